This is an optimization exercise on Yosys and OpenROAD, whose aim is small area, a short achievable clock period and few clock cycles, not a production implementation. RTL that was checked went through simulation tests only; none was proved equivalent to the original. Runs are listed by start time; runs that overlapped did not see each other's results, and the first one shown may already differ from the original design. Some runs may be left out. An edit can pass the tests and still lose a function that they never use. No functional check of the RTL was part of runs 3 to 11, 16, 17, 20 and 31 to 33. Power is estimated from default activity; no workload was simulated.

$ cat run.sh
#!/bin/bash
# synth_recipe.tcl (not shown) runs the flow's synth.tcl, then flattens the netlist and writes it again
# the make line also repeats each setting of config.mk as NAME=value (left out here)
make -C /OpenROAD-flow-scripts/flow DESIGN_CONFIG=/design/flow/config.mk WORK_HOME=/design/flow/orfs CLKGATE_MAP_FILE= SYNTH_SCRIPT=/design/flow/synth_recipe.tcl finish
$ cat config.mk
export PLATFORM = sky130hd
export DESIGN_NAME = SOBEL
export DESIGN_NICKNAME = SOBEL
export VERILOG_FILES = /design/flow/design.v
export SDC_FILE = /design/flow/constraint.sdc
export NUM_CORES = 4
export LEC_CHECK = 0
export CAP_MARGIN = 20
export CORE_MARGIN = 2
export CORE_UTILIZATION = 40
export SLEW_MARGIN = 20
$ cat constraint.sdc
create_clock -name core_clock -period 5.0 [get_ports {clk}]
set_input_delay 1.0000 -clock core_clock [delete_from_list [all_inputs] [get_ports {clk}]]
set_output_delay 1.0000 -clock core_clock [all_outputs]
set_load 0.01 [all_outputs]
$ cat design.v
`timescale 1ns/10ps
module  SOBEL(clk,reset,busy,ready,iaddr,idata,cdata_rd,cdata_wr,caddr_rd,caddr_wr,cwr,crd,csel	);
input				clk;
input				reset;
output	reg 		busy;	
input				ready;	
output 	reg [16:0]		iaddr;
input  	[7:0]		idata;	
input	[7:0]		cdata_rd;
output	reg [7:0]		cdata_wr;
output 	[15:0]		caddr_rd;
output 	reg [15:0]	caddr_wr;
output	reg         cwr;
output              crd;
output 	reg [1:0]	csel;
parameter STATE_INIT   = 4'b0,
          STATE_REC    = 4'b1,
          STATE_SEND_X = 4'b10,
          STATE_SEND_Y = 4'b100,
          STATE_SEND_F = 4'b101,
          STATE_FIN    = 4'b11,
          STATE_SEC_REC = 4'b110,
          STATE_WAIT_1 = 4'b1000,
          STATE_WAIT = 4'b111,
          STATE_WAIT_2 = 4'b1001,
          STATE_WAIT_3 = 4'b1010,
          STATE_WAIT_4 = 4'b1011;
integer i;
reg [3:0] state;
reg [3:0] nxt_state;
reg [7:0] buffer[8:0];
reg [8:0] row;
reg [8:0] col;
reg [1:0] cnt;
reg act_cnt;
reg [16:0] base_addr;
reg nxt;
reg incr_addr;
reg incr_w_addr;
reg x;
reg data_ok;
reg [7:0]data_x;
reg [7:0]data_y;
reg signed[8:0] t1;
reg signed[9:0] t2;
reg signed[8:0] t3;
reg signed[9:0] t4;
reg signed[9:0] t5;
reg send_x;
reg send_y;
reg busyx;
wire [8:0]combine;
wire next_state;
wire [1:0] cmp_cnt;
wire nxt_col;
wire nxt_row;
wire first_row;
wire first_col;
wire last_row;
wire last_col;
wire [16:0] add_base_addr;
wire [16:0] add_i_addr1;
wire [16:0] add_i_addr2;
wire [7:0] mul1;
wire [7:0] mul2;
wire [7:0] mul3;
wire [7:0] mul4;
wire signed [8:0] add1;
wire signed [9:0] add2;
wire signed [8:0] add3;
wire signed [10:0] result;
wire [7:0] ans;
assign first_row = row == 9'b1;
assign first_col = col == 9'b1;
assign cmp_cnt   = (first_row) ? 2'b01 : 2'b10;
assign next_state = cnt == cmp_cnt;
assign nxt_col   = (next_state & first_col) | nxt;
assign nxt_row   = nxt_col & last_col;
assign last_row  = row == 9'd256; 
assign last_col  = col == 9'd257;
assign add_base_addr = (last_col & next_state) ? 17'd2:17'd1;
assign add_i_addr1 = (nxt_col & next_state) ? 17'd2 : nxt_col ? 17'd1 : 17'd258;
assign add_i_addr2 = (nxt_col & next_state) ? base_addr : nxt_col ? base_addr : iaddr;
assign mul1 = (x) ? buffer[2] : buffer[6];
assign add1 = {1'b0,buffer[8]} - {1'b0,mul1};
assign mul2 = (x) ? buffer[7] : buffer[5];
assign mul3 = (x) ? buffer[1] : buffer[3];
assign add2 = {1'b0,mul2,1'b0} - {1'b0,mul3,1'b0};
assign mul4 = (x) ? buffer[6] : buffer[2];
assign add3 = {1'b0,mul4} - {1'b0,buffer[0]};
assign result = t4 + t5; 
assign ans = result[10] ? 8'b0 : |result[10:8] ? 8'hff : result[7:0];
assign combine = {1'b0,data_x} + {1'b0,data_y};
assign caddr_rd = 16'd0;
assign crd = 1'b0;
always@(posedge clk or posedge reset) begin
    if(reset) begin
       state <= STATE_INIT; 
    end
    else begin
        state <= nxt_state;
    end
end
always@(*)begin
    nxt_state = state;
    case(state)
        STATE_INIT  :nxt_state = (ready)?STATE_WAIT_1:STATE_INIT;
        STATE_WAIT_1 :nxt_state = STATE_WAIT_2;
        STATE_WAIT_2 :nxt_state = STATE_REC;
        STATE_REC   :nxt_state = (next_state & first_col) ? STATE_SEC_REC:(next_state)?STATE_WAIT:STATE_REC;
        STATE_SEC_REC :nxt_state = (next_state) ? STATE_WAIT :STATE_SEC_REC;
        STATE_WAIT  :nxt_state =STATE_WAIT_3;
        STATE_WAIT_3:nxt_state =STATE_SEND_X;
        STATE_SEND_X:nxt_state =STATE_SEND_Y;
        STATE_SEND_Y:nxt_state =STATE_SEND_F;
        STATE_SEND_F:nxt_state =(last_row & nxt_row)?STATE_FIN :STATE_REC;
    endcase
end
always@(*) begin
    act_cnt = 1'b0;
    nxt = 1'b0;
    busyx = 1'b1;
    incr_addr = 1'b0;
    incr_w_addr = 1'b0;
    csel = 2'b0;
    x = 1'b0;
    send_x = 1'b0;
    send_y = 1'b0;
    cwr = 1'b0;
    data_ok = 1'b0;
    cdata_wr = 8'b0;
    case(state)
        STATE_INIT:begin
            busyx = 1'b0;
        end
        STATE_REC:begin
            act_cnt = 1'b1;
            incr_addr = 1'b1;
            data_ok = 1'b1;
        end
        STATE_SEC_REC:begin
            act_cnt = 1'b1;
            incr_addr = 1'b1;
            data_ok = 1'b1;
        end
        STATE_WAIT:begin
            x = 1'b1;
        end
        STATE_SEND_X:begin
            send_x = 1'b1;
            csel = 2'b1;
            cwr = 1'b1;
            cdata_wr = ans;
        end
        STATE_SEND_Y:begin
            send_y = 1'b1;
            cwr = 1'b1;
            csel = 2'b10;
            cdata_wr = ans;
        end
        STATE_SEND_F:begin
            cwr = 1'b1;
            nxt = 1'b1;
            incr_addr = 1'b1;
            incr_w_addr = 1'b1;
            csel = 2'b11;
            cdata_wr = combine[8:1] + {7'b0,combine[0]};
        end
        STATE_FIN:begin
            busyx = 1'b0;
        end
    endcase
end
always@(posedge clk or posedge reset) begin
    if(reset) begin
        col <= 9'b1;
        row <= 9'b1;
        cnt <= 2'b0;
        base_addr <= 17'd258;
        caddr_wr <= 16'd0;
        iaddr <= 17'd259;
        t1 <= 9'b0;
        t2 <= 10'b0;
        t3 <= 9'b0;
        busy <= 1'b0;
        t4 <= 10'b0;
        t5 <= 10'b0;
    end
    else begin
        col <= (nxt_row) ? 9'b1 : (nxt_col) ? col + 9'b1 : col;
        row <= (nxt_row) ? row + 9'b1 : row;
        cnt <= (nxt_row | nxt_col ) ? 2'b0: act_cnt ? cnt + 2'b1 : cnt; 
        base_addr <=  (~next_state)?base_addr : (first_row & last_col)? 17'd258  : base_addr + add_base_addr;
        caddr_wr <= (incr_w_addr) ? caddr_wr + 16'd1 : caddr_wr;
        iaddr <= (~incr_addr)?iaddr: add_i_addr1 + add_i_addr2;
        t1 <= add1;
        t2 <= add2;
        t3 <= add3;
        busy <= busyx;
        t4 <= t1 + t3;
        t5 <= t2;
    end
end
always@(posedge clk) begin
    data_x <= (send_x) ? ans:data_x;
    data_y <= (send_y) ? ans:data_y;
end
always@(posedge clk or posedge reset) begin
    if(reset) begin
        for(i=0;i<9;i=i+1) 
            buffer[i] <= 8'b0;
    end
    else if(nxt_row) begin
        for(i=0;i<9;i=i+1) 
            buffer[i] <= 8'b0;
    end
    else if(data_ok) begin
        if(first_row)begin
            buffer[0] <= idata;
            buffer[1] <= buffer[0];
            buffer[3] <= buffer[1];
            buffer[4] <= buffer[3];
            buffer[6] <= buffer[4];
            buffer[7] <= buffer[6];  
        end
        else begin
            buffer[0] <= idata;
            for(i=0;i<8;i=i+1) 
                buffer[i+1] <= buffer[i];
        end
    end
end
endmodule
==> results of run 1 <==
## registers in the layout, summed over array words and instances, names as in the netlist
name       count
t1             9
col            9
t5             9
data_y         8
t3             9
t4            10
cnt            2
state          4
buffer        72
busy           1
iaddr         17
caddr_wr      16
base_addr     17
t2             9
data_x         8
row            9
## report_power, final
group          internal, mW  total [mW]  switching, mW
registers              1.88        1.94         0.0563
logic                 0.313       0.737          0.424
clock network          1.14        1.83          0.691
total                  3.33        4.50           1.17
## final timing paths
kind,from,endpoint,slack (ns)
max,t4[1]$_DFF_PP0_,cdata_wr[2],0.24
min,t2[5]$_DFF_PP0_,t5[5]$_DFF_PP0_,0.34
max reg2reg,row[0]$_DFFE_PP1P_,iaddr[14]$_DFFE_PP0P_,0.50
min reg2reg,t2[5]$_DFF_PP0_,t5[5]$_DFF_PP0_,0.34
max in group asynchronous,reset,caddr_wr[14]$_DFFE_PP0P_,2.86
min in group asynchronous,reset,iaddr[16]$_DFFE_PP0P_,0.85
## placed cells by master (no fill, tap or decap), types with 6 or more instances in the layout
| cell | n |
|---|---|
| dfrtp_1 | 186 |
| nand2b_1 | 11 |
| fa_1 | 8 |
| clkbuf_16 | 26 |
| and3_1 | 12 |
| clkdlybuf4s50_1 | 55 |
| or2_2 | 6 |
| nor3_1 | 15 |
| a31oi_1 | 9 |
| edfxtp_1 | 16 |
| nor2_1 | 86 |
| mux2_2 | 16 |
| o21bai_1 | 10 |
| conb_1 | 17 |
| mux2i_1 | 40 |
| xnor2_1 | 54 |
| clkbuf_8 | 6 |
| nand3_1 | 23 |
| xor2_1 | 36 |
| buf_4 | 17 |
| a21oi_1 | 113 |
| nor2b_1 | 10 |
| nand2_1 | 191 |
| nand4_1 | 21 |
| a21o_1 | 19 |
| a211oi_1 | 21 |
| ha_1 | 63 |
| inv_1 | 54 |
| o21ai_0 | 29 |
| dfstp_2 | 7 |
## layout make-up
cell class	instances	area [µm²]	share of cell area [%]
Clock buffer	37	752.0	5.616
Clock inverter	6	83.83	0.6261
Multi-Input combinational cell	888	5842	43.63
Timing Repair Buffer	73	698.2	5.214
Inverter	56	214.0	1.598
Sequential cell	209	5319	39.73
Tap cell	384	480.5	3.588
## logic make-up after synthesis
| logic type | count (synthesis) |
|---|---|
| AOI/OAI and AO/OA | 246 |
| xor gates and xnor gates | 90 |
| adders and majority gates | 71 |
| buffers and inverters | 130 |
| DFF | 209 |
| muxes | 57 |
| other | 1 |
| and+or+nand+nor | 407 |
## worst max-delay path, cell delays in order (launching register included)
cell and delay, ns:
dfrtp_1 0.36, ha_1 0.21, inv_1 0.07, fa_1 0.19, nor2b_1 0.05, o21ai_0 0.20
a21boi_0 0.18, o311a_1 0.35, nor3_1 0.14, mux2i_1 0.09, nor4_1 0.35, nor3_1 0.11
buf_4 0.19, or2_2 0.29, clkdlybuf4s50_1 0.48
## layer usage
metal  up-vias  wire length (µm)  global-route usage (%)
li1       4235                 -                       -
met1      3958             12600                   25.02
met2       143             10540                   25.12
met3        27               911                   2.143
met4         0               418                   3.576
met5         -                 0                       0
## per-stage QoR
step                      power, mW  utilization [%]  hold WS [ns]  std cells  instance area [µm²]
after floorplan               2.547                -        0.3312       1227                11690
after global placement        2.684            43.74        0.3343       1610                12550
after detailed placement      2.701            43.74        0.3355       1610                12550
after CTS                     4.557            46.65        0.3452       1653                13390
after global routing          4.741            46.65        0.3453       1653                13390
final                         4.498            46.65        0.3406       1653                13390
==> flow_summary.yaml, run 1 <==
cts:
  postCtsHoldBufs: 0
  cts.path.max_buffers: 3
  clk_latency_ns: 0.51
  numCtsBuffers: 25
  cts_sinks: 209
  cts-root-buf: "clkbuf_16"
  cts_tree: "done"
  clkSlewWorstSetupHoldPaths_ns: 0.06
  post_cts_buffers: 0
  htreeDepth: 1
  cts_resized: 0
global_routing:
  grt_use_total_pct: 16.48
  antenna_found_initial: 0
  grt_pass1_vias: 8108
  grt-ovfl-total: 0
  grt_max_degree: 179
  grt_first_pass_wirelength_mm: 41.82
timing:
  setup_violations: 0
  max_slew.worst_pin.slew_ns: 0.9876
  clock.fmax_ghz: 0.2103
  setup_tns_ns: 0
  fin_skew_ns: 0.01773
  fin_crit_sh_pct: 95.11
  hold_viol: 0
  timing.final.ws_setup_ns: 0.2447
  slew_headroom_pct: 34.16
  rsz0062_at_grt: "false"
  fin_crit_ns: 4.755
  finalMaxSlewViolations: 0
die:
  pin_count: 81
  dieArea_um2: 30450
  die_h_um: 174.5
  initial_core_util_pct: 40.51
  dieWidth_um: 174.5
  num_rows: 62
  core_area_um2: 28700
route:
  ant_nets: 0
  wl_per_cell_um: 14.80
  drc: 0
  num_vias: 8363
  wl_mm: 24.47
  via_per_inst: 5.059
  drtPass1Iterations: 4
  drt_iter0_markers: 381
placed_design:
  post-place-ws_ns: 0.5331
  io_buffers: 55
  post-dp-hpwl_mm: 16.18
  place_congestion: 0.7814
logic_synthesis:
  synth_edf_count: 16
  ys_async_sr_fraction_pct: 92.34
  synth_warnings: 2
  synth_top_family_by_area: "simple AND/OR/NAND/NOR gates"
  synth_compound_area_share_pct: 13.16
  synth.distinct_cells: 75
  syn_inst: 1211
  synth_fa_ha_area_share_pct: 8.156
  ys_top_cells_by_area: "dfrtp_1, ha_1, nand2_1, a21oi_1, edfxtp_1"
  yosys.area_share.simple_pct: 16.14
  yosys_most_used_dff: "dfrtp_1"
  synth.cell_area_um2: 11630
  yosysSeqAreaShare_pct: 45.74
  syn_avg_cell_area_um2: 9.603
  yosysMostFrequentCell: "nand2_1"
  yosys.area.top_type: "dfrtp_1"
  synth_top_area_share_pct: 40.03
  synth_xor_area_share_pct: 6.779
  synthMuxAreaShare_pct: 5.122
  synth_common_cells: "nand2_1, dfrtp_1, a21oi_1"
  ys_ff_latch: 209
power_and_ir_drop:
  p_per_area_nw_per_um2: 336.0
  peakVddDrop_mv: 0.2781
  p_leak_nw: 6.073
outcome:
  status: "finished clean"
finish:
  n_fill_cell: 2713
  drive_gt1_share_pct: 8.353
  area_growth_pct: 15.14
  num_antenna_cells: 0
  nNetsFinal: 1343
critical_path:
  reg2reg_depth: 21
  end_kind: "primary output"
  crit_required_ns: 4.00
  crit_fanout: 8
  arrival_ns: 3.76
  startpoint_type: "flop"
  crit_type: "flop to primary output"
worst_hold_path:
  min_path_cells: 0
  min_path_type: "flop to flop"
flow_run:
  cap_violations: 0
Testbench counts, summed over its fixed seeds: cycles 2,099,216.
==> run 2: changes to the inputs <==
==> design.v (replaced) <==
`timescale 1ns/10ps
module  SOBEL(clk,reset,busy,ready,iaddr,idata,cdata_rd,cdata_wr,caddr_rd,caddr_wr,cwr,crd,csel	);
input				clk;
input				reset;
output	reg 		busy;
input				ready;
output 	reg [16:0]		iaddr;
input  	[7:0]		idata;
input	[7:0]		cdata_rd;
output	reg [7:0]		cdata_wr;
output 	[15:0]		caddr_rd;
output 	reg [15:0]	caddr_wr;
output	reg         cwr;
output              crd;
output 	reg [1:0]	csel;
assign caddr_rd = 16'd0;
assign crd = 1'b0;
wire top = csel == 2'd3;
wire mid = csel == 2'd1;
wire bot = csel == 2'd2;
reg vnext;       
reg init;        
wire rowend = caddr_wr[7:0] == 8'd254;    
wire done   = top & cwr & (&caddr_wr);
reg [10:0] F;    
reg [9:0]  W;    
reg [9:0]  N;    
reg [10:0] G1;   
reg [10:0] G2;   
reg [8:0]  G3;   
reg [7:0]  ybuf;
wire [9:0] pix  = mid ? {1'b0, idata, 1'b0} : {2'b0, idata};
wire [7:0] xc = F[10]  ? 8'd0 : (|F[9:8])  ? 8'hff : F[7:0];
wire [7:0] yc = G1[10] ? 8'd0 : (|G1[9:8]) ? 8'hff : G1[7:0];
wire [8:0] csum = {1'b0, cdata_wr} + {1'b0, ybuf} + 9'd1;
always @(posedge clk) begin
    F  <= (top ? {1'b0, W} : F) - {1'b0, pix};
    N  <= (top ? 10'd0 : N) + pix;
    if (top) W <= N;
    if (top) begin
        G1 <= G2 + {3'b0, idata};
        G2 <= {{2{G3[8]}}, G3} + {2'b0, idata, 1'b0};
        G3 <= {1'b0, idata};
    end else if (bot) begin
        G1 <= G1 - {3'b0, idata};
        G2 <= G2 - {2'b0, idata, 1'b0};
        G3 <= G3 - {1'b0, idata};
    end
    cdata_wr <= top ? xc : ybuf;
    ybuf     <= top ? yc : csum[8:1];
end
always @(posedge clk or posedge reset) begin
    if (reset) begin
        busy     <= 1'b0;
        csel     <= 2'd3;
        iaddr    <= 17'd0;
        caddr_wr <= 16'd0;
        cwr      <= 1'b0;
        vnext    <= 1'b0;
        init     <= 1'b1;
    end else if (busy) begin
        csel  <= done ? 2'd0 : {csel[0] ^ csel[1], csel[1]};
        iaddr <= iaddr + (bot ? 17'h1FDFD : 17'd258) + {16'd0, bot & rowend};
        if (top) begin
            cwr      <= vnext & ~done;
            vnext    <= ~rowend & ~init;
            init     <= init & ~iaddr[0];
            if (cwr) caddr_wr <= caddr_wr + 16'd1;
            if (done) busy <= 1'b0;
        end
    end else begin
        busy <= ready & (csel != 2'd0);
    end
end
endmodule
==> run 2 against run 1 <==
Cell count shrank 27%; design area shrank 29%; via count shrank 25%; largest cell class unchanged; setup slack gained 1.2 ns; highest routed layer unchanged; clock skew shrank 0.0037 ns; combinational power is essentially flat; register-to-register slack gained 0.90 ns; global-route usage grew 1.1 points; sequential power shrank about 40%; synthesized cell count shrank 29%.
==> flow_summary.yaml, run 2 <==
die:
  die_h_um: 146.9
  core_area_um2: 20100
  initial_core_util_pct: 40.61
  num_rows: 52
  dieArea_um2: 21570
  pin_count: 81
  dieWidth_um: 146.9
cts:
  htreeDepth: 4
  cts_sinks: 117
  cts_tree: "done"
  cts_resized: 0
  postCtsHoldBufs: 0
  numCtsBuffers: 17
  cts-root-buf: "clkbuf_16"
  post_cts_buffers: 0
  clkSlewWorstSetupHoldPaths_ns: 0.06
  clk_latency_ns: 0.42
  cts.path.max_buffers: 2
flow_run:
  cap_violations: 0
critical_path:
  crit_buf_inv: 2
  r2r_start: "csel[0]$_DFFE_PP1P_"
  end_kind: "flop"
  startpoint_type: "flop"
  reg2reg_depth: 12
  crit_fanout: 18
  max_stage_delay_ns: 0.58
  crit_required_ns: 5.27
  reg2reg_setup_slack_ns: 1.40
  arrival_ns: 3.87
  cp_slowest_cell: "dfstp_2"
  crit_type: "flop to flop"
  r2r_end: "iaddr[14]$_DFFE_PP0P_"
  cp_cell_sequence: "inv_1 > ha_1 > and3_1 > fa_1 > inv_1 > fa_1 > nor2b_1 > o31a_1 > o21ba_2 > o31ai_1 > mux2i_1 > o311ai_0"
  cp_top_family: "adder cells"
placed_design:
  post-dp-hpwl_mm: 12.90
  dp_cells: 1171
  place_congestion: 0.8041
  io_buffers: 55
timing:
  fin_skew_ns: 0.01400
  setup_violations: 0
  setup_tns_ns: 0
  slew_headroom_pct: 45.81
  hold_viol: 0
  clock.fmax_ghz: 0.2779
  rsz0062_at_grt: "false"
  max_slew.worst_pin.slew_ns: 0.8116
  fin_crit_ns: 3.598
  fin_crit_sh_pct: 71.96
  finalMaxSlewViolations: 0
outcome:
  status: "finished clean"
logic_synthesis:
  ys_top_cells_by_area: "edfxtp_1, ha_1, dfrtp_1, dfxtp_1, xnor2_1"
  yosys_most_used_dff: "edfxtp_1"
  synth_edf_count: 40
  syn_avg_cell_area_um2: 9.438
  synth_top_area_share_pct: 14.71
  yosysSeqAreaShare_pct: 36.03
  synth_common_cells: "ha_1, nand2_1, nor2_1"
  yosys.area.top_type: "edfxtp_1"
  synth.distinct_cells: 62
  synth.cell_area_um2: 8164
  synth_warnings: 1
  ys_ff_latch: 117
  syn_inst: 865
  yosysMostFrequentCell: "ha_1"
  ys_async_sr_fraction_pct: 33.33
worst_hold_path:
  hold_path.startpoint: "N[2]$_DFF_P_"
  min_path_type: "flop to flop"
  min_path_cells: 0
  holdPathEnd: "W[2]$_DFFE_PP_"
route:
  drtPass1Iterations: 7
  ant_nets: 0
  wl_per_cell_um: 15.04
  drc: 0
  drt_iter0_markers: 342
  num_vias: 6234
  via_per_inst: 5.182
  wl_mm: 18.10
finish:
  area_growth_pct: 17.10
  layout_common_cells: "ha_1, nand2_1, nor2_1, clkdlybuf4s50_1, inv_1"
  largest_register_ffs: 17
  num_antenna_cells: 0
  reg_top3: "iaddr (17), caddr_wr (16)"
  drive_gt1_share_pct: 7.074
  nNetsFinal: 1034
  n_fill_cell: 1918
  final_cells: 1203
  final_common_cell: "ha_1"
  largest-register: "iaddr"
global_routing:
  grt_use_total_pct: 17.59
  antenna_found_initial: 0
  grt_first_pass_wirelength_mm: 30.50
  grt_max_degree: 50
  grt_pass1_vias: 6096
  grt-ovfl-total: 0
power_and_ir_drop:
  peakVddDrop_mv: 0.2323
  p_per_area_nw_per_um2: 333.3
  p_leak_nw: 4.017
-- run 2: stage by stage --
step	hold slack [ns]	total power [mW]	setup slack, ns	util, %	instance area [µm²]
floorplan	0.4005	1.779	1.352	-	8224
global placement	0.4028	1.894	1.065	44.50	8947
detailed placement	0.4072	1.914	0.9894	44.50	8947
CTS	0.4212	3.223	1.352	47.55	9560
global route	0.4363	3.372	1.128	47.55	9560
finish	0.4213	3.187	1.402	47.55	9560
-- run 2: worst register-to-register path: cells and delay by family, from the launching register on --
| family | cells | cell delay [ns] |
|---|---|---|
| AND/OR/NAND/NOR | 2 | 0.37 |
| adder cells (fa/ha/maj) | 3 | 1.11 |
| AO/OA/AOI/OAI | 4 | 1.00 |
| flip-flops | 1 | 0.58 |
| multiplexers | 1 | 0.21 |
| buffers and inverters | 2 | 0.18 |
-- run 2: routing by layer --
metal	part of all wire, %	GRT usage [%]
met5	0	0
met4	1.2	5.825
met3	4.0	3.975
met2	45	27.44
met1	50	24.23
-- run 2: layout make-up --
cell class                      count  area [µm²]  share of cell area, %
Clock buffer                       19       432.9                  4.528
Clock inverter                     13       180.2                  1.885
Inverter                           53       198.9                  2.081
Multi-Input combinational cell    671        4881                  51.05
Sequential cell                   117        2942                  30.77
Tap cell                          270       337.8                  3.534
Timing Repair Buffer               60       588.1                  6.151
-- run 2: how the worst max path moves through the flow --
stage | cells after the start | endpoint | startpoint | slack, ns
5_1_grt | 9 | iaddr[13]$_DFFE_PP0P_ | csel[1]$_DFFE_PP1P_ | 1.13
4_1_cts | 12 | iaddr[12]$_DFFE_PP0P_ | csel[0]$_DFFE_PP1P_ | 1.35
3_5_place_dp | 12 | N[8]$_DFF_P_ | idata[1] | 0.99
3_3_place_gp | 12 | N[8]$_DFF_P_ | idata[1] | 1.06
2_1_floorplan | 13 | F[10]$_DFF_P_ | csel[1]$_DFFE_PP1P_ | 1.35
6_report | 12 | iaddr[14]$_DFFE_PP0P_ | csel[0]$_DFFE_PP1P_ | 1.40
-- run 2: cell families after synthesis --
family                   synth area share (%)
flip-flops                              36.03
other                                 0.04593
adder cells (fa/ha/maj)                 15.48
AO/OA/AOI/OAI                           19.05
AND/OR/NAND/NOR                         14.27
multiplexers                            3.402
buffers and inverters                   5.073
XOR/XNOR                                6.651
-- run 2: where the power goes --
part           internal, mW  leakage [nW]  switching [mW]  total, mW
Sequential             1.11          1.17          0.0572       1.16
Clock                 0.833         0.297           0.457       1.29
Combinational         0.358          2.55           0.377      0.735
Testbench counts for the RTL of run 2, summed over its fixed seeds: cycles 789,540.
==> run 3: changes to the inputs <==
--- a/design.v
+++ b/design.v
@@ -15,2 +15,30 @@
 output 	reg [1:0]	csel;
+function [10:0] radd;
+    input [10:0] a;
+    input [10:0] b;
+    input        ci;
+    integer k;
+    reg c;
+    begin
+        c = ci;
+        for (k = 0; k < 11; k = k + 1) begin
+            radd[k] = a[k] ^ b[k] ^ c;
+            c = (a[k] & b[k]) | (c & (a[k] ^ b[k]));
+        end
+    end
+endfunction
+function [16:0] radd17;
+    input [16:0] a;
+    input [16:0] b;
+    input        ci;
+    integer k;
+    reg c;
+    begin
+        c = ci;
+        for (k = 0; k < 17; k = k + 1) begin
+            radd17[k] = a[k] ^ b[k] ^ c;
+            c = (a[k] & b[k]) | (c & (a[k] ^ b[k]));
+        end
+    end
+endfunction
 assign caddr_rd = 16'd0;
@@ -34,15 +62,15 @@
 wire [7:0] yc = G1[10] ? 8'd0 : (|G1[9:8]) ? 8'hff : G1[7:0];
-wire [8:0] csum = {1'b0, cdata_wr} + {1'b0, ybuf} + 9'd1;
+wire [10:0] csum = radd({3'b0, cdata_wr}, {3'b0, ybuf}, 1'b1);
 always @(posedge clk) begin
-    F  <= (top ? {1'b0, W} : F) - {1'b0, pix};
-    N  <= (top ? 10'd0 : N) + pix;
+    F  <= radd(top ? {1'b0, W} : F, ~{1'b0, pix}, 1'b1);
+    N  <= radd({1'b0, top ? 10'd0 : N}, {1'b0, pix}, 1'b0);
     if (top) W <= N;
     if (top) begin
-        G1 <= G2 + {3'b0, idata};
-        G2 <= {{2{G3[8]}}, G3} + {2'b0, idata, 1'b0};
+        G1 <= radd(G2, {3'b0, idata}, 1'b0);
+        G2 <= radd({{2{G3[8]}}, G3}, {2'b0, idata, 1'b0}, 1'b0);
         G3 <= {1'b0, idata};
     end else if (bot) begin
-        G1 <= G1 - {3'b0, idata};
-        G2 <= G2 - {2'b0, idata, 1'b0};
-        G3 <= G3 - {1'b0, idata};
+        G1 <= radd(G1, ~{3'b0, idata}, 1'b1);
+        G2 <= radd(G2, ~{2'b0, idata, 1'b0}, 1'b1);
+        G3 <= radd({2'b0, G3}, ~{3'b0, idata}, 1'b1);
     end
@@ -62,3 +90,3 @@
         csel  <= done ? 2'd0 : {csel[0] ^ csel[1], csel[1]};
-        iaddr <= iaddr + (bot ? 17'h1FDFD : 17'd258) + {16'd0, bot & rowend};
+        iaddr <= radd17(iaddr, bot ? 17'h1FDFD : 17'd258, bot & rowend);
         if (top) begin
@@ -67,3 +95,3 @@
             init     <= init & ~iaddr[0];
-            if (cwr) caddr_wr <= caddr_wr + 16'd1;
+            if (cwr) caddr_wr <= radd17({1'b0, caddr_wr}, 17'd0, 1'b1);
             if (done) busy <= 1'b0;
==> run 3 against run 2 <==
Now fails the layout checks on negative setup slack; routed wire length shrank 31%; setup slack lost 2.9 ns; critical path depth grew 15; largest power group unchanged.
==> flow_summary.yaml, run 3 <==
outcome:
  status: "complete, but fails checks"
  checkFailReasons: "negative setup slack"
timing:
  setup_violations: 5
  finalMaxSlewViolations: 0
  timing.final.ws_setup_ns: -1.512
  setup_tns_ns: -5.091
  slew_headroom_pct: 36.16
  fin_crit_sh_pct: 130.2
  fin_skew_ns: 0.007291
  fin_crit_ns: 6.512
  hold_viol: 0
  max_slew.worst_pin.slew_ns: 0.9576
  clock.fmax_ghz: 0.1536
  rsz0062_at_grt: "true"
  holdWs_ns: 0.4214
critical_path:
  cp_slowest_cell: "dfstp_2"
  cp_top_family: "adder cells"
  reg2reg_depth: 27
  crit_fanout: 4
  crit_type: "flop to flop"
  cpMostUsedCell: "fa_2"
  crit_required_ns: 5.30
  crit_buf_inv: 6
  end_kind: "flop"
  arrival_ns: 6.81
  max_stage_delay_ns: 0.53
  crit_cells: 27
  startpoint_type: "flop"
cts:
  clk_latency_ns: 0.41
  clkSlewWorstSetupHoldPaths_ns: 0.06
  postCtsHoldBufs: 0
  htreeDepth: 4
  cts-root-buf: "clkbuf_16"
  cts_sinks: 117
  cts_tree: "done"
  numCtsBuffers: 17
  cts.path.max_buffers: 2
logic_synthesis:
  synth_common_cells: "fa_1, inv_1, edfxtp_1"
  syn_inst: 526
  ys_async_sr_fraction_pct: 33.33
  synth_edf_count: 40
  synth_top_area_share_pct: 21.25
  ys_top_cells_by_area: "fa_1, edfxtp_1, dfrtp_1, dfxtp_1, ha_1"
  syn_avg_cell_area_um2: 12.89
  synth.distinct_cells: 37
  synth_warnings: 1
  yosys_most_used_dff: "edfxtp_1"
  synth.cell_area_um2: 6782
  yosysSeqAreaShare_pct: 43.38
  ys_ff_latch: 117
  yosys.area.top_type: "fa_1"
route:
  drc: 0
  drt_iter0_markers: 130
  ant_nets: 0
  num_vias: 3978
  drtPass1Iterations: 4
  via_per_inst: 4.669
  wl_per_cell_um: 14.75
  wl_mm: 12.57
global_routing:
  grt_use_total_pct: 15.77
  grt_pass1_vias: 4592
  grt-ovfl-total: 0
  use_met2_pct: 26.87
  busiest_layer: "met2"
  use_met3_pct: 4.422
  grt_max_degree: 89
  antenna_found_initial: 0
  grt_use_met1_pct: 19.50
  grt_first_pass_wirelength_mm: 22.25
finish:
  layout_common_cells: "inv_1, fa_1, clkdlybuf4s50_1, edfxtp_1, buf_4"
  num_antenna_cells: 0
  drive_gt1_share_pct: 23.42
  reg_top3: "iaddr (17), caddr_wr (16)"
  area_growth_pct: 24.58
  largest-register: "iaddr"
  final_common_cell: "inv_1"
  largest_register_ffs: 17
  nNetsFinal: 745
die:
  num_rows: 47
  core_area_um2: 16580
  pin_count: 81
  initial_core_util_pct: 40.89
  dieArea_um2: 18010
  dieWidth_um: 134.2
  die_h_um: 134.2
power_and_ir_drop:
  p_per_area_nw_per_um2: 334.0
  swShare_pct: 25.53
  p_leak_nw: 3.723
  peakVddDrop_mv: 0.2286
  internal_power_mw: 2.102
  comb_power_share_pct: 14.0
  clkPwrFrac_pct: 44.4
  pwr-share-seq_pct: 41.6
  power_mw: 2.822
  p_sw_mw: 0.7205
placed_design:
  post-place-ws_ns: -1.550
  io_buffers: 55
  post-dp-hpwl_mm: 9.206
  place_congestion: 0.7520
worst_hold_path:
  min_path_type: "flop to flop"
  min_path_cells: 0
flow_run:
  cap_violations: 0
## run 3: per-layer routing
layer	routed length [µm]	part of all wire (%)
met1	5373	43
met2	6444	51
met3	605	4.8
met4	144	1.1
met5	0	0
## run 3: logic make-up (layout without fill, tap and decap cells)
logic type      count (synthesis)  in the layout  synth area share, %
other cells                     1             17              0.05530
fa+ha+maj                     107            107                27.71
buf+inv                       109            199                7.454
compound gates                 41             41                3.340
xor+xnor                       10             10                1.292
flops                         117            117                43.38
simple gates                   72             72                5.369
mux                            69             69                11.40
## run 3: path summary, 6_finish.rpt
path,startpoint,end,slack [ns]
worst max-delay path,csel[0]$_DFFE_PP1P_,iaddr[16]$_DFFE_PP0P_,-1.51
worst min-delay path,N[4]$_DFF_P_,W[4]$_DFFE_PP_,0.42
worst max register to register,csel[0]$_DFFE_PP1P_,iaddr[16]$_DFFE_PP0P_,-1.51
worst min register to register,N[4]$_DFF_P_,W[4]$_DFFE_PP_,0.42
max in group asynchronous,reset,init$_DFFE_PP1P_,3.62
min in group asynchronous,reset,caddr_wr[0]$_DFFE_PP0P_,1.03
## run 3: power by group through the flow
| stage | logic [mW] | registers [mW] | clock network (mW) |
|---|---|---|---|
| final | 0.394 | 1.17 | 1.25 |
| after global routing | 0.480 | 1.19 | 1.33 |
| after CTS | 0.412 | 1.18 | 1.28 |
| after detailed placement | 0.405 | 1.19 | 0 |
| after global placement | 0.377 | 1.19 | 0 |
| after floorplan | 0.335 | 1.15 | 0 |
## run 3: worst register-to-register path, cell delays in order, from the launching register on
cell and delay (ns):
dfstp_2 0.53, inv_2 0.05, ha_4 0.18, inv_4 0.06, nor4_4 0.04, fa_2 0.34, inv_2 0.06, fa_2 0.18
inv_2 0.04, fa_2 0.33, fa_2 0.35, fa_2 0.35, fa_2 0.35, fa_2 0.35, inv_2 0.06, fa_2 0.20
ha_4 0.12, inv_2 0.04, ha_4 0.15, fa_2 0.37, fa_2 0.37, fa_2 0.37, fa_2 0.38, fa_2 0.37
fa_2 0.37, xor2_1 0.17, nand2_1 0.09, xnor2_1 0.14
## run 3: metrics by stage
step | utilization, % | cells | instance area (µm²)
6_report | 50.94 | 852 | 8448
5_1_grt | 50.94 | 852 | 8448
2_1_floorplan | - | 542 | 6898
3_3_place_gp | 46.79 | 815 | 7760
4_1_cts | 50.82 | 850 | 8428
3_5_place_dp | 46.79 | 815 | 7760
## run 3: layout make-up
cell class	count	area, µm²
fillers	1462	8135
multi-input cells	316	3501
flip-flops and latches	117	2942
repair buffers	94	845.8
clock buffers	19	454.2
inverters	73	276.5
well taps	220	275.3
clock inverters	13	153.9
## run 3: repair_timing
item | 4_1_cts | 5_1_grt
setup endpoints to repair | 6 | 12
pin swaps | 0 | 1
buffers inserted | 3 | 2
endpoints found under the hold margin | 0 | 0
gates resized for setup | 8 | 2
==> run 4: changes to the inputs <==
==> design.v (replaced) <==
`timescale 1ns/10ps
module  SOBEL(clk,reset,busy,ready,iaddr,idata,cdata_rd,cdata_wr,caddr_rd,caddr_wr,cwr,crd,csel	);
input				clk;
input				reset;
output	reg 		busy;
input				ready;
output 	reg [16:0]		iaddr;
input  	[7:0]		idata;
input	[7:0]		cdata_rd;
output	reg [7:0]		cdata_wr;
output 	[15:0]		caddr_rd;
output 	reg [15:0]	caddr_wr;
output	reg         cwr;
output              crd;
output 	reg [1:0]	csel;
function [16:0] add;
    input [16:0] a;
    input [16:0] b;
    input        ci;
    integer i, j;
    reg [16:0] p, g, x;
    begin
        x = a ^ b;
        p = x;
        g = a & b;
        g[0] = g[0] | (p[0] & ci);
        for (i = 1; i <= 5; i = i + 1)
            for (j = 2**i - 1; j < 17; j = j + 2**i) begin
                g[j] = g[j] | (p[j] & g[j - 2**(i-1)]);
                p[j] = p[j] & p[j - 2**(i-1)];
            end
        for (i = 5; i > 0; i = i - 1)
            for (j = 2**i + 2**(i-1) - 1; j < 17; j = j + 2**i) begin
                g[j] = g[j] | (p[j] & g[j - 2**(i-1)]);
                p[j] = p[j] & p[j - 2**(i-1)];
            end
        add = x ^ {g[15:0], ci};
    end
endfunction
assign caddr_rd = 16'd0;
assign crd = 1'b0;
wire top = csel == 2'd3;
wire mid = csel == 2'd1;
wire bot = csel == 2'd2;
reg vnext;       
reg init;        
wire rowend = caddr_wr[7:0] == 8'd254;    
wire done   = top & cwr & (&caddr_wr);
reg [9:0]  N;     
reg [9:0]  S1;    
reg [9:0]  S2;    
reg [8:0]  K;     
reg [8:0]  D1;    
reg [10:0] G2;    
reg [7:0]  ybuf;
wire [9:0]  pix = mid ? {1'b0, idata, 1'b0} : {2'b0, idata};
wire [8:0]  d0  = ~K;                                    
wire [16:0] nsum = add({7'd0, top ? 10'd0 : N}, {7'd0, pix}, 1'b0);
wire [16:0] ksum = add({8'd0, K}, {9'd0, idata}, 1'b0);
wire [16:0] gx   = add({7'd0, S2}, ~{7'd0, N}, 1'b1);    
wire [16:0] gy   = add({6'd0, G2}, {{8{d0[8]}}, d0}, 1'b0);
wire [16:0] g2n  = add({{8{D1[8]}}, D1}, {{7{d0[8]}}, d0, 1'b0}, 1'b0);
wire [16:0] csum = add({9'd0, cdata_wr}, {9'd0, ybuf}, 1'b1);
wire [7:0] xc = gx[10] ? 8'd0 : (|gx[9:8]) ? 8'hff : gx[7:0];
wire [7:0] yc = gy[10] ? 8'd0 : (|gy[9:8]) ? 8'hff : gy[7:0];
always @(posedge clk) begin
    N <= nsum[9:0];
    if (top) begin
        S1 <= N;
        S2 <= S1;
        D1 <= d0;
        G2 <= g2n[10:0];
        K  <= ~{1'b0, idata};
    end else if (bot) begin
        K  <= ksum[8:0];
    end
    cdata_wr <= top ? xc : ybuf;
    ybuf     <= top ? yc : csum[8:1];
end
always @(posedge clk or posedge reset) begin
    if (reset) begin
        busy     <= 1'b0;
        csel     <= 2'd3;
        iaddr    <= 17'd0;
        caddr_wr <= 16'd0;
        cwr      <= 1'b0;
        vnext    <= 1'b0;
        init     <= 1'b1;
    end else if (busy) begin
        csel  <= done ? 2'd0 : {csel[0] ^ csel[1], csel[1]};
        iaddr <= add(iaddr, bot ? 17'h1FDFD : 17'd258, bot & rowend);
        if (top) begin
            cwr      <= vnext & ~done;
            vnext    <= ~rowend & ~init;
            init     <= init & ~iaddr[0];
            if (cwr) caddr_wr <= add({1'b0, caddr_wr}, 17'd1, 1'b0);
            if (done) busy <= 1'b0;
        end
    end else begin
        busy <= ready & (csel != 2'd0);
    end
end
endmodule
==> run 4 against run 3 <==
The run now finishes clean; routed wire length is 5.6% higher; power grew 16%; cell count increased by 11%; highest routed layer unchanged.
==> flow_summary.yaml, run 4 <==
route:
  ant_nets: 0
  num_vias: 4600
  drc: 0
  drtPass1Iterations: 4
  drt_iter0_markers: 99
  via_per_inst: 4.847
  wl_mm: 13.26
  wl_per_cell_um: 13.98
timing:
  finalMaxSlewViolations: 0
  timing.final.ws_setup_ns: 1.027
  rsz0062_at_grt: "false"
  slew_headroom_pct: 42.74
  max_slew.worst_pin.slew_ns: 0.8590
  setup_violations: 0
  hold_viol: 0
  fin_skew_ns: 0.006835
  holdWs_ns: 0.4168
  fin_crit_sh_pct: 79.46
  setup_tns_ns: 0
  clock.fmax_ghz: 0.2517
  fin_crit_ns: 3.973
critical_path:
  startpoint_type: "flop"
  r2r_start: "csel[1]$_DFFE_PP1P_"
  arrival_ns: 4.27
  r2r_end: "iaddr[14]$_DFFE_PP0P_"
  crit_fanout: 13
  end_kind: "flop"
  crit_required_ns: 5.30
  reg2reg_setup_slack_ns: 1.03
  crit_type: "flop to flop"
  reg2reg_depth: 13
logic_synthesis:
  yosysMostFrequentCell: "ha_1"
  synth_warnings: 1
  yosys_most_used_dff: "edfxtp_1"
  synth_edf_count: 49
  ys_top_cells_by_area: "edfxtp_1, ha_1, dfrtp_1, fa_1, dfxtp_1"
  yosys.area.top_type: "edfxtp_1"
  synth_common_cells: "ha_1, inv_1, nand2_1"
  synth.distinct_cells: 56
  synth.cell_area_um2: 7117
  ys_async_sr_fraction_pct: 34.21
  syn_avg_cell_area_um2: 10.97
  synth_top_area_share_pct: 20.68
  syn_inst: 649
  ys_ff_latch: 114
  yosysSeqAreaShare_pct: 41.75
worst_hold_path:
  hold_path.startpoint: "D1[0]$_DFFE_PP_"
  min_path_cells: 0
  min_path_type: "flop to flop"
  holdPathEnd: "G2[0]$_DFFE_PP_"
cts:
  cts.path.max_buffers: 2
  post_cts_buffers: 0
  clkSlewWorstSetupHoldPaths_ns: 0.05
  postCtsHoldBufs: 0
  numCtsBuffers: 17
  clk_latency_ns: 0.41
  cts_sinks: 114
  cts_resized: 0
  cts_tree: "done"
  htreeDepth: 4
  cts-root-buf: "clkbuf_16"
power_and_ir_drop:
  power_mw: 3.263
  p_leak_nw: 3.694
  peakVddDrop_mv: 0.3101
  p_per_area_nw_per_um2: 387.8
die:
  num_rows: 48
  dieArea_um2: 18870
  core_area_um2: 17360
  dieWidth_um: 137.4
  pin_count: 81
  die_h_um: 137.4
  initial_core_util_pct: 41.00
placed_design:
  dp_cells: 917
  io_buffers: 55
  post-place-ws_ns: 1.013
  place_congestion: 0.7814
  post-dp-hpwl_mm: 9.879
global_routing:
  grt_pass1_vias: 4722
  grt_first_pass_wirelength_mm: 22.60
  grt_max_degree: 82
  grt_use_total_pct: 15.48
  antenna_found_initial: 0
  grt-ovfl-total: 0
finish:
  drive_gt1_share_pct: 8.564
  largest_register_ffs: 17
  nNetsFinal: 838
  area_growth_pct: 18.25
  num_antenna_cells: 0
  reg_top3: "iaddr (17), caddr_wr (16), G2 (11)"
  layout_common_cells: "ha_1, inv_1, clkdlybuf4s50_1, nand2_1, edfxtp_1"
  final_common_cell: "ha_1"
  final_cells: 949
  largest-register: "iaddr"
flow_run:
  cap_violations: 0
outcome:
  status: "finished clean"
run 4: cell types whose count changed in the layout (fill, tap and decap cells not counted), sizes merged, moves of 16 or more:
cell / change
a21oi: +29
buf: -35
fa: -37
ha: +38
mux2: -32
mux2i: -16
nand2: +21
nand2b: +16
nor2: +26
xnor2: +24
run 4: power breakdown:
| part | switching [mW] | internal, mW |
|---|---|---|
| combinational | 0.478 | 0.439 |
| sequential | 0.0987 | 1.09 |
| clock | 0.418 | 0.739 |
| total | 0.994 | 2.27 |
run 4: critical path, stage by stage (launching register included):
cell and delay [ns]:
dfstp_2 0.59, ha_1 0.52, and2_1 0.22, fa_1 0.19, inv_1 0.06, fa_1 0.38
nand2b_1 0.17, a21oi_1 0.19, o21ai_0 0.15, o21ai_1 0.42, a21o_1 0.18, a21o_1 0.12
fa_1 0.40, mux2_2 0.27
run 4: kinds of logic (layout without fill, tap and decap cells):
| group | after synthesis | in the layout | synth area share [%] |
|---|---|---|---|
| AND/OR/NAND/NOR | 162 | 162 | 10.97 |
| XOR/XNOR | 39 | 39 | 5.063 |
| adder cells (fa/ha/maj) | 108 | 108 | 22.68 |
| AO/OA/AOI/OAI | 105 | 105 | 9.968 |
| flip-flops | 114 | 114 | 41.75 |
| buffers and inverters | 99 | 158 | 6.329 |
| other | 1 | 17 | 0.05269 |
| multiplexers | 21 | 21 | 3.182 |
run 4: worst max-delay path by stage:
stage,endpoint,start,depth (start not counted)
floorplan,N[9]$_DFF_P_,csel[1]$_DFFE_PP1P_,15
global placement,iaddr[14]$_DFFE_PP0P_,csel[1]$_DFFE_PP1P_,13
detailed placement,iaddr[14]$_DFFE_PP0P_,csel[1]$_DFFE_PP1P_,13
CTS,iaddr[14]$_DFFE_PP0P_,csel[1]$_DFFE_PP1P_,13
global route,iaddr[14]$_DFFE_PP0P_,csel[1]$_DFFE_PP1P_,13
finish,iaddr[14]$_DFFE_PP0P_,csel[1]$_DFFE_PP1P_,13
run 4: area by class of cell:
cell class | count | area (µm²)
clock buffers | 21 | 450.4
clock inverters | 11 | 112.6
fillers | 1551 | 8941
inverters | 67 | 251.5
multi-input cells | 452 | 3767
flip-flops and latches | 114 | 2972
well taps | 225 | 281.5
repair buffers | 59 | 580.6
run 4: routing by layer:
metal	GRT usage (%)	up-vias	wire length (µm)	share of wire [%]
met4	3.780	0	128	0.97
met5	0	-	0	0
li1	-	2313	-	-
met1	19.67	2184	5946	45
met3	6.107	10	984	7.4
met2	24.79	93	6204	47
run 4: metrics by stage:
| stage | util [%] | area [µm²] |
|---|---|---|
| after floorplan | - | 7177 |
| after global placement | 45.24 | 7853 |
| after detailed placement | 45.24 | 7853 |
| after CTS | 48.49 | 8416 |
| after global routing | 48.49 | 8416 |
| final | 48.49 | 8416 |
==> run 5: changes to the inputs <==
--- a/config.mk
+++ b/config.mk
@@ -10,2 +10,3 @@
 export CORE_UTILIZATION = 40
+export SETUP_SLACK_MARGIN = 2.0
 export SLEW_MARGIN = 20
==> run 5 against run 4 <==
Still clean; non-clock buffer count rose by 44; routed wire length up 11%; critical path depth is 3 higher; global-route usage grew 1.4 points; combinational power up 32%; largest power group is now clock.
==> flow_summary.yaml, run 5 <==
timing:
  rsz0062_at_grt: "true"
  max_slew.worst_pin.slew_ns: 0.7413
  finalMaxSlewViolations: 0
  holdWs_ns: 0.4163
  fin_crit_ns: 3.142
  setup_tns_ns: 0
  fin_crit_sh_pct: 62.83
  hold_viol: 0
  timing.final.ws_setup_ns: 1.858
  slew_headroom_pct: 50.53
  setup_violations: 0
  fin_skew_ns: 0.007621
  clock.fmax_ghz: 0.3183
die:
  pin_count: 81
  dieArea_um2: 18870
  core_area_um2: 17360
  dieWidth_um: 137.4
  num_rows: 48
  die_h_um: 137.4
  initial_core_util_pct: 41.00
global_routing:
  antenna_found_initial: 0
  grt_pass1_vias: 5129
  grt_use_total_pct: 16.90
  grt_max_degree: 40
  grt-ovfl-total: 0
  grt_first_pass_wirelength_mm: 24.56
critical_path:
  end_kind: "flop"
  arrival_ns: 3.44
  startpoint_type: "flop"
  crit_fanout: 2
  crit_type: "flop to flop"
  crit_required_ns: 5.30
logic_synthesis:
  synth.cell_area_um2: 7117
  synth_top_area_share_pct: 20.68
  synth_edf_count: 49
  ys_ff_latch: 114
  synth.distinct_cells: 56
  ys_async_sr_fraction_pct: 34.21
  yosysSeqAreaShare_pct: 41.75
  synth_warnings: 1
  syn_inst: 649
  ys_top_cells_by_area: "edfxtp_1, ha_1, dfrtp_1, fa_1, dfxtp_1"
  syn_avg_cell_area_um2: 10.97
  synth_common_cells: "ha_1, inv_1, nand2_1"
  yosysMostFrequentCell: "ha_1"
  yosys_most_used_dff: "edfxtp_1"
  yosys.area.top_type: "edfxtp_1"
route:
  wl_per_cell_um: 14.78
  ant_nets: 0
  num_vias: 4909
  drc: 0
  drt_iter0_markers: 217
  wl_mm: 14.67
  via_per_inst: 4.944
  drtPass1Iterations: 4
power_and_ir_drop:
  p_per_area_nw_per_um2: 400.5
  peakVddDrop_mv: 0.2792
  p_leak_nw: 4.011
finish:
  layout_common_cells: "ha_1, inv_1, clkdlybuf4s50_1, edfxtp_1, nand2_1"
  num_antenna_cells: 0
  nNetsFinal: 882
  area_growth_pct: 28.50
  largest_register_ffs: 17
  largest-register: "iaddr"
  reg_top3: "iaddr (17), caddr_wr (16), G2 (11)"
  design_area_um2: 9145
  drive_gt1_share_pct: 22.40
  n_fill_cell: 1496
  final_common_cell: "ha_1"
worst_hold_path:
  min_path_type: "flop to flop"
placed_design:
  io_buffers: 55
  post-dp-hpwl_mm: 10.03
  post-place-ws_ns: 1.249
  place_congestion: 0.7811
  placed_cell_area_um2: 7921
outcome:
  status: "finished clean"
cts:
  numCtsBuffers: 17
  cts.path.max_buffers: 2
  clk_latency_ns: 0.41
  clkSlewWorstSetupHoldPaths_ns: 0.06
  cts_sinks: 114
  cts_tree: "done"
  cts-root-buf: "clkbuf_16"
  htreeDepth: 4
  postCtsHoldBufs: 0
flow_run:
  cap_violations: 0
==> run 5: changes by cell type in the layout (fill, tap and decap cells not counted), moves of 4 or more <==
| cell | before | now |
|---|---|---|
| a21oi_1 | 35 | 31 |
| fa_2 | 0 | 10 |
| fa_1 | 35 | 25 |
| ha_1 | 72 | 66 |
| ha_4 | 1 | 5 |
| nor2_1 | 37 | 30 |
| nor2_4 | 0 | 5 |
| clkdlybuf4s50_1 | 55 | 51 |
| inv_1 | 67 | 59 |
| o311ai_0 | 8 | 1 |
| inv_2 | 0 | 8 |
| buf_4 | 4 | 44 |
| o311ai_1 | 0 | 7 |
| o21ai_0 | 11 | 4 |
==> run 5: path summary, 6_finish.rpt <==
kind                                    startpoint               endpoint  slack [ns]  depth (start not counted)
hold reg to reg                    S1[3]$_DFFE_PP_        S2[3]$_DFFE_PP_        0.42                          0
min in group asynchronous                    reset  iaddr[15]$_DFFE_PP0P_        1.01                          3
max in group asynchronous                    reset    csel[0]$_DFFE_PP1P_        3.61                          3
hold / removal                     S1[3]$_DFFE_PP_        S2[3]$_DFFE_PP_        0.42                          0
setup reg to reg           caddr_wr[0]$_DFFE_PP0P_  iaddr[14]$_DFFE_PP0P_        1.86                         16
setup / recovery           caddr_wr[0]$_DFFE_PP0P_  iaddr[14]$_DFFE_PP0P_        1.86                         16
==> run 5: repair_timing <==
item,CTS,global route
setup endpoints to repair,34,28
buffers inserted,14,31
gates resized for setup,39,44
pin swaps,11,28
==> run 5: per-layer routing <==
metal | part of all wire, % | track usage, % | vias to the layer above
li1 | - | - | 2410
met1 | 43 | 19.82 | 2384
met2 | 50 | 29.08 | 95
met3 | 5.5 | 5.923 | 20
met4 | 1.4 | 5.155 | 0
met5 | 0 | 0 | -
==> run 5: cell families (layout without fill, tap and decap cells) <==
group,after synthesis,after routing,synth area share [%]
adders and majority gates,108,108,22.68
DFF,114,114,41.75
xor gates and xnor gates,39,39,5.063
other,1,17,0.05269
and+or+nand+nor,162,162,10.97
muxes,21,21,3.182
AOI/OAI and AO/OA,105,105,9.968
buffers and inverters,99,202,6.329
==> run 5: per-stage QoR <==
step	total power [mW]	utilization, %	instances
5_1_grt	3.887	52.69	993
2_1_floorplan	1.870	-	665
3_5_place_dp	2.168	45.64	916
3_3_place_gp	2.118	45.64	916
4_1_cts	3.546	50.70	962
6_report	3.662	52.69	993
==> run 5: final cells by class <==
cell class,instances,area [µm²],area share [%]
Clock buffer,26,563.0,6.157
Inverter,67,251.5,2.750
Sequential cell,114,2978,32.56
Tap cell,225,281.5,3.078
Multi-Input combinational cell,452,4083,44.64
Timing Repair Buffer,103,925.9,10.12
Clock inverter,6,62.56,0.6841
==> run 5: report_power, final <==
group / leakage [nW] / internal [mW] / switching (mW)
Sequential: 1.14 / 1.09 / 0.103
Combinational: 2.57 / 0.597 / 0.614
Clock: 0.300 / 0.824 / 0.430
==> run 5: worst max-delay path: stages, from the launching register on <==
cell,delay (ns)
dfrtp_1,0.39
inv_2,0.09
ha_4,0.14
nand3_4,0.07
nor2_4,0.10
and2_4,0.14
fa_2,0.19
inv_2,0.04
fa_2,0.33
nand2b_4,0.16
a21oi_4,0.18
o21ai_4,0.09
o21ai_4,0.13
a21o_1,0.12
a21o_1,0.12
fa_2,0.43
mux2_2,0.28
==> run 6: changes to the inputs <==
--- a/config.mk
+++ b/config.mk
@@ -10,3 +10,3 @@
 export CORE_UTILIZATION = 40
-export SETUP_SLACK_MARGIN = 2.0
+export SETUP_SLACK_MARGIN = 2.8
 export SLEW_MARGIN = 20
==> run 6 against run 5 <==
Still clean; design area is 4.0% higher; register-to-register slack hardly changed; power is 1.3% higher; sequential power hardly changed; cell count is 2.3% higher; largest cell class unchanged.
==> flow_summary.yaml, run 6 <==
timing:
  setup_violations: 0
  finalMaxSlewViolations: 0
  fin_crit_ns: 3.141
  max_slew.worst_pin.slew_ns: 0.8297
  hold_viol: 0
  rsz0062_at_grt: "true"
  setup_tns_ns: 0
  clock.fmax_ghz: 0.3184
  slew_headroom_pct: 44.48
  fin_skew_ns: 0.01219
  fin_crit_sh_pct: 62.81
cts:
  clkSlewWorstSetupHoldPaths_ns: 0.06
  cts-root-buf: "clkbuf_16"
  numCtsBuffers: 17
  cts.path.max_buffers: 2
  htreeDepth: 4
  cts_tree: "done"
  postCtsHoldBufs: 0
  cts_sinks: 114
  clk_latency_ns: 0.42
finish:
  utilization_pct: 54.79
  final_cells: 1016
  area_growth_pct: 33.63
  layout_common_cells: "ha_1, inv_1, edfxtp_1, nand2_1, buf_4"
  reg_top3: "iaddr (17), caddr_wr (16), G2 (11)"
  design_area_um2: 9510
  drive_gt1_share_pct: 31.10
  final_common_cell: "ha_1"
  num_antenna_cells: 0
  largest_register_ffs: 17
  largest-register: "iaddr"
  nNetsFinal: 905
die:
  core_area_um2: 17360
  initial_core_util_pct: 41.00
  dieArea_um2: 18870
  dieWidth_um: 137.4
  die_h_um: 137.4
  num_rows: 48
  pin_count: 81
global_routing:
  grt-ovfl-total: 0
  grt_max_degree: 40
  grt_first_pass_wirelength_mm: 24.24
  grt_use_total_pct: 16.71
  antenna_found_initial: 0
  grt_pass1_vias: 5087
route:
  wl_per_cell_um: 15.62
  drc: 0
  num_vias: 5100
  via_per_inst: 5.020
  ant_nets: 0
  drtPass1Iterations: 4
  drt_iter0_markers: 157
  wl_mm: 15.87
critical_path:
  cp_slowest_cell: "dfstp_2"
  crit_type: "flop to flop"
  reg2reg_setup_slack_ns: 1.86
  startpoint_type: "flop"
  reg2reg_depth: 12
  max_stage_delay_ns: 0.55
  r2r_end: "iaddr[14]$_DFFE_PP0P_"
  arrival_ns: 3.45
  end_kind: "flop"
  r2r_start: "csel[0]$_DFFE_PP1P_"
  cp_cell_sequence: "inv_2 > ha_4 > buf_4 > ha_1 > a211oi_1 > nand2_1 > o21ai_4 > o21ai_4 > a21o_1 > a21o_1 > fa_1 > mux2_2"
  crit_required_ns: 5.31
  crit_fanout: 12
logic_synthesis:
  synth_edf_count: 49
  syn_inst: 649
  syn_avg_cell_area_um2: 10.97
  ys_top_cells_by_area: "edfxtp_1, ha_1, dfrtp_1, fa_1, dfxtp_1"
  synth_top_area_share_pct: 20.68
  synth.cell_area_um2: 7117
  synth.distinct_cells: 56
  ys_ff_latch: 114
  yosysSeqAreaShare_pct: 41.75
  yosys_most_used_dff: "edfxtp_1"
  yosys.area.top_type: "edfxtp_1"
  synth_warnings: 1
  ys_async_sr_fraction_pct: 34.21
  yosysMostFrequentCell: "ha_1"
  synth_common_cells: "ha_1, inv_1, nand2_1"
power_and_ir_drop:
  swShare_pct: 32.98
  p_sw_mw: 1.223
  p_leak_nw: 4.286
  power_mw: 3.708
  pwr-share-seq_pct: 32.2
  comb_power_share_pct: 37.4
  clkPwrFrac_pct: 30.4
  internal_power_mw: 2.485
  peakVddDrop_mv: 0.2958
  p_per_area_nw_per_um2: 389.9
placed_design:
  dp_cells: 916
  io_buffers: 55
  place_congestion: 0.7744
  placed_cell_area_um2: 8030
  post-dp-hpwl_mm: 10.14
outcome:
  status: "finished clean"
worst_hold_path:
  min_path_cells: 0
  min_path_type: "flop to flop"
  hold_path.startpoint: "S1[2]$_DFFE_PP_"
  holdPathEnd: "S2[2]$_DFFE_PP_"
flow_run:
  cap_violations: 0
run 6: changes by cell type in the layout (fill, tap and decap cells not counted), moves of 6 or more:
cell,previous run,this run
a21oi_1,31,25
xnor2_2,1,7
buf_6,3,22
inv_1,59,53
a21oi_2,3,9
fa_1,25,14
clkdlybuf4s50_1,51,4
fa_2,10,21
dlygate4sd2_1,1,41
run 6: worst max-delay path by stage:
stage	start	slack, ns	to	depth (start not counted)
floorplan	csel[1]$_DFFE_PP1P_	1.74	iaddr[14]$_DFFE_PP0P_	13
global placement	idata[0]	1.34	N[8]$_DFF_P_	12
detailed placement	idata[0]	1.32	N[8]$_DFF_P_	12
CTS	G2[0]$_DFFE_PP_	1.84	ybuf[0]$_DFF_P_	10
global route	caddr_wr[0]$_DFFE_PP0P_	1.74	iaddr[14]$_DFFE_PP0P_	16
finish	csel[0]$_DFFE_PP1P_	1.86	iaddr[14]$_DFFE_PP0P_	12
run 6: per-layer routing:
layer  vias up  global-route usage, %  wire (µm)
met2        93                  29.41       8225
met1      2540                  19.81       6805
met4         0                  5.326        166
met5         -                      0          0
met3        13                  4.489        673
li1       2454                      -          -
run 6: area by class of cell:
| type | count | area [µm²] |
|---|---|---|
| Clock inverter | 9 | 52.55 |
| Sequential cell | 114 | 2983 |
| Clock buffer | 23 | 499.2 |
| Timing Repair Buffer | 125 | 1177 |
| Fill cell | 1489 | 7846 |
| Inverter | 67 | 259.0 |
| Tap cell | 225 | 281.5 |
| Multi-Input combinational cell | 453 | 4258 |
run 6: what timing repair did:
action                     CTS  global route
pin swaps                   45            37
cloned                       0             3
resized for setup          135            58
buffers inserted            38            27
setup endpoints to repair  126            65
run 6: worst max-delay path, delay by kind of cell, from the launching register on:
kind | cells | cell delay [ns]
flops | 1 | 0.55
buf+inv | 2 | 0.26
compound gates | 5 | 0.85
mux | 1 | 0.27
simple gates | 1 | 0.12
fa+ha+maj | 3 | 0.98
run 6: cell families (layout without fill, tap and decap cells):
group / after synthesis / count (layout) / share of synthesized area (%)
DFF: 114 / 114 / 41.75
adders and majority gates: 108 / 108 / 22.68
other: 1 / 17 / 0.05269
and+or+nand+nor: 162 / 163 / 10.97
xor gates and xnor gates: 39 / 39 / 5.063
AOI/OAI and AO/OA: 105 / 105 / 9.968
muxes: 21 / 21 / 3.182
buffers and inverters: 99 / 224 / 6.329
run 6: power by group through the flow:
stage | logic (mW) | clock network, mW | registers, mW
final | 1.39 | 1.13 | 1.19
after global routing | 1.53 | 1.19 | 1.21
after CTS | 1.21 | 1.15 | 1.19
after detailed placement | 1.08 | 0 | 1.22
after global placement | 1.04 | 0 | 1.21
after floorplan | 0.780 | 0 | 1.22
run 6: through the flow:
step	hold WS, ns	worst slack (ns)
floorplan	0.4003	1.740
global placement	0.4003	1.343
detailed placement	0.4045	1.317
CTS	0.4170	1.841
global route	0.4232	1.736
finish	0.4155	1.860
==> run 7: changes to the inputs <==
--- a/design.v
+++ b/design.v
@@ -19,21 +19,3 @@
     input        ci;
-    integer i, j;
-    reg [16:0] p, g, x;
-    begin
-        x = a ^ b;
-        p = x;
-        g = a & b;
-        g[0] = g[0] | (p[0] & ci);
-        for (i = 1; i <= 5; i = i + 1)
-            for (j = 2**i - 1; j < 17; j = j + 2**i) begin
-                g[j] = g[j] | (p[j] & g[j - 2**(i-1)]);
-                p[j] = p[j] & p[j - 2**(i-1)];
-            end
-        for (i = 5; i > 0; i = i - 1)
-            for (j = 2**i + 2**(i-1) - 1; j < 17; j = j + 2**i) begin
-                g[j] = g[j] | (p[j] & g[j - 2**(i-1)]);
-                p[j] = p[j] & p[j - 2**(i-1)];
-            end
-        add = x ^ {g[15:0], ci};
-    end
+    add = a + b + {16'd0, ci};
 endfunction
--- a/config.mk
+++ b/config.mk
@@ -10,3 +10,3 @@
 export CORE_UTILIZATION = 40
-export SETUP_SLACK_MARGIN = 2.8
+export SETUP_SLACK_MARGIN = 2.0
 export SLEW_MARGIN = 20
==> run 7 against run 6 <==
Area after synthesis grew 2.8%; critical endpoint is now N[9]$_DFF_P_; combinational power is 52% lower; sequential cell count unchanged; hold slack worse by 0.0039 ns; largest power group is now clock.
==> flow_summary.yaml, run 7 <==
route:
  route.layer.met1.wl_mm: 7.365
  drtPass1Iterations: 6
  routed.top_layer: "met4"
  met2_length_mm: 7.805
  wl_met3_um: 761
  drt_iter0_markers: 294
  drc: 0
  via_per_inst: 5.379
  num_vias: 5562
  wl_mm: 16.24
  wl_per_cell_um: 15.71
  ant_nets: 0
placed_design:
  dp_cells: 988
  place_congestion: 0.8317
  io_buffers: 55
  placed_cell_area_um2: 8078
  post-dp-hpwl_mm: 11.67
critical_path:
  crit_fanout: 4
  crit_type: "primary input to flop"
  reg2reg_setup_slack_ns: 2.10
  startpoint_type: "primary input"
  reg2reg_depth: 13
  r2r_start: "csel[0]$_DFFE_PP1P_"
  end_kind: "flop"
  arrival_ns: 3.24
  r2r_end: "iaddr[16]$_DFFE_PP0P_"
  crit_required_ns: 5.33
global_routing:
  grt_pass1_vias: 5662
  antenna_found_initial: 0
  grt_first_pass_wirelength_mm: 26.84
  grt_max_degree: 40
  grt_use_total_pct: 16.94
  grt-ovfl-total: 0
die:
  core_area_um2: 17960
  initial_core_util_pct: 40.71
  num_rows: 49
  die_h_um: 139.2
  pin_count: 81
  dieWidth_um: 139.2
  dieArea_um2: 19380
cts:
  cts-root-buf: "clkbuf_16"
  numCtsBuffers: 17
  htreeDepth: 4
  cts_sinks: 114
  clk_latency_ns: 0.41
  cts.path.max_buffers: 2
  cts_tree: "done"
  clkSlewWorstSetupHoldPaths_ns: 0.06
  postCtsHoldBufs: 0
finish:
  num_antenna_cells: 0
  layout_common_cells: "ha_1, clkdlybuf4s50_1, inv_1, edfxtp_1, nand2_1"
  largest_register_ffs: 17
  area_growth_pct: 21.03
  design_area_um2: 8851
  largest-register: "iaddr"
  nNetsFinal: 891
  reg_top3: "iaddr (17), caddr_wr (16), G2 (11)"
  drive_gt1_share_pct: 13.29
  final_cells: 1034
  final_common_cell: "ha_1"
power_and_ir_drop:
  p_leak_nw: 3.703
  p_per_area_nw_per_um2: 331.1
  peakVddDrop_mv: 0.2998
logic_synthesis:
  synth_top_area_share_pct: 20.12
  synth_warnings: 1
  ys_ff_latch: 114
  synth.distinct_cells: 75
  synth.cell_area_um2: 7313
  synth_edf_count: 49
  ys_top_cells_by_area: "edfxtp_1, dfrtp_1, ha_1, dfxtp_1, xnor2_1"
  yosysMostFrequentCell: "ha_1"
  synth_common_cells: "ha_1, inv_1, edfxtp_1"
  yosys_most_used_dff: "edfxtp_1"
  ys_async_sr_fraction_pct: 34.21
  yosysSeqAreaShare_pct: 40.63
  yosys.area.top_type: "edfxtp_1"
  syn_avg_cell_area_um2: 10.26
  syn_inst: 713
timing:
  finalMaxSlewViolations: 0
  clock.fmax_ghz: 0.3435
  setup_tns_ns: 0
  fin_skew_ns: 0.01089
  setup_violations: 0
  rsz0062_at_grt: "true"
  fin_crit_sh_pct: 58.23
  holdWs_ns: 0.4116
  fin_crit_ns: 2.911
  hold_viol: 0
worst_hold_path:
  holdPathEnd: "S2[8]$_DFFE_PP_"
  min_path_cells: 0
  hold_path.startpoint: "S1[8]$_DFFE_PP_"
  min_path_type: "flop to flop"
flow_run:
  cap_violations: 0
outcome:
  status: "finished clean"
## run 7: cell types whose count changed in the layout (fill, tap and decap cells not counted), sizes merged, moves of 12 or more
cell	delta
o21ai	+23
inv	-12
nand3	+12
fa	-27
dlygate4sd2	-38
clkdlybuf4s50	+48
buf	-57
## run 7: worst max-delay path by stage
stage | endpoint | from | slack [ns] | cells past startpoint
2_1_floorplan | N[9]$_DFF_P_ | csel[1]$_DFFE_PP1P_ | 1.90 | 11
3_3_place_gp | N[9]$_DFF_P_ | idata[1] | 1.41 | 10
3_5_place_dp | N[9]$_DFF_P_ | idata[1] | 1.36 | 10
4_1_cts | iaddr[12]$_DFFE_PP0P_ | caddr_wr[0]$_DFFE_PP0P_ | 2.02 | 13
5_1_grt | iaddr[16]$_DFFE_PP0P_ | caddr_wr[0]$_DFFE_PP0P_ | 1.96 | 14
6_report | N[9]$_DFF_P_ | idata[3] | 2.09 | 8
## run 7: cell families (layout without fill, tap and decap cells)
group                      Yosys count  count (layout)  share of synthesized area, %
AOI/OAI and AO/OA                  166             166                         16.48
adders and majority gates           80              80                         14.51
and+or+nand+nor                    191             191                         13.09
buffers and inverters               81             157                         5.047
DFF                                114             114                         40.63
other                                1              17                       0.05128
muxes                               21              21                         3.131
xor gates and xnor gates            59              59                         7.066
## run 7: per-stage QoR
stage | util, % | worst slack [ns] | total power, mW
after global routing | 49.27 | 1.962 | 3.079
after global placement | 44.97 | 1.405 | 1.703
after floorplan | - | 1.905 | 1.596
after detailed placement | 44.97 | 1.364 | 1.722
final | 49.27 | 2.089 | 2.931
after CTS | 48.76 | 2.021 | 2.944
## run 7: timing repair
action / in CTS / in global routing
gates resized for setup: 14 / 10
pin swaps: 5 / 9
buffers inserted: 7 / 7
setup endpoints to repair: 10 / 8
## run 7: cell type report
type                       instances  area, µm²
tap                              229      286.5
clock buffer                      20      479.2
fill                            1639       9112
inverter                          53      198.9
sequential                       114       2973
multi-input combinational        534       4101
timing repair buffer              72      694.4
clock inverter                    12      117.6
## run 7: where the power goes
group,switching (mW),internal [mW]
registers,0.0275,1.03
logic,0.377,0.287
clock network,0.459,0.749
## run 7: per-layer routing
metal	track usage, %	vias to the layer above
li1	-	2731
met1	20.88	2681
met2	28.78	126
met3	4.921	24
met4	5.316	0
met5	0	-
## run 7: worst max-delay path, cell delays in order
cell             delay (ns)
clkdlybuf4s50_1        0.50
mux2_2                 0.31
ha_1                   0.34
nand2_1                0.08
o21ai_1                0.09
or4_4                  0.43
a2111o_1               0.39
o211ai_1               0.10
==> run 8: changes to the inputs <==
==> design.v (replaced) <==
`timescale 1ns/10ps
module  SOBEL(clk,reset,busy,ready,iaddr,idata,cdata_rd,cdata_wr,caddr_rd,caddr_wr,cwr,crd,csel	);
input				clk;
input				reset;
output	reg 		busy;
input				ready;
output 	reg [16:0]		iaddr;
input  	[7:0]		idata;
input	[7:0]		cdata_rd;
output	reg [7:0]		cdata_wr;
output 	[15:0]		caddr_rd;
output 	reg [15:0]	caddr_wr;
output	reg         cwr;
output              crd;
output 	reg [1:0]	csel;
assign caddr_rd = 16'd0;
assign crd = 1'b0;
wire rtop = csel == 2'd2;
wire rbot = csel == 2'd1;
wire top  = csel == 2'd3;
wire mid  = csel == 2'd1;
wire bot  = csel == 2'd2;
reg vnext;       
reg init;        
wire rowend = caddr_wr[7:0] == 8'd254;    
wire done   = top & cwr & (&caddr_wr);
reg [7:0]  idr;   
reg [9:0]  N;     
reg [9:0]  S1;    
reg [9:0]  S2;    
reg [8:0]  K;     
reg [8:0]  D1;    
reg [10:0] G2;    
reg [7:0]  ybuf;
wire [9:0]  pix = mid ? {1'b0, idr, 1'b0} : {2'b0, idr};
wire [8:0]  d0  = ~K;                                    
wire [9:0]  nsum = (top ? 10'd0 : N) + pix;
wire [8:0]  ksum = K + {1'b0, idr};
wire [10:0] gx   = {1'b0, S2} - {1'b0, N};               
wire [10:0] gy   = G2 + {{2{d0[8]}}, d0};
wire [10:0] g2n  = {{2{D1[8]}}, D1} + {d0[8], d0, 1'b0};
wire [8:0]  csum = {1'b0, cdata_wr} + {1'b0, ybuf} + 9'd1;
wire [7:0] xc = gx[10] ? 8'd0 : (|gx[9:8]) ? 8'hff : gx[7:0];
wire [7:0] yc = gy[10] ? 8'd0 : (|gy[9:8]) ? 8'hff : gy[7:0];
always @(posedge clk) begin
    idr <= idata;
    N <= nsum;
    if (top) begin
        S1 <= N;
        S2 <= S1;
        D1 <= d0;
        G2 <= g2n;
        K  <= ~{1'b0, idr};
    end else if (bot) begin
        K  <= ksum;
    end
    cdata_wr <= top ? xc : ybuf;
    ybuf     <= top ? yc : csum[8:1];
end
always @(posedge clk or posedge reset) begin
    if (reset) begin
        busy     <= 1'b0;
        csel     <= 2'd2;
        iaddr    <= 17'd0;
        caddr_wr <= 16'd0;
        cwr      <= 1'b0;
        vnext    <= 1'b0;
        init     <= 1'b1;
    end else if (busy) begin
        csel  <= done ? 2'd0 : {~csel[1] | ~csel[0], csel[1]};
        iaddr <= rbot ? iaddr + 17'h1FDFD + {16'd0, rowend} : iaddr + 17'd258;
        if (top) begin
            cwr      <= vnext & ~done;
            vnext    <= ~rowend & ~init;
            init     <= init & ~iaddr[0];
            if (cwr) caddr_wr <= caddr_wr + 16'd1;
            if (done) busy <= 1'b0;
        end
    end else begin
        busy <= ready & (csel != 2'd0);
    end
end
endmodule
--- a/config.mk
+++ b/config.mk
@@ -10,3 +10,3 @@
 export CORE_UTILIZATION = 40
-export SETUP_SLACK_MARGIN = 2.0
+export SETUP_SLACK_MARGIN = 2.2
 export SLEW_MARGIN = 20
==> run 8 against run 7 <==
Largest cell class unchanged; fmax rose by 6.7%; clock skew down 0.0030 ns; still clean on timing, DRC and antenna; global-route usage up 0.16 points; sequential cell count up 8; die area shrank 4.4%.
==> flow_summary.yaml, run 8 <==
die:
  num_rows: 48
  core_area_um2: 17180
  dieWidth_um: 136.1
  pin_count: 81
  initial_core_util_pct: 40.63
  dieArea_um2: 18520
  die_h_um: 136.1
timing:
  slew_headroom_pct: 55.53
  fin_skew_ns: 0.007938
  finalMaxSlewViolations: 0
  fin_crit_sh_pct: 54.55
  setup_violations: 0
  rsz0062_at_grt: "false"
  clock.fmax_ghz: 0.3666
  fin_crit_ns: 2.728
  setup_tns_ns: 0
  max_slew.worst_pin.slew_ns: 0.6671
  hold_viol: 0
finish:
  final_cells: 1006
  layout_common_cells: "nand2_1, nor2_1, ha_1, clkdlybuf4s50_1, edfxtp_1"
  reg_top3: "iaddr (17), caddr_wr (16), G2 (11)"
  largest-register: "iaddr"
  design_area_um2: 8532
  nNetsFinal: 852
  largest_register_ffs: 17
  num_antenna_cells: 0
  area_growth_pct: 22.25
  final_common_cell: "nand2_1"
  drive_gt1_share_pct: 10.88
  n_fill_cell: 1557
global_routing:
  grt_use_total_pct: 17.10
  grt-ovfl-total: 0
  grt_pass1_vias: 5065
  grt_first_pass_wirelength_mm: 24.63
  antenna_found_initial: 1
  grt_max_degree: 61
logic_synthesis:
  synth_edf_count: 49
  synth_top_area_share_pct: 21.08
  yosys.area.top_type: "edfxtp_1"
  synth.distinct_cells: 69
  ys_top_cells_by_area: "edfxtp_1, dfrtp_1, ha_1, dfxtp_1, xnor2_1"
  synth_warnings: 1
  yosys_most_used_dff: "edfxtp_1"
  synth.cell_area_um2: 6979
  syn_avg_cell_area_um2: 10.10
  syn_inst: 691
  yosysMostFrequentCell: "nand2_1"
  ys_ff_latch: 122
  yosysSeqAreaShare_pct: 44.85
  synth_common_cells: "nand2_1, ha_1, nor2_1"
  ys_async_sr_fraction_pct: 31.97
cts:
  cts.path.max_buffers: 2
  htreeDepth: 4
  cts_sinks: 122
  postCtsHoldBufs: 0
  cts_tree: "done"
  numCtsBuffers: 17
  clk_latency_ns: 0.42
  cts-root-buf: "clkbuf_16"
  clkSlewWorstSetupHoldPaths_ns: 0.06
route:
  ant_nets: 0
  drt_iter0_markers: 249
  num_vias: 5217
  wl_mm: 15.10
  drtPass1Iterations: 5
  drc: 0
  wl_per_cell_um: 15.01
  via_per_inst: 5.186
power_and_ir_drop:
  p_leak_nw: 3.564
  peakVddDrop_mv: 0.2485
  p_per_area_nw_per_um2: 351.4
  power_mw: 2.998
placed_design:
  post-dp-hpwl_mm: 10.60
  io_buffers: 55
  place_congestion: 0.8183
  placed_cell_area_um2: 7719
  dp_cells: 957
critical_path:
  cp_slowest_cell: "dfstp_4"
  max_stage_delay_ns: 0.69
  crit_type: "flop to flop"
  startpoint_type: "flop"
  crit_fanout: 7
  end_kind: "flop"
  crit_required_ns: 5.30
  arrival_ns: 3.03
  cp_cell_sequence: "nand2_8 > and2_1 > ha_2 > fa_2 > a21o_1 > a21oi_2 > nor2b_1 > o21a_1 > o41a_1 > xor2_1"
worst_hold_path:
  min_path_type: "flop to flop"
outcome:
  status: "finished clean"
flow_run:
  cap_violations: 0
==> run 8: changes by cell type in the layout (fill, tap and decap cells not counted), sizes merged, moves of 9 or more <==
| cell | change |
|---|---|
| nor2 | +15 |
| nor2b | -9 |
| inv | -16 |
| mux2 | -15 |
| nand2 | +20 |
| nand3 | -10 |
| ha | -13 |
==> run 8: repair_timing <==
item                                    CTS  global route
setup buffers                             7             8
endpoints found under the hold margin     0             0
gates cloned                              1             1
resized for setup                         9            12
pin swaps                                 2             5
endpoints found under the setup margin   18            14
==> run 8: area by class of cell <==
type,instances,area [µm²],share of cell area (%)
sequential,122,3139,36.79
multi-input combinational,515,3661,42.91
timing repair inverter,1,11.26,0.1320
inverter,39,172.7,2.024
clock buffer,17,425.4,4.986
timing repair buffer,72,689.4,8.080
clock inverter,15,151.4,1.774
tap,225,281.5,3.300
==> run 8: cell families after synthesis <==
group / after synthesis / share of synthesized area (%)
DFF: 122 / 44.85
adders and majority gates: 65 / 12.30
muxes: 4 / 0.5737
AOI/OAI and AO/OA: 153 / 14.75
xor gates and xnor gates: 63 / 7.906
buffers and inverters: 71 / 4.948
other: 1 / 0.05373
and+or+nand+nor: 212 / 14.61
==> run 8: worst max-delay path, delay by kind of cell, from the launching register on <==
family          cells  cell delay (ns)
xor+xnor            1             0.15
simple gates        3             0.38
fa+ha+maj           2             0.55
compound gates      4             0.85
flops               1             0.69
==> run 8: routing by layer <==
layer | track usage (%) | vias to the layer above | part of all wire, %
met3 | 4.549 | 25 | 4.5
li1 | - | 2616 | -
met1 | 21.66 | 2462 | 46
met2 | 26.66 | 114 | 47
met4 | 9.201 | 0 | 2.7
met5 | 0 | - | 0
==> run 8: where the power goes <==
part | switching [mW] | internal (mW)
clock network | 0.465 | 0.731
registers | 0.0302 | 1.10
logic | 0.367 | 0.306
total | 0.862 | 2.14
==> run 8: path summary, 6_finish.rpt <==
path	from	depth (start not counted)	slack, ns	end
max in group asynchronous	reset	3	3.61	busy$_DFF_PP0_
worst min register to register	S1[6]$_DFFE_PP_	0	0.42	S2[6]$_DFFE_PP_
worst max-delay path	csel[1]$_DFFE_PP1P_	10	2.27	N[8]$_DFF_P_
min in group asynchronous	reset	3	1.00	caddr_wr[13]$_DFFE_PP0P_
worst max register to register	csel[1]$_DFFE_PP1P_	10	2.27	N[8]$_DFF_P_
worst min-delay path	S1[6]$_DFFE_PP_	0	0.42	S2[6]$_DFFE_PP_
==> run 8: metrics by stage <==
| step | setup WS (ns) | utilization (%) | hold slack (ns) |
|---|---|---|---|
| finish | 2.272 | 49.67 | 0.4174 |
| global route | 2.184 | 49.67 | 0.4287 |
| CTS | 2.200 | 48.85 | 0.4196 |
| detailed placement | 1.594 | 44.94 | 0.4052 |
| global placement | 1.698 | 44.94 | 0.4006 |
| floorplan | 2.200 | - | 0.4003 |
==> run 9: changes to the inputs <==
--- a/config.mk
+++ b/config.mk
@@ -10,3 +10,3 @@
 export CORE_UTILIZATION = 40
-export SETUP_SLACK_MARGIN = 2.2
+export SETUP_SLACK_MARGIN = 2.8
 export SLEW_MARGIN = 20
==> run 9 against run 8 <==
Clock skew decreased by 0.0024 ns; critical endpoint unchanged; still clean on timing, DRC and antenna; sequential share of layout area is 3.5 points lower; design area increased by 11%; non-clock buffer count grew 62; area after synthesis did not move; clock power about the same; register-to-register slack better by 0.09 ns; setup slack better by 0.094 ns; critical path depth is the same; routed wire length is 9.9% higher; core utilization increased by 5.7 points.
==> flow_summary.yaml, run 9 <==
global_routing:
  antenna_found_initial: 0
  grt_max_degree: 59
  grt_first_pass_wirelength_mm: 26.41
  grt_use_total_pct: 18.32
  grt_pass1_vias: 5506
  grt-ovfl-total: 0
critical_path:
  crit_buf_inv: 0
  crit_fanout: 5
  cp_slowest_cell: "dfstp_4"
  r2r_start: "csel[1]$_DFFE_PP1P_"
  r2r_end: "N[8]$_DFF_P_"
  reg2reg_depth: 10
  crit_type: "flop to flop"
  crit_required_ns: 5.30
  cp_cell_sequence: "nand2_8 > and2_4 > ha_4 > fa_2 > a21o_1 > a21oi_2 > nor2b_1 > o21a_1 > o41a_1 > xor2_1"
  startpoint_type: "flop"
  reg2reg_setup_slack_ns: 2.37
  max_stage_delay_ns: 0.68
  cp_top_family: "compound AO/OA/AOI/OAI gates"
  end_kind: "flop"
  arrival_ns: 2.93
die:
  dieWidth_um: 136.1
  initial_core_util_pct: 40.63
  pin_count: 81
  num_rows: 48
  dieArea_um2: 18520
  die_h_um: 136.1
  core_area_um2: 17180
worst_hold_path:
  min_path_type: "flop to flop"
  hold_path.startpoint: "S1[6]$_DFFE_PP_"
  min_path_cells: 0
  holdPathEnd: "S2[6]$_DFFE_PP_"
timing:
  fin_crit_sh_pct: 52.67
  finalMaxSlewViolations: 0
  max_slew.worst_pin.slew_ns: 0.5239
  fin_crit_ns: 2.633
  fin_skew_ns: 0.005521
  slew_headroom_pct: 64.75
  rsz0062_at_grt: "true"
  setup_violations: 0
  setup_tns_ns: 0
  clock.fmax_ghz: 0.3797
  hold_viol: 0
cts:
  clk_latency_ns: 0.41
  cts_tree: "done"
  postCtsHoldBufs: 0
  htreeDepth: 4
  cts.path.max_buffers: 2
  numCtsBuffers: 17
  cts-root-buf: "clkbuf_16"
  clkSlewWorstSetupHoldPaths_ns: 0.05
  cts_sinks: 122
flow_run:
  cap_violations: 0
finish:
  layout_common_cells: "nand2_1, buf_4, nor2_1, edfxtp_1, ha_1"
  largest-register: "iaddr"
  nNetsFinal: 914
  n_fill_cell: 1476
  reg_top3: "iaddr (17), caddr_wr (16), G2 (11)"
  largest_register_ffs: 17
  area_growth_pct: 36.25
  final_cells: 1068
  num_antenna_cells: 0
  drive_gt1_share_pct: 26.69
  final_common_cell: "nand2_1"
outcome:
  status: "finished clean"
route:
  wl_per_cell_um: 15.54
  ant_nets: 0
  via_per_inst: 5.228
  wl_mm: 16.60
  drtPass1Iterations: 5
  drt_iter0_markers: 293
  drc: 0
  num_vias: 5584
logic_synthesis:
  ys_ff_latch: 122
  ys_top_cells_by_area: "edfxtp_1, dfrtp_1, ha_1, dfxtp_1, xnor2_1"
  synth.cell_area_um2: 6979
  syn_inst: 691
  yosysSeqAreaShare_pct: 44.85
  synth_edf_count: 49
  ys_async_sr_fraction_pct: 31.97
  synth_warnings: 1
  yosysMostFrequentCell: "nand2_1"
  yosys_most_used_dff: "edfxtp_1"
  synth_top_area_share_pct: 21.08
  synth.distinct_cells: 69
  yosys.area.top_type: "edfxtp_1"
  synth_common_cells: "nand2_1, ha_1, nor2_1"
  syn_avg_cell_area_um2: 10.10
placed_design:
  post-dp-hpwl_mm: 10.54
  io_buffers: 55
  place_congestion: 0.8210
  dp_cells: 957
power_and_ir_drop:
  p_per_area_nw_per_um2: 329.5
  p_leak_nw: 4.174
  peakVddDrop_mv: 0.2581
[run 9: worst max path at each step]
stage / depth (start not counted) / to / from / slack [ns]
floorplan: 12 / N[8]$_DFF_P_ / csel[1]$_DFFE_PP1P_ / 2.20
global placement: 9 / N[9]$_DFF_P_ / csel[1]$_DFFE_PP1P_ / 1.70
detailed placement: 10 / N[9]$_DFF_P_ / csel[0]$_DFFE_PP0P_ / 1.64
CTS: 10 / N[9]$_DFF_P_ / csel[1]$_DFFE_PP1P_ / 2.41
global route: 10 / N[8]$_DFF_P_ / csel[1]$_DFFE_PP1P_ / 2.32
finish: 10 / N[8]$_DFF_P_ / csel[1]$_DFFE_PP1P_ / 2.37
[run 9: what timing repair did]
| item | 4_1_cts | 5_1_grt |
|---|---|---|
| endpoints found under the hold margin | 0 | 0 |
| cloned | 2 | 0 |
| setup endpoints to repair | 121 | 38 |
| pin swaps | 33 | 42 |
| buffers inserted | 48 | 29 |
| gates resized for setup | 139 | 56 |
[run 9: through the flow]
stage               setup slack, ns  area, µm²  hold slack [ns]  power, mW  util, %
floorplan                     2.200       7146           0.4003      1.654        -
finish                        2.367       9509           0.4149      3.133    55.36
global route                  2.323       9509           0.4208      3.297    55.36
CTS                           2.409       9009           0.4170      3.066    52.45
global placement              1.703       7739           0.4001      1.754    45.05
detailed placement            1.638       7739           0.4057      1.777    45.05
[run 9: power by group]
| part | internal [mW] | leakage, nW | switching (mW) |
|---|---|---|---|
| logic | 0.391 | 2.66 | 0.425 |
| clock network | 0.765 | 0.282 | 0.418 |
| registers | 1.10 | 1.23 | 0.0320 |
| total | 2.26 | 4.17 | 0.875 |
[run 9: cells by family after synthesis]
kind of cell / count (synthesis) / synth area share, %
buffers and inverters: 71 / 4.948
DFF: 122 / 44.85
AOI/OAI and AO/OA: 153 / 14.75
xor gates and xnor gates: 63 / 7.906
muxes: 4 / 0.5737
and+or+nand+nor: 212 / 14.61
other: 1 / 0.05373
adders and majority gates: 65 / 12.30
[run 9: layer usage]
layer / GRT usage, % / up-vias / part of all wire [%]
met5: 0 / - / 0
met4: 8.275 / 0 / 2.7
met3: 4.847 / 31 / 4.9
met2: 29.84 / 130 / 48
met1: 22.77 / 2681 / 44
li1: - / 2742 / -
[run 9: cell type report]
| class | instances | area (µm²) | area share (%) |
|---|---|---|---|
| timing repair inverter | 1 | 16.27 | 0.1711 |
| clock inverter | 9 | 95.09 | 1.000 |
| clock buffer | 23 | 478.0 | 5.026 |
| multi-input combinational | 515 | 4120 | 43.33 |
| tap | 225 | 281.5 | 2.961 |
| timing repair buffer | 134 | 1176 | 12.37 |
| inverter | 39 | 180.2 | 1.895 |
| sequential | 122 | 3162 | 33.25 |
==> run 10: changes to the inputs <==
--- a/config.mk
+++ b/config.mk
@@ -10,3 +10,4 @@
 export CORE_UTILIZATION = 40
-export SETUP_SLACK_MARGIN = 2.8
+export CTS_BUF_LIST = sky130_fd_sc_hd__clkbuf_4
+export SETUP_SLACK_MARGIN = 2.2
 export SLEW_MARGIN = 20
==> run 10 against run 9 <==
Sequential power is essentially flat; critical path depth unchanged; design area fell by 14%; area after synthesis is the same; die area unchanged; combinational power shrank 19%; setup slack got worse by 0.11 ns; global-route usage is 1.2 points lower; cell count decreased by 6.0%; first-iteration DRC count up 5.8%; power fell by 21%; synthesized cell count unchanged; critical endpoint unchanged; largest cell class unchanged; largest power group is now sequential cells.
==> flow_summary.yaml, run 10 <==
outcome:
  status: "finished clean"
route:
  drc: 0
  wl_mm: 14.93
  wl_per_cell_um: 14.87
  drt_iter0_markers: 310
  drtPass1Iterations: 4
  via_per_inst: 5.190
  ant_nets: 0
  num_vias: 5211
critical_path:
  arrival_ns: 3.17
  crit_required_ns: 5.42
  crit_fanout: 5
  startpoint_type: "flop"
  end_kind: "flop"
  crit_type: "flop to flop"
die:
  dieArea_um2: 18520
  pin_count: 81
  initial_core_util_pct: 40.63
  die_h_um: 136.1
  core_area_um2: 17180
  num_rows: 48
  dieWidth_um: 136.1
timing:
  hold_viol: 0
  setup_violations: 0
  setup_tns_ns: 0
  rsz0062_at_grt: "true"
  clock.fmax_ghz: 0.3639
  finalMaxSlewViolations: 0
  holdWs_ns: 0.4250
  slew_headroom_pct: 55.42
  fin_skew_ns: 0.01872
  fin_crit_ns: 2.748
  fin_crit_sh_pct: 54.96
  max_slew.worst_pin.slew_ns: 0.6687
finish:
  nNetsFinal: 849
  area_growth_pct: 17.50
  largest_register_ffs: 17
  final_common_cell: "nand2_1"
  drive_gt1_share_pct: 10.67
  reg_top3: "iaddr (17), caddr_wr (16), G2 (11)"
  n_fill_cell: 1602
  layout_common_cells: "nand2_1, ha_1, nor2_1, clkdlybuf4s50_1, edfxtp_1"
  final_cells: 1004
  largest-register: "iaddr"
power_and_ir_drop:
  power_mw: 2.474
  peakVddDrop_mv: 0.1433
  p_leak_nw: 3.428
  p_per_area_nw_per_um2: 301.7
global_routing:
  grt_max_degree: 61
  grt-ovfl-total: 0
  use_met3_pct: 4.661
  busiest_layer: "met2"
  antenna_found_initial: 2
  grt_first_pass_wirelength_mm: 24.68
  grt_pass1_vias: 5108
  grt_use_total_pct: 17.10
  grt_use_met1_pct: 21.25
  use_met2_pct: 27.36
logic_synthesis:
  syn_inst: 691
  yosysSeqAreaShare_pct: 44.85
  ys_async_sr_fraction_pct: 31.97
  yosysMostFrequentCell: "nand2_1"
  yosys.area.top_type: "edfxtp_1"
  syn_avg_cell_area_um2: 10.10
  synth_edf_count: 49
  synth.distinct_cells: 69
  synth_warnings: 1
  ys_top_cells_by_area: "edfxtp_1, dfrtp_1, ha_1, dfxtp_1, xnor2_1"
  yosys_most_used_dff: "edfxtp_1"
  synth.cell_area_um2: 6979
  synth_top_area_share_pct: 21.08
  synth_common_cells: "nand2_1, ha_1, nor2_1"
  ys_ff_latch: 122
cts:
  cts.path.max_buffers: 2
  numCtsBuffers: 17
  cts-root-buf: "clkbuf_4"
  htreeDepth: 4
  cts_tree: "done"
  clkSlewWorstSetupHoldPaths_ns: 0.12
  clk_latency_ns: 0.53
  cts_sinks: 122
  postCtsHoldBufs: 0
placed_design:
  dp_cells: 957
  io_buffers: 55
  place_congestion: 0.8183
  post-dp-hpwl_mm: 10.60
flow_run:
  cap_violations: 0
worst_hold_path:
  min_path_type: "flop to flop"
-- run 10: cells by family (layout without fill, tap and decap cells) --
logic type               count (synthesis)  in the layout  share of synthesized area, %
AO/OA/AOI/OAI                          153            153                         14.75
XOR/XNOR                                63             63                         7.906
adder cells (fa/ha/maj)                 65             65                         12.30
buffers and inverters                   71            141                         4.948
flip-flops                             122            122                         44.85
multiplexers                             4              4                        0.5737
other                                    1             18                       0.05373
AND/OR/NAND/NOR                        212            213                         14.61
-- run 10: report_power, final --
group,total (mW),switching [mW],internal [mW],leakage [nW]
clock network,0.688,0.393,0.295,0.136
logic,0.659,0.360,0.299,2.04
registers,1.13,0.0306,1.10,1.25
-- run 10: routing by layer --
metal,share of wire [%],vias up
met5,0,-
met2,47,126
met4,2.6,0
met3,4.5,27
met1,46,2449
li1,-,2609
-- run 10: path summary, 6_finish.rpt --
path,startpoint,cells after the start,endpoint,slack (ns)
max,csel[1]$_DFFE_PP1P_,10,N[8]$_DFF_P_,2.25
min,S1[1]$_DFFE_PP_,0,S2[1]$_DFFE_PP_,0.42
max reg2reg,csel[1]$_DFFE_PP1P_,10,N[8]$_DFF_P_,2.25
min reg2reg,S1[1]$_DFFE_PP_,0,S2[1]$_DFFE_PP_,0.42
max in group asynchronous,reset,3,iaddr[2]$_DFFE_PP0P_,3.74
min in group asynchronous,reset,3,caddr_wr[12]$_DFFE_PP0P_,0.87
-- run 10: repair_timing --
item,4_1_cts,5_1_grt
pin swaps,2,8
gates resized for setup,10,14
hold endpoints to repair,0,0
buffers inserted,9,4
gates cloned,1,0
setup endpoints to repair,17,17
-- run 10: worst max-delay path: stages (launching register included) --
cell and delay (ns):
dfstp_4 0.70, nand2_8 0.10, and2_4 0.17, ha_4 0.16
fa_2 0.36, a21o_1 0.17, a21oi_2 0.13, nor2b_1 0.07
o21a_1 0.20, o41a_1 0.43, xor2_1 0.15
-- run 10: cell type report --
type                    count  area, µm²  area share, %
diodes                      1      2.502        0.03052
clock buffers              17      127.6          1.556
clock inverters            15      151.4          1.846
inverters                  39      172.7          2.106
multi-input cells         515       3657          44.60
flip-flops and latches    122       3142          38.31
well taps                 225      281.5          3.433
repair buffers             70      665.6          8.117
-- run 10: per-stage QoR --
stage	cell area [µm²]	worst slack [ns]	utilization, %
6_report	8200	2.252	47.74
5_1_grt	8200	2.148	47.74
4_1_cts	8112	2.193	47.22
3_5_place_dp	7719	1.594	44.94
3_3_place_gp	7719	1.698	44.94
2_1_floorplan	7126	2.200	-
==> run 11: changes to the inputs <==
--- a/config.mk
+++ b/config.mk
@@ -10,3 +10,4 @@
 export CORE_UTILIZATION = 40
-export CTS_BUF_LIST = sky130_fd_sc_hd__clkbuf_4
+export CTS_BUF_LIST = sky130_fd_sc_hd__clkbuf_8
+export CTS_CLUSTER_SIZE = 30
 export SETUP_SLACK_MARGIN = 2.2
==> run 11 against run 10 <==
Still clean on timing, DRC and antenna; die area is the same; register-to-register slack is essentially flat; core utilization rose by 0.95 points; cell count increased by 0.50%; area after synthesis unchanged; via count is 0.15% lower; design area rose by 2.0%; synthesized cell count is the same; routed wire length up 0.68%; critical endpoint is now N[9]$_DFF_P_; largest power group unchanged; highest routed layer unchanged.
==> flow_summary.yaml, run 11 <==
outcome:
  status: "finished clean"
route:
  wl_mm: 15.03
  drtPass1Iterations: 4
  drt_iter0_markers: 275
  ant_nets: 0
  wl_per_cell_um: 14.89
  num_vias: 5203
  drc: 0
  via_per_inst: 5.157
cts:
  postCtsHoldBufs: 0
  cts_tree: "done"
  cts-root-buf: "clkbuf_8"
  numCtsBuffers: 17
  cts.path.max_buffers: 2
  htreeDepth: 4
  clk_latency_ns: 0.45
  cts_sinks: 122
  clkSlewWorstSetupHoldPaths_ns: 0.08
logic_synthesis:
  synth_top_area_share_pct: 21.08
  yosysSeqAreaShare_pct: 44.85
  syn_avg_cell_area_um2: 10.10
  yosys.area.top_type: "edfxtp_1"
  synth_edf_count: 49
  synth.cell_area_um2: 6979
  synth.distinct_cells: 69
  synth_common_cells: "nand2_1, ha_1, nor2_1"
  ys_top_cells_by_area: "edfxtp_1, dfrtp_1, ha_1, dfxtp_1, xnor2_1"
  syn_inst: 691
  synth_warnings: 1
  yosys_most_used_dff: "edfxtp_1"
  ys_async_sr_fraction_pct: 31.97
  yosysMostFrequentCell: "nand2_1"
  ys_ff_latch: 122
global_routing:
  grt_first_pass_wirelength_mm: 24.61
  grt-ovfl-total: 0
  antenna_found_initial: 1
  grt_max_degree: 61
  grt_use_total_pct: 17.09
  grt_pass1_vias: 5067
timing:
  clock.fmax_ghz: 0.3641
  fin_skew_ns: 0.01110
  fin_crit_ns: 2.746
  rsz0062_at_grt: "true"
  setup_tns_ns: 0
  max_slew.worst_pin.slew_ns: 0.6624
  finalMaxSlewViolations: 0
  fin_crit_sh_pct: 54.93
  hold_viol: 0
  setup_violations: 0
  slew_headroom_pct: 55.84
die:
  core_area_um2: 17180
  num_rows: 48
  initial_core_util_pct: 40.63
  dieArea_um2: 18520
  pin_count: 81
  die_h_um: 136.1
  dieWidth_um: 136.1
critical_path:
  crit_required_ns: 5.36
  arrival_ns: 3.10
  cp_cell_sequence: "nand2_8 > and2_1 > ha_2 > a21o_1 > a21oi_2 > o21ai_2 > or4_4 > a2111o_1 > o211ai_1"
  max_stage_delay_ns: 0.69
  reg2reg_depth: 9
  end_kind: "flop"
  crit_fanout: 7
  reg2reg_setup_slack_ns: 2.25
  cp_slowest_cell: "dfstp_4"
  r2r_end: "N[9]$_DFF_P_"
  cp_top_family: "compound AO/OA/AOI/OAI gates"
  crit_type: "flop to flop"
  startpoint_type: "flop"
  r2r_start: "csel[1]$_DFFE_PP1P_"
  crit_buf_inv: 0
worst_hold_path:
  min_path_type: "flop to flop"
  hold_path.startpoint: "S1[6]$_DFFE_PP_"
  holdPathEnd: "S2[6]$_DFFE_PP_"
  min_path_cells: 0
finish:
  largest-register: "iaddr"
  layout_common_cells: "nand2_1, nor2_1, ha_1, clkdlybuf4s50_1, edfxtp_1"
  area_growth_pct: 19.83
  seqCellArea_um2: 3139
  nNetsFinal: 855
  final_common_cell: "nand2_1"
  n_fill_cell: 1581
  drive_gt1_share_pct: 11.22
  largest_register_ffs: 17
  design_area_um2: 8363
  multi_input_area_um2: 3661
  reg_top3: "iaddr (17), caddr_wr (16), G2 (11)"
  num_antenna_cells: 0
power_and_ir_drop:
  p_per_area_nw_per_um2: 317.7
  p_leak_nw: 3.493
  peakVddDrop_mv: 0.1614
flow_run:
  cap_violations: 0
placed_design:
  placed_cell_area_um2: 7719
  io_buffers: 55
  place_congestion: 0.8183
  post-dp-hpwl_mm: 10.60
-- run 11: cell type report --
| cell class | count | share of cell area, % |
|---|---|---|
| Multi-Input combinational cell | 515 | 43.78 |
| Sequential cell | 122 | 37.54 |
| Timing Repair Buffer | 75 | 8.513 |
| Tap cell | 225 | 3.366 |
| Clock buffer | 17 | 2.798 |
| Inverter | 39 | 2.065 |
| Clock inverter | 15 | 1.810 |
| Timing Repair inverter | 1 | 0.1346 |
-- run 11: routing by layer --
layer | part of all wire [%] | up-vias | GRT usage, %
met5 | 0 | - | 0
met4 | 3.3 | 0 | 9.664
met3 | 4.4 | 34 | 4.549
met2 | 47 | 126 | 26.69
met1 | 46 | 2428 | 21.41
li1 | - | 2615 | -
-- run 11: power breakdown --
group	internal [mW]	switching, mW	leakage [nW]
clock network	0.441	0.417	0.180
registers	1.10	0.0303	1.26
logic	0.306	0.366	2.06
-- run 11: worst max path at each step --
stage	startpoint	to	slack [ns]	cells past startpoint
after floorplan	csel[1]$_DFFE_PP1P_	N[8]$_DFF_P_	2.20	12
after global routing	csel[1]$_DFFE_PP1P_	N[9]$_DFF_P_	2.17	9
after detailed placement	csel[1]$_DFFE_PP1P_	N[9]$_DFF_P_	1.59	9
after global placement	csel[1]$_DFFE_PP1P_	N[9]$_DFF_P_	1.70	9
after CTS	csel[1]$_DFFE_PP1P_	N[9]$_DFF_P_	2.19	9
final	csel[1]$_DFFE_PP1P_	N[9]$_DFF_P_	2.25	9
-- run 11: what timing repair did --
action / in CTS / in global routing
pin swaps: 2 / 5
resized for setup: 10 / 11
endpoints found under the setup margin: 18 / 13
setup buffers: 7 / 11
cloned: 1 / 1
-- run 11: cells by family (layout without fill, tap and decap cells) --
kind of cell | Yosys count | in the layout | share of synthesized area (%)
AOI/OAI and AO/OA | 153 | 153 | 14.75
xor gates and xnor gates | 63 | 63 | 7.906
adders and majority gates | 65 | 65 | 12.30
buffers and inverters | 71 | 147 | 4.948
DFF | 122 | 122 | 44.85
muxes | 4 | 4 | 0.5737
other | 1 | 17 | 0.05373
and+or+nand+nor | 212 | 213 | 14.61
-- run 11: per-stage QoR --
| stage | utilization, % | setup WS (ns) | power [mW] | std cells | hold WS, ns |
|---|---|---|---|---|---|
| 5_1_grt | 48.69 | 2.173 | 2.822 | 1009 | 0.4313 |
| 3_3_place_gp | 44.94 | 1.698 | 1.753 | 957 | 0.4006 |
| 6_report | 48.69 | 2.254 | 2.657 | 1009 | 0.4205 |
| 2_1_floorplan | - | 2.200 | 1.654 | 707 | 0.4003 |
| 4_1_cts | 47.75 | 2.192 | 2.652 | 997 | 0.4237 |
| 3_5_place_dp | 44.94 | 1.594 | 1.784 | 957 | 0.4052 |
==> run 12: changes to the inputs <==
--- a/design.v
+++ b/design.v
@@ -17,12 +17,12 @@
 assign crd = 1'b0;
-wire rtop = csel == 2'd2;
+wire rmid = csel == 2'd3;
 wire rbot = csel == 2'd1;
 wire top  = csel == 2'd3;
-wire mid  = csel == 2'd1;
-wire bot  = csel == 2'd2;
+reg ptop;        
+reg pbot;        
 reg vnext;       
-reg init;        
+reg started;     
 wire rowend = caddr_wr[7:0] == 8'd254;    
 wire done   = top & cwr & (&caddr_wr);
-reg [7:0]  idr;   
+reg [8:0]  idr;   
 reg [9:0]  N;     
@@ -34,6 +34,5 @@
 reg [7:0]  ybuf;
-wire [9:0]  pix = mid ? {1'b0, idr, 1'b0} : {2'b0, idr};
 wire [8:0]  d0  = ~K;                                    
-wire [9:0]  nsum = (top ? 10'd0 : N) + pix;
-wire [8:0]  ksum = K + {1'b0, idr};
+wire [9:0]  nsum = (ptop ? 10'd0 : N) + {1'b0, idr};
+wire [8:0]  ksum = K + idr;
 wire [10:0] gx   = {1'b0, S2} - {1'b0, N};               
@@ -45,5 +44,5 @@
 always @(posedge clk) begin
-    idr <= idata;
+    idr <= rmid ? {idata, 1'b0} : {1'b0, idata};
     N <= nsum;
-    if (top) begin
+    if (ptop) begin
         S1 <= N;
@@ -52,8 +51,8 @@
         G2 <= g2n;
-        K  <= ~{1'b0, idr};
-    end else if (bot) begin
+        K  <= ~idr;
+    end else if (pbot) begin
         K  <= ksum;
     end
-    cdata_wr <= top ? xc : ybuf;
-    ybuf     <= top ? yc : csum[8:1];
+    cdata_wr <= ptop ? xc : ybuf;
+    ybuf     <= ptop ? yc : csum[8:1];
 end
@@ -62,3 +61,5 @@
         busy     <= 1'b0;
-        csel     <= 2'd2;
+        csel     <= 2'd0;
+        ptop     <= 1'b0;
+        pbot     <= 1'b0;
         iaddr    <= 17'd0;
@@ -67,5 +68,7 @@
         vnext    <= 1'b0;
-        init     <= 1'b1;
+        started  <= 1'b0;
     end else if (busy) begin
         csel  <= done ? 2'd0 : {~csel[1] | ~csel[0], csel[1]};
+        ptop  <= csel == 2'd2;
+        pbot  <= csel == 2'd1;
         iaddr <= rbot ? iaddr + 17'h1FDFD + {16'd0, rowend} : iaddr + 17'd258;
@@ -73,4 +76,4 @@
             cwr      <= vnext & ~done;
-            vnext    <= ~rowend & ~init;
-            init     <= init & ~iaddr[0];
+            vnext    <= ~rowend & started;
+            started  <= started | iaddr[0];
             if (cwr) caddr_wr <= caddr_wr + 16'd1;
@@ -78,4 +81,5 @@
         end
-    end else begin
-        busy <= ready & (csel != 2'd0);
+    end else if (ready & ~started) begin
+        busy <= 1'b1;
+        csel <= 2'd2;
     end
--- a/config.mk
+++ b/config.mk
@@ -10,4 +10,3 @@
 export CORE_UTILIZATION = 40
-export CTS_BUF_LIST = sky130_fd_sc_hd__clkbuf_8
-export CTS_CLUSTER_SIZE = 30
+export CTS_BUF_LIST = sky130_fd_sc_hd__clkbuf_4 sky130_fd_sc_hd__clkbuf_8
 export SETUP_SLACK_MARGIN = 2.2
==> run 12 against run 11 <==
Critical path depth shrank 8; design area grew 1.5%; fmax grew 3.8%; sequential cell count grew 3; still clean; via count grew 1.4%; setup slack gained 0.10 ns; critical endpoint is now busy; highest routed layer unchanged; first-iteration DRC count grew 13%; register-to-register slack gained 0.12 ns; largest cell class unchanged.
==> flow_summary.yaml, run 12 <==
logic_synthesis:
  ys_top_cells_by_area: "edfxtp_1, dfrtp_1, ha_1, dfxtp_1, xnor2_1"
  syn_avg_cell_area_um2: 10.26
  synth.distinct_cells: 70
  yosysSeqAreaShare_pct: 44.51
  yosysMostFrequentCell: "ha_1"
  synth_edf_count: 49
  ys_ff_latch: 125
  synth.cell_area_um2: 7184
  syn_inst: 700
  synth_common_cells: "ha_1, nand2_1, nor2_1"
  ys_async_sr_fraction_pct: 32.80
  synth_warnings: 1
  yosys_most_used_dff: "edfxtp_1"
  synth_top_area_share_pct: 20.48
  yosys.area.top_type: "edfxtp_1"
critical_path:
  end_kind: "primary output"
  crit_fanout: 27
  cp-endpoint: "busy"
  arrival_ns: 1.65
  crit_cells: 1
  crit_type: "flop to primary output"
  cp_slowest_cell: "dfrtp_4"
  r2r_start: "K[0]$_DFFE_PP_"
  crit_start: "busy$_DFF_PP0_"
  crit_buf_inv: 1
  startpoint_type: "flop"
  max_stage_delay_ns: 0.61
  cp_cell_sequence: "clkdlybuf4s50_1"
  reg2reg_depth: 10
  cp_top_family: "flip-flops"
  crit_required_ns: 4.00
  r2r_end: "ybuf[6]$_DFF_P_"
  reg2reg_setup_slack_ns: 2.37
cts:
  numCtsBuffers: 17
  clk_latency_ns: 0.44
  clkSlewWorstSetupHoldPaths_ns: 0.07
  cts_tree: "done"
  postCtsHoldBufs: 0
  htreeDepth: 4
  cts_sinks: 125
  cts.path.max_buffers: 2
  cts-root-buf: "clkbuf_8"
finish:
  largest-register: "iaddr"
  layout_common_cells: "ha_1, nand2_1, clkdlybuf4s50_1, nor2_1, edfxtp_1"
  drive_gt1_share_pct: 9.897
  n_fill_cell: 1638
  reg_top3: "iaddr (17), caddr_wr (16), G2 (11)"
  final_cells: 1007
  design_area_um2: 8489
  num_antenna_cells: 0
  final_common_cell: "ha_1"
  area_growth_pct: 18.16
  nNetsFinal: 849
  largest_register_ffs: 17
timing:
  max_slew.worst_pin.slew_ns: 0.8138
  rsz0062_at_grt: "false"
  setup_tns_ns: 0
  setup_violations: 0
  holdWs_ns: 0.4238
  fin_skew_ns: 0.01023
  slew_headroom_pct: 45.63
  fin_crit_sh_pct: 52.92
  finalMaxSlewViolations: 0
  hold_viol: 0
  clock.fmax_ghz: 0.3779
  fin_crit_ns: 2.646
global_routing:
  grt_use_total_pct: 16.21
  grt-ovfl-total: 0
  antenna_found_initial: 0
  grt_first_pass_wirelength_mm: 25.49
  grt_pass1_vias: 5256
  grt_max_degree: 55
die:
  num_rows: 49
  dieArea_um2: 19050
  initial_core_util_pct: 40.41
  dieWidth_um: 138.0
  die_h_um: 138.0
  pin_count: 81
  core_area_um2: 17780
placed_design:
  place_congestion: 0.8712
  dp_cells: 970
  placed_cell_area_um2: 7899
  io_buffers: 55
  post-dp-hpwl_mm: 10.86
route:
  wl_met3_um: 860
  route.layer.met1.wl_mm: 6.772
  wl_mm: 14.96
  drtPass1Iterations: 4
  routed.top_layer: "met4"
  drc: 0
  num_vias: 5278
  via_per_inst: 5.241
  wl_per_cell_um: 14.86
  ant_nets: 0
  drt_iter0_markers: 310
  met2_length_mm: 7.091
worst_hold_path:
  min_path_type: "flop to flop"
  hold_path.startpoint: "S1[2]$_DFFE_PP_"
  min_path_cells: 0
flow_run:
  cap_violations: 0
outcome:
  status: "finished clean"
[run 12: layout make-up]
class / instances / area, µm² / share of cell area (%)
clock buffer: 21 / 264.0 / 3.110
clock inverter: 11 / 191.4 / 2.255
inverter: 39 / 146.4 / 1.724
multi-input combinational: 520 / 3789 / 44.63
sequential: 125 / 3206 / 37.76
tap: 229 / 286.5 / 3.375
timing repair buffer: 62 / 606.8 / 7.148
[run 12: what timing repair did]
item                                    CTS  global route
setup buffers                             0             5
pin swaps                                 1             4
gates resized for setup                   8            15
endpoints found under the setup margin    9            19
hold endpoints to repair                  0             0
[run 12: cell families (layout without fill, tap and decap cells)]
| kind of cell | Yosys count | count (layout) | share of synthesized area (%) |
|---|---|---|---|
| DFF | 125 | 125 | 44.51 |
| muxes | 12 | 12 | 1.794 |
| other | 1 | 17 | 0.05220 |
| adders and majority gates | 65 | 65 | 11.95 |
| AOI/OAI and AO/OA | 146 | 146 | 13.85 |
| buffers and inverters | 71 | 133 | 5.050 |
| xor gates and xnor gates | 64 | 64 | 7.802 |
| and+or+nand+nor | 216 | 216 | 14.99 |
[run 12: how the worst min path moves through the flow]
stage	end
2_1_floorplan	G2[0]$_DFFE_PP_
3_3_place_gp	S2[2]$_DFFE_PP_
3_5_place_dp	S2[8]$_DFFE_PP_
4_1_cts	S2[8]$_DFFE_PP_
5_1_grt	S2[8]$_DFFE_PP_
6_report	S2[2]$_DFFE_PP_
[run 12: per-layer routing]
layer	vias to the layer above	track usage, %
li1	2638	-
met1	2490	20.53
met2	130	26.32
met3	20	4.988
met4	0	5.800
met5	-	0
[run 12: stage by stage]
step                setup WS [ns]  utilization (%)
floorplan                   2.177                -
global placement            2.140            44.43
detailed placement          2.019            44.43
CTS                         2.205            47.16
global route                2.170            47.75
finish                      2.354            47.75
Testbench counts for the RTL of run 12, summed over its fixed seeds: cycles 789,544.
Power of run 12 is not shown: the default activity estimate is doubtful for this run.
==> run 13: changes to the inputs <==
--- a/config.mk
+++ b/config.mk
@@ -10,3 +10,4 @@
 export CORE_UTILIZATION = 40
-export CTS_BUF_LIST = sky130_fd_sc_hd__clkbuf_4 sky130_fd_sc_hd__clkbuf_8
+export CTS_BUF_LIST = sky130_fd_sc_hd__clkbuf_8
+export CTS_CLUSTER_SIZE = 30
 export SETUP_SLACK_MARGIN = 2.2
==> run 13 against run 12 <==
Area after synthesis did not move; critical endpoint unchanged; first-iteration DRC count fell by 1.3%; global-route usage did not move; critical path depth did not move; sequential cell count did not move; sequential share of layout area rose by 0.067 points.
==> flow_summary.yaml, run 13 <==
timing:
  max_slew.worst_pin.slew_ns: 0.8124
  hold_viol: 0
  fin_skew_ns: 0.01115
  finalMaxSlewViolations: 0
  fin_crit_ns: 2.647
  slew_headroom_pct: 45.73
  setup_violations: 0
  clock.fmax_ghz: 0.3778
  fin_crit_sh_pct: 52.94
  setup_tns_ns: 0
  rsz0062_at_grt: "false"
placed_design:
  post-dp-hpwl_mm: 10.86
  place_congestion: 0.8712
  io_buffers: 55
die:
  dieWidth_um: 138.0
  initial_core_util_pct: 40.41
  core_area_um2: 17780
  pin_count: 81
  num_rows: 49
  dieArea_um2: 19050
  die_h_um: 138.0
flow_run:
  cap_violations: 0
logic_synthesis:
  synth.distinct_cells: 70
  yosys_most_used_dff: "edfxtp_1"
  synth_warnings: 1
  synth_top_area_share_pct: 20.48
  syn_avg_cell_area_um2: 10.26
  syn_inst: 700
  synth_edf_count: 49
  ys_async_sr_fraction_pct: 32.80
  ys_top_cells_by_area: "edfxtp_1, dfrtp_1, ha_1, dfxtp_1, xnor2_1"
  yosysMostFrequentCell: "ha_1"
  synth_common_cells: "ha_1, nand2_1, nor2_1"
  yosys.area.top_type: "edfxtp_1"
  synth.cell_area_um2: 7184
  ys_ff_latch: 125
  yosysSeqAreaShare_pct: 44.51
finish:
  drive_gt1_share_pct: 9.383
  largest-register: "iaddr"
  reg_top3: "iaddr (17), caddr_wr (16), G2 (11)"
  largest_register_ffs: 17
  num_antenna_cells: 0
  area_growth_pct: 17.96
  final_common_cell: "ha_1"
  nNetsFinal: 849
  layout_common_cells: "ha_1, nand2_1, clkdlybuf4s50_1, nor2_1, edfxtp_1"
cts:
  cts-root-buf: "clkbuf_8"
  clkSlewWorstSetupHoldPaths_ns: 0.07
  cts_sinks: 125
  numCtsBuffers: 17
  cts_tree: "done"
  htreeDepth: 4
  cts.path.max_buffers: 2
  clk_latency_ns: 0.44
critical_path:
  crit_type: "flop to primary output"
  cp_top_family: "flip-flops"
  crit_buf_inv: 1
  arrival_ns: 1.65
  startpoint_type: "flop"
  crit_fanout: 27
  crit_required_ns: 4.00
  cp_cell_sequence: "clkdlybuf4s50_1"
  cp_slowest_cell: "dfrtp_4"
  max_stage_delay_ns: 0.61
  end_kind: "primary output"
global_routing:
  antenna_found_initial: 0
  grt_first_pass_wirelength_mm: 25.48
  grt_max_degree: 55
  grt_use_total_pct: 16.21
  grt-ovfl-total: 0
  grt_pass1_vias: 5253
route:
  ant_nets: 0
  via_per_inst: 5.269
  drtPass1Iterations: 4
  wl_per_cell_um: 14.80
  drc: 0
  wl_mm: 14.90
  drt_iter0_markers: 306
  num_vias: 5306
worst_hold_path:
  min_path_type: "flop to flop"
outcome:
  status: "finished clean"
[run 13: cell counts after synthesis]
Identical to the previous run, type by type.
[run 13: routing by layer]
layer	GRT usage [%]	vias up	share of wire (%)
met4	5.800	0	1.6
met1	20.53	2511	45
met3	4.988	20	5.8
met5	0	-	0
met2	26.32	134	48
li1	-	2641	-
[run 13: area by class of cell]
| class | count | area [µm²] |
|---|---|---|
| Inverter | 39 | 146.4 |
| Fill cell | 1643 | 9305 |
| Timing Repair Buffer | 62 | 606.8 |
| Multi-Input combinational cell | 520 | 3789 |
| Sequential cell | 125 | 3206 |
| Clock inverter | 15 | 206.4 |
| Tap cell | 229 | 286.5 |
| Clock buffer | 17 | 234.0 |
[run 13: metrics by stage]
step	cells	setup WS (ns)	utilization (%)	cell area [µm²]	hold slack [ns]
after global placement	970	2.140	44.43	7899	0.4005
after floorplan	716	2.177	-	7297	0.4003
after global routing	1007	2.170	47.66	8474	0.4298
after detailed placement	970	2.019	44.43	7899	0.4062
final	1007	2.353	47.66	8474	0.4198
after CTS	1002	2.205	47.08	8371	0.4231
[run 13: cell families (layout without fill, tap and decap cells)]
kind of cell               after synthesis  in the layout  share of synthesized area (%)
adders and majority gates               65             65                          11.95
muxes                                   12             12                          1.794
other                                    1             17                        0.05220
buffers and inverters                   71            133                          5.050
AOI/OAI and AO/OA                      146            146                          13.85
DFF                                    125            125                          44.51
and+or+nand+nor                        216            216                          14.99
xor gates and xnor gates                64             64                          7.802
[run 13: worst paths after layout]
path	start	endpoint	slack (ns)	cells after the start
max	busy$_DFF_PP0_	busy	2.35	1
max in group asynchronous	reset	caddr_wr[6]$_DFFE_PP0P_	3.44	3
max reg2reg	K[0]$_DFFE_PP_	ybuf[2]$_DFF_P_	2.38	10
min in group asynchronous	reset	iaddr[15]$_DFFE_PP0P_	0.93	2
min	S1[8]$_DFFE_PP_	S2[8]$_DFFE_PP_	0.42	0
min reg2reg	S1[8]$_DFFE_PP_	S2[8]$_DFFE_PP_	0.42	0
[run 13: what timing repair did]
item	4_1_cts	5_1_grt
hold buffers	0	0
setup buffers	0	5
endpoints found under the setup margin	9	19
pin swaps	1	4
resized for setup	8	15
Power of run 13 is not shown: the default activity estimate is doubtful for this run.
==> run 14: changes to the inputs <==
--- a/config.mk
+++ b/config.mk
@@ -9,3 +9,3 @@
 export CORE_MARGIN = 2
-export CORE_UTILIZATION = 40
+export CORE_UTILIZATION = 60
 export CTS_BUF_LIST = sky130_fd_sc_hd__clkbuf_8
==> run 14 against run 13 <==
Setup slack got worse by 0.028 ns; critical path depth rose by 9; cell count down 8.5%; largest cell class unchanged; highest routed layer unchanged.
==> flow_summary.yaml, run 14 <==
global_routing:
  grt_pass1_vias: 5283
  grt_use_met1_pct: 29.26
  antenna_found_initial: 0
  grt-ovfl-total: 0
  grt_max_degree: 44
  busiest_layer: "met2"
  use_met2_pct: 40.36
  use_met3_pct: 5.367
  grt_first_pass_wirelength_mm: 24.38
  grt_use_total_pct: 23.70
finish:
  seqCellArea_um2: 3206
  drive_gt1_share_pct: 10.03
  reg_top3: "iaddr (17), caddr_wr (16), G2 (11)"
  largest_register_ffs: 17
  num_antenna_cells: 0
  final_common_cell: "ha_1"
  largest-register: "iaddr"
  nNetsFinal: 849
  multi_input_area_um2: 3794
  layout_common_cells: "ha_1, nand2_1, clkdlybuf4s50_1, nor2_1, edfxtp_1"
  n_fill_cell: 872
  area_growth_pct: 16.25
logic_synthesis:
  syn_inst: 700
  ys_async_sr_fraction_pct: 32.80
  yosys_most_used_dff: "edfxtp_1"
  synth_edf_count: 49
  yosys.area.top_type: "edfxtp_1"
  synth_common_cells: "ha_1, nand2_1, nor2_1"
  syn_avg_cell_area_um2: 10.26
  synth.cell_area_um2: 7184
  ys_ff_latch: 125
  yosysSeqAreaShare_pct: 44.51
  synth.distinct_cells: 70
  synth_top_area_share_pct: 20.48
  ys_top_cells_by_area: "edfxtp_1, dfrtp_1, ha_1, dfxtp_1, xnor2_1"
  yosysMostFrequentCell: "ha_1"
  synth_warnings: 1
placed_design:
  post-dp-hpwl_mm: 10.45
  io_buffers: 55
  place_congestion: 0.8700
flow_run:
  cap_violations: 0
route:
  drt_iter0_markers: 229
  num_vias: 5399
  ant_nets: 0
  drtPass1Iterations: 4
  drc: 0
  wl_per_cell_um: 16.32
  wl_mm: 15.03
  via_per_inst: 5.862
die:
  pin_count: 81
  die_h_um: 113.4
  dieWidth_um: 113.4
  dieArea_um2: 12870
  initial_core_util_pct: 62.12
  core_area_um2: 11560
  num_rows: 39
timing:
  clock.fmax_ghz: 0.3738
  rsz0062_at_grt: "false"
  fin_skew_ns: 0.009878
  slew_headroom_pct: 49.36
  hold_viol: 0
  setup_tns_ns: 0
  finalMaxSlewViolations: 0
  max_slew.worst_pin.slew_ns: 0.7580
  fin_crit_ns: 2.675
  setup_violations: 0
  fin_crit_sh_pct: 53.51
critical_path:
  cpMostUsedCell: "inv_1"
  max_stage_delay_ns: 0.44
  crit_required_ns: 5.31
  crit_buf_inv: 2
  cp_top_family: "compound AO/OA/AOI/OAI gates"
  crit_fanout: 8
  arrival_ns: 2.98
  cp_cell_sequence: "inv_1 > ha_1 > inv_1 > fa_1 > nand2b_1 > a21oi_2 > o211a_4 > a311oi_4 > a2111oi_1 > o22ai_1"
  crit_type: "flop to flop"
  cp_slowest_cell: "a2111oi_1"
  end_kind: "flop"
  startpoint_type: "flop"
cts:
  numCtsBuffers: 17
  cts_tree: "done"
  clkSlewWorstSetupHoldPaths_ns: 0.08
  postCtsHoldBufs: 0
  clk_latency_ns: 0.45
  cts.path.max_buffers: 2
  cts-root-buf: "clkbuf_8"
  htreeDepth: 4
  cts_sinks: 125
outcome:
  status: "finished clean"
worst_hold_path:
  min_path_type: "flop to flop"
-- run 14: cell types whose count changed in the layout (fill, tap and decap cells not counted), moves of 2 or more --
cell	previous run	this run
inv_1	39	36
clkinv_4	2	5
bufinv_16	5	1
buf_4	6	4
inv_6	0	3
-- run 14: worst paths after layout --
kind / from / end / slack [ns] / depth (start not counted)
setup reg to reg: K[0]$_DFFE_PP_ / ybuf[6]$_DFF_P_ / 2.32 / 10
setup / recovery: K[0]$_DFFE_PP_ / ybuf[6]$_DFF_P_ / 2.32 / 10
hold / removal: S1[0]$_DFFE_PP_ / S2[0]$_DFFE_PP_ / 0.42 / 0
max in group asynchronous: reset / iaddr[4]$_DFFE_PP0P_ / 3.42 / 3
hold reg to reg: S1[0]$_DFFE_PP_ / S2[0]$_DFFE_PP_ / 0.42 / 0
min in group asynchronous: reset / caddr_wr[10]$_DFFE_PP0P_ / 0.96 / 2
-- run 14: cell families (layout without fill, tap and decap cells) --
logic type	Yosys count	count (layout)	share of synthesized area, %
other cells	1	17	0.05220
mux	12	12	1.794
compound gates	146	146	13.85
flops	125	125	44.51
buf+inv	71	133	5.050
simple gates	216	216	14.99
xor+xnor	64	64	7.802
fa+ha+maj	65	65	11.95
-- run 14: what timing repair did --
item | in CTS | in global routing
resized for setup | 5 | 18
gates cloned | 0 | 0
pin swaps | 1 | 4
setup endpoints to repair | 13 | 18
buffers inserted | 1 | 5
-- run 14: area by class of cell --
type                       count  share of cell area [%]
clock inverter                14                   1.633
multi-input combinational    520                   45.42
sequential                   125                   38.38
inverter                      39                   1.753
clock buffer                  18                   2.966
timing repair buffer          62                   7.700
tap                          143                   2.142
-- run 14: metrics by stage --
step | setup WS [ns] | hold slack, ns | cell area, µm² | cells | util (%)
3_5_place_dp | 1.798 | 0.4045 | 7784 | 883 | 67.31
6_report | 2.325 | 0.4233 | 8352 | 921 | 72.22
5_1_grt | 2.132 | 0.4354 | 8352 | 921 | 72.22
3_3_place_gp | 1.975 | 0.4014 | 7784 | 883 | 67.31
2_1_floorplan | 2.177 | 0.4003 | 7297 | 716 | -
4_1_cts | 2.096 | 0.4232 | 8202 | 916 | 70.92
-- run 14: routing by layer --
layer | wire length [µm] | part of all wire [%]
met5 | 0 | 0
met4 | 424 | 2.8
met3 | 554 | 3.7
met2 | 7536 | 50
met1 | 6513 | 43
Power of run 14 is not shown: the default activity estimate is doubtful for this run.
==> run 15: changes to the inputs <==
--- a/config.mk
+++ b/config.mk
@@ -7,5 +7,6 @@
 export LEC_CHECK = 0
+export ABC_CLOCK_PERIOD_IN_PS = 2200
 export CAP_MARGIN = 20
 export CORE_MARGIN = 2
-export CORE_UTILIZATION = 60
+export CORE_UTILIZATION = 40
 export CTS_BUF_LIST = sky130_fd_sc_hd__clkbuf_8
==> run 15 against run 14 <==
Sequential share of layout area shrank 0.56 points; design area is 1.5% higher; global-route usage fell by 7.5 points; fmax up 1.1%; area after synthesis unchanged; register-to-register slack improved by 0.06 ns; clock skew grew 0.0013 ns; hold slack lost 0.0035 ns; die area up 48%; first-iteration DRC count increased by 34%; sequential cell count unchanged; synthesized cell count stayed put.
==> flow_summary.yaml, run 15 <==
critical_path:
  cp_cell_sequence: "clkdlybuf4s50_1"
  arrival_ns: 1.65
  crit_type: "flop to primary output"
  crit_buf_inv: 1
  reg2reg_setup_slack_ns: 2.38
  r2r_start: "K[0]$_DFFE_PP_"
  r2r_end: "ybuf[2]$_DFF_P_"
  cp_top_family: "flip-flops"
  max_stage_delay_ns: 0.61
  crit_fanout: 27
  cp_slowest_cell: "dfrtp_4"
  end_kind: "primary output"
  crit_required_ns: 4.00
  startpoint_type: "flop"
  reg2reg_depth: 10
timing:
  rsz0062_at_grt: "false"
  fin_crit_sh_pct: 52.94
  setup_violations: 0
  max_slew.worst_pin.slew_ns: 0.8124
  fin_skew_ns: 0.01115
  slew_headroom_pct: 45.73
  holdWs_ns: 0.4198
  setup_tns_ns: 0
  hold_viol: 0
  finalMaxSlewViolations: 0
  clock.fmax_ghz: 0.3778
  fin_crit_ns: 2.647
logic_synthesis:
  synth_compound_area_share_pct: 13.85
  synth_warnings: 1
  synth_top_family_by_area: "simple AND/OR/NAND/NOR gates"
  synth_common_cells: "ha_1, nand2_1, nor2_1"
  synth_top_area_share_pct: 20.48
  synth_xor_area_share_pct: 7.802
  yosys.area.top_type: "edfxtp_1"
  synth_fa_ha_area_share_pct: 11.95
  ys_async_sr_fraction_pct: 32.80
  synthMuxAreaShare_pct: 1.794
  yosys.area_share.simple_pct: 14.99
  syn_avg_cell_area_um2: 10.26
  ys_ff_latch: 125
  yosysMostFrequentCell: "ha_1"
  synth_edf_count: 49
  synth.cell_area_um2: 7184
  ys_top_cells_by_area: "edfxtp_1, dfrtp_1, ha_1, dfxtp_1, xnor2_1"
  yosys_most_used_dff: "edfxtp_1"
  synth.distinct_cells: 70
  syn_inst: 700
  yosysSeqAreaShare_pct: 44.51
route:
  ant_nets: 0
  wl_per_cell_um: 14.80
  wl_mm: 14.90
  num_vias: 5306
  drt_iter0_markers: 306
  via_per_inst: 5.269
  drc: 0
  drtPass1Iterations: 4
cts:
  numCtsBuffers: 17
  htreeDepth: 4
  cts_tree: "done"
  cts_sinks: 125
  clk_latency_ns: 0.44
  cts.path.max_buffers: 2
  cts-root-buf: "clkbuf_8"
  clkSlewWorstSetupHoldPaths_ns: 0.07
outcome:
  status: "finished clean"
finish:
  nNetsFinal: 849
  reg_top3: "iaddr (17), caddr_wr (16), G2 (11)"
  largest-register: "iaddr"
  utilization_pct: 47.66
  final_common_cell: "ha_1"
  num_antenna_cells: 0
  area_growth_pct: 17.96
  drive_gt1_share_pct: 9.383
  layout_common_cells: "ha_1, nand2_1, clkdlybuf4s50_1, nor2_1, edfxtp_1"
  largest_register_ffs: 17
placed_design:
  post-dp-hpwl_mm: 10.86
  place_congestion: 0.8712
  io_buffers: 55
die:
  dieArea_um2: 19050
  dieWidth_um: 138.0
  num_rows: 49
  core_area_um2: 17780
  initial_core_util_pct: 40.41
  die_h_um: 138.0
  pin_count: 81
worst_hold_path:
  min_path_cells: 0
  hold_path.startpoint: "S1[8]$_DFFE_PP_"
  holdPathEnd: "S2[8]$_DFFE_PP_"
  min_path_type: "flop to flop"
global_routing:
  grt_pass1_vias: 5253
  grt-ovfl-total: 0
  grt_max_degree: 55
  grt_first_pass_wirelength_mm: 25.48
  antenna_found_initial: 0
  grt_use_total_pct: 16.21
flow_run:
  cap_violations: 0
## run 15: cell count changes in the layout (fill, tap and decap cells not counted), sizes merged
cell,previous run,this run
clkinv,7,4
clkbuf,18,17
bufinv,1,5
## run 15: worst max-delay path by stage
stage	startpoint	cells after the start	endpoint	slack, ns
after floorplan	ptop$_DFFE_PP0P_	11	N[9]$_DFF_P_	2.18
after global placement	K[0]$_DFFE_PP_	10	ybuf[3]$_DFF_P_	2.14
after detailed placement	K[0]$_DFFE_PP_	10	ybuf[3]$_DFF_P_	2.02
after CTS	K[0]$_DFFE_PP_	10	ybuf[2]$_DFF_P_	2.20
after global routing	K[0]$_DFFE_PP_	10	ybuf[2]$_DFF_P_	2.17
final	busy$_DFF_PP0_	1	busy	2.35
## run 15: cell type report
type | count | area, µm²
Inverter | 39 | 146.4
Multi-Input combinational cell | 520 | 3789
Sequential cell | 125 | 3206
Clock buffer | 17 | 234.0
Fill cell | 1643 | 9305
Tap cell | 229 | 286.5
Clock inverter | 15 | 206.4
Timing Repair Buffer | 62 | 606.8
## run 15: through the flow
step                setup slack (ns)  cell area [µm²]  instances
finish                         2.353             8474       1007
floorplan                      2.177             7297        716
global placement               2.140             7899        970
CTS                            2.205             8371       1002
global route                   2.170             8474       1007
detailed placement             2.019             7899        970
## run 15: cells by family (layout without fill, tap and decap cells)
logic type	count (synthesis)	count (layout)
other	1	17
buffers and inverters	71	133
AND/OR/NAND/NOR	216	216
adder cells (fa/ha/maj)	65	65
flip-flops	125	125
XOR/XNOR	64	64
multiplexers	12	12
AO/OA/AOI/OAI	146	146
## run 15: repair_timing
item,4_1_cts,5_1_grt
hold buffers,0,0
pin swaps,1,4
buffers inserted,0,5
endpoints found under the setup margin,9,19
resized for setup,8,15
## run 15: metal layers
metal  track usage [%]  wire [µm]  vias up
met3             4.988        861       20
met1             20.53       6703     2511
met4             5.800        236        0
met2             26.32       7103      134
li1                  -          -     2641
met5                 0          0        -
Power of run 15 is not shown: the default activity estimate is doubtful for this run.
==> run 16: changes to the inputs <==
--- a/design.v
+++ b/design.v
@@ -21,2 +21,3 @@
 reg ptop;        
+reg pmid;        
 reg pbot;        
@@ -28,31 +29,27 @@
 reg [9:0]  N;     
-reg [9:0]  S1;    
-reg [9:0]  S2;    
-reg [8:0]  K;     
-reg [8:0]  D1;    
+reg [9:0]  W;     
+reg [10:0] FF;    
+reg [10:0] G1;    
 reg [10:0] G2;    
+reg [8:0]  G3;    
 reg [7:0]  ybuf;
-wire [8:0]  d0  = ~K;                                    
-wire [9:0]  nsum = (ptop ? 10'd0 : N) + {1'b0, idr};
-wire [8:0]  ksum = K + idr;
-wire [10:0] gx   = {1'b0, S2} - {1'b0, N};               
-wire [10:0] gy   = G2 + {{2{d0[8]}}, d0};
-wire [10:0] g2n  = {{2{D1[8]}}, D1} + {d0[8], d0, 1'b0};
-wire [8:0]  csum = {1'b0, cdata_wr} + {1'b0, ybuf} + 9'd1;
+wire [8:0]  gs  = pmid ? 9'd0 : idr ^ {9{pbot}};
+wire [10:0] gs1 = {{2{gs[8]}}, gs};
+wire [11:0] g1n = {ptop ? G2 : G1, 1'b1} + {gs1, pbot};
+wire [11:0] g2n = {ptop ? {{2{G3[8]}}, G3} : G2, 1'b1} + {gs1[9:0], pbot, pbot};
+wire [9:0]  g3n = {ptop ? 9'd0 : G3, 1'b1} + {gs, pbot};
+wire [9:0] csum = {1'b0, cdata_wr, 1'b1} + {1'b0, ybuf, 1'b1};     
+wire [10:0] gx = ~FF;
 wire [7:0] xc = gx[10] ? 8'd0 : (|gx[9:8]) ? 8'hff : gx[7:0];
-wire [7:0] yc = gy[10] ? 8'd0 : (|gy[9:8]) ? 8'hff : gy[7:0];
+wire [7:0] yc = G1[10] ? 8'd0 : (|G1[9:8]) ? 8'hff : G1[7:0];
 always @(posedge clk) begin
     idr <= rmid ? {idata, 1'b0} : {1'b0, idata};
-    N <= nsum;
-    if (ptop) begin
-        S1 <= N;
-        S2 <= S1;
-        D1 <= d0;
-        G2 <= g2n;
-        K  <= ~idr;
-    end else if (pbot) begin
-        K  <= ksum;
-    end
+    N   <= (ptop ? 10'd0 : N) + {1'b0, idr};
+    FF  <= (ptop ? ~{1'b0, W} : FF) + {2'b0, idr};
+    if (ptop) W <= N;
+    G1  <= g1n[11:1];
+    G2  <= g2n[11:1];
+    G3  <= g3n[9:1];
     cdata_wr <= ptop ? xc : ybuf;
-    ybuf     <= ptop ? yc : csum[8:1];
+    ybuf     <= ptop ? yc : csum[9:2];
 end
@@ -63,2 +60,3 @@
         ptop     <= 1'b0;
+        pmid     <= 1'b0;
         pbot     <= 1'b0;
@@ -72,2 +70,3 @@
         ptop  <= csel == 2'd2;
+        pmid  <= csel == 2'd3;
         pbot  <= csel == 2'd1;
--- a/config.mk
+++ b/config.mk
@@ -7,3 +7,2 @@
 export LEC_CHECK = 0
-export ABC_CLOCK_PERIOD_IN_PS = 2200
 export CAP_MARGIN = 20
@@ -13,3 +12,3 @@
 export CTS_CLUSTER_SIZE = 30
-export SETUP_SLACK_MARGIN = 2.2
+export SETUP_SLACK_MARGIN = 2.6
 export SLEW_MARGIN = 20
==> run 16 against run 15 <==
Still clean on timing, DRC and antenna; clock-buffer cell count is the same; first-iteration DRC count fell by 18%; critical path depth up 7; critical path type is now flop to flop; critical endpoint is now G1[10]$_DFF_P_.
==> flow_summary.yaml, run 16 <==
worst_hold_path:
  hold_path.startpoint: "N[5]$_DFF_P_"
  min_path_cells: 0
  min_path_type: "flop to flop"
  holdPathEnd: "W[5]$_DFFE_PP_"
logic_synthesis:
  yosysMostFrequentCell: "dfxtp_1"
  syn_inst: 794
  syn_avg_cell_area_um2: 9.263
  synth.distinct_cells: 60
  ys_ff_latch: 129
  ys_async_sr_fraction_pct: 32.56
  ys_top_cells_by_area: "dfxtp_1, dfrtp_1, ha_1, xnor2_1, edfxtp_1"
  synth_warnings: 1
  synth_common_cells: "dfxtp_1, nand2_1, nor2_1"
  synth.cell_area_um2: 7355
  yosys.area.top_type: "dfxtp_1"
  yosysSeqAreaShare_pct: 39.33
  synth_top_area_share_pct: 20.96
  yosys_most_used_dff: "dfxtp_1"
  synth_edf_count: 10
global_routing:
  grt_pass1_vias: 5576
  grt_use_total_pct: 17.67
  antenna_found_initial: 0
  grt_max_degree: 43
  grt-ovfl-total: 0
  grt_first_pass_wirelength_mm: 27.46
cts:
  htreeDepth: 4
  cts.path.max_buffers: 2
  cts-root-buf: "clkbuf_8"
  clkSlewWorstSetupHoldPaths_ns: 0.08
  clk_latency_ns: 0.45
  cts_tree: "done"
  cts_sinks: 129
  numCtsBuffers: 17
placed_design:
  place_congestion: 0.7987
  post-place-ws_ns: 1.892
  dp_cells: 1053
  post-dp-hpwl_mm: 10.95
  io_buffers: 55
timing:
  hold_viol: 0
  fin_crit_ns: 2.429
  rsz0062_at_grt: "true"
  fin_crit_sh_pct: 48.59
  finalMaxSlewViolations: 0
  max_slew.worst_pin.slew_ns: 0.6696
  setup_violations: 0
  fin_skew_ns: 0.009527
  holdWs_ns: 0.4288
  clock.fmax_ghz: 0.4116
  slew_headroom_pct: 55.27
  timing.final.ws_setup_ns: 2.571
  setup_tns_ns: 0
route:
  wl_mm: 17.05
  drtPass1Iterations: 5
  drc: 0
  ant_nets: 0
  num_vias: 5775
  wl_per_cell_um: 14.81
  drt_iter0_markers: 252
  via_per_inst: 5.017
die:
  pin_count: 81
  dieArea_um2: 19490
  die_h_um: 139.6
  dieWidth_um: 139.6
  num_rows: 49
  initial_core_util_pct: 40.80
  core_area_um2: 18020
critical_path:
  crit_type: "flop to flop"
  reg2reg_setup_slack_ns: 2.57
  crit_fanout: 6
  r2r_start: "ptop$_DFFE_PP0P_"
  end_kind: "flop"
  arrival_ns: 2.81
  reg2reg_depth: 8
  startpoint_type: "flop"
  r2r_end: "G1[10]$_DFF_P_"
  crit_required_ns: 5.38
finish:
  nNetsFinal: 993
  area_growth_pct: 31.56
  largest-register: "iaddr"
  drive_gt1_share_pct: 25.16
  layout_common_cells: "dfxtp_1, nand2_1, xnor2_1, nor2_1, buf_4"
  final_cells: 1151
  final_common_cell: "dfxtp_1"
  multi_input_area_um2: 4652
  n_fill_cell: 1633
  largest_register_ffs: 17
  seqCellArea_um2: 2928
  reg_top3: "iaddr (17), caddr_wr (16)"
  num_antenna_cells: 0
outcome:
  status: "finished clean"
flow_run:
  cap_violations: 0
## run 16: how the worst max path moves through the flow
stage,end,slack (ns),cells after the start,from
4_1_cts,G2[10]$_DFF_P_,2.53,9,pbot$_DFFE_PP0P_
3_3_place_gp,G1[9]$_DFF_P_,1.92,10,pbot$_DFFE_PP0P_
2_1_floorplan,G1[9]$_DFF_P_,2.39,10,ptop$_DFFE_PP0P_
5_1_grt,G3[7]$_DFF_P_,2.48,11,pbot$_DFFE_PP0P_
3_5_place_dp,G1[9]$_DFF_P_,1.89,10,pbot$_DFFE_PP0P_
6_report,G1[10]$_DFF_P_,2.57,8,ptop$_DFFE_PP0P_
## run 16: what timing repair did
item,4_1_cts,5_1_grt
cloned,2,0
endpoints found under the setup margin,77,47
hold buffers,0,0
pin swaps,24,41
gates resized for setup,83,85
buffers inserted,47,17
## run 16: kinds of logic (layout without fill, tap and decap cells)
kind of cell               after synthesis  count (layout)  synth area share [%]
AOI/OAI and AO/OA                      155             155                 13.44
xor gates and xnor gates                86              86                 10.24
adders and majority gates               65              65                 11.57
buffers and inverters                   77             189                 4.950
DFF                                    129             129                 39.33
muxes                                   28              28                 4.236
other                                    1              17               0.05099
and+or+nand+nor                        253             253                 16.18
## run 16: layout make-up
cell class              count  area share [%]
flip-flops and latches    129           30.26
multi-input cells         604           48.08
clock inverters            15           2.470
repair buffers            123           12.40
well taps                 229           2.961
inverters                  34           1.410
clock buffers              17           2.418
## run 16: critical path, cell delays in order, from the launching register on
cell and delay [ns]:
dfrtp_4 0.51, buf_12 0.16, mux2_2 0.27, ha_1 0.35, or2_2 0.31, o2111a_1 0.16
a311o_1 0.33, a21oi_2 0.15, xnor2_1 0.12
## run 16: metrics by stage
stage / instance area, µm² / utilization (%)
2_1_floorplan: 7596 / -
3_3_place_gp: 8139 / 45.15
3_5_place_dp: 8139 / 45.15
4_1_cts: 9199 / 51.03
5_1_grt: 9676 / 53.68
6_report: 9676 / 53.68
## run 16: layer usage
metal,wire length [µm],vias up,global-route usage [%]
li1,-,2939,-
met1,8033,2697,23.26
met2,7828,116,27.84
met3,851,23,5.678
met4,338,0,5.421
met5,0,-,0
Power of run 16 is not shown: the default activity estimate is doubtful for this run.
==> run 17: changes to the inputs <==
--- a/config.mk
+++ b/config.mk
@@ -12,3 +12,3 @@
 export CTS_CLUSTER_SIZE = 30
-export SETUP_SLACK_MARGIN = 2.6
+export SETUP_SLACK_MARGIN = 2.2
 export SLEW_MARGIN = 20
==> run 17 against run 16 <==
Hold slack lost 0.0020 ns; cell count shrank 5.0%; design area shrank 12%; largest cell class unchanged; highest routed layer unchanged.
==> flow_summary.yaml, run 17 <==
global_routing:
  antenna_found_initial: 0
  grt_first_pass_wirelength_mm: 25.11
  grt_pass1_vias: 5106
  grt-ovfl-total: 0
  grt_max_degree: 43
  grt_use_total_pct: 15.88
cts:
  numCtsBuffers: 17
  htreeDepth: 4
  cts-root-buf: "clkbuf_8"
  clk_latency_ns: 0.46
  cts_sinks: 129
  cts_tree: "done"
  clkSlewWorstSetupHoldPaths_ns: 0.08
  cts.path.max_buffers: 2
timing:
  rsz0062_at_grt: "false"
  clock.fmax_ghz: 0.3759
  setup_tns_ns: 0
  hold_viol: 0
  timing.final.ws_setup_ns: 2.340
  fin_crit_sh_pct: 53.21
  holdWs_ns: 0.4268
  setup_violations: 0
  fin_crit_ns: 2.660
  slew_headroom_pct: 55.36
  max_slew.worst_pin.slew_ns: 0.6671
  fin_skew_ns: 0.01238
  finalMaxSlewViolations: 0
logic_synthesis:
  yosysSeqAreaShare_pct: 39.33
  syn_avg_cell_area_um2: 9.263
  synth_warnings: 1
  synth_top_area_share_pct: 20.96
  yosys.area.top_type: "dfxtp_1"
  synth_edf_count: 10
  ys_async_sr_fraction_pct: 32.56
  synth_common_cells: "dfxtp_1, nand2_1, nor2_1"
  syn_inst: 794
  yosys_most_used_dff: "dfxtp_1"
  yosysMostFrequentCell: "dfxtp_1"
  synth.cell_area_um2: 7355
  synth.distinct_cells: 60
  ys_top_cells_by_area: "dfxtp_1, dfrtp_1, ha_1, xnor2_1, edfxtp_1"
  ys_ff_latch: 129
finish:
  n_fill_cell: 1761
  multi_input_area_um2: 4168
  reg_top3: "iaddr (17), caddr_wr (16)"
  largest-register: "iaddr"
  design_area_um2: 8494
  largest_register_ffs: 17
  area_growth_pct: 15.50
  drive_gt1_share_pct: 9.259
  layout_common_cells: "dfxtp_1, nand2_1, nor2_1, xnor2_1, ha_1"
  nNetsFinal: 935
  seqCellArea_um2: 2904
  num_antenna_cells: 0
  final_common_cell: "dfxtp_1"
critical_path:
  crit_type: "flop to primary output"
  arrival_ns: 1.66
  max_stage_delay_ns: 0.61
  crit_fanout: 29
  crit_cells: 1
  startpoint_type: "flop"
  cp-endpoint: "busy"
  crit_buf_inv: 1
  crit_start: "busy$_DFF_PP0_"
  reg2reg_depth: 9
  crit_required_ns: 4.00
  cp_slowest_cell: "dfrtp_4"
  r2r_end: "G1[10]$_DFF_P_"
  r2r_start: "pbot$_DFFE_PP0P_"
  end_kind: "primary output"
  reg2reg_setup_slack_ns: 2.34
  cp_cell_sequence: "clkdlybuf4s50_1"
  cp_top_family: "flip-flops"
route:
  wl_mm: 14.89
  ant_nets: 0
  num_vias: 5405
  drtPass1Iterations: 4
  drc: 0
  via_per_inst: 4.945
  wl_per_cell_um: 13.62
  drt_iter0_markers: 209
worst_hold_path:
  min_path_type: "flop to flop"
placed_design:
  post-place-ws_ns: 1.961
  place_congestion: 0.7562
  post-dp-hpwl_mm: 10.82
  placed_cell_area_um2: 8039
  io_buffers: 55
flow_run:
  cap_violations: 0
die:
  die_h_um: 139.6
  pin_count: 81
  num_rows: 49
  core_area_um2: 18020
  initial_core_util_pct: 40.80
  dieWidth_um: 139.6
  dieArea_um2: 19490
outcome:
  status: "finished clean"
==> run 17: worst min-delay path by stage <==
stage                       from             end  slack, ns  cells past startpoint
floorplan           N[0]$_DFF_P_  W[0]$_DFFE_PP_       0.40                      0
global placement    N[2]$_DFF_P_  W[2]$_DFFE_PP_       0.40                      0
detailed placement  N[1]$_DFF_P_  W[1]$_DFFE_PP_       0.41                      0
CTS                 N[2]$_DFF_P_  W[2]$_DFFE_PP_       0.43                      0
global route        N[5]$_DFF_P_  W[5]$_DFFE_PP_       0.44                      0
finish              N[2]$_DFF_P_  W[2]$_DFFE_PP_       0.43                      0
==> run 17: per-stage QoR <==
stage,utilization (%),cells
floorplan,-,810
global placement,44.60,1054
detailed placement,44.60,1054
CTS,46.74,1087
global route,47.13,1093
finish,47.13,1093
==> run 17: timing repair <==
item / in CTS / in global routing
hold buffers: 0 / 0
buffers inserted: 1 / 6
gates cloned: 0 / 0
resized for setup: 4 / 7
endpoints found under the setup margin: 15 / 10
==> run 17: metal layers <==
metal | vias up | global-route usage [%] | wire length (µm)
met4 | 0 | 5.316 | 242
met1 | 2452 | 22.99 | 7653
li1 | 2831 | - | -
met3 | 18 | 4.508 | 750
met5 | - | 0 | 0
met2 | 104 | 22.78 | 6242
==> run 17: logic make-up (layout without fill, tap and decap cells) <==
| kind of cell | Yosys count | after routing | share of synthesized area [%] |
|---|---|---|---|
| xor+xnor | 86 | 86 | 10.24 |
| simple gates | 253 | 253 | 16.18 |
| flops | 129 | 129 | 39.33 |
| other cells | 1 | 17 | 0.05099 |
| compound gates | 155 | 155 | 13.44 |
| buf+inv | 77 | 131 | 4.950 |
| fa+ha+maj | 65 | 65 | 11.57 |
| mux | 28 | 28 | 4.236 |
==> run 17: layout make-up <==
cell class	count	area share [%]
Clock buffer	17	2.754
Clock inverter	15	1.576
Inverter	34	1.547
Multi-Input combinational cell	604	49.06
Sequential cell	129	34.19
Tap cell	229	3.373
Timing Repair Buffer	65	7.497
==> run 17: worst reg2reg max path, cell delays in order (launching register included) <==
cell and delay (ns):
dfrtp_4 0.56, buf_4 0.17, xnor2_1 0.11, nor2_1 0.28
ha_1 0.35, or2_2 0.31, o2111a_1 0.15, a311o_1 0.36
a21oi_1 0.19, xnor2_1 0.13
Power of run 17 is not shown: the default activity estimate is doubtful for this run.
==> run 18: changes to the inputs <==
--- a/design.v
+++ b/design.v
@@ -21,3 +21,2 @@
 reg ptop;        
-reg pmid;        
 reg pbot;        
@@ -29,27 +28,31 @@
 reg [9:0]  N;     
-reg [9:0]  W;     
-reg [10:0] FF;    
-reg [10:0] G1;    
+reg [9:0]  S1;    
+reg [9:0]  S2;    
+reg [8:0]  K;     
+reg [8:0]  D1;    
 reg [10:0] G2;    
-reg [8:0]  G3;    
 reg [7:0]  ybuf;
-wire [8:0]  gs  = pmid ? 9'd0 : idr ^ {9{pbot}};
-wire [10:0] gs1 = {{2{gs[8]}}, gs};
-wire [11:0] g1n = {ptop ? G2 : G1, 1'b1} + {gs1, pbot};
-wire [11:0] g2n = {ptop ? {{2{G3[8]}}, G3} : G2, 1'b1} + {gs1[9:0], pbot, pbot};
-wire [9:0]  g3n = {ptop ? 9'd0 : G3, 1'b1} + {gs, pbot};
-wire [9:0] csum = {1'b0, cdata_wr, 1'b1} + {1'b0, ybuf, 1'b1};     
-wire [10:0] gx = ~FF;
+wire [8:0]  d0  = ~K;                                    
+wire [9:0]  nsum = (ptop ? 10'd0 : N) + {1'b0, idr};
+wire [8:0]  ksum = K + idr;
+wire [10:0] gx   = {1'b0, S2} - {1'b0, N};               
+wire [10:0] gy   = G2 + {{2{d0[8]}}, d0};
+wire [10:0] g2n  = {{2{D1[8]}}, D1} + {d0[8], d0, 1'b0};
+wire [8:0]  csum = {1'b0, cdata_wr} + {1'b0, ybuf} + 9'd1;
 wire [7:0] xc = gx[10] ? 8'd0 : (|gx[9:8]) ? 8'hff : gx[7:0];
-wire [7:0] yc = G1[10] ? 8'd0 : (|G1[9:8]) ? 8'hff : G1[7:0];
+wire [7:0] yc = gy[10] ? 8'd0 : (|gy[9:8]) ? 8'hff : gy[7:0];
 always @(posedge clk) begin
     idr <= rmid ? {idata, 1'b0} : {1'b0, idata};
-    N   <= (ptop ? 10'd0 : N) + {1'b0, idr};
-    FF  <= (ptop ? ~{1'b0, W} : FF) + {2'b0, idr};
-    if (ptop) W <= N;
-    G1  <= g1n[11:1];
-    G2  <= g2n[11:1];
-    G3  <= g3n[9:1];
+    N <= nsum;
+    if (ptop) begin
+        S1 <= N;
+        S2 <= S1;
+        D1 <= d0;
+        G2 <= g2n;
+        K  <= ~idr;
+    end else if (pbot) begin
+        K  <= ksum;
+    end
     cdata_wr <= ptop ? xc : ybuf;
-    ybuf     <= ptop ? yc : csum[9:2];
+    ybuf     <= ptop ? yc : csum[8:1];
 end
@@ -60,3 +63,2 @@
         ptop     <= 1'b0;
-        pmid     <= 1'b0;
         pbot     <= 1'b0;
@@ -70,3 +72,2 @@
         ptop  <= csel == 2'd2;
-        pmid  <= csel == 2'd3;
         pbot  <= csel == 2'd1;
==> flow/run.sh (new file) <==
#!/bin/bash
# The standard layout, with plain buffers (instead of delay cells) on the
# input and output ports. Each tool's output goes to its own log here.
set -euo pipefail
export BUFFER_PORTS_ARGS="-buffer_cell sky130_fd_sc_hd__buf_2"
bash standard.sh > standard.log 2>&1
==> standard.sh (new file) <==
#!/bin/bash
# synth_recipe.tcl (not shown) runs the flow's synth.tcl, then flattens the netlist and writes it again
# the make line also repeats each setting of config.mk as NAME=value (left out here)
make -C /OpenROAD-flow-scripts/flow DESIGN_CONFIG=/design/flow/config.mk WORK_HOME=/design/flow/orfs CLKGATE_MAP_FILE= SYNTH_SCRIPT=/design/flow/synth_recipe.tcl "${@:-finish}"
removed: run.sh
==> run 18 against run 17 <==
Still clean; sequential share of layout area grew 5.0 points; clock-buffer cell count grew 4; area after synthesis shrank 2.3%; global-route usage shrank 0.11 points; setup slack gained 0.027 ns; synthesized cell count shrank 12%; non-clock buffer count shrank 4; cell count shrank 8.0%; largest cell class unchanged.
==> flow_summary.yaml, run 18 <==
outcome:
  status: "finished clean"
logic_synthesis:
  syn_avg_cell_area_um2: 10.26
  synth_common_cells: "ha_1, nand2_1, nor2_1"
  ys_ff_latch: 125
  yosys.area.top_type: "edfxtp_1"
  ys_top_cells_by_area: "edfxtp_1, dfrtp_1, ha_1, dfxtp_1, xnor2_1"
  synth.cell_area_um2: 7184
  synth_top_area_share_pct: 20.48
  synth_edf_count: 49
  ys_async_sr_fraction_pct: 32.80
  syn_inst: 700
  yosysSeqAreaShare_pct: 44.51
  yosysMostFrequentCell: "ha_1"
  synth_warnings: 1
  synth.distinct_cells: 70
  yosys_most_used_dff: "edfxtp_1"
timing:
  setup_violations: 0
  setup_tns_ns: 0
  fin_crit_sh_pct: 52.67
  max_slew.worst_pin.slew_ns: 0.8444
  clock.fmax_ghz: 0.3797
  finalMaxSlewViolations: 0
  fin_crit_ns: 2.634
  fin_skew_ns: 0.01216
  slew_headroom_pct: 43.71
  hold_viol: 0
  rsz0062_at_grt: "true"
cts:
  clkSlewWorstSetupHoldPaths_ns: 0.07
  clk_latency_ns: 0.43
  cts-root-buf: "clkbuf_8"
  postCtsHoldBufs: 0
  cts_tree: "done"
  cts.path.max_buffers: 2
  cts_sinks: 125
  htreeDepth: 4
  numCtsBuffers: 17
finish:
  nNetsFinal: 848
  num_antenna_cells: 0
  area_growth_pct: 13.74
  design_area_um2: 8172
  largest_register_ffs: 17
  reg_top3: "iaddr (17), caddr_wr (16), G2 (11)"
  utilization_pct: 45.96
  n_fill_cell: 1667
  final_common_cell: "ha_1"
  drive_gt1_share_pct: 16.60
  layout_common_cells: "ha_1, nand2_1, buf_2, nor2_1, edfxtp_1"
  largest-register: "iaddr"
die:
  die_h_um: 138.0
  pin_count: 81
  initial_core_util_pct: 40.41
  dieArea_um2: 19050
  core_area_um2: 17780
  num_rows: 49
  dieWidth_um: 138.0
global_routing:
  grt-ovfl-total: 0
  grt_max_degree: 46
  antenna_found_initial: 1
  grt_first_pass_wirelength_mm: 24.85
  grt_pass1_vias: 5135
  grt_use_total_pct: 15.77
critical_path:
  arrival_ns: 2.95
  startpoint_type: "flop"
  crit_required_ns: 5.32
  crit_type: "flop to flop"
  reg2reg_setup_slack_ns: 2.37
  crit_fanout: 24
  end_kind: "flop"
  cp_cell_sequence: "nor2b_1 > ha_1 > fa_1 > a21o_1 > a21oi_2 > o21bai_1 > a2111oi_0 > nor3_1 > xor2_1"
  cp_slowest_cell: "dfrtp_4"
  max_stage_delay_ns: 0.66
route:
  wl_mm: 14.70
  wl_per_cell_um: 14.61
  ant_nets: 0
  via_per_inst: 5.251
  drt_iter0_markers: 254
  drc: 0
  drtPass1Iterations: 5
  num_vias: 5283
placed_design:
  post-dp-hpwl_mm: 10.80
  place_congestion: 0.8616
  placed_cell_area_um2: 7624
  io_buffers: 55
worst_hold_path:
  min_path_type: "flop to flop"
flow_run:
  cap_violations: 0
run 18: cell types whose count changed after synthesis, sizes merged, moves of 8 or more:
cell	previous run	this run
nand3	29	17
nand2	76	56
mux2	25	7
dfxtp	77	35
o21ai	46	29
nor2b	28	13
o21a	10	2
edfxtp	10	49
a2111oi	0	10
nor2	70	55
xnor2	65	43
clkbuf	18	8
a311oi	1	9
run 18: worst max-delay path, delay by kind of cell, from the launching register on:
family,cells,cell delay [ns]
and+or+nand+nor,2,0.22
AOI/OAI and AO/OA,4,0.88
xor gates and xnor gates,1,0.15
DFF,1,0.66
adders and majority gates,2,0.62
run 18: cells by family after synthesis:
| family | share of synthesized area, % |
|---|---|
| other cells | 0.05220 |
| compound gates | 13.85 |
| buf+inv | 5.050 |
| simple gates | 14.99 |
| fa+ha+maj | 11.95 |
| xor+xnor | 7.802 |
| mux | 1.794 |
| flops | 44.51 |
run 18: final cells by class:
| type | instances | area (µm²) | share of cell area, % |
|---|---|---|---|
| clock buffer | 21 | 289.0 | 3.537 |
| clock inverter | 11 | 91.34 | 1.118 |
| inverter | 39 | 146.4 | 1.791 |
| multi-input combinational | 520 | 3816 | 46.70 |
| sequential | 125 | 3202 | 39.18 |
| tap | 229 | 286.5 | 3.506 |
| timing repair buffer | 61 | 340.3 | 4.165 |
run 18: stage by stage:
| step | cells | hold slack (ns) | setup WS [ns] |
|---|---|---|---|
| floorplan | 716 | 0.4003 | 2.177 |
| finish | 1006 | 0.4188 | 2.366 |
| global placement | 970 | 0.4000 | 2.083 |
| detailed placement | 970 | 0.4045 | 2.121 |
| global route | 1006 | 0.4296 | 2.196 |
| CTS | 1002 | 0.4226 | 2.202 |
run 18: metal layers:
layer	share of wire (%)	wire (µm)	GRT usage [%]	up-vias
met4	1.6	236	5.854	0
met2	47	6969	25.35	115
met3	5.2	771	4.641	19
met1	46	6724	20.25	2518
li1	-	-	-	2631
met5	0	0	0	-
run 18: what timing repair did:
action / CTS / global route
resized for setup: 4 / 21
pin swaps: 1 / 3
endpoints found under the setup margin: 8 / 18
buffers inserted: 0 / 4
run 18: worst paths after layout:
| kind | cells after the start | from | to |
|---|---|---|---|
| max in group asynchronous | 3 | reset | ptop$_DFFE_PP0P_ |
| worst max-delay path | 9 | ptop$_DFFE_PP0P_ | N[8]$_DFF_P_ |
| worst max register to register | 9 | ptop$_DFFE_PP0P_ | N[8]$_DFF_P_ |
| worst min-delay path | 0 | S1[2]$_DFFE_PP_ | S2[2]$_DFFE_PP_ |
| worst min register to register | 0 | S1[2]$_DFFE_PP_ | S2[2]$_DFFE_PP_ |
| min in group asynchronous | 3 | reset | caddr_wr[14]$_DFFE_PP0P_ |
Testbench counts for the RTL of run 18, summed over its fixed seeds: cycles 789,544.
Power of run 18 is not shown: the default activity estimate is doubtful for this run.
==> run 19: changes to the inputs <==
--- a/config.mk
+++ b/config.mk
@@ -12,3 +12,3 @@
 export CTS_CLUSTER_SIZE = 30
-export SETUP_SLACK_MARGIN = 2.2
+export SETUP_SLACK_MARGIN = 2.0
 export SLEW_MARGIN = 20
==> run 19 against run 18 <==
Core utilization shrank 0.81 points; highest routed layer unchanged; setup slack lost 0.24 ns; sequential share of layout area grew 0.70 points; critical path depth grew 1; via count grew 0.32%; fmax shrank 8.2%; register-to-register slack lost 0.24 ns; clock skew shrank 0.0038 ns; cell count shrank 0.40%; die area is the same; sequential cell count is the same.
==> flow_summary.yaml, run 19 <==
timing:
  rsz0062_at_grt: "true"
  fin_skew_ns: 0.008324
  slew_headroom_pct: 33.19
  clock.fmax_ghz: 0.3484
  max_slew.worst_pin.slew_ns: 0.9944
  setup_tns_ns: 0
  fin_crit_sh_pct: 57.40
  finalMaxSlewViolations: 0
  setup_violations: 0
  hold_viol: 0
  fin_crit_ns: 2.870
logic_synthesis:
  yosysSeqAreaShare_pct: 44.51
  synth_top_area_share_pct: 20.48
  ys_top_cells_by_area: "edfxtp_1, dfrtp_1, ha_1, dfxtp_1, xnor2_1"
  syn_avg_cell_area_um2: 10.26
  synth_warnings: 1
  synth_common_cells: "ha_1, nand2_1, nor2_1"
  ys_async_sr_fraction_pct: 32.80
  ys_ff_latch: 125
  syn_inst: 700
  synth.distinct_cells: 70
  yosys_most_used_dff: "edfxtp_1"
  synth.cell_area_um2: 7184
  yosysMostFrequentCell: "ha_1"
  synth_edf_count: 49
  yosys.area.top_type: "edfxtp_1"
finish:
  design_area_um2: 8028
  layout_common_cells: "ha_1, nand2_1, buf_2, nor2_1, edfxtp_1"
  num_antenna_cells: 0
  utilization_pct: 45.15
  nNetsFinal: 844
  largest_register_ffs: 17
  largest-register: "iaddr"
  area_growth_pct: 11.74
  drive_gt1_share_pct: 13.84
  reg_top3: "iaddr (17), caddr_wr (16), G2 (11)"
  final_common_cell: "ha_1"
global_routing:
  antenna_found_initial: 0
  grt_use_total_pct: 15.77
  grt_pass1_vias: 5254
  grt-ovfl-total: 0
  grt_first_pass_wirelength_mm: 24.74
  grt_max_degree: 68
placed_design:
  post-dp-hpwl_mm: 10.85
  place_congestion: 0.8445
  placed_cell_area_um2: 7609
  io_buffers: 55
cts:
  cts_tree: "done"
  post_cts_buffers: 0
  clkSlewWorstSetupHoldPaths_ns: 0.07
  numCtsBuffers: 17
  cts-root-buf: "clkbuf_8"
  htreeDepth: 4
  cts.path.max_buffers: 2
  cts_sinks: 125
  clk_latency_ns: 0.44
route:
  drc: 0
  wl_mm: 14.70
  via_per_inst: 5.289
  ant_nets: 0
  drt_iter0_markers: 285
  num_vias: 5300
  drtPass1Iterations: 4
  wl_per_cell_um: 14.67
critical_path:
  startpoint_type: "flop"
  crit_type: "flop to flop"
  reg2reg_depth: 10
  end_kind: "flop"
  crit_fanout: 8
  crit_required_ns: 5.29
  arrival_ns: 3.16
  reg2reg_setup_slack_ns: 2.13
die:
  num_rows: 49
  dieArea_um2: 19050
  core_area_um2: 17780
  dieWidth_um: 138.0
  pin_count: 81
  initial_core_util_pct: 40.41
  die_h_um: 138.0
outcome:
  status: "finished clean"
worst_hold_path:
  min_path_cells: 0
  min_path_type: "flop to flop"
flow_run:
  cap_violations: 0
run 19: cell types whose count changed in the layout (fill, tap and decap cells not counted), sizes merged:
| cell | before | now |
|---|---|---|
| clkbuf | 21 | 17 |
| clkinvlp | 0 | 2 |
| bufinv | 1 | 4 |
| buf | 61 | 57 |
| clkinv | 5 | 4 |
run 19: worst max-delay path, stage by stage (launching register included):
cell       delay, ns
edfxtp_1        0.40
inv_1           0.13
ha_1            0.18
inv_1           0.05
fa_1            0.39
nand2b_1        0.18
a21oi_1         0.28
o211a_1         0.27
a311oi_1        0.24
a2111oi_1       0.46
o22ai_1         0.15
run 19: final timing paths:
check                                 from                     to
max in group asynchronous            reset       ptop$_DFFE_PP0P_
hold / removal             S1[1]$_DFFE_PP_        S2[1]$_DFFE_PP_
hold reg to reg            S1[1]$_DFFE_PP_        S2[1]$_DFFE_PP_
setup / recovery            K[0]$_DFFE_PP_        ybuf[2]$_DFF_P_
setup reg to reg            K[0]$_DFFE_PP_        ybuf[2]$_DFF_P_
min in group asynchronous            reset  iaddr[13]$_DFFE_PP0P_
run 19: what timing repair did:
action | CTS | global route
gates resized for setup | 0 | 4
hold buffers | 0 | 0
setup endpoints to repair | 0 | 6
endpoints found under the hold margin | 0 | 0
run 19: routing by layer:
metal	global-route usage [%]	part of all wire, %	vias up
met5	0	0	-
li1	-	-	2623
met4	6.928	2.5	0
met1	19.14	45	2539
met3	4.122	4.7	29
met2	26.52	48	109
run 19: final cells by class:
cell class,instances,area [µm²]
Clock buffer,17,234.0
Clock inverter,15,180.2
Fill cell,1706,9752
Inverter,39,146.4
Multi-Input combinational cell,520,3689
Sequential cell,125,3202
Tap cell,229,286.5
Timing Repair Buffer,57,290.3
run 19: kinds of logic after synthesis:
kind of cell | synth area share (%)
XOR/XNOR | 7.802
AO/OA/AOI/OAI | 13.85
multiplexers | 1.794
buffers and inverters | 5.050
adder cells (fa/ha/maj) | 11.95
AND/OR/NAND/NOR | 14.99
other | 0.05220
flip-flops | 44.51
run 19: stage by stage:
stage | hold WS, ns | setup slack, ns | instances
after CTS | 0.4176 | 2.071 | 1002
final | 0.4149 | 2.130 | 1002
after detailed placement | 0.4066 | 2.089 | 970
after floorplan | 0.4003 | 2.011 | 716
after global placement | 0.4005 | 2.095 | 970
after global routing | 0.4220 | 1.933 | 1002
Power of run 19 is not shown: the default activity estimate is doubtful for this run.
==> run 20: changes to the inputs <==
--- a/design.v
+++ b/design.v
@@ -15,2 +15,26 @@
 output 	reg [1:0]	csel;
+function [11:0] add;
+    input [11:0] a;
+    input [11:0] b;
+    input        ci;
+    integer i, j;
+    reg [11:0] p, g, x;
+    begin
+        x = a ^ b;
+        p = x;
+        g = a & b;
+        g[0] = g[0] | (p[0] & ci);
+        for (i = 1; i <= 4; i = i + 1)
+            for (j = 2**i - 1; j < 12; j = j + 2**i) begin
+                g[j] = g[j] | (p[j] & g[j - 2**(i-1)]);
+                p[j] = p[j] & p[j - 2**(i-1)];
+            end
+        for (i = 4; i > 0; i = i - 1)
+            for (j = 2**i + 2**(i-1) - 1; j < 12; j = j + 2**i) begin
+                g[j] = g[j] | (p[j] & g[j - 2**(i-1)]);
+                p[j] = p[j] & p[j - 2**(i-1)];
+            end
+        add = x ^ {g[10:0], ci};
+    end
+endfunction
 assign caddr_rd = 16'd0;
@@ -35,8 +59,8 @@
 wire [8:0]  d0  = ~K;                                    
-wire [9:0]  nsum = (ptop ? 10'd0 : N) + {1'b0, idr};
-wire [8:0]  ksum = K + idr;
-wire [10:0] gx   = {1'b0, S2} - {1'b0, N};               
-wire [10:0] gy   = G2 + {{2{d0[8]}}, d0};
-wire [10:0] g2n  = {{2{D1[8]}}, D1} + {d0[8], d0, 1'b0};
-wire [8:0]  csum = {1'b0, cdata_wr} + {1'b0, ybuf} + 9'd1;
+wire [11:0] nsum = add({2'd0, ptop ? 10'd0 : N}, {3'd0, idr}, 1'b0);
+wire [11:0] ksum = add({3'd0, K}, {3'd0, idr}, 1'b0);
+wire [11:0] gx   = add({2'd0, S2}, ~{2'd0, N}, 1'b1);    
+wire [11:0] gy   = add({1'b0, G2}, {3'd0, d0[8], d0[8], d0}, 1'b0);
+wire [11:0] g2n  = add({3'd0, D1[8], D1[8], D1}, {2'd0, d0[8], d0, 1'b0}, 1'b0);
+wire [11:0] csum = add({4'd0, cdata_wr}, {4'd0, ybuf}, 1'b1);
 wire [7:0] xc = gx[10] ? 8'd0 : (|gx[9:8]) ? 8'hff : gx[7:0];
@@ -45,3 +69,3 @@
     idr <= rmid ? {idata, 1'b0} : {1'b0, idata};
-    N <= nsum;
+    N <= nsum[9:0];
     if (ptop) begin
@@ -50,6 +74,6 @@
         D1 <= d0;
-        G2 <= g2n;
+        G2 <= g2n[10:0];
         K  <= ~idr;
     end else if (pbot) begin
-        K  <= ksum;
+        K  <= ksum[8:0];
     end
--- a/config.mk
+++ b/config.mk
@@ -12,3 +12,3 @@
 export CTS_CLUSTER_SIZE = 30
-export SETUP_SLACK_MARGIN = 2.0
+export SETUP_SLACK_MARGIN = 2.2
 export SLEW_MARGIN = 20
==> run 20 against run 19 <==
Still clean on timing, DRC and antenna; sequential cell count unchanged; non-clock buffer count rose by 5; core utilization increased by 1.9 points; die area decreased by 3.3%; first-iteration DRC count decreased by 34%; register-to-register slack gained 0.05 ns; clock-buffer cell count is the same.
==> flow_summary.yaml, run 20 <==
outcome:
  status: "finished clean"
timing:
  hold_viol: 0
  clock.fmax_ghz: 0.3549
  fin_crit_ns: 2.818
  max_slew.worst_pin.slew_ns: 0.7012
  rsz0062_at_grt: "true"
  finalMaxSlewViolations: 0
  fin_crit_sh_pct: 56.36
  setup_violations: 0
  fin_skew_ns: 0.008511
  slew_headroom_pct: 53.25
  setup_tns_ns: 0
global_routing:
  antenna_found_initial: 0
  grt_max_degree: 42
  grt_use_total_pct: 16.33
  grt-ovfl-total: 0
  grt_first_pass_wirelength_mm: 23.48
  grt_pass1_vias: 4892
finish:
  layout_common_cells: "buf_2, inv_1, ha_1, edfxtp_1, nand2_1"
  n_fill_cell: 1571
  drive_gt1_share_pct: 22.13
  largest_register_ffs: 17
  reg_top3: "iaddr (17), caddr_wr (16), G2 (11)"
  num_antenna_cells: 0
  area_growth_pct: 16.07
  largest-register: "iaddr"
  nNetsFinal: 800
  final_common_cell: "buf_2"
logic_synthesis:
  synth_common_cells: "inv_1, ha_1, edfxtp_1"
  syn_inst: 637
  yosys_most_used_dff: "edfxtp_1"
  ys_async_sr_fraction_pct: 32.80
  synth_top_area_share_pct: 21.20
  yosysSeqAreaShare_pct: 46.09
  ys_ff_latch: 125
  ys_top_cells_by_area: "edfxtp_1, dfrtp_1, dfxtp_1, ha_1, fa_1"
  yosys.area.top_type: "edfxtp_1"
  synth.cell_area_um2: 6939
  synth.distinct_cells: 58
  syn_avg_cell_area_um2: 10.89
  synth_warnings: 1
  synth_edf_count: 49
  yosysMostFrequentCell: "inv_1"
route:
  wl_per_cell_um: 14.94
  route.layer.met1.wl_mm: 6.126
  drtPass1Iterations: 4
  num_vias: 4732
  drt_iter0_markers: 188
  routed.top_layer: "met4"
  via_per_inst: 5.039
  ant_nets: 0
  met2_length_mm: 7.161
  drc: 0
  wl_met3_um: 617
  wl_mm: 14.03
power_and_ir_drop:
  p_leak_nw: 3.569
  peakVddDrop_mv: 0.2003
  power_mw: 2.853
  p_per_area_nw_per_um2: 354.3
cts:
  htreeDepth: 4
  cts_sinks: 125
  cts_tree: "done"
  clk_latency_ns: 0.44
  cts-root-buf: "clkbuf_8"
  cts.path.max_buffers: 2
  clkSlewWorstSetupHoldPaths_ns: 0.07
  numCtsBuffers: 17
critical_path:
  cp_cell_sequence: "inv_2 > ha_4 > inv_2 > fa_2 > nor2b_2 > o2111ai_2 > and2_4 > o21ai_2 > fa_1 > or3_4 > o22ai_2 > nor2_1"
  cpMostUsedCell: "inv_2"
  cp_top_family: "adder cells"
  crit_fanout: 8
  max_stage_delay_ns: 0.42
  crit_type: "flop to flop"
  end_kind: "flop"
  startpoint_type: "flop"
  crit_buf_inv: 2
  arrival_ns: 3.12
  cp_slowest_cell: "edfxtp_1"
  crit_required_ns: 5.30
flow_run:
  cap_violations: 0
placed_design:
  io_buffers: 55
  place_congestion: 0.7660
  post-dp-hpwl_mm: 10.08
worst_hold_path:
  min_path_type: "flop to flop"
die:
  num_rows: 48
  pin_count: 81
  initial_core_util_pct: 40.54
  die_h_um: 135.7
  dieWidth_um: 135.7
  core_area_um2: 17120
  dieArea_um2: 18420
==> run 20: cell count changes in the layout (fill, tap and decap cells not counted), moves of 7 or more <==
cell / previous run / this run
nor2_1: 54 / 35
o21ai_1: 18 / 1
fa_1: 6 / 22
o21ai_0: 11 / 27
xnor2_1: 43 / 28
o22ai_2: 0 / 14
inv_1: 40 / 53
nand2_1: 56 / 43
a21oi_1: 33 / 23
a311oi_1: 8 / 0
ha_1: 59 / 51
nor2b_1: 13 / 6
==> run 20: per-layer routing <==
metal  global-route usage [%]  vias to the layer above
li1                         -                     2313
met1                    19.60                     2328
met2                    28.37                       80
met3                    5.275                       11
met4                    4.167                        0
met5                        0                        -
==> run 20: path summary, 6_finish.rpt <==
check                                startpoint                    end  slack, ns  cells past startpoint
max in group asynchronous                 reset       ptop$_DFFE_PP0P_       3.93                      3
worst max-delay path             K[0]$_DFFE_PP_        ybuf[2]$_DFF_P_       2.18                     12
worst max register to register   K[0]$_DFFE_PP_        ybuf[2]$_DFF_P_       2.18                     12
worst min-delay path            S1[3]$_DFFE_PP_        S2[3]$_DFFE_PP_       0.42                      0
worst min register to register  S1[3]$_DFFE_PP_        S2[3]$_DFFE_PP_       0.42                      0
min in group asynchronous                 reset  iaddr[15]$_DFFE_PP0P_       0.68                      3
==> run 20: what timing repair did <==
action,in CTS,in global routing
setup buffers,2,2
resized for setup,20,24
hold buffers,0,0
setup endpoints to repair,21,21
pin swaps,8,8
==> run 20: final cells by class <==
type / instances / area [µm²] / area share (%)
sequential: 125 / 3203 / 39.77
clock inverter: 15 / 197.7 / 2.455
tap: 225 / 281.5 / 3.495
clock buffer: 17 / 234.0 / 2.905
inverter: 58 / 217.7 / 2.703
timing repair buffer: 62 / 340.3 / 4.226
multi-input combinational: 437 / 3580 / 44.45
==> run 20: kinds of logic (layout without fill, tap and decap cells) <==
group	Yosys count	in the layout	share of synthesized area (%)
flops	125	125	46.09
mux	10	10	1.569
compound gates	119	119	11.13
xor+xnor	52	52	6.563
buf+inv	91	152	5.950
simple gates	159	159	11.31
fa+ha+maj	80	80	17.35
other cells	1	17	0.05404
==> run 20: through the flow <==
step	setup slack (ns)	hold WS [ns]	std cells	instance area [µm²]	utilization, %
after floorplan	2.143	0.4003	653	7046	-
after global placement	1.987	0.4005	903	7401	43.24
after detailed placement	1.909	0.4045	903	7401	43.24
after CTS	2.081	0.4222	937	7938	46.37
after global routing	2.084	0.4355	939	8054	47.05
final	2.182	0.4195	939	8054	47.05
==> run 20: power breakdown <==
part           switching, mW  internal [mW]
Sequential            0.0724           1.19
Clock                  0.421          0.541
Combinational          0.310          0.316
Total                  0.803           2.05
==> run 21: changes to the inputs <==
--- a/design.v
+++ b/design.v
@@ -15,26 +15,2 @@
 output 	reg [1:0]	csel;
-function [11:0] add;
-    input [11:0] a;
-    input [11:0] b;
-    input        ci;
-    integer i, j;
-    reg [11:0] p, g, x;
-    begin
-        x = a ^ b;
-        p = x;
-        g = a & b;
-        g[0] = g[0] | (p[0] & ci);
-        for (i = 1; i <= 4; i = i + 1)
-            for (j = 2**i - 1; j < 12; j = j + 2**i) begin
-                g[j] = g[j] | (p[j] & g[j - 2**(i-1)]);
-                p[j] = p[j] & p[j - 2**(i-1)];
-            end
-        for (i = 4; i > 0; i = i - 1)
-            for (j = 2**i + 2**(i-1) - 1; j < 12; j = j + 2**i) begin
-                g[j] = g[j] | (p[j] & g[j - 2**(i-1)]);
-                p[j] = p[j] & p[j - 2**(i-1)];
-            end
-        add = x ^ {g[10:0], ci};
-    end
-endfunction
 assign caddr_rd = 16'd0;
@@ -59,8 +35,8 @@
 wire [8:0]  d0  = ~K;                                    
-wire [11:0] nsum = add({2'd0, ptop ? 10'd0 : N}, {3'd0, idr}, 1'b0);
-wire [11:0] ksum = add({3'd0, K}, {3'd0, idr}, 1'b0);
-wire [11:0] gx   = add({2'd0, S2}, ~{2'd0, N}, 1'b1);    
-wire [11:0] gy   = add({1'b0, G2}, {3'd0, d0[8], d0[8], d0}, 1'b0);
-wire [11:0] g2n  = add({3'd0, D1[8], D1[8], D1}, {2'd0, d0[8], d0, 1'b0}, 1'b0);
-wire [11:0] csum = add({4'd0, cdata_wr}, {4'd0, ybuf}, 1'b1);
+wire [9:0]  nsum = (ptop ? 10'd0 : N) + {1'b0, idr};
+wire [8:0]  ksum = K + idr;
+wire [10:0] gx   = {1'b0, S2} - {1'b0, N};               
+wire [10:0] gy   = G2 + {{2{d0[8]}}, d0};
+wire [10:0] g2n  = {{2{D1[8]}}, D1} + {d0[8], d0, 1'b0};
+wire [8:0]  csum = {1'b0, cdata_wr} + {1'b0, ybuf} + 9'd1;
 wire [7:0] xc = gx[10] ? 8'd0 : (|gx[9:8]) ? 8'hff : gx[7:0];
@@ -69,3 +45,3 @@
     idr <= rmid ? {idata, 1'b0} : {1'b0, idata};
-    N <= nsum[9:0];
+    N <= nsum;
     if (ptop) begin
@@ -74,6 +50,6 @@
         D1 <= d0;
-        G2 <= g2n[10:0];
+        G2 <= g2n;
         K  <= ~idr;
     end else if (pbot) begin
-        K  <= ksum[8:0];
+        K  <= ksum;
     end
--- a/config.mk
+++ b/config.mk
@@ -12,3 +12,3 @@
 export CTS_CLUSTER_SIZE = 30
-export SETUP_SLACK_MARGIN = 2.2
+export SETUP_SLACK_MARGIN = 2.7
 export SLEW_MARGIN = 20
==> run 21 against run 20 <==
Still clean on timing, DRC and antenna; sequential share of layout area shrank 4.1 points; hold slack got worse by 0.0013 ns; die area increased by 3.4%; sequential cell count did not move; non-clock buffer count increased by 49; global-route usage rose by 0.41 points; setup slack improved by 0.41 ns; critical path depth decreased by 1; area after synthesis is 3.5% higher.
==> flow_summary.yaml, run 21 <==
outcome:
  status: "finished clean"
logic_synthesis:
  synth_edf_count: 49
  ys_top_cells_by_area: "edfxtp_1, dfrtp_1, ha_1, dfxtp_1, xnor2_1"
  synth_top_family_by_area: "simple AND/OR/NAND/NOR gates"
  synth_xor_area_share_pct: 7.802
  synth_fa_ha_area_share_pct: 11.95
  syn_avg_cell_area_um2: 10.26
  synth.distinct_cells: 70
  yosysSeqAreaShare_pct: 44.51
  yosys.area.top_type: "edfxtp_1"
  synth.cell_area_um2: 7184
  yosysMostFrequentCell: "ha_1"
  ys_async_sr_fraction_pct: 32.80
  yosys.area_share.simple_pct: 14.99
  synth_compound_area_share_pct: 13.85
  syn_inst: 700
  ys_ff_latch: 125
  synth_warnings: 1
  yosys_most_used_dff: "edfxtp_1"
  synth_top_area_share_pct: 20.48
  synth_common_cells: "ha_1, nand2_1, nor2_1"
  synthMuxAreaShare_pct: 1.794
finish:
  design_area_um2: 9016
  drive_gt1_share_pct: 28.78
  largest_register_ffs: 17
  largest-register: "iaddr"
  n_fill_cell: 1604
  reg_top3: "iaddr (17), caddr_wr (16), G2 (11)"
  layout_common_cells: "nand2_1, buf_2, nor2_1, edfxtp_1, buf_4"
  utilization_pct: 50.71
  nNetsFinal: 898
  area_growth_pct: 25.50
critical_path:
  crit_fanout: 8
  crit_required_ns: 5.31
  cp_slowest_cell: "edfxtp_1"
  max_stage_delay_ns: 0.41
  crit_type: "flop to flop"
  end_kind: "flop"
  r2r_start: "K[0]$_DFFE_PP_"
  cp_top_family: "compound AO/OA/AOI/OAI gates"
  cpMostUsedCell: "inv_2"
  crit_buf_inv: 3
  crit_start: "K[0]$_DFFE_PP_"
  cp_cell_sequence: "inv_2 > ha_4 > inv_2 > fa_2 > nand2b_4 > a21oi_4 > o211a_4 > a311oi_4 > buf_12 > a2111oi_4 > o22ai_1"
  arrival_ns: 2.73
  startpoint_type: "flop"
cts:
  clk_latency_ns: 0.44
  clkSlewWorstSetupHoldPaths_ns: 0.08
  htreeDepth: 4
  cts.path.max_buffers: 2
  cts-root-buf: "clkbuf_8"
  cts_sinks: 125
  cts_tree: "done"
  postCtsHoldBufs: 0
  numCtsBuffers: 17
route:
  drt_iter0_markers: 319
  wl_per_cell_um: 15.50
  wl_mm: 16.39
  num_vias: 5632
  ant_nets: 0
  drc: 0
  drtPass1Iterations: 4
  via_per_inst: 5.328
timing:
  slew_headroom_pct: 54.63
  max_slew.worst_pin.slew_ns: 0.6744
  clock.fmax_ghz: 0.4147
  rsz0062_at_grt: "true"
  fin_crit_sh_pct: 48.22
  setup_violations: 0
  fin_crit_ns: 2.411
  hold_viol: 0
  fin_skew_ns: 0.01501
  finalMaxSlewViolations: 0
  setup_tns_ns: 0
worst_hold_path:
  hold_path.startpoint: "S1[3]$_DFFE_PP_"
  min_path_type: "flop to flop"
global_routing:
  grt_max_degree: 42
  grt_use_total_pct: 16.74
  grt_first_pass_wirelength_mm: 26.18
  grt-ovfl-total: 0
  antenna_found_initial: 1
  grt_pass1_vias: 5473
die:
  pin_count: 81
  num_rows: 49
  die_h_um: 138.0
  dieArea_um2: 19050
  core_area_um2: 17780
  dieWidth_um: 138.0
  initial_core_util_pct: 40.41
placed_design:
  placed_cell_area_um2: 7665
  place_congestion: 0.8510
  io_buffers: 55
  post-dp-hpwl_mm: 10.98
flow_run:
  cap_violations: 0
[run 21: per-layer routing]
metal / wire [µm] / up-vias / global-route usage (%) / share of wire [%]
li1: - / 2749 / - / -
met1: 7193 / 2717 / 20.21 / 44
met2: 7987 / 138 / 28.06 / 49
met3: 854 / 28 / 4.849 / 5.2
met4: 349 / 0 / 7.089 / 2.1
met5: 0 / - / 0 / 0
[run 21: stage by stage]
step	setup slack [ns]	hold WS [ns]	std cells
4_1_cts	2.563	0.4197	1039
5_1_grt	2.470	0.4234	1056
6_report	2.589	0.4182	1057
3_5_place_dp	2.220	0.4057	970
3_3_place_gp	2.236	0.4004	970
2_1_floorplan	2.177	0.4003	716
[run 21: what timing repair did]
action                                  CTS  global route
endpoints found under the setup margin   43            27
resized for setup                        70            34
pin swaps                                27            32
setup buffers                            37            17
[run 21: path summary, 6_finish.rpt]
kind,depth (start not counted),slack (ns),endpoint
worst min-delay path,0,0.42,S2[3]$_DFFE_PP_
max in group asynchronous,3,3.91,ptop$_DFFE_PP0P_
min in group asynchronous,3,0.68,caddr_wr[7]$_DFFE_PP0P_
worst max-delay path,11,2.59,ybuf[6]$_DFF_P_
worst min register to register,0,0.42,S2[3]$_DFFE_PP_
worst max register to register,11,2.59,ybuf[6]$_DFF_P_
[run 21: area by class of cell]
cell class                 count  area [µm²]  area share (%)
inverter                      39       151.4           1.679
antenna                        1       2.502         0.02775
timing repair buffer         111       779.5           8.646
clock inverter                14       128.9           1.429
clock buffer                  18       247.7           2.748
tap                          229       286.5           3.178
multi-input combinational    520        4207           46.66
sequential                   125        3213           35.64
[run 21: cell families after synthesis]
| group | count (synthesis) |
|---|---|
| compound gates | 146 |
| other cells | 1 |
| mux | 12 |
| buf+inv | 71 |
| fa+ha+maj | 65 |
| simple gates | 216 |
| xor+xnor | 64 |
| flops | 125 |
[run 21: worst register-to-register path, cell delays in order (launching register included)]
cell       delay (ns)
edfxtp_1         0.41
inv_2            0.11
ha_4             0.14
inv_2            0.03
fa_2             0.33
nand2b_4         0.16
a21oi_4          0.18
o211a_4          0.24
a311oi_4         0.11
buf_12           0.18
a2111oi_4        0.28
o22ai_1          0.11
Testbench counts for the RTL of run 21, summed over its fixed seeds: cycles 789,544.
Power of run 21 is not shown: the default activity estimate is doubtful for this run.
==> run 22: changes to the inputs <==
--- a/config.mk
+++ b/config.mk
@@ -12,3 +12,3 @@
 export CTS_CLUSTER_SIZE = 30
-export SETUP_SLACK_MARGIN = 2.7
+export SETUP_SLACK_MARGIN = 2.4
 export SLEW_MARGIN = 20
==> run 22 against run 21 <==
Synthesized cell count is the same; cell count shrank 4.3%; clock skew shrank 0.0042 ns; critical path type unchanged; routed wire length shrank 7.5%; hold slack gained 0.0058 ns; sequential cell count is the same; sequential share of layout area grew 2.6 points; area after synthesis is the same.
==> flow_summary.yaml, run 22 <==
global_routing:
  antenna_found_initial: 2
  grt_pass1_vias: 5229
  grt_max_degree: 68
  grt_first_pass_wirelength_mm: 25.20
  grt_use_total_pct: 16.08
  grt-ovfl-total: 0
cts:
  clkSlewWorstSetupHoldPaths_ns: 0.07
  postCtsHoldBufs: 0
  clk_latency_ns: 0.44
  cts_tree: "done"
  cts-root-buf: "clkbuf_8"
  htreeDepth: 4
  numCtsBuffers: 17
  cts_sinks: 125
  cts.path.max_buffers: 2
finish:
  final_common_cell: "ha_1"
  largest-register: "iaddr"
  layout_common_cells: "ha_1, nand2_1, buf_2, nor2_1, edfxtp_1"
  n_fill_cell: 1654
  drive_gt1_share_pct: 18.57
  area_growth_pct: 16.60
  largest_register_ffs: 17
  nNetsFinal: 852
  reg_top3: "iaddr (17), caddr_wr (16), G2 (11)"
route:
  wl_mm: 15.16
  drtPass1Iterations: 5
  route.layer.met1.wl_mm: 6.783
  wl_met3_um: 814
  via_per_inst: 5.234
  drt_iter0_markers: 280
  routed.top_layer: "met4"
  met2_length_mm: 7.282
  ant_nets: 0
  wl_per_cell_um: 14.98
  num_vias: 5297
  drc: 0
timing:
  max_slew.worst_pin.slew_ns: 0.7266
  finalMaxSlewViolations: 0
  slew_headroom_pct: 51.56
  setup_violations: 0
  fin_crit_sh_pct: 50.83
  fin_crit_ns: 2.541
  fin_skew_ns: 0.01086
  hold_viol: 0
  setup_tns_ns: 0
  clock.fmax_ghz: 0.3935
  rsz0062_at_grt: "true"
  holdWs_ns: 0.4240
critical_path:
  end_kind: "flop"
  crit_buf_inv: 1
  crit_required_ns: 5.36
  max_stage_delay_ns: 0.69
  crit_fanout: 8
  cp_top_family: "compound AO/OA/AOI/OAI gates"
  reg2reg_setup_slack_ns: 2.46
  arrival_ns: 2.90
  cp_cell_sequence: "inv_1 > ha_1 > o211ai_1 > a21oi_4 > o211a_4 > a311oi_4 > a211oi_1 > a22oi_1"
  cp_slowest_cell: "a311oi_4"
  r2r_end: "ybuf[7]$_DFF_P_"
  r2r_start: "K[3]$_DFFE_PP_"
  reg2reg_depth: 8
  startpoint_type: "flop"
  crit_type: "flop to flop"
die:
  core_area_um2: 17780
  initial_core_util_pct: 40.41
  pin_count: 81
  dieArea_um2: 19050
  die_h_um: 138.0
  num_rows: 49
  dieWidth_um: 138.0
logic_synthesis:
  yosysSeqAreaShare_pct: 44.51
  ys_ff_latch: 125
  synth_warnings: 1
  yosys.area.top_type: "edfxtp_1"
  yosys.area_share.simple_pct: 14.99
  synth.distinct_cells: 70
  synth_compound_area_share_pct: 13.85
  yosysMostFrequentCell: "ha_1"
  synth_fa_ha_area_share_pct: 11.95
  synthMuxAreaShare_pct: 1.794
  synth_edf_count: 49
  syn_inst: 700
  ys_async_sr_fraction_pct: 32.80
  synth_top_family_by_area: "simple AND/OR/NAND/NOR gates"
  synth_top_area_share_pct: 20.48
  ys_top_cells_by_area: "edfxtp_1, dfrtp_1, ha_1, dfxtp_1, xnor2_1"
  synth_xor_area_share_pct: 7.802
  yosys_most_used_dff: "edfxtp_1"
  synth_common_cells: "ha_1, nand2_1, nor2_1"
  syn_avg_cell_area_um2: 10.26
  synth.cell_area_um2: 7184
placed_design:
  place_congestion: 0.8577
  io_buffers: 55
  post-dp-hpwl_mm: 10.86
worst_hold_path:
  min_path_cells: 0
  hold_path.startpoint: "S1[0]$_DFFE_PP_"
  holdPathEnd: "S2[0]$_DFFE_PP_"
  min_path_type: "flop to flop"
flow_run:
  cap_violations: 0
outcome:
  status: "finished clean"
-- run 22: cell count changes in the layout (fill, tap and decap cells not counted), moves of 4 or more --
cell     change
a21oi_1      +6
a21oi_2      -5
ha_2         -7
buf_6        -7
ha_1        +15
ha_4         -8
buf_4       -36
fa_2         -4
inv_2        -6
inv_1        +4
fa_1         +4
-- run 22: cell type report --
cell class / instances / area [µm²] / area share (%)
clock buffers: 18 / 247.7 / 2.957
repair buffers: 65 / 357.8 / 4.272
clock inverters: 14 / 214.0 / 2.554
multi-input cells: 520 / 3914 / 46.72
flip-flops and latches: 125 / 3203 / 38.24
inverters: 39 / 148.9 / 1.777
well taps: 229 / 286.5 / 3.420
diodes: 2 / 5.005 / 0.05975
-- run 22: per-layer routing --
layer  up-vias  global-route usage, %
li1       2644                      -
met1      2503                  20.67
met2       125                  25.92
met3        25                  4.745
met4         0                  5.747
met5         -                      0
-- run 22: stage by stage --
stage          setup slack [ns]  cell area, µm²  utilization [%]  instances
6_report                  2.459            8377            47.11       1012
5_1_grt                   2.259            8372            47.09       1010
2_1_floorplan             2.177            7297                -        716
4_1_cts                   2.406            8200            46.12       1004
3_3_place_gp              2.117            7624            42.88        970
3_5_place_dp              2.125            7624            42.88        970
-- run 22: kinds of logic after synthesis --
| kind of cell | Yosys count |
|---|---|
| AO/OA/AOI/OAI | 146 |
| XOR/XNOR | 64 |
| adder cells (fa/ha/maj) | 65 |
| buffers and inverters | 71 |
| flip-flops | 125 |
| multiplexers | 12 |
| other | 1 |
| AND/OR/NAND/NOR | 216 |
-- run 22: how the worst max path moves through the flow --
stage,startpoint,to,slack (ns),cells after the start
detailed placement,K[0]$_DFFE_PP_,ybuf[1]$_DFF_P_,2.13,10
finish,K[3]$_DFFE_PP_,ybuf[7]$_DFF_P_,2.46,8
CTS,S2[0]$_DFFE_PP_,cdata_wr[4]$_DFF_P_,2.41,9
floorplan,ptop$_DFFE_PP0P_,N[9]$_DFF_P_,2.18,11
global route,K[3]$_DFFE_PP_,ybuf[7]$_DFF_P_,2.26,8
global placement,K[0]$_DFFE_PP_,ybuf[3]$_DFF_P_,2.12,10
-- run 22: timing repair --
item | in CTS | in global routing
endpoints found under the setup margin | 19 | 20
pin swaps | 3 | 9
gates resized for setup | 23 | 25
setup buffers | 2 | 6
-- run 22: worst reg2reg max path, delay by kind of cell (launching register included) --
family	cells	cell delay, ns
buf+inv	1	0.14
fa+ha+maj	1	0.31
compound gates	6	1.62
flops	1	0.39
Power of run 22 is not shown: the default activity estimate is doubtful for this run.
==> run 23: changes to the inputs <==
--- a/config.mk
+++ b/config.mk
@@ -10,4 +10,5 @@
 export CORE_UTILIZATION = 40
-export CTS_BUF_LIST = sky130_fd_sc_hd__clkbuf_8
-export CTS_CLUSTER_SIZE = 30
+export CTS_BUF_LIST = sky130_fd_sc_hd__clkbuf_16
+export CTS_CLUSTER_DIAMETER = 150
+export CTS_CLUSTER_SIZE = 40
 export SETUP_SLACK_MARGIN = 2.4
==> run 23 against run 22 <==
Still clean; die area stayed put; cell count rose by 0.30%; clock skew down 0.0045 ns; via count increased by 0.98%; setup slack gained 0.00061 ns; global-route usage increased by 0.17 points; hold slack got worse by 0.0040 ns.
==> flow_summary.yaml, run 23 <==
cts:
  cts_tree: "done"
  cts-root-buf: "clkbuf_16"
  clk_latency_ns: 0.42
  htreeDepth: 4
  clkSlewWorstSetupHoldPaths_ns: 0.06
  cts_sinks: 125
  numCtsBuffers: 17
  cts.path.max_buffers: 2
  postCtsHoldBufs: 0
logic_synthesis:
  syn_inst: 700
  ys_top_cells_by_area: "edfxtp_1, dfrtp_1, ha_1, dfxtp_1, xnor2_1"
  synth.cell_area_um2: 7184
  ys_async_sr_fraction_pct: 32.80
  synth.distinct_cells: 70
  synth_top_area_share_pct: 20.48
  yosysMostFrequentCell: "ha_1"
  yosysSeqAreaShare_pct: 44.51
  ys_ff_latch: 125
  synth_warnings: 1
  synth_edf_count: 49
  yosys_most_used_dff: "edfxtp_1"
  syn_avg_cell_area_um2: 10.26
  yosys.area.top_type: "edfxtp_1"
  synth_common_cells: "ha_1, nand2_1, nor2_1"
route:
  wl_mm: 15.44
  via_per_inst: 5.270
  drt_iter0_markers: 311
  wl_per_cell_um: 15.22
  wl_met3_um: 791
  drtPass1Iterations: 4
  route.layer.met1.wl_mm: 6.908
  num_vias: 5349
  ant_nets: 0
  routed.top_layer: "met4"
  met2_length_mm: 7.407
  drc: 0
critical_path:
  crit_type: "flop to flop"
  crit_required_ns: 5.34
  arrival_ns: 2.88
  end_kind: "flop"
  startpoint_type: "flop"
  crit_fanout: 8
global_routing:
  grt_use_total_pct: 16.25
  grt_pass1_vias: 5231
  grt-ovfl-total: 0
  grt_max_degree: 68
  grt_first_pass_wirelength_mm: 25.40
  antenna_found_initial: 2
finish:
  drive_gt1_share_pct: 19.39
  seqCellArea_um2: 3203
  largest_register_ffs: 17
  area_growth_pct: 19.91
  largest-register: "iaddr"
  reg_top3: "iaddr (17), caddr_wr (16), G2 (11)"
  final_common_cell: "ha_1"
  layout_common_cells: "ha_1, nand2_1, buf_2, nor2_1, edfxtp_1"
  multi_input_area_um2: 3940
  design_area_um2: 8615
  n_fill_cell: 1630
  nNetsFinal: 855
placed_design:
  post-dp-hpwl_mm: 10.86
  placed_cell_area_um2: 7624
  post-place-ws_ns: 2.125
  place_congestion: 0.8577
  io_buffers: 55
die:
  num_rows: 49
  pin_count: 81
  dieArea_um2: 19050
  initial_core_util_pct: 40.41
  core_area_um2: 17780
  die_h_um: 138.0
  dieWidth_um: 138.0
timing:
  fin_crit_sh_pct: 50.82
  slew_headroom_pct: 58.35
  rsz0062_at_grt: "true"
  fin_crit_ns: 2.541
  max_slew.worst_pin.slew_ns: 0.6240
  hold_viol: 0
  finalMaxSlewViolations: 0
  setup_tns_ns: 0
  clock.fmax_ghz: 0.3936
  fin_skew_ns: 0.006375
  timing.final.ws_setup_ns: 2.459
  setup_violations: 0
flow_run:
  cap_violations: 0
worst_hold_path:
  min_path_type: "flop to flop"
outcome:
  status: "finished clean"
==> run 23: changes by cell type in the layout (fill, tap and decap cells not counted), moves of 2 or more <==
cell,previous run,this run
buf_6,0,2
a2111oi_4,4,6
clkbuf_16,0,17
a2111oi_2,3,1
clkbuf_8,18,0
inv_1,35,32
inv_2,3,6
==> run 23: what timing repair did <==
action / CTS / global route
setup endpoints to repair: 19 / 20
buffers inserted: 3 / 8
pin swaps: 3 / 11
gates resized for setup: 17 / 39
==> run 23: metrics by stage <==
step	utilization [%]	instances	hold WS, ns
floorplan	-	716	0.4003
global placement	42.88	970	0.4008
detailed placement	42.88	970	0.4056
CTS	47.04	1005	0.4192
global route	48.42	1013	0.4323
finish	48.45	1015	0.4200
==> run 23: layout make-up <==
| cell class | count | area share (%) |
|---|---|---|
| Multi-Input combinational cell | 520 | 45.74 |
| Sequential cell | 125 | 37.18 |
| Clock buffer | 17 | 4.938 |
| Timing Repair Buffer | 68 | 4.503 |
| Tap cell | 229 | 3.326 |
| Clock inverter | 15 | 2.527 |
| Inverter | 39 | 1.728 |
| Antenna cell | 2 | 0.05810 |
==> run 23: metal layers <==
metal / vias to the layer above / track usage [%]
li1: 2655 / -
met1: 2544 / 20.76
met2: 120 / 26.24
met3: 30 / 4.641
met4: 0 / 6.284
met5: - / 0
==> run 23: worst max-delay path: stages (launching register included) <==
cell and delay [ns]:
edfxtp_1 0.41, inv_2 0.09, ha_1 0.16, inv_1 0.06
fa_2 0.36, nand2b_4 0.18, a21oi_4 0.21, o211a_4 0.23
buf_4 0.12, mux2i_2 0.24, a311oi_4 0.05, buf_6 0.17
a22oi_1 0.16
==> run 23: cells by family (layout without fill, tap and decap cells) <==
group / after synthesis / count (layout) / synth area share [%]
XOR/XNOR: 64 / 64 / 7.802
flip-flops: 125 / 125 / 44.51
adder cells (fa/ha/maj): 65 / 65 / 11.95
other: 1 / 19 / 0.05220
AO/OA/AOI/OAI: 146 / 146 / 13.85
multiplexers: 12 / 12 / 1.794
AND/OR/NAND/NOR: 216 / 216 / 14.99
buffers and inverters: 71 / 139 / 5.050
==> run 23: worst paths after layout <==
check	from	endpoint	slack, ns	depth (start not counted)
worst min register to register	S1[1]$_DFFE_PP_	S2[1]$_DFFE_PP_	0.42	0
min in group asynchronous	reset	iaddr[15]$_DFFE_PP0P_	0.70	3
worst max register to register	K[0]$_DFFE_PP_	ybuf[7]$_DFF_P_	2.46	12
worst min-delay path	S1[1]$_DFFE_PP_	S2[1]$_DFFE_PP_	0.42	0
max in group asynchronous	reset	ptop$_DFFE_PP0P_	3.91	3
worst max-delay path	K[0]$_DFFE_PP_	ybuf[7]$_DFF_P_	2.46	12
Power of run 23 is not shown: the default activity estimate is doubtful for this run.
==> run 24: changes to the inputs <==
--- a/design.v
+++ b/design.v
@@ -9,3 +9,3 @@
 input	[7:0]		cdata_rd;
-output	reg [7:0]		cdata_wr;
+output	[7:0]		cdata_wr;
 output 	[15:0]		caddr_rd;
@@ -24,3 +24,3 @@
 reg started;     
-wire rowend = caddr_wr[7:0] == 8'd254;    
+reg  rowend;     
 wire done   = top & cwr & (&caddr_wr);
@@ -33,3 +33,4 @@
 reg [10:0] G2;    
-reg [7:0]  ybuf;
+reg [10:0] cw;    
+reg [10:0] ybuf;  
 wire [8:0]  d0  = ~K;                                    
@@ -40,5 +41,5 @@
 wire [10:0] g2n  = {{2{D1[8]}}, D1} + {d0[8], d0, 1'b0};
-wire [8:0]  csum = {1'b0, cdata_wr} + {1'b0, ybuf} + 9'd1;
-wire [7:0] xc = gx[10] ? 8'd0 : (|gx[9:8]) ? 8'hff : gx[7:0];
-wire [7:0] yc = gy[10] ? 8'd0 : (|gy[9:8]) ? 8'hff : gy[7:0];
+wire [7:0]  yc   = ybuf[10] ? 8'd0 : (|ybuf[9:8]) ? 8'hff : ybuf[7:0];
+wire [9:0]  csum = {1'b0, cdata_wr, 1'b1} + {1'b0, yc, 1'b1};   
+assign cdata_wr = cw[10] ? 8'd0 : (|cw[9:8]) ? 8'hff : cw[7:0];
 always @(posedge clk) begin
@@ -55,4 +56,4 @@
     end
-    cdata_wr <= ptop ? xc : ybuf;
-    ybuf     <= ptop ? yc : csum[8:1];
+    cw   <= ptop ? gx : {3'd0, yc};
+    ybuf <= ptop ? gy : {3'd0, csum[9:2]};
 end
@@ -69,2 +70,3 @@
         started  <= 1'b0;
+        rowend   <= 1'b0;
     end else if (busy) begin
@@ -79,2 +81,3 @@
             if (cwr) caddr_wr <= caddr_wr + 16'd1;
+            rowend   <= caddr_wr[7:0] == (cwr ? 8'd253 : 8'd254);
             if (done) busy <= 1'b0;
--- a/config.mk
+++ b/config.mk
@@ -10,6 +10,5 @@
 export CORE_UTILIZATION = 40
-export CTS_BUF_LIST = sky130_fd_sc_hd__clkbuf_16
-export CTS_CLUSTER_DIAMETER = 150
-export CTS_CLUSTER_SIZE = 40
-export SETUP_SLACK_MARGIN = 2.4
+export CTS_BUF_LIST = sky130_fd_sc_hd__clkbuf_8
+export CTS_CLUSTER_SIZE = 30
+export SETUP_SLACK_MARGIN = 2.6
 export SLEW_MARGIN = 20
==> run 24 against run 23 <==
Still clean on timing, DRC and antenna; setup slack gained 0.12 ns; fmax grew 4.9%; hold slack lost 0.0037 ns; design area shrank 1.5%; die area grew 1.9%; routed wire length shrank 5.9%; clock-buffer cell count grew 1; cell count grew 2.4%; largest cell class unchanged.
==> flow_summary.yaml, run 24 <==
route:
  drc: 0
  ant_nets: 0
  wl_per_cell_um: 13.99
  drtPass1Iterations: 4
  via_per_inst: 5.008
  num_vias: 5203
  wl_mm: 14.54
  drt_iter0_markers: 256
finish:
  largest_register_ffs: 17
  drive_gt1_share_pct: 21.73
  largest-register: "iaddr"
  reg_top3: "iaddr (17), caddr_wr (16)"
  final_common_cell: "nor2_1"
  utilization_pct: 47.22
  num_antenna_cells: 0
  area_growth_pct: 15.86
  layout_common_cells: "nor2_1, nand2_1, ha_1, buf_2, edfxtp_1"
  nNetsFinal: 880
outcome:
  status: "finished clean"
logic_synthesis:
  ys_top_cells_by_area: "edfxtp_1, dfrtp_1, dfxtp_1, ha_1, xnor2_1"
  yosysMostFrequentCell: "nor2_1"
  yosys.area.top_type: "edfxtp_1"
  synth_common_cells: "nor2_1, ha_1, nand2_1"
  yosys_most_used_dff: "edfxtp_1"
  synth_edf_count: 49
  syn_inst: 730
  ys_ff_latch: 132
  synth_warnings: 1
  synth.distinct_cells: 68
  synth.cell_area_um2: 7322
  syn_avg_cell_area_um2: 10.03
  yosysSeqAreaShare_pct: 45.66
  synth_top_area_share_pct: 20.10
  ys_async_sr_fraction_pct: 31.82
critical_path:
  arrival_ns: 1.42
  crit_required_ns: 4.00
  crit_fanout: 7
  startpoint_type: "flop"
  end_kind: "primary output"
  crit_type: "flop to primary output"
global_routing:
  grt_first_pass_wirelength_mm: 24.09
  antenna_found_initial: 0
  grt_pass1_vias: 4959
  grt-ovfl-total: 0
  grt_max_degree: 43
  grt_use_total_pct: 15.33
flow_run:
  cap_violations: 0
cts:
  cts-root-buf: "clkbuf_8"
  numCtsBuffers: 17
  clk_latency_ns: 0.44
  clkSlewWorstSetupHoldPaths_ns: 0.08
  htreeDepth: 4
  cts_sinks: 132
  cts_tree: "done"
  cts.path.max_buffers: 2
timing:
  finalMaxSlewViolations: 0
  setup_violations: 0
  fin_crit_ns: 2.422
  fin_crit_sh_pct: 48.44
  holdWs_ns: 0.4164
  hold_viol: 0
  rsz0062_at_grt: "true"
  clock.fmax_ghz: 0.4129
  slew_headroom_pct: 55.36
  fin_skew_ns: 0.01186
  setup_tns_ns: 0
  max_slew.worst_pin.slew_ns: 0.6682
die:
  pin_count: 81
  die_h_um: 139.3
  num_rows: 49
  dieWidth_um: 139.3
  initial_core_util_pct: 40.76
  dieArea_um2: 19400
  core_area_um2: 17960
placed_design:
  place_congestion: 0.7926
  io_buffers: 55
  post-dp-hpwl_mm: 10.16
worst_hold_path:
  min_path_type: "flop to flop"
==> run 24: changes by cell type after synthesis, moves of 8 or more <==
| cell | delta |
|---|---|
| o21ai_1 | -18 |
| a311oi_1 | -8 |
| clkbuf_1 | +8 |
| o21ai_0 | +40 |
| nor2_1 | +19 |
| a2111oi_0 | -9 |
| o211ai_1 | -8 |
==> run 24: final cells by class <==
cell class              instances  area (µm²)
clock buffers                  18       247.7
clock inverters                14       150.1
fillers                      1717        9480
inverters                      42       162.7
multi-input cells             532        3854
flip-flops and latches        132        3349
well taps                     229       286.5
repair buffers                 72       432.9
==> run 24: worst max-delay path, cell delays in order (launching register included) <==
cell and delay (ns):
dfxtp_2 0.33, or2_4 0.29, nor2_2 0.09, or2_4 0.12
inv_2 0.04, buf_6 0.11
==> run 24: logic make-up (layout without fill, tap and decap cells) <==
| group | after synthesis | after routing | synth area share [%] |
|---|---|---|---|
| simple gates | 223 | 223 | 14.46 |
| compound gates | 153 | 153 | 13.59 |
| flops | 132 | 132 | 45.66 |
| buf+inv | 82 | 146 | 5.280 |
| fa+ha+maj | 64 | 64 | 11.55 |
| xor+xnor | 60 | 60 | 7.177 |
| mux | 15 | 15 | 2.239 |
| other cells | 1 | 17 | 0.05122 |
==> run 24: timing repair <==
action | CTS | global route
endpoints found under the setup margin | 19 | 25
buffers inserted | 6 | 9
resized for setup | 17 | 31
hold buffers | 0 | 0
pin swaps | 8 | 16
==> run 24: worst paths after layout <==
check / from / to / slack (ns) / cells after the start
setup / recovery: cw[9]$_SDFF_PN0_ / cdata_wr[1] / 2.58 / 5
hold / removal: S1[4]$_DFFE_PP_ / S2[4]$_DFFE_PP_ / 0.42 / 0
setup reg to reg: K[0]$_DFFE_PP_ / K[8]$_DFFE_PP_ / 2.61 / 8
hold reg to reg: S1[4]$_DFFE_PP_ / S2[4]$_DFFE_PP_ / 0.42 / 0
min in group asynchronous: reset / cwr$_DFFE_PP0P_ / 0.69 / 3
max in group asynchronous: reset / ptop$_DFFE_PP0P_ / 3.92 / 3
==> run 24: metal layers <==
layer | track usage [%] | vias up | wire length, µm
li1 | - | 2698 | -
met1 | 20.59 | 2417 | 7086
met2 | 24.15 | 75 | 6709
met3 | 4.439 | 13 | 578
met4 | 4.519 | 0 | 164
met5 | 0 | - | 0
==> run 24: metrics by stage <==
step	cells	setup WS, ns	instance area (µm²)
after global placement	992	2.243	7784
after detailed placement	992	2.218	7784
final	1039	2.578	8483
after global routing	1039	2.478	8483
after CTS	1030	2.533	8298
after floorplan	746	2.531	7477
Testbench counts for the RTL of run 24, summed over its fixed seeds: cycles 789,544.
Power of run 24 is not shown: the default activity estimate is doubtful for this run.
==> run 25: changes to the inputs <==
--- a/flow/run.sh
+++ b/flow/run.sh
@@ -4,3 +4,3 @@
 set -euo pipefail
-export BUFFER_PORTS_ARGS="-buffer_cell sky130_fd_sc_hd__buf_2"
+export BUFFER_PORTS_ARGS="-buffer_cell sky130_fd_sc_hd__buf_1"
 bash standard.sh > standard.log 2>&1
--- a/config.mk
+++ b/config.mk
@@ -12,3 +12,3 @@
 export CTS_CLUSTER_SIZE = 30
-export SETUP_SLACK_MARGIN = 2.6
+export SETUP_SLACK_MARGIN = 2.4
 export SLEW_MARGIN = 20
==> run 25 against run 24 <==
Global-route usage about the same; sequential cell count is the same; die area is the same; clock-buffer cell count down 1; clock skew rose by 0.0012 ns; first-iteration DRC count rose by 25%; core utilization fell by 1.4 points; cell count shrank 0.87%; area after synthesis unchanged; synthesized cell count unchanged; register-to-register slack got worse by 0.16 ns; setup slack got worse by 0.13 ns.
==> flow_summary.yaml, run 25 <==
cts:
  numCtsBuffers: 17
  cts_tree: "done"
  clk_latency_ns: 0.44
  htreeDepth: 4
  cts_sinks: 132
  clkSlewWorstSetupHoldPaths_ns: 0.07
  cts.path.max_buffers: 2
  cts-root-buf: "clkbuf_8"
finish:
  final_common_cell: "nor2_1"
  reg_top3: "iaddr (17), caddr_wr (16)"
  num_antenna_cells: 0
  largest-register: "iaddr"
  n_fill_cell: 1738
  layout_common_cells: "nor2_1, nand2_1, ha_1, buf_1, edfxtp_1"
  utilization_pct: 45.82
  drive_gt1_share_pct: 9.863
  nNetsFinal: 871
  area_growth_pct: 12.41
  seqCellArea_um2: 3348
  largest_register_ffs: 17
  multi_input_area_um2: 3711
worst_hold_path:
  min_path_type: "flop to flop"
  holdPathEnd: "S2[2]$_DFFE_PP_"
  hold_path.startpoint: "S1[2]$_DFFE_PP_"
  min_path_cells: 0
placed_design:
  place_congestion: 0.7735
  io_buffers: 55
  post-dp-hpwl_mm: 10.13
  post-place-ws_ns: 2.268
global_routing:
  grt_first_pass_wirelength_mm: 24.21
  grt-ovfl-total: 0
  grt_max_degree: 43
  grt_pass1_vias: 5050
  grt_use_total_pct: 15.34
  antenna_found_initial: 0
route:
  wl_mm: 14.53
  drc: 0
  wl_per_cell_um: 14.10
  drtPass1Iterations: 4
  ant_nets: 0
  drt_iter0_markers: 321
  via_per_inst: 5.021
  num_vias: 5172
timing:
  slew_headroom_pct: 48.35
  hold_viol: 0
  clock.fmax_ghz: 0.3924
  setup_violations: 0
  setup_tns_ns: 0
  timing.final.ws_setup_ns: 2.452
  finalMaxSlewViolations: 0
  holdWs_ns: 0.4196
  fin_crit_sh_pct: 50.96
  fin_skew_ns: 0.01309
  max_slew.worst_pin.slew_ns: 0.7748
  fin_crit_ns: 2.548
  rsz0062_at_grt: "true"
critical_path:
  reg2reg_depth: 8
  crit_type: "flop to flop"
  r2r_end: "K[8]$_DFFE_PP_"
  crit_fanout: 3
  arrival_ns: 2.74
  r2r_start: "K[1]$_DFFE_PP_"
  reg2reg_setup_slack_ns: 2.45
  startpoint_type: "flop"
  crit_required_ns: 5.19
  end_kind: "flop"
logic_synthesis:
  synth_common_cells: "nor2_1, ha_1, nand2_1"
  yosys.area.top_type: "edfxtp_1"
  synth.distinct_cells: 68
  ys_async_sr_fraction_pct: 31.82
  yosysMostFrequentCell: "nor2_1"
  syn_avg_cell_area_um2: 10.03
  ys_top_cells_by_area: "edfxtp_1, dfrtp_1, dfxtp_1, ha_1, xnor2_1"
  synth.cell_area_um2: 7322
  ys_ff_latch: 132
  syn_inst: 730
  yosys_most_used_dff: "edfxtp_1"
  yosysSeqAreaShare_pct: 45.66
  synth_edf_count: 49
  synth_top_area_share_pct: 20.10
  synth_warnings: 1
die:
  dieWidth_um: 139.3
  initial_core_util_pct: 40.76
  dieArea_um2: 19400
  die_h_um: 139.3
  pin_count: 81
  core_area_um2: 17960
  num_rows: 49
outcome:
  status: "finished clean"
flow_run:
  cap_violations: 0
[run 25: cell count changes in the layout (fill, tap and decap cells not counted), sizes merged]
| cell | before | now |
|---|---|---|
| bufinv | 2 | 4 |
| buf | 72 | 62 |
| clkinv | 4 | 3 |
[run 25: how the worst max path moves through the flow]
| stage | startpoint | to | slack (ns) | cells past startpoint |
|---|---|---|---|---|
| final | K[1]$_DFFE_PP_ | K[8]$_DFFE_PP_ | 2.45 | 8 |
| after global routing | K[0]$_DFFE_PP_ | K[8]$_DFFE_PP_ | 2.36 | 8 |
| after detailed placement | ybuf[9]$_SDFF_PN0_ | ybuf[6]$_DFF_P_ | 2.27 | 10 |
| after floorplan | ptop$_DFFE_PP0P_ | N[9]$_DFF_P_ | 2.41 | 13 |
| after CTS | cw[9]$_SDFF_PN0_ | cdata_wr[1] | 2.42 | 5 |
| after global placement | ybuf[9]$_SDFF_PN0_ | ybuf[6]$_DFF_P_ | 2.27 | 10 |
[run 25: critical path, cell delays in order, from the launching register on]
cell and delay (ns):
edfxtp_1 0.43, buf_4 0.18, fa_1 0.49, a211oi_2 0.28, o21bai_1 0.18, a2111oi_4 0.35
o31a_1 0.19, o21ai_1 0.06, xor2_1 0.16
[run 25: repair_timing]
action / in CTS / in global routing
buffers inserted: 1 / 4
endpoints found under the setup margin: 5 / 10
hold buffers: 0 / 0
resized for setup: 3 / 13
pin swaps: 1 / 2
endpoints found under the hold margin: 0 / 0
[run 25: stage by stage]
stage | cells | area, µm²
5_1_grt | 1030 | 8230
6_report | 1030 | 8230
4_1_cts | 1026 | 8133
3_3_place_gp | 993 | 7680
2_1_floorplan | 746 | 7418
3_5_place_dp | 993 | 7680
[run 25: routing by layer]
layer / wire [µm] / share of wire (%) / track usage (%)
met4: 139 / 0.96 / 4.253
met3: 732 / 5.0 / 4.955
met1: 6899 / 47 / 19.91
met2: 6757 / 47 / 24.72
met5: 0 / 0 / 0
[run 25: area by class of cell]
| cell class | instances | share of cell area (%) |
|---|---|---|
| sequential | 132 | 40.68 |
| tap | 229 | 3.481 |
| multi-input combinational | 532 | 45.09 |
| clock buffer | 17 | 2.843 |
| clock inverter | 15 | 2.296 |
| inverter | 42 | 1.915 |
| timing repair buffer | 63 | 3.694 |
[run 25: logic make-up (layout without fill, tap and decap cells)]
logic type | after synthesis | in the layout | synth area share, %
compound gates | 153 | 153 | 13.59
xor+xnor | 60 | 60 | 7.177
fa+ha+maj | 64 | 64 | 11.55
buf+inv | 82 | 137 | 5.280
flops | 132 | 132 | 45.66
mux | 15 | 15 | 2.239
other cells | 1 | 17 | 0.05122
simple gates | 223 | 223 | 14.46
Power of run 25 is not shown: the default activity estimate is doubtful for this run.
==> run 26: changes to the inputs <==
--- a/flow/run.sh
+++ b/flow/run.sh
@@ -4,3 +4,3 @@
 set -euo pipefail
-export BUFFER_PORTS_ARGS="-buffer_cell sky130_fd_sc_hd__buf_1"
+export BUFFER_PORTS_ARGS="-buffer_cell sky130_fd_sc_hd__buf_2"
 bash standard.sh > standard.log 2>&1
==> run 26 against run 25 <==
Core utilization about the same; critical path depth stayed put; synthesized cell count did not move; die area is the same; hold slack better by 0.0041 ns; via count rose by 0.48%.
==> flow_summary.yaml, run 26 <==
critical_path:
  startpoint_type: "flop"
  cp_slowest_cell: "edfxtp_1"
  cp_cell_sequence: "buf_4 > fa_2 > a211oi_2 > o21bai_2 > a2111oi_4 > o31a_1 > o21ai_0 > xor2_1"
  arrival_ns: 2.66
  crit_required_ns: 5.19
  r2r_start: "K[1]$_DFFE_PP_"
  max_stage_delay_ns: 0.45
  crit_fanout: 4
  reg2reg_setup_slack_ns: 2.53
  end_kind: "flop"
  r2r_end: "K[8]$_DFFE_PP_"
  reg2reg_depth: 8
  crit_type: "flop to flop"
finish:
  area_growth_pct: 12.32
  largest-register: "iaddr"
  reg_top3: "iaddr (17), caddr_wr (16)"
  drive_gt1_share_pct: 16.96
  final_common_cell: "nor2_1"
  final_cells: 1032
  multi_input_area_um2: 3706
  nNetsFinal: 872
  layout_common_cells: "nor2_1, nand2_1, ha_1, buf_2, o21ai_0"
  largest_register_ffs: 17
  seqCellArea_um2: 3349
  n_fill_cell: 1711
cts:
  htreeDepth: 4
  cts_tree: "done"
  clkSlewWorstSetupHoldPaths_ns: 0.07
  cts.path.max_buffers: 2
  cts-root-buf: "clkbuf_8"
  numCtsBuffers: 17
  postCtsHoldBufs: 0
  cts_sinks: 132
  clk_latency_ns: 0.45
die:
  dieWidth_um: 139.3
  dieArea_um2: 19400
  die_h_um: 139.3
  core_area_um2: 17960
  num_rows: 49
  pin_count: 81
  initial_core_util_pct: 40.76
route:
  wl_met3_um: 753
  wl_mm: 14.45
  wl_per_cell_um: 14.00
  route.layer.met1.wl_mm: 6.756
  routed.top_layer: "met5"
  via_per_inst: 5.036
  num_vias: 5197
  drc: 0
  drt_iter0_markers: 277
  drtPass1Iterations: 5
  met2_length_mm: 6.680
  ant_nets: 0
logic_synthesis:
  synth_fa_ha_area_share_pct: 11.55
  yosysMostFrequentCell: "nor2_1"
  syn_avg_cell_area_um2: 10.03
  synth.cell_area_um2: 7322
  ys_async_sr_fraction_pct: 31.82
  yosys.area.top_type: "edfxtp_1"
  synth_edf_count: 49
  synth_top_family_by_area: "simple AND/OR/NAND/NOR gates"
  syn_inst: 730
  synth_top_area_share_pct: 20.10
  synth_xor_area_share_pct: 7.177
  synth_compound_area_share_pct: 13.59
  ys_ff_latch: 132
  ys_top_cells_by_area: "edfxtp_1, dfrtp_1, dfxtp_1, ha_1, xnor2_1"
  yosysSeqAreaShare_pct: 45.66
  yosys_most_used_dff: "edfxtp_1"
  synth_warnings: 1
  synthMuxAreaShare_pct: 2.239
  synth_common_cells: "nor2_1, ha_1, nand2_1"
  yosys.area_share.simple_pct: 14.46
  synth.distinct_cells: 68
placed_design:
  dp_cells: 993
  io_buffers: 55
  place_congestion: 0.7750
  post-dp-hpwl_mm: 10.10
global_routing:
  grt_first_pass_wirelength_mm: 23.71
  antenna_found_initial: 3
  grt-ovfl-total: 0
  grt_max_degree: 43
  grt_use_total_pct: 15.21
  grt_pass1_vias: 4965
timing:
  fin_crit_ns: 2.468
  rsz0062_at_grt: "true"
  fin_skew_ns: 0.006908
  hold_viol: 0
  setup_violations: 0
  setup_tns_ns: 0
  max_slew.worst_pin.slew_ns: 0.7817
  fin_crit_sh_pct: 49.36
  holdWs_ns: 0.4236
  slew_headroom_pct: 47.89
  finalMaxSlewViolations: 0
  clock.fmax_ghz: 0.4052
outcome:
  status: "finished clean"
flow_run:
  cap_violations: 0
worst_hold_path:
  min_path_type: "flop to flop"
  min_path_cells: 0
  hold_path.startpoint: "S1[1]$_DFFE_PP_"
  holdPathEnd: "S2[1]$_DFFE_PP_"
## run 26: cell counts after synthesis
No cell type changed its count.
## run 26: what timing repair did
item,CTS,global route
gates resized for setup,2,11
setup buffers,1,5
pin swaps,1,2
endpoints found under the setup margin,5,10
## run 26: cell families (layout without fill, tap and decap cells)
| group | after synthesis | count (layout) |
|---|---|---|
| simple gates | 223 | 223 |
| compound gates | 153 | 153 |
| flops | 132 | 132 |
| buf+inv | 82 | 138 |
| fa+ha+maj | 64 | 64 |
| xor+xnor | 60 | 60 |
| mux | 15 | 15 |
| other cells | 1 | 18 |
## run 26: critical path: cells and delay by family (launching register included)
kind	cells	cell delay (ns)
buf+inv	1	0.18
compound gates	5	1.00
xor+xnor	1	0.16
fa+ha+maj	1	0.41
flops	1	0.45
## run 26: through the flow
step	setup WS (ns)	utilization [%]	cell area [µm²]
global route	2.329	45.78	8224
floorplan	2.408	-	7418
CTS	2.346	45.19	8118
detailed placement	2.222	43.14	7749
finish	2.532	45.78	8224
global placement	2.271	43.14	7749
## run 26: layout make-up
cell class	instances	area share [%]
Timing Repair Buffer	64	4.610
Tap cell	229	3.484
Multi-Input combinational cell	532	45.06
Clock buffer	17	2.845
Antenna cell	1	0.03043
Inverter	42	1.917
Clock inverter	15	1.324
Sequential cell	132	40.73
## run 26: worst max-delay path by stage
stage / startpoint / to / slack, ns / cells past startpoint
2_1_floorplan: ptop$_DFFE_PP0P_ / N[9]$_DFF_P_ / 2.41 / 13
3_3_place_gp: ybuf[9]$_SDFF_PN0_ / ybuf[6]$_DFF_P_ / 2.27 / 10
3_5_place_dp: ybuf[9]$_SDFF_PN0_ / ybuf[6]$_DFF_P_ / 2.22 / 10
4_1_cts: ybuf[9]$_SDFF_PN0_ / ybuf[6]$_DFF_P_ / 2.35 / 10
5_1_grt: ybuf[9]$_SDFF_PN0_ / ybuf[6]$_DFF_P_ / 2.33 / 10
6_report: K[1]$_DFFE_PP_ / K[8]$_DFFE_PP_ / 2.53 / 8
## run 26: routing by layer
metal  vias up  GRT usage [%]
li1       2685              -
met1      2392          19.55
met2        96          23.84
met3        22          4.990
met4         2          5.954
met5         -              0
Power of run 26 is not shown: the default activity estimate is doubtful for this run.
==> run 27: changes to the inputs <==
==> flow/run.sh (replaced) <==
#!/bin/bash
# The standard layout, with plain buffers (instead of delay cells) on the
# input and output ports and larger clock-tree clusters. Each tool's output
# goes to its own log here.
set -euo pipefail
export BUFFER_PORTS_ARGS="-buffer_cell sky130_fd_sc_hd__buf_2"
export CTS_ARGS="-sink_clustering_enable -repair_clock_nets -sink_clustering_size 30 -sink_clustering_max_diameter 300 -buf_list sky130_fd_sc_hd__clkbuf_8"
bash standard.sh > standard.log 2>&1
==> run 27 against run 26 <==
Critical endpoint unchanged; register-to-register slack about the same; sequential share of layout area unchanged; highest routed layer unchanged; sequential cell count did not move; via count did not move; first-iteration DRC count is the same.
==> flow_summary.yaml, run 27 <==
timing:
  max_slew.worst_pin.slew_ns: 0.7817
  fin_crit_ns: 2.468
  rsz0062_at_grt: "true"
  hold_viol: 0
  setup_violations: 0
  clock.fmax_ghz: 0.4052
  fin_crit_sh_pct: 49.36
  fin_skew_ns: 0.006908
  slew_headroom_pct: 47.89
  setup_tns_ns: 0
  finalMaxSlewViolations: 0
critical_path:
  end_kind: "flop"
  cp_cell_sequence: "buf_4 > fa_2 > a211oi_2 > o21bai_2 > a2111oi_4 > o31a_1 > o21ai_0 > xor2_1"
  crit_type: "flop to flop"
  crit_fanout: 4
  cp_slowest_cell: "edfxtp_1"
  max_stage_delay_ns: 0.45
  arrival_ns: 2.66
  startpoint_type: "flop"
  crit_required_ns: 5.19
route:
  met2_length_mm: 6.680
  drt_iter0_markers: 277
  drtPass1Iterations: 5
  drc: 0
  route.layer.met1.wl_mm: 6.756
  via_per_inst: 5.036
  wl_met3_um: 753
  wl_per_cell_um: 14.00
  wl_mm: 14.45
  routed.top_layer: "met5"
  num_vias: 5197
  ant_nets: 0
global_routing:
  antenna_found_initial: 3
  grt-ovfl-total: 0
  grt_first_pass_wirelength_mm: 23.71
  grt_pass1_vias: 4965
  grt_max_degree: 43
  grt_use_total_pct: 15.21
cts:
  cts.path.max_buffers: 2
  clk_latency_ns: 0.45
  clkSlewWorstSetupHoldPaths_ns: 0.07
  cts_sinks: 132
  numCtsBuffers: 17
  htreeDepth: 4
  cts_tree: "done"
  cts-root-buf: "clkbuf_8"
logic_synthesis:
  ys_ff_latch: 132
  synth_top_area_share_pct: 20.10
  syn_inst: 730
  synth.cell_area_um2: 7322
  synth_warnings: 1
  synth.distinct_cells: 68
  ys_top_cells_by_area: "edfxtp_1, dfrtp_1, dfxtp_1, ha_1, xnor2_1"
  synth_common_cells: "nor2_1, ha_1, nand2_1"
  ys_async_sr_fraction_pct: 31.82
  synth_edf_count: 49
  syn_avg_cell_area_um2: 10.03
  yosys_most_used_dff: "edfxtp_1"
  yosysMostFrequentCell: "nor2_1"
  yosysSeqAreaShare_pct: 45.66
  yosys.area.top_type: "edfxtp_1"
placed_design:
  io_buffers: 55
  post-dp-hpwl_mm: 10.10
  place_congestion: 0.7750
finish:
  reg_top3: "iaddr (17), caddr_wr (16)"
  multi_input_area_um2: 3706
  largest_register_ffs: 17
  largest-register: "iaddr"
  n_fill_cell: 1711
  drive_gt1_share_pct: 16.96
  nNetsFinal: 872
  seqCellArea_um2: 3349
  layout_common_cells: "nor2_1, nand2_1, ha_1, buf_2, o21ai_0"
  final_common_cell: "nor2_1"
  area_growth_pct: 12.32
die:
  initial_core_util_pct: 40.76
  dieArea_um2: 19400
  dieWidth_um: 139.3
  num_rows: 49
  pin_count: 81
  core_area_um2: 17960
  die_h_um: 139.3
worst_hold_path:
  min_path_type: "flop to flop"
outcome:
  status: "finished clean"
flow_run:
  cap_violations: 0
[run 27: cell counts after synthesis]
Identical to the previous run, type by type.
[run 27: per-stage QoR]
step                utilization [%]  instances  instance area [µm²]  hold WS, ns  setup slack (ns)
CTS                           45.19       1026                 8118       0.4238             2.346
detailed placement            43.14        993                 7749       0.4061             2.222
global route                  45.78       1032                 8224       0.4277             2.329
floorplan                         -        746                 7418       0.4003             2.408
global placement              43.14        993                 7749       0.4006             2.271
finish                        45.78       1032                 8224       0.4236             2.532
[run 27: final timing paths]
check                                start                  end  slack (ns)  cells after the start
setup reg to reg            K[1]$_DFFE_PP_       K[8]$_DFFE_PP_        2.53                      8
hold reg to reg            S1[1]$_DFFE_PP_      S2[1]$_DFFE_PP_        0.42                      0
min in group asynchronous            reset  csel[0]$_DFFE_PP0P_        0.68                      3
setup / recovery            K[1]$_DFFE_PP_       K[8]$_DFFE_PP_        2.53                      8
max in group asynchronous            reset     ptop$_DFFE_PP0P_        3.92                      3
hold / removal             S1[1]$_DFFE_PP_      S2[1]$_DFFE_PP_        0.42                      0
[run 27: cells by family after synthesis]
group	after synthesis	share of synthesized area [%]
buffers and inverters	82	5.280
muxes	15	2.239
xor gates and xnor gates	60	7.177
adders and majority gates	64	11.55
and+or+nand+nor	223	14.46
AOI/OAI and AO/OA	153	13.59
DFF	132	45.66
other	1	0.05122
[run 27: worst max-delay path, delay by kind of cell (launching register included)]
kind / cells / cell delay [ns]
fa+ha+maj: 1 / 0.41
buf+inv: 1 / 0.18
xor+xnor: 1 / 0.16
flops: 1 / 0.45
compound gates: 5 / 1.00
[run 27: what timing repair did]
| action | CTS | global route |
|---|---|---|
| endpoints found under the hold margin | 0 | 0 |
| pin swaps | 1 | 2 |
| setup buffers | 1 | 5 |
| cloned | 0 | 0 |
| hold buffers | 0 | 0 |
| resized for setup | 2 | 11 |
| endpoints found under the setup margin | 5 | 10 |
[run 27: area by class of cell]
type,count,area share [%]
Clock buffer,17,2.845
Sequential cell,132,40.73
Tap cell,229,3.484
Antenna cell,1,0.03043
Multi-Input combinational cell,532,45.06
Clock inverter,15,1.324
Timing Repair Buffer,64,4.610
Inverter,42,1.917
[run 27: routing by layer]
metal | global-route usage [%] | up-vias
met4 | 5.954 | 2
li1 | - | 2685
met1 | 19.55 | 2392
met2 | 23.84 | 96
met3 | 4.990 | 22
met5 | 0 | -
Power of run 27 is not shown: the default activity estimate is doubtful for this run.
==> run 28: changes to the inputs <==
==> flow/run.sh (replaced) <==
#!/bin/bash
# The standard layout, with plain buffers (instead of delay cells) on the
# input and output ports, and full/half adder cells left out so that abc
# maps the adders itself. Each tool's output goes to its own log here.
set -euo pipefail
export BUFFER_PORTS_ARGS="-buffer_cell sky130_fd_sc_hd__buf_2"
export DONT_USE_CELLS="sky130_fd_sc_hd__fa_1 sky130_fd_sc_hd__fa_2 sky130_fd_sc_hd__fa_4 sky130_fd_sc_hd__ha_1 sky130_fd_sc_hd__ha_2 sky130_fd_sc_hd__ha_4 sky130_fd_sc_hd__fah_1 sky130_fd_sc_hd__fahcin_1 sky130_fd_sc_hd__fahcon_1"
bash standard.sh > standard.log 2>&1
==> run 28 against run 27 <==
Still clean; die area unchanged; area after synthesis unchanged; clock skew unchanged; fmax unchanged; critical path type unchanged.
==> flow_summary.yaml, run 28 <==
route:
  drc: 0
  drtPass1Iterations: 5
  wl_mm: 14.45
  via_per_inst: 5.036
  ant_nets: 0
  drt_iter0_markers: 277
  num_vias: 5197
  wl_per_cell_um: 14.00
die:
  dieArea_um2: 19400
  die_h_um: 139.3
  dieWidth_um: 139.3
  pin_count: 81
  core_area_um2: 17960
  num_rows: 49
  initial_core_util_pct: 40.76
finish:
  utilization_pct: 45.78
  n_fill_cell: 1711
  final_common_cell: "nor2_1"
  multi_input_area_um2: 3706
  layout_common_cells: "nor2_1, nand2_1, ha_1, buf_2, o21ai_0"
  nNetsFinal: 872
  reg_top3: "iaddr (17), caddr_wr (16)"
  largest_register_ffs: 17
  drive_gt1_share_pct: 16.96
  seqCellArea_um2: 3349
  largest-register: "iaddr"
  area_growth_pct: 12.32
placed_design:
  post-dp-hpwl_mm: 10.10
  place_congestion: 0.7750
  io_buffers: 55
logic_synthesis:
  ys_ff_latch: 132
  yosys.area.top_type: "edfxtp_1"
  synth_warnings: 1
  synth_edf_count: 49
  yosysMostFrequentCell: "nor2_1"
  syn_inst: 730
  yosysSeqAreaShare_pct: 45.66
  synth.cell_area_um2: 7322
  synth_common_cells: "nor2_1, ha_1, nand2_1"
  synth_top_area_share_pct: 20.10
  synth.distinct_cells: 68
  yosys_most_used_dff: "edfxtp_1"
  ys_async_sr_fraction_pct: 31.82
  ys_top_cells_by_area: "edfxtp_1, dfrtp_1, dfxtp_1, ha_1, xnor2_1"
  syn_avg_cell_area_um2: 10.03
timing:
  setup_violations: 0
  fin_crit_sh_pct: 49.36
  rsz0062_at_grt: "true"
  fin_skew_ns: 0.006908
  finalMaxSlewViolations: 0
  max_slew.worst_pin.slew_ns: 0.7817
  clock.fmax_ghz: 0.4052
  fin_crit_ns: 2.468
  setup_tns_ns: 0
  hold_viol: 0
  slew_headroom_pct: 47.89
cts:
  cts.path.max_buffers: 2
  clk_latency_ns: 0.45
  postCtsHoldBufs: 0
  cts_tree: "done"
  htreeDepth: 4
  cts_sinks: 132
  numCtsBuffers: 17
  cts-root-buf: "clkbuf_8"
  clkSlewWorstSetupHoldPaths_ns: 0.07
global_routing:
  antenna_found_initial: 3
  grt-ovfl-total: 0
  grt_pass1_vias: 4965
  grt_use_total_pct: 15.21
  grt_first_pass_wirelength_mm: 23.71
  grt_max_degree: 43
critical_path:
  arrival_ns: 2.66
  crit_fanout: 4
  startpoint_type: "flop"
  cp_cell_sequence: "buf_4 > fa_2 > a211oi_2 > o21bai_2 > a2111oi_4 > o31a_1 > o21ai_0 > xor2_1"
  cp_slowest_cell: "edfxtp_1"
  crit_type: "flop to flop"
  max_stage_delay_ns: 0.45
  end_kind: "flop"
  crit_required_ns: 5.19
flow_run:
  cap_violations: 0
worst_hold_path:
  min_path_type: "flop to flop"
outcome:
  status: "finished clean"
## run 28: metrics by stage
| stage | hold slack (ns) | worst slack (ns) | area (µm²) | std cells |
|---|---|---|---|---|
| finish | 0.4236 | 2.532 | 8224 | 1032 |
| global route | 0.4277 | 2.329 | 8224 | 1032 |
| CTS | 0.4238 | 2.346 | 8118 | 1026 |
| detailed placement | 0.4061 | 2.222 | 7749 | 993 |
| global placement | 0.4006 | 2.271 | 7749 | 993 |
| floorplan | 0.4003 | 2.408 | 7418 | 746 |
## run 28: metal layers
layer | track usage, % | vias up | wire length, µm
met5 | 0 | - | 11
met2 | 23.84 | 96 | 6680
met3 | 4.990 | 22 | 753
met1 | 19.55 | 2392 | 6756
met4 | 5.954 | 2 | 244
li1 | - | 2685 | -
## run 28: path summary, 6_finish.rpt
| check | startpoint | to | slack, ns | cells after the start |
|---|---|---|---|---|
| min in group asynchronous | reset | csel[0]$_DFFE_PP0P_ | 0.68 | 3 |
| worst max-delay path | K[1]$_DFFE_PP_ | K[8]$_DFFE_PP_ | 2.53 | 8 |
| max in group asynchronous | reset | ptop$_DFFE_PP0P_ | 3.92 | 3 |
| worst min register to register | S1[1]$_DFFE_PP_ | S2[1]$_DFFE_PP_ | 0.42 | 0 |
| worst min-delay path | S1[1]$_DFFE_PP_ | S2[1]$_DFFE_PP_ | 0.42 | 0 |
| worst max register to register | K[1]$_DFFE_PP_ | K[8]$_DFFE_PP_ | 2.53 | 8 |
## run 28: cells by family (layout without fill, tap and decap cells)
logic type / Yosys count / after routing / share of synthesized area, %
muxes: 15 / 15 / 2.239
buffers and inverters: 82 / 138 / 5.280
and+or+nand+nor: 223 / 223 / 14.46
other: 1 / 18 / 0.05122
adders and majority gates: 64 / 64 / 11.55
DFF: 132 / 132 / 45.66
xor gates and xnor gates: 60 / 60 / 7.177
AOI/OAI and AO/OA: 153 / 153 / 13.59
## run 28: repair_timing
| item | in CTS | in global routing |
|---|---|---|
| setup buffers | 1 | 5 |
| gates resized for setup | 2 | 11 |
| pin swaps | 1 | 2 |
| endpoints found under the setup margin | 5 | 10 |
## run 28: worst max-delay path, delay by kind of cell, from the launching register on
family                   cells  cell delay (ns)
AO/OA/AOI/OAI                5             1.00
XOR/XNOR                     1             0.16
adder cells (fa/ha/maj)      1             0.41
buffers and inverters        1             0.18
flip-flops                   1             0.45
## run 28: area by class of cell
class	instances	share of cell area, %
Multi-Input combinational cell	532	45.06
Timing Repair Buffer	64	4.610
Sequential cell	132	40.73
Antenna cell	1	0.03043
Tap cell	229	3.484
Clock buffer	17	2.845
Inverter	42	1.917
Clock inverter	15	1.324
Power of run 28 is not shown: the default activity estimate is doubtful for this run.
==> run 29: changes to the inputs <==
==> flow/run.sh (replaced) <==
#!/bin/bash
# The standard layout, with plain buffers (instead of delay cells) on the
# input and output ports, and full/half adder cells left out so that abc
# maps the adders itself. Each tool's output goes to its own log here.
set -euo pipefail
cp config.mk own_config.mk
echo 'export DONT_USE_CELLS = sky130_fd_sc_hd__fa_1 sky130_fd_sc_hd__fa_2 sky130_fd_sc_hd__fa_4 sky130_fd_sc_hd__ha_1 sky130_fd_sc_hd__ha_2 sky130_fd_sc_hd__ha_4 sky130_fd_sc_hd__fah_1 sky130_fd_sc_hd__fahcin_1 sky130_fd_sc_hd__fahcon_1' >> own_config.mk
echo 'export BUFFER_PORTS_ARGS = -buffer_cell sky130_fd_sc_hd__buf_2' >> own_config.mk
sed "s#DESIGN_CONFIG=[^ ]*config.mk#DESIGN_CONFIG=$PWD/own_config.mk#" standard.sh > own_standard.sh
bash own_standard.sh > standard.log 2>&1
==> run 29 against run 28 <==
Via count is 2.6% higher; fmax shrank 20%; die area is 4.1% lower; non-clock buffer count is 49 higher; sequential cell count stayed put; synthesized cell count down 3.3%; critical path type unchanged; critical endpoint is now G2[9]$_DFFE_PP_; highest routed layer is now met4.
==> flow_summary.yaml, run 29 <==
cts:
  clkSlewWorstSetupHoldPaths_ns: 0.07
  cts-root-buf: "clkbuf_8"
  cts_sinks: 132
  postCtsHoldBufs: 0
  numCtsBuffers: 17
  htreeDepth: 4
  clk_latency_ns: 0.44
  cts.path.max_buffers: 2
  cts_tree: "done"
logic_synthesis:
  synth_top_area_share_pct: 20.99
  syn_avg_cell_area_um2: 9.930
  yosys.area.top_type: "edfxtp_1"
  synth_warnings: 1
  synth_edf_count: 49
  yosysSeqAreaShare_pct: 47.69
  ys_async_sr_fraction_pct: 31.82
  ys_ff_latch: 132
  synth_common_cells: "xnor2_1, nor2_1, edfxtp_1"
  yosysMostFrequentCell: "xnor2_1"
  synth.cell_area_um2: 7010
  yosys_most_used_dff: "edfxtp_1"
  syn_inst: 706
  synth.distinct_cells: 59
  ys_top_cells_by_area: "edfxtp_1, dfrtp_1, dfxtp_1, xnor2_1, nor2_1"
route:
  wl_per_cell_um: 14.65
  ant_nets: 0
  drtPass1Iterations: 4
  wl_mm: 15.31
  drc: 0
  num_vias: 5330
  via_per_inst: 5.100
  drt_iter0_markers: 339
timing:
  fin_crit_sh_pct: 61.56
  fin_crit_ns: 3.078
  rsz0062_at_grt: "true"
  setup_violations: 0
  setup_tns_ns: 0
  max_slew.worst_pin.slew_ns: 0.6636
  fin_skew_ns: 0.009957
  hold_viol: 0
  slew_headroom_pct: 55.35
  finalMaxSlewViolations: 0
  clock.fmax_ghz: 0.3249
finish:
  final_common_cell: "xnor2_1"
  multi_input_area_um2: 3712
  nNetsFinal: 826
  reg_top3: "iaddr (17), caddr_wr (16)"
  seqCellArea_um2: 3378
  design_area_um2: 8602
  layout_common_cells: "xnor2_1, nor2_1, buf_2, buf_4, edfxtp_1"
  area_growth_pct: 22.70
  largest_register_ffs: 17
  n_fill_cell: 1535
  drive_gt1_share_pct: 29.27
  largest-register: "iaddr"
  final_cells: 1045
  num_antenna_cells: 0
flow_run:
  cap_violations: 0
global_routing:
  grt_pass1_vias: 5208
  grt-ovfl-total: 0
  grt_max_degree: 52
  antenna_found_initial: 0
  grt_use_total_pct: 16.88
  grt_first_pass_wirelength_mm: 24.64
die:
  dieArea_um2: 18600
  initial_core_util_pct: 40.67
  pin_count: 81
  die_h_um: 136.4
  num_rows: 48
  core_area_um2: 17240
  dieWidth_um: 136.4
placed_design:
  dp_cells: 957
  io_buffers: 55
  place_congestion: 0.8300
  post-dp-hpwl_mm: 10.13
  placed_cell_area_um2: 7437
worst_hold_path:
  min_path_cells: 0
  min_path_type: "flop to flop"
critical_path:
  crit_fanout: 4
  crit_required_ns: 5.19
  end_kind: "flop"
  arrival_ns: 3.27
  startpoint_type: "flop"
  crit_type: "flop to flop"
  reg2reg_depth: 9
outcome:
  status: "finished clean"
## run 29: cell count changes after synthesis, sizes merged, moves of 11 or more
cell,before,now
ha,58,0
xnor2,41,91
o21ai,51,27
maj3,0,20
nand2,58,42
clkbuf,16,27
inv,42,31
## run 29: cell families after synthesis
logic type / count (synthesis) / share of synthesized area, %
mux: 22 / 3.373
xor+xnor: 120 / 14.99
simple gates: 222 / 15.92
buf+inv: 78 / 5.122
flops: 132 / 47.69
compound gates: 111 / 9.887
fa+ha+maj: 20 / 2.963
other cells: 1 / 0.05349
## run 29: what timing repair did
item | in CTS | in global routing
setup buffers | 38 | 18
setup endpoints to repair | 37 | 27
pin swaps | 24 | 19
resized for setup | 51 | 40
## run 29: final cells by class
class                   count  share of cell area, %
flip-flops and latches    132                  39.27
repair buffers            113                  8.480
clock buffers              23                  3.680
clock inverters             9                 0.7418
multi-input cells         512                  43.16
well taps                 225                  3.273
inverters                  31                  1.396
## run 29: worst paths after layout
check | from | to | slack [ns]
worst max-delay path | K[0]$_DFFE_PP_ | G2[9]$_DFFE_PP_ | 1.92
worst min-delay path | S1[4]$_DFFE_PP_ | S2[4]$_DFFE_PP_ | 0.42
worst max register to register | K[0]$_DFFE_PP_ | G2[9]$_DFFE_PP_ | 1.92
worst min register to register | S1[4]$_DFFE_PP_ | S2[4]$_DFFE_PP_ | 0.42
max in group asynchronous | reset | ptop$_DFFE_PP0P_ | 3.92
min in group asynchronous | reset | caddr_wr[10]$_DFFE_PP0P_ | 0.66
## run 29: through the flow
stage / hold slack (ns) / util (%) / worst slack, ns
floorplan: 0.4003 / - / 1.953
global placement: 0.4007 / 43.15 / 1.811
detailed placement: 0.4062 / 43.15 / 1.767
CTS: 0.4216 / 48.11 / 1.951
global route: 0.4379 / 49.91 / 1.848
finish: 0.4198 / 49.91 / 1.922
## run 29: per-layer routing
metal	global-route usage (%)	vias to the layer above	wire [µm]	share of wire, %
li1	-	2606	-	-
met1	21.00	2575	6960	45
met2	28.00	122	7466	49
met3	3.840	27	548	3.6
met4	7.523	0	335	2.2
met5	0	-	0	0
## run 29: worst max-delay path, cell delays in order (launching register included)
cell      delay [ns]
edfxtp_1        0.43
nand2b_4        0.17
maj3_2          0.33
maj3_2          0.32
maj3_2          0.32
maj3_2          0.32
maj3_2          0.31
maj3_2          0.35
mux2i_1         0.19
xnor2_1         0.08
Power of run 29 is not shown: the default activity estimate is doubtful for this run.
==> run 30: changes to the inputs <==
==> flow/run.sh (replaced) <==
#!/bin/bash
# The standard layout, with plain buffers (instead of delay cells) on the
# input and output ports. Each tool's output goes to its own log here.
set -euo pipefail
export BUFFER_PORTS_ARGS="-buffer_cell sky130_fd_sc_hd__buf_2"
bash standard.sh > standard.log 2>&1
--- a/config.mk
+++ b/config.mk
@@ -9,3 +9,3 @@
 export CORE_MARGIN = 2
-export CORE_UTILIZATION = 40
+export CORE_UTILIZATION = 55
 export CTS_BUF_LIST = sky130_fd_sc_hd__clkbuf_8
==> run 30 against run 29 <==
Routed wire length down 1.5%; sequential cell count unchanged; critical endpoint is now cdata_wr[1]; synthesized cell count up 3.4%; register-to-register slack better by 0.60 ns; setup slack better by 0.58 ns; critical path type is now flop to primary output; die area down 23%; hold slack better by 0.0030 ns; core utilization up 13 points; global-route usage up 5.1 points; non-clock buffer count down 50; clock-buffer cell count down 5.
==> flow_summary.yaml, run 30 <==
outcome:
  status: "finished clean"
critical_path:
  crit_type: "flop to primary output"
  r2r_end: "K[8]$_DFFE_PP_"
  reg2reg_setup_slack_ns: 2.52
  cp-endpoint: "cdata_wr[1]"
  startpoint_type: "flop"
  reg2reg_depth: 8
  crit_start: "cw[9]$_SDFF_PN0_"
  crit_fanout: 7
  arrival_ns: 1.50
  crit_required_ns: 4.00
  end_kind: "primary output"
  r2r_start: "K[1]$_DFFE_PP_"
timing:
  max_slew.worst_pin.slew_ns: 0.7342
  fin_crit_sh_pct: 49.98
  slew_headroom_pct: 51.05
  fin_crit_ns: 2.499
  rsz0062_at_grt: "true"
  setup_tns_ns: 0
  finalMaxSlewViolations: 0
  timing.final.ws_setup_ns: 2.501
  clock.fmax_ghz: 0.4001
  setup_violations: 0
  hold_viol: 0
  fin_skew_ns: 0.007428
placed_design:
  io_buffers: 55
  place_congestion: 0.8179
  post-dp-hpwl_mm: 10.65
  post-place-ws_ns: 2.201
cts:
  htreeDepth: 4
  cts_sinks: 132
  clkSlewWorstSetupHoldPaths_ns: 0.08
  clk_latency_ns: 0.45
  cts-root-buf: "clkbuf_8"
  cts_tree: "done"
  cts.path.max_buffers: 2
  postCtsHoldBufs: 0
  numCtsBuffers: 17
finish:
  n_fill_cell: 1128
  nNetsFinal: 871
  drive_gt1_share_pct: 16.98
  largest-register: "iaddr"
  layout_common_cells: "nor2_1, nand2_1, ha_1, buf_2"
  num_antenna_cells: 0
  multi_input_area_um2: 3726
  final_common_cell: "nor2_1"
  seqCellArea_um2: 3348
  reg_top3: "iaddr (17), caddr_wr (16)"
  largest_register_ffs: 17
  area_growth_pct: 12.13
logic_synthesis:
  ys_ff_latch: 132
  syn_inst: 730
  synth_top_area_share_pct: 20.10
  ys_async_sr_fraction_pct: 31.82
  synth_common_cells: "nor2_1, ha_1, nand2_1"
  yosys.area.top_type: "edfxtp_1"
  yosysMostFrequentCell: "nor2_1"
  syn_avg_cell_area_um2: 10.03
  synth.distinct_cells: 68
  yosys_most_used_dff: "edfxtp_1"
  ys_top_cells_by_area: "edfxtp_1, dfrtp_1, dfxtp_1, ha_1, xnor2_1"
  synth_edf_count: 49
  synth.cell_area_um2: 7322
  synth_warnings: 1
  yosysSeqAreaShare_pct: 45.66
global_routing:
  antenna_found_initial: 0
  grt_use_total_pct: 22.00
  grt_first_pass_wirelength_mm: 24.83
  grt_pass1_vias: 5349
  grt_max_degree: 43
  grt-ovfl-total: 0
worst_hold_path:
  min_path_type: "flop to flop"
route:
  drtPass1Iterations: 4
  drc: 0
  num_vias: 5371
  ant_nets: 0
  wl_per_cell_um: 15.44
  via_per_inst: 5.497
  wl_mm: 15.08
  drt_iter0_markers: 238
die:
  dieArea_um2: 14250
  num_rows: 42
  initial_core_util_pct: 55.73
  die_h_um: 119.4
  pin_count: 81
  core_area_um2: 13140
  dieWidth_um: 119.4
flow_run:
  cap_violations: 0
[run 30: cell types whose count changed after synthesis, moves of 11 or more]
| cell | before | now |
|---|---|---|
| clkbuf_1 | 27 | 15 |
| ha_1 | 0 | 58 |
| inv_1 | 31 | 42 |
| maj3_1 | 14 | 0 |
| nand2_1 | 42 | 58 |
| o21ai_0 | 27 | 51 |
| xnor2_1 | 91 | 41 |
[run 30: worst min path at each step]
| stage | cells after the start | end | startpoint | slack (ns) |
|---|---|---|---|---|
| final | 0 | S2[6]$_DFFE_PP_ | S1[6]$_DFFE_PP_ | 0.42 |
| after global routing | 0 | S2[6]$_DFFE_PP_ | S1[6]$_DFFE_PP_ | 0.43 |
| after CTS | 0 | S2[6]$_DFFE_PP_ | S1[6]$_DFFE_PP_ | 0.42 |
| after detailed placement | 0 | S2[6]$_DFFE_PP_ | S1[6]$_DFFE_PP_ | 0.40 |
| after global placement | 0 | S2[3]$_DFFE_PP_ | S1[3]$_DFFE_PP_ | 0.40 |
| after floorplan | 0 | G2[0]$_DFFE_PP_ | D1[0]$_DFFE_PP_ | 0.40 |
[run 30: kinds of logic after synthesis]
family | share of synthesized area [%]
flip-flops | 45.66
multiplexers | 2.239
AND/OR/NAND/NOR | 14.46
adder cells (fa/ha/maj) | 11.55
XOR/XNOR | 7.177
buffers and inverters | 5.280
other | 0.05122
AO/OA/AOI/OAI | 13.59
[run 30: stage by stage]
stage               hold WS [ns]  util (%)  cells  instance area [µm²]
floorplan                 0.4003         -    746                 7418
global placement          0.4008     58.48    940                 7682
detailed placement        0.4045     58.48    940                 7682
CTS                       0.4249     61.66    973                 8100
global route              0.4329     62.50    977                 8210
finish                    0.4228     62.50    977                 8210
[run 30: worst max-delay path, stage by stage, from the launching register on]
cell and delay, ns:
dfxtp_1 0.33, or2_4 0.15, nor2_1 0.04, or2_2 0.30, inv_1 0.10, buf_2 0.13
[run 30: area by class of cell]
type / count / area share, %
Multi-Input combinational cell: 532 / 45.38
Clock buffer: 18 / 3.017
Inverter: 42 / 1.920
Timing Repair Buffer: 63 / 4.526
Tap cell: 176 / 2.682
Sequential cell: 132 / 40.78
Clock inverter: 14 / 1.692
[run 30: what timing repair did]
action / CTS / global route
resized for setup: 3 / 14
pin swaps: 0 / 3
endpoints found under the hold margin: 0 / 0
setup buffers: 1 / 4
setup endpoints to repair: 5 / 11
[run 30: per-layer routing]
metal	wire length, µm	up-vias	part of all wire, %	global-route usage (%)
met3	597	20	4.0	5.077
met5	0	-	0	0
met4	351	0	2.3	10.74
met1	6483	2558	43	26.37
li1	-	2675	-	-
met2	7647	118	51	37.32
Power of run 30 is not shown: the default activity estimate is doubtful for this run.
==> run 31: changes to the inputs <==
--- a/design.v
+++ b/design.v
@@ -59,2 +59,7 @@
 end
+always @(posedge clk) begin
+    ptop <= busy & (csel == 2'd2);
+    pbot <= busy & (csel == 2'd1);
+    if (ptop) rowend <= caddr_wr[7:0] == (cwr ? 8'd253 : 8'd254);
+end
 always @(posedge clk or posedge reset) begin
@@ -63,4 +68,2 @@
         csel     <= 2'd0;
-        ptop     <= 1'b0;
-        pbot     <= 1'b0;
         iaddr    <= 17'd0;
@@ -70,7 +73,4 @@
         started  <= 1'b0;
-        rowend   <= 1'b0;
     end else if (busy) begin
         csel  <= done ? 2'd0 : {~csel[1] | ~csel[0], csel[1]};
-        ptop  <= csel == 2'd2;
-        pbot  <= csel == 2'd1;
         iaddr <= rbot ? iaddr + 17'h1FDFD + {16'd0, rowend} : iaddr + 17'd258;
@@ -81,3 +81,2 @@
             if (cwr) caddr_wr <= caddr_wr + 16'd1;
-            rowend   <= caddr_wr[7:0] == (cwr ? 8'd253 : 8'd254);
             if (done) busy <= 1'b0;
--- a/config.mk
+++ b/config.mk
@@ -9,5 +9,6 @@
 export CORE_MARGIN = 2
-export CORE_UTILIZATION = 55
+export CORE_UTILIZATION = 40
 export CTS_BUF_LIST = sky130_fd_sc_hd__clkbuf_8
 export CTS_CLUSTER_SIZE = 30
+export PLACE_DENSITY = 0.75
 export SETUP_SLACK_MARGIN = 2.4
==> run 31 against run 30 <==
Still clean; routed wire length down 2.7%; clock skew grew 0.0052 ns; sequential cell count stayed put; critical path depth increased by 5; largest cell class unchanged; highest routed layer unchanged.
==> flow_summary.yaml, run 31 <==
outcome:
  status: "finished clean"
placed_design:
  post-dp-hpwl_mm: 10.14
  io_buffers: 55
  place_congestion: 0.8369
  placed_cell_area_um2: 7697
critical_path:
  crit_fanout: 7
  end_kind: "flop"
  cp_cell_sequence: "or2_2 > nor2_1 > nor2_1 > ha_1 > nand3b_1 > o21ai_0 > nor3_1 > nor3_2 > a2111oi_0 > a211o_1"
  crit_start: "ybuf[9]$_SDFF_PN0_"
  crit_required_ns: 5.33
  cp_top_family: "simple AND/OR/NAND/NOR gates"
  cp_slowest_cell: "ha_1"
  max_stage_delay_ns: 0.38
  cpMostUsedCell: "nor2_1"
  crit_type: "flop to flop"
  arrival_ns: 2.82
  startpoint_type: "flop"
  r2r_start: "ybuf[9]$_SDFF_PN0_"
  crit_buf_inv: 0
logic_synthesis:
  ys_ff_latch: 132
  synth_warnings: 1
  synth_common_cells: "nor2_1, ha_1, nand2_1"
  ys_async_sr_fraction_pct: 29.55
  synth.cell_area_um2: 7278
  synth_top_area_share_pct: 20.63
  syn_avg_cell_area_um2: 10.01
  synth.distinct_cells: 63
  yosysMostFrequentCell: "nor2_1"
  syn_inst: 727
  ys_top_cells_by_area: "edfxtp_1, dfrtp_1, dfxtp_1, ha_1, xnor2_1"
  synth_edf_count: 50
  yosys.area.top_type: "edfxtp_1"
  yosys_most_used_dff: "edfxtp_1"
  yosysSeqAreaShare_pct: 45.87
timing:
  slew_headroom_pct: 50.01
  setup_violations: 0
  fin_skew_ns: 0.01265
  fin_crit_sh_pct: 49.80
  fin_crit_ns: 2.490
  clock.fmax_ghz: 0.4016
  finalMaxSlewViolations: 0
  setup_tns_ns: 0
  max_slew.worst_pin.slew_ns: 0.7498
  rsz0062_at_grt: "true"
  hold_viol: 0
finish:
  layout_common_cells: "nor2_1, ha_1, buf_2, nand2_1, edfxtp_1"
  drive_gt1_share_pct: 16.31
  reg_top3: "iaddr (17), caddr_wr (16)"
  design_area_um2: 8245
  final_common_cell: "nor2_1"
  area_growth_pct: 13.29
  largest_register_ffs: 17
  num_antenna_cells: 0
  largest-register: "iaddr"
  nNetsFinal: 867
cts:
  htreeDepth: 4
  cts_sinks: 132
  cts_tree: "done"
  cts-root-buf: "clkbuf_8"
  clk_latency_ns: 0.44
  numCtsBuffers: 17
  cts.path.max_buffers: 2
  clkSlewWorstSetupHoldPaths_ns: 0.08
route:
  ant_nets: 0
  via_per_inst: 5.148
  num_vias: 5282
  drc: 0
  drtPass1Iterations: 5
  drt_iter0_markers: 269
  wl_per_cell_um: 14.30
  wl_mm: 14.67
global_routing:
  grt-ovfl-total: 0
  grt_use_total_pct: 15.16
  grt_max_degree: 42
  antenna_found_initial: 0
  grt_first_pass_wirelength_mm: 23.98
  grt_pass1_vias: 5077
die:
  initial_core_util_pct: 40.66
  pin_count: 81
  dieWidth_um: 138.9
  die_h_um: 138.9
  num_rows: 49
  core_area_um2: 17900
  dieArea_um2: 19290
flow_run:
  cap_violations: 0
worst_hold_path:
  hold_path.startpoint: "D1[0]$_DFFE_PP_"
  min_path_type: "flop to flop"
==> run 31: changes by cell type in the layout (fill, tap and decap cells not counted), sizes merged, moves of 3 or more <==
cell	before	now
nand3	11	18
o21ai	51	44
nor2	73	79
clkinvlp	1	6
inv	51	46
nand2	58	54
buf	63	60
bufinv	1	4
dfrtp	42	39
or4	5	2
==> run 31: kinds of logic (layout without fill, tap and decap cells) <==
kind of cell               count (synthesis)  count (layout)  synth area share [%]
other                                      1              17               0.05152
DFF                                      132             132                 45.87
muxes                                     15              15                 2.252
AOI/OAI and AO/OA                        144             144                 12.86
adders and majority gates                 64              64                 11.62
and+or+nand+nor                          230             230                 14.80
buffers and inverters                     80             134                 5.209
xor gates and xnor gates                  61              61                 7.341
==> run 31: routing by layer <==
layer	wire, µm	up-vias	GRT usage [%]	part of all wire (%)
met5	0	-	0	0
met4	176	0	4.253	1.2
met3	811	13	4.558	5.5
met2	6798	137	23.80	46
met1	6884	2485	20.46	47
li1	-	2647	-	-
==> run 31: area by class of cell <==
type                       instances  area [µm²]
fill                            1671        9657
multi-input combinational        531        3672
sequential                       132        3346
timing repair buffer              60       345.3
tap                              229       286.5
clock buffer                      17       234.0
clock inverter                    15       203.9
inverter                          42       157.7
==> run 31: repair_timing <==
action,in CTS,in global routing
hold buffers,0,0
pin swaps,0,2
setup buffers,1,2
cloned,0,0
endpoints found under the setup margin,6,14
resized for setup,3,12
==> run 31: worst paths after layout <==
path                                    endpoint  cells after the start  slack (ns)
setup / recovery                 ybuf[6]$_DFF_P_                     10        2.51
hold / removal                   G2[0]$_DFFE_PP_                      0        0.42
setup reg to reg                 ybuf[6]$_DFF_P_                     10        2.51
hold reg to reg                  G2[0]$_DFFE_PP_                      0        0.42
max in group asynchronous         busy$_DFF_PP0_                      3        3.96
min in group asynchronous  iaddr[15]$_DFFE_PP0P_                      3        0.65
==> run 31: metrics by stage <==
stage          cells  hold slack, ns  util [%]  setup WS (ns)
2_1_floorplan    743          0.4003         -          2.423
6_report        1026          0.4233     46.06          2.510
4_1_cts         1024          0.4234     45.62          2.413
3_3_place_gp     991          0.4006     43.00          2.275
5_1_grt         1026          0.4345     46.06          2.339
3_5_place_dp     991          0.4054     43.00          2.222
==> run 31: worst reg2reg max path: cells and delay by family, from the launching register on <==
kind / cells / cell delay [ns]
flops: 1 / 0.31
fa+ha+maj: 1 / 0.38
simple gates: 6 / 1.03
compound gates: 3 / 0.67
Power of run 31 is not shown: the default activity estimate is doubtful for this run.
==> run 32: changes to the inputs <==
--- a/config.mk
+++ b/config.mk
@@ -12,3 +12,3 @@
 export CTS_CLUSTER_SIZE = 30
-export PLACE_DENSITY = 0.75
+export PLACE_DENSITY = 0.85
 export SETUP_SLACK_MARGIN = 2.4
==> run 32 against run 31 <==
Non-clock buffer count increased by 3; sequential cell count unchanged; design area decreased by 0.55%; cell count increased by 0.29%; synthesized cell count unchanged; critical path depth decreased by 2; routed wire length about the same; still clean; fmax decreased by 2.8%; highest routed layer unchanged; core utilization decreased by 0.25 points; clock-buffer cell count unchanged; hold slack got worse by 0.0011 ns.
==> flow_summary.yaml, run 32 <==
outcome:
  status: "finished clean"
route:
  drtPass1Iterations: 5
  drc: 0
  wl_mm: 14.68
  via_per_inst: 5.183
  wl_per_cell_um: 14.27
  drt_iter0_markers: 312
  num_vias: 5333
  ant_nets: 0
die:
  dieArea_um2: 19290
  pin_count: 81
  initial_core_util_pct: 40.66
  num_rows: 49
  dieWidth_um: 138.9
  core_area_um2: 17900
  die_h_um: 138.9
logic_synthesis:
  synth.distinct_cells: 63
  synth_top_area_share_pct: 20.63
  yosysMostFrequentCell: "nor2_1"
  synth.cell_area_um2: 7278
  ys_ff_latch: 132
  yosys_most_used_dff: "edfxtp_1"
  syn_inst: 727
  yosys.area.top_type: "edfxtp_1"
  synth_edf_count: 50
  ys_top_cells_by_area: "edfxtp_1, dfrtp_1, dfxtp_1, ha_1, xnor2_1"
  syn_avg_cell_area_um2: 10.01
  ys_async_sr_fraction_pct: 29.55
  synth_warnings: 1
  yosysSeqAreaShare_pct: 45.87
  synth_common_cells: "nor2_1, ha_1, nand2_1"
cts:
  cts_tree: "done"
  cts-root-buf: "clkbuf_8"
  numCtsBuffers: 17
  clkSlewWorstSetupHoldPaths_ns: 0.08
  cts_sinks: 132
  cts.path.max_buffers: 2
  htreeDepth: 4
  clk_latency_ns: 0.45
timing:
  clock.fmax_ghz: 0.3903
  rsz0062_at_grt: "true"
  setup_tns_ns: 0
  fin_crit_ns: 2.562
  fin_crit_sh_pct: 51.24
  slew_headroom_pct: 48.56
  fin_skew_ns: 0.01241
  max_slew.worst_pin.slew_ns: 0.7715
  hold_viol: 0
  finalMaxSlewViolations: 0
  holdWs_ns: 0.4223
  setup_violations: 0
critical_path:
  crit_required_ns: 5.19
  crit_cells: 8
  crit_buf_inv: 0
  reg2reg_depth: 8
  reg2reg_setup_slack_ns: 2.44
  cp_slowest_cell: "fa_1"
  arrival_ns: 2.75
  end_kind: "flop"
  r2r_start: "K[0]$_DFFE_PP_"
  crit_fanout: 3
  crit_start: "K[0]$_DFFE_PP_"
  cp-endpoint: "K[8]$_DFFE_PP_"
  crit_type: "flop to flop"
  r2r_end: "K[8]$_DFFE_PP_"
  startpoint_type: "flop"
  cp_cell_sequence: "ha_1 > fa_1 > a211oi_2 > o21bai_1 > a2111oi_2 > o31a_1 > o21ai_0 > xor2_1"
  max_stage_delay_ns: 0.43
  cp_top_family: "compound AO/OA/AOI/OAI gates"
finish:
  largest_register_ffs: 17
  drive_gt1_share_pct: 16.13
  area_growth_pct: 12.67
  layout_common_cells: "nor2_1, ha_1, buf_2, nand2_1, edfxtp_1"
  nNetsFinal: 870
  largest-register: "iaddr"
  final_cells: 1029
  num_antenna_cells: 0
  final_common_cell: "nor2_1"
  reg_top3: "iaddr (17), caddr_wr (16)"
  design_area_um2: 8200
flow_run:
  cap_violations: 0
placed_design:
  io_buffers: 55
  place_congestion: 0.8627
  placed_cell_area_um2: 7697
  dp_cells: 991
  post-dp-hpwl_mm: 10.27
global_routing:
  antenna_found_initial: 0
  grt_first_pass_wirelength_mm: 24.30
  grt_pass1_vias: 5152
  grt_use_total_pct: 15.32
  grt-ovfl-total: 0
  grt_max_degree: 42
worst_hold_path:
  min_path_type: "flop to flop"
run 32: what timing repair did:
item                       4_1_cts  5_1_grt
setup endpoints to repair        3       12
hold buffers                     0        0
setup buffers                    1        5
gates resized for setup          2       10
pin swaps                        0        3
gates cloned                     0        0
run 32: cell families after synthesis:
kind of cell,Yosys count,synth area share (%)
flops,132,45.87
other cells,1,0.05152
buf+inv,80,5.209
fa+ha+maj,64,11.62
simple gates,230,14.80
compound gates,144,12.86
xor+xnor,61,7.341
mux,15,2.252
run 32: routing by layer:
layer / share of wire (%) / GRT usage (%) / vias to the layer above / wire, µm
met2: 47 / 24.79 / 142 / 6930
met3: 6.3 / 4.834 / 21 / 918
met4: 1.8 / 5.210 / 0 / 264
met5: 0 / 0 / - / 0
met1: 45 / 19.50 / 2509 / 6569
li1: - / - / 2661 / -
run 32: how the worst min path moves through the flow:
stage	to	from	depth (start not counted)	slack, ns
6_report	S2[9]$_DFFE_PP_	S1[9]$_DFFE_PP_	0	0.42
5_1_grt	S2[7]$_DFFE_PP_	S1[7]$_DFFE_PP_	0	0.44
4_1_cts	S2[9]$_DFFE_PP_	S1[9]$_DFFE_PP_	0	0.42
3_5_place_dp	S2[9]$_DFFE_PP_	S1[9]$_DFFE_PP_	0	0.41
3_3_place_gp	S2[5]$_DFFE_PP_	S1[5]$_DFFE_PP_	0	0.40
2_1_floorplan	G2[0]$_DFFE_PP_	D1[0]$_DFFE_PP_	0	0.40
run 32: stage by stage:
step | setup slack (ns) | util, %
final | 2.438 | 45.81
after global routing | 2.286 | 45.81
after CTS | 2.404 | 45.42
after detailed placement | 2.246 | 43.00
after global placement | 2.322 | 43.00
after floorplan | 2.423 | -
run 32: final cells by class:
cell class	count	area, µm²
fill	1642	9702
clock buffer	17	234.0
inverter	42	157.7
timing repair buffer	63	347.8
sequential	132	3344
clock inverter	15	168.9
multi-input combinational	531	3661
tap	229	286.5
run 32: worst reg2reg max path, delay by kind of cell, from the launching register on:
| family | cells | cell delay, ns |
|---|---|---|
| adder cells (fa/ha/maj) | 2 | 0.68 |
| AO/OA/AOI/OAI | 5 | 1.05 |
| flip-flops | 1 | 0.41 |
| XOR/XNOR | 1 | 0.16 |
Power of run 32 is not shown: the default activity estimate is doubtful for this run.
==> run 33: changes to the inputs <==
--- a/design.v
+++ b/design.v
@@ -15,2 +15,16 @@
 output 	reg [1:0]	csel;
+function [10:0] csadd;
+    input [10:0] a;
+    input [10:0] b;
+    input        ci;
+    reg [5:0] lo;
+    reg [5:0] h0;
+    reg [5:0] h1;
+    begin
+        lo = {1'b0, a[4:0]} + {1'b0, b[4:0]} + {5'd0, ci};
+        h0 = {a[10:5]} + {b[10:5]};
+        h1 = {a[10:5]} + {b[10:5]} + 6'd1;
+        csadd = {lo[5] ? h1 : h0, lo[4:0]};
+    end
+endfunction
 assign caddr_rd = 16'd0;
@@ -36,7 +50,7 @@
 wire [8:0]  d0  = ~K;                                    
-wire [9:0]  nsum = (ptop ? 10'd0 : N) + {1'b0, idr};
-wire [8:0]  ksum = K + idr;
-wire [10:0] gx   = {1'b0, S2} - {1'b0, N};               
-wire [10:0] gy   = G2 + {{2{d0[8]}}, d0};
-wire [10:0] g2n  = {{2{D1[8]}}, D1} + {d0[8], d0, 1'b0};
+wire [10:0] nsum = csadd({1'b0, ptop ? 10'd0 : N}, {2'b0, idr}, 1'b0);
+wire [10:0] ksum = csadd({2'b0, K}, {2'b0, idr}, 1'b0);
+wire [10:0] gx   = csadd({1'b0, S2}, ~{1'b0, N}, 1'b1);   
+wire [10:0] gy   = csadd(G2, {{2{d0[8]}}, d0}, 1'b0);
+wire [10:0] g2n  = csadd({{2{D1[8]}}, D1}, {d0[8], d0, 1'b0}, 1'b0);
 wire [7:0]  yc   = ybuf[10] ? 8'd0 : (|ybuf[9:8]) ? 8'hff : ybuf[7:0];
@@ -46,3 +60,3 @@
     idr <= rmid ? {idata, 1'b0} : {1'b0, idata};
-    N <= nsum;
+    N <= nsum[9:0];
     if (ptop) begin
@@ -54,3 +68,3 @@
     end else if (pbot) begin
-        K  <= ksum;
+        K  <= ksum[8:0];
     end
@@ -58,7 +72,2 @@
     ybuf <= ptop ? gy : {3'd0, csum[9:2]};
-end
-always @(posedge clk) begin
-    ptop <= busy & (csel == 2'd2);
-    pbot <= busy & (csel == 2'd1);
-    if (ptop) rowend <= caddr_wr[7:0] == (cwr ? 8'd253 : 8'd254);
 end
@@ -68,2 +77,4 @@
         csel     <= 2'd0;
+        ptop     <= 1'b0;
+        pbot     <= 1'b0;
         iaddr    <= 17'd0;
@@ -73,4 +84,7 @@
         started  <= 1'b0;
+        rowend   <= 1'b0;
     end else if (busy) begin
         csel  <= done ? 2'd0 : {~csel[1] | ~csel[0], csel[1]};
+        ptop  <= csel == 2'd2;
+        pbot  <= csel == 2'd1;
         iaddr <= rbot ? iaddr + 17'h1FDFD + {16'd0, rowend} : iaddr + 17'd258;
@@ -81,2 +95,3 @@
             if (cwr) caddr_wr <= caddr_wr + 16'd1;
+            rowend   <= caddr_wr[7:0] == (cwr ? 8'd253 : 8'd254);
             if (done) busy <= 1'b0;
--- a/config.mk
+++ b/config.mk
@@ -12,3 +12,3 @@
 export CTS_CLUSTER_SIZE = 30
-export PLACE_DENSITY = 0.85
+export PLACE_DENSITY = 0.75
 export SETUP_SLACK_MARGIN = 2.4
==> run 33 against run 32 <==
Routed wire length down 2.3%; global-route usage shrank 0.40 points; hold slack better by 0.0033 ns; fmax grew 1.7%; clock skew grew 0.0016 ns; critical path type unchanged; critical endpoint is now G2[10]$_DFFE_PP_.
==> flow_summary.yaml, run 33 <==
outcome:
  status: "finished clean"
finish:
  reg_top3: "iaddr (17), caddr_wr (16)"
  largest-register: "iaddr"
  nNetsFinal: 884
  final_common_cell: "nor2_1"
  layout_common_cells: "nor2_1, ha_1, xnor2_1, buf_2"
  seqCellArea_um2: 3348
  n_fill_cell: 1706
  multi_input_area_um2: 3871
  utilization_pct: 45.51
  drive_gt1_share_pct: 16.17
  design_area_um2: 8428
  largest_register_ffs: 17
  area_growth_pct: 12.53
die:
  num_rows: 50
  initial_core_util_pct: 40.45
  dieArea_um2: 19830
  die_h_um: 140.8
  core_area_um2: 18520
  pin_count: 81
  dieWidth_um: 140.8
timing:
  fin_skew_ns: 0.01402
  clock.fmax_ghz: 0.3969
  setup_tns_ns: 0
  setup_violations: 0
  slew_headroom_pct: 52.98
  fin_crit_ns: 2.519
  max_slew.worst_pin.slew_ns: 0.7045
  finalMaxSlewViolations: 0
  rsz0062_at_grt: "true"
  fin_crit_sh_pct: 50.38
  hold_viol: 0
global_routing:
  grt_use_met1_pct: 19.63
  busiest_layer: "met2"
  use_met3_pct: 4.382
  grt-ovfl-total: 0
  use_met2_pct: 23.85
  grt_max_degree: 44
  grt_pass1_vias: 4985
  antenna_found_initial: 3
  grt_first_pass_wirelength_mm: 23.78
  grt_use_total_pct: 14.91
critical_path:
  r2r_start: "K[4]$_DFFE_PP_"
  reg2reg_setup_slack_ns: 2.48
  cp_top_family: "simple AND/OR/NAND/NOR gates"
  reg2reg_depth: 10
  arrival_ns: 2.77
  crit_fanout: 3
  cp_slowest_cell: "or4_1"
  crit_buf_inv: 2
  crit_type: "flop to flop"
  r2r_end: "G2[10]$_DFFE_PP_"
  max_stage_delay_ns: 0.49
  cp_cell_sequence: "inv_2 > ha_2 > inv_1 > fa_2 > nand2b_1 > a21oi_2 > xnor2_2 > nand3b_1 > or4_1 > o311ai_1"
  startpoint_type: "flop"
  crit_required_ns: 5.25
  end_kind: "flop"
logic_synthesis:
  yosys.area.top_type: "edfxtp_1"
  synth_fa_ha_area_share_pct: 13.46
  yosys_most_used_dff: "edfxtp_1"
  synth_top_family_by_area: "adder cells"
  synth_top_area_share_pct: 19.65
  ys_ff_latch: 132
  synthMuxAreaShare_pct: 2.890
  synth_warnings: 1
  synth.cell_area_um2: 7490
  synth_compound_area_share_pct: 11.39
  yosysMostFrequentCell: "nor2_1"
  synth_common_cells: "nor2_1, ha_1, xnor2_1"
  yosys.area_share.simple_pct: 13.25
  ys_top_cells_by_area: "edfxtp_1, dfrtp_1, dfxtp_1, ha_1, xnor2_1"
  synth.distinct_cells: 58
  synth_xor_area_share_pct: 9.004
  synth_edf_count: 49
  syn_inst: 728
  ys_async_sr_fraction_pct: 31.82
  yosysSeqAreaShare_pct: 44.64
  syn_avg_cell_area_um2: 10.29
route:
  ant_nets: 0
  wl_per_cell_um: 13.80
  drc: 0
  wl_mm: 14.35
  via_per_inst: 5.052
  drt_iter0_markers: 238
  drtPass1Iterations: 4
  num_vias: 5254
cts:
  clk_latency_ns: 0.44
  numCtsBuffers: 17
  cts_tree: "done"
  postCtsHoldBufs: 0
  cts.path.max_buffers: 2
  cts-root-buf: "clkbuf_8"
  cts_sinks: 132
  clkSlewWorstSetupHoldPaths_ns: 0.08
  htreeDepth: 4
placed_design:
  post-dp-hpwl_mm: 10.23
  placed_cell_area_um2: 7929
  place_congestion: 0.8097
  io_buffers: 55
worst_hold_path:
  holdPathEnd: "G2[0]$_DFFE_PP_"
  min_path_cells: 0
  hold_path.startpoint: "D1[0]$_DFFE_PP_"
  min_path_type: "flop to flop"
flow_run:
  cap_violations: 0
==> run 33: changes by cell type in the layout (fill, tap and decap cells not counted), sizes merged, moves of 4 or more <==
cell	before	now
xnor2	41	58
o21ai	44	29
o211ai	1	5
fa	6	11
a21o	7	20
a21boi	5	0
nor2	79	69
nor3	20	10
nand3	18	14
inv	44	56
ha	58	63
or2	9	3
==> run 33: what timing repair did <==
item / in CTS / in global routing
resized for setup: 3 / 12
endpoints found under the setup margin: 12 / 11
buffers inserted: 3 / 6
pin swaps: 2 / 6
==> run 33: worst max path at each step <==
stage | start | to | slack (ns) | cells past startpoint
2_1_floorplan | ptop$_DFFE_PP0P_ | N[6]$_DFF_P_ | 2.41 | 8
3_3_place_gp | K[4]$_DFFE_PP_ | G2[10]$_DFFE_PP_ | 2.40 | 9
3_5_place_dp | ptop$_DFFE_PP0P_ | N[6]$_DFF_P_ | 2.34 | 5
4_1_cts | cw[9]$_SDFF_PN0_ | cdata_wr[1] | 2.42 | 5
5_1_grt | K[5]$_DFFE_PP_ | ybuf[10]$_SDFF_PN0_ | 2.35 | 9
6_report | K[4]$_DFFE_PP_ | G2[10]$_DFFE_PP_ | 2.48 | 10
==> run 33: cell type report <==
class | count | share of cell area [%]
clock inverter | 13 | 1.128
timing repair buffer | 65 | 4.305
multi-input combinational | 524 | 45.93
antenna | 2 | 0.05938
inverter | 51 | 2.271
clock buffer | 19 | 3.103
sequential | 132 | 39.73
tap | 234 | 3.474
==> run 33: stage by stage <==
step / hold WS (ns) / setup slack, ns / std cells
3_5_place_dp: 0.4063 / 2.341 / 997
6_report: 0.4256 / 2.481 / 1040
5_1_grt: 0.4318 / 2.350 / 1039
2_1_floorplan: 0.4003 / 2.407 / 744
3_3_place_gp: 0.4000 / 2.404 / 997
4_1_cts: 0.4245 / 2.420 / 1032
==> run 33: worst register-to-register path, delay by kind of cell (launching register included) <==
kind	cells	cell delay, ns
fa+ha+maj	2	0.56
buf+inv	2	0.15
simple gates	3	0.78
xor+xnor	1	0.15
compound gates	2	0.29
flops	1	0.41
==> run 33: kinds of logic (layout without fill, tap and decap cells) <==
| kind of cell | count (synthesis) | in the layout |
|---|---|---|
| mux | 20 | 20 |
| flops | 132 | 132 |
| other cells | 1 | 19 |
| xor+xnor | 77 | 77 |
| buf+inv | 88 | 148 |
| simple gates | 204 | 204 |
| compound gates | 132 | 132 |
| fa+ha+maj | 74 | 74 |
==> run 33: layer usage <==
metal	vias to the layer above	wire, µm
li1	2631	-
met1	2491	6680
met2	113	6704
met3	17	741
met4	2	209
met5	-	11
Power of run 33 is not shown: the default activity estimate is doubtful for this run.
==> run 34: changes to the inputs <==
--- a/design.v
+++ b/design.v
@@ -15,16 +15,2 @@
 output 	reg [1:0]	csel;
-function [10:0] csadd;
-    input [10:0] a;
-    input [10:0] b;
-    input        ci;
-    reg [5:0] lo;
-    reg [5:0] h0;
-    reg [5:0] h1;
-    begin
-        lo = {1'b0, a[4:0]} + {1'b0, b[4:0]} + {5'd0, ci};
-        h0 = {a[10:5]} + {b[10:5]};
-        h1 = {a[10:5]} + {b[10:5]} + 6'd1;
-        csadd = {lo[5] ? h1 : h0, lo[4:0]};
-    end
-endfunction
 assign caddr_rd = 16'd0;
@@ -50,7 +36,7 @@
 wire [8:0]  d0  = ~K;                                    
-wire [10:0] nsum = csadd({1'b0, ptop ? 10'd0 : N}, {2'b0, idr}, 1'b0);
-wire [10:0] ksum = csadd({2'b0, K}, {2'b0, idr}, 1'b0);
-wire [10:0] gx   = csadd({1'b0, S2}, ~{1'b0, N}, 1'b1);   
-wire [10:0] gy   = csadd(G2, {{2{d0[8]}}, d0}, 1'b0);
-wire [10:0] g2n  = csadd({{2{D1[8]}}, D1}, {d0[8], d0, 1'b0}, 1'b0);
+wire [9:0]  nsum = (ptop ? 10'd0 : N) + {1'b0, idr};
+wire [8:0]  ksum = K + idr;
+wire [10:0] gx   = {1'b0, S2} - {1'b0, N};               
+wire [10:0] gy   = G2 + {{2{d0[8]}}, d0};
+wire [10:0] g2n  = {{2{D1[8]}}, D1} + {d0[8], d0, 1'b0};
 wire [7:0]  yc   = ybuf[10] ? 8'd0 : (|ybuf[9:8]) ? 8'hff : ybuf[7:0];
@@ -60,3 +46,3 @@
     idr <= rmid ? {idata, 1'b0} : {1'b0, idata};
-    N <= nsum[9:0];
+    N <= nsum;
     if (ptop) begin
@@ -68,3 +54,3 @@
     end else if (pbot) begin
-        K  <= ksum[8:0];
+        K  <= ksum;
     end
==> run 34 against run 33 <==
Still clean on timing, DRC and antenna; global-route usage shrank 0.34 points; clock skew decreased by 0.0011 ns; critical path depth is 5 lower; critical path type is now flop to primary output.
==> flow_summary.yaml, run 34 <==
cts:
  clk_latency_ns: 0.44
  cts.path.max_buffers: 2
  cts_tree: "done"
  cts_sinks: 132
  postCtsHoldBufs: 0
  htreeDepth: 4
  clkSlewWorstSetupHoldPaths_ns: 0.07
  cts-root-buf: "clkbuf_8"
  numCtsBuffers: 17
logic_synthesis:
  yosys_most_used_dff: "edfxtp_1"
  yosys.area.top_type: "edfxtp_1"
  synth_edf_count: 49
  synth_common_cells: "nor2_1, ha_1, nand2_1"
  synth.cell_area_um2: 7322
  syn_avg_cell_area_um2: 10.03
  yosysMostFrequentCell: "nor2_1"
  ys_top_cells_by_area: "edfxtp_1, dfrtp_1, dfxtp_1, ha_1, xnor2_1"
  synth.distinct_cells: 68
  ys_ff_latch: 132
  ys_async_sr_fraction_pct: 31.82
  synth_top_area_share_pct: 20.10
  synth_warnings: 1
  yosysSeqAreaShare_pct: 45.66
  syn_inst: 730
outcome:
  status: "finished clean"
die:
  pin_count: 81
  initial_core_util_pct: 40.76
  core_area_um2: 17960
  num_rows: 49
  dieArea_um2: 19400
  dieWidth_um: 139.3
  die_h_um: 139.3
finish:
  n_fill_cell: 1692
  num_antenna_cells: 0
  seqCellArea_um2: 3347
  reg_top3: "iaddr (17), caddr_wr (16)"
  area_growth_pct: 11.64
  drive_gt1_share_pct: 15.23
  nNetsFinal: 871
  final_common_cell: "nor2_1"
  largest-register: "iaddr"
  multi_input_area_um2: 3690
  largest_register_ffs: 17
  layout_common_cells: "nor2_1, nand2_1, ha_1, buf_2"
timing:
  fin_skew_ns: 0.01290
  hold_viol: 0
  finalMaxSlewViolations: 0
  max_slew.worst_pin.slew_ns: 0.7764
  rsz0062_at_grt: "true"
  setup_tns_ns: 0
  clock.fmax_ghz: 0.4085
  fin_crit_ns: 2.448
  slew_headroom_pct: 48.24
  setup_violations: 0
  fin_crit_sh_pct: 48.96
placed_design:
  place_congestion: 0.8766
  post-dp-hpwl_mm: 10.16
  io_buffers: 55
route:
  drtPass1Iterations: 6
  drt_iter0_markers: 207
  ant_nets: 0
  wl_per_cell_um: 13.52
  wl_mm: 13.93
  via_per_inst: 5.129
  num_vias: 5283
  drc: 0
critical_path:
  startpoint_type: "flop"
  crit_buf_inv: 2
  cp_top_family: "simple AND/OR/NAND/NOR gates"
  cp_cell_sequence: "or2_4 > nor2_1 > or2_2 > inv_1 > buf_2"
  max_stage_delay_ns: 0.33
  end_kind: "primary output"
  reg2reg_depth: 8
  arrival_ns: 1.45
  cp_slowest_cell: "dfxtp_1"
  crit_cells: 5
  crit_required_ns: 4.00
  crit_fanout: 7
  crit_type: "flop to primary output"
global_routing:
  grt_pass1_vias: 5058
  grt_first_pass_wirelength_mm: 23.36
  grt_max_degree: 47
  antenna_found_initial: 1
  grt-ovfl-total: 0
  grt_use_total_pct: 14.57
flow_run:
  cap_violations: 0
worst_hold_path:
  min_path_cells: 0
  min_path_type: "flop to flop"
run 34: final timing paths:
| check | start | endpoint | slack [ns] |
|---|---|---|---|
| max | cw[8]$_SDFF_PN0_ | cdata_wr[1] | 2.55 |
| min | S1[3]$_DFFE_PP_ | S2[3]$_DFFE_PP_ | 0.42 |
| max reg2reg | K[1]$_DFFE_PP_ | G2[10]$_DFFE_PP_ | 2.57 |
| min reg2reg | S1[3]$_DFFE_PP_ | S2[3]$_DFFE_PP_ | 0.42 |
| max in group asynchronous | reset | ptop$_DFFE_PP0P_ | 3.91 |
| min in group asynchronous | reset | iaddr[15]$_DFFE_PP0P_ | 0.69 |
run 34: cell families after synthesis:
logic type,share of synthesized area (%)
AOI/OAI and AO/OA,13.59
muxes,2.239
and+or+nand+nor,14.46
xor gates and xnor gates,7.177
other,0.05122
DFF,45.66
buffers and inverters,5.280
adders and majority gates,11.55
run 34: routing by layer:
layer,track usage [%],routed length (µm),up-vias
met2,23.30,6512,112
met5,0,0,-
met3,4.370,739,19
met1,18.66,6466,2476
li1,-,-,2676
met4,5.582,211,0
run 34: metrics by stage:
step           hold slack (ns)  std cells  utilization [%]  worst slack (ns)  instance area, µm²
2_1_floorplan           0.4003        746                -             2.408                7418
3_3_place_gp            0.4001        994            43.18             2.311                7756
3_5_place_dp            0.4045        994            43.18             2.255                7756
4_1_cts                 0.4182       1026            45.16             2.345                8113
5_1_grt                 0.4240       1030            45.50             2.358                8174
6_report                0.4164       1030            45.50             2.552                8174
run 34: repair_timing:
item,4_1_cts,5_1_grt
setup buffers,0,4
gates resized for setup,3,10
setup endpoints to repair,5,11
pin swaps,0,2
run 34: cell type report:
cell class | instances | area share (%)
clock buffers | 17 | 2.862
clock inverters | 15 | 1.378
inverters | 42 | 1.929
multi-input cells | 532 | 45.14
flip-flops and latches | 132 | 40.95
well taps | 229 | 3.505
repair buffers | 63 | 4.240
Testbench counts for the RTL of run 34, summed over its fixed seeds: cycles 789,544.
Power of run 34 is not shown: the default activity estimate is doubtful for this run.
==> run 35: changes to the inputs <==
--- a/config.mk
+++ b/config.mk
@@ -13,3 +13,3 @@
 export PLACE_DENSITY = 0.75
-export SETUP_SLACK_MARGIN = 2.4
+export SETUP_SLACK_MARGIN = 2.6
 export SLEW_MARGIN = 20
==> run 35 against run 34 <==
Routed wire length grew 7.3%; via count grew 1.4%; highest routed layer unchanged; global-route usage grew 0.57 points.
==> flow_summary.yaml, run 35 <==
finish:
  nNetsFinal: 880
  drive_gt1_share_pct: 20.62
  largest-register: "iaddr"
  largest_register_ffs: 17
  reg_top3: "iaddr (17), caddr_wr (16)"
  final_common_cell: "nor2_1"
  num_antenna_cells: 0
  area_growth_pct: 14.88
  layout_common_cells: "nor2_1, nand2_1, ha_1, buf_2, edfxtp_1"
route:
  num_vias: 5359
  drc: 0
  drt_iter0_markers: 240
  ant_nets: 0
  via_per_inst: 5.158
  wl_mm: 14.95
  drtPass1Iterations: 4
  wl_per_cell_um: 14.39
logic_synthesis:
  ys_top_cells_by_area: "edfxtp_1, dfrtp_1, dfxtp_1, ha_1, xnor2_1"
  synth_warnings: 1
  syn_avg_cell_area_um2: 10.03
  synth.cell_area_um2: 7322
  syn_inst: 730
  synth_edf_count: 49
  yosysMostFrequentCell: "nor2_1"
  ys_ff_latch: 132
  yosysSeqAreaShare_pct: 45.66
  synth_top_area_share_pct: 20.10
  synth.distinct_cells: 68
  synth_common_cells: "nor2_1, ha_1, nand2_1"
  ys_async_sr_fraction_pct: 31.82
  yosys.area.top_type: "edfxtp_1"
  yosys_most_used_dff: "edfxtp_1"
global_routing:
  antenna_found_initial: 0
  grt_max_degree: 43
  grt-ovfl-total: 0
  grt_use_total_pct: 15.14
  grt_first_pass_wirelength_mm: 24.01
  grt_pass1_vias: 5121
worst_hold_path:
  min_path_type: "flop to flop"
  holdPathEnd: "S2[7]$_DFFE_PP_"
  min_path_cells: 0
  hold_path.startpoint: "S1[7]$_DFFE_PP_"
die:
  initial_core_util_pct: 40.76
  die_h_um: 139.3
  core_area_um2: 17960
  pin_count: 81
  dieWidth_um: 139.3
  dieArea_um2: 19400
  num_rows: 49
critical_path:
  r2r_end: "K[8]$_DFFE_PP_"
  cp_slowest_cell: "dfxtp_2"
  reg2reg_depth: 8
  end_kind: "primary output"
  max_stage_delay_ns: 0.32
  crit_type: "flop to primary output"
  startpoint_type: "flop"
  crit_required_ns: 4.00
  reg2reg_setup_slack_ns: 2.60
  crit_fanout: 7
  r2r_start: "K[0]$_DFFE_PP_"
  cpMostUsedCell: "or2_4"
  arrival_ns: 1.42
  cp_cell_sequence: "or2_4 > nor2_2 > or2_4 > inv_4 > buf_6"
timing:
  rsz0062_at_grt: "true"
  finalMaxSlewViolations: 0
  fin_skew_ns: 0.009647
  slew_headroom_pct: 49.14
  setup_tns_ns: 0
  fin_crit_sh_pct: 48.33
  hold_viol: 0
  fin_crit_ns: 2.416
  max_slew.worst_pin.slew_ns: 0.7629
  setup_violations: 0
  clock.fmax_ghz: 0.4139
cts:
  htreeDepth: 4
  postCtsHoldBufs: 0
  cts-root-buf: "clkbuf_8"
  cts.path.max_buffers: 2
  cts_tree: "done"
  clk_latency_ns: 0.44
  numCtsBuffers: 17
  clkSlewWorstSetupHoldPaths_ns: 0.08
  cts_sinks: 132
placed_design:
  place_congestion: 0.8389
  post-dp-hpwl_mm: 10.18
  io_buffers: 55
outcome:
  status: "finished clean"
flow_run:
  cap_violations: 0
[run 35: worst max-delay path by stage]
stage / startpoint / to / slack [ns] / cells after the start
floorplan: ptop$_DFFE_PP0P_ / N[6]$_DFF_P_ / 2.53 / 12
global placement: ptop$_DFFE_PP0P_ / N[9]$_DFF_P_ / 2.31 / 10
global route: K[1]$_DFFE_PP_ / K[7]$_DFFE_PP_ / 2.49 / 9
CTS: cw[8]$_SDFF_PN0_ / cdata_wr[1] / 2.54 / 5
detailed placement: ptop$_DFFE_PP0P_ / N[9]$_DFF_P_ / 2.25 / 10
finish: cw[9]$_SDFF_PN0_ / cdata_wr[1] / 2.58 / 5
[run 35: critical path: cells and delay by family (launching register included)]
kind	cells	cell delay (ns)
flops	1	0.32
simple gates	3	0.52
buf+inv	2	0.14
[run 35: logic make-up after synthesis]
kind of cell / after synthesis / share of synthesized area, %
adders and majority gates: 64 / 11.55
other: 1 / 0.05122
and+or+nand+nor: 223 / 14.46
DFF: 132 / 45.66
AOI/OAI and AO/OA: 153 / 13.59
muxes: 15 / 2.239
xor gates and xnor gates: 60 / 7.177
buffers and inverters: 82 / 5.280
[run 35: cell type report]
cell class | instances | area [µm²]
well taps | 229 | 286.5
clock inverters | 15 | 137.6
fillers | 1642 | 9552
flip-flops and latches | 132 | 3349
multi-input cells | 532 | 3806
inverters | 42 | 165.2
repair buffers | 72 | 432.9
clock buffers | 17 | 234.0
[run 35: metrics by stage]
| stage | cells | hold slack, ns | util, % | worst slack (ns) | area (µm²) |
|---|---|---|---|---|---|
| 2_1_floorplan | 746 | 0.4003 | - | 2.531 | 7477 |
| 3_3_place_gp | 992 | 0.4013 | 43.33 | 2.314 | 7784 |
| 3_5_place_dp | 992 | 0.4045 | 43.33 | 2.252 | 7784 |
| 4_1_cts | 1030 | 0.4214 | 45.96 | 2.537 | 8257 |
| 5_1_grt | 1039 | 0.4334 | 46.83 | 2.493 | 8412 |
| 6_report | 1039 | 0.4222 | 46.83 | 2.584 | 8412 |
[run 35: repair_timing]
| action | CTS | global route |
|---|---|---|
| endpoints found under the setup margin | 18 | 22 |
| resized for setup | 20 | 20 |
| setup buffers | 6 | 9 |
| pin swaps | 8 | 10 |
[run 35: routing by layer]
metal / wire length [µm] / global-route usage [%] / vias to the layer above
met1: 6950 / 19.16 / 2528
met4: 346 / 5.954 / 0
met5: 0 / 0 / -
met3: 772 / 4.542 / 23
li1: - / - / 2684
met2: 6879 / 24.38 / 124
Power of run 35 is not shown: the default activity estimate is doubtful for this run.
==> run 36: changes to the inputs <==
--- a/config.mk
+++ b/config.mk
@@ -13,3 +13,3 @@
 export PLACE_DENSITY = 0.75
-export SETUP_SLACK_MARGIN = 2.6
+export SETUP_SLACK_MARGIN = 2.2
 export SLEW_MARGIN = 20
==> run 36 against run 35 <==
Still clean on timing, DRC and antenna; area after synthesis did not move; clock skew hardly changed; core utilization fell by 1.2 points; first-iteration DRC count is 7.1% higher.
==> flow_summary.yaml, run 36 <==
logic_synthesis:
  syn_inst: 730
  ys_ff_latch: 132
  synth_common_cells: "nor2_1, ha_1, nand2_1"
  ys_top_cells_by_area: "edfxtp_1, dfrtp_1, dfxtp_1, ha_1, xnor2_1"
  yosys.area.top_type: "edfxtp_1"
  synth.distinct_cells: 68
  synth_edf_count: 49
  ys_async_sr_fraction_pct: 31.82
  synth_top_area_share_pct: 20.10
  yosysMostFrequentCell: "nor2_1"
  yosysSeqAreaShare_pct: 45.66
  syn_avg_cell_area_um2: 10.03
  yosys_most_used_dff: "edfxtp_1"
  synth_warnings: 1
  synth.cell_area_um2: 7322
timing:
  fin_skew_ns: 0.009763
  setup_violations: 0
  holdWs_ns: 0.4200
  finalMaxSlewViolations: 0
  rsz0062_at_grt: "true"
  setup_tns_ns: 0
  hold_viol: 0
  clock.fmax_ghz: 0.3783
  max_slew.worst_pin.slew_ns: 0.8944
  fin_crit_ns: 2.643
  slew_headroom_pct: 40.38
  fin_crit_sh_pct: 52.86
global_routing:
  grt_pass1_vias: 5115
  grt_use_total_pct: 15.26
  grt_max_degree: 43
  grt_first_pass_wirelength_mm: 24.31
  antenna_found_initial: 0
  grt-ovfl-total: 0
critical_path:
  cp_slowest_cell: "dfrtp_1"
  arrival_ns: 1.64
  crit_type: "flop to primary output"
  cp_top_family: "flip-flops"
  max_stage_delay_ns: 0.93
  end_kind: "primary output"
  crit_required_ns: 4.00
  startpoint_type: "flop"
  crit_fanout: 30
  crit_buf_inv: 1
  cp_cell_sequence: "buf_2"
cts:
  htreeDepth: 4
  numCtsBuffers: 17
  clk_latency_ns: 0.45
  cts_tree: "done"
  cts.path.max_buffers: 2
  clkSlewWorstSetupHoldPaths_ns: 0.08
  cts_sinks: 132
  cts-root-buf: "clkbuf_8"
placed_design:
  io_buffers: 55
  place_congestion: 0.8322
  post-dp-hpwl_mm: 10.20
finish:
  multi_input_area_um2: 3659
  drive_gt1_share_pct: 15.16
  largest-register: "iaddr"
  n_fill_cell: 1630
  nNetsFinal: 868
  reg_top3: "iaddr (17), caddr_wr (16)"
  final_common_cell: "nor2_1"
  utilization_pct: 45.66
  seqCellArea_um2: 3347
  area_growth_pct: 12.01
  largest_register_ffs: 17
  num_antenna_cells: 0
  layout_common_cells: "nor2_1, nand2_1, ha_1, buf_2, o21ai_0"
flow_run:
  cap_violations: 0
die:
  core_area_um2: 17960
  pin_count: 81
  dieArea_um2: 19400
  dieWidth_um: 139.3
  initial_core_util_pct: 40.76
  num_rows: 49
  die_h_um: 139.3
route:
  num_vias: 5256
  drt_iter0_markers: 257
  drtPass1Iterations: 5
  wl_mm: 14.24
  via_per_inst: 5.118
  ant_nets: 0
  wl_per_cell_um: 13.87
  drc: 0
worst_hold_path:
  min_path_type: "flop to flop"
outcome:
  status: "finished clean"
[run 36: cell counts after synthesis]
Identical to the previous run, type by type.
[run 36: worst paths after layout]
check | end | cells after the start | start | slack [ns]
min in group asynchronous | caddr_wr[7]$_DFFE_PP0P_ | 3 | reset | 0.67
min | S2[9]$_DFFE_PP_ | 0 | S1[9]$_DFFE_PP_ | 0.42
max | busy | 1 | busy$_DFF_PP0_ | 2.36
max reg2reg | N[8]$_DFF_P_ | 11 | ptop$_DFFE_PP0P_ | 2.37
max in group asynchronous | ptop$_DFFE_PP0P_ | 3 | reset | 3.93
min reg2reg | S2[9]$_DFFE_PP_ | 0 | S1[9]$_DFFE_PP_ | 0.42
[run 36: timing repair]
item | 4_1_cts | 5_1_grt
setup endpoints to repair | 2 | 4
hold buffers | 0 | 0
resized for setup | 1 | 3
buffers inserted | 1 | 1
[run 36: cell type report]
type                       instances  share of cell area (%)
inverter                          42                   1.922
tap                              229                   3.494
clock buffer                      18                   3.021
sequential                       132                   40.81
clock inverter                    14                   2.121
multi-input combinational        532                   44.61
timing repair buffer              60                   4.027
[run 36: cells by family after synthesis]
family,Yosys count,share of synthesized area (%)
AND/OR/NAND/NOR,223,14.46
AO/OA/AOI/OAI,153,13.59
flip-flops,132,45.66
buffers and inverters,82,5.280
adder cells (fa/ha/maj),64,11.55
XOR/XNOR,60,7.177
multiplexers,15,2.239
other,1,0.05122
[run 36: metrics by stage]
step / std cells / area, µm² / worst slack (ns)
2_1_floorplan: 746 / 7388 / 2.254
3_3_place_gp: 993 / 7741 / 2.199
3_5_place_dp: 993 / 7741 / 2.175
4_1_cts: 1026 / 8182 / 2.262
5_1_grt: 1027 / 8202 / 2.136
6_report: 1027 / 8202 / 2.357
[run 36: per-layer routing]
metal / wire length [µm] / part of all wire, % / track usage [%]
met4: 218 / 1.5 / 4.785
met3: 924 / 6.5 / 4.714
met1: 6534 / 46 / 19.66
met2: 6566 / 46 / 24.69
met5: 0 / 0 / 0
[run 36: worst reg2reg max path, stage by stage, from the launching register on]
cell	delay, ns
dfrtp_4	0.58
buf_6	0.25
nor2b_1	0.17
ha_1	0.20
inv_1	0.06
fa_1	0.39
nor2b_1	0.13
o21ai_0	0.12
a21boi_1	0.20
o21ai_0	0.12
a21oi_1	0.19
xor2_1	0.15
Power of run 36 is not shown: the default activity estimate is doubtful for this run.
==> run 37: changes to the inputs <==
--- a/config.mk
+++ b/config.mk
@@ -12,4 +12,4 @@
 export CTS_CLUSTER_SIZE = 30
-export PLACE_DENSITY = 0.75
-export SETUP_SLACK_MARGIN = 2.2
+export PLACE_DENSITY = 0.65
+export SETUP_SLACK_MARGIN = 2.4
 export SLEW_MARGIN = 20
==> run 37 against run 36 <==
Still clean; global-route usage decreased by 0.35 points; cell count about the same; die area stayed put; sequential cell count is the same; setup slack better by 0.15 ns; fmax is 5.9% higher; synthesized cell count stayed put; first-iteration DRC count down 42%; design area is 0.35% higher; core utilization increased by 0.16 points; largest cell class unchanged.
==> flow_summary.yaml, run 37 <==
timing:
  fin_skew_ns: 0.007954
  fin_crit_ns: 2.495
  setup_violations: 0
  hold_viol: 0
  finalMaxSlewViolations: 0
  fin_crit_sh_pct: 49.89
  rsz0062_at_grt: "true"
  slew_headroom_pct: 49.25
  clock.fmax_ghz: 0.4009
  setup_tns_ns: 0
  max_slew.worst_pin.slew_ns: 0.7612
logic_synthesis:
  yosys.area.top_type: "edfxtp_1"
  yosysSeqAreaShare_pct: 45.66
  synth_common_cells: "nor2_1, ha_1, nand2_1"
  synth_top_area_share_pct: 20.10
  synth_edf_count: 49
  synth.cell_area_um2: 7322
  syn_inst: 730
  ys_ff_latch: 132
  yosysMostFrequentCell: "nor2_1"
  synth.distinct_cells: 68
  syn_avg_cell_area_um2: 10.03
  yosys_most_used_dff: "edfxtp_1"
  synth_warnings: 1
  ys_async_sr_fraction_pct: 31.82
  ys_top_cells_by_area: "edfxtp_1, dfrtp_1, dfxtp_1, ha_1, xnor2_1"
placed_design:
  post-dp-hpwl_mm: 9.822
  place_congestion: 0.8036
  io_buffers: 55
finish:
  largest-register: "iaddr"
  reg_top3: "iaddr (17), caddr_wr (16)"
  largest_register_ffs: 17
  utilization_pct: 45.82
  drive_gt1_share_pct: 16.52
  nNetsFinal: 869
  layout_common_cells: "nor2_1, nand2_1, ha_1, buf_2, o21ai_0"
  n_fill_cell: 1703
  final_common_cell: "nor2_1"
  num_antenna_cells: 0
  area_growth_pct: 12.41
cts:
  cts-root-buf: "clkbuf_8"
  cts_sinks: 132
  clk_latency_ns: 0.45
  clkSlewWorstSetupHoldPaths_ns: 0.09
  htreeDepth: 4
  numCtsBuffers: 17
  cts_tree: "done"
  cts.path.max_buffers: 2
  postCtsHoldBufs: 0
route:
  drt_iter0_markers: 150
  ant_nets: 0
  via_per_inst: 5.034
  drtPass1Iterations: 4
  num_vias: 5175
  wl_mm: 13.96
  wl_per_cell_um: 13.58
  drc: 0
global_routing:
  antenna_found_initial: 0
  grt-ovfl-total: 0
  grt_first_pass_wirelength_mm: 23.70
  grt_max_degree: 43
  grt_use_total_pct: 14.91
  grt_pass1_vias: 4933
critical_path:
  crit_buf_inv: 0
  end_kind: "flop"
  max_stage_delay_ns: 0.44
  startpoint_type: "flop"
  crit_required_ns: 5.20
  cp_top_family: "compound AO/OA/AOI/OAI gates"
  cp_slowest_cell: "fa_1"
  cp_cell_sequence: "ha_1 > fa_1 > a211oi_2 > o21bai_1 > a2111oi_2 > o31a_1 > o21ai_0 > xor2_1"
  arrival_ns: 2.70
  crit_type: "flop to flop"
  crit_fanout: 3
outcome:
  status: "finished clean"
die:
  num_rows: 49
  die_h_um: 139.3
  dieWidth_um: 139.3
  pin_count: 81
  dieArea_um2: 19400
  initial_core_util_pct: 40.76
  core_area_um2: 17960
worst_hold_path:
  min_path_type: "flop to flop"
flow_run:
  cap_violations: 0
run 37: cell counts after synthesis:
No cell type changed its count.
run 37: per-stage QoR:
stage	cells	setup WS, ns	area (µm²)	hold WS, ns
6_report	1028	2.505	8230	0.4233
5_1_grt	1028	2.316	8230	0.4264
4_1_cts	1026	2.413	8172	0.4222
3_5_place_dp	993	2.199	7749	0.4045
3_3_place_gp	993	2.296	7749	0.4005
2_1_floorplan	746	2.408	7418	0.4003
run 37: path summary, 6_finish.rpt:
kind	startpoint	end	slack [ns]	cells after the start
worst max-delay path	K[0]$_DFFE_PP_	K[8]$_DFFE_PP_	2.51	8
worst min-delay path	S1[0]$_DFFE_PP_	S2[0]$_DFFE_PP_	0.42	0
worst max register to register	K[0]$_DFFE_PP_	K[8]$_DFFE_PP_	2.51	8
worst min register to register	S1[0]$_DFFE_PP_	S2[0]$_DFFE_PP_	0.42	0
max in group asynchronous	reset	ptop$_DFFE_PP0P_	3.92	3
min in group asynchronous	reset	iaddr[16]$_DFFE_PP0P_	0.67	3
run 37: routing by layer:
metal  global-route usage (%)  wire length (µm)
met1                    19.71              6659
met2                    23.56              6433
met3                    4.680               719
met4                    4.466               146
met5                        0                 0
run 37: cell families (layout without fill, tap and decap cells):
kind of cell / Yosys count / after routing / share of synthesized area, %
fa+ha+maj: 64 / 64 / 11.55
flops: 132 / 132 / 45.66
compound gates: 153 / 153 / 13.59
simple gates: 223 / 223 / 14.46
buf+inv: 82 / 135 / 5.280
other cells: 1 / 17 / 0.05122
xor+xnor: 60 / 60 / 7.177
mux: 15 / 15 / 2.239
run 37: what timing repair did:
| item | CTS | global route |
|---|---|---|
| buffers inserted | 1 | 2 |
| endpoints found under the setup margin | 5 | 10 |
| endpoints found under the hold margin | 0 | 0 |
| gates resized for setup | 3 | 7 |
| gates cloned | 0 | 0 |
| pin swaps | 0 | 2 |
run 37: cell type report:
type	instances	area (µm²)	area share (%)
Timing Repair Buffer	61	350.3	4.257
Tap cell	229	286.5	3.481
Multi-Input combinational cell	532	3695	44.89
Clock buffer	17	234.0	2.843
Sequential cell	132	3349	40.70
Clock inverter	15	157.7	1.915
Inverter	42	157.7	1.915
Power of run 37 is not shown: the default activity estimate is doubtful for this run.
==> run 38: changes to the inputs <==
--- a/config.mk
+++ b/config.mk
@@ -7,3 +7,3 @@
 export LEC_CHECK = 0
-export CAP_MARGIN = 20
+export CAP_MARGIN = 0
 export CORE_MARGIN = 2
@@ -12,4 +12,4 @@
 export CTS_CLUSTER_SIZE = 30
-export PLACE_DENSITY = 0.65
+export PLACE_DENSITY = 0.75
 export SETUP_SLACK_MARGIN = 2.4
-export SLEW_MARGIN = 20
+export SLEW_MARGIN = 0
==> run 38 against run 37 <==
Hold slack lost 0.0069 ns; synthesized cell count is the same; sequential share of layout area grew 0.25 points; critical endpoint is now cdata_wr[1]; largest cell class unchanged.
==> flow_summary.yaml, run 38 <==
finish:
  nNetsFinal: 871
  reg_top3: "iaddr (17), caddr_wr (16)"
  largest_register_ffs: 17
  num_antenna_cells: 0
  seqCellArea_um2: 3347
  largest-register: "iaddr"
  n_fill_cell: 1692
  multi_input_area_um2: 3690
  layout_common_cells: "nor2_1, nand2_1, ha_1, buf_2"
  final_common_cell: "nor2_1"
  drive_gt1_share_pct: 15.23
  area_growth_pct: 11.64
placed_design:
  post-dp-hpwl_mm: 10.16
  io_buffers: 55
  place_congestion: 0.8766
global_routing:
  grt-ovfl-total: 0
  antenna_found_initial: 1
  grt_use_total_pct: 14.57
  grt_pass1_vias: 5058
  grt_first_pass_wirelength_mm: 23.36
  grt_max_degree: 47
route:
  num_vias: 5283
  wl_mm: 13.93
  wl_per_cell_um: 13.52
  drc: 0
  ant_nets: 0
  drtPass1Iterations: 6
  via_per_inst: 5.129
  drt_iter0_markers: 207
cts:
  cts_tree: "done"
  htreeDepth: 4
  cts.path.max_buffers: 2
  clk_latency_ns: 0.44
  numCtsBuffers: 17
  clkSlewWorstSetupHoldPaths_ns: 0.07
  cts_sinks: 132
  cts-root-buf: "clkbuf_8"
die:
  core_area_um2: 17960
  initial_core_util_pct: 40.76
  dieArea_um2: 19400
  die_h_um: 139.3
  dieWidth_um: 139.3
  num_rows: 49
  pin_count: 81
timing:
  rsz0062_at_grt: "true"
  slew_headroom_pct: 48.24
  holdWs_ns: 0.4164
  fin_skew_ns: 0.01290
  fin_crit_sh_pct: 48.96
  fin_crit_ns: 2.448
  setup_tns_ns: 0
  setup_violations: 0
  clock.fmax_ghz: 0.4085
  max_slew.worst_pin.slew_ns: 0.7764
  hold_viol: 0
  finalMaxSlewViolations: 0
logic_synthesis:
  ys_async_sr_fraction_pct: 31.82
  ys_top_cells_by_area: "edfxtp_1, dfrtp_1, dfxtp_1, ha_1, xnor2_1"
  ys_ff_latch: 132
  synth_edf_count: 49
  yosys.area.top_type: "edfxtp_1"
  synth.cell_area_um2: 7322
  yosys_most_used_dff: "edfxtp_1"
  syn_inst: 730
  synth.distinct_cells: 68
  yosysSeqAreaShare_pct: 45.66
  synth_top_area_share_pct: 20.10
  synth_common_cells: "nor2_1, ha_1, nand2_1"
  syn_avg_cell_area_um2: 10.03
  synth_warnings: 1
  yosysMostFrequentCell: "nor2_1"
critical_path:
  crit_fanout: 7
  crit_type: "flop to primary output"
  cp_top_family: "simple AND/OR/NAND/NOR gates"
  cp_slowest_cell: "dfxtp_1"
  arrival_ns: 1.45
  end_kind: "primary output"
  cp_cell_sequence: "or2_4 > nor2_1 > or2_2 > inv_1 > buf_2"
  crit_buf_inv: 2
  startpoint_type: "flop"
  max_stage_delay_ns: 0.33
  crit_required_ns: 4.00
worst_hold_path:
  min_path_type: "flop to flop"
flow_run:
  cap_violations: 0
outcome:
  status: "finished clean"
run 38: cells by family after synthesis:
group           share of synthesized area [%]
xor+xnor                                7.177
mux                                     2.239
simple gates                            14.46
flops                                   45.66
buf+inv                                 5.280
compound gates                          13.59
other cells                           0.05122
fa+ha+maj                               11.55
run 38: path summary, 6_finish.rpt:
kind	from	to	slack (ns)	cells past startpoint
worst max-delay path	cw[8]$_SDFF_PN0_	cdata_wr[1]	2.55	5
worst min-delay path	S1[3]$_DFFE_PP_	S2[3]$_DFFE_PP_	0.42	0
worst max register to register	K[1]$_DFFE_PP_	G2[10]$_DFFE_PP_	2.57	8
worst min register to register	S1[3]$_DFFE_PP_	S2[3]$_DFFE_PP_	0.42	0
max in group asynchronous	reset	ptop$_DFFE_PP0P_	3.91	3
min in group asynchronous	reset	iaddr[15]$_DFFE_PP0P_	0.69	3
run 38: what timing repair did:
action | in CTS | in global routing
hold buffers | 0 | 0
setup endpoints to repair | 5 | 11
gates resized for setup | 3 | 10
setup buffers | 0 | 4
pin swaps | 0 | 2
run 38: worst reg2reg max path, stage by stage (launching register included):
cell and delay, ns:
edfxtp_1 0.40, inv_1 0.18, ha_1 0.26, a21o_1 0.19
a21oi_1 0.22, o21ai_0 0.15, or4_1 0.40, o311ai_0 0.19
o221a_2 0.30
run 38: layer usage:
metal  vias up  track usage (%)  routed length, µm
li1       2676                -                  -
met1      2476            18.66               6466
met2       112            23.30               6512
met3        19            4.370                739
met4         0            5.582                211
met5         -                0                  0
run 38: final cells by class:
class / count / area share (%)
Timing Repair Buffer: 63 / 4.240
Clock buffer: 17 / 2.862
Inverter: 42 / 1.929
Clock inverter: 15 / 1.378
Multi-Input combinational cell: 532 / 45.14
Sequential cell: 132 / 40.95
Tap cell: 229 / 3.505
run 38: stage by stage:
step / cell area [µm²] / cells / worst slack, ns / utilization, %
global placement: 7756 / 994 / 2.311 / 43.18
detailed placement: 7756 / 994 / 2.255 / 43.18
floorplan: 7418 / 746 / 2.408 / -
global route: 8174 / 1030 / 2.358 / 45.50
finish: 8174 / 1030 / 2.552 / 45.50
CTS: 8113 / 1026 / 2.345 / 45.16
Power of run 38 is not shown: the default activity estimate is doubtful for this run.

-- static timing again, ports no longer ideal --
In the flow no input, the clock included, has a driving cell. The finished layouts below were timed again as built, in two steps.
Step 1 sets driving cells, clkbuf_16 on the clock port and buf_2 on the other inputs (assumed; they add their load-dependent delay and slew).
Step 2 times the ports against the registers' clock, not the clock port: input delays grow and output delays shrink by t, the midpoint of the rising clock arrivals with the driver on.
Slacks: ideal / step 1 / step 2; pairs: ideal / step 1.
| run | shift t [ns] | slack for setup (ns) | worst setup path after step 2 | worst slew at a driven data input, ns | pins driven straight from the clock port |
|---|---|---|---|---|---|
| run 1 | 0.553 | 0.245 / 0.197 / 0.504 | register to register | 0.03 | 1 |
| run 2 | 0.455 | 1.402 / 1.402 / 0.996 | input to register | 0.03 | 1 |
| run 3 | 0.449 | -1.512 / -1.512 / -1.512 | register to register | 0.04 | 1 |
| run 4 | 0.447 | 1.027 / 1.027 / 1.027 | register to register | 0.06 | 1 |
| run 5 | 0.452 | 1.858 / 1.858 / 1.736 | input to register | 0.05 | 1 |
| run 6 | 0.450 | 1.859 / 1.859 / 1.808 | input to register | 0.06 | 1 |
| run 7 | 0.448 | 2.089 / 2.096 / 1.660 | input to register | 0.06 | 1 |
| run 8 | 0.454 | 2.272 / 2.272 / 2.272 | register to register | 0.04 | 1 |
| run 9 | 0.456 | 2.367 / 2.367 / 2.367 | register to register | 0.04 | 1 |
| run 10 | 0.560 | 2.252 / 2.252 / 2.252 | register to register | 0.04 | 1 |
| run 11 | 0.478 | 2.254 / 2.254 / 2.254 | register to register | 0.04 | 1 |
| run 12 | 0.473 | 2.354 / 2.316 / 2.369 | register to register | 0.06 | 1 |
| run 13 | 0.471 | 2.353 / 2.316 / 2.375 | register to register | 0.06 | 1 |
| run 14 | 0.477 | 2.325 / 2.320 / 2.325 | register to register | 0.05 | 1 |
| run 15 | 0.471 | 2.353 / 2.316 / 2.375 | register to register | 0.06 | 1 |
| run 16 | 0.485 | 2.571 / 2.571 / 2.571 | register to register | 0.06 | 1 |
| run 17 | 0.487 | 2.340 / 2.303 / 2.341 | register to register | 0.05 | 1 |
| run 18 | 0.464 | 2.366 / 2.366 / 2.366 | register to register | 0.05 | 1 |
| run 19 | 0.472 | 2.130 / 2.130 / 2.130 | register to register | 0.06 | 1 |
| run 20 | 0.470 | 2.182 / 2.182 / 2.182 | register to register | 0.05 | 1 |
| run 21 | 0.476 | 2.589 / 2.589 / 2.589 | register to register | 0.06 | 1 |
| run 22 | 0.476 | 2.459 / 2.459 / 2.459 | register to register | 0.06 | 1 |
| run 23 | 0.462 | 2.459 / 2.459 / 2.459 | register to register | 0.06 | 1 |
| run 24 | 0.467 | 2.578 / 2.543 / 2.611 | register to register | 0.04 | 1 |
| run 25 | 0.469 | 2.452 / 2.452 / 2.452 | register to register | 0.06 | 1 |
| run 26 | 0.483 | 2.532 / 2.502 / 2.532 | register to register | 0.06 | 1 |
| run 27 | 0.483 | 2.532 / 2.502 / 2.532 | register to register | 0.06 | 1 |
| run 28 | 0.483 | 2.532 / 2.502 / 2.532 | register to register | 0.06 | 1 |
| run 29 | 0.472 | 1.922 / 1.922 / 1.922 | register to register | 0.04 | 1 |
| run 30 | 0.480 | 2.501 / 2.462 / 2.516 | register to register | 0.04 | 1 |
| run 31 | 0.470 | 2.510 / 2.506 / 2.510 | register to register | 0.05 | 1 |
| run 32 | 0.478 | 2.438 / 2.438 / 2.438 | register to register | 0.05 | 1 |
| run 33 | 0.468 | 2.481 / 2.481 / 2.481 | register to register | 0.06 | 1 |
| run 34 | 0.466 | 2.552 / 2.518 / 2.571 | register to register | 0.05 | 1 |
| run 35 | 0.477 | 2.584 / 2.545 / 2.599 | register to register | 0.05 | 1 |
| run 36 | 0.475 | 2.357 / 2.323 / 2.367 | register to register | 0.05 | 1 |
| run 37 | 0.479 | 2.505 / 2.485 / 2.505 | register to register | 0.05 | 1 |
| run 38 | 0.466 | 2.552 / 2.518 / 2.571 | register to register | 0.05 | 1 |
The setup slack of run 7, which loses most, moves by +0.007 ns with the drivers and by -0.429 ns with both steps.
